Background: an optimization exercise with open tools, aiming at small area and a short achievable clock period. Do not read the settings as production practice.
Where RTL was checked, it was by simulation tests only, not by an equivalence proof against the original.
The runs stand in the order in which they began. Some may have run side by side, so a run need not build on the results above it, and the first need not be the original design.
The series may have gaps, and a smaller design here may also do less where the tests do not look.
The RTL of runs 3 to 9, 12 to 16, 18, 19, 21, 22 and 24 to 26 was laid out without a check of its function.
Power is estimated from default activity; no workload was simulated.

--- design/flow/config.mk ---
export PLATFORM = sky130hd
export DESIGN_NAME = core_pipeline
export DESIGN_NICKNAME = core_pipeline
export VERILOG_FILES = /design/flow/design.v
export SDC_FILE = /design/flow/constraint.sdc
export NUM_CORES = 4
export LEC_CHECK = 0
export CAP_MARGIN = 20
export CORE_MARGIN = 2
export CORE_UTILIZATION = 40
export SLEW_MARGIN = 20
--- design/flow/constraint.sdc ---
create_clock -name core_clock -period 7.0 [get_ports {i_clk}]
set_input_delay 1.4000 -clock core_clock [delete_from_list [all_inputs] [get_ports {i_clk}]]
set_output_delay 1.4000 -clock core_clock [all_outputs]
set_load 0.01 [all_outputs]
--- design/flow/design.v ---
`timescale 1ns / 1ps
module comb_stage_fetch
    #(
      parameter ADDRESS_SIZE = 10,
      parameter DATA_SIZE = 32 
     )
    (
    input wire i_clk,
    input wire i_rst_n,
    input wire i_sys_halt,
    input wire [15:0] i_instruction,
    input wire i_program_counter_load,
    input wire i_program_counter_stop,
    input wire [ADDRESS_SIZE - 1:0] i_program_counter,
    output wire [ADDRESS_SIZE - 1:0] o_program_counter,
    output wire [15:0] o_instruction
    );
    reg [ADDRESS_SIZE - 1:0] r_program_counter;
    always@(posedge i_clk, negedge i_rst_n)
    begin
        if(~i_rst_n)
            r_program_counter <= 0;
        else if(i_sys_halt)
            r_program_counter <= r_program_counter;
        else case( { i_program_counter_load, i_program_counter_stop} )
                2'b00: r_program_counter <= r_program_counter + 1; 
                2'b01: r_program_counter <= r_program_counter; 
                2'b10: r_program_counter <= i_program_counter; 
                2'b11: r_program_counter <= r_program_counter; 
            endcase
    end
    assign o_program_counter = r_program_counter;
    assign o_instruction = i_instruction;
endmodule
`timescale 1ns / 1ps
module seq_register_fetch
    #(
      parameter ADDRESS_SIZE = 10,
      parameter DATA_SIZE = 32 
     )
    (
    input wire i_clk,
    input wire i_rst_n,
    input wire i_flush,
    input wire i_sys_halt,
    input wire [15:0] i_instruction,
    output reg [15:0] o_instruction
    );
    always@(posedge i_clk, negedge i_rst_n)
    begin   
        if(~i_rst_n)
            o_instruction <= 0;
        else
            if(i_sys_halt)
                o_instruction <= o_instruction;
            else
            begin
                if(i_flush) 
                    o_instruction <= 0;
                else 
                    o_instruction <= i_instruction;
            end            
    end
endmodule
`timescale 1ns / 1ps
module comb_stage_read
    #(
      parameter ADDRESS_SIZE = 10,
      parameter DATA_SIZE = 32  
     )
    (
    input wire [15:0] i_instruction,
    input wire signed [DATA_SIZE - 1:0] i_operand1,
    input wire signed [DATA_SIZE - 1:0] i_operand2,
    output wire [1:0] o_instruction_type,
    output reg [7 - 1:0] o_alu_instruction,
    output reg [7 - 1:0] o_brl_instruction,
    output reg [5 - 1:0] o_mem_instruction,
    output reg [4 - 1:0] o_ctrl_instruction,
    output reg [5:0] o_value,
    output reg [7:0] o_constant,
    output reg signed [5:0] o_offset,
    output reg [2:0] o_cond,
    output reg [2:0] o_source1,
    output reg [2:0] o_source2,
    output reg [2:0] o_destination,
    output wire signed [DATA_SIZE - 1:0] o_operand1,
    output wire signed [DATA_SIZE - 1:0] o_operand2,
    output wire [15:0] o_instruction
    );
    always@(*)  
    begin
       o_alu_instruction = 0;
       o_brl_instruction = 0;
       o_mem_instruction = 0;
       o_ctrl_instruction = 0;
       o_value = 0;
       o_constant = 0;
       o_offset = 0;
       o_cond = 0;
       o_source1 = 0; 
       o_source2 = 0;
       o_destination = 0;
       case(i_instruction[15:14])
        2'b11:
            begin             
                o_alu_instruction = i_instruction[15:9];
                o_destination = i_instruction[8:6]; 
                o_source1 = i_instruction[5:3];
                o_source2 = i_instruction[2:0]; 
            end 
        2'b01:
            begin
                o_brl_instruction = i_instruction[15:9];
                o_destination = i_instruction[8:6]; 
                o_source1 = 0; 
                o_source2 = i_instruction[8:6]; 
                o_value = i_instruction[5:0];              
            end 
        2'b00:
            begin
                o_mem_instruction = i_instruction[15:11];
                o_destination = i_instruction[10:8]; 
                o_source2 = i_instruction[10:8]; 
                o_source1 = i_instruction[2:0];
                o_constant = i_instruction[7:0];              
            end 
        2'b10:
            begin
                o_ctrl_instruction = i_instruction[15:12];
                o_destination = 0;
                o_source2 = i_instruction[8:6]; 
                o_source1 = i_instruction[2:0]; 
                o_offset = i_instruction[5:0];
                o_cond  = i_instruction[11:9];                
            end 
        default: 
            begin
                o_source1 = 0;
                o_source2 = 0;
            end
        endcase 
    end
    assign o_operand1 = i_operand1;
    assign o_operand2 = i_operand2;
    assign o_instruction_type = i_instruction[15:14]; 
    assign o_instruction = i_instruction;
endmodule
`timescale 1ns / 1ps
module seq_register_read
    #(
      parameter ADDRESS_SIZE = 10,
      parameter DATA_SIZE = 32  
     )
    (
    input wire i_clk,
    input wire i_rst_n,
    input wire i_flush,
    input wire i_sys_halt,
    input wire [15:0] i_instruction,
    input wire  [1:0] i_instruction_type,
    input wire  [7 - 1:0] i_alu_instruction,
    input wire  [7 - 1:0] i_brl_instruction,
    input wire  [5 - 1:0] i_mem_instruction,
    input wire  [4 - 1:0] i_ctrl_instruction,
    input wire  [5:0] i_value,
    input wire  [7:0] i_constant,
    input wire signed [5:0] i_offset,
    input wire  [2:0] i_cond,
    input wire  [2:0] i_destination,
    input wire signed [DATA_SIZE - 1:0] i_operand1,
    input wire signed [DATA_SIZE - 1:0] i_operand2,
    input wire i_read_operand1,
    input wire i_read_operand2,
    output reg [1:0] o_instruction_type,
    output reg [7 - 1:0] o_alu_instruction,
    output reg [7 - 1:0] o_brl_instruction,
    output reg [5 - 1:0] o_mem_instruction,
    output reg [4 - 1:0] o_ctrl_instruction,
    output reg [5:0] o_value,
    output reg [7:0] o_constant,
    output reg signed [5:0] o_offset,
    output reg [2:0] o_cond,
    output reg [2:0] o_destination,
    output reg signed [DATA_SIZE - 1:0] o_operand1,
    output reg signed [DATA_SIZE - 1:0] o_operand2,
    output reg [15:0] o_instruction,
    output reg o_read_operand1,
    output reg o_read_operand2
    );
    always@(posedge i_clk, negedge i_rst_n)
    begin
        if(~i_rst_n)
        begin
            o_operand1 <= 0;
            o_operand2 <= 0;
            o_instruction_type <= 0;
            o_alu_instruction <= 0;
            o_brl_instruction <= 0;
            o_mem_instruction <= 0;
            o_ctrl_instruction <= 0;
            o_value <= 0;
            o_constant <= 0;
            o_offset <= 0;
            o_cond <= 0;
            o_destination <= 0;
            o_operand1 <= 0;
            o_operand2 <= 0;
            o_instruction <= 0;
            o_read_operand1 <= 0;
            o_read_operand2 <= 0;
        end
        else if(i_sys_halt)
            begin
                o_operand1 <= o_operand1;
                o_operand2 <= o_operand2;
                o_instruction_type <= o_instruction_type;
                o_alu_instruction <= o_alu_instruction;
                o_brl_instruction <= o_brl_instruction;
                o_mem_instruction <= o_mem_instruction;
                o_ctrl_instruction <= o_ctrl_instruction;
                o_value <= o_value;
                o_constant <= o_constant;
                o_offset <= o_offset;
                o_cond <= o_cond;
                o_destination <= o_destination;
                o_operand1 <= o_operand1;
                o_operand2 <= o_operand2;
                o_instruction <= o_instruction;
                o_read_operand1 <= o_read_operand1;
                o_read_operand2 <= o_read_operand2;
            end
            else
            begin 
                if(i_flush)
                        begin        
                            o_operand1 <= 0;
                            o_operand2 <= 0;
                            o_instruction_type <= 0;
                            o_alu_instruction <= 0;
                            o_brl_instruction <= 0;
                            o_mem_instruction <= 0;
                            o_ctrl_instruction <= 0;
                            o_value <= 0;
                            o_constant <= 0;
                            o_offset <= 0;
                            o_cond <= 0;
                            o_destination <= 0;
                            o_operand1 <= 0;
                            o_operand2 <= 0;
                            o_instruction <= 0;
                            o_read_operand1 <= 0;
                            o_read_operand2 <= 0;
                        end
                    else
                        begin         
                            o_operand1 <= i_operand1;
                            o_operand2 <= i_operand2;
                            o_instruction_type <= i_instruction_type;
                            o_alu_instruction <= i_alu_instruction;
                            o_brl_instruction <= i_brl_instruction;
                            o_mem_instruction <= i_mem_instruction;
                            o_ctrl_instruction <= i_ctrl_instruction;
                            o_value <= i_value;
                            o_constant <= i_constant;
                            o_offset <= i_offset;
                            o_cond <= i_cond;
                            o_destination <= i_destination;
                            o_operand1 <= i_operand1;
                            o_operand2 <= i_operand2;
                            o_instruction <= i_instruction;
                            o_read_operand1 <= i_read_operand1;
                            o_read_operand2 <= i_read_operand2;
                        end           
        end
     end
endmodule
`timescale 1ns / 1ps
module comb_source_extractor(
    input wire [15:0] i_instruction,
    output reg o_source1_flag,
    output reg o_source2_flag,
    output reg [2:0] o_source1,
    output reg [2:0] o_source2
    );
    always@(*)
    begin
    o_source1_flag = 0;
    o_source2_flag = 0;
    o_source1 = 0;
    o_source2 = 0;
        case(i_instruction[15:14])
            2'b11:
            begin
                if(i_instruction[15:9] == 7'b1111_111)
                    begin
                        o_source1_flag = 1'b0;
                        o_source2_flag = 1'b0;
                        o_source1 = 3'd0;
                        o_source2 = 3'd0;
                    end
                else
                    begin
                        o_source1_flag = 1'b1;
                        o_source2_flag = 1'b1;
                        o_source1 = i_instruction[5:3];
                        o_source2 = i_instruction[2:0];
                    end
            end
            2'b01:
            begin
                o_source2_flag = 1'b1;
                o_source1_flag = 1'b0;
                o_source2 = i_instruction[8:6];
                o_source1 = 3'd0;
            end
            2'b00:
            begin
                case(i_instruction[15:11])
                5'b00010:
                     begin
                       o_source1_flag = 1'b0; 
                       o_source2_flag = 1'b1;
                       o_source1 = 3'd0;
                       o_source2 = i_instruction[10:8];
                    end
                5'b00110:
                     begin
                       o_source1_flag = 1'b1; 
                       o_source2_flag = 1'b0;
                       o_source1 = i_instruction[2:0];
                       o_source2 = 3'd0;
                    end
                5'b00100:
                     begin
                       o_source1_flag = 1'b1; 
                       o_source2_flag = 1'b1;
                       o_source1 = i_instruction[2:0];
                       o_source2 = i_instruction[10:8];
                    end
                default:
                    begin
                       o_source1_flag = 1'b0; 
                       o_source2_flag = 1'b0;
                       o_source1 = 3'd0;
                       o_source2 = 3'd0;
                    end
                endcase
            end
            2'b10:
            begin
                case(i_instruction[15:12])
                4'b1010:
                     begin
                       o_source1_flag = 1'b1; 
                       o_source2_flag = 1'b0;
                       o_source1 = i_instruction[2:0];
                       o_source2 = 3'd0;
                    end
                4'b1000:
                     begin
                       o_source1_flag = 1'b0; 
                       o_source2_flag = 1'b0;
                       o_source1 = 3'd0;
                       o_source2 = 3'd0;
                    end
                4'b1011:
                     begin
                       o_source1_flag = 1'b1; 
                       o_source2_flag = 1'b1;
                       o_source1 = i_instruction[2:0];
                       o_source2 = i_instruction[8:6];
                    end
                4'b1001:
                     begin
                       o_source1_flag = 1'b0; 
                       o_source2_flag = 1'b1;
                       o_source1 = 3'd0;
                       o_source2 = i_instruction[8:6];
                    end
                default:
                    begin
                       o_source1_flag = 1'b0; 
                       o_source2_flag = 1'b0;
                       o_source1 = 3'd0;
                       o_source2 = 3'd0;
                    end
                endcase
            end
        endcase
    end
endmodule
`timescale 1ns / 1ps
module comb_destination_extractor(
    input wire [15:0] i_instruction,
    output reg o_destination_flag,
    output reg [2:0] o_destination
    );
    always@(*)
    begin
    o_destination_flag = 1'b0;
    o_destination = 0;
        case(i_instruction[15:14])
            2'b11:
            begin
                if(i_instruction[15:9] == 7'b1111_111)
                    begin
                        o_destination_flag = 1'b0;
                        o_destination = 3'd0;
                    end
                else
                    begin
                        o_destination_flag = 1'b1;
                        o_destination = i_instruction[8:6];
                    end
            end
            2'b01:
            begin
                o_destination_flag = 1'b1;
                o_destination = i_instruction[8:6];
            end
            2'b00:
            begin
                if( (i_instruction[15:11] == 5'b00100) || (i_instruction[15:11] == 5'b00000) )
                    begin
                        o_destination_flag = 1'b0;
                        o_destination = 3'd0;
                    end
                else
                    begin
                        o_destination_flag = 1'b1;
                        o_destination = i_instruction[10:8];
                    end                
            end
            2'b10:
            begin
                o_destination_flag = 1'b0;
                o_destination = 3'd0;
            end
        endcase
    end
endmodule
`timescale 1ns / 1ps
module comb_data_dependency_block_war
    #(
      parameter ADDRESS_SIZE = 10,
      parameter DATA_SIZE = 32  
     )
    (    
    input wire [15:0] i_instruction_read,
    input wire [15:0] i_instruction_execute,
    input wire [15:0] i_instruction_write,
    output reg o_forward_operand1_execute,
    output reg o_forward_operand2_execute,
    output reg o_forward_operand1_write,
    output reg o_forward_operand2_write
    );
    wire w_source1_flag;
    wire w_source2_flag;
    wire w_destination_flag_execute;
    wire w_destination_flag_write;
    wire [2:0] w_source1_read;
    wire [2:0] w_source2_read;
    wire [2:0] w_destination_execute;
    wire [2:0] w_destination_write;
    reg r_mux_operand1_execute;
    reg r_mux_operand2_execute;
    reg r_mux_operand1_write;
    reg r_mux_operand2_write;
    comb_source_extractor SOURCE_EXTRACTOR_READ(
        .i_instruction(i_instruction_read),
        .o_source1_flag(w_source1_flag),
        .o_source2_flag(w_source2_flag),
        .o_source1(w_source1_read),
        .o_source2(w_source2_read)
        );
    comb_destination_extractor DESTINATION_EXTRACTOR_EXECUTE(
        .i_instruction(i_instruction_execute),
        .o_destination_flag(w_destination_flag_execute),
        .o_destination(w_destination_execute)
        );
    comb_destination_extractor DESTINATION_EXTRACTOR_WRITE(
        .i_instruction(i_instruction_write),
        .o_destination_flag(w_destination_flag_write),
        .o_destination(w_destination_write)
        );   
     always@(*)
     begin
     r_mux_operand1_execute = 0;
     if( w_source1_flag  && w_destination_flag_execute )
        begin
            if(w_source1_read == w_destination_execute)
                r_mux_operand1_execute = 1'b1;
            else 
                r_mux_operand1_execute = 0;
        end  
     end
     always@(*)
     begin
     r_mux_operand2_execute = 0;
     if(  w_source2_flag && w_destination_flag_execute )
        begin
            if(w_source2_read == w_destination_execute)
                r_mux_operand2_execute = 1'b1;
            else
                r_mux_operand2_execute = 0;
        end  
     end
     always@(*)
     begin
     r_mux_operand1_write = 0;
     if( w_source1_flag && w_destination_flag_write )
        begin
            if(w_source1_read == w_destination_write)
                r_mux_operand1_write = 1'b1;
            else
                r_mux_operand1_write = 0;
        end  
     end
     always@(*)
     begin
     r_mux_operand2_write = 0;
     if(  w_source2_flag && w_destination_flag_write )
        begin
            if(w_source2_read == w_destination_write)
                r_mux_operand2_write = 1'b1;
            else                
                r_mux_operand2_write = 0;
        end  
     end
     always@(*) 
     begin
     o_forward_operand1_execute = 0;
     o_forward_operand2_execute = 0;
     o_forward_operand1_write = 0;
     o_forward_operand2_write = 0;
     case({r_mux_operand1_execute,r_mux_operand2_execute,r_mux_operand1_write,r_mux_operand2_write})
         4'b1000: 
            begin
                o_forward_operand1_execute = 1;
                o_forward_operand2_execute = 0;
                o_forward_operand1_write = 0;
                o_forward_operand2_write = 0;
            end
         4'b0100: 
            begin
                o_forward_operand1_execute = 0;
                o_forward_operand2_execute = 1;
                o_forward_operand1_write = 0;
                o_forward_operand2_write = 0;
            end
         4'b0010: 
            begin
                o_forward_operand1_execute = 0;
                o_forward_operand2_execute = 0;
                o_forward_operand1_write = 1;
                o_forward_operand2_write = 0;
            end
         4'b0001: 
            begin
                o_forward_operand1_execute = 0;
                o_forward_operand2_execute = 0;
                o_forward_operand1_write = 0;
                o_forward_operand2_write = 1;
            end
        4'b1010: 
            begin
                o_forward_operand1_execute = 1;
                o_forward_operand2_execute = 0;
                o_forward_operand1_write = 0;
                o_forward_operand2_write = 0;
            end
         4'b0101: 
            begin
                o_forward_operand1_execute = 0;
                o_forward_operand2_execute = 1;
                o_forward_operand1_write = 0;
                o_forward_operand2_write = 0;
            end
         4'b1100: 
            begin
                o_forward_operand1_execute = 1;
                o_forward_operand2_execute = 1;
                o_forward_operand1_write = 0;
                o_forward_operand2_write = 0;
            end
         4'b0011: 
            begin
                o_forward_operand1_execute = 0;
                o_forward_operand2_execute = 0;
                o_forward_operand1_write = 1;
                o_forward_operand2_write = 1;
            end
        4'b0000: 
            begin
                o_forward_operand1_execute = 0;
                o_forward_operand2_execute = 0;
                o_forward_operand1_write = 0;
                o_forward_operand2_write = 0;
            end
        4'b0110: 
            begin
                o_forward_operand1_execute = 0;
                o_forward_operand2_execute = 1;
                o_forward_operand1_write = 1;
                o_forward_operand2_write = 0;
            end
        4'b0111: 
            begin
                o_forward_operand1_execute = 0;
                o_forward_operand2_execute = 1;
                o_forward_operand1_write = 1;
                o_forward_operand2_write = 0;
            end
        4'b1001: 
            begin
                o_forward_operand1_execute = 1;
                o_forward_operand2_execute = 0;
                o_forward_operand1_write = 0;
                o_forward_operand2_write = 1;
            end
        4'b1011: 
            begin
                o_forward_operand1_execute = 1;
                o_forward_operand2_execute = 0;
                o_forward_operand1_write = 0;
                o_forward_operand2_write = 1;
            end
        4'b1101: 
            begin
                o_forward_operand1_execute = 1;
                o_forward_operand2_execute = 1;
                o_forward_operand1_write = 0;
                o_forward_operand2_write = 0;
            end
        4'b1110: 
            begin
                o_forward_operand1_execute = 1;
                o_forward_operand2_execute = 1;
                o_forward_operand1_write = 0;
                o_forward_operand2_write = 0;
            end
       4'b1111: 
            begin
                o_forward_operand1_execute = 1;
                o_forward_operand2_execute = 1;
                o_forward_operand1_write = 0;
                o_forward_operand2_write = 0;
            end
     endcase
     end 
endmodule
`timescale 1ns / 1ps
module comb_data_dependency_block_raw
    #(
      parameter ADDRESS_SIZE = 10,
      parameter DATA_SIZE = 32  
     )
    (    
    input wire [15:0] i_instruction_read,
    input wire [15:0] i_instruction_execute,
    input wire [15:0] i_instruction_write,
    output reg o_forward_operand1_execute,
    output reg o_forward_operand2_execute,
    output reg o_forward_operand1_write,
    output reg o_forward_operand2_write
    );
    wire w_source1_flag_read;
    wire w_source2_flag_read;
    wire w_source1_flag_execute;
    wire w_source2_flag_execute;
    wire w_source1_flag_write;
    wire w_source2_flag_write;
    wire [2:0] w_source1_read;
    wire [2:0] w_source2_read;
    wire [2:0] w_source1_execute;
    wire [2:0] w_source2_execute;
    wire [2:0] w_source1_write;
    wire [2:0] w_source2_write;
    reg r_mux_operand1_execute;
    reg r_mux_operand2_execute;
    reg r_mux_operand1_write;
    reg r_mux_operand2_write;
    comb_source_extractor SOURCE_EXTRACTOR_READ(
        .i_instruction(i_instruction_read),
        .o_source1_flag(w_source1_flag_read),
        .o_source2_flag(w_source2_flag_read),
        .o_source1(w_source1_read),
        .o_source2(w_source2_read)
        );
    comb_source_extractor SOURCE_EXTRACTOR_EXECUTE(
        .i_instruction(i_instruction_execute),
        .o_source1_flag(w_source1_flag_execute),
        .o_source2_flag(w_source2_flag_execute),
        .o_source1(w_source1_execute),
        .o_source2(w_source2_execute)
        );
    comb_source_extractor SOURCE_EXTRACTOR_WRITE(
        .i_instruction(i_instruction_write),
        .o_source1_flag(w_source1_flag_write),
        .o_source2_flag(w_source2_flag_write),
        .o_source1(w_source1_write),
        .o_source2(w_source2_write)
        );   
     always@(*)
     begin
     r_mux_operand1_execute = 0;
     r_mux_operand2_execute = 0;
     if( (w_source1_flag_read || w_source2_flag_read) && (w_source1_execute || w_source2_execute) )
        begin
            if(w_source1_read == w_source1_execute)
                r_mux_operand1_execute = 1'b1;
            else 
                r_mux_operand1_execute = 0;
            if(w_source2_read == w_source2_execute)
                r_mux_operand2_execute = 1'b1;
            else
                r_mux_operand2_execute = 0;
            if(w_source1_read == w_source2_execute)
                r_mux_operand1_execute = 1'b1;
            else 
                r_mux_operand1_execute = 0;
            if(w_source2_read == w_source1_execute)
                r_mux_operand2_execute = 1'b1;
            else
                r_mux_operand2_execute = 0;
        end  
     end
     always@(*)
     begin
     r_mux_operand1_write = 0;
     r_mux_operand2_write = 0;
     if( (w_source1_flag_read || w_source2_flag_read) && (w_source1_write || w_source2_write) )
        begin
            if(w_source1_read == w_source1_write)
                r_mux_operand1_write = 1'b1;
            else 
                r_mux_operand1_write = 0;
            if(w_source2_read == w_source2_write)
                r_mux_operand2_write = 1'b1;
            else
                r_mux_operand2_write = 0;
            if(w_source1_read == w_source2_write)
                r_mux_operand1_write = 1'b1;
            else 
                r_mux_operand1_write = 0;
            if(w_source2_read == w_source1_write)
                r_mux_operand2_write = 1'b1;
            else
                r_mux_operand2_write = 0;
        end  
     end
     always@(*) 
     begin
     o_forward_operand1_execute = 0;
     o_forward_operand2_execute = 0;
     o_forward_operand1_write = 0;
     o_forward_operand2_write = 0;
     case({r_mux_operand1_execute,r_mux_operand2_execute,r_mux_operand1_write,r_mux_operand2_write})
         4'b1000: 
            begin
                o_forward_operand1_execute = 1;
                o_forward_operand2_execute = 0;
                o_forward_operand1_write = 0;
                o_forward_operand2_write = 0;
            end
         4'b0100: 
            begin
                o_forward_operand1_execute = 0;
                o_forward_operand2_execute = 1;
                o_forward_operand1_write = 0;
                o_forward_operand2_write = 0;
            end
         4'b0010: 
            begin
                o_forward_operand1_execute = 0;
                o_forward_operand2_execute = 0;
                o_forward_operand1_write = 1;
                o_forward_operand2_write = 0;
            end
         4'b0001: 
            begin
                o_forward_operand1_execute = 0;
                o_forward_operand2_execute = 0;
                o_forward_operand1_write = 0;
                o_forward_operand2_write = 1;
            end
        4'b1010: 
            begin
                o_forward_operand1_execute = 1;
                o_forward_operand2_execute = 0;
                o_forward_operand1_write = 0;
                o_forward_operand2_write = 0;
            end
         4'b0101: 
            begin
                o_forward_operand1_execute = 0;
                o_forward_operand2_execute = 1;
                o_forward_operand1_write = 0;
                o_forward_operand2_write = 0;
            end
         4'b1100: 
            begin
                o_forward_operand1_execute = 1;
                o_forward_operand2_execute = 1;
                o_forward_operand1_write = 0;
                o_forward_operand2_write = 0;
            end
         4'b0011: 
            begin
                o_forward_operand1_execute = 0;
                o_forward_operand2_execute = 0;
                o_forward_operand1_write = 1;
                o_forward_operand2_write = 1;
            end
        4'b0000: 
            begin
                o_forward_operand1_execute = 0;
                o_forward_operand2_execute = 0;
                o_forward_operand1_write = 0;
                o_forward_operand2_write = 0;
            end
        4'b0110: 
            begin
                o_forward_operand1_execute = 0;
                o_forward_operand2_execute = 1;
                o_forward_operand1_write = 1;
                o_forward_operand2_write = 0;
            end
        4'b0111: 
            begin
                o_forward_operand1_execute = 0;
                o_forward_operand2_execute = 1;
                o_forward_operand1_write = 1;
                o_forward_operand2_write = 0;
            end
        4'b1001: 
            begin
                o_forward_operand1_execute = 1;
                o_forward_operand2_execute = 0;
                o_forward_operand1_write = 0;
                o_forward_operand2_write = 1;
            end
        4'b1011: 
            begin
                o_forward_operand1_execute = 1;
                o_forward_operand2_execute = 0;
                o_forward_operand1_write = 0;
                o_forward_operand2_write = 1;
            end
        4'b1101: 
            begin
                o_forward_operand1_execute = 1;
                o_forward_operand2_execute = 1;
                o_forward_operand1_write = 0;
                o_forward_operand2_write = 0;
            end
        4'b1110: 
            begin
                o_forward_operand1_execute = 1;
                o_forward_operand2_execute = 1;
                o_forward_operand1_write = 0;
                o_forward_operand2_write = 0;
            end
       4'b1111: 
            begin
                o_forward_operand1_execute = 1;
                o_forward_operand2_execute = 1;
                o_forward_operand1_write = 0;
                o_forward_operand2_write = 0;
            end
     endcase
     end 
endmodule
`timescale 1ns / 1ps
module comb_data_dependency_block
#(
      parameter ADDRESS_SIZE = 10,
      parameter DATA_SIZE = 32  
     )
    (    
    input wire [15:0] i_instruction_read,
    input wire [15:0] i_instruction_execute,
    input wire [15:0] i_instruction_write,
    input wire [DATA_SIZE-1:0] i_result_execute,
    input wire [DATA_SIZE-1:0] i_result_write,
    input wire [DATA_SIZE-1:0] i_operand1,
    input wire [DATA_SIZE-1:0] i_operand2,
    output wire [DATA_SIZE-1:0] o_operand1,
    output wire [DATA_SIZE-1:0] o_operand2,
    output reg o_read_operand1,
    output reg o_read_operand2
    );
    wire w_forward_operand1_execute_war;
    wire w_forward_operand2_execute_war;
    wire w_forward_operand1_write_war;
    wire w_forward_operand2_write_war;
    wire w_forward_operand1_execute_raw;
    wire w_forward_operand2_execute_raw;
    wire w_forward_operand1_write_raw;
    wire w_forward_operand2_write_raw;
    comb_data_dependency_block_war
    #(
      .ADDRESS_SIZE(ADDRESS_SIZE),
      .DATA_SIZE(DATA_SIZE)  
     )WAR_BLOCK
    (    
        .i_instruction_read(i_instruction_read),
        .i_instruction_execute(i_instruction_execute),
        .i_instruction_write(i_instruction_write),
        .o_forward_operand1_execute(w_forward_operand1_execute_war),
        .o_forward_operand2_execute(w_forward_operand2_execute_war),
        .o_forward_operand1_write(w_forward_operand1_write_war),
        .o_forward_operand2_write(w_forward_operand2_write_war)
    );
        comb_data_dependency_block_raw
    #(
      .ADDRESS_SIZE(ADDRESS_SIZE),
      .DATA_SIZE(DATA_SIZE)  
     )RAW_BLOCK
    (    
        .i_instruction_read(i_instruction_read),
        .i_instruction_execute(i_instruction_execute),
        .i_instruction_write(i_instruction_write),
        .o_forward_operand1_execute(w_forward_operand1_execute_raw),
        .o_forward_operand2_execute(w_forward_operand2_execute_raw),
        .o_forward_operand1_write(w_forward_operand1_write_raw),
        .o_forward_operand2_write(w_forward_operand2_write_raw)
    );
    always@(*)
    begin
    o_read_operand1 = 0;
    if( (i_instruction_execute[15:11] == 5'b00110) && w_forward_operand1_execute_war )
        o_read_operand1 = 1;
    else
        o_read_operand1 = 0;
    end
    always@(*)
    begin
    o_read_operand2 = 0;
    if( (i_instruction_execute[15:11] == 5'b00110) && w_forward_operand2_execute_war )
        o_read_operand2 = 1;
    else
        o_read_operand2 = 0;
    end
    assign o_operand1 = (w_forward_operand1_execute_war) ? i_result_execute :
    (w_forward_operand1_write_war) ? i_result_write : i_operand1;
    assign o_operand2 = (w_forward_operand2_execute_war) ? i_result_execute :
    (w_forward_operand2_write_war) ? i_result_write : i_operand2;
endmodule
`timescale 1ns / 1ps
module comb_stage_execute
    #(
      parameter ADDRESS_SIZE = 10,
      parameter DATA_SIZE = 32  
     )
    (
    input wire [15:0] i_instruction, 
    input wire  [1:0] i_instruction_type,
    input wire  [7 - 1:0] i_alu_instruction,
    input wire  [7 - 1:0] i_brl_instruction,
    input wire  [5 - 1:0] i_mem_instruction,
    input wire  [4 - 1:0] i_ctrl_instruction,
    input wire  [ADDRESS_SIZE - 1:0] i_program_counter,
    input wire  [5:0] i_value,
    input wire  [7:0] i_constant,
    input wire signed [5:0] i_offset,
    input wire  [2:0] i_cond,
    input wire  [2:0] i_destination,
    input wire signed [DATA_SIZE - 1:0] i_operand1,
    input wire signed [DATA_SIZE - 1:0] i_operand2,
    output reg  o_data_source, 
    output reg  [ADDRESS_SIZE - 1:0] o_address,
    output reg  [DATA_SIZE - 1:0] o_data,
    output reg  o_read,
    output reg  o_write,
    output reg  [ADDRESS_SIZE - 1:0] o_program_counter,
    output reg  o_program_counter_load,
    output reg  o_program_counter_stop,
    output wire  [2:0] o_destination,
    output reg signed [DATA_SIZE - 1:0] o_result,
    output reg o_register_file_write,
    output wire [15:0] o_instruction,
    output reg o_flush
    );
    always@(*)  
    begin
       o_flush = 0;
       o_address = 0;
       o_data = 0;
       o_read = 0;
       o_write = 0;
       o_program_counter = 0;
       o_program_counter_load = 0;
       o_program_counter_stop = 0;
       o_result = 0;
       o_data_source = 0;
       o_register_file_write = 0;
       case(i_instruction_type)
        2'b11:
            begin
                case(i_alu_instruction)
                    7'b1100_000:
                        begin
                           o_data_source = 0;
                           o_register_file_write = 1;
                           o_result = i_operand1 + i_operand2;
                        end
                    7'b1100_100:
                        begin
                           o_data_source = 0;
                           o_register_file_write = 1;
                           o_result = i_operand1 + i_operand2;
                        end
                    7'b1101_000:
                        begin
                           o_data_source = 0;
                           o_register_file_write = 1;
                           o_result = i_operand1 - i_operand2;
                        end
                    7'b1101_100:
                        begin
                            o_data_source = 0;
                           o_register_file_write = 1;
                           o_result = i_operand1 - i_operand2;
                        end
                    7'b1110_000:
                        begin
                           o_data_source = 0;
                           o_register_file_write = 1;
                           o_result = i_operand1 & i_operand2;
                        end
                    7'b1110_010:
                        begin
                           o_data_source = 0;
                           o_register_file_write = 1;
                           o_result = i_operand1 | i_operand2;
                        end
                    7'b1110_100:
                        begin
                            o_data_source = 0;
                           o_register_file_write = 1;
                           o_result = i_operand1 ^ i_operand2;
                        end
                    7'b1111_000:
                        begin
                           o_data_source = 0;
                           o_register_file_write = 1;
                           o_result = ~( i_operand1 & i_operand2 );
                        end
                    7'b1111_010:
                        begin
                           o_data_source = 0;
                           o_register_file_write = 1;
                           o_result = ~( i_operand1 | i_operand2 );
                        end
                    7'b1111_100:
                        begin
                           o_data_source = 0;
                           o_register_file_write = 1;
                           o_result = ~( i_operand1 ^ i_operand2 );
                        end
                    7'b1111_111:
                        begin
                            o_program_counter_stop = 1; 
                        end
                    default: o_result = o_result ; 
                endcase 
            end 
        2'b01:
            begin
                case(i_brl_instruction)
                    7'b0100_000:
                        begin
                           o_data_source = 0;
                           o_register_file_write = 1;
                           o_result = i_operand2 >> i_value;
                        end
                    7'b0101_000:
                        begin
                           o_data_source = 0;
                           o_register_file_write = 1;
                           o_result = i_operand2 >>> i_value;
                        end
                    7'b0110_000:
                        begin
                           o_data_source = 0;
                           o_register_file_write = 1;
                           o_result = i_operand2 << i_value;
                        end
                    default: o_result = o_result ; 
                endcase 
            end 
        2'b00:
            begin
                case(i_mem_instruction)
                    5'b00110:
                        begin
                           o_data_source = 1;
                           o_register_file_write = 1;                       
                           o_read = 1'b1; 
                           o_write = 1'b0;
                           o_address = i_operand1[ADDRESS_SIZE - 1:0]; 
                        end
                    5'b00010:
                        begin
                           o_data_source = 0;
                           o_register_file_write = 1;                         
                           o_result = { i_operand2[DATA_SIZE - 1:8], i_constant }; 
                        end
                    5'b00100:
                        begin
                           o_data_source = 0;
                           o_register_file_write = 0;
                           o_read = 1'b0;
                           o_write = 1'b1; 
                           o_address = i_operand2[ADDRESS_SIZE - 1:0]; 
                           o_data = i_operand1;
                        end
                    5'b00000:
                        begin
                            o_data_source = 0;
                            o_register_file_write = 0;
                            o_result = o_result;
                        end
                    default: o_result = o_result;
                endcase 
            end 
        2'b10:
            begin
                case(i_ctrl_instruction)
                    4'b1010:
                        begin
                           o_flush = 1;
                           o_data_source = 0;
                           o_register_file_write = 0;
                           o_program_counter_load = 1;
                           o_program_counter = i_operand1;
                        end
                    4'b1000:
                        begin
                           o_flush = 1;
                           o_data_source = 0;
                           o_register_file_write = 0;
                           o_program_counter_load = 1;
                           o_program_counter = $signed(i_program_counter) + i_offset;
                        end 
                    4'b1011:
                        begin
                           o_data_source = 0;
                           o_register_file_write = 0;
                           case(i_cond)
                              3'b000: if(i_operand2[DATA_SIZE - 1] == 1'b1) 
                                    begin
                                        o_program_counter = i_operand1;
                                        o_program_counter_load = 1;
                                        o_flush = 1;
                                    end
                                  else
                                    o_program_counter = o_program_counter; 
                              3'b001: if(i_operand2[DATA_SIZE - 1] != 1'b1) 
                                     begin
                                        o_program_counter = i_operand1;
                                        o_program_counter_load = 1;
                                        o_flush = 1;
                                     end
                                   else
                                     o_program_counter = o_program_counter; 
                              3'b010: if(i_operand2 == 0) 
                                    begin
                                        o_program_counter = i_operand1;
                                        o_program_counter_load = 1;
                                        o_flush = 1;
                                     end
                                   else
                                     o_program_counter = o_program_counter; 
                              3'b011: if(i_operand2 != 0) 
                                    begin
                                        o_program_counter = i_operand1;
                                        o_program_counter_load = 1;
                                        o_flush = 1;
                                     end
                                   else
                                     o_program_counter = o_program_counter;
                              default: o_result = o_result;
                           endcase
                        end  
                    4'b1001:
                        begin
                           o_data_source = 0;
                           o_register_file_write = 0;
                           case(i_cond)
                              3'b000: if(i_operand2[DATA_SIZE - 1] == 1'b1)
                                    begin
                                        o_program_counter = $signed(i_program_counter) + i_offset;
                                        o_program_counter_load = 1;
                                        o_flush = 1;
                                    end
                                  else
                                    o_program_counter = o_program_counter; 
                              3'b001: if(i_operand2[DATA_SIZE - 1] != 1'b1)
                                    begin
                                        o_program_counter = $signed(i_program_counter) + i_offset;
                                        o_program_counter_load = 1;
                                        o_flush = 1;
                                    end
                                  else
                                    o_program_counter = o_program_counter; 
                              3'b010: if(i_operand2 == 0)
                                    begin
                                        o_program_counter = $signed(i_program_counter) + i_offset;
                                        o_program_counter_load = 1;
                                        o_flush = 1;
                                    end
                                  else
                                    o_program_counter = o_program_counter; 
                             3'b011: if(i_operand2 != 0)
                                    begin
                                        o_program_counter = $signed(i_program_counter) + i_offset;
                                        o_program_counter_load = 1;
                                        o_flush = 1;
                                    end
                                  else
                                    o_program_counter = o_program_counter; 
                              default: o_result = o_result;
                           endcase
                        end
                    default: o_result = o_result;
                endcase 
            end 
        endcase 
    end 
    assign o_destination = i_destination;
    assign o_instruction = i_instruction;
endmodule
`timescale 1ns / 1ps
module seq_register_execute
    #(
      parameter ADDRESS_SIZE = 10,
      parameter DATA_SIZE = 32  
     )
    (
    input wire [15:0] i_instruction,    
    input wire i_clk,
    input wire i_rst_n,
    input wire i_sys_halt,
    input wire i_data_source,
    input wire [2:0] i_destination,
    input wire signed [DATA_SIZE - 1:0] i_result,
    input wire i_register_file_write,
    output reg o_data_source,
    output reg [2:0] o_destination,
    output reg signed [DATA_SIZE - 1:0] o_result,
    output reg o_register_file_write,
    output reg [15:0] o_instruction
    );
    always@(posedge i_clk, negedge i_rst_n)
    begin
        if(~i_rst_n)
            begin
                o_destination <= 0;
                o_result <= 0;
                o_register_file_write <= 0;
                o_data_source <= 0;
                o_instruction <= 0;
            end
        else if(i_sys_halt)
                begin
                    o_destination <= o_destination;
                    o_result <= o_result;
                    o_register_file_write <= o_register_file_write;
                    o_data_source <= o_data_source;
                    o_instruction <= o_instruction;
                end
        else 
            begin
                o_destination <= i_destination;
                o_result <= i_result;
                o_register_file_write <= i_register_file_write;
                o_data_source <= i_data_source;
                o_instruction <= i_instruction;
            end           
    end
endmodule
`timescale 1ns / 1ps
module comb_stage_write
    #(
      parameter ADDRESS_SIZE = 10,
      parameter DATA_SIZE = 32  
     )
    (    
    input wire i_data_source,
    input wire [2:0] i_destination,
    input wire signed [DATA_SIZE - 1:0] i_result,
    input wire i_register_file_write,
    input wire signed [DATA_SIZE - 1:0]i_data,
    output wire  [2:0] o_destination,
    output wire signed [DATA_SIZE - 1:0] o_result,
    output wire o_register_file_write
    );
    assign o_result = ( i_data_source ) ? i_data : i_result;
    assign o_register_file_write = i_register_file_write;
    assign o_destination = i_destination;
endmodule
`timescale 1ns / 1ps
module seq_register_file
    #(
      parameter ADDRESS_SIZE = 10,
      parameter DATA_SIZE = 32  
     )
     (
    input wire i_clk,
    input wire i_rst_n,
    input wire [2:0] i_source1,
    input wire [2:0] i_source2,
    input wire [2:0] i_destination,
    input wire [DATA_SIZE - 1:0] i_result,
    input wire i_register_file_write,
    output wire [DATA_SIZE - 1:0] o_operand1,
    output wire [DATA_SIZE - 1:0] o_operand2
     );
    reg signed [DATA_SIZE - 1 : 0] r_register_file [0:7];
    always@(posedge i_clk, negedge i_rst_n)
    begin
        if(~i_rst_n)
            begin               
                r_register_file[3'b000] <= 0;
                r_register_file[3'b001] <= 0;
                r_register_file[3'b010] <= 0;
                r_register_file[3'b011] <= 0;
                r_register_file[3'b100] <= 0;
                r_register_file[3'b101] <= 0;
                r_register_file[3'b110] <= 0;
                r_register_file[3'b111] <= 0;                          
            end
        else if(i_register_file_write) 
                r_register_file[i_destination] <= i_result;      
   end
   assign o_operand1 = r_register_file[i_source1];
   assign o_operand2 = r_register_file[i_source2];
 endmodule 
`timescale 1ns / 1ps
module core_pipeline
    #(
      parameter ADDRESS_SIZE = 10,
      parameter DATA_SIZE = 32  
     )
    (
    input wire i_clk,
    input wire i_rst_n,
    input wire i_sys_stop,
    input wire i_sys_start,
    input wire signed [DATA_SIZE - 1:0] i_data,
    input wire [15:0] i_instruction,
    output wire o_read,
    output wire o_write,
    output wire [ADDRESS_SIZE - 1:0] o_address,
    output wire signed [DATA_SIZE - 1:0]o_data,
    output wire [ADDRESS_SIZE - 1:0] o_program_counter
    );
    wire [15:0] w_instruction1;
    wire [15:0] w_instruction2;
    wire [15:0] w_instruction3;
    wire [1:0] w_instruction_type1;
    wire [7 - 1:0] w_alu_instruction1;
    wire [7 - 1:0] w_brl_instruction1;
    wire [5 - 1:0] w_mem_instruction1;
    wire [4 - 1:0] w_ctrl_instruction1;
    wire [5:0] w_value1;
    wire [7:0] w_constant1;
    wire signed [5:0] w_offset1;
    wire [2:0] w_cond1;
    wire [2:0] w_source11;
    wire [2:0] w_source21;
    wire [2:0] w_destination1;
    wire signed [DATA_SIZE - 1:0] w_operand11;
    wire signed [DATA_SIZE - 1:0] w_operand21;
    wire [15:0] w_instruction4;
    wire [1:0] w_instruction_type2;
    wire [7 - 1:0] w_alu_instruction2;
    wire [7 - 1:0] w_brl_instruction2;
    wire [5 - 1:0] w_mem_instruction2;
    wire [4 - 1:0] w_ctrl_instruction2;
    wire [5:0] w_value2;
    wire [7:0] w_constant2;
    wire signed [5:0] w_offset2;
    wire [2:0] w_cond2;
    wire [2:0] w_destination2;
    wire signed [DATA_SIZE - 1:0] w_operand12;
    wire signed [DATA_SIZE - 1:0] w_operand22;
    wire w_program_counter_load1;
    wire w_program_counter_stop1;
    wire [ADDRESS_SIZE - 1:0] w_program_counter1; 
    wire [ADDRESS_SIZE - 1:0] w_program_counter2; 
    wire [15:0] w_instruction5;
    wire w_data_source1;
    wire [2:0] w_destination3;
    wire signed [DATA_SIZE - 1:0] w_result1;
    wire w_register_file_write1;
    wire [15:0] w_instruction6;
    wire w_data_source2;
    wire [2:0] w_destination4;
    wire signed [DATA_SIZE - 1:0] w_result2;
    wire w_register_file_write2;
    wire w_flush1;
    wire [2:0] w_destination5;
    wire signed [DATA_SIZE - 1:0] w_result3;
    wire w_register_file_write3;
    wire signed [DATA_SIZE - 1:0] w_operand13;
    wire signed [DATA_SIZE - 1:0] w_operand23;
    wire signed [DATA_SIZE - 1:0] w_operand14;
    wire signed [DATA_SIZE - 1:0] w_operand24;
    wire w_read_operand11;
    wire w_read_operand21;
    wire w_read_operand12;
    wire w_read_operand22;
    wire signed [DATA_SIZE - 1:0] w_read_operand1;
    wire signed [DATA_SIZE - 1:0] w_read_operand2;
    reg r_sys_halt;
    always@(posedge i_clk)
    begin
        if(i_sys_stop)
            r_sys_halt <= 1;
        else if(i_sys_start)
            r_sys_halt <= 0;
    end
    comb_stage_fetch 
    #(
      .ADDRESS_SIZE(ADDRESS_SIZE),
      .DATA_SIZE(DATA_SIZE) 
     )FETCH_COMB
    (
        .i_clk(i_clk),
        .i_rst_n(i_rst_n),
        .i_sys_halt(r_sys_halt),
        .i_instruction(i_instruction),
        .i_program_counter_load(w_program_counter_load1),
        .i_program_counter_stop(w_program_counter_stop1),
        .i_program_counter(w_program_counter2),
        .o_program_counter(w_program_counter1),
        .o_instruction(w_instruction1)
    );
    seq_register_fetch
    #(
      .ADDRESS_SIZE(ADDRESS_SIZE),
      .DATA_SIZE(DATA_SIZE) 
     )FETCH_REG
    (
        .i_clk(i_clk),
        .i_rst_n(i_rst_n),
        .i_flush(w_flush1),
        .i_sys_halt(r_sys_halt),
        .i_instruction(w_instruction1),
        .o_instruction(w_instruction2)
    );
    comb_stage_read
    #(
      .ADDRESS_SIZE(ADDRESS_SIZE),
      .DATA_SIZE(DATA_SIZE) 
     )READ_COMB
    (
        .i_instruction(w_instruction2),
        .i_operand1(w_operand14),
        .i_operand2(w_operand24),
        .o_instruction_type(w_instruction_type1),
        .o_alu_instruction(w_alu_instruction1),
        .o_brl_instruction(w_brl_instruction1),
        .o_mem_instruction(w_mem_instruction1),
        .o_ctrl_instruction(w_ctrl_instruction1),
        .o_value(w_value1),
        .o_constant(w_constant1),
        .o_offset(w_offset1),
        .o_cond(w_cond1),
        .o_source1(w_source11),
        .o_source2(w_source21),
        .o_destination(w_destination1),
        .o_operand1(w_operand11),
        .o_operand2(w_operand21),
        .o_instruction(w_instruction3)
    );
    seq_register_read
    #(
      .ADDRESS_SIZE(ADDRESS_SIZE),
      .DATA_SIZE(DATA_SIZE) 
     )READ_REG
    (
        .i_clk(i_clk),
        .i_rst_n(i_rst_n),
        .i_flush(w_flush1),
        .i_sys_halt(r_sys_halt),
        .i_instruction(w_instruction3),
        .i_instruction_type(w_instruction_type1),
        .i_alu_instruction(w_alu_instruction1),
        .i_brl_instruction(w_brl_instruction1),
        .i_mem_instruction(w_mem_instruction1),
        .i_ctrl_instruction(w_ctrl_instruction1),
        .i_value(w_value1),
        .i_constant(w_constant1),
        .i_offset(w_offset1),
        .i_cond(w_cond1),
        .i_destination(w_destination1),
        .i_operand1(w_operand11),
        .i_operand2(w_operand21),
        .i_read_operand1(w_read_operand11),
        .i_read_operand2(w_read_operand21),
        .o_instruction_type(w_instruction_type2),
        .o_alu_instruction(w_alu_instruction2),
        .o_brl_instruction(w_brl_instruction2),
        .o_mem_instruction(w_mem_instruction2),
        .o_ctrl_instruction(w_ctrl_instruction2),
        .o_value(w_value2),
        .o_constant(w_constant2),
        .o_offset(w_offset2),
        .o_cond(w_cond2),
        .o_destination(w_destination2),
        .o_operand1(w_operand12),
        .o_operand2(w_operand22),
        .o_instruction(w_instruction4),
        .o_read_operand1(w_read_operand12),
        .o_read_operand2(w_read_operand22)
    );
    comb_data_dependency_block 
    #(
      .ADDRESS_SIZE(ADDRESS_SIZE),
      .DATA_SIZE(DATA_SIZE)
      )DATA_CONTROL
       (
        .i_instruction_read(w_instruction2),
        .i_instruction_execute(w_instruction4),
        .i_instruction_write(w_instruction6),
        .i_result_execute(w_result1),
        .i_result_write(w_result3),
        .i_operand1(w_operand13),
        .i_operand2(w_operand23),
        .o_operand1(w_operand14),
        .o_operand2(w_operand24),
        .o_read_operand1(w_read_operand11),
        .o_read_operand2(w_read_operand21)
    );
    assign w_read_operand1 = (w_read_operand12)? i_data : w_operand12;
    assign w_read_operand2 = (w_read_operand22)? i_data : w_operand22;
    comb_stage_execute
    #(
      .ADDRESS_SIZE(ADDRESS_SIZE),
      .DATA_SIZE(DATA_SIZE) 
     )EXECUTE_COMB
    ( 
        .i_instruction(w_instruction4),
        .i_instruction_type(w_instruction_type2),
        .i_alu_instruction(w_alu_instruction2),
        .i_brl_instruction(w_brl_instruction2),
        .i_mem_instruction(w_mem_instruction2),
        .i_ctrl_instruction(w_ctrl_instruction2),
        .i_program_counter(w_program_counter1),
        .i_value(w_value2),
        .i_constant(w_constant2),
        .i_offset(w_offset2),
        .i_cond(w_cond2),
        .i_destination(w_destination2),
        .i_operand1(w_read_operand1),
        .i_operand2(w_read_operand2),
        .o_data_source(w_data_source1), 
        .o_address(o_address),
        .o_data(o_data),
        .o_read(o_read),
        .o_write(o_write),
        .o_program_counter(w_program_counter2),
        .o_program_counter_load(w_program_counter_load1),
        .o_program_counter_stop(w_program_counter_stop1),
        .o_destination(w_destination3),
        .o_result(w_result1),
        .o_register_file_write(w_register_file_write1),
        .o_instruction(w_instruction5),
        .o_flush(w_flush1)
    );
    seq_register_execute
    #(
      .ADDRESS_SIZE(ADDRESS_SIZE),
      .DATA_SIZE(DATA_SIZE) 
     )EXECUTE_REG
    (    
        .i_clk(i_clk),
        .i_rst_n(i_rst_n),
        .i_sys_halt(r_sys_halt),
        .i_instruction(w_instruction5),
        .i_data_source(w_data_source1),
        .i_destination(w_destination3),
        .i_result(w_result1),
        .i_register_file_write(w_register_file_write1),
        .o_data_source(w_data_source2),
        .o_destination(w_destination4),
        .o_result(w_result2),
        .o_register_file_write(w_register_file_write2),
        .o_instruction(w_instruction6)
    );
    comb_stage_write
    #(
      .ADDRESS_SIZE(ADDRESS_SIZE),
      .DATA_SIZE(DATA_SIZE) 
     )WRITE_COMB
    (    
        .i_data_source(w_data_source2),
        .i_destination(w_destination4),
        .i_result(w_result2),
        .i_register_file_write(w_register_file_write2),
        .i_data(i_data),
        .o_destination(w_destination5),
        .o_result(w_result3),
        .o_register_file_write(w_register_file_write3)
    );
    seq_register_file
    #(
      .ADDRESS_SIZE(ADDRESS_SIZE),
      .DATA_SIZE(DATA_SIZE)  
     )REG_FILE
     (
        .i_clk(i_clk),
        .i_rst_n(i_rst_n),
        .i_source1(w_source11),
        .i_source2(w_source21),
        .i_destination(w_destination5),
        .i_result(w_result3),
        .i_register_file_write(w_register_file_write3),
        .o_operand1(w_operand13),
        .o_operand2(w_operand23)
     );
     assign o_program_counter = w_program_counter1; 
endmodule
--- design/flow/run.sh ---
#!/bin/bash
# synth_recipe.tcl (not shown) runs the flow's synth.tcl, then flattens the netlist and writes it again
# the make line also repeats each setting of config.mk as NAME=value (left out here)
make -C /OpenROAD-flow-scripts/flow DESIGN_CONFIG=/design/flow/config.mk WORK_HOME=/design/flow/orfs CLKGATE_MAP_FILE= SYNTH_SCRIPT=/design/flow/synth_recipe.tcl finish
==> results by group, run 1 <==
Outcome
  – Run status: finished clean

Cells and area
  – # nets final: 4407
  – Multi-input gate area: 0.0228 mm2
  – Share of layout cells above drive strength 1: 11.8%
  – Fin util: 44.9%
  – Area growth syn-to-layout: 10.9%
  – Post-route design area: 0.0399 mm2
  – Final Instance Count excl. Fillers: 5446
  – Storage element area: 0.0114 mm2
  – Fill count: 8626

Place
  – Final GP Congestion: 1.12
  – Worst slack, placed: 0.326 ns
  – Post-Place Cell Area: 0.0383 mm2
  – DPL Wire Length: 107000 um
  – Dpl cells: 5351
  – IO buf count: 105

Synth
  – Yosys top cell area share: 31.5%
  – Synth Area per Inst: 8.37 um2
  – Post-synthesis sequential area ratio: 31.6%
  – Net count after synthesis: 4464
  – Post-synth ARST share: 99.8%
  – Synthesized instance count: 4297
  – Most common library cells after synthesis: 665 x nand2_1, 453 x dfrtp_1, 377 x nor2_1
  – Top_reg_cell synth: dfrtp_1
  – Post-synth EDFFs: 0
  – Register bit total from synthesis: 454
  – Top cell type by total area after synthesis: dfrtp_1
  – Top cells by area, synth: dfrtp_1 32%, nand2_1 6.9%, mux2i_1 6.9%
  – Area of the mapped netlist: 0.0360 mm2
  – Top-count cell post-synth: nand2_1
  – Warnings, synthesis: 14
  – Synth cell types: 97

GRT
  – Gr busiest metal: met2
  – Met1 usage: 44.3%
  – Largest net degree at the start of global routing: 178
  – Vias in the first global route: 32683
  – M3 GR Usage: 6.94%
  – Met2 usage in global routing: 48.4%
  – Initial antenna violation count: 4
  – Global route total overflow: 0
  – First-pass GRT wire length: 225000 um
  – Gr usage total: 32.0%

Floorplanning
  – Die Ht: 304 um
  – Rows: 109
  – Die Width: 304 um
  – Starting Density: 40.5%
  – Die Footprint: 0.0923 mm2
  – I/O pin count: 106
  – CORE AREA: 0.0888 mm2

Clocking
  – CTS Hold Buffers Added: 0
  – CTS resizes: 0
  – CTS sink count: 454
  – Root Buffer: clkbuf_16
  – CTS tree: done
  – H-tree depth: 2
  – Setup Buffers After CTS: 0
  – Clock buffer depth: 3
  – CTS Buf Count: 50
  – Worst-path clk slew: 0.06 ns
  – Clk latency of the worst-skew pair: 0.62 ns

Drt
  – Post-Route WL: 152000 um
  – Routed vias: 35179
  – 1st-iter DRT viols: 4433
  – Residual DRC: 0
  – Post-route ant nets: 0
  – DRT Pass-1 Iters: 7
  – Drt via density: 6.46
  – DR WL/cell: 28.0 um

STA
  – Worst setup slack after layout: 0.788 ns
  – Fin. Hold Viols: 0
  – Fin Setup TNS: 0 ns
  – Slew at the pin closest to its max-slew limit: 1.14 ns
  – Period utilization: 88.7%
  – Slew margin rel.: 21.5%
  – Clk_skew: 0.0326 ns
  – Fin Hold WS: 0.490 ns
  – Min cycle time layout: 6.21 ns
  – Fmax: 161 MHz
  – Final setup fails: 0
  – RSZ-0062 raised after global routing: false
  – Slew Viols, Final: 0

Power
  – Sequential share of power: 28.4%
  – Combinational Power Share: 56.7%
  – Switch share: 48.8%
  – Worst IR drop on VDD: 210 uV
  – Lkg Pwr: 16.3 nW
  – P_int: 8.87 mW
  – Clock power share: 15.0%
  – Tot Pwr: 17.3 mW
  – Pwr dens: 435 mW/mm2
  – Net Sw Power: 8.46 mW

Worst setup path
  – CP Cell Sequence: clkdlybuf4s50_1 -> mux2i_1 -> ha_1 -> o221ai_1 -> nand4bb_1 -> or3_1 -> nand2_1 -> xnor2_1 -> ha_1 -> a21oi_1 -> o21ai_0 -> a21o_1 -> a2111oi_0 -> o21ba_2 -> o21ai_0 -> mux2i_1 -> nand2b_1 -> a221o_1
  – Crit Path Class: in2reg
  – Critical path arrival: 6.69 ns
  – Data required, critical path: 7.48 ns
  – Crit-path max cell delay: 0.58 ns
  – Crit path max fanout: 6
  – Crit start category: primary input
  – Slowest stage cell, crit path: clkdlybuf4s50_1
  – Critical path endpoint category: flop

Worst hold path
  – Hold/Removal Path Class: reg2reg

Flow run
  – Max-cap check violation count: 0
-- state kept, by name, summed over array words and instances, names as in the netlist, 3 cells and up --
signal / count
FETCH_COMB.r_program_counter: 10
READ_REG.o_destination: 3
READ_REG.o_cond: 3
READ_REG.o_offset: 6
READ_REG.o_alu_instruction: 6
READ_REG.o_value: 6
READ_REG.o_instruction: 9
READ_REG.o_mem_instruction: 5
EXECUTE_REG.o_destination: 3
READ_REG.o_constant: 8
FETCH_REG.o_instruction: 16
READ_REG.o_operand2: 32
EXECUTE_REG.o_instruction: 10
EXECUTE_REG.o_result: 32
READ_REG.o_brl_instruction: 7
READ_REG.o_ctrl_instruction: 4
READ_REG.o_operand1: 32
REG_FILE.r_register_file: 256
-- kinds of logic (layout without fill, tap and decap cells) --
group	after synthesis	count (layout)	share of synthesized area, %
AO/OA/AOI/OAI	1251	1251	22.4
XOR/XNOR	94	94	2.31
adder cells (fa/ha/maj)	115	115	4.04
buffers and inverters	483	465	5.48
flip-flops	454	454	31.6
multiplexers	448	448	16.5
other	0	2	0
AND/OR/NAND/NOR	1452	1452	17.7
-- layout make-up --
type                    count  area share [%]
well taps                1165            3.65
inverters                 115            1.08
clock inverters            17           0.367
repair buffers            259            5.73
clock buffers              74            3.54
diodes                      2          0.0125
multi-input cells        3360            57.1
flip-flops and latches    454            28.5
-- worst paths after layout --
path / from / end / slack [ns] / cells after the start
worst max-delay path: i_data[0] / READ_REG.o_operand2[29] / 0.79 / 18
max in group asynchronous: i_rst_n / READ_REG.o_operand1[14] / 4.98 / 2
worst max register to register: READ_REG.o_read_operand2 / READ_REG.o_operand2[29] / 1.08 / 17
min in group asynchronous: i_rst_n / REG_FILE.r_register_file[7][28] / 0.66 / 1
worst min register to register: READ_REG.o_destination[0] / READ_REG.o_destination[0] / 0.49 / 2
worst min-delay path: READ_REG.o_destination[0] / READ_REG.o_destination[0] / 0.49 / 2
-- layer usage --
layer	up-vias	share of wire, %
met4	6	4.8
met2	1980	43
met5	-	0.026
met1	17245	42
met3	396	10
li1	15552	-
-- critical path: cells and delay by family --
family | cells | cell delay [ns]
and+or+nand+nor | 4 | 1.24
AOI/OAI and AO/OA | 8 | 2.05
adders and majority gates | 2 | 0.62
muxes | 2 | 0.73
buffers and inverters | 1 | 0.58
xor gates and xnor gates | 1 | 0.08
-- cell usage in the layout, fill, tap and decap left out, types with 107 or more instances in the layout --
cell     synthesis  final
nand2_1        665    665
dfrtp_1        453    445
nor2_1         377    371
o21ai_0        360    360
a21oi_1        308    307
mux2i_1        249    246
buf_4            8    146
nand3_1        129    129
ha_1           113    113
inv_1          107    107
-- power by group through the flow --
stage	registers (mW)	clock network [mW]	logic [mW]
global route	5.05	2.72	10.6
global placement	4.88	0	9.41
finish	4.92	2.59	9.83
floorplan	4.35	0	6.60
CTS	4.87	2.62	9.54
detailed placement	4.90	0	9.50
==> inputs of run 2 (changes only) <==
==> design/flow/design.v (replaced) <==
`timescale 1ns / 1ps
module core_pipeline
    #(
      parameter ADDRESS_SIZE = 10,
      parameter DATA_SIZE = 32
     )
    (
    input wire i_clk,
    input wire i_rst_n,
    input wire i_sys_stop,
    input wire i_sys_start,
    input wire signed [DATA_SIZE - 1:0] i_data,
    input wire [15:0] i_instruction,
    output wire o_read,
    output wire o_write,
    output wire [ADDRESS_SIZE - 1:0] o_address,
    output wire signed [DATA_SIZE - 1:0] o_data,
    output wire [ADDRESS_SIZE - 1:0] o_program_counter
    );
    reg r_sys_halt;
    always @(posedge i_clk)
    begin
        if (i_sys_stop)
            r_sys_halt <= 1'b1;
        else if (i_sys_start)
            r_sys_halt <= 1'b0;
    end
    reg [ADDRESS_SIZE - 1:0] r_pc;      
    reg [15:0] r_ir_read;               
    reg [15:0] r_ir_exec;               
    reg        r_wr_we;                 
    reg        r_wr_load;               
    reg [2:0]  r_wr_dest;               
    reg [DATA_SIZE - 1:0] r_wr_result;  
    reg [DATA_SIZE - 1:0] r_rf [0:7];   
    wire [15:0] ir = r_ir_exec;
    wire g_alu  = ir[15:14] == 2'b11;
    wire g_brl  = ir[15:14] == 2'b01;
    wire g_mem  = ir[15:14] == 2'b00;
    wire g_ctrl = ir[15:14] == 2'b10;
    wire i_arith = g_alu & ~ir[13];
    wire i_logic = g_alu & ir[13] & ~ir[9];
    wire i_halt  = g_alu & ir[9];
    wire i_loadc = g_mem & (ir[13:12] == 2'b01);
    wire i_store = g_mem & (ir[13:12] == 2'b10);
    wire i_load  = g_mem & (ir[13:12] == 2'b11);
    wire i_shl   = g_brl & ir[13];
    wire i_shr   = g_brl & ~ir[13];
    wire [2:0] idx_p = ir[2:0];
    wire [2:0] idx_q = g_alu ? ir[5:3] : g_mem ? ir[10:8] : ir[8:6];
    wire [DATA_SIZE - 1:0] w_wr_value = r_wr_load ? i_data : r_wr_result;
    wire [DATA_SIZE - 1:0] op_p = (r_wr_we && r_wr_dest == idx_p) ? w_wr_value : r_rf[idx_p];
    wire [DATA_SIZE - 1:0] op_q = (r_wr_we && r_wr_dest == idx_q) ? w_wr_value : r_rf[idx_q];
    wire [DATA_SIZE - 1:0] sum = ir[12] ? (op_q - op_p) : (op_q + op_p);
    wire [DATA_SIZE - 1:0] lg0 = ir[11] ? (op_q ^ op_p) : ir[10] ? (op_q | op_p) : (op_q & op_p);
    wire [DATA_SIZE - 1:0] lg = ir[12] ? ~lg0 : lg0;
    function [DATA_SIZE - 1:0] rev;
        input [DATA_SIZE - 1:0] x;
        integer k;
        begin
            for (k = 0; k < DATA_SIZE; k = k + 1)
                rev[k] = x[DATA_SIZE - 1 - k];
        end
    endfunction
    wire [5:0] sh_n = g_brl ? ir[5:0] : 6'd0;
    wire sh_fill = ir[12] & op_q[DATA_SIZE - 1] & g_brl;
    wire [DATA_SIZE - 1:0] sh_in = i_shl ? rev(op_q) : op_q;
    wire signed [DATA_SIZE:0] sh_ext = {sh_fill, sh_in};
    wire signed [DATA_SIZE:0] sh_a = sh_ext >>> sh_n[4:0];
    wire [DATA_SIZE - 1:0] sh_r = sh_n[5] ? {DATA_SIZE{sh_fill}} : sh_a[DATA_SIZE - 1:0];
    wire [DATA_SIZE - 1:0] sh_lc = {sh_r[DATA_SIZE - 1:8], i_loadc ? ir[7:0] : sh_r[7:0]};
    wire [DATA_SIZE - 1:0] result =
        i_arith ? sum :
        i_logic ? lg :
        i_shl   ? rev(sh_r) : sh_lc;
    wire ex_we = (g_alu & ~ir[9]) | g_brl | i_loadc | i_load;
    wire [2:0] ex_dest = g_mem ? ir[10:8] : ir[8:6];
    assign o_read = i_load;
    assign o_write = i_store;
    assign o_address = i_load ? op_p[ADDRESS_SIZE - 1:0] :
                       i_store ? op_q[ADDRESS_SIZE - 1:0] : {ADDRESS_SIZE{1'b0}};
    assign o_data = i_store ? op_p : {DATA_SIZE{1'b0}};
    reg cond;
    always @(*)
    begin
        case (ir[11:9])
            3'd0: cond = op_q[DATA_SIZE - 1];
            3'd1: cond = ~op_q[DATA_SIZE - 1];
            3'd2: cond = op_q == 0;
            3'd3: cond = op_q != 0;
            default: cond = 1'b0;
        endcase
    end
    wire take = g_ctrl & (~ir[12] | cond);
    wire [ADDRESS_SIZE - 1:0] target = ir[13] ? op_p[ADDRESS_SIZE - 1:0] :
        r_pc + {{(ADDRESS_SIZE - 6){ir[5]}}, ir[5:0]};
    always @(posedge i_clk, negedge i_rst_n)
    begin
        if (~i_rst_n)
            r_pc <= 0;
        else if (~r_sys_halt)
        begin
            if (take)
                r_pc <= target;
            else if (~i_halt)
                r_pc <= r_pc + 1'b1;
        end
    end
    assign o_program_counter = r_pc;
    always @(posedge i_clk, negedge i_rst_n)
    begin
        if (~i_rst_n)
        begin
            r_ir_read <= 0;
            r_ir_exec <= 0;
        end
        else if (~r_sys_halt)
        begin
            if (take)
            begin
                r_ir_read <= 0;
                r_ir_exec <= 0;
            end
            else
            begin
                r_ir_read <= i_instruction;
                r_ir_exec <= r_ir_read;
            end
        end
    end
    always @(posedge i_clk, negedge i_rst_n)
    begin
        if (~i_rst_n)
        begin
            r_wr_we <= 1'b0;
            r_wr_load <= 1'b0;
            r_wr_dest <= 3'd0;
            r_wr_result <= 0;
        end
        else if (~r_sys_halt)
        begin
            r_wr_we <= ex_we;
            r_wr_load <= i_load;
            r_wr_dest <= ex_dest;
            r_wr_result <= result;
        end
    end
    integer r;
    always @(posedge i_clk, negedge i_rst_n)
    begin
        if (~i_rst_n)
        begin
            for (r = 0; r < 8; r = r + 1)
                r_rf[r] <= 0;
        end
        else if (r_wr_we)
            r_rf[r_wr_dest] <= w_wr_value;
    end
endmodule
==> results by group, run 2 <==
Drt
  – Met2 wire len: 51300 um
  – Drt via density: 6.44
  – Post-Route WL: 123000 um
  – 1st-iter DRT viols: 3910
  – Routed vias: 28620
  – DRT met1 WL: 50800 um
  – DR WL/cell: 27.6 um
  – Highest metal used: met4
  – Post-route ant nets: 0
  – DRT Pass-1 Iters: 9
  – Residual DRC: 0
  – Metal3 WL: 14200 um

Synth
  – Yosys top cell area share: 30.4%
  – Register bit total from synthesis: 336
  – Post-synth EDFFs: 0
  – Top-count cell post-synth: nand2_1
  – Synthesized instance count: 3456
  – Top_reg_cell synth: dfrtp_1
  – Top cells by area, synth: dfrtp_1 30%, mux2i_1 7.1%, nand2_1 6.0%
  – Post-synthesis sequential area ratio: 30.5%
  – Post-Synth Simple-Gate Area: 17.7%
  – Synth Area per Inst: 7.98 um2
  – Compound-cell area share of the yosys netlist: 26.5%
  – Top cell type by total area after synthesis: dfrtp_1
  – Largest family of logic cells by synthesized area: compound AO/OA/AOI/OAI gates
  – Proportion of synthesized area in mux cells: 10.6%
  – Synth Area in XOR/XNOR: 3.48%
  – Warnings, synthesis: 2
  – Most common library cells after synthesis: 443 x nand2_1, 355 x nor2_1, 335 x dfrtp_1
  – Area share of fa/ha/maj cells after synthesis: 5.05%
  – Area of the mapped netlist: 0.0276 mm2
  – Synth cell types: 107
  – Post-synth ARST share: 99.7%
  – Net count after synthesis: 3618

Floorplanning
  – Die Footprint: 0.0711 mm2
  – Rows: 96
  – Starting Density: 40.3%
  – Die Width: 267 um
  – Die Ht: 267 um
  – I/O pin count: 106
  – CORE AREA: 0.0685 mm2

Cells and area
  – Reg with most FFs: r_rf
  – Commonest non-fill, non-tap cell in the layout: nand2_1
  – Max reg flops: 256
  – Most frequent cells in the layout: 441 x nand2_1, 355 x nor2_1, 327 x dfrtp_1, 321 x o21ai_0, 293 x a21oi_1
  – Ant diodes: 0
  – Top Registers: r_rf x256, r_wr_result x32
  – # nets final: 3697
  – Final Instance Count excl. Fillers: 4446
  – Area growth syn-to-layout: 15.3%
  – Share of layout cells above drive strength 1: 12.1%

Clocking
  – CTS tree: done
  – Clk latency of the worst-skew pair: 0.61 ns
  – Setup Buffers After CTS: 0
  – CTS Buf Count: 41
  – CTS sink count: 336
  – H-tree depth: 2
  – Root Buffer: clkbuf_16
  – Clock buffer depth: 3
  – CTS Hold Buffers Added: 0
  – Worst-path clk slew: 0.07 ns

Place
  – DPL Wire Length: 88400 um
  – Dpl cells: 4374
  – IO buf count: 105
  – Final GP Congestion: 1.01

STA
  – Clk_skew: 0.0354 ns
  – Fin Setup TNS: 0 ns
  – Slew at the pin closest to its max-slew limit: 1.16 ns
  – Min cycle time layout: 6.70 ns
  – Fin. Hold Viols: 0
  – Slew Viols, Final: 0
  – Final setup fails: 0
  – Fin Hold WS: 0.484 ns
  – Fmax: 149 MHz
  – Period utilization: 95.8%
  – Slew margin rel.: 22.9%
  – RSZ-0062 raised after global routing: false

Flow run
  – Max-cap check violation count: 0

Worst setup path
  – Worst Setup EP: r_wr_result[30]
  – Critical path endpoint category: flop
  – RR Startpoint: r_ir_exec[14]
  – Slowest stage cell, crit path: dfrtp_1
  – Data required, critical path: 7.50 ns
  – Crit start category: flop
  – Critical path arrival: 7.20 ns
  – Reg2Reg Depth: 25
  – Crit path max fanout: 18
  – Worst R2R End: r_wr_result[30]
  – Crit Path Class: reg2reg
  – Crit-path max cell delay: 0.68 ns
  – Worst Setup SP: r_ir_exec[14]
  – R2R Setup Slk: 0.30 ns
  – Top cell by count, worst path: buf_4

Worst hold path
  – HP Start: r_ir_read[7]
  – Hold/Removal Path Class: reg2reg

GRT
  – Global route total overflow: 0
  – First-pass GRT wire length: 180000 um
  – Gr usage total: 34.0%
  – Vias in the first global route: 26886
  – Initial antenna violation count: 1
  – Largest net degree at the start of global routing: 127

Outcome
  – Run status: finished clean
-- run 2: cell types whose count changed in the layout (fill, tap and decap cells not counted), moves of 17 or more --
cell,previous run,this run
nand2_1,665,441
dfrtp_1,445,327
mux4_2,106,23
mux2_2,90,26
nand3_1,129,69
buf_4,146,202
mux2i_1,246,193
o21ai_0,360,321
a22o_1,45,13
a211oi_1,29,57
and3_1,35,7
nand2b_1,31,50
xnor2_1,60,78
a221oi_1,39,22
-- run 2: how the worst min path moves through the flow --
stage / slack, ns / depth (start not counted) / to
finish: 0.48 / 2 / r_ir_read[7]
global route: 0.50 / 2 / r_ir_read[8]
CTS: 0.49 / 2 / r_ir_read[7]
detailed placement: 0.47 / 2 / r_ir_read[8]
global placement: 0.47 / 2 / r_ir_read[8]
floorplan: 0.45 / 1 / r_wr_result[24]
-- run 2: critical path, delay by kind of cell (launching register included) --
family          cells  cell delay [ns]
simple gates        4             0.48
flops               1             0.68
buf+inv             3             0.83
mux                 3             0.92
fa+ha+maj           2             0.71
xor+xnor            1             0.19
compound gates     12             2.79
-- run 2: area by class of cell --
class                   instances  area [um2]
fillers                      6828       36700
multi-input cells            2724       17500
flip-flops and latches        336        8420
repair buffers                318        2790
clock buffers                  57        1210
well taps                     882        1100
inverters                     114         430
clock inverters                15         285
-- run 2: routing by layer --
metal	track usage [%]	up-vias
li1	-	12657
met5	0	-
met4	15.9	0
met3	7.95	335
met1	47.3	13768
met2	49.8	1860
-- run 2: logic make-up (layout without fill, tap and decap cells) --
family	Yosys count	after routing
compound gates	1145	1145
flops	336	336
xor+xnor	106	106
simple gates	1109	1109
buf+inv	396	504
mux	254	254
fa+ha+maj	110	110
-- run 2: what timing repair did --
item                                    4_1_cts  5_1_grt
endpoints found under the setup margin        0        2
gates resized for setup                       0        2
endpoints found under the hold margin         0        0
-- run 2: stage by stage --
stage | area [um2] | setup slack, ns | util, %
CTS | 31800 | 0.541 | 46.4
floorplan | 27600 | 0.842 | -
finish | 31800 | 0.297 | 46.4
detailed placement | 30300 | 0.199 | 44.2
global placement | 30300 | 0.285 | 44.2
global route | 31800 | 0.0213 | 46.4
Power of run 2 is left out: the tool's default activity adds up to more than one toggle a clock period on the data nets, which glitch-free logic cannot reach.
==> inputs of run 3 (changes only) <==
--- a/design/flow/design.v
+++ b/design/flow/design.v
@@ -48,12 +48,50 @@
     wire i_shr   = g_brl & ~ir[13];
     wire [2:0] idx_p = ir[2:0];
     wire [2:0] idx_q = g_alu ? ir[5:3] : g_mem ? ir[10:8] : ir[8:6];
+    wire fwd_p = r_wr_we & (r_wr_dest == idx_p);
+    wire fwd_q = r_wr_we & (r_wr_dest == idx_q);
+    reg [DATA_SIZE - 1:0] rf_p, rf_q;
+    integer k;
+    always @(*)
+    begin
+        rf_p = {DATA_SIZE{fwd_p & ~r_wr_load}} & r_wr_result;
+        rf_q = {DATA_SIZE{fwd_q & ~r_wr_load}} & r_wr_result;
+        for (k = 0; k < 8; k = k + 1)
+        begin
+            rf_p = rf_p | ({DATA_SIZE{~fwd_p & (idx_p == k)}} & r_rf[k]);
+            rf_q = rf_q | ({DATA_SIZE{~fwd_q & (idx_q == k)}} & r_rf[k]);
+        end
+    end
+    wire [DATA_SIZE - 1:0] op_p = rf_p | ({DATA_SIZE{fwd_p & r_wr_load}} & i_data);
+    wire [DATA_SIZE - 1:0] op_q = rf_q | ({DATA_SIZE{fwd_q & r_wr_load}} & i_data);
     wire [DATA_SIZE - 1:0] w_wr_value = r_wr_load ? i_data : r_wr_result;
-    wire [DATA_SIZE - 1:0] op_p = (r_wr_we && r_wr_dest == idx_p) ? w_wr_value : r_rf[idx_p];
-    wire [DATA_SIZE - 1:0] op_q = (r_wr_we && r_wr_dest == idx_q) ? w_wr_value : r_rf[idx_q];
-    wire [DATA_SIZE - 1:0] sum = ir[12] ? (op_q - op_p) : (op_q + op_p);
-    wire [DATA_SIZE - 1:0] lg0 = ir[11] ? (op_q ^ op_p) : ir[10] ? (op_q | op_p) : (op_q & op_p);
-    wire [DATA_SIZE - 1:0] lg = ir[12] ? ~lg0 : lg0;
+    wire sub = ~ir[13] & ir[12];
+    wire [DATA_SIZE - 1:0] b = op_p ^ {DATA_SIZE{sub}};
+    wire [DATA_SIZE - 1:0] g0 = op_q & b;
+    wire [DATA_SIZE - 1:0] p0 = op_q ^ b;
+    wire [DATA_SIZE - 1:0] n0 = ~(op_q | b);
+    wire [DATA_SIZE - 1:0] pg [0:5];
+    wire [DATA_SIZE - 1:0] pp [0:5];
+    assign pg[0] = {g0[DATA_SIZE - 2:0], sub};
+    assign pp[0] = {p0[DATA_SIZE - 2:0], 1'b0};
+    genvar l, j;
+    generate
+        for (l = 0; l < 5; l = l + 1) begin : pfx
+            for (j = 0; j < DATA_SIZE; j = j + 1) begin : pos
+                if ((j >> l) & 1) begin : comb
+                    assign pg[l + 1][j] = pg[l][j] | (pp[l][j] & pg[l][((j >> l) << l) - 1]);
+                    assign pp[l + 1][j] = pp[l][j] & pp[l][((j >> l) << l) - 1];
+                end else begin : pass
+                    assign pg[l + 1][j] = pg[l][j];
+                    assign pp[l + 1][j] = pp[l][j];
+                end
+            end
+        end
+    endgenerate
+    wire [DATA_SIZE - 1:0] sum = p0 ^ pg[5];
+    wire lg_a = i_logic & (ir[11] ? ir[12] : ~ir[12]);            
+    wire lg_x = i_logic & (ir[12] ? ~(ir[11] | ir[10]) : (ir[11] | ir[10]));  
+    wire lg_n = i_logic & ir[12];                                  
     function [DATA_SIZE - 1:0] rev;
         input [DATA_SIZE - 1:0] x;
         integer k;
@@ -62,17 +100,23 @@
                 rev[k] = x[DATA_SIZE - 1 - k];
         end
     endfunction
-    wire [5:0] sh_n = g_brl ? ir[5:0] : 6'd0;
-    wire sh_fill = ir[12] & op_q[DATA_SIZE - 1] & g_brl;
+    wire [4:0] sh_n = g_brl ? ir[4:0] : 5'd0;
+    wire sh_big = g_brl & ir[5];
+    wire sh_fill = ir[12] & op_q[DATA_SIZE - 1];
     wire [DATA_SIZE - 1:0] sh_in = i_shl ? rev(op_q) : op_q;
     wire signed [DATA_SIZE:0] sh_ext = {sh_fill, sh_in};
-    wire signed [DATA_SIZE:0] sh_a = sh_ext >>> sh_n[4:0];
-    wire [DATA_SIZE - 1:0] sh_r = sh_n[5] ? {DATA_SIZE{sh_fill}} : sh_a[DATA_SIZE - 1:0];
-    wire [DATA_SIZE - 1:0] sh_lc = {sh_r[DATA_SIZE - 1:8], i_loadc ? ir[7:0] : sh_r[7:0]};
+    wire signed [DATA_SIZE:0] sh_a = sh_ext >>> sh_n;
+    wire [DATA_SIZE - 1:0] sh_r = sh_a[DATA_SIZE - 1:0];
+    wire s_add = i_arith;
+    wire s_shr = (i_shr & ~ir[5]) | g_mem;
+    wire s_shl = i_shl & ~ir[5];
+    wire s_fill = i_shr & ir[5] & sh_fill;
+    wire [DATA_SIZE - 1:0] s_shr_v = {{(DATA_SIZE - 8){s_shr}}, {8{s_shr & ~i_loadc}}};
     wire [DATA_SIZE - 1:0] result =
-        i_arith ? sum :
-        i_logic ? lg :
-        i_shl   ? rev(sh_r) : sh_lc;
+        ({DATA_SIZE{s_add}} & sum) |
+        ({DATA_SIZE{lg_a}} & g0) | ({DATA_SIZE{lg_x}} & p0) | ({DATA_SIZE{lg_n}} & n0) |
+        (s_shr_v & sh_r) | ({DATA_SIZE{s_shl}} & rev(sh_r)) |
+        {{(DATA_SIZE - 8){s_fill}}, {8{s_fill}} | ({8{i_loadc}} & ir[7:0])};
     wire ex_we = (g_alu & ~ir[9]) | g_brl | i_loadc | i_load;
     wire [2:0] ex_dest = g_mem ? ir[10:8] : ir[8:6];
     assign o_read = i_load;
--- a/design/flow/config.mk
+++ b/design/flow/config.mk
@@ -8,4 +8,5 @@
 export CAP_MARGIN = 20
 export CORE_MARGIN = 2
 export CORE_UTILIZATION = 40
+export SETUP_SLACK_MARGIN = 3.0
 export SLEW_MARGIN = 20
==> results by group, run 3 <==
Drt
  – Residual DRC: 0
  – 1st-iter DRT viols: 5465
  – Drt via density: 7.08
  – DR WL/cell: 34.1 um
  – Post-route ant nets: 0
  – Routed vias: 30099
  – Post-Route WL: 145000 um
  – DRT Pass-1 Iters: 17

Cells and area
  – Reg with most FFs: r_rf
  – Area growth syn-to-layout: 49.0%
  – Commonest non-fill, non-tap cell in the layout: nand2_1
  – Share of layout cells above drive strength 1: 34.9%
  – # nets final: 3573
  – Multi-input gate area: 0.0173 mm2
  – Storage element area: 0.00843 mm2
  – Top Registers: r_rf x256, r_wr_result x32
  – Fill count: 4951
  – Most frequent cells in the layout: 444 x nand2_1, 404 x buf_4, 324 x dfrtp_1, 312 x o21ai_0, 144 x buf_6
  – Max reg flops: 256

Worst hold path
  – Hold depth: 1
  – Hold/Removal Path Class: reg2reg

Flow run
  – Max-cap check violation count: 0

Place
  – Final GP Congestion: 1.03
  – IO buf count: 105
  – DPL Wire Length: 89300 um

STA
  – Fmax: 173 MHz
  – Fin. Hold Viols: 0
  – Slew at the pin closest to its max-slew limit: 1.12 ns
  – Final setup fails: 0
  – Slew margin rel.: 25.2%
  – Slew Viols, Final: 0
  – Fin Setup TNS: 0 ns
  – RSZ-0062 raised after global routing: true
  – Clk_skew: 0.0397 ns
  – Min cycle time layout: 5.79 ns
  – Period utilization: 82.8%

GRT
  – First-pass GRT wire length: 196000 um
  – Initial antenna violation count: 4
  – Global route total overflow: 0
  – Largest net degree at the start of global routing: 134
  – Vias in the first global route: 27450
  – Gr usage total: 44.0%

Clocking
  – Clk latency of the worst-skew pair: 0.61 ns
  – CTS tree: done
  – Root Buffer: clkbuf_16
  – CTS Buf Count: 41
  – H-tree depth: 2
  – CTS Hold Buffers Added: 0
  – Clock buffer depth: 3
  – CTS sink count: 336
  – Worst-path clk slew: 0.06 ns

Worst setup path
  – Critical path endpoint category: flop
  – CP delay by family, top: compound AO/OA/AOI/OAI gates
  – Crit Path Class: reg2reg
  – Bufs and invs on worst path: 3
  – Crit-path max cell delay: 0.57 ns
  – CP Cell Sequence: buf_4 -> or4bb_4 -> buf_12 -> nand2_1 -> nor4_2 -> nor4_2 -> nand4_1 -> buf_4 -> ha_4 -> a21o_1 -> a21o_1 -> a21oi_2 -> nor2_2 -> o31a_1 -> a221o_1 -> a211o_1 -> a21o_1 -> a21oi_2 -> or3b_4 -> a21oi_2 -> o32a_1
  – Data required, critical path: 7.46 ns
  – Critical Path Stages: 21
  – Crit path max fanout: 20
  – Reg2Reg Depth: 21
  – Crit start category: flop
  – Slowest stage cell, crit path: or4bb_4
  – Critical path arrival: 6.25 ns
  – R2R Setup Slk: 1.21 ns

Floorplanning
  – Starting Density: 40.4%
  – I/O pin count: 106
  – Die Ht: 248 um
  – Die Footprint: 0.0616 mm2
  – Rows: 89
  – CORE AREA: 0.0590 mm2
  – Die Width: 248 um

Synth
  – Yosys top cell area share: 35.1%
  – Synthesized instance count: 2916
  – Post-synth EDFFs: 0
  – Synth cell types: 97
  – Post-synthesis sequential area ratio: 35.2%
  – Post-synth ARST share: 99.7%
  – Top_reg_cell synth: dfrtp_1
  – Register bit total from synthesis: 336
  – Area of the mapped netlist: 0.0239 mm2
  – Synth Area per Inst: 8.18 um2
  – Warnings, synthesis: 2
  – Top cell type by total area after synthesis: dfrtp_1
  – Net count after synthesis: 3047
  – Top cells by area, synth: dfrtp_1 35%, o21ai_0 7.7%, nand2_1 7.6%
  – Most common library cells after synthesis: 484 x nand2_1, 367 x o21ai_0, 335 x dfrtp_1
  – Top-count cell post-synth: nand2_1

Outcome
  – Run status: finished clean
-- run 3: cell count changes after synthesis, sizes merged, moves of 29 or more --
| cell | delta |
|---|---|
| a31oi | -37 |
| a22oi | +60 |
| buf | -36 |
| nand2b | -32 |
| a211oi | -29 |
| a21oi | -190 |
| ha | -34 |
| a222oi | +58 |
| nand2 | +40 |
| nor2 | -190 |
| o22ai | -33 |
| mux2i | -109 |
| nor4 | +82 |
-- run 3: cell type report --
cell class,count,share of cell area (%)
timing repair buffer,714,19.9
tap,773,2.72
antenna,3,0.0211
inverter,100,1.10
clock buffer,56,3.33
multi-input combinational,2249,48.5
sequential,336,23.7
clock inverter,19,0.693
-- run 3: timing repair --
item | 4_1_cts | 5_1_grt
setup endpoints to repair | 118 | 118
buffers inserted | 286 | 133
gates resized for setup | 657 | 330
pin swaps | 183 | 177
cloned | 22 | 10
-- run 3: path summary, 6_finish.rpt --
path	start	endpoint
max reg2reg	r_wr_dest[2]	r_wr_result[24]
min	r_wr_result[22]	r_wr_result[22]
max	r_wr_dest[2]	r_wr_result[24]
min in group asynchronous	i_rst_n	r_rf[1][24]
min reg2reg	r_wr_result[22]	r_wr_result[22]
max in group asynchronous	i_rst_n	r_wr_load
-- run 3: metal layers --
metal | track usage [%] | share of wire (%) | vias up
met5 | 0 | 0.019 | -
met4 | 29.3 | 9.4 | 4
met3 | 13.7 | 15 | 891
met2 | 61.8 | 39 | 2786
met1 | 57.8 | 36 | 14451
li1 | - | - | 11967
-- run 3: cell families after synthesis --
family	after synthesis	synth area share, %
mux	116	5.34
simple gates	1022	19.9
flops	336	35.2
buf+inv	345	5.96
xor+xnor	60	2.23
fa+ha+maj	79	4.30
compound gates	958	27.0
-- run 3: through the flow --
step	instance area, um2	setup slack, ns	instances	utilization (%)	hold WS [ns]
3_3_place_gp	26700	0.671	3721	45.2	0.464
4_1_cts	33100	1.83	4104	56.0	0.490
2_1_floorplan	24300	1.95	2916	-	0.450
6_report	35500	1.21	4250	60.2	0.486
5_1_grt	35500	1.20	4248	60.2	0.512
3_5_place_dp	26700	0.602	3721	45.2	0.470
Power of run 3 is left out for the same reason.
==> inputs of run 4 (changes only) <==
==> design/flow/design.v (replaced) <==
`timescale 1ns / 1ps
module rf_read_port
    #(parameter DATA_SIZE = 32)
    (
    input wire [8 * DATA_SIZE - 1:0] i_rf,
    input wire [2:0] i_idx,
    input wire i_fwd_res,
    input wire i_fwd_ld,
    input wire [DATA_SIZE - 1:0] i_wr_result,
    output reg [DATA_SIZE - 1:0] o_value
    );
    integer k;
    always @(*)
    begin
        o_value = {DATA_SIZE{i_fwd_res}} & i_wr_result;
        for (k = 0; k < 8; k = k + 1)
            o_value = o_value |
                ({DATA_SIZE{~i_fwd_res & ~i_fwd_ld & (i_idx == k)}} & i_rf[k * DATA_SIZE +: DATA_SIZE]);
    end
endmodule
module late_operand
    #(parameter DATA_SIZE = 32)
    (
    input wire [DATA_SIZE - 1:0] i_value,
    input wire i_ld,
    input wire [DATA_SIZE - 1:0] i_data,
    output wire [DATA_SIZE - 1:0] o_value
    );
    assign o_value = i_value | ({DATA_SIZE{i_ld}} & i_data);
endmodule
module add_unit
    #(parameter DATA_SIZE = 32)
    (
    input wire [DATA_SIZE - 1:0] i_q,
    input wire [DATA_SIZE - 1:0] i_p,
    input wire i_sub,
    output wire [DATA_SIZE - 1:0] o_sum,
    output wire [DATA_SIZE - 1:0] o_and,
    output wire [DATA_SIZE - 1:0] o_xor,
    output wire [DATA_SIZE - 1:0] o_nor
    );
    wire [DATA_SIZE - 1:0] c;
    add_xor #(.DATA_SIZE(DATA_SIZE)) PROP (.i_q(i_q), .i_p(i_p), .i_sub(i_sub), .o_xor(o_xor));
    add_and #(.DATA_SIZE(DATA_SIZE)) GEN (.i_q(i_q), .i_p(i_p), .i_sub(i_sub), .o_and(o_and), .o_nor(o_nor));
    add_prefix #(.DATA_SIZE(DATA_SIZE)) CARRY (.i_g(o_and), .i_p(o_xor), .i_cin(i_sub), .o_c(c));
    add_sum #(.DATA_SIZE(DATA_SIZE)) SUM (.i_p(o_xor), .i_c(c), .o_sum(o_sum));
endmodule
module add_xor
    #(parameter DATA_SIZE = 32)
    (
    input wire [DATA_SIZE - 1:0] i_q,
    input wire [DATA_SIZE - 1:0] i_p,
    input wire i_sub,
    output wire [DATA_SIZE - 1:0] o_xor
    );
    assign o_xor = i_q ^ i_p ^ {DATA_SIZE{i_sub}};
endmodule
module add_and
    #(parameter DATA_SIZE = 32)
    (
    input wire [DATA_SIZE - 1:0] i_q,
    input wire [DATA_SIZE - 1:0] i_p,
    input wire i_sub,
    output wire [DATA_SIZE - 1:0] o_and,
    output wire [DATA_SIZE - 1:0] o_nor
    );
    wire [DATA_SIZE - 1:0] b = i_p ^ {DATA_SIZE{i_sub}};
    assign o_and = i_q & b;
    assign o_nor = ~(i_q | b);
endmodule
module add_prefix
    #(parameter DATA_SIZE = 32)
    (
    input wire [DATA_SIZE - 1:0] i_g,
    input wire [DATA_SIZE - 1:0] i_p,
    input wire i_cin,
    output wire [DATA_SIZE - 1:0] o_c
    );
    wire [DATA_SIZE - 1:0] pg [0:5];
    wire [DATA_SIZE - 1:0] pp [0:5];
    assign pg[0] = {i_g[DATA_SIZE - 2:0], i_cin};
    assign pp[0] = {i_p[DATA_SIZE - 2:0], 1'b0};
    genvar l, j;
    generate
        for (l = 0; l < 5; l = l + 1) begin : pfx
            for (j = 0; j < DATA_SIZE; j = j + 1) begin : pos
                if ((j >> l) & 1) begin : comb
                    assign pg[l + 1][j] = pg[l][j] | (pp[l][j] & pg[l][((j >> l) << l) - 1]);
                    assign pp[l + 1][j] = pp[l][j] & pp[l][((j >> l) << l) - 1];
                end else begin : pass
                    assign pg[l + 1][j] = pg[l][j];
                    assign pp[l + 1][j] = pp[l][j];
                end
            end
        end
    endgenerate
    assign o_c = pg[5];
endmodule
module add_sum
    #(parameter DATA_SIZE = 32)
    (
    input wire [DATA_SIZE - 1:0] i_p,
    input wire [DATA_SIZE - 1:0] i_c,
    output wire [DATA_SIZE - 1:0] o_sum
    );
    assign o_sum = i_p ^ i_c;
endmodule
module shift_unit
    #(parameter DATA_SIZE = 32)
    (
    input wire [DATA_SIZE - 1:0] i_q,
    input wire [4:0] i_n,
    input wire i_left,
    input wire i_arith,
    output wire [DATA_SIZE - 1:0] o_value,
    output wire o_fill
    );
    function [DATA_SIZE - 1:0] rev;
        input [DATA_SIZE - 1:0] x;
        integer k;
        begin
            for (k = 0; k < DATA_SIZE; k = k + 1)
                rev[k] = x[DATA_SIZE - 1 - k];
        end
    endfunction
    assign o_fill = i_arith & i_q[DATA_SIZE - 1];
    wire [DATA_SIZE - 1:0] sh_in = i_left ? rev(i_q) : i_q;
    wire signed [DATA_SIZE:0] sh_ext = {o_fill, sh_in};
    wire signed [DATA_SIZE:0] sh_a = sh_ext >>> i_n;
    assign o_value = sh_a[DATA_SIZE - 1:0];
endmodule
`timescale 1ns / 1ps
module core_pipeline
    #(
      parameter ADDRESS_SIZE = 10,
      parameter DATA_SIZE = 32
     )
    (
    input wire i_clk,
    input wire i_rst_n,
    input wire i_sys_stop,
    input wire i_sys_start,
    input wire signed [DATA_SIZE - 1:0] i_data,
    input wire [15:0] i_instruction,
    output wire o_read,
    output wire o_write,
    output wire [ADDRESS_SIZE - 1:0] o_address,
    output wire signed [DATA_SIZE - 1:0] o_data,
    output wire [ADDRESS_SIZE - 1:0] o_program_counter
    );
    reg r_sys_halt;
    always @(posedge i_clk)
    begin
        if (i_sys_stop)
            r_sys_halt <= 1'b1;
        else if (i_sys_start)
            r_sys_halt <= 1'b0;
    end
    reg [ADDRESS_SIZE - 1:0] r_pc;      
    reg [15:0] r_ir_read;               
    reg [15:0] r_ir_exec;               
    reg        r_wr_we;                 
    reg        r_wr_load;               
    reg [2:0]  r_wr_dest;               
    reg [DATA_SIZE - 1:0] r_wr_result;  
    reg [DATA_SIZE - 1:0] r_rf [0:7];   
    wire [15:0] ir = r_ir_exec;
    wire g_alu  = ir[15:14] == 2'b11;
    wire g_brl  = ir[15:14] == 2'b01;
    wire g_mem  = ir[15:14] == 2'b00;
    wire g_ctrl = ir[15:14] == 2'b10;
    wire i_arith = g_alu & ~ir[13];
    wire i_logic = g_alu & ir[13] & ~ir[9];
    wire i_halt  = g_alu & ir[9];
    wire i_loadc = g_mem & (ir[13:12] == 2'b01);
    wire i_store = g_mem & (ir[13:12] == 2'b10);
    wire i_load  = g_mem & (ir[13:12] == 2'b11);
    wire i_shl   = g_brl & ir[13];
    wire i_shr   = g_brl & ~ir[13];
    wire ex_we = (g_alu & ~ir[9]) | g_brl | i_loadc | i_load;
    wire [2:0] ex_dest = g_mem ? ir[10:8] : ir[8:6];
    wire [15:0] ir_rd = r_ir_read;
    wire [2:0] rd_idx_p = ir_rd[2:0];
    wire [2:0] rd_idx_q = (ir_rd[15:14] == 2'b11) ? ir_rd[5:3] :
                          (ir_rd[15:14] == 2'b00) ? ir_rd[10:8] : ir_rd[8:6];
    wire rd_fwd_p = ex_we & (ex_dest == rd_idx_p);
    wire rd_fwd_q = ex_we & (ex_dest == rd_idx_q);
    reg [2:0] r_idx_q;
    reg r_fwd_p_res, r_fwd_p_ld, r_fwd_q_res, r_fwd_q_ld;
    always @(posedge i_clk)
    begin
        if (~r_sys_halt)
        begin
            r_idx_q <= rd_idx_q;
            r_fwd_p_res <= rd_fwd_p & ~i_load;
            r_fwd_p_ld <= rd_fwd_p & i_load;
            r_fwd_q_res <= rd_fwd_q & ~i_load;
            r_fwd_q_ld <= rd_fwd_q & i_load;
        end
    end
    wire [2:0] idx_p = ir[2:0];
    wire [2:0] idx_q = r_idx_q;
    wire [8 * DATA_SIZE - 1:0] rf_flat = {r_rf[7], r_rf[6], r_rf[5], r_rf[4],
                                          r_rf[3], r_rf[2], r_rf[1], r_rf[0]};
    wire [DATA_SIZE - 1:0] rf_p, rf_q, op_p, op_q;
    rf_read_port #(.DATA_SIZE(DATA_SIZE)) READ_P (
        .i_rf(rf_flat), .i_idx(idx_p), .i_fwd_res(r_fwd_p_res), .i_fwd_ld(r_fwd_p_ld),
        .i_wr_result(r_wr_result), .o_value(rf_p));
    rf_read_port #(.DATA_SIZE(DATA_SIZE)) READ_Q (
        .i_rf(rf_flat), .i_idx(idx_q), .i_fwd_res(r_fwd_q_res), .i_fwd_ld(r_fwd_q_ld),
        .i_wr_result(r_wr_result), .o_value(rf_q));
    late_operand #(.DATA_SIZE(DATA_SIZE)) OP_P (
        .i_value(rf_p), .i_ld(r_fwd_p_ld), .i_data(i_data), .o_value(op_p));
    late_operand #(.DATA_SIZE(DATA_SIZE)) OP_Q (
        .i_value(rf_q), .i_ld(r_fwd_q_ld), .i_data(i_data), .o_value(op_q));
    wire [DATA_SIZE - 1:0] w_wr_value = r_wr_load ? i_data : r_wr_result;
    wire sub = ~ir[13] & ir[12];
    wire [DATA_SIZE - 1:0] sum, g0, p0, n0;
    add_unit #(.DATA_SIZE(DATA_SIZE)) ADDER (
        .i_q(op_q), .i_p(op_p), .i_sub(sub),
        .o_sum(sum), .o_and(g0), .o_xor(p0), .o_nor(n0));
    wire lg_a = i_logic & (ir[11] ? ir[12] : ~ir[12]);                       
    wire lg_x = i_logic & (ir[12] ? ~(ir[11] | ir[10]) : (ir[11] | ir[10]));  
    wire lg_n = i_logic & ir[12];                                             
    function [DATA_SIZE - 1:0] rev;
        input [DATA_SIZE - 1:0] x;
        integer k;
        begin
            for (k = 0; k < DATA_SIZE; k = k + 1)
                rev[k] = x[DATA_SIZE - 1 - k];
        end
    endfunction
    wire [DATA_SIZE - 1:0] sh_r;
    wire sh_fill;
    shift_unit #(.DATA_SIZE(DATA_SIZE)) SHIFTER (
        .i_q(op_q), .i_n(g_brl ? ir[4:0] : 5'd0), .i_left(i_shl), .i_arith(ir[12]),
        .o_value(sh_r), .o_fill(sh_fill));
    wire s_add = i_arith;
    wire s_shr = (i_shr & ~ir[5]) | g_mem;
    wire s_shl = i_shl & ~ir[5];
    wire s_fill = i_shr & ir[5] & sh_fill;
    wire [DATA_SIZE - 1:0] s_shr_v = {{(DATA_SIZE - 8){s_shr}}, {8{s_shr & ~i_loadc}}};
    wire [DATA_SIZE - 1:0] result =
        ({DATA_SIZE{s_add}} & sum) |
        ({DATA_SIZE{lg_a}} & g0) | ({DATA_SIZE{lg_x}} & p0) | ({DATA_SIZE{lg_n}} & n0) |
        (s_shr_v & sh_r) | ({DATA_SIZE{s_shl}} & rev(sh_r)) |
        {{(DATA_SIZE - 8){s_fill}}, {8{s_fill}} | ({8{i_loadc}} & ir[7:0])};
    assign o_read = i_load;
    assign o_write = i_store;
    assign o_address = i_load ? op_p[ADDRESS_SIZE - 1:0] :
                       i_store ? op_q[ADDRESS_SIZE - 1:0] : {ADDRESS_SIZE{1'b0}};
    assign o_data = i_store ? op_p : {DATA_SIZE{1'b0}};
    reg cond;
    always @(*)
    begin
        case (ir[11:9])
            3'd0: cond = op_q[DATA_SIZE - 1];
            3'd1: cond = ~op_q[DATA_SIZE - 1];
            3'd2: cond = op_q == 0;
            3'd3: cond = op_q != 0;
            default: cond = 1'b0;
        endcase
    end
    wire take = g_ctrl & (~ir[12] | cond);
    wire [ADDRESS_SIZE - 1:0] target = ir[13] ? op_p[ADDRESS_SIZE - 1:0] :
        r_pc + {{(ADDRESS_SIZE - 6){ir[5]}}, ir[5:0]};
    always @(posedge i_clk, negedge i_rst_n)
    begin
        if (~i_rst_n)
            r_pc <= 0;
        else if (~r_sys_halt)
        begin
            if (take)
                r_pc <= target;
            else if (~i_halt)
                r_pc <= r_pc + 1'b1;
        end
    end
    assign o_program_counter = r_pc;
    always @(posedge i_clk, negedge i_rst_n)
    begin
        if (~i_rst_n)
        begin
            r_ir_read[15:11] <= 5'd0;
            r_ir_exec[15:11] <= 5'd0;
        end
        else if (~r_sys_halt)
        begin
            if (take)
            begin
                r_ir_read[15:11] <= 5'd0;
                r_ir_exec[15:11] <= 5'd0;
            end
            else
            begin
                r_ir_read[15:11] <= i_instruction[15:11];
                r_ir_exec[15:11] <= r_ir_read[15:11];
            end
        end
    end
    always @(posedge i_clk)
    begin
        if (~r_sys_halt)
        begin
            r_ir_read[10:0] <= i_instruction[10:0];
            r_ir_exec[10:0] <= r_ir_read[10:0];
        end
    end
    always @(posedge i_clk, negedge i_rst_n)
    begin
        if (~i_rst_n)
            r_wr_we <= 1'b0;
        else if (~r_sys_halt)
            r_wr_we <= ex_we;
    end
    always @(posedge i_clk)
    begin
        if (~r_sys_halt)
        begin
            r_wr_load <= i_load;
            r_wr_dest <= ex_dest;
            r_wr_result <= result;
        end
    end
    integer r;
    always @(posedge i_clk, negedge i_rst_n)
    begin
        if (~i_rst_n)
        begin
            for (r = 0; r < 8; r = r + 1)
                r_rf[r] <= 0;
        end
        else if (r_wr_we)
            r_rf[r_wr_dest] <= w_wr_value;
    end
endmodule
--- a/design/flow/config.mk
+++ b/design/flow/config.mk
@@ -8,5 +8,6 @@
 export CAP_MARGIN = 20
 export CORE_MARGIN = 2
 export CORE_UTILIZATION = 40
-export SETUP_SLACK_MARGIN = 3.0
+export PLACE_DENSITY = 0.45
 export SLEW_MARGIN = 20
+export SYNTH_HIERARCHICAL = 1
==> results by group, run 4 <==
Worst setup path
  – Crit start category: flop
  – Data required, critical path: 7.30 ns
  – Reg2Reg Depth: 16
  – CP delay by family, top: compound AO/OA/AOI/OAI gates
  – R2R Setup Slk: 1.14 ns
  – Crit Path Class: reg2reg
  – Critical path arrival: 6.16 ns
  – Critical path endpoint category: flop
  – Crit path max fanout: 21
  – Worst R2R End: r_wr_result[28]
  – Slowest stage cell, crit path: or4b_1
  – CP Cell Sequence: buf_4 -> or4b_1 -> o32ai_1 -> or3_1 -> a21o_1 -> xor3_1 -> nand2_1 -> o21ai_0 -> a221oi_1 -> o31ai_4 -> a31oi_2 -> o21ai_0 -> a21o_1 -> xor2_1 -> a221oi_1 -> nand3_1
  – RR Startpoint: r_fwd_q_res
  – Crit-path max cell delay: 1.02 ns
  – Bufs and invs on worst path: 1

Outcome
  – Run status: finished clean

Worst hold path
  – HP Start: r_ir_read[10]
  – Hold depth: 0
  – Hold/Removal Path Class: reg2reg
  – Hold worst-path end: r_ir_exec[10]

GRT
  – Gr usage total: 31.3%
  – M3 GR Usage: 4.10%
  – Met2 usage in global routing: 49.0%
  – Met1 usage: 44.1%
  – First-pass GRT wire length: 148000 um
  – Largest net degree at the start of global routing: 118
  – Vias in the first global route: 21049
  – Initial antenna violation count: 0
  – Global route total overflow: 0
  – Gr busiest metal: met2

Floorplanning
  – Die Footprint: 0.0644 mm2
  – Starting Density: 40.4%
  – I/O pin count: 106
  – CORE AREA: 0.0617 mm2
  – Die Ht: 254 um
  – Rows: 91
  – Die Width: 254 um

Place
  – DPL Wire Length: 71500 um
  – Final GP Congestion: 0.954
  – IO buf count: 105
  – Dpl cells: 3462

Synth
  – Top cell type by total area after synthesis: dfrtp_1
  – Top cells by area, synth: dfrtp_1 28%, mux2i_1 12%, edfxtp_1 7.8%
  – Net count after synthesis: 2735
  – Register bit total from synthesis: 343
  – Area of the mapped netlist: 0.0249 mm2
  – Synth Area per Inst: 9.34 um2
  – Most common library cells after synthesis: 310 x mux2i_1, 310 x nand2_1, 277 x dfrtp_1
  – Top_reg_cell synth: dfrtp_1
  – Synth cell types: 88
  – Post-synthesis sequential area ratio: 35.7%
  – Warnings, synthesis: 11
  – Post-synth ARST share: 80.8%
  – Synthesized instance count: 2672
  – Yosys top cell area share: 27.8%
  – Post-synth EDFFs: 65

Flow run
  – Max-cap check violation count: 0

Clocking
  – Root Buffer: clkbuf_16
  – Setup Buffers After CTS: 0
  – CTS resizes: 0
  – Clk latency of the worst-skew pair: 0.61 ns
  – CTS Buf Count: 43
  – CTS sink count: 343
  – Worst-path clk slew: 0.06 ns
  – Clock buffer depth: 3
  – H-tree depth: 2
  – CTS Hold Buffers Added: 0
  – CTS tree: done

Power
  – Lkg Pwr: 12.3 nW
  – Switch share: 44.4%
  – Clock power share: 18.5%
  – Tot Pwr: 11.9 mW
  – Worst IR drop on VDD: 177 uV
  – Pwr dens: 426 mW/mm2
  – Combinational Power Share: 49.7%
  – Net Sw Power: 5.27 mW
  – Sequential share of power: 31.8%
  – P_int: 6.61 mW

Drt
  – DR WL/cell: 28.7 um
  – Post-Route WL: 102000 um
  – Post-route ant nets: 0
  – Drt via density: 6.22
  – Residual DRC: 0
  – DRT Pass-1 Iters: 7
  – 1st-iter DRT viols: 2469
  – Routed vias: 22015

STA
  – Fin. Hold Viols: 0
  – Clk_skew: 0.0422 ns
  – Fin Setup TNS: 0 ns
  – Slew at the pin closest to its max-slew limit: 1.12 ns
  – RSZ-0062 raised after global routing: false
  – Min cycle time layout: 5.86 ns
  – Final setup fails: 0
  – Period utilization: 83.7%
  – Fmax: 171 MHz
  – Slew Viols, Final: 0
  – Slew margin rel.: 24.7%

Cells and area
  – Max reg flops: 256
  – Fill count: 6042
  – Share of layout cells above drive strength 1: 8.33%
  – Area growth syn-to-layout: 11.9%
  – Reg with most FFs: r_rf
  – # nets final: 2733
  – Most frequent cells in the layout: 310 x nand2_1, 310 x mux2i_1, 277 x dfrtp_1, 230 x nor2_1, 185 x o21ai_0
  – Top Registers: r_rf x256, r_wr_result x32
  – Final Instance Count excl. Fillers: 3539
[run 4: changes by cell type in the layout (fill, tap and decap cells not counted), sizes merged, moves of 65 or more]
cell    before  now
nor4       100   12
xor2         4   70
nor2       169  235
buf        634   64
o21ai      368  202
edfxtp       0   65
nand2      484  310
a22oi       88    3
a21o        14   90
mux2i       90  310
[run 4: metrics by stage]
stage | worst slack, ns | util, % | hold slack (ns) | instance area, um2
after global placement | 1.31 | 43.0 | 0.434 | 26500
after CTS | 1.21 | 45.2 | 0.456 | 27900
after floorplan | 2.59 | - | 0.418 | 24900
after detailed placement | 1.32 | 43.0 | 0.439 | 26500
after global routing | 0.941 | 45.2 | 0.466 | 27900
final | 1.14 | 45.2 | 0.454 | 27900
[run 4: area by class of cell]
| type | count | area, um2 | share of cell area, % |
|---|---|---|---|
| multi-input cells | 2076 | 14900 | 53.3 |
| flip-flops and latches | 343 | 8900 | 31.9 |
| repair buffers | 168 | 1580 | 5.66 |
| clock buffers | 65 | 1220 | 4.37 |
| well taps | 837 | 1050 | 3.75 |
| clock inverters | 11 | 145 | 0.520 |
| inverters | 38 | 143 | 0.511 |
| diodes | 1 | 2.50 | 0.00897 |
[run 4: power groups by stage]
| stage | sequential [mW] | combinational [mW] | clock (mW) |
|---|---|---|---|
| after floorplan | 3.46 | 4.13 | 0 |
| after global placement | 3.75 | 5.75 | 0 |
| after detailed placement | 3.77 | 5.78 | 0 |
| after CTS | 3.75 | 5.81 | 2.25 |
| after global routing | 3.88 | 6.35 | 2.32 |
| final | 3.78 | 5.90 | 2.20 |
[run 4: kinds of logic (layout without fill, tap and decap cells)]
group	Yosys count	in the layout	share of synthesized area, %
muxes	377	377	17.5
AOI/OAI and AO/OA	757	757	20.2
DFF	343	343	35.7
other	0	1	0
buffers and inverters	253	282	5.05
adders and majority gates	11	11	0.582
and+or+nand+nor	818	818	15.1
xor gates and xnor gates	113	113	5.92
[run 4: metal layers]
metal	share of wire (%)	routed length, um
met5	0	0
met4	4.0	4070
met3	6.4	6530
met2	45	45800
met1	45	45300
[run 4: worst max path at each step]
stage | start | end | slack, ns | cells after the start
after global routing | r_fwd_q_res | r_wr_result[31] | 0.94 | 16
after CTS | r_idx_q[2] | o_address[2] | 1.21 | 6
after floorplan | r_ir_exec[2] | r_wr_result[14] | 2.59 | 17
after global placement | r_fwd_q_res | r_wr_result[28] | 1.31 | 16
final | r_fwd_q_res | r_wr_result[28] | 1.14 | 16
after detailed placement | r_idx_q[2] | r_wr_result[31] | 1.32 | 15
==> inputs of run 5 (changes only) <==
--- a/design/flow/config.mk
+++ b/design/flow/config.mk
@@ -5,9 +5,11 @@
 export SDC_FILE = /design/flow/constraint.sdc
 export NUM_CORES = 4
 export LEC_CHECK = 0
+export ABC_AREA = 1
 export CAP_MARGIN = 20
 export CORE_MARGIN = 2
 export CORE_UTILIZATION = 40
 export PLACE_DENSITY = 0.45
+export SETUP_SLACK_MARGIN = 1.5
 export SLEW_MARGIN = 20
 export SYNTH_HIERARCHICAL = 1
==> results by group, run 5 <==
Clocking
  – CTS Buf Count: 44
  – Worst-path clk slew: 0.06 ns
  – CTS sink count: 343
  – Clock buffer depth: 3
  – Root Buffer: clkbuf_16
  – CTS Hold Buffers Added: 0
  – H-tree depth: 2
  – Clk latency of the worst-skew pair: 0.61 ns
  – CTS tree: done

Cells and area
  – Fin util: 45.2%
  – Share of layout cells above drive strength 1: 13.0%
  – Commonest non-fill, non-tap cell in the layout: nand2_1
  – Reg with most FFs: r_rf
  – Most frequent cells in the layout: 1574 x nand2_1, 530 x nand3_1, 507 x inv_1, 336 x nor2_1
  – Max reg flops: 256
  – Area growth syn-to-layout: 12.4%
  – # nets final: 4405
  – Final Instance Count excl. Fillers: 5326
  – Ant diodes: 0
  – Top Registers: r_rf x256, r_wr_result x32

Synth
  – Top_reg_cell synth: dfrtp_1
  – Register bit total from synthesis: 343
  – Post-Synth Simple-Gate Area: 41.4%
  – Yosys top cell area share: 24.2%
  – Area of the mapped netlist: 0.0287 mm2
  – Post-synthesis sequential area ratio: 31.0%
  – Post-synth ARST share: 80.8%
  – Top cell type by total area after synthesis: dfrtp_1
  – Warnings, synthesis: 11
  – Synth Area per Inst: 6.64 um2
  – Compound-cell area share of the yosys netlist: 3.24%
  – Post-synth EDFFs: 65
  – Proportion of synthesized area in mux cells: 11.3%
  – Synth cell types: 57
  – Synthesized instance count: 4323
  – Net count after synthesis: 4386
  – Top-count cell post-synth: nand2_1
  – Synth Area in XOR/XNOR: 0.550%
  – Largest family of logic cells by synthesized area: simple AND/OR/NAND/NOR gates
  – Most common library cells after synthesis: 1575 x nand2_1, 530 x nand3_1, 508 x inv_1
  – Top cells by area, synth: dfrtp_1 24%, nand2_1 21%, mux2_2 11%
  – Area share of fa/ha/maj cells after synthesis: 0.506%

STA
  – Slew at the pin closest to its max-slew limit: 1.09 ns
  – Slew margin rel.: 27.1%
  – Clk_skew: 0.0405 ns
  – RSZ-0062 raised after global routing: false
  – Worst setup slack after layout: 1.63 ns
  – Fmax: 186 MHz
  – Min cycle time layout: 5.37 ns
  – Final setup fails: 0
  – Period utilization: 76.8%
  – Slew Viols, Final: 0
  – Fin. Hold Viols: 0
  – Fin Setup TNS: 0 ns
  – Fin Hold WS: 0.450 ns

Worst setup path
  – Slowest stage cell, crit path: clkdlybuf4s50_1
  – Critical path endpoint category: output port
  – Bufs and invs on worst path: 4
  – Crit start category: flop
  – Crit-path max cell delay: 0.61 ns
  – Critical path arrival: 3.97 ns
  – Crit path max fanout: 81
  – Crit Path Class: reg2out
  – Data required, critical path: 5.60 ns
  – CP delay by family, top: buffers and inverters
  – CP Cell Sequence: nor2_8 -> buf_8 -> nand4_1 -> nand2_1 -> nor2_1 -> nand3_1 -> inv_1 -> nand2_1 -> inv_1 -> o22ai_1 -> clkdlybuf4s50_1

Power
  – Net Sw Power: 5.54 mW
  – Worst IR drop on VDD: 200 uV
  – Switch share: 46.7%
  – Lkg Pwr: 16.5 nW
  – P_int: 6.33 mW
  – Pwr dens: 368 mW/mm2
  – Clock power share: 20.1%
  – Combinational Power Share: 48.7%
  – Sequential share of power: 31.3%

Drt
  – Routed vias: 29187
  – Post-Route WL: 122000 um
  – Residual DRC: 0
  – Drt via density: 5.48
  – Post-route ant nets: 0
  – DR WL/cell: 22.9 um
  – DRT Pass-1 Iters: 5
  – 1st-iter DRT viols: 2924

Place
  – DPL Wire Length: 79900 um
  – Dpl cells: 5202
  – Final GP Congestion: 0.959
  – IO buf count: 105
  – Worst slack, placed: 1.46 ns

Floorplanning
  – Die Ht: 272 um
  – I/O pin count: 106
  – Rows: 98
  – Starting Density: 40.3%
  – Die Width: 272 um
  – Die Footprint: 0.0739 mm2
  – CORE AREA: 0.0712 mm2

GRT
  – Largest net degree at the start of global routing: 114
  – Vias in the first global route: 27381
  – Gr usage total: 32.4%
  – Global route total overflow: 0
  – Initial antenna violation count: 1
  – First-pass GRT wire length: 181000 um

Flow run
  – Max-cap check violation count: 0

Outcome
  – Run status: finished clean

Worst hold path
  – Hold/Removal Path Class: reg2reg
[run 5: metal layers]
metal  routed length [um]  vias up  track usage [%]
met5                    9        -                0
met4                 4230        2             11.4
met3                 8400      221             4.08
met2                55000     1067             50.8
met1                54400    13924             45.9
li1                     -    13973                -
[run 5: path summary, 6_finish.rpt]
| check | slack, ns | end | from | depth (start not counted) |
|---|---|---|---|---|
| worst min register to register | 0.45 | r_ir_exec[10] | r_ir_read[10] | 0 |
| min in group asynchronous | 0.78 | r_rf[6][0] | i_rst_n | 1 |
| max in group asynchronous | 4.77 | r_pc[7] | i_rst_n | 2 |
| worst min-delay path | 0.45 | r_ir_exec[10] | r_ir_read[10] | 0 |
| worst max register to register | 1.94 | r_wr_result[24] | r_idx_q[2] | 26 |
| worst max-delay path | 1.63 | o_address[2] | r_fwd_q_ld | 11 |
[run 5: final cells by class]
cell class                 count  area, um2
clock inverter                12        199
inverter                     532       2010
tap                          950       1190
sequential                   343       8900
fill                        7503      39000
multi-input combinational   3211      16600
timing repair buffer         210       2090
clock buffer                  68       1270
[run 5: stage by stage]
stage | power [mW] | cell area, um2
5_1_grt | 12.7 | 32200
4_1_cts | 11.8 | 32000
3_3_place_gp | 9.36 | 30200
2_1_floorplan | 7.44 | 28700
6_report | 11.9 | 32200
3_5_place_dp | 9.33 | 30200
[run 5: kinds of logic (layout without fill, tap and decap cells)]
logic type	count (synthesis)	in the layout
compound gates	138	138
xor+xnor	18	18
fa+ha+maj	11	11
buf+inv	772	822
flops	343	343
mux	289	289
simple gates	2752	2755
[run 5: repair_timing]
item                                   CTS  global route
setup endpoints to repair               40            14
pin swaps                                7             4
cloned                                   3             2
setup buffers                           28            11
endpoints found under the hold margin    0             0
resized for setup                        4             6
[run 5: power by group through the flow]
stage	clock network, mW	registers, mW	logic [mW]
floorplan	0	3.44	4.00
global placement	0	3.73	5.62
detailed placement	0	3.70	5.63
CTS	2.43	3.68	5.68
global route	2.51	3.82	6.37
finish	2.38	3.71	5.78
[run 5: worst register-to-register path, stage by stage (launching register included)]
cell and delay [ns]:
edfxtp_1 0.39, buf_4 0.35, nor2_4 0.66, buf_4 0.44
nand3_1 0.13, nand2_1 0.10, nor2_1 0.04, nand3_1 0.07
inv_1 0.04, nand2_1 0.42, inv_1 0.13, nand2_1 0.08
nand3_1 0.08, nand2_1 0.16, nand2_1 0.07, inv_1 0.07
nand2_1 0.05, nand2_1 0.16, nand2_1 0.07, nand2_1 0.29
a21oi_1 0.12, nand2_1 0.11, inv_1 0.04, nand2_1 0.05
nand2_1 0.05, a221oi_1 0.36, nand4_1 0.21
==> inputs of run 6 (changes only) <==
==> design/flow/flow/run.sh (new file) <==
#!/bin/bash
# Layout flow: the standard flow (standard.sh, unchanged synthesis),
# with the port buffers made of buf_4 cells instead of the slow delay-cell
# buffers the resizer otherwise picks (and cannot resize away).
set -euo pipefail
echo 'export BUFFER_PORTS_ARGS = -buffer_cell sky130_fd_sc_hd__buf_4' >> config.mk
bash standard.sh > standard_flow.log 2>&1
==> design/flow/standard.sh (new file) <==
#!/bin/bash
# synth_recipe.tcl (not shown) runs the flow's synth.tcl, then flattens the netlist and writes it again
# the make line also repeats each setting of config.mk as NAME=value (left out here)
make -C /OpenROAD-flow-scripts/flow DESIGN_CONFIG=/design/flow/config.mk WORK_HOME=/design/flow/orfs CLKGATE_MAP_FILE= SYNTH_SCRIPT=/design/flow/synth_recipe.tcl "${@:-finish}"
--- a/design/flow/config.mk
+++ b/design/flow/config.mk
@@ -5,11 +5,11 @@
 export SDC_FILE = /design/flow/constraint.sdc
 export NUM_CORES = 4
 export LEC_CHECK = 0
-export ABC_AREA = 1
 export CAP_MARGIN = 20
 export CORE_MARGIN = 2
 export CORE_UTILIZATION = 40
 export PLACE_DENSITY = 0.45
-export SETUP_SLACK_MARGIN = 1.5
+export SETUP_SLACK_MARGIN = 2.0
 export SLEW_MARGIN = 20
 export SYNTH_HIERARCHICAL = 1
+export BUFFER_PORTS_ARGS = -buffer_cell sky130_fd_sc_hd__buf_4
removed: design/flow/run.sh
==> results by group, run 6 <==
Cells and area
  – Commonest non-fill, non-tap cell in the layout: nand2_1
  – # nets final: 2764
  – Final Instance Count excl. Fillers: 3574
  – Max reg flops: 256
  – Share of layout cells above drive strength 1: 15.8%
  – Reg with most FFs: r_rf
  – Top Registers: r_rf x256, r_wr_result x32
  – Most frequent cells in the layout: 310 x nand2_1, 309 x mux2i_1, 277 x dfrtp_1, 229 x nor2_1, 183 x o21ai_0
  – Area growth syn-to-layout: 13.4%

Flow run
  – Max-cap check violation count: 0

Synth
  – Largest family of logic cells by synthesized area: compound AO/OA/AOI/OAI gates
  – Synth Area in XOR/XNOR: 5.92%
  – Top_reg_cell synth: dfrtp_1
  – Area of the mapped netlist: 0.0249 mm2
  – Net count after synthesis: 2735
  – Synthesized instance count: 2672
  – Synth cell types: 88
  – Synth Area per Inst: 9.34 um2
  – Warnings, synthesis: 11
  – Yosys top cell area share: 27.8%
  – Top cell type by total area after synthesis: dfrtp_1
  – Top cells by area, synth: dfrtp_1 28%, mux2i_1 12%, edfxtp_1 7.8%
  – Post-synthesis sequential area ratio: 35.7%
  – Post-synth EDFFs: 65
  – Area share of fa/ha/maj cells after synthesis: 0.582%
  – Post-Synth Simple-Gate Area: 15.1%
  – Compound-cell area share of the yosys netlist: 20.2%
  – Post-synth ARST share: 80.8%
  – Most common library cells after synthesis: 310 x mux2i_1, 310 x nand2_1, 277 x dfrtp_1
  – Proportion of synthesized area in mux cells: 17.5%
  – Register bit total from synthesis: 343

Floorplanning
  – Die Width: 254 um
  – I/O pin count: 106
  – CORE AREA: 0.0617 mm2
  – Die Footprint: 0.0644 mm2
  – Starting Density: 40.4%
  – Die Ht: 254 um
  – Rows: 91

STA
  – Fmax: 204 MHz
  – Slew Viols, Final: 0
  – Final setup fails: 0
  – Clk_skew: 0.0434 ns
  – Slew at the pin closest to its max-slew limit: 1.08 ns
  – Slew margin rel.: 27.2%
  – Period utilization: 69.9%
  – Fin. Hold Viols: 0
  – Fin Setup TNS: 0 ns
  – Min cycle time layout: 4.89 ns
  – RSZ-0062 raised after global routing: true

Worst setup path
  – Crit Path Class: reg2reg
  – CP Cell Sequence: buf_4 -> or4bb_4 -> o22ai_1 -> or3_1 -> a21o_2 -> xor3_4 -> a21o_4 -> a31o_4 -> a31oi_4 -> o21bai_1 -> a21o_1 -> a21o_1 -> a21o_1 -> xor2_1 -> a221oi_2 -> nand3_1
  – Slowest stage cell, crit path: or4bb_4
  – Critical path endpoint category: flop
  – Bufs and invs on worst path: 1
  – Worst Setup SP: r_idx_q[1]
  – R2R Setup Slk: 2.11 ns
  – Reg2Reg Depth: 16
  – Crit start category: flop
  – Worst R2R End: r_wr_result[14]
  – RR Startpoint: r_idx_q[1]
  – Top cell by count, worst path: a21o_1
  – Crit-path max cell delay: 0.68 ns
  – Critical Path Stages: 16
  – Critical path arrival: 5.19 ns
  – Worst Setup EP: r_wr_result[14]
  – CP delay by family, top: compound AO/OA/AOI/OAI gates
  – Crit path max fanout: 12
  – Data required, critical path: 7.30 ns

Power
  – Worst IR drop on VDD: 189 uV
  – Pwr dens: 428 mW/mm2
  – Lkg Pwr: 12.7 nW

Drt
  – 1st-iter DRT viols: 2383
  – Residual DRC: 0
  – DRT Pass-1 Iters: 8
  – Routed vias: 22231
  – DR WL/cell: 29.4 um
  – Post-Route WL: 105000 um
  – Post-route ant nets: 0
  – Drt via density: 6.22

GRT
  – Largest net degree at the start of global routing: 108
  – Gr usage total: 32.2%
  – Initial antenna violation count: 2
  – Global route total overflow: 0
  – Vias in the first global route: 21389
  – First-pass GRT wire length: 151000 um

Clocking
  – Worst-path clk slew: 0.06 ns
  – Clk latency of the worst-skew pair: 0.61 ns
  – Clock buffer depth: 3
  – CTS sink count: 343
  – CTS Buf Count: 43
  – Root Buffer: clkbuf_16
  – CTS tree: done
  – H-tree depth: 2

Worst hold path
  – Hold/Removal Path Class: reg2reg

Outcome
  – Run status: finished clean

Place
  – DPL Wire Length: 72700 um
  – Final GP Congestion: 0.963
  – IO buf count: 105
  – Dpl cells: 3457
run 6: changes by cell type after synthesis, moves of 80 or more:
cell,delta
a21oi_1,+109
inv_1,-474
buf_2,-88
mux2_2,-252
nor2_1,-123
nand2_1,-1265
nand4_1,-204
o21ai_0,+170
nand3_1,-484
mux2i_1,+309
clkbuf_1,+80
o22ai_1,+80
run 6: stage by stage:
stage                     power [mW]  instance area [um2]  utilization (%)  hold WS (ns)  setup slack, ns
after floorplan                 7.59                24900                -         0.418             2.59
after global placement          9.54                26200             42.5         0.435             1.11
after detailed placement        9.56                26200             42.5         0.439             1.11
after CTS                       11.9                27900             45.3         0.455             2.00
after global routing            12.8                28300             45.8         0.470             1.98
final                           12.1                28300             45.8         0.456             2.11
run 6: area by class of cell:
cell class	instances	area [um2]
clock inverters	14	140
well taps	837	1050
repair buffers	197	1660
flip-flops and latches	343	8900
multi-input cells	2078	15100
diodes	1	2.50
fillers	6003	33400
clock buffers	66	1280
inverters	38	143
run 6: report_power, final:
group	leakage [nW]	internal, mW	switching, mW
registers	3.79	2.93	0.860
clock network	0.697	1.31	0.952
logic	8.17	2.47	3.59
run 6: layer usage:
layer / part of all wire [%] / routed length [um] / vias to the layer above / global-route usage, %
met2: 45 / 47100 / 934 / 49.9
li1: - / - / 9952 / -
met1: 44 / 45800 / 11150 / 45.0
met4: 4.1 / 4280 / 0 / 12.3
met5: 0 / 0 / - / 0
met3: 7.5 / 7830 / 195 / 5.24
run 6: what timing repair did:
| item | in CTS | in global routing |
|---|---|---|
| setup buffers | 14 | 19 |
| resized for setup | 46 | 51 |
| hold buffers | 0 | 0 |
| pin swaps | 5 | 13 |
| gates cloned | 1 | 2 |
| endpoints found under the setup margin | 67 | 23 |
run 6: worst min-delay path by stage:
stage	start	end	cells after the start
6_report	r_ir_read[10]	r_ir_exec[10]	0
5_1_grt	r_ir_read[5]	r_ir_exec[5]	0
4_1_cts	r_ir_read[10]	r_ir_exec[10]	0
3_5_place_dp	r_ir_read[10]	r_ir_exec[10]	0
3_3_place_gp	r_ir_read[10]	r_ir_exec[10]	0
2_1_floorplan	r_ir_read[10]	r_ir_exec[10]	0
run 6: logic make-up after synthesis:
family | Yosys count
simple gates | 818
mux | 377
buf+inv | 253
xor+xnor | 113
flops | 343
fa+ha+maj | 11
compound gates | 757
==> inputs of run 7 (changes only) <==
--- a/design/flow/config.mk
+++ b/design/flow/config.mk
@@ -9,7 +9,7 @@
 export CORE_MARGIN = 2
 export CORE_UTILIZATION = 40
 export PLACE_DENSITY = 0.45
-export SETUP_SLACK_MARGIN = 2.0
+export SETUP_SLACK_MARGIN = 3.0
 export SLEW_MARGIN = 20
 export SYNTH_HIERARCHICAL = 1
 export BUFFER_PORTS_ARGS = -buffer_cell sky130_fd_sc_hd__buf_4
==> results by group, run 7 <==
Worst setup path
  – Crit path max fanout: 8
  – Crit start category: flop
  – CP delay by family, top: compound AO/OA/AOI/OAI gates
  – Data required, critical path: 7.45 ns
  – Critical path endpoint category: flop
  – Bufs and invs on worst path: 4
  – Critical path arrival: 5.05 ns
  – Crit Path Class: reg2reg
  – Top cell by count, worst path: buf_12
  – CP Cell Sequence: buf_12 -> or4b_4 -> buf_12 -> buf_12 -> o22ai_1 -> a211o_1 -> a21o_2 -> mux4_2 -> buf_4 -> mux2i_4 -> mux4_2 -> o21ai_0 -> a222oi_1 -> nand3_1
  – Crit-path max cell delay: 0.73 ns
  – Slowest stage cell, crit path: o21ai_0

Cells and area
  – Commonest non-fill, non-tap cell in the layout: nand2_1
  – Area growth syn-to-layout: 33.4%
  – Share of layout cells above drive strength 1: 31.8%
  – Storage element area: 0.00890 mm2
  – Final Instance Count excl. Fillers: 3817
  – Most frequent cells in the layout: 300 x nand2_1, 279 x buf_4, 276 x dfrtp_1, 275 x mux2i_1, 217 x nor2_1
  – Post-route design area: 0.0333 mm2
  – # nets final: 3008
  – Fin util: 53.9%
  – Max reg flops: 256
  – Top Registers: r_rf x256, r_wr_result x32
  – Fill count: 5610
  – Reg with most FFs: r_rf
  – Multi-input gate area: 0.0171 mm2

Power
  – Worst IR drop on VDD: 187 uV
  – Lkg Pwr: 14.6 nW
  – Tot Pwr: 13.9 mW
  – Pwr dens: 419 mW/mm2

Clocking
  – CTS sink count: 343
  – CTS Buf Count: 43
  – Worst-path clk slew: 0.06 ns
  – Clk latency of the worst-skew pair: 0.60 ns
  – CTS tree: done
  – H-tree depth: 2
  – Clock buffer depth: 3
  – CTS Hold Buffers Added: 0
  – Root Buffer: clkbuf_16

STA
  – Fmax: 218 MHz
  – Fin Hold WS: 0.458 ns
  – RSZ-0062 raised after global routing: true
  – Clk_skew: 0.0427 ns
  – Slew at the pin closest to its max-slew limit: 1.24 ns
  – Min cycle time layout: 4.60 ns
  – Slew margin rel.: 16.4%
  – Fin Setup TNS: 0 ns
  – Period utilization: 65.7%
  – Worst setup slack after layout: 2.40 ns
  – Slew Viols, Final: 0
  – Fin. Hold Viols: 0
  – Final setup fails: 0

Floorplanning
  – Die Ht: 254 um
  – Die Footprint: 0.0644 mm2
  – Die Width: 254 um
  – Rows: 91
  – Starting Density: 40.4%
  – CORE AREA: 0.0617 mm2
  – I/O pin count: 106

Synth
  – Top_reg_cell synth: dfrtp_1
  – Top cell type by total area after synthesis: dfrtp_1
  – Most common library cells after synthesis: 310 x mux2i_1, 310 x nand2_1, 277 x dfrtp_1
  – Post-synth EDFFs: 65
  – Post-synth ARST share: 80.8%
  – Net count after synthesis: 2735
  – Synthesized instance count: 2672
  – Area of the mapped netlist: 0.0249 mm2
  – Post-synthesis sequential area ratio: 35.7%
  – Synth Area per Inst: 9.34 um2
  – Top cells by area, synth: dfrtp_1 28%, mux2i_1 12%, edfxtp_1 7.8%
  – Warnings, synthesis: 11
  – Yosys top cell area share: 27.8%
  – Synth cell types: 88
  – Register bit total from synthesis: 343

Drt
  – Post-route ant nets: 0
  – Routed vias: 23770
  – Post-Route WL: 113000 um
  – DRT Pass-1 Iters: 9
  – 1st-iter DRT viols: 2372
  – Drt via density: 6.23
  – DR WL/cell: 29.5 um
  – Residual DRC: 0

Place
  – Final GP Congestion: 0.925
  – IO buf count: 105
  – Dpl cells: 3451
  – DPL Wire Length: 70500 um
  – Worst slack, placed: 1.36 ns
  – Post-Place Cell Area: 0.0262 mm2

GRT
  – Largest net degree at the start of global routing: 121
  – Global route total overflow: 0
  – Initial antenna violation count: 3
  – Gr usage total: 34.2%
  – First-pass GRT wire length: 161000 um
  – Vias in the first global route: 22766

Outcome
  – Run status: finished clean

Worst hold path
  – Hold/Removal Path Class: reg2reg

Flow run
  – Max-cap check violation count: 0
-- run 7: cell counts after synthesis --
Identical to the previous run, type by type.
-- run 7: final cells by class --
cell class / count / share of cell area, %
antenna: 1 / 0.00752
clock buffer: 68 / 3.85
clock inverter: 11 / 0.365
inverter: 38 / 0.436
multi-input combinational: 2082 / 51.3
sequential: 343 / 26.8
tap: 837 / 3.15
timing repair buffer: 437 / 14.1
-- run 7: where the power goes --
group,internal (mW),switching (mW)
logic,3.61,4.27
registers,2.93,0.858
clock network,1.30,0.955
total,7.85,6.08
-- run 7: cell families after synthesis --
kind of cell	after synthesis	synth area share [%]
and+or+nand+nor	818	15.1
AOI/OAI and AO/OA	757	20.2
muxes	377	17.5
DFF	343	35.7
buffers and inverters	253	5.05
xor gates and xnor gates	113	5.92
adders and majority gates	11	0.582
-- run 7: worst register-to-register path: stages (launching register included) --
cell and delay [ns]:
edfxtp_1 0.46, buf_12 0.18, or4b_4 0.58, buf_12 0.18
buf_12 0.15, o22ai_1 0.19, a211o_1 0.13, a21o_2 0.33
mux4_2 0.38, buf_4 0.13, mux2i_4 0.08, mux4_2 0.51
o21ai_0 0.73, a222oi_1 0.26, nand3_1 0.18
-- run 7: path summary, 6_finish.rpt --
path                              endpoint     startpoint  slack, ns  depth (start not counted)
setup / recovery           r_wr_result[13]    r_fwd_q_res       2.40                         14
max in group asynchronous      r_rf[6][18]        i_rst_n       4.74                          2
setup reg to reg           r_wr_result[13]    r_fwd_q_res       2.40                         14
hold / removal               r_ir_exec[10]  r_ir_read[10]       0.46                          0
min in group asynchronous       r_rf[1][6]        i_rst_n       0.88                          1
hold reg to reg              r_ir_exec[10]  r_ir_read[10]       0.46                          0
-- run 7: metal layers --
| layer | global-route usage [%] | vias up | part of all wire (%) |
|---|---|---|---|
| li1 | - | 10456 | - |
| met1 | 45.7 | 12006 | 41 |
| met2 | 54.9 | 1058 | 46 |
| met3 | 5.29 | 250 | 7.3 |
| met4 | 15.2 | 0 | 4.8 |
| met5 | 0 | - | 0 |
-- run 7: timing repair --
item	in CTS	in global routing
cloned	25	5
endpoints found under the setup margin	95	95
gates resized for setup	400	231
pin swaps	122	116
hold endpoints to repair	0	0
buffers inserted	176	80
==> inputs of run 8 (changes only) <==
--- a/design/flow/design.v
+++ b/design/flow/design.v
@@ -3,9 +3,8 @@
     #(parameter DATA_SIZE = 32)
     (
     input wire [8 * DATA_SIZE - 1:0] i_rf,
-    input wire [2:0] i_idx,
+    input wire [7:0] i_sel,
     input wire i_fwd_res,
-    input wire i_fwd_ld,
     input wire [DATA_SIZE - 1:0] i_wr_result,
     output reg [DATA_SIZE - 1:0] o_value
     );
@@ -14,8 +13,7 @@
     begin
         o_value = {DATA_SIZE{i_fwd_res}} & i_wr_result;
         for (k = 0; k < 8; k = k + 1)
-            o_value = o_value |
-                ({DATA_SIZE{~i_fwd_res & ~i_fwd_ld & (i_idx == k)}} & i_rf[k * DATA_SIZE +: DATA_SIZE]);
+            o_value = o_value | ({DATA_SIZE{i_sel[k]}} & i_rf[k * DATA_SIZE +: DATA_SIZE]);
     end
 endmodule
 module late_operand
@@ -185,29 +183,32 @@
                           (ir_rd[15:14] == 2'b00) ? ir_rd[10:8] : ir_rd[8:6];
     wire rd_fwd_p = ex_we & (ex_dest == rd_idx_p);
     wire rd_fwd_q = ex_we & (ex_dest == rd_idx_q);
-    reg [2:0] r_idx_q;
+    reg [7:0] r_sel_p, r_sel_q;
     reg r_fwd_p_res, r_fwd_p_ld, r_fwd_q_res, r_fwd_q_ld;
+    integer s;
     always @(posedge i_clk)
     begin
         if (~r_sys_halt)
         begin
-            r_idx_q <= rd_idx_q;
+            for (s = 0; s < 8; s = s + 1)
+            begin
+                r_sel_p[s] <= ~rd_fwd_p & (rd_idx_p == s);
+                r_sel_q[s] <= ~rd_fwd_q & (rd_idx_q == s);
+            end
             r_fwd_p_res <= rd_fwd_p & ~i_load;
             r_fwd_p_ld <= rd_fwd_p & i_load;
             r_fwd_q_res <= rd_fwd_q & ~i_load;
             r_fwd_q_ld <= rd_fwd_q & i_load;
         end
     end
-    wire [2:0] idx_p = ir[2:0];
-    wire [2:0] idx_q = r_idx_q;
     wire [8 * DATA_SIZE - 1:0] rf_flat = {r_rf[7], r_rf[6], r_rf[5], r_rf[4],
                                           r_rf[3], r_rf[2], r_rf[1], r_rf[0]};
     wire [DATA_SIZE - 1:0] rf_p, rf_q, op_p, op_q;
     rf_read_port #(.DATA_SIZE(DATA_SIZE)) READ_P (
-        .i_rf(rf_flat), .i_idx(idx_p), .i_fwd_res(r_fwd_p_res), .i_fwd_ld(r_fwd_p_ld),
+        .i_rf(rf_flat), .i_sel(r_sel_p), .i_fwd_res(r_fwd_p_res),
         .i_wr_result(r_wr_result), .o_value(rf_p));
     rf_read_port #(.DATA_SIZE(DATA_SIZE)) READ_Q (
-        .i_rf(rf_flat), .i_idx(idx_q), .i_fwd_res(r_fwd_q_res), .i_fwd_ld(r_fwd_q_ld),
+        .i_rf(rf_flat), .i_sel(r_sel_q), .i_fwd_res(r_fwd_q_res),
         .i_wr_result(r_wr_result), .o_value(rf_q));
     late_operand #(.DATA_SIZE(DATA_SIZE)) OP_P (
         .i_value(rf_p), .i_ld(r_fwd_p_ld), .i_data(i_data), .o_value(op_p));
--- a/design/flow/config.mk
+++ b/design/flow/config.mk
@@ -9,7 +9,7 @@
 export CORE_MARGIN = 2
 export CORE_UTILIZATION = 40
 export PLACE_DENSITY = 0.45
-export SETUP_SLACK_MARGIN = 3.0
+export SETUP_SLACK_MARGIN = 2.0
 export SLEW_MARGIN = 20
 export SYNTH_HIERARCHICAL = 1
 export BUFFER_PORTS_ARGS = -buffer_cell sky130_fd_sc_hd__buf_4
==> results by group, run 8 <==
GRT
  – First-pass GRT wire length: 144000 um
  – Gr usage total: 32.0%
  – Global route total overflow: 0
  – Vias in the first global route: 20366
  – Largest net degree at the start of global routing: 153
  – Initial antenna violation count: 0

Clocking
  – Root Buffer: clkbuf_16
  – Clock buffer depth: 3
  – H-tree depth: 2
  – Worst-path clk slew: 0.06 ns
  – CTS Buf Count: 44
  – CTS sink count: 356
  – CTS tree: done
  – CTS Hold Buffers Added: 0
  – Clk latency of the worst-skew pair: 0.61 ns

STA
  – RSZ-0062 raised after global routing: true
  – Period utilization: 68.4%
  – Final setup fails: 0
  – Slew at the pin closest to its max-slew limit: 1.18 ns
  – Fmax: 209 MHz
  – Slew Viols, Final: 0
  – Clk_skew: 0.0329 ns
  – Fin. Hold Viols: 0
  – Fin Setup TNS: 0 ns
  – Fin Hold WS: 0.448 ns
  – Slew margin rel.: 20.4%
  – Min cycle time layout: 4.79 ns
  – Worst setup slack after layout: 2.21 ns

Worst hold path
  – HP Start: r_ir_read[10]
  – Hold/Removal Path Class: reg2reg
  – Hold depth: 0
  – Hold worst-path end: r_ir_exec[10]

Place
  – Final GP Congestion: 0.912
  – DPL Wire Length: 66500 um
  – Worst slack, placed: 1.90 ns
  – IO buf count: 105

Worst setup path
  – CP Cell Sequence: buf_4 -> a222oi_1 -> nand3_1 -> a21o_1 -> xor3_1 -> nand2_1 -> o21ai_0 -> a221oi_1 -> o31ai_4 -> a31oi_2 -> inv_1 -> nand2_1 -> a21boi_0 -> xor2_1 -> a221oi_1 -> nand3_1
  – Critical path endpoint category: flop
  – Slowest stage cell, crit path: edfxtp_1
  – Bufs and invs on worst path: 2
  – Data required, critical path: 7.32 ns
  – R2R Setup Slk: 2.21 ns
  – Crit path max fanout: 27
  – Worst R2R End: r_wr_result[25]
  – Reg2Reg Depth: 16
  – Crit Path Class: reg2reg
  – Crit-path max cell delay: 0.54 ns
  – CP delay by family, top: compound AO/OA/AOI/OAI gates
  – Critical path arrival: 5.10 ns
  – Crit start category: flop
  – RR Startpoint: r_sel_p[0]

Synth
  – Top_reg_cell synth: dfrtp_1
  – Top cell type by total area after synthesis: dfrtp_1
  – Synth Area in XOR/XNOR: 6.28%
  – Compound-cell area share of the yosys netlist: 27.3%
  – Warnings, synthesis: 11
  – Top-count cell post-synth: dfrtp_1
  – Yosys top cell area share: 29.1%
  – Post-synth ARST share: 77.8%
  – Register bit total from synthesis: 356
  – Post-synthesis sequential area ratio: 39.0%
  – Proportion of synthesized area in mux cells: 8.54%
  – Top cells by area, synth: dfrtp_1 29%, edfxtp_1 9.8%, a222oi_1 4.0%
  – Net count after synthesis: 2497
  – Post-Synth Simple-Gate Area: 13.8%
  – Largest family of logic cells by synthesized area: compound AO/OA/AOI/OAI gates
  – Synthesized instance count: 2434
  – Area of the mapped netlist: 0.0238 mm2
  – Synth Area per Inst: 9.79 um2
  – Most common library cells after synthesis: 277 x dfrtp_1, 245 x nand2_1, 230 x nor2_1
  – Post-synth EDFFs: 78
  – Synth cell types: 85
  – Area share of fa/ha/maj cells after synthesis: 0.609%

Floorplanning
  – Rows: 89
  – Die Ht: 248 um
  – Starting Density: 40.4%
  – I/O pin count: 106
  – Die Footprint: 0.0615 mm2
  – Die Width: 248 um
  – CORE AREA: 0.0589 mm2

Cells and area
  – # nets final: 2540
  – Fill count: 5650
  – Share of layout cells above drive strength 1: 17.0%
  – Most frequent cells in the layout: 276 x dfrtp_1, 245 x nand2_1, 223 x nor2_1, 182 x buf_4, 166 x a21oi_1
  – Reg with most FFs: r_rf
  – Max reg flops: 256
  – Area growth syn-to-layout: 13.4%
  – Commonest non-fill, non-tap cell in the layout: dfrtp_1
  – Top Registers: r_rf x256, r_wr_result x32

Power
  – Lkg Pwr: 11.0 nW
  – Switch share: 41.9%
  – P_int: 6.56 mW
  – Sequential share of power: 34.6%
  – Clock power share: 21.9%
  – Pwr dens: 418 mW/mm2
  – Net Sw Power: 4.72 mW
  – Worst IR drop on VDD: 242 uV
  – Combinational Power Share: 43.4%

Drt
  – Post-Route WL: 99400 um
  – DRT Pass-1 Iters: 9
  – DR WL/cell: 30.2 um
  – Drt via density: 6.47
  – 1st-iter DRT viols: 2969
  – Routed vias: 21273
  – Residual DRC: 0
  – Post-route ant nets: 0

Outcome
  – Run status: finished clean

Flow run
  – Max-cap check violation count: 0
==> run 8: kinds of logic after synthesis <==
logic type                 Yosys count
AOI/OAI and AO/OA                  849
xor gates and xnor gates           115
adders and majority gates           11
buffers and inverters              221
DFF                                356
muxes                              147
and+or+nand+nor                    735
==> run 8: layout make-up <==
| cell class | instances | area [um2] | area share, % |
|---|---|---|---|
| multi-input cells | 1858 | 13500 | 50.1 |
| flip-flops and latches | 356 | 9300 | 34.4 |
| repair buffers | 192 | 1530 | 5.65 |
| clock buffers | 66 | 1340 | 4.95 |
| well taps | 773 | 967 | 3.58 |
| clock inverters | 16 | 236 | 0.876 |
| inverters | 25 | 95.1 | 0.352 |
| diodes | 1 | 2.50 | 0.00927 |
==> run 8: how the worst max path moves through the flow <==
stage	from	to	slack, ns	cells past startpoint
5_1_grt	r_ir_exec[14]	r_wr_result[4]	2.00	8
4_1_cts	r_sel_p[3]	r_wr_result[28]	2.01	15
3_3_place_gp	r_ir_exec[12]	r_wr_result[28]	1.86	14
6_report	r_sel_p[0]	r_wr_result[25]	2.21	16
2_1_floorplan	i_data[0]	r_wr_result[14]	2.77	12
3_5_place_dp	r_ir_exec[12]	r_wr_result[28]	1.90	14
==> run 8: power groups by stage <==
stage / clock, mW / combinational (mW) / sequential, mW
after floorplan: 0 / 3.45 / 3.64
after global placement: 0 / 4.72 / 3.89
after detailed placement: 0 / 4.76 / 3.91
after CTS: 2.52 / 4.77 / 3.89
after global routing: 2.60 / 5.31 / 4.02
final: 2.48 / 4.90 / 3.90
==> run 8: stage by stage <==
stage	area, um2	power [mW]	std cells	util [%]
global placement	25100	8.61	3168	42.6
floorplan	23800	7.08	2434	-
global route	27000	11.9	3286	45.8
detailed placement	25100	8.67	3168	42.6
finish	27000	11.3	3287	45.8
CTS	26700	11.2	3251	45.3
==> run 8: timing repair <==
| action | 4_1_cts | 5_1_grt |
|---|---|---|
| resized for setup | 0 | 5 |
| endpoints found under the hold margin | 0 | 0 |
| pin swaps | 1 | 1 |
| gates cloned | 1 | 0 |
| endpoints found under the setup margin | 7 | 25 |
| buffers inserted | 0 | 35 |
==> run 8: per-layer routing <==
layer / vias up / global-route usage (%) / routed length [um]
li1: 9425 / - / -
met1: 10701 / 43.1 / 42300
met2: 955 / 51.0 / 45600
met3: 192 / 5.10 / 7380
met4: 0 / 13.9 / 4180
met5: - / 0 / 0
==> run 8: worst reg2reg max path, stage by stage (launching register included) <==
cell      delay [ns]
edfxtp_1        0.54
buf_4           0.36
a222oi_1        0.30
nand3_1         0.28
a21o_1          0.39
xor3_1          0.51
nand2_1         0.10
o21ai_0         0.12
a221oi_1        0.46
o31ai_4         0.21
a31oi_2         0.28
inv_1           0.13
nand2_1         0.12
a21boi_0        0.11
xor2_1          0.17
a221oi_1        0.31
nand3_1         0.13
==> inputs of run 9 (changes only) <==
--- a/design/flow/config.mk
+++ b/design/flow/config.mk
@@ -9,7 +9,7 @@
 export CORE_MARGIN = 2
 export CORE_UTILIZATION = 40
 export PLACE_DENSITY = 0.45
-export SETUP_SLACK_MARGIN = 2.0
+export SETUP_SLACK_MARGIN = 2.5
 export SLEW_MARGIN = 20
 export SYNTH_HIERARCHICAL = 1
 export BUFFER_PORTS_ARGS = -buffer_cell sky130_fd_sc_hd__buf_4
==> results by group, run 9 <==
Drt
  – DRT Pass-1 Iters: 9
  – Drt via density: 6.49
  – Routed vias: 21442
  – Post-route ant nets: 0
  – 1st-iter DRT viols: 2870
  – DR WL/cell: 30.4 um
  – Residual DRC: 0
  – Post-Route WL: 100000 um

Worst setup path
  – Reg2Reg Depth: 14
  – R2R Setup Slk: 2.57 ns
  – Data required, critical path: 7.33 ns
  – Crit start category: flop
  – Critical path endpoint category: flop
  – Crit path max fanout: 32
  – RR Startpoint: r_sel_q[4]
  – Crit Path Class: reg2reg
  – Worst R2R End: r_wr_result[31]
  – Critical path arrival: 4.76 ns

Synth
  – Compound-cell area share of the yosys netlist: 27.3%
  – Top_reg_cell synth: dfrtp_1
  – Synth cell types: 85
  – Warnings, synthesis: 11
  – Post-synth ARST share: 77.8%
  – Area of the mapped netlist: 0.0238 mm2
  – Synthesized instance count: 2434
  – Top-count cell post-synth: dfrtp_1
  – Post-synth EDFFs: 78
  – Post-synthesis sequential area ratio: 39.0%
  – Post-Synth Simple-Gate Area: 13.8%
  – Synth Area in XOR/XNOR: 6.28%
  – Top cells by area, synth: dfrtp_1 29%, edfxtp_1 9.8%, a222oi_1 4.0%
  – Top cell type by total area after synthesis: dfrtp_1
  – Net count after synthesis: 2497
  – Synth Area per Inst: 9.79 um2
  – Proportion of synthesized area in mux cells: 8.54%
  – Register bit total from synthesis: 356
  – Most common library cells after synthesis: 277 x dfrtp_1, 245 x nand2_1, 230 x nor2_1
  – Area share of fa/ha/maj cells after synthesis: 0.609%
  – Yosys top cell area share: 29.1%
  – Largest family of logic cells by synthesized area: compound AO/OA/AOI/OAI gates

STA
  – Fin. Hold Viols: 0
  – Min cycle time layout: 4.43 ns
  – Fin Setup TNS: 0 ns
  – Slew Viols, Final: 0
  – Slew margin rel.: 25.5%
  – RSZ-0062 raised after global routing: true
  – Clk_skew: 0.0301 ns
  – Period utilization: 63.4%
  – Slew at the pin closest to its max-slew limit: 1.10 ns
  – Final setup fails: 0
  – Worst setup slack after layout: 2.57 ns
  – Fmax: 225 MHz

Cells and area
  – Area growth syn-to-layout: 15.0%
  – Most frequent cells in the layout: 276 x dfrtp_1, 245 x nand2_1, 223 x nor2_1, 193 x buf_4, 164 x a21oi_1
  – Max reg flops: 256
  – Top Registers: r_rf x256, r_wr_result x32
  – Commonest non-fill, non-tap cell in the layout: dfrtp_1
  – Reg with most FFs: r_rf
  – # nets final: 2559
  – Final Instance Count excl. Fillers: 3306
  – Share of layout cells above drive strength 1: 19.6%
  – Fill count: 5623
  – Fin util: 46.5%

Worst hold path
  – Hold worst-path end: r_ir_exec[10]
  – Hold/Removal Path Class: reg2reg
  – Hold depth: 0
  – HP Start: r_ir_read[10]

Floorplanning
  – Starting Density: 40.4%
  – Die Footprint: 0.0615 mm2
  – CORE AREA: 0.0589 mm2
  – Rows: 89
  – Die Width: 248 um
  – I/O pin count: 106
  – Die Ht: 248 um

Flow run
  – Max-cap check violation count: 0

Clocking
  – Clk latency of the worst-skew pair: 0.61 ns
  – Clock buffer depth: 3
  – Worst-path clk slew: 0.06 ns
  – CTS Buf Count: 44
  – Root Buffer: clkbuf_16
  – CTS tree: done
  – CTS sink count: 356
  – H-tree depth: 2

Place
  – Worst slack, placed: 1.90 ns
  – Dpl cells: 3168
  – Final GP Congestion: 0.912
  – IO buf count: 105
  – DPL Wire Length: 66500 um

Outcome
  – Run status: finished clean

Power
  – Pwr dens: 417 mW/mm2
  – Lkg Pwr: 11.1 nW
  – Worst IR drop on VDD: 240 uV

GRT
  – Global route total overflow: 0
  – Vias in the first global route: 20621
  – Gr usage total: 32.3%
  – First-pass GRT wire length: 145000 um
  – Initial antenna violation count: 0
  – Largest net degree at the start of global routing: 153
## run 9: cell types whose count changed in the layout (fill, tap and decap cells not counted), sizes merged
| cell | previous run | this run |
|---|---|---|
| and2 | 71 | 72 |
| buf | 192 | 210 |
## run 9: worst max-delay path by stage
stage	from	end	slack, ns
global placement	r_ir_exec[12]	r_wr_result[28]	1.86
CTS	r_fwd_p_res	r_wr_result[28]	2.53
floorplan	i_data[0]	r_wr_result[14]	2.77
global route	r_fwd_p_res	r_wr_result[31]	2.45
detailed placement	r_ir_exec[12]	r_wr_result[28]	1.90
finish	r_sel_q[4]	r_wr_result[31]	2.57
## run 9: worst max-delay path: stages (launching register included)
cell and delay (ns):
edfxtp_1 0.35, buf_4 0.32, a222oi_1 0.40, nand3_1 0.30, a21o_2 0.39, xor3_1 0.36, a31o_4 0.22, a31oi_4 0.12
o31ai_4 0.43, a31oi_4 0.16, o211a_1 0.27, o31ai_1 0.32, xor2_1 0.11, a221oi_1 0.27, nand3_1 0.10
## run 9: metrics by stage
step	area (um2)	power (mW)	hold WS (ns)
final	27400	11.4	0.450
after detailed placement	25100	8.67	0.437
after global placement	25100	8.61	0.432
after CTS	27000	11.2	0.452
after global routing	27400	12.1	0.468
after floorplan	23800	7.08	0.418
## run 9: final cells by class
class | instances | area, um2 | area share (%)
multi-input cells | 1859 | 13800 | 50.3
flip-flops and latches | 356 | 9300 | 33.9
repair buffers | 210 | 1680 | 6.13
clock buffers | 66 | 1340 | 4.88
well taps | 773 | 967 | 3.53
clock inverters | 16 | 236 | 0.863
inverters | 25 | 95.1 | 0.347
diodes | 1 | 2.50 | 0.00913
## run 9: power breakdown
part | switching, mW | internal, mW | total, mW
sequential | 0.885 | 3.02 | 3.91
clock | 0.996 | 1.48 | 2.48
combinational | 2.91 | 2.13 | 5.04
total | 4.79 | 6.63 | 11.4
## run 9: metal layers
layer / track usage, % / wire length, um / vias up
met5: 0 / 0 / -
met4: 14.6 / 4700 / 0
met3: 5.19 / 7510 / 204
met2: 51.4 / 46000 / 994
met1: 43.4 / 42200 / 10793
li1: - / - / 9451
## run 9: kinds of logic after synthesis
kind of cell,count (synthesis)
AOI/OAI and AO/OA,849
and+or+nand+nor,735
DFF,356
buffers and inverters,221
muxes,147
xor gates and xnor gates,115
adders and majority gates,11
## run 9: repair_timing
| action | CTS | global route |
|---|---|---|
| hold buffers | 0 | 0 |
| pin swaps | 2 | 21 |
| setup buffers | 35 | 18 |
| gates cloned | 2 | 0 |
| hold endpoints to repair | 0 | 0 |
| resized for setup | 16 | 71 |
| setup endpoints to repair | 38 | 27 |
==> inputs of run 10 (changes only) <==
--- a/design/flow/design.v
+++ b/design/flow/design.v
@@ -74,6 +74,7 @@
     input wire i_cin,
     output wire [DATA_SIZE - 1:0] o_c
     );
+    localparam H = DATA_SIZE / 2;
     wire [DATA_SIZE - 1:0] pg [0:5];
     wire [DATA_SIZE - 1:0] pp [0:5];
     assign pg[0] = {i_g[DATA_SIZE - 2:0], i_cin};
@@ -81,19 +82,41 @@
     genvar l, j;
     generate
         for (l = 0; l < 5; l = l + 1) begin : pfx
+            wire [H - 1:0] g_hi, p_hi, g_lo, p_lo, g_out, p_out;
             for (j = 0; j < DATA_SIZE; j = j + 1) begin : pos
                 if ((j >> l) & 1) begin : comb
-                    assign pg[l + 1][j] = pg[l][j] | (pp[l][j] & pg[l][((j >> l) << l) - 1]);
-                    assign pp[l + 1][j] = pp[l][j] & pp[l][((j >> l) << l) - 1];
+                    localparam integer K = ((j >> (l + 1)) << l) + (j & ((1 << l) - 1));
+                    assign g_hi[K] = pg[l][j];
+                    assign p_hi[K] = pp[l][j];
+                    assign g_lo[K] = pg[l][((j >> l) << l) - 1];
+                    assign p_lo[K] = pp[l][((j >> l) << l) - 1];
+                    assign pg[l + 1][j] = g_out[K];
+                    assign pp[l + 1][j] = p_out[K];
                 end else begin : pass
                     assign pg[l + 1][j] = pg[l][j];
                     assign pp[l + 1][j] = pp[l][j];
                 end
             end
+            add_prefix_level #(.H(H), .WITH_P(l < 4)) LVL (
+                .i_g_hi(g_hi), .i_p_hi(p_hi), .i_g_lo(g_lo), .i_p_lo(p_lo),
+                .o_g(g_out), .o_p(p_out));
         end
     endgenerate
     assign o_c = pg[5];
 endmodule
+module add_prefix_level
+    #(parameter H = 16, parameter WITH_P = 1)
+    (
+    input wire [H - 1:0] i_g_hi,
+    input wire [H - 1:0] i_p_hi,
+    input wire [H - 1:0] i_g_lo,
+    input wire [H - 1:0] i_p_lo,
+    output wire [H - 1:0] o_g,
+    output wire [H - 1:0] o_p
+    );
+    assign o_g = i_g_hi | (i_p_hi & i_g_lo);
+    assign o_p = WITH_P ? (i_p_hi & i_p_lo) : {H{1'b0}};
+endmodule
 module add_sum
     #(parameter DATA_SIZE = 32)
     (
@@ -171,8 +194,9 @@
     wire i_logic = g_alu & ir[13] & ~ir[9];
     wire i_halt  = g_alu & ir[9];
     wire i_loadc = g_mem & (ir[13:12] == 2'b01);
-    wire i_store = g_mem & (ir[13:12] == 2'b10);
-    wire i_load  = g_mem & (ir[13:12] == 2'b11);
+    reg r_ex_store, r_ex_load;           
+    wire i_store = r_ex_store;
+    wire i_load  = r_ex_load;
     wire i_shl   = g_brl & ir[13];
     wire i_shr   = g_brl & ~ir[13];
     wire ex_we = (g_alu & ~ir[9]) | g_brl | i_loadc | i_load;
@@ -284,6 +308,8 @@
         begin
             r_ir_read[15:11] <= 5'd0;
             r_ir_exec[15:11] <= 5'd0;
+            r_ex_store <= 1'b0;
+            r_ex_load <= 1'b0;
         end
         else if (~r_sys_halt)
         begin
@@ -291,11 +317,15 @@
             begin
                 r_ir_read[15:11] <= 5'd0;
                 r_ir_exec[15:11] <= 5'd0;
+                r_ex_store <= 1'b0;
+                r_ex_load <= 1'b0;
             end
             else
             begin
                 r_ir_read[15:11] <= i_instruction[15:11];
                 r_ir_exec[15:11] <= r_ir_read[15:11];
+                r_ex_store <= (r_ir_read[15:12] == 4'b0010);
+                r_ex_load <= (r_ir_read[15:12] == 4'b0011);
             end
         end
     end
--- a/design/flow/config.mk
+++ b/design/flow/config.mk
@@ -9,7 +9,7 @@
 export CORE_MARGIN = 2
 export CORE_UTILIZATION = 40
 export PLACE_DENSITY = 0.45
-export SETUP_SLACK_MARGIN = 2.5
+export SETUP_SLACK_MARGIN = 3.5
 export SLEW_MARGIN = 20
 export SYNTH_HIERARCHICAL = 1
 export BUFFER_PORTS_ARGS = -buffer_cell sky130_fd_sc_hd__buf_4
==> results by group, run 10 <==
Power
  – Lkg Pwr: 12.5 nW
  – Sequential share of power: 32.1%
  – Tot Pwr: 12.2 mW
  – Switch share: 41.9%
  – Worst IR drop on VDD: 220 uV
  – Net Sw Power: 5.11 mW
  – Combinational Power Share: 47.9%
  – P_int: 7.09 mW
  – Clock power share: 20.0%
  – Pwr dens: 398 mW/mm2

Cells and area
  – Post-route design area: 0.0306 mm2
  – Fin util: 50.8%
  – Most frequent cells in the layout: 279 x dfrtp_1, 236 x nand2_1, 203 x nor2_1, 195 x buf_4
  – Reg with most FFs: r_rf
  – Commonest non-fill, non-tap cell in the layout: dfrtp_1
  – # nets final: 2722
  – Share of layout cells above drive strength 1: 28.7%
  – Fill count: 5601
  – Max reg flops: 256
  – Area growth syn-to-layout: 25.6%
  – Top Registers: r_rf x256, r_wr_result x32

Drt
  – DRT Pass-1 Iters: 11
  – DR WL/cell: 30.6 um
  – 1st-iter DRT viols: 2839
  – Routed vias: 22559
  – Drt via density: 6.48
  – Post-route ant nets: 0
  – Post-Route WL: 106000 um
  – Residual DRC: 0

Floorplanning
  – Die Width: 251 um
  – Die Footprint: 0.0630 mm2
  – I/O pin count: 106
  – Starting Density: 40.4%
  – Rows: 90
  – Die Ht: 251 um
  – CORE AREA: 0.0604 mm2

Place
  – Post-Place Cell Area: 0.0257 mm2
  – DPL Wire Length: 66500 um
  – Final GP Congestion: 0.917
  – IO buf count: 105

Clocking
  – H-tree depth: 2
  – Clk latency of the worst-skew pair: 0.63 ns
  – CTS tree: done
  – Worst-path clk slew: 0.06 ns
  – Root Buffer: clkbuf_16
  – CTS Hold Buffers Added: 0
  – Clock buffer depth: 3
  – CTS sink count: 358
  – CTS Buf Count: 46

Synth
  – Synth Area per Inst: 9.74 um2
  – Warnings, synthesis: 11
  – Synthesized instance count: 2505
  – Area of the mapped netlist: 0.0244 mm2
  – Net count after synthesis: 2568

STA
  – Fmax: 242 MHz
  – Fin. Hold Viols: 0
  – Slew margin rel.: 21.3%
  – RSZ-0062 raised after global routing: true
  – Period utilization: 59.1%
  – Final setup fails: 0
  – Slew Viols, Final: 0
  – Slew at the pin closest to its max-slew limit: 1.17 ns
  – Fin Setup TNS: 0 ns
  – Clk_skew: 0.0661 ns
  – Min cycle time layout: 4.14 ns

Worst setup path
  – Bufs and invs on worst path: 5
  – Crit-path max cell delay: 0.50 ns
  – Crit start category: flop
  – CP delay by family, top: multiplexers
  – Slowest stage cell, crit path: mux4_2
  – Critical path endpoint category: flop
  – Crit path max fanout: 7
  – Data required, critical path: 7.29 ns
  – Crit Path Class: reg2reg
  – CP Cell Sequence: buf_6 -> buf_8 -> buf_8 -> a222oi_1 -> nand3_1 -> a21o_4 -> buf_12 -> mux4_2 -> mux2_4 -> mux4_2 -> a211o_4 -> buf_4 -> nand2_2 -> nand4_1
  – Critical path arrival: 4.43 ns

Flow run
  – Max-cap check violation count: 0

GRT
  – Initial antenna violation count: 0
  – Global route total overflow: 0
  – Vias in the first global route: 21347
  – First-pass GRT wire length: 151000 um
  – Largest net degree at the start of global routing: 157
  – Gr usage total: 32.5%

Worst hold path
  – Hold/Removal Path Class: reg2reg

Outcome
  – Run status: finished clean
-- run 10: timing repair --
item                       4_1_cts  5_1_grt
setup endpoints to repair       96       96
cloned                          10       10
resized for setup              290      162
buffers inserted                77       54
pin swaps                       78      119
-- run 10: power groups by stage --
stage | combinational (mW) | clock [mW] | sequential (mW)
after global placement | 4.78 | 0 | 3.90
after global routing | 6.28 | 2.55 | 4.02
final | 5.84 | 2.44 | 3.91
after detailed placement | 4.83 | 0 | 3.91
after floorplan | 3.59 | 0 | 3.62
after CTS | 5.37 | 2.47 | 3.87
-- run 10: layout make-up --
| class | instances | area [um2] | share of cell area, % |
|---|---|---|---|
| multi-input cells | 1937 | 15600 | 50.8 |
| flip-flops and latches | 358 | 9340 | 30.5 |
| repair buffers | 297 | 3150 | 10.3 |
| clock buffers | 72 | 1370 | 4.47 |
| well taps | 782 | 978 | 3.19 |
| clock inverters | 13 | 168 | 0.547 |
| inverters | 19 | 80.1 | 0.261 |
| diodes | 1 | 2.50 | 0.00817 |
-- run 10: per-layer routing --
layer,wire [um],vias to the layer above,part of all wire (%),track usage (%)
met2,49000,1038,46,52.1
met3,7380,223,6.9,4.96
met1,46100,11419,43,45.1
met5,0,-,0,0
li1,-,9879,-,-
met4,3880,0,3.6,10.5
-- run 10: per-stage QoR --
stage	hold slack (ns)	worst slack (ns)	instances
2_1_floorplan	0.418	3.09	2505
3_3_place_gp	0.450	2.35	3242
3_5_place_dp	0.445	2.37	3242
4_1_cts	0.451	2.98	3414
5_1_grt	0.463	2.83	3478
6_report	0.452	2.86	3479
-- run 10: final timing paths --
kind | endpoint | slack (ns) | start | cells past startpoint
max in group asynchronous | r_rf[6][28] | 4.90 | i_rst_n | 2
max | r_wr_result[1] | 2.86 | r_sel_q[4] | 14
max reg2reg | r_wr_result[1] | 2.86 | r_sel_q[4] | 14
min | r_ir_exec[10] | 0.45 | r_ir_read[10] | 0
min reg2reg | r_ir_exec[10] | 0.45 | r_ir_read[10] | 0
min in group asynchronous | r_rf[0][3] | 0.71 | i_rst_n | 1
-- run 10: worst reg2reg max path, cell delays in order, from the launching register on --
cell	delay, ns
edfxtp_1	0.38
buf_6	0.16
buf_8	0.14
buf_8	0.14
a222oi_1	0.28
nand3_1	0.25
a21o_4	0.29
buf_12	0.15
mux4_2	0.50
mux2_4	0.29
mux4_2	0.50
a211o_4	0.37
buf_4	0.15
nand2_2	0.04
nand4_1	0.20
==> inputs of run 11 (changes only) <==
--- a/design/flow/config.mk
+++ b/design/flow/config.mk
@@ -9,7 +9,7 @@
 export CORE_MARGIN = 2
 export CORE_UTILIZATION = 40
 export PLACE_DENSITY = 0.45
-export SETUP_SLACK_MARGIN = 3.5
+export SETUP_SLACK_MARGIN = 3.0
 export SLEW_MARGIN = 20
 export SYNTH_HIERARCHICAL = 1
 export BUFFER_PORTS_ARGS = -buffer_cell sky130_fd_sc_hd__buf_4
==> results by group, run 11 <==
Outcome
  – Run status: finished clean

Worst setup path
  – Critical path arrival: 4.36 ns
  – Slowest stage cell, crit path: mux4_2
  – RR Startpoint: r_sel_q[4]
  – Crit-path max cell delay: 0.51 ns
  – Reg2Reg Depth: 11
  – CP delay by family, top: compound AO/OA/AOI/OAI gates
  – Critical path endpoint category: flop
  – Crit Path Class: reg2reg
  – Crit start category: flop
  – Data required, critical path: 7.31 ns
  – Critical Path Stages: 11
  – CP Cell Sequence: buf_12 -> buf_6 -> a222oi_1 -> nand3_1 -> a21o_4 -> mux4_2 -> mux2_4 -> mux4_2 -> a211o_1 -> a222oi_1 -> nand3_1
  – Crit path max fanout: 10
  – Worst Setup EP: r_wr_result[30]
  – Worst R2R End: r_wr_result[30]
  – R2R Setup Slk: 2.95 ns
  – Worst Setup SP: r_sel_q[4]
  – Bufs and invs on worst path: 2

GRT
  – Gr usage total: 32.2%
  – Largest net degree at the start of global routing: 179
  – First-pass GRT wire length: 150000 um
  – Vias in the first global route: 21162
  – Global route total overflow: 0
  – Initial antenna violation count: 2

Floorplanning
  – Rows: 90
  – Die Footprint: 0.0630 mm2
  – Die Width: 251 um
  – CORE AREA: 0.0604 mm2
  – Die Ht: 251 um
  – I/O pin count: 106
  – Starting Density: 40.4%

Cells and area
  – Most frequent cells in the layout: 276 x dfrtp_1, 259 x nand2_1, 211 x buf_4, 206 x nor2_1, 152 x o21ai_0
  – # nets final: 2695
  – Max reg flops: 256
  – Ant diodes: 0
  – Share of layout cells above drive strength 1: 24.0%
  – Final Instance Count excl. Fillers: 3450
  – Area growth syn-to-layout: 19.7%
  – Top Registers: r_rf x256, r_wr_result x32
  – Commonest non-fill, non-tap cell in the layout: dfrtp_1
  – Fill count: 5695
  – Reg with most FFs: r_rf

Clocking
  – Worst-path clk slew: 0.06 ns
  – CTS tree: done
  – CTS sink count: 358
  – H-tree depth: 2
  – Clock buffer depth: 3
  – Root Buffer: clkbuf_16
  – CTS Hold Buffers Added: 0
  – CTS Buf Count: 45
  – Clk latency of the worst-skew pair: 0.61 ns

STA
  – Fmax: 247 MHz
  – Slew at the pin closest to its max-slew limit: 1.13 ns
  – RSZ-0062 raised after global routing: true
  – Clk_skew: 0.0362 ns
  – Period utilization: 57.9%
  – Min cycle time layout: 4.05 ns
  – Fin Hold WS: 0.465 ns
  – Slew Viols, Final: 0
  – Final setup fails: 0
  – Slew margin rel.: 24.8%
  – Fin Setup TNS: 0 ns
  – Fin. Hold Viols: 0

Drt
  – Post-route ant nets: 0
  – DRT Pass-1 Iters: 10
  – Post-Route WL: 106000 um
  – 1st-iter DRT viols: 2833
  – DR WL/cell: 30.7 um
  – Drt via density: 6.51
  – Residual DRC: 0
  – Routed vias: 22471

Place
  – IO buf count: 105
  – Final GP Congestion: 0.916
  – DPL Wire Length: 66300 um
  – Dpl cells: 3244

Power
  – Sequential share of power: 33.2%
  – P_int: 6.81 mW
  – Switch share: 42.1%
  – Worst IR drop on VDD: 186 uV
  – Pwr dens: 403 mW/mm2
  – Net Sw Power: 4.95 mW
  – Combinational Power Share: 46.8%
  – Clock power share: 20.0%
  – Tot Pwr: 11.8 mW
  – Lkg Pwr: 12.0 nW

Flow run
  – Max-cap check violation count: 0

Synth
  – Area of the mapped netlist: 0.0244 mm2
  – Warnings, synthesis: 11
  – Synthesized instance count: 2505
  – Net count after synthesis: 2568
  – Synth Area per Inst: 9.74 um2

Worst hold path
  – Hold/Removal Path Class: reg2reg
run 11: worst min-delay path by stage:
stage                              from            end  cells past startpoint
after global placement     r_ir_read[9]   r_ir_exec[9]                      0
after floorplan           r_ir_read[10]  r_ir_exec[10]                      0
after CTS                  r_ir_read[9]   r_ir_exec[9]                      0
after global routing      r_ir_read[10]  r_ir_exec[10]                      0
final                      r_ir_read[9]   r_ir_exec[9]                      0
after detailed placement  r_ir_read[10]  r_ir_exec[10]                      0
run 11: layer usage:
metal	wire length [um]	vias up	track usage [%]
met5	11	-	0
met4	3340	2	11.2
met3	7760	196	4.70
met2	49500	1113	51.6
met1	45400	11328	44.6
li1	-	9832	-
run 11: stage by stage:
step                cell area (um2)  util [%]  setup WS (ns)
CTS                           28100      46.5           2.96
global placement              25600      42.4           2.30
floorplan                     24400         -           3.01
finish                        29200      48.4           2.95
global route                  29200      48.4           2.91
detailed placement            25600      42.4           2.24
run 11: area by class of cell:
class                   instances  area (um2)  area share [%]
multi-input cells            1940       14800            50.8
clock buffers                  67        1350            4.62
inverters                      19        76.3           0.261
repair buffers                268        2480            8.49
clock inverters                16         131           0.450
flip-flops and latches        358        9350            32.0
well taps                     782         978            3.35
run 11: repair_timing:
item | CTS | global route
setup endpoints to repair | 96 | 66
pin swaps | 32 | 70
endpoints found under the hold margin | 0 | 0
gates resized for setup | 118 | 152
cloned | 5 | 8
buffers inserted | 54 | 55
run 11: power by group through the flow:
stage               Sequential [mW]  Combinational, mW  Clock (mW)
floorplan                      3.62               3.55           0
global placement               3.90               4.74           0
detailed placement             3.91               4.79           0
CTS                            3.86               5.06        2.40
global route                   4.01               5.90        2.48
finish                         3.90               5.50        2.35
==> inputs of run 12 (changes only) <==
--- a/design/flow/design.v
+++ b/design/flow/design.v
@@ -6,26 +6,18 @@
     input wire [7:0] i_sel,
     input wire i_fwd_res,
     input wire [DATA_SIZE - 1:0] i_wr_result,
+    input wire i_fwd_ld,
+    input wire [DATA_SIZE - 1:0] i_data,
     output reg [DATA_SIZE - 1:0] o_value
     );
     integer k;
     always @(*)
     begin
-        o_value = {DATA_SIZE{i_fwd_res}} & i_wr_result;
+        o_value = ({DATA_SIZE{i_fwd_res}} & i_wr_result) | ({DATA_SIZE{i_fwd_ld}} & i_data);
         for (k = 0; k < 8; k = k + 1)
             o_value = o_value | ({DATA_SIZE{i_sel[k]}} & i_rf[k * DATA_SIZE +: DATA_SIZE]);
     end
 endmodule
-module late_operand
-    #(parameter DATA_SIZE = 32)
-    (
-    input wire [DATA_SIZE - 1:0] i_value,
-    input wire i_ld,
-    input wire [DATA_SIZE - 1:0] i_data,
-    output wire [DATA_SIZE - 1:0] o_value
-    );
-    assign o_value = i_value | ({DATA_SIZE{i_ld}} & i_data);
-endmodule
 module add_unit
     #(parameter DATA_SIZE = 32)
     (
@@ -227,17 +219,13 @@
     end
     wire [8 * DATA_SIZE - 1:0] rf_flat = {r_rf[7], r_rf[6], r_rf[5], r_rf[4],
                                           r_rf[3], r_rf[2], r_rf[1], r_rf[0]};
-    wire [DATA_SIZE - 1:0] rf_p, rf_q, op_p, op_q;
+    wire [DATA_SIZE - 1:0] op_p, op_q;
     rf_read_port #(.DATA_SIZE(DATA_SIZE)) READ_P (
-        .i_rf(rf_flat), .i_sel(r_sel_p), .i_fwd_res(r_fwd_p_res),
-        .i_wr_result(r_wr_result), .o_value(rf_p));
+        .i_rf(rf_flat), .i_sel(r_sel_p), .i_fwd_res(r_fwd_p_res), .i_wr_result(r_wr_result),
+        .i_fwd_ld(r_fwd_p_ld), .i_data(i_data), .o_value(op_p));
     rf_read_port #(.DATA_SIZE(DATA_SIZE)) READ_Q (
-        .i_rf(rf_flat), .i_sel(r_sel_q), .i_fwd_res(r_fwd_q_res),
-        .i_wr_result(r_wr_result), .o_value(rf_q));
-    late_operand #(.DATA_SIZE(DATA_SIZE)) OP_P (
-        .i_value(rf_p), .i_ld(r_fwd_p_ld), .i_data(i_data), .o_value(op_p));
-    late_operand #(.DATA_SIZE(DATA_SIZE)) OP_Q (
-        .i_value(rf_q), .i_ld(r_fwd_q_ld), .i_data(i_data), .o_value(op_q));
+        .i_rf(rf_flat), .i_sel(r_sel_q), .i_fwd_res(r_fwd_q_res), .i_wr_result(r_wr_result),
+        .i_fwd_ld(r_fwd_q_ld), .i_data(i_data), .o_value(op_q));
     wire [DATA_SIZE - 1:0] w_wr_value = r_wr_load ? i_data : r_wr_result;
     wire sub = ~ir[13] & ir[12];
     wire [DATA_SIZE - 1:0] sum, g0, p0, n0;
==> results by group, run 12 <==
Outcome
  – Run status: finished clean

STA
  – Fin Hold WS: 0.483 ns
  – Period utilization: 57.6%
  – Clk_skew: 0.0301 ns
  – Worst setup slack after layout: 2.97 ns
  – Final setup fails: 0
  – Fmax: 248 MHz
  – Slew at the pin closest to its max-slew limit: 1.22 ns
  – Slew margin rel.: 18.4%
  – RSZ-0062 raised after global routing: true
  – Fin Setup TNS: 0 ns
  – Slew Viols, Final: 0
  – Min cycle time layout: 4.03 ns
  – Fin. Hold Viols: 0

Worst setup path
  – Bufs and invs on worst path: 2
  – Critical path endpoint category: flop
  – CP delay by family, top: compound AO/OA/AOI/OAI gates
  – Reg2Reg Depth: 14
  – Critical path arrival: 4.34 ns
  – Crit-path max cell delay: 0.46 ns
  – CP Cell Sequence: buf_4 -> a22oi_2 -> nand4_1 -> buf_6 -> xor3_4 -> a21o_1 -> a21o_1 -> a21o_4 -> a21o_4 -> a21o_1 -> xor2_1 -> a221oi_2 -> nand3_1
  – Crit Path Class: in2reg
  – Crit start category: primary input
  – Data required, critical path: 7.31 ns
  – Crit path max fanout: 8
  – RR Startpoint: r_sel_q[6]
  – Worst Setup SP: i_data[0]
  – R2R Setup Slk: 2.98 ns
  – Critical Path Stages: 13
  – Slowest stage cell, crit path: xor3_4
  – Top cell by count, worst path: a21o_1
  – Worst Setup EP: r_wr_result[28]
  – Worst R2R End: r_wr_result[28]

Clocking
  – CTS tree: done
  – Clk latency of the worst-skew pair: 0.60 ns
  – Worst-path clk slew: 0.06 ns
  – Clock buffer depth: 3
  – H-tree depth: 2
  – CTS Buf Count: 45
  – Root Buffer: clkbuf_16
  – CTS sink count: 358

Power
  – P_int: 6.87 mW
  – Sequential share of power: 32.8%
  – Clock power share: 20.1%
  – Switch share: 41.7%
  – Lkg Pwr: 12.0 nW
  – Pwr dens: 405 mW/mm2
  – Net Sw Power: 4.91 mW
  – Combinational Power Share: 47.2%
  – Worst IR drop on VDD: 217 uV

Cells and area
  – Post-route design area: 0.0291 mm2
  – Multi-input gate area: 0.0143 mm2
  – # nets final: 2744
  – Final Instance Count excl. Fillers: 3498
  – Max reg flops: 256
  – Top Registers: r_rf x256, r_wr_result x32
  – Storage element area: 0.00935 mm2
  – Commonest non-fill, non-tap cell in the layout: dfrtp_1
  – Most frequent cells in the layout: 277 x dfrtp_1, 263 x buf_4, 261 x nand2_1, 205 x nor2_1, 193 x a22oi_1
  – Reg with most FFs: r_rf
  – Area growth syn-to-layout: 19.6%
  – Fill count: 5676
  – Share of layout cells above drive strength 1: 21.8%

Drt
  – Routed vias: 22738
  – DR WL/cell: 31.1 um
  – Post-Route WL: 109000 um
  – DRT Pass-1 Iters: 7
  – Drt via density: 6.50
  – Residual DRC: 0
  – 1st-iter DRT viols: 2518
  – Post-route ant nets: 0

GRT
  – Gr usage total: 33.7%
  – Largest net degree at the start of global routing: 122
  – Initial antenna violation count: 4
  – Vias in the first global route: 22076
  – First-pass GRT wire length: 155000 um
  – Global route total overflow: 0

Floorplanning
  – Rows: 90
  – Die Ht: 251 um
  – Die Footprint: 0.0628 mm2
  – I/O pin count: 106
  – Starting Density: 40.4%
  – CORE AREA: 0.0602 mm2
  – Die Width: 251 um

Synth
  – Area of the mapped netlist: 0.0243 mm2
  – Synth Area per Inst: 9.71 um2
  – Synthesized instance count: 2505
  – Warnings, synthesis: 11
  – Net count after synthesis: 2568

Flow run
  – Max-cap check violation count: 0

Worst hold path
  – Hold/Removal Path Class: reg2reg
  – HP Start: r_ir_read[10]

Place
  – Worst slack, placed: 1.53 ns
  – Post-Place Cell Area: 0.0256 mm2
  – Final GP Congestion: 0.950
  – IO buf count: 105
  – DPL Wire Length: 65000 um
  – Dpl cells: 3251
[run 12: cell types whose count changed in the layout (fill, tap and decap cells not counted), moves of 48 or more]
cell / delta
a22oi_1: +125
a21o_4: -48
nand3_1: -54
nand4_1: +64
a222oi_1: -64
buf_4: +52
[run 12: worst reg2reg max path: cells and delay by family (launching register included)]
family	cells	cell delay, ns
DFF	1	0.41
xor gates and xnor gates	2	0.66
buffers and inverters	2	0.39
AOI/OAI and AO/OA	8	1.95
and+or+nand+nor	2	0.34
[run 12: power groups by stage]
| stage | logic [mW] | clock network (mW) | registers (mW) |
|---|---|---|---|
| 5_1_grt | 6.00 | 2.50 | 3.96 |
| 2_1_floorplan | 3.59 | 0 | 3.61 |
| 6_report | 5.56 | 2.37 | 3.86 |
| 3_3_place_gp | 4.89 | 0 | 3.83 |
| 3_5_place_dp | 4.92 | 0 | 3.85 |
| 4_1_cts | 5.31 | 2.42 | 3.82 |
[run 12: how the worst min path moves through the flow]
stage	to	slack (ns)	cells after the start
after floorplan	r_ir_exec[10]	0.42	0
after global placement	r_ir_exec[10]	0.44	0
after detailed placement	r_ir_exec[10]	0.47	0
after CTS	r_ir_exec[10]	0.49	0
after global routing	r_ir_exec[10]	0.50	0
final	r_ir_exec[10]	0.48	0
[run 12: metrics by stage]
stage | power (mW) | utilization, %
6_report | 11.8 | 48.3
5_1_grt | 12.5 | 48.3
4_1_cts | 11.5 | 47.2
3_5_place_dp | 8.77 | 42.6
3_3_place_gp | 8.72 | 42.5
2_1_floorplan | 7.20 | -
[run 12: routing by layer]
metal	wire length [um]	track usage, %	vias up
li1	-	-	9921
met1	44700	44.7	11377
met2	50600	54.2	1181
met3	8600	5.84	257
met4	5020	15.1	2
met5	8	0	-
[run 12: final cells by class]
cell class	count	share of cell area, %
Antenna cell	2	0.0172
Clock buffer	62	4.34
Clock inverter	18	0.740
Inverter	19	0.267
Multi-Input combinational cell	1935	49.0
Sequential cell	358	32.1
Tap cell	782	3.36
Timing Repair Buffer	322	10.1
[run 12: what timing repair did]
action / CTS / global route
pin swaps: 64 / 32
endpoints found under the setup margin: 95 / 38
hold buffers: 0 / 0
cloned: 4 / 4
gates resized for setup: 49 / 74
setup buffers: 132 / 24
==> inputs of run 13 (changes only) <==
--- a/design/flow/design.v
+++ b/design/flow/design.v
@@ -4,16 +4,14 @@
     (
     input wire [8 * DATA_SIZE - 1:0] i_rf,
     input wire [7:0] i_sel,
-    input wire i_fwd_res,
-    input wire [DATA_SIZE - 1:0] i_wr_result,
-    input wire i_fwd_ld,
-    input wire [DATA_SIZE - 1:0] i_data,
+    input wire i_fwd,
+    input wire [DATA_SIZE - 1:0] i_wr_value,
     output reg [DATA_SIZE - 1:0] o_value
     );
     integer k;
     always @(*)
     begin
-        o_value = ({DATA_SIZE{i_fwd_res}} & i_wr_result) | ({DATA_SIZE{i_fwd_ld}} & i_data);
+        o_value = {DATA_SIZE{i_fwd}} & i_wr_value;
         for (k = 0; k < 8; k = k + 1)
             o_value = o_value | ({DATA_SIZE{i_sel[k]}} & i_rf[k * DATA_SIZE +: DATA_SIZE]);
     end
@@ -30,8 +28,10 @@
     output wire [DATA_SIZE - 1:0] o_nor
     );
     wire [DATA_SIZE - 1:0] c;
-    add_xor #(.DATA_SIZE(DATA_SIZE)) PROP (.i_q(i_q), .i_p(i_p), .i_sub(i_sub), .o_xor(o_xor));
-    add_and #(.DATA_SIZE(DATA_SIZE)) GEN (.i_q(i_q), .i_p(i_p), .i_sub(i_sub), .o_and(o_and), .o_nor(o_nor));
+    wire [DATA_SIZE - 1:0] b;
+    add_xor #(.DATA_SIZE(DATA_SIZE)) INV (.i_q(i_p), .i_p({DATA_SIZE{i_sub}}), .o_xor(b));
+    add_xor #(.DATA_SIZE(DATA_SIZE)) PROP (.i_q(i_q), .i_p(b), .o_xor(o_xor));
+    add_and #(.DATA_SIZE(DATA_SIZE)) GEN (.i_q(i_q), .i_b(b), .o_and(o_and), .o_nor(o_nor));
     add_prefix #(.DATA_SIZE(DATA_SIZE)) CARRY (.i_g(o_and), .i_p(o_xor), .i_cin(i_sub), .o_c(c));
     add_sum #(.DATA_SIZE(DATA_SIZE)) SUM (.i_p(o_xor), .i_c(c), .o_sum(o_sum));
 endmodule
@@ -40,23 +40,20 @@
     (
     input wire [DATA_SIZE - 1:0] i_q,
     input wire [DATA_SIZE - 1:0] i_p,
-    input wire i_sub,
     output wire [DATA_SIZE - 1:0] o_xor
     );
-    assign o_xor = i_q ^ i_p ^ {DATA_SIZE{i_sub}};
+    assign o_xor = i_q ^ i_p;
 endmodule
 module add_and
     #(parameter DATA_SIZE = 32)
     (
     input wire [DATA_SIZE - 1:0] i_q,
-    input wire [DATA_SIZE - 1:0] i_p,
-    input wire i_sub,
+    input wire [DATA_SIZE - 1:0] i_b,
     output wire [DATA_SIZE - 1:0] o_and,
     output wire [DATA_SIZE - 1:0] o_nor
     );
-    wire [DATA_SIZE - 1:0] b = i_p ^ {DATA_SIZE{i_sub}};
-    assign o_and = i_q & b;
-    assign o_nor = ~(i_q | b);
+    assign o_and = i_q & i_b;
+    assign o_nor = ~(i_q | i_b);
 endmodule
 module add_prefix
     #(parameter DATA_SIZE = 32)
@@ -200,7 +197,7 @@
     wire rd_fwd_p = ex_we & (ex_dest == rd_idx_p);
     wire rd_fwd_q = ex_we & (ex_dest == rd_idx_q);
     reg [7:0] r_sel_p, r_sel_q;
-    reg r_fwd_p_res, r_fwd_p_ld, r_fwd_q_res, r_fwd_q_ld;
+    reg r_fwd_p, r_fwd_q;
     integer s;
     always @(posedge i_clk)
     begin
@@ -211,22 +208,18 @@
                 r_sel_p[s] <= ~rd_fwd_p & (rd_idx_p == s);
                 r_sel_q[s] <= ~rd_fwd_q & (rd_idx_q == s);
             end
-            r_fwd_p_res <= rd_fwd_p & ~i_load;
-            r_fwd_p_ld <= rd_fwd_p & i_load;
-            r_fwd_q_res <= rd_fwd_q & ~i_load;
-            r_fwd_q_ld <= rd_fwd_q & i_load;
+            r_fwd_p <= rd_fwd_p;
+            r_fwd_q <= rd_fwd_q;
         end
     end
     wire [8 * DATA_SIZE - 1:0] rf_flat = {r_rf[7], r_rf[6], r_rf[5], r_rf[4],
                                           r_rf[3], r_rf[2], r_rf[1], r_rf[0]};
     wire [DATA_SIZE - 1:0] op_p, op_q;
+    wire [DATA_SIZE - 1:0] w_wr_value = r_wr_load ? i_data : r_wr_result;
     rf_read_port #(.DATA_SIZE(DATA_SIZE)) READ_P (
-        .i_rf(rf_flat), .i_sel(r_sel_p), .i_fwd_res(r_fwd_p_res), .i_wr_result(r_wr_result),
-        .i_fwd_ld(r_fwd_p_ld), .i_data(i_data), .o_value(op_p));
+        .i_rf(rf_flat), .i_sel(r_sel_p), .i_fwd(r_fwd_p), .i_wr_value(w_wr_value), .o_value(op_p));
     rf_read_port #(.DATA_SIZE(DATA_SIZE)) READ_Q (
-        .i_rf(rf_flat), .i_sel(r_sel_q), .i_fwd_res(r_fwd_q_res), .i_wr_result(r_wr_result),
-        .i_fwd_ld(r_fwd_q_ld), .i_data(i_data), .o_value(op_q));
-    wire [DATA_SIZE - 1:0] w_wr_value = r_wr_load ? i_data : r_wr_result;
+        .i_rf(rf_flat), .i_sel(r_sel_q), .i_fwd(r_fwd_q), .i_wr_value(w_wr_value), .o_value(op_q));
     wire sub = ~ir[13] & ir[12];
     wire [DATA_SIZE - 1:0] sum, g0, p0, n0;
     add_unit #(.DATA_SIZE(DATA_SIZE)) ADDER (
==> results by group, run 13 <==
Floorplanning
  – Die Ht: 245 um
  – CORE AREA: 0.0577 mm2
  – Die Footprint: 0.0603 mm2
  – Starting Density: 40.4%
  – Die Width: 245 um
  – I/O pin count: 106
  – Rows: 88

Cells and area
  – Share of layout cells above drive strength 1: 33.3%
  – Most frequent cells in the layout: 279 x dfrtp_1, 237 x nand2_1, 223 x buf_4, 207 x nor2_1, 152 x o21ai_0
  – Area growth syn-to-layout: 32.4%
  – Commonest non-fill, non-tap cell in the layout: dfrtp_1
  – # nets final: 2739
  – Reg with most FFs: r_rf
  – Ant diodes: 0
  – Top Registers: r_rf x256, r_wr_result x32
  – Max reg flops: 256

Worst setup path
  – Critical path arrival: 2.92 ns
  – R2R Setup Slk: 2.76 ns
  – Worst R2R End: r_wr_result[30]
  – Reg2Reg Depth: 13
  – RR Startpoint: r_wr_load
  – Data required, critical path: 5.60 ns
  – Slowest stage cell, crit path: a221oi_2
  – CP Cell Sequence: buf_6 -> mux2i_4 -> inv_2 -> a22o_1 -> a221oi_2 -> nand3_4 -> buf_6 -> buf_6 -> nand2_4 -> o21ai_2 -> buf_4
  – Crit start category: primary input
  – Top cell by count, worst path: buf_6
  – Critical path endpoint category: output port
  – Crit Path Class: in2out
  – Crit-path max cell delay: 0.25 ns
  – Crit path max fanout: 3

Synth
  – Area of the mapped netlist: 0.0233 mm2
  – Warnings, synthesis: 11
  – Net count after synthesis: 2526
  – Synth Area per Inst: 9.47 um2
  – Synthesized instance count: 2463

Power
  – Tot Pwr: 13.2 mW
  – Worst IR drop on VDD: 254 uV
  – Switch share: 43.7%
  – Clock power share: 17.4%
  – Sequential share of power: 29.5%
  – Combinational Power Share: 53.2%
  – Net Sw Power: 5.77 mW
  – Lkg Pwr: 12.0 nW
  – P_int: 7.43 mW
  – Pwr dens: 428 mW/mm2

STA
  – Worst setup slack after layout: 2.68 ns
  – Period utilization: 61.7%
  – RSZ-0062 raised after global routing: true
  – Min cycle time layout: 4.32 ns
  – Slew at the pin closest to its max-slew limit: 1.29 ns
  – Fin. Hold Viols: 0
  – Final setup fails: 0
  – Slew margin rel.: 14.2%
  – Fin Setup TNS: 0 ns
  – Slew Viols, Final: 0
  – Clk_skew: 0.0254 ns
  – Fmax: 232 MHz

Drt
  – DRT Pass-1 Iters: 6
  – Post-Route WL: 107000 um
  – DR WL/cell: 30.9 um
  – Drt via density: 6.50
  – Routed vias: 22578
  – Residual DRC: 0
  – 1st-iter DRT viols: 3033
  – Post-route ant nets: 0

Clocking
  – Worst-path clk slew: 0.06 ns
  – CTS tree: done
  – CTS Buf Count: 44
  – CTS sink count: 356
  – H-tree depth: 2
  – Clk latency of the worst-skew pair: 0.59 ns
  – Root Buffer: clkbuf_16
  – Clock buffer depth: 3

Place
  – DPL Wire Length: 64300 um
  – Worst slack, placed: 1.55 ns
  – Final GP Congestion: 0.920
  – IO buf count: 105

GRT
  – Vias in the first global route: 21644
  – Gr usage total: 35.3%
  – Largest net degree at the start of global routing: 140
  – Initial antenna violation count: 7
  – First-pass GRT wire length: 155000 um
  – M3 GR Usage: 6.47%
  – Global route total overflow: 0
  – Met2 usage in global routing: 53.6%
  – Met1 usage: 48.7%
  – Gr busiest metal: met2

Worst hold path
  – Hold worst-path end: r_ir_exec[4]
  – HP Start: r_ir_read[4]
  – Hold/Removal Path Class: reg2reg
  – Hold depth: 0

Flow run
  – Max-cap check violation count: 0

Outcome
  – Run status: finished clean
run 13: worst max path at each step:
stage	start	cells after the start	end	slack, ns
3_3_place_gp	i_data[6]	16	r_wr_result[29]	1.53
5_1_grt	i_data[1]	11	o_address[1]	2.61
2_1_floorplan	i_data[0]	15	r_wr_result[30]	2.49
6_report	i_data[1]	11	o_address[1]	2.68
4_1_cts	i_data[10]	9	o_data[10]	2.71
3_5_place_dp	i_data[5]	16	r_wr_result[20]	1.55
run 13: what timing repair did:
item,in CTS,in global routing
endpoints found under the setup margin,96,96
cloned,7,1
hold buffers,0,0
pin swaps,142,93
buffers inserted,143,46
gates resized for setup,370,134
endpoints found under the hold margin,0,0
run 13: power groups by stage:
| stage | logic, mW | clock network (mW) | registers, mW |
|---|---|---|---|
| finish | 7.02 | 2.29 | 3.89 |
| global route | 7.49 | 2.42 | 3.99 |
| CTS | 6.47 | 2.33 | 3.85 |
| detailed placement | 5.30 | 0 | 3.89 |
| global placement | 5.25 | 0 | 3.86 |
| floorplan | 3.81 | 0 | 3.64 |
run 13: area by class of cell:
cell class | count | area [um2]
sequential | 356 | 9280
fill | 5278 | 26800
clock inverter | 10 | 93.8
inverter | 51 | 196
tap | 765 | 957
clock buffer | 70 | 1330
multi-input combinational | 1871 | 15600
timing repair buffer | 352 | 3410
run 13: metal layers:
metal  part of all wire [%]  vias to the layer above
met5                  0.023                        -
met4                    5.5                        4
met3                    8.6                      299
met2                     44                     1211
met1                     42                    11317
li1                       -                     9747
run 13: worst max-delay path: cells and delay by family:
kind / cells / cell delay (ns)
buf+inv: 5 / 0.60
compound gates: 3 / 0.52
simple gates: 2 / 0.23
mux: 1 / 0.16
run 13: metrics by stage:
stage / hold WS (ns) / cells / cell area [um2] / utilization (%)
floorplan: 0.418 / 2463 / 23900 / -
global placement: 0.435 / 3198 / 25300 / 43.9
detailed placement: 0.439 / 3198 / 25300 / 43.9
CTS: 0.453 / 3428 / 29800 / 51.7
global route: 0.479 / 3475 / 30900 / 53.5
finish: 0.453 / 3475 / 30900 / 53.5
==> inputs of run 14 (changes only) <==
--- a/design/flow/config.mk
+++ b/design/flow/config.mk
@@ -7,8 +7,8 @@
 export LEC_CHECK = 0
 export CAP_MARGIN = 20
 export CORE_MARGIN = 2
-export CORE_UTILIZATION = 40
-export PLACE_DENSITY = 0.45
+export CORE_UTILIZATION = 55
+export PLACE_DENSITY = 0.65
 export SETUP_SLACK_MARGIN = 3.0
 export SLEW_MARGIN = 20
 export SYNTH_HIERARCHICAL = 1
==> results by group, run 14 <==
Outcome
  – Run status: finished clean

Place
  – Final GP Congestion: 1.01
  – IO buf count: 105
  – Dpl cells: 2966
  – DPL Wire Length: 54300 um

STA
  – Fmax: 229 MHz
  – Slew margin rel.: 18.7%
  – RSZ-0062 raised after global routing: true
  – Slew Viols, Final: 0
  – Fin. Hold Viols: 0
  – Slew at the pin closest to its max-slew limit: 1.21 ns
  – Min cycle time layout: 4.37 ns
  – Period utilization: 62.4%
  – Clk_skew: 0.0303 ns
  – Final setup fails: 0
  – Fin Setup TNS: 0 ns

Floorplanning
  – Die Ht: 210 um
  – Die Width: 210 um
  – Rows: 75
  – Die Footprint: 0.0441 mm2
  – CORE AREA: 0.0419 mm2
  – I/O pin count: 106
  – Starting Density: 55.7%

Drt
  – DRT Pass-1 Iters: 10
  – Residual DRC: 0
  – 1st-iter DRT viols: 3775
  – Post-route ant nets: 0
  – Drt via density: 7.14
  – Post-Route WL: 94000 um
  – Routed vias: 23020
  – DR WL/cell: 29.1 um

Synth
  – Net count after synthesis: 2526
  – Synthesized instance count: 2463
  – Synth Area per Inst: 9.47 um2
  – Area of the mapped netlist: 0.0233 mm2
  – Warnings, synthesis: 11

Clocking
  – Worst-path clk slew: 0.06 ns
  – CTS Buf Count: 41
  – Clk latency of the worst-skew pair: 0.59 ns
  – CTS sink count: 356
  – Clock buffer depth: 3
  – CTS Hold Buffers Added: 0
  – Root Buffer: clkbuf_16
  – H-tree depth: 2
  – CTS tree: done

GRT
  – Gr usage total: 41.9%
  – First-pass GRT wire length: 139000 um
  – Global route total overflow: 0
  – Largest net degree at the start of global routing: 133
  – Initial antenna violation count: 1
  – Vias in the first global route: 22138

Cells and area
  – # nets final: 2721
  – Ant diodes: 0
  – Top Registers: r_rf x256, r_wr_result x32
  – Fill count: 3109
  – Most frequent cells in the layout: 279 x dfrtp_1, 236 x buf_4, 230 x nand2_1, 211 x nor2_1, 145 x o21ai_0
  – Reg with most FFs: r_rf
  – Area growth syn-to-layout: 28.0%
  – Share of layout cells above drive strength 1: 32.0%
  – Final Instance Count excl. Fillers: 3226
  – Max reg flops: 256
  – Commonest non-fill, non-tap cell in the layout: dfrtp_1

Flow run
  – Max-cap check violation count: 0

Worst hold path
  – Hold/Removal Path Class: reg2reg

Worst setup path
  – Crit start category: primary input
  – Crit path max fanout: 3
  – Data required, critical path: 5.60 ns
  – Critical path endpoint category: output port
  – Critical path arrival: 2.97 ns
  – Crit Path Class: in2out

Power
  – Worst IR drop on VDD: 259 uV
  – Pwr dens: 425 mW/mm2
  – Tot Pwr: 12.7 mW
  – Lkg Pwr: 11.8 nW
run 14: layer usage:
layer,routed length (um),vias up,global-route usage [%]
met5,13,-,0
met4,6450,2,24.4
met2,42000,1675,65.3
li1,-,9709,-
met3,11000,434,11.3
met1,34600,11200,52.8
run 14: worst paths after layout:
path,from,endpoint,slack (ns),cells after the start
min,r_ir_read[9],r_ir_exec[9],0.45,0
min reg2reg,r_ir_read[9],r_ir_exec[9],0.45,0
max in group asynchronous,i_rst_n,r_rf[0][26],4.82,2
min in group asynchronous,i_rst_n,r_rf[0][16],0.79,1
max reg2reg,r_wr_load,r_wr_result[30],2.70,14
max,i_data[2],o_address[2],2.63,10
run 14: what timing repair did:
action / CTS / global route
resized for setup: 283 / 158
pin swaps: 118 / 72
cloned: 9 / 3
setup buffers: 131 / 45
endpoints found under the setup margin: 96 / 96
endpoints found under the hold margin: 0 / 0
run 14: layout make-up:
| type | instances | area (um2) | area share (%) |
|---|---|---|---|
| Tap cell | 539 | 674 | 2.26 |
| Timing Repair Buffer | 335 | 3090 | 10.3 |
| Inverter | 51 | 193 | 0.645 |
| Sequential cell | 356 | 9280 | 31.1 |
| Multi-Input combinational cell | 1873 | 15300 | 51.4 |
| Clock buffer | 62 | 1220 | 4.08 |
| Clock inverter | 10 | 61.3 | 0.205 |
run 14: power breakdown:
group | internal [mW] | total (mW) | switching, mW
Sequential | 3.02 | 3.89 | 0.862
Clock | 1.20 | 2.10 | 0.904
Combinational | 2.90 | 6.69 | 3.79
Total | 7.12 | 12.7 | 5.56
run 14: metrics by stage:
stage	setup slack [ns]	utilization, %	instance area (um2)	hold slack, ns
5_1_grt	2.58	71.3	29900	0.472
6_report	2.63	71.3	29900	0.450
4_1_cts	2.73	68.7	28800	0.452
3_5_place_dp	1.65	59.8	25000	0.438
3_3_place_gp	1.72	59.8	25000	0.440
2_1_floorplan	2.49	-	23900	0.418
run 14: worst max-delay path, cell delays in order:
cell and delay [ns]:
buf_6 0.09, mux2i_4 0.16, inv_2 0.06, a22o_1 0.23
a221oi_2 0.22, nand3_2 0.23, buf_6 0.20, nand2_1 0.05
o21ai_1 0.11, buf_4 0.21
==> inputs of run 15 (changes only) <==
--- a/design/flow/design.v
+++ b/design/flow/design.v
@@ -4,14 +4,16 @@
     (
     input wire [8 * DATA_SIZE - 1:0] i_rf,
     input wire [7:0] i_sel,
-    input wire i_fwd,
-    input wire [DATA_SIZE - 1:0] i_wr_value,
+    input wire i_fwd_res,
+    input wire [DATA_SIZE - 1:0] i_wr_result,
+    input wire i_fwd_ld,
+    input wire [DATA_SIZE - 1:0] i_data,
     output reg [DATA_SIZE - 1:0] o_value
     );
     integer k;
     always @(*)
     begin
-        o_value = {DATA_SIZE{i_fwd}} & i_wr_value;
+        o_value = ({DATA_SIZE{i_fwd_res}} & i_wr_result) | ({DATA_SIZE{i_fwd_ld}} & i_data);
         for (k = 0; k < 8; k = k + 1)
             o_value = o_value | ({DATA_SIZE{i_sel[k]}} & i_rf[k * DATA_SIZE +: DATA_SIZE]);
     end
@@ -135,9 +137,19 @@
     endfunction
     assign o_fill = i_arith & i_q[DATA_SIZE - 1];
     wire [DATA_SIZE - 1:0] sh_in = i_left ? rev(i_q) : i_q;
-    wire signed [DATA_SIZE:0] sh_ext = {o_fill, sh_in};
-    wire signed [DATA_SIZE:0] sh_a = sh_ext >>> i_n;
-    assign o_value = sh_a[DATA_SIZE - 1:0];
+    wire [3:0] a = 4'b0001 << i_n[1:0];
+    wire [3:0] b = 4'b0001 << i_n[3:2];
+    wire [DATA_SIZE + 2:0] x0 = {{3{o_fill}}, sh_in};
+    wire [DATA_SIZE - 1:0] x1, x2;
+    wire [DATA_SIZE + 11:0] x1e = {{12{o_fill}}, x1};
+    genvar i;
+    generate
+        for (i = 0; i < DATA_SIZE; i = i + 1) begin : bitx
+            assign x1[i] = (a[0] & x0[i]) | (a[1] & x0[i + 1]) | (a[2] & x0[i + 2]) | (a[3] & x0[i + 3]);
+            assign x2[i] = (b[0] & x1e[i]) | (b[1] & x1e[i + 4]) | (b[2] & x1e[i + 8]) | (b[3] & x1e[i + 12]);
+        end
+    endgenerate
+    assign o_value = i_n[4] ? {{16{o_fill}}, x2[DATA_SIZE - 1:16]} : x2;
 endmodule
 `timescale 1ns / 1ps
 module core_pipeline
@@ -197,7 +209,7 @@
     wire rd_fwd_p = ex_we & (ex_dest == rd_idx_p);
     wire rd_fwd_q = ex_we & (ex_dest == rd_idx_q);
     reg [7:0] r_sel_p, r_sel_q;
-    reg r_fwd_p, r_fwd_q;
+    reg r_fwd_p_res, r_fwd_p_ld, r_fwd_q_res, r_fwd_q_ld;
     integer s;
     always @(posedge i_clk)
     begin
@@ -208,18 +220,22 @@
                 r_sel_p[s] <= ~rd_fwd_p & (rd_idx_p == s);
                 r_sel_q[s] <= ~rd_fwd_q & (rd_idx_q == s);
             end
-            r_fwd_p <= rd_fwd_p;
-            r_fwd_q <= rd_fwd_q;
+            r_fwd_p_res <= rd_fwd_p & ~i_load;
+            r_fwd_p_ld <= rd_fwd_p & i_load;
+            r_fwd_q_res <= rd_fwd_q & ~i_load;
+            r_fwd_q_ld <= rd_fwd_q & i_load;
         end
     end
     wire [8 * DATA_SIZE - 1:0] rf_flat = {r_rf[7], r_rf[6], r_rf[5], r_rf[4],
                                           r_rf[3], r_rf[2], r_rf[1], r_rf[0]};
     wire [DATA_SIZE - 1:0] op_p, op_q;
-    wire [DATA_SIZE - 1:0] w_wr_value = r_wr_load ? i_data : r_wr_result;
     rf_read_port #(.DATA_SIZE(DATA_SIZE)) READ_P (
-        .i_rf(rf_flat), .i_sel(r_sel_p), .i_fwd(r_fwd_p), .i_wr_value(w_wr_value), .o_value(op_p));
+        .i_rf(rf_flat), .i_sel(r_sel_p), .i_fwd_res(r_fwd_p_res), .i_wr_result(r_wr_result),
+        .i_fwd_ld(r_fwd_p_ld), .i_data(i_data), .o_value(op_p));
     rf_read_port #(.DATA_SIZE(DATA_SIZE)) READ_Q (
-        .i_rf(rf_flat), .i_sel(r_sel_q), .i_fwd(r_fwd_q), .i_wr_value(w_wr_value), .o_value(op_q));
+        .i_rf(rf_flat), .i_sel(r_sel_q), .i_fwd_res(r_fwd_q_res), .i_wr_result(r_wr_result),
+        .i_fwd_ld(r_fwd_q_ld), .i_data(i_data), .o_value(op_q));
+    wire [DATA_SIZE - 1:0] w_wr_value = r_wr_load ? i_data : r_wr_result;
     wire sub = ~ir[13] & ir[12];
     wire [DATA_SIZE - 1:0] sum, g0, p0, n0;
     add_unit #(.DATA_SIZE(DATA_SIZE)) ADDER (
--- a/design/flow/config.mk
+++ b/design/flow/config.mk
@@ -7,8 +7,8 @@
 export LEC_CHECK = 0
 export CAP_MARGIN = 20
 export CORE_MARGIN = 2
-export CORE_UTILIZATION = 55
-export PLACE_DENSITY = 0.65
+export CORE_UTILIZATION = 40
+export PLACE_DENSITY = 0.45
 export SETUP_SLACK_MARGIN = 3.0
 export SLEW_MARGIN = 20
 export SYNTH_HIERARCHICAL = 1
==> results by group, run 15 <==
Clocking
  – H-tree depth: 2
  – Clock buffer depth: 3
  – CTS sink count: 358
  – Worst-path clk slew: 0.06 ns
  – CTS Hold Buffers Added: 0
  – Root Buffer: clkbuf_16
  – CTS tree: done
  – CTS Buf Count: 45
  – Clk latency of the worst-skew pair: 0.60 ns

Cells and area
  – Reg with most FFs: r_rf
  – Most frequent cells in the layout: 275 x dfrtp_1, 265 x nand2_1, 257 x buf_4, 209 x nor2_1, 202 x a22oi_1
  – Fin util: 48.6%
  – # nets final: 2700
  – Area growth syn-to-layout: 20.1%
  – Share of layout cells above drive strength 1: 21.7%
  – Commonest non-fill, non-tap cell in the layout: dfrtp_1
  – Max reg flops: 256
  – Top Registers: r_rf x256, r_wr_result x32

GRT
  – Largest net degree at the start of global routing: 152
  – Gr usage total: 34.0%
  – Global route total overflow: 0
  – Initial antenna violation count: 4
  – Vias in the first global route: 21588
  – First-pass GRT wire length: 150000 um

Drt
  – DRT Pass-1 Iters: 10
  – Post-Route WL: 105000 um
  – Drt via density: 6.47
  – 1st-iter DRT viols: 2308
  – Residual DRC: 0
  – DR WL/cell: 30.6 um
  – Post-route ant nets: 0
  – Routed vias: 22271

Place
  – IO buf count: 105
  – DPL Wire Length: 63600 um
  – Final GP Congestion: 0.988

Synth
  – Net count after synthesis: 2533
  – Synth Area per Inst: 9.48 um2
  – Synthesized instance count: 2470
  – Area of the mapped netlist: 0.0234 mm2
  – Warnings, synthesis: 11

STA
  – Min cycle time layout: 4.04 ns
  – RSZ-0062 raised after global routing: true
  – Slew Viols, Final: 0
  – Final setup fails: 0
  – Clk_skew: 0.0249 ns
  – Slew margin rel.: 27.3%
  – Period utilization: 57.7%
  – Fin. Hold Viols: 0
  – Fin Setup TNS: 0 ns
  – Fmax: 247 MHz
  – Slew at the pin closest to its max-slew limit: 1.08 ns

Power
  – Lkg Pwr: 11.2 nW
  – Pwr dens: 409 mW/mm2
  – Clock power share: 20.3%
  – Sequential share of power: 33.5%
  – Switch share: 42.5%
  – Worst IR drop on VDD: 224 uV
  – P_int: 6.60 mW
  – Tot Pwr: 11.5 mW
  – Net Sw Power: 4.88 mW
  – Combinational Power Share: 46.2%

Floorplanning
  – Die Width: 246 um
  – Die Ht: 246 um
  – Rows: 88
  – I/O pin count: 106
  – CORE AREA: 0.0578 mm2
  – Starting Density: 40.5%
  – Die Footprint: 0.0605 mm2

Flow run
  – Max-cap check violation count: 0

Worst setup path
  – Critical path arrival: 2.64 ns
  – Data required, critical path: 5.60 ns
  – Critical path endpoint category: output port
  – Crit start category: flop
  – Crit Path Class: reg2out
  – Crit path max fanout: 32

Worst hold path
  – Hold/Removal Path Class: reg2reg

Outcome
  – Run status: finished clean
==> run 15: worst max-delay path, cell delays in order, from the launching register on <==
cell,delay (ns)
edfxtp_1,0.34
buf_6,0.49
a221oi_2,0.15
nand4_1,0.14
buf_4,0.22
nand2_1,0.07
o21ai_0,0.37
buf_4,0.21
==> run 15: path summary, 6_finish.rpt <==
path / to / slack, ns / startpoint / cells past startpoint
worst max-delay path: o_address[9] / 2.96 / r_fwd_q_res / 7
worst min-delay path: r_ir_exec[9] / 0.45 / r_ir_read[9] / 0
worst max register to register: r_wr_result[17] / 3.01 / r_sel_p[2] / 16
worst min register to register: r_ir_exec[9] / 0.45 / r_ir_read[9] / 0
max in group asynchronous: r_pc[9] / 4.87 / i_rst_n / 2
min in group asynchronous: r_rf[1][20] / 0.74 / i_rst_n / 1
==> run 15: through the flow <==
| stage | instances | area (um2) | hold slack, ns | setup slack [ns] |
|---|---|---|---|---|
| 6_report | 3441 | 28100 | 0.451 | 2.96 |
| 5_1_grt | 3441 | 28100 | 0.466 | 2.90 |
| 4_1_cts | 3382 | 27200 | 0.453 | 2.99 |
| 3_5_place_dp | 3210 | 24800 | 0.439 | 1.83 |
| 3_3_place_gp | 3210 | 24800 | 0.440 | 1.83 |
| 2_1_floorplan | 2470 | 23400 | 0.418 | 2.98 |
==> run 15: layout make-up <==
class,instances,area [um2]
fill,5533,29700
clock buffer,70,1360
sequential,358,9350
clock inverter,14,110
multi-input combinational,1918,13700
inverter,16,66.3
timing repair buffer,298,2600
antenna,2,5.00
tap,765,957
==> run 15: repair_timing <==
item                                   CTS  global route
buffers inserted                        85            51
setup endpoints to repair               96            56
pin swaps                               43            39
endpoints found under the hold margin    0             0
gates resized for setup                 45            75
gates cloned                             3             6
==> run 15: power groups by stage <==
| stage | clock [mW] | sequential, mW | combinational (mW) |
|---|---|---|---|
| final | 2.33 | 3.85 | 5.31 |
| after global routing | 2.46 | 3.95 | 5.74 |
| after CTS | 2.37 | 3.82 | 4.93 |
| after detailed placement | 0 | 3.85 | 4.67 |
| after global placement | 0 | 3.82 | 4.63 |
| after floorplan | 0 | 3.60 | 3.37 |
==> run 15: layer usage <==
layer / GRT usage [%] / share of wire, %
met1: 46.2 / 42
met2: 52.8 / 45
met3: 5.76 / 8.1
met4: 15.7 / 4.8
met5: 0 / 0.021
==> inputs of run 16 (changes only) <==
--- a/design/flow/config.mk
+++ b/design/flow/config.mk
@@ -7,8 +7,8 @@
 export LEC_CHECK = 0
 export CAP_MARGIN = 20
 export CORE_MARGIN = 2
-export CORE_UTILIZATION = 40
-export PLACE_DENSITY = 0.45
+export CORE_UTILIZATION = 55
+export PLACE_DENSITY = 0.65
 export SETUP_SLACK_MARGIN = 3.0
 export SLEW_MARGIN = 20
 export SYNTH_HIERARCHICAL = 1
==> results by group, run 16 <==
Outcome
  – Run status: finished clean

Cells and area
  – Fill count: 3472
  – # nets final: 2656
  – Top Registers: r_rf x256, r_wr_result x32
  – Share of layout cells above drive strength 1: 20.1%
  – Most frequent cells in the layout: 279 x dfrtp_1, 265 x nand2_1, 229 x buf_4, 209 x nor2_1, 204 x a22oi_1
  – Reg with most FFs: r_rf
  – Area growth syn-to-layout: 16.6%
  – Fin util: 65.1%
  – Commonest non-fill, non-tap cell in the layout: dfrtp_1
  – Max reg flops: 256

Worst hold path
  – Hold/Removal Path Class: reg2reg
  – Hold depth: 0

STA
  – Fmax: 244 MHz
  – Slew at the pin closest to its max-slew limit: 1.23 ns
  – Fin Setup TNS: 0 ns
  – Slew margin rel.: 17.6%
  – RSZ-0062 raised after global routing: true
  – Clk_skew: 0.0185 ns
  – Period utilization: 58.7%
  – Final setup fails: 0
  – Fin. Hold Viols: 0
  – Slew Viols, Final: 0
  – Min cycle time layout: 4.11 ns

Clocking
  – H-tree depth: 2
  – Clk latency of the worst-skew pair: 0.59 ns
  – CTS Hold Buffers Added: 0
  – Root Buffer: clkbuf_16
  – CTS Buf Count: 41
  – CTS tree: done
  – Clock buffer depth: 3
  – CTS sink count: 358
  – Worst-path clk slew: 0.06 ns

Drt
  – Met2 wire len: 41800 um
  – Routed vias: 22612
  – Metal3 WL: 11300 um
  – Post-route ant nets: 0
  – 1st-iter DRT viols: 3214
  – Highest metal used: met4
  – Drt via density: 7.14
  – Residual DRC: 0
  – DRT met1 WL: 36200 um
  – DR WL/cell: 30.5 um
  – DRT Pass-1 Iters: 7
  – Post-Route WL: 96400 um

GRT
  – Global route total overflow: 0
  – Largest net degree at the start of global routing: 147
  – Vias in the first global route: 21501
  – First-pass GRT wire length: 139000 um
  – Gr usage total: 42.5%
  – Initial antenna violation count: 3

Floorplanning
  – Die Ht: 210 um
  – Die Width: 210 um
  – Starting Density: 55.8%
  – CORE AREA: 0.0419 mm2
  – Rows: 75
  – I/O pin count: 106
  – Die Footprint: 0.0442 mm2

Synth
  – Synthesized instance count: 2470
  – Net count after synthesis: 2533
  – Warnings, synthesis: 11
  – Area of the mapped netlist: 0.0234 mm2
  – Synth Area per Inst: 9.48 um2

Worst setup path
  – Data required, critical path: 7.32 ns
  – Crit path max fanout: 8
  – Critical path arrival: 4.42 ns
  – Reg2Reg Depth: 16
  – Crit Path Class: in2reg
  – Crit start category: primary input
  – Critical path endpoint category: flop

Power
  – Pwr dens: 418 mW/mm2
  – Worst IR drop on VDD: 278 uV
  – Tot Pwr: 11.4 mW
  – Lkg Pwr: 11.0 nW

Flow run
  – Max-cap check violation count: 0

Place
  – IO buf count: 105
  – Final GP Congestion: 1.08
  – DPL Wire Length: 57000 um
[run 16: worst paths after layout]
| check | end | slack [ns] | from |
|---|---|---|---|
| worst min register to register | r_ir_exec[9] | 0.47 | r_ir_read[9] |
| max in group asynchronous | r_pc[4] | 4.88 | i_rst_n |
| worst min-delay path | r_ir_exec[9] | 0.47 | r_ir_read[9] |
| min in group asynchronous | r_rf[5][21] | 0.78 | i_rst_n |
| worst max-delay path | r_wr_result[23] | 2.89 | i_data[5] |
| worst max register to register | r_wr_result[23] | 2.95 | r_sel_p[2] |
[run 16: per-stage QoR]
step,cells,setup WS (ns),instance area (um2),hold slack (ns)
detailed placement,2971,1.99,24400,0.454
CTS,3125,2.95,26600,0.468
floorplan,2470,2.98,23400,0.418
finish,3166,2.89,27300,0.470
global placement,2971,1.92,24400,0.460
global route,3166,2.91,27300,0.471
[run 16: repair_timing]
item | in CTS | in global routing
setup endpoints to repair | 95 | 74
buffers inserted | 77 | 34
resized for setup | 11 | 83
pin swaps | 42 | 37
cloned | 3 | 4
[run 16: layout make-up]
cell class              instances  area [um2]  share of cell area, %
repair buffers                259        2180                   8.00
inverters                      16        61.3                  0.225
clock buffers                  57        1240                   4.54
flip-flops and latches        358        9340                   34.2
clock inverters                17         215                  0.789
diodes                          3        7.51                 0.0275
well taps                     539         674                   2.47
multi-input cells            1917       13600                   49.7
[run 16: power by group]
group          internal [mW]  total (mW)  switching [mW]
registers               3.02        3.85           0.831
logic                   2.18        5.21            3.04
clock network           1.39        2.34           0.946
[run 16: critical path, stage by stage]
cell	delay, ns
buf_4	0.13
a221oi_2	0.26
nand4_1	0.19
buf_4	0.21
xor2_2	0.17
xor2_2	0.24
and2_1	0.17
and2_2	0.23
a21o_4	0.27
a21o_4	0.28
a21o_1	0.18
xor2_1	0.18
a221oi_1	0.34
nand3_1	0.14
[run 16: per-layer routing]
metal,GRT usage [%],vias to the layer above
li1,-,9620
met1,55.3,10888
met2,63.3,1677
met3,10.6,427
met4,27.8,0
met5,0,-
==> inputs of run 17 (changes only) <==
--- a/design/flow/design.v
+++ b/design/flow/design.v
@@ -65,48 +65,102 @@
     input wire i_cin,
     output wire [DATA_SIZE - 1:0] o_c
     );
-    localparam H = DATA_SIZE / 2;
-    wire [DATA_SIZE - 1:0] pg [0:5];
-    wire [DATA_SIZE - 1:0] pp [0:5];
-    assign pg[0] = {i_g[DATA_SIZE - 2:0], i_cin};
-    assign pp[0] = {i_p[DATA_SIZE - 2:0], 1'b0};
-    genvar l, j;
-    generate
-        for (l = 0; l < 5; l = l + 1) begin : pfx
-            wire [H - 1:0] g_hi, p_hi, g_lo, p_lo, g_out, p_out;
-            for (j = 0; j < DATA_SIZE; j = j + 1) begin : pos
-                if ((j >> l) & 1) begin : comb
-                    localparam integer K = ((j >> (l + 1)) << l) + (j & ((1 << l) - 1));
-                    assign g_hi[K] = pg[l][j];
-                    assign p_hi[K] = pp[l][j];
-                    assign g_lo[K] = pg[l][((j >> l) << l) - 1];
-                    assign p_lo[K] = pp[l][((j >> l) << l) - 1];
-                    assign pg[l + 1][j] = g_out[K];
-                    assign pp[l + 1][j] = p_out[K];
-                end else begin : pass
-                    assign pg[l + 1][j] = pg[l][j];
-                    assign pp[l + 1][j] = pp[l][j];
-                end
-            end
-            add_prefix_level #(.H(H), .WITH_P(l < 4)) LVL (
-                .i_g_hi(g_hi), .i_p_hi(p_hi), .i_g_lo(g_lo), .i_p_lo(p_lo),
-                .o_g(g_out), .o_p(p_out));
-        end
-    endgenerate
-    assign o_c = pg[5];
-endmodule
-module add_prefix_level
-    #(parameter H = 16, parameter WITH_P = 1)
-    (
-    input wire [H - 1:0] i_g_hi,
-    input wire [H - 1:0] i_p_hi,
-    input wire [H - 1:0] i_g_lo,
-    input wire [H - 1:0] i_p_lo,
-    output wire [H - 1:0] o_g,
-    output wire [H - 1:0] o_p
-    );
-    assign o_g = i_g_hi | (i_p_hi & i_g_lo);
-    assign o_p = WITH_P ? (i_p_hi & i_p_lo) : {H{1'b0}};
+    wire [DATA_SIZE - 1:0] g0 = {i_g[DATA_SIZE - 2:0], i_cin};
+    wire [DATA_SIZE - 1:0] p0 = {i_p[DATA_SIZE - 2:0], 1'b0};
+    wire [15:0] L0_T_g, L0_T_p;
+    add_prefix_aoi #(.K(16), .WITH_P(1)) L0_T (
+        .i_g_hi({g0[31], g0[29], g0[27], g0[25], g0[23], g0[21], g0[19], g0[17], g0[15], g0[13], g0[11], g0[9], g0[7], g0[5], g0[3], g0[1]}),
+        .i_p_hi({p0[31], p0[29], p0[27], p0[25], p0[23], p0[21], p0[19], p0[17], p0[15], p0[13], p0[11], p0[9], p0[7], p0[5], p0[3], p0[1]}),
+        .i_g_lo({g0[30], g0[28], g0[26], g0[24], g0[22], g0[20], g0[18], g0[16], g0[14], g0[12], g0[10], g0[8], g0[6], g0[4], g0[2], g0[0]}),
+        .i_p_lo({p0[30], p0[28], p0[26], p0[24], p0[22], p0[20], p0[18], p0[16], p0[14], p0[12], p0[10], p0[8], p0[6], p0[4], p0[2], 1'b0}),
+        .o_g(L0_T_g), .o_p(L0_T_p));
+    wire gi_0 = ~L0_T_g[0];
+    wire gi_1 = ~L0_T_g[2];
+    wire gi_2 = ~L0_T_g[4];
+    wire gi_3 = ~L0_T_g[6];
+    wire gi_4 = ~L0_T_g[8];
+    wire gi_5 = ~L0_T_g[10];
+    wire gi_6 = ~L0_T_g[12];
+    wire gi_7 = ~L0_T_g[14];
+    wire pi_8 = ~L0_T_p[0];
+    wire pi_9 = ~L0_T_p[2];
+    wire pi_10 = ~L0_T_p[4];
+    wire pi_11 = ~L0_T_p[6];
+    wire pi_12 = ~L0_T_p[8];
+    wire pi_13 = ~L0_T_p[10];
+    wire pi_14 = ~L0_T_p[12];
+    wire pi_15 = ~L0_T_p[14];
+    wire [7:0] L1_T_g, L1_T_p;
+    add_prefix_aoi #(.K(8), .WITH_P(1)) L1_T (
+        .i_g_hi({g0[30], g0[26], g0[22], g0[18], g0[14], g0[10], g0[6], g0[2]}),
+        .i_p_hi({p0[30], p0[26], p0[22], p0[18], p0[14], p0[10], p0[6], p0[2]}),
+        .i_g_lo({gi_7, gi_6, gi_5, gi_4, gi_3, gi_2, gi_1, gi_0}),
+        .i_p_lo({pi_15, pi_14, pi_13, pi_12, pi_11, pi_10, pi_9, pi_8}),
+        .o_g(L1_T_g), .o_p(L1_T_p));
+    wire [7:0] L1_N_g, L1_N_p;
+    add_prefix_oai #(.K(8), .WITH_P(1)) L1_N (
+        .i_g_hi({L0_T_g[15], L0_T_g[13], L0_T_g[11], L0_T_g[9], L0_T_g[7], L0_T_g[5], L0_T_g[3], L0_T_g[1]}),
+        .i_p_hi({L0_T_p[15], L0_T_p[13], L0_T_p[11], L0_T_p[9], L0_T_p[7], L0_T_p[5], L0_T_p[3], L0_T_p[1]}),
+        .i_g_lo({L0_T_g[14], L0_T_g[12], L0_T_g[10], L0_T_g[8], L0_T_g[6], L0_T_g[4], L0_T_g[2], L0_T_g[0]}),
+        .i_p_lo({L0_T_p[14], L0_T_p[12], L0_T_p[10], L0_T_p[8], L0_T_p[6], L0_T_p[4], L0_T_p[2], L0_T_p[0]}),
+        .o_g(L1_N_g), .o_p(L1_N_p));
+    wire [7:0] L2_T_g, L2_T_p;
+    add_prefix_aoi #(.K(8), .WITH_P(1)) L2_T (
+        .i_g_hi({L1_N_g[7], g0[28], L1_N_g[5], g0[20], L1_N_g[3], g0[12], L1_N_g[1], g0[4]}),
+        .i_p_hi({L1_N_p[7], p0[28], L1_N_p[5], p0[20], L1_N_p[3], p0[12], L1_N_p[1], p0[4]}),
+        .i_g_lo({L1_N_g[6], L1_N_g[6], L1_N_g[4], L1_N_g[4], L1_N_g[2], L1_N_g[2], L1_N_g[0], L1_N_g[0]}),
+        .i_p_lo({L1_N_p[6], L1_N_p[6], L1_N_p[4], L1_N_p[4], L1_N_p[2], L1_N_p[2], L1_N_p[0], L1_N_p[0]}),
+        .o_g(L2_T_g), .o_p(L2_T_p));
+    wire gi_16 = ~L1_N_g[0];
+    wire gi_17 = ~L1_N_g[2];
+    wire gi_18 = ~L1_N_g[4];
+    wire gi_19 = ~L1_N_g[6];
+    wire pi_20 = ~L1_N_p[0];
+    wire pi_21 = ~L1_N_p[2];
+    wire pi_22 = ~L1_N_p[4];
+    wire pi_23 = ~L1_N_p[6];
+    wire [7:0] L2_N_g, L2_N_p;
+    add_prefix_oai #(.K(8), .WITH_P(1)) L2_N (
+        .i_g_hi({L1_T_g[7], L0_T_g[14], L1_T_g[5], L0_T_g[10], L1_T_g[3], L0_T_g[6], L1_T_g[1], L0_T_g[2]}),
+        .i_p_hi({L1_T_p[7], L0_T_p[14], L1_T_p[5], L0_T_p[10], L1_T_p[3], L0_T_p[6], L1_T_p[1], L0_T_p[2]}),
+        .i_g_lo({gi_19, gi_19, gi_18, gi_18, gi_17, gi_17, gi_16, gi_16}),
+        .i_p_lo({pi_23, pi_23, pi_22, pi_22, pi_21, pi_21, pi_20, pi_20}),
+        .o_g(L2_N_g), .o_p(L2_N_p));
+    wire gi_24 = ~L2_T_g[1];
+    wire gi_25 = ~L2_T_g[5];
+    wire pi_26 = ~L2_T_p[1];
+    wire pi_27 = ~L2_T_p[5];
+    wire [7:0] L3_T_g, L3_T_p;
+    add_prefix_aoi #(.K(8), .WITH_P(1)) L3_T (
+        .i_g_hi({L2_N_g[7], L2_N_g[6], L1_N_g[6], g0[24], L2_N_g[3], L2_N_g[2], L1_N_g[2], g0[8]}),
+        .i_p_hi({L2_N_p[7], L2_N_p[6], L1_N_p[6], p0[24], L2_N_p[3], L2_N_p[2], L1_N_p[2], p0[8]}),
+        .i_g_lo({gi_25, gi_25, gi_25, gi_25, gi_24, gi_24, gi_24, gi_24}),
+        .i_p_lo({pi_27, pi_27, pi_27, pi_27, pi_26, pi_26, pi_26, pi_26}),
+        .o_g(L3_T_g), .o_p(L3_T_p));
+    wire [7:0] L3_N_g, L3_N_p;
+    add_prefix_oai #(.K(8), .WITH_P(1)) L3_N (
+        .i_g_hi({L2_T_g[7], L2_T_g[6], L1_T_g[6], L0_T_g[12], L2_T_g[3], L2_T_g[2], L1_T_g[2], L0_T_g[4]}),
+        .i_p_hi({L2_T_p[7], L2_T_p[6], L1_T_p[6], L0_T_p[12], L2_T_p[3], L2_T_p[2], L1_T_p[2], L0_T_p[4]}),
+        .i_g_lo({L2_T_g[5], L2_T_g[5], L2_T_g[5], L2_T_g[5], L2_T_g[1], L2_T_g[1], L2_T_g[1], L2_T_g[1]}),
+        .i_p_lo({L2_T_p[5], L2_T_p[5], L2_T_p[5], L2_T_p[5], L2_T_p[1], L2_T_p[1], L2_T_p[1], L2_T_p[1]}),
+        .o_g(L3_N_g), .o_p(L3_N_p));
+    wire [7:0] L4_T_g, L4_T_p;
+    add_prefix_aoi #(.K(8), .WITH_P(0)) L4_T (
+        .i_g_hi({L3_N_g[7], L3_N_g[6], L3_N_g[5], L3_N_g[4], L2_N_g[5], L2_N_g[4], L1_N_g[4], g0[16]}),
+        .i_p_hi({L3_N_p[7], L3_N_p[6], L3_N_p[5], L3_N_p[4], L2_N_p[5], L2_N_p[4], L1_N_p[4], p0[16]}),
+        .i_g_lo({L3_N_g[3], L3_N_g[3], L3_N_g[3], L3_N_g[3], L3_N_g[3], L3_N_g[3], L3_N_g[3], L3_N_g[3]}),
+        .i_p_lo({L3_N_p[3], L3_N_p[3], L3_N_p[3], L3_N_p[3], L3_N_p[3], L3_N_p[3], L3_N_p[3], L3_N_p[3]}),
+        .o_g(L4_T_g), .o_p(L4_T_p));
+    wire gi_28 = ~L3_N_g[3];
+    wire pi_29 = ~L3_N_p[3];
+    wire [7:0] L4_N_g, L4_N_p;
+    add_prefix_oai #(.K(8), .WITH_P(0)) L4_N (
+        .i_g_hi({L3_T_g[7], L3_T_g[6], L3_T_g[5], L3_T_g[4], L2_T_g[5], L2_T_g[4], L1_T_g[4], L0_T_g[8]}),
+        .i_p_hi({L3_T_p[7], L3_T_p[6], L3_T_p[5], L3_T_p[4], L2_T_p[5], L2_T_p[4], L1_T_p[4], L0_T_p[8]}),
+        .i_g_lo({gi_28, gi_28, gi_28, gi_28, gi_28, gi_28, gi_28, gi_28}),
+        .i_p_lo({pi_29, pi_29, pi_29, pi_29, pi_29, pi_29, pi_29, pi_29}),
+        .o_g(L4_N_g), .o_p(L4_N_p));
+    assign o_c = {L4_T_g[7], L4_N_g[7], L4_N_g[6], L4_T_g[6], L4_N_g[5], L4_T_g[5], L4_T_g[4], L4_N_g[4], L4_N_g[3], L4_T_g[3], L4_T_g[2], L4_N_g[2], L4_T_g[1], L4_N_g[1], L4_N_g[0], L4_T_g[0], L3_N_g[3], L3_T_g[3], L3_T_g[2], L3_N_g[2], L3_T_g[1], L3_N_g[1], L3_N_g[0], L3_T_g[0], L2_T_g[1], L2_N_g[1], L2_N_g[0], L2_T_g[0], L1_N_g[0], L1_T_g[0], L0_T_g[0], g0[0]};
 endmodule
 module add_sum
     #(parameter DATA_SIZE = 32)
@@ -115,7 +169,33 @@
     input wire [DATA_SIZE - 1:0] i_c,
     output wire [DATA_SIZE - 1:0] o_sum
     );
-    assign o_sum = i_p ^ i_c;
+    assign o_sum = i_p ^ i_c ^ 32'h96696996;
+endmodule
+module add_prefix_aoi
+    #(parameter K = 16, parameter WITH_P = 1)
+    (
+    input wire [K - 1:0] i_g_hi,
+    input wire [K - 1:0] i_p_hi,
+    input wire [K - 1:0] i_g_lo,
+    input wire [K - 1:0] i_p_lo,
+    output wire [K - 1:0] o_g,
+    output wire [K - 1:0] o_p
+    );
+    assign o_g = ~(i_g_hi | (i_p_hi & i_g_lo));
+    assign o_p = WITH_P ? ~(i_p_hi & i_p_lo) : {K{1'b0}};
+endmodule
+module add_prefix_oai
+    #(parameter K = 16, parameter WITH_P = 1)
+    (
+    input wire [K - 1:0] i_g_hi,
+    input wire [K - 1:0] i_p_hi,
+    input wire [K - 1:0] i_g_lo,
+    input wire [K - 1:0] i_p_lo,
+    output wire [K - 1:0] o_g,
+    output wire [K - 1:0] o_p
+    );
+    assign o_g = ~(i_g_hi & (i_p_hi | i_g_lo));
+    assign o_p = WITH_P ? ~(i_p_hi | i_p_lo) : {K{1'b0}};
 endmodule
 module shift_unit
     #(parameter DATA_SIZE = 32)
--- a/design/flow/config.mk
+++ b/design/flow/config.mk
@@ -7,8 +7,8 @@
 export LEC_CHECK = 0
 export CAP_MARGIN = 20
 export CORE_MARGIN = 2
-export CORE_UTILIZATION = 55
-export PLACE_DENSITY = 0.65
+export CORE_UTILIZATION = 40
+export PLACE_DENSITY = 0.45
 export SETUP_SLACK_MARGIN = 3.0
 export SLEW_MARGIN = 20
 export SYNTH_HIERARCHICAL = 1
==> results by group, run 17 <==
STA
  – Fmax: 247 MHz
  – Period utilization: 57.7%
  – Clk_skew: 0.0178 ns
  – Final setup fails: 0
  – Slew margin rel.: 21.0%
  – Slew at the pin closest to its max-slew limit: 1.18 ns
  – Fin. Hold Viols: 0
  – Fin Setup TNS: 0 ns
  – Min cycle time layout: 4.04 ns
  – RSZ-0062 raised after global routing: true
  – Slew Viols, Final: 0

Clocking
  – Clock buffer depth: 3
  – CTS sink count: 358
  – CTS Buf Count: 44
  – Clk latency of the worst-skew pair: 0.59 ns
  – CTS tree: done
  – Root Buffer: clkbuf_16
  – H-tree depth: 2
  – Worst-path clk slew: 0.05 ns

Floorplanning
  – Die Ht: 245 um
  – CORE AREA: 0.0575 mm2
  – Die Footprint: 0.0598 mm2
  – Starting Density: 40.3%
  – Rows: 88
  – Die Width: 245 um
  – I/O pin count: 106

Flow run
  – Max-cap check violation count: 0

GRT
  – Vias in the first global route: 21777
  – First-pass GRT wire length: 152000 um
  – Largest net degree at the start of global routing: 112
  – Gr usage total: 34.8%
  – Initial antenna violation count: 4
  – Global route total overflow: 0

Drt
  – Routed vias: 22743
  – Post-Route WL: 108000 um
  – Residual DRC: 0
  – DRT Pass-1 Iters: 7
  – Post-route ant nets: 0
  – 1st-iter DRT viols: 2895
  – DR WL/cell: 30.8 um
  – Drt via density: 6.52

Worst hold path
  – Hold/Removal Path Class: reg2reg

Place
  – IO buf count: 105
  – DPL Wire Length: 67300 um
  – Final GP Congestion: 0.973

Cells and area
  – # nets final: 2751
  – Area growth syn-to-layout: 22.9%
  – Most frequent cells in the layout: 299 x buf_4, 297 x nand2_1, 279 x dfrtp_1, 214 x nor2_1, 197 x a22oi_1
  – Ant diodes: 0
  – Fill count: 5490
  – Top Registers: r_rf x256, r_wr_result x32
  – Reg with most FFs: r_rf
  – Max reg flops: 256
  – Commonest non-fill, non-tap cell in the layout: buf_4
  – Share of layout cells above drive strength 1: 24.9%

Synth
  – Warnings, synthesis: 10
  – Synthesized instance count: 2479
  – Synth Area per Inst: 9.34 um2
  – Area of the mapped netlist: 0.0231 mm2
  – Net count after synthesis: 2542

Power
  – Lkg Pwr: 11.2 nW
  – Pwr dens: 414 mW/mm2
  – Worst IR drop on VDD: 245 uV
  – Tot Pwr: 11.8 mW

Worst setup path
  – CP Cell Sequence: buf_4 -> a22oi_1 -> nand4_1 -> buf_4 -> nand2_1 -> o21ai_0 -> buf_4
  – Crit start category: primary input
  – Critical path arrival: 2.64 ns
  – Crit path max fanout: 3
  – Crit Path Class: in2out
  – Data required, critical path: 5.60 ns
  – Crit-path max cell delay: 0.24 ns
  – Top cell by count, worst path: buf_4
  – Critical path endpoint category: output port
  – Slowest stage cell, crit path: buf_4
  – CP delay by family, top: buffers and inverters
  – Bufs and invs on worst path: 3

Outcome
  – Run status: finished clean
run 17: per-stage QoR:
stage / util, % / hold slack, ns / cells / cell area, um2 / setup WS (ns)
finish: 49.5 / 0.454 / 3489 / 28400 / 2.96
global placement: 43.0 / 0.445 / 3229 / 24700 / 1.66
floorplan: - / 0.418 / 2479 / 23200 / 2.93
detailed placement: 43.0 / 0.444 / 3229 / 24700 / 1.58
global route: 49.5 / 0.483 / 3489 / 28400 / 2.89
CTS: 47.7 / 0.457 / 3432 / 27400 / 2.96
run 17: cell type report:
cell class	count	area [um2]	area share [%]
clock buffer	59	1270	4.47
clock inverter	23	203	0.713
inverter	44	170	0.598
multi-input combinational	1898	13500	47.5
sequential	358	9340	32.9
tap	765	957	3.37
timing repair buffer	342	2990	10.5
run 17: timing repair:
item / 4_1_cts / 5_1_grt
endpoints found under the setup margin: 96 / 63
resized for setup: 52 / 89
hold buffers: 0 / 0
gates cloned: 3 / 3
setup buffers: 118 / 54
pin swaps: 50 / 46
run 17: path summary, 6_finish.rpt:
check,from,endpoint,slack (ns),cells after the start
max,i_data[1],o_address[1],2.96,7
min,r_ir_read[9],r_ir_exec[9],0.45,0
max reg2reg,r_sel_q[3],r_wr_result[3],3.02,14
min reg2reg,r_ir_read[9],r_ir_exec[9],0.45,0
max in group asynchronous,i_rst_n,r_wr_we,4.55,2
min in group asynchronous,i_rst_n,r_rf[5][20],0.84,1
run 17: power breakdown:
| part | internal, mW | switching [mW] | total [mW] |
|---|---|---|---|
| logic | 2.29 | 3.25 | 5.55 |
| registers | 3.02 | 0.834 | 3.85 |
| clock network | 1.39 | 0.984 | 2.37 |
| total | 6.70 | 5.07 | 11.8 |
run 17: metal layers:
layer | GRT usage, % | part of all wire [%]
met2 | 54.7 | 45
met5 | 0 | 0
met4 | 18.0 | 6.0
met1 | 46.5 | 41
met3 | 5.33 | 8.1
==> inputs of run 18 (changes only) <==
--- a/design/flow/design.v
+++ b/design/flow/design.v
@@ -285,6 +285,7 @@
     wire [15:0] ir_rd = r_ir_read;
     wire [2:0] rd_idx_p = ir_rd[2:0];
     wire [2:0] rd_idx_q = (ir_rd[15:14] == 2'b11) ? ir_rd[5:3] :
+                          (ir_rd[15:12] == 4'b0011) ? ir_rd[2:0] :
                           (ir_rd[15:14] == 2'b00) ? ir_rd[10:8] : ir_rd[8:6];
     wire rd_fwd_p = ex_we & (ex_dest == rd_idx_p);
     wire rd_fwd_q = ex_we & (ex_dest == rd_idx_q);
@@ -349,8 +350,7 @@
         {{(DATA_SIZE - 8){s_fill}}, {8{s_fill}} | ({8{i_loadc}} & ir[7:0])};
     assign o_read = i_load;
     assign o_write = i_store;
-    assign o_address = i_load ? op_p[ADDRESS_SIZE - 1:0] :
-                       i_store ? op_q[ADDRESS_SIZE - 1:0] : {ADDRESS_SIZE{1'b0}};
+    assign o_address = (i_load | i_store) ? op_q[ADDRESS_SIZE - 1:0] : {ADDRESS_SIZE{1'b0}};
     assign o_data = i_store ? op_p : {DATA_SIZE{1'b0}};
     reg cond;
     always @(*)
--- a/design/flow/config.mk
+++ b/design/flow/config.mk
@@ -9,7 +9,7 @@
 export CORE_MARGIN = 2
 export CORE_UTILIZATION = 40
 export PLACE_DENSITY = 0.45
-export SETUP_SLACK_MARGIN = 3.0
+export SETUP_SLACK_MARGIN = 3.3
 export SLEW_MARGIN = 20
 export SYNTH_HIERARCHICAL = 1
 export BUFFER_PORTS_ARGS = -buffer_cell sky130_fd_sc_hd__buf_4
==> results by group, run 18 <==
Floorplanning
  – Starting Density: 40.6%
  – Die Width: 244 um
  – I/O pin count: 106
  – Rows: 87
  – Die Footprint: 0.0595 mm2
  – Die Ht: 244 um
  – CORE AREA: 0.0567 mm2

Cells and area
  – # nets final: 2810
  – Share of layout cells above drive strength 1: 31.9%
  – Fill count: 5167
  – Commonest non-fill, non-tap cell in the layout: dfrtp_1
  – Reg with most FFs: r_rf
  – Multi-input gate area: 0.0145 mm2
  – Max reg flops: 256
  – Most frequent cells in the layout: 278 x dfrtp_1, 259 x nand2_1, 242 x buf_4, 217 x nor2_1
  – Storage element area: 0.00935 mm2
  – Top Registers: r_rf x256, r_wr_result x32
  – Area growth syn-to-layout: 33.1%

STA
  – Min cycle time layout: 3.99 ns
  – Worst setup slack after layout: 3.01 ns
  – Slew margin rel.: 19.9%
  – Clk_skew: 0.0169 ns
  – Slew at the pin closest to its max-slew limit: 1.20 ns
  – Final setup fails: 0
  – Fin Setup TNS: 0 ns
  – Slew Viols, Final: 0
  – RSZ-0062 raised after global routing: true
  – Period utilization: 57.0%
  – Fin. Hold Viols: 0
  – Fmax: 250 MHz

Drt
  – Routed vias: 23363
  – Post-route ant nets: 0
  – DR WL/cell: 31.8 um
  – Drt via density: 6.60
  – Residual DRC: 0
  – DRT Pass-1 Iters: 8
  – 1st-iter DRT viols: 2937
  – Post-Route WL: 113000 um

Worst hold path
  – HP Start: r_ir_read[9]
  – Hold/Removal Path Class: reg2reg

GRT
  – Gr usage total: 36.6%
  – Vias in the first global route: 22552
  – First-pass GRT wire length: 159000 um
  – Initial antenna violation count: 5
  – Largest net degree at the start of global routing: 146
  – Global route total overflow: 0

Place
  – Final GP Congestion: 0.971
  – Worst slack, placed: 1.53 ns
  – IO buf count: 105
  – DPL Wire Length: 63000 um

Clocking
  – CTS sink count: 358
  – CTS Hold Buffers Added: 0
  – Worst-path clk slew: 0.06 ns
  – CTS tree: done
  – Clk latency of the worst-skew pair: 0.59 ns
  – H-tree depth: 2
  – CTS Buf Count: 45
  – Clock buffer depth: 3
  – Root Buffer: clkbuf_16

Power
  – Worst IR drop on VDD: 248 uV
  – Tot Pwr: 13.0 mW
  – Pwr dens: 424 mW/mm2
  – Lkg Pwr: 12.1 nW

Worst setup path
  – RR Startpoint: r_sel_p[3]
  – Data required, critical path: 5.60 ns
  – Crit path max fanout: 8
  – Worst Setup SP: r_sel_p[6]
  – Critical path arrival: 2.59 ns
  – Crit Path Class: reg2out
  – Crit start category: flop
  – Critical path endpoint category: output port

Synth
  – Warnings, synthesis: 10
  – Synthesized instance count: 2470
  – Synth Area per Inst: 9.33 um2
  – Area of the mapped netlist: 0.0230 mm2
  – Net count after synthesis: 2533

Outcome
  – Run status: finished clean

Flow run
  – Max-cap check violation count: 0
## run 18: cell type report
| class | count | area share [%] |
|---|---|---|
| clock buffers | 69 | 4.23 |
| diodes | 3 | 0.0245 |
| repair buffers | 408 | 13.9 |
| inverters | 44 | 0.645 |
| multi-input cells | 1890 | 47.2 |
| clock inverters | 14 | 0.518 |
| flip-flops and latches | 358 | 30.5 |
| well taps | 756 | 3.08 |
## run 18: final timing paths
path                                   end  slack, ns  depth (start not counted)
max                              o_data[8]       3.01                          9
max reg2reg                r_wr_result[17]       3.01                         18
min reg2reg                   r_ir_exec[9]       0.49                          0
min                           r_ir_exec[9]       0.49                          0
max in group asynchronous    r_ir_exec[13]       4.78                          2
min in group asynchronous      r_rf[1][18]       0.80                          1
## run 18: power by group
group	switching, mW	internal [mW]
clock	0.984	1.39
sequential	0.871	3.03
combinational	3.79	2.92
total	5.65	7.34
## run 18: worst max-delay path, stage by stage (launching register included)
cell and delay (ns):
edfxtp_1 0.40, buf_6 0.16, buf_12 0.16, a22o_1 0.24, a221oi_4 0.29, nand4_1 0.13
buf_4 0.19, buf_4 0.14, and2_1 0.13, buf_4 0.14
## run 18: routing by layer
| layer | GRT usage (%) | wire (um) | vias up |
|---|---|---|---|
| met5 | 0 | 10 | - |
| li1 | - | - | 9887 |
| met4 | 22.1 | 7700 | 2 |
| met3 | 6.75 | 9380 | 396 |
| met1 | 47.2 | 44600 | 11748 |
| met2 | 57.1 | 50900 | 1330 |
## run 18: what timing repair did
action	in CTS	in global routing
setup endpoints to repair	96	96
gates cloned	11	8
pin swaps	131	139
resized for setup	334	175
buffers inserted	190	46
endpoints found under the hold margin	0	0
## run 18: metrics by stage
step	std cells	hold slack, ns	area (um2)	util [%]
final	3542	0.491	30700	54.1
after global routing	3541	0.512	30700	54.1
after global placement	3199	0.473	24400	43.1
after CTS	3483	0.492	29300	51.7
after floorplan	2470	0.426	23100	-
after detailed placement	3199	0.480	24400	43.1
==> inputs of run 19 (changes only) <==
--- a/design/flow/config.mk
+++ b/design/flow/config.mk
@@ -9,7 +9,8 @@
 export CORE_MARGIN = 2
 export CORE_UTILIZATION = 40
 export PLACE_DENSITY = 0.45
-export SETUP_SLACK_MARGIN = 3.3
+export SETUP_SLACK_MARGIN = 3.6
 export SLEW_MARGIN = 20
 export SYNTH_HIERARCHICAL = 1
+export TNS_END_PERCENT = 0
 export BUFFER_PORTS_ARGS = -buffer_cell sky130_fd_sc_hd__buf_4
==> results by group, run 19 <==
STA
  – Final setup fails: 0
  – Fin Setup TNS: 0 ns
  – Period utilization: 56.9%
  – Slew Viols, Final: 0
  – RSZ-0062 raised after global routing: true
  – Fin. Hold Viols: 0
  – Fin Hold WS: 0.468 ns
  – Fmax: 251 MHz
  – Min cycle time layout: 3.98 ns
  – Clk_skew: 0.0296 ns
  – Slew margin rel.: 21.8%
  – Slew at the pin closest to its max-slew limit: 1.17 ns

GRT
  – Initial antenna violation count: 2
  – Global route total overflow: 0
  – Largest net degree at the start of global routing: 136
  – First-pass GRT wire length: 151000 um
  – Gr usage total: 34.6%
  – Vias in the first global route: 21818

Synth
  – Synth Area per Inst: 9.33 um2
  – Net count after synthesis: 2533
  – Synthesized instance count: 2470
  – Warnings, synthesis: 10
  – Area of the mapped netlist: 0.0230 mm2

Place
  – Final GP Congestion: 1.00
  – IO buf count: 105
  – DPL Wire Length: 64200 um
  – Post-Place Cell Area: 0.0245 mm2

Drt
  – Post-Route WL: 106000 um
  – 1st-iter DRT viols: 2580
  – Routed vias: 22379
  – Drt via density: 6.49
  – Post-route ant nets: 0
  – DRT Pass-1 Iters: 9
  – Residual DRC: 0
  – DR WL/cell: 30.7 um

Clocking
  – CTS Buf Count: 45
  – Worst-path clk slew: 0.06 ns
  – H-tree depth: 2
  – CTS Hold Buffers Added: 0
  – Clock buffer depth: 3
  – CTS tree: done
  – Clk latency of the worst-skew pair: 0.61 ns
  – CTS sink count: 358
  – Root Buffer: clkbuf_16

Worst setup path
  – Data required, critical path: 5.60 ns
  – Critical path arrival: 2.58 ns
  – Worst Setup EP: o_address[0]
  – Crit start category: flop
  – Worst R2R End: r_wr_result[15]
  – Crit path max fanout: 8
  – Reg2Reg Depth: 14
  – R2R Setup Slk: 3.02 ns
  – Worst Setup SP: r_sel_q[2]
  – Critical path endpoint category: output port
  – Crit Path Class: reg2out
  – RR Startpoint: r_sel_q[2]

Floorplanning
  – Starting Density: 40.6%
  – CORE AREA: 0.0567 mm2
  – Die Footprint: 0.0595 mm2
  – Die Width: 244 um
  – Rows: 87
  – I/O pin count: 106
  – Die Ht: 244 um

Power
  – Pwr dens: 427 mW/mm2
  – Lkg Pwr: 11.1 nW
  – Worst IR drop on VDD: 220 uV

Cells and area
  – Most frequent cells in the layout: 278 x nand2_1, 276 x dfrtp_1, 265 x buf_4, 218 x nor2_1, 193 x a22oi_1
  – Area growth syn-to-layout: 23.2%
  – # nets final: 2717
  – Commonest non-fill, non-tap cell in the layout: nand2_1
  – Reg with most FFs: r_rf
  – Share of layout cells above drive strength 1: 24.9%
  – Post-route design area: 0.0284 mm2
  – Max reg flops: 256
  – Top Registers: r_rf x256, r_wr_result x32

Outcome
  – Run status: finished clean

Worst hold path
  – Hold/Removal Path Class: reg2reg

Flow run
  – Max-cap check violation count: 0
==> run 19: worst min-delay path by stage <==
stage / end / slack, ns / from / cells after the start
finish: r_ir_exec[10] / 0.47 / r_ir_read[10] / 0
CTS: r_ir_exec[10] / 0.46 / r_ir_read[10] / 0
floorplan: r_ir_exec[10] / 0.43 / r_ir_read[10] / 0
global placement: r_ir_exec[5] / 0.46 / r_ir_read[5] / 0
detailed placement: r_ir_exec[10] / 0.45 / r_ir_read[10] / 0
global route: r_ir_exec[10] / 0.47 / r_ir_read[10] / 0
==> run 19: final cells by class <==
cell class,count,area [um2]
Tap cell,756,946
Timing Repair inverter,1,8.76
Antenna cell,2,5.00
Multi-Input combinational cell,1889,13600
Clock inverter,15,166
Inverter,44,199
Fill cell,5358,28300
Clock buffer,69,1310
Sequential cell,358,9350
Timing Repair Buffer,315,2840
==> run 19: stage by stage <==
stage | util, % | total power [mW] | setup WS, ns | std cells
after CTS | 48.8 | 11.7 | 3.13 | 3427
after global placement | 43.2 | 8.73 | 1.95 | 3207
after detailed placement | 43.2 | 8.80 | 1.92 | 3207
final | 50.1 | 12.1 | 3.02 | 3449
after floorplan | - | 7.19 | 2.94 | 2470
after global routing | 50.0 | 12.8 | 2.98 | 3447
==> run 19: what timing repair did <==
| item | in CTS | in global routing |
|---|---|---|
| gates cloned | 5 | 3 |
| pin swaps | 68 | 39 |
| setup buffers | 131 | 17 |
| endpoints found under the setup margin | 96 | 96 |
| resized for setup | 115 | 83 |
==> run 19: critical path: stages (launching register included) <==
cell and delay [ns]:
edfxtp_1 0.41, buf_6 0.17, buf_12 0.17, a22o_1 0.23, a221oi_2 0.20, nand4_1 0.20, buf_12 0.20, nor2b_1 0.17
buf_4 0.21
==> run 19: layer usage <==
metal,routed length [um],global-route usage [%],vias to the layer above
met5,0,0,-
met4,6180,17.8,0
met3,8960,6.53,289
met2,48400,54.9,1151
met1,42500,45.1,11218
li1,-,-,9721
==> run 19: power by group <==
part / switching, mW / internal (mW)
Sequential: 0.856 / 3.03
Combinational: 3.42 / 2.44
Clock: 0.996 / 1.37
Total: 5.27 / 6.84
==> inputs of run 20 (changes only) <==
--- a/design/flow/design.v
+++ b/design/flow/design.v
@@ -285,7 +285,6 @@
     wire [15:0] ir_rd = r_ir_read;
     wire [2:0] rd_idx_p = ir_rd[2:0];
     wire [2:0] rd_idx_q = (ir_rd[15:14] == 2'b11) ? ir_rd[5:3] :
-                          (ir_rd[15:12] == 4'b0011) ? ir_rd[2:0] :
                           (ir_rd[15:14] == 2'b00) ? ir_rd[10:8] : ir_rd[8:6];
     wire rd_fwd_p = ex_we & (ex_dest == rd_idx_p);
     wire rd_fwd_q = ex_we & (ex_dest == rd_idx_q);
@@ -350,7 +349,8 @@
         {{(DATA_SIZE - 8){s_fill}}, {8{s_fill}} | ({8{i_loadc}} & ir[7:0])};
     assign o_read = i_load;
     assign o_write = i_store;
-    assign o_address = (i_load | i_store) ? op_q[ADDRESS_SIZE - 1:0] : {ADDRESS_SIZE{1'b0}};
+    assign o_address = i_load ? op_p[ADDRESS_SIZE - 1:0] :
+                       i_store ? op_q[ADDRESS_SIZE - 1:0] : {ADDRESS_SIZE{1'b0}};
     assign o_data = i_store ? op_p : {DATA_SIZE{1'b0}};
     reg cond;
     always @(*)
--- a/design/flow/config.mk
+++ b/design/flow/config.mk
@@ -7,10 +7,9 @@
 export LEC_CHECK = 0
 export CAP_MARGIN = 20
 export CORE_MARGIN = 2
-export CORE_UTILIZATION = 40
-export PLACE_DENSITY = 0.45
-export SETUP_SLACK_MARGIN = 3.6
+export CORE_UTILIZATION = 55
+export PLACE_DENSITY = 0.65
+export SETUP_SLACK_MARGIN = 3.0
 export SLEW_MARGIN = 20
 export SYNTH_HIERARCHICAL = 1
-export TNS_END_PERCENT = 0
 export BUFFER_PORTS_ARGS = -buffer_cell sky130_fd_sc_hd__buf_4
==> results by group, run 20 <==
Outcome
  – Run status: finished clean

Flow run
  – Max-cap check violation count: 0

Clocking
  – Root Buffer: clkbuf_16
  – CTS Hold Buffers Added: 0
  – CTS Buf Count: 42
  – Worst-path clk slew: 0.06 ns
  – Clk latency of the worst-skew pair: 0.59 ns
  – Clock buffer depth: 3
  – CTS tree: done
  – H-tree depth: 2
  – CTS sink count: 358

Drt
  – Highest metal used: met5
  – Residual DRC: 0
  – Met2 wire len: 41900 um
  – Routed vias: 22791
  – Drt via density: 7.16
  – Metal3 WL: 10900 um
  – Post-route ant nets: 0
  – DRT met1 WL: 34500 um
  – DRT Pass-1 Iters: 10
  – DR WL/cell: 29.6 um
  – Post-Route WL: 94100 um
  – 1st-iter DRT viols: 3125

STA
  – Slew margin rel.: 19.9%
  – Final setup fails: 0
  – Min cycle time layout: 4.04 ns
  – Worst setup slack after layout: 2.96 ns
  – Period utilization: 57.7%
  – Fmax: 248 MHz
  – Fin. Hold Viols: 0
  – Fin Hold WS: 0.461 ns
  – Clk_skew: 0.0235 ns
  – Fin Setup TNS: 0 ns
  – Slew at the pin closest to its max-slew limit: 1.19 ns
  – Slew Viols, Final: 0
  – RSZ-0062 raised after global routing: true

Cells and area
  – # nets final: 2673
  – Share of layout cells above drive strength 1: 21.9%
  – Multi-input gate area: 0.0133 mm2
  – Area growth syn-to-layout: 17.6%
  – Top Registers: r_rf x256, r_wr_result x32
  – Fin util: 65.1%
  – Reg with most FFs: r_rf
  – Most frequent cells in the layout: 298 x nand2_1, 278 x dfrtp_1, 239 x buf_4, 215 x nor2_1, 196 x a22oi_1
  – Max reg flops: 256
  – Fill count: 3446
  – Commonest non-fill, non-tap cell in the layout: nand2_1
  – Storage element area: 0.00935 mm2

Worst setup path
  – Crit path max fanout: 31
  – Crit Path Class: in2reg
  – Critical path arrival: 4.55 ns
  – R2R Setup Slk: 3.02 ns
  – Bufs and invs on worst path: 3
  – CP delay by family, top: simple AND/OR/NAND/NOR gates
  – CP Cell Sequence: buf_4 -> a22oi_1 -> nand4_1 -> buf_4 -> nor4_1 -> and4_1 -> and3_1 -> o311ai_4 -> buf_4 -> or4_1 -> nand3_1
  – Data required, critical path: 7.52 ns
  – Reg2Reg Depth: 13
  – Crit-path max cell delay: 0.65 ns
  – Crit start category: primary input
  – Critical path endpoint category: flop
  – Slowest stage cell, crit path: nor4_1
  – Top cell by count, worst path: buf_4
  – RR Startpoint: r_sel_q[6]
  – Worst R2R End: r_wr_result[9]

GRT
  – First-pass GRT wire length: 140000 um
  – Vias in the first global route: 22158
  – Gr usage total: 42.9%
  – Global route total overflow: 0
  – Initial antenna violation count: 2
  – Largest net degree at the start of global routing: 145

Floorplanning
  – Rows: 75
  – Die Footprint: 0.0437 mm2
  – CORE AREA: 0.0418 mm2
  – Die Width: 209 um
  – Starting Density: 55.4%
  – I/O pin count: 106
  – Die Ht: 209 um

Worst hold path
  – HP Start: r_ir_read[10]
  – Hold/Removal Path Class: reg2reg
  – Hold depth: 0
  – Hold worst-path end: r_ir_exec[10]

Power
  – Tot Pwr: 11.4 mW
  – Lkg Pwr: 10.7 nW
  – Pwr dens: 419 mW/mm2
  – Worst IR drop on VDD: 272 uV

Place
  – IO buf count: 105
  – Final GP Congestion: 1.04
  – DPL Wire Length: 57300 um
  – Worst slack, placed: 1.84 ns

Synth
  – Synth Area per Inst: 9.34 um2
  – Area of the mapped netlist: 0.0231 mm2
  – Warnings, synthesis: 10
  – Net count after synthesis: 2542
  – Synthesized instance count: 2479
## run 20: final cells by class
type	instances	share of cell area [%]
clock buffers	63	4.60
multi-input cells	1898	49.0
inverters	44	0.648
well taps	539	2.48
repair buffers	266	8.11
flip-flops and latches	358	34.4
diodes	1	0.00920
clock inverters	15	0.754
## run 20: power by group
group	internal [mW]	total, mW	switching [mW]
sequential	3.02	3.86	0.841
combinational	2.12	5.20	3.09
clock	1.40	2.33	0.938
total	6.53	11.4	4.87
## run 20: per-stage QoR
step | instance area, um2 | instances
2_1_floorplan | 23200 | 2479
3_3_place_gp | 24200 | 2986
3_5_place_dp | 24200 | 2986
4_1_cts | 26600 | 3157
5_1_grt | 27200 | 3183
6_report | 27200 | 3184
## run 20: timing repair
| item | in CTS | in global routing |
|---|---|---|
| endpoints found under the setup margin | 74 | 43 |
| cloned | 4 | 0 |
| setup buffers | 89 | 24 |
| resized for setup | 31 | 81 |
| pin swaps | 44 | 25 |
## run 20: worst max-delay path by stage
stage	startpoint	to	cells past startpoint
after floorplan	i_data[5]	r_wr_result[29]	13
after global placement	i_data[7]	r_wr_result[27]	14
after detailed placement	i_data[7]	r_wr_result[30]	14
after CTS	r_sel_q[1]	o_address[9]	7
after global routing	i_data[23]	r_wr_result[30]	14
final	i_data[16]	r_pc[9]	11
## run 20: worst register-to-register path, cell delays in order, from the launching register on
cell and delay, ns:
edfxtp_1 0.40, buf_6 0.17, bufbuf_16 0.31, a22o_1 0.21
a221oi_2 0.17, nand4_1 0.11, buf_4 0.20, buf_4 0.17
mux4_2 0.53, mux4_2 0.54, o22ai_1 0.18, a31oi_1 0.15
a221oi_1 0.34, nand3_1 0.20
## run 20: layer usage
layer / global-route usage (%) / vias to the layer above
li1: - / 9616
met1: 54.6 / 11002
met2: 65.8 / 1719
met3: 10.6 / 452
met4: 27.2 / 2
met5: 0 / -
==> inputs of run 21 (changes only) <==
--- a/design/flow/design.v
+++ b/design/flow/design.v
@@ -285,6 +285,7 @@
     wire [15:0] ir_rd = r_ir_read;
     wire [2:0] rd_idx_p = ir_rd[2:0];
     wire [2:0] rd_idx_q = (ir_rd[15:14] == 2'b11) ? ir_rd[5:3] :
+                          (ir_rd[15:12] == 4'b0011) ? ir_rd[2:0] :
                           (ir_rd[15:14] == 2'b00) ? ir_rd[10:8] : ir_rd[8:6];
     wire rd_fwd_p = ex_we & (ex_dest == rd_idx_p);
     wire rd_fwd_q = ex_we & (ex_dest == rd_idx_q);
@@ -349,8 +350,7 @@
         {{(DATA_SIZE - 8){s_fill}}, {8{s_fill}} | ({8{i_loadc}} & ir[7:0])};
     assign o_read = i_load;
     assign o_write = i_store;
-    assign o_address = i_load ? op_p[ADDRESS_SIZE - 1:0] :
-                       i_store ? op_q[ADDRESS_SIZE - 1:0] : {ADDRESS_SIZE{1'b0}};
+    assign o_address = (i_load | i_store) ? op_q[ADDRESS_SIZE - 1:0] : {ADDRESS_SIZE{1'b0}};
     assign o_data = i_store ? op_p : {DATA_SIZE{1'b0}};
     reg cond;
     always @(*)
--- a/design/flow/config.mk
+++ b/design/flow/config.mk
@@ -9,7 +9,8 @@
 export CORE_MARGIN = 2
 export CORE_UTILIZATION = 55
 export PLACE_DENSITY = 0.65
-export SETUP_SLACK_MARGIN = 3.0
+export SETUP_SLACK_MARGIN = 3.6
 export SLEW_MARGIN = 20
 export SYNTH_HIERARCHICAL = 1
+export TNS_END_PERCENT = 0
 export BUFFER_PORTS_ARGS = -buffer_cell sky130_fd_sc_hd__buf_4
==> results by group, run 21 <==
Cells and area
  – Reg with most FFs: r_rf
  – Share of layout cells above drive strength 1: 22.0%
  – Fin util: 65.8%
  – Area growth syn-to-layout: 17.4%
  – Top Registers: r_rf x256, r_wr_result x32
  – # nets final: 2662
  – Fill count: 3387
  – Ant diodes: 0
  – Commonest non-fill, non-tap cell in the layout: dfrtp_1
  – Max reg flops: 256
  – Most frequent cells in the layout: 279 x dfrtp_1, 277 x nand2_1, 237 x buf_4, 219 x nor2_1, 193 x a22oi_1

Drt
  – Post-route ant nets: 0
  – DRT Pass-1 Iters: 10
  – Drt via density: 7.22
  – Residual DRC: 0
  – Post-Route WL: 95300 um
  – DR WL/cell: 30.2 um
  – 1st-iter DRT viols: 3577
  – Routed vias: 22818

Clocking
  – Clk latency of the worst-skew pair: 0.59 ns
  – CTS Buf Count: 42
  – CTS tree: done
  – Root Buffer: clkbuf_16
  – CTS sink count: 358
  – Clock buffer depth: 3
  – H-tree depth: 2
  – Worst-path clk slew: 0.06 ns

Floorplanning
  – I/O pin count: 106
  – Starting Density: 56.0%
  – CORE AREA: 0.0411 mm2
  – Die Footprint: 0.0435 mm2
  – Die Width: 209 um
  – Die Ht: 209 um
  – Rows: 74

GRT
  – Initial antenna violation count: 2
  – First-pass GRT wire length: 140000 um
  – Vias in the first global route: 21745
  – Largest net degree at the start of global routing: 119
  – Gr usage total: 42.9%
  – Global route total overflow: 0

Place
  – DPL Wire Length: 56700 um
  – Final GP Congestion: 0.993
  – IO buf count: 105
  – Worst slack, placed: 1.94 ns

STA
  – RSZ-0062 raised after global routing: true
  – Period utilization: 57.6%
  – Worst setup slack after layout: 2.97 ns
  – Fin Hold WS: 0.457 ns
  – Fmax: 248 MHz
  – Slew at the pin closest to its max-slew limit: 1.09 ns
  – Fin Setup TNS: 0 ns
  – Slew margin rel.: 27.6%
  – Fin. Hold Viols: 0
  – Min cycle time layout: 4.03 ns
  – Final setup fails: 0
  – Clk_skew: 0.0295 ns
  – Slew Viols, Final: 0

Synth
  – Area of the mapped netlist: 0.0230 mm2
  – Warnings, synthesis: 10
  – Synthesized instance count: 2470
  – Net count after synthesis: 2533
  – Synth Area per Inst: 9.33 um2

Worst setup path
  – Crit Path Class: in2reg
  – Worst R2R End: r_wr_result[13]
  – Critical path endpoint category: flop
  – Crit path max fanout: 5
  – Reg2Reg Depth: 10
  – Crit start category: primary input
  – RR Startpoint: r_sel_q[3]
  – R2R Setup Slk: 2.97 ns
  – Critical path arrival: 4.33 ns
  – Data required, critical path: 7.30 ns

Power
  – Worst IR drop on VDD: 333 uV
  – Lkg Pwr: 10.7 nW
  – Pwr dens: 435 mW/mm2
  – Tot Pwr: 11.7 mW

Worst hold path
  – Hold depth: 0
  – HP Start: r_ir_read[10]
  – Hold/Removal Path Class: reg2reg
  – Hold worst-path end: r_ir_exec[10]

Outcome
  – Run status: finished clean

Flow run
  – Max-cap check violation count: 0
-- run 21: timing repair --
item                                   4_1_cts  5_1_grt
hold buffers                                 0        0
gates resized for setup                     59       41
setup endpoints to repair                   96       96
pin swaps                                   65       19
buffers inserted                            96       11
cloned                                       4        1
endpoints found under the hold margin        0        0
-- run 21: how the worst max path moves through the flow --
stage,to,cells after the start,startpoint
CTS,o_data[5],6,i_data[5]
global placement,r_wr_result[17],14,i_data[7]
global route,r_wr_result[28],15,i_data[2]
floorplan,r_wr_result[29],13,i_data[5]
finish,r_wr_result[13],9,i_data[11]
detailed placement,r_wr_result[17],14,i_data[1]
-- run 21: per-layer routing --
layer	track usage, %	wire (um)
met5	0	10
met4	28.5	7510
met3	11.3	12000
met2	64.6	41300
met1	54.8	34500
-- run 21: power by group --
group          total [mW]  internal [mW]  switching, mW
clock                2.26           1.33          0.936
sequential           3.86           3.03          0.832
combinational        5.62           2.30           3.33
total                11.7           6.65           5.09
-- run 21: final cells by class --
class / instances / area (um2) / area share [%]
Clock buffer: 54 / 1170 / 4.32
Multi-Input combinational cell: 1891 / 13300 / 49.1
Inverter: 44 / 199 / 0.736
Sequential cell: 358 / 9340 / 34.6
Timing Repair Buffer: 261 / 2170 / 8.02
Clock inverter: 20 / 213 / 0.787
Tap cell: 532 / 666 / 2.46
Timing Repair inverter: 1 / 8.76 / 0.0324
-- run 21: critical path: stages --
cell and delay [ns]:
buf_4 0.13, a22oi_1 0.18, nand4_1 0.35, mux4_2 0.64
mux2_2 0.32, mux2i_1 0.39, o21ai_0 0.41, a222oi_1 0.39
nand3_1 0.12
-- run 21: per-stage QoR --
step | cell area, um2 | std cells
floorplan | 23100 | 2470
global placement | 24100 | 2975
detailed placement | 24100 | 2975
CTS | 26700 | 3149
global route | 27000 | 3161
finish | 27000 | 3161
==> inputs of run 22 (changes only) <==
--- a/design/flow/config.mk
+++ b/design/flow/config.mk
@@ -9,7 +9,7 @@
 export CORE_MARGIN = 2
 export CORE_UTILIZATION = 55
 export PLACE_DENSITY = 0.65
-export SETUP_SLACK_MARGIN = 3.6
+export SETUP_SLACK_MARGIN = 4.0
 export SLEW_MARGIN = 20
 export SYNTH_HIERARCHICAL = 1
 export TNS_END_PERCENT = 0
==> results by group, run 22 <==
Power
  – Clock power share: 19.3%
  – Switch share: 43.4%
  – P_int: 6.65 mW
  – Pwr dens: 435 mW/mm2
  – Sequential share of power: 32.9%
  – Worst IR drop on VDD: 333 uV
  – Net Sw Power: 5.09 mW
  – Lkg Pwr: 10.7 nW
  – Combinational Power Share: 47.8%

Clocking
  – Clk latency of the worst-skew pair: 0.59 ns
  – H-tree depth: 2
  – CTS tree: done
  – CTS sink count: 358
  – Worst-path clk slew: 0.06 ns
  – Root Buffer: clkbuf_16
  – Clock buffer depth: 3
  – CTS Buf Count: 42
  – CTS Hold Buffers Added: 0

Worst setup path
  – Slowest stage cell, crit path: mux4_2
  – Crit path max fanout: 5
  – Crit Path Class: in2reg
  – Crit start category: primary input
  – CP Cell Sequence: buf_4 -> a22oi_1 -> nand4_1 -> mux4_2 -> mux2_2 -> mux2i_1 -> o21ai_0 -> a222oi_1 -> nand3_1
  – Bufs and invs on worst path: 1
  – Data required, critical path: 7.30 ns
  – Critical path endpoint category: flop
  – Critical path arrival: 4.33 ns
  – Crit-path max cell delay: 0.64 ns
  – CP delay by family, top: multiplexers

STA
  – Period utilization: 57.6%
  – Fmax: 248 MHz
  – Fin Setup TNS: 0 ns
  – Clk_skew: 0.0295 ns
  – Fin Hold WS: 0.457 ns
  – Slew Viols, Final: 0
  – RSZ-0062 raised after global routing: true
  – Min cycle time layout: 4.03 ns
  – Slew margin rel.: 27.6%
  – Fin. Hold Viols: 0
  – Slew at the pin closest to its max-slew limit: 1.09 ns
  – Final setup fails: 0

Place
  – IO buf count: 105
  – Post-Place Cell Area: 0.0241 mm2
  – Dpl cells: 2975
  – Final GP Congestion: 0.993
  – DPL Wire Length: 56700 um

Cells and area
  – Top Registers: r_rf x256, r_wr_result x32
  – # nets final: 2662
  – Commonest non-fill, non-tap cell in the layout: dfrtp_1
  – Area growth syn-to-layout: 17.4%
  – Max reg flops: 256
  – Post-route design area: 0.0270 mm2
  – Fill count: 3387
  – Most frequent cells in the layout: 279 x dfrtp_1, 277 x nand2_1, 237 x buf_4, 219 x nor2_1, 193 x a22oi_1
  – Reg with most FFs: r_rf
  – Ant diodes: 0
  – Final Instance Count excl. Fillers: 3161
  – Share of layout cells above drive strength 1: 22.0%

GRT
  – Gr usage total: 42.9%
  – Initial antenna violation count: 2
  – Global route total overflow: 0
  – First-pass GRT wire length: 140000 um
  – Largest net degree at the start of global routing: 119
  – Vias in the first global route: 21745

Drt
  – Post-route ant nets: 0
  – DRT Pass-1 Iters: 10
  – DR WL/cell: 30.2 um
  – Post-Route WL: 95300 um
  – Routed vias: 22818
  – Drt via density: 7.22
  – Residual DRC: 0
  – 1st-iter DRT viols: 3577

Synth
  – Area of the mapped netlist: 0.0230 mm2
  – Synth Area per Inst: 9.33 um2
  – Warnings, synthesis: 10
  – Net count after synthesis: 2533
  – Synthesized instance count: 2470

Floorplanning
  – Rows: 74
  – Die Footprint: 0.0435 mm2
  – Die Ht: 209 um
  – Die Width: 209 um
  – I/O pin count: 106
  – Starting Density: 56.0%
  – CORE AREA: 0.0411 mm2

Flow run
  – Max-cap check violation count: 0

Outcome
  – Run status: finished clean

Worst hold path
  – Hold/Removal Path Class: reg2reg
-- run 22: final cells by class --
cell class,instances,area (um2),area share [%]
multi-input combinational,1891,13300,49.1
inverter,44,199,0.736
sequential,358,9340,34.6
timing repair inverter,1,8.76,0.0324
tap,532,666,2.46
timing repair buffer,261,2170,8.02
clock inverter,20,213,0.787
clock buffer,54,1170,4.32
-- run 22: power groups by stage --
| stage | Combinational, mW | Clock [mW] | Sequential (mW) |
|---|---|---|---|
| floorplan | 3.55 | 0 | 3.63 |
| global placement | 4.75 | 0 | 3.82 |
| detailed placement | 4.82 | 0 | 3.86 |
| CTS | 5.26 | 2.27 | 3.82 |
| global route | 6.00 | 2.35 | 3.96 |
| finish | 5.62 | 2.26 | 3.86 |
-- run 22: metal layers --
metal  GRT usage, %  part of all wire [%]  routed length, um  vias to the layer above
met5              0                 0.010                 10                        -
met4           28.5                   7.9               7510                        2
met3           11.3                    13              12000                      465
met2           64.6                    43              41300                     1793
met1           54.8                    36              34500                    10988
li1               -                     -                  -                     9570
-- run 22: worst paths after layout --
check	from	slack, ns	to	cells past startpoint
worst max-delay path	i_data[11]	2.97	r_wr_result[13]	9
min in group asynchronous	i_rst_n	0.85	r_rf[1][17]	1
worst min register to register	r_ir_read[10]	0.46	r_ir_exec[10]	0
max in group asynchronous	i_rst_n	4.55	r_ir_read[15]	2
worst min-delay path	r_ir_read[10]	0.46	r_ir_exec[10]	0
worst max register to register	r_sel_q[3]	2.97	r_wr_result[13]	10
-- run 22: per-stage QoR --
step	utilization, %	power, mW	setup WS [ns]
6_report	65.8	11.7	2.97
5_1_grt	65.8	12.3	2.95
4_1_cts	65.0	11.3	3.15
3_5_place_dp	58.7	8.68	1.94
3_3_place_gp	58.7	8.56	1.95
2_1_floorplan	-	7.19	2.94
-- run 22: what timing repair did --
action / CTS / global route
setup buffers: 96 / 11
setup endpoints to repair: 96 / 97
cloned: 4 / 1
gates resized for setup: 59 / 41
pin swaps: 65 / 19
==> inputs of run 23 (changes only) <==
--- a/design/flow/design.v
+++ b/design/flow/design.v
@@ -207,29 +207,68 @@
     output wire [DATA_SIZE - 1:0] o_value,
     output wire o_fill
     );
-    function [DATA_SIZE - 1:0] rev;
-        input [DATA_SIZE - 1:0] x;
-        integer k;
-        begin
-            for (k = 0; k < DATA_SIZE; k = k + 1)
-                rev[k] = x[DATA_SIZE - 1 - k];
-        end
-    endfunction
     assign o_fill = i_arith & i_q[DATA_SIZE - 1];
-    wire [DATA_SIZE - 1:0] sh_in = i_left ? rev(i_q) : i_q;
     wire [3:0] a = 4'b0001 << i_n[1:0];
     wire [3:0] b = 4'b0001 << i_n[3:2];
-    wire [DATA_SIZE + 2:0] x0 = {{3{o_fill}}, sh_in};
     wire [DATA_SIZE - 1:0] x1, x2;
-    wire [DATA_SIZE + 11:0] x1e = {{12{o_fill}}, x1};
-    genvar i;
-    generate
-        for (i = 0; i < DATA_SIZE; i = i + 1) begin : bitx
-            assign x1[i] = (a[0] & x0[i]) | (a[1] & x0[i + 1]) | (a[2] & x0[i + 2]) | (a[3] & x0[i + 3]);
-            assign x2[i] = (b[0] & x1e[i]) | (b[1] & x1e[i + 4]) | (b[2] & x1e[i + 8]) | (b[3] & x1e[i + 12]);
+    shift_step_a #(.DATA_SIZE(DATA_SIZE)) STEP_A (
+        .i_x(i_q), .i_fill(o_fill), .i_sel_r(a & {4{~i_left}}), .i_sel_l(a & {4{i_left}}), .o_y(x1));
+    shift_step_b #(.DATA_SIZE(DATA_SIZE)) STEP_B (
+        .i_x(x1), .i_fill(o_fill), .i_sel(b), .o_y(x2));
+    shift_step_c #(.DATA_SIZE(DATA_SIZE)) STEP_C (
+        .i_x(x2), .i_fill(o_fill), .i_n4(i_n[4]), .o_y(o_value));
+endmodule
+module shift_step_a
+    #(parameter DATA_SIZE = 32)
+    (
+    input wire [DATA_SIZE - 1:0] i_x,
+    input wire i_fill,
+    input wire [3:0] i_sel_r,
+    input wire [3:0] i_sel_l,
+    output reg [DATA_SIZE - 1:0] o_y
+    );
+    integer i, k;
+    always @(*)
+    begin
+        for (i = 0; i < DATA_SIZE; i = i + 1)
+        begin
+            o_y[i] = 1'b0;
+            for (k = 0; k < 4; k = k + 1)
+                if (i + k < DATA_SIZE)
+                    o_y[i] = o_y[i] | (i_sel_r[k] & i_x[i + k]) | (i_sel_l[k] & i_x[DATA_SIZE - 1 - i - k]);
+                else
+                    o_y[i] = o_y[i] | (i_sel_r[k] & i_fill);
         end
-    endgenerate
-    assign o_value = i_n[4] ? {{16{o_fill}}, x2[DATA_SIZE - 1:16]} : x2;
+    end
+endmodule
+module shift_step_b
+    #(parameter DATA_SIZE = 32)
+    (
+    input wire [DATA_SIZE - 1:0] i_x,
+    input wire i_fill,
+    input wire [3:0] i_sel,
+    output reg [DATA_SIZE - 1:0] o_y
+    );
+    integer i, k;
+    always @(*)
+    begin
+        for (i = 0; i < DATA_SIZE; i = i + 1)
+        begin
+            o_y[i] = 1'b0;
+            for (k = 0; k < 4; k = k + 1)
+                o_y[i] = o_y[i] | (i_sel[k] & ((i + 4 * k < DATA_SIZE) ? i_x[i + 4 * k] : i_fill));
+        end
+    end
+endmodule
+module shift_step_c
+    #(parameter DATA_SIZE = 32)
+    (
+    input wire [DATA_SIZE - 1:0] i_x,
+    input wire i_fill,
+    input wire i_n4,
+    output wire [DATA_SIZE - 1:0] o_y
+    );
+    assign o_y = i_n4 ? {{(DATA_SIZE / 2){i_fill}}, i_x[DATA_SIZE - 1:DATA_SIZE / 2]} : i_x;
 endmodule
 `timescale 1ns / 1ps
 module core_pipeline
--- a/design/flow/config.mk
+++ b/design/flow/config.mk
@@ -9,7 +9,7 @@
 export CORE_MARGIN = 2
 export CORE_UTILIZATION = 55
 export PLACE_DENSITY = 0.65
-export SETUP_SLACK_MARGIN = 4.0
+export SETUP_SLACK_MARGIN = 3.6
 export SLEW_MARGIN = 20
 export SYNTH_HIERARCHICAL = 1
 export TNS_END_PERCENT = 0
==> results by group, run 23 <==
Synth
  – Warnings, synthesis: 11
  – Synthesized instance count: 2569
  – Net count after synthesis: 2632
  – Area of the mapped netlist: 0.0234 mm2
  – Synth Area per Inst: 9.12 um2

Power
  – Tot Pwr: 12.5 mW
  – Net Sw Power: 5.52 mW
  – Pwr dens: 448 mW/mm2
  – Lkg Pwr: 11.0 nW
  – Worst IR drop on VDD: 264 uV
  – Switch share: 44.0%
  – Clock power share: 17.6%
  – P_int: 7.01 mW
  – Combinational Power Share: 51.5%
  – Sequential share of power: 30.9%

Clocking
  – H-tree depth: 2
  – Clock buffer depth: 3
  – Worst-path clk slew: 0.06 ns
  – CTS sink count: 358
  – CTS Hold Buffers Added: 0
  – CTS Buf Count: 42
  – Clk latency of the worst-skew pair: 0.59 ns
  – CTS tree: done
  – Root Buffer: clkbuf_16

Cells and area
  – Multi-input gate area: 0.0138 mm2
  – Commonest non-fill, non-tap cell in the layout: a22oi_1
  – Post-route design area: 0.0280 mm2
  – # nets final: 2777
  – Most frequent cells in the layout: 342 x a22oi_1, 285 x buf_4, 277 x nand2_1, 277 x dfrtp_1, 187 x nor2_1
  – Storage element area: 0.00935 mm2
  – Ant diodes: 0
  – Top Registers: r_rf x256, r_wr_result x32
  – Fill count: 3441
  – Share of layout cells above drive strength 1: 23.9%
  – Max reg flops: 256
  – Reg with most FFs: r_rf
  – Area growth syn-to-layout: 19.4%

STA
  – Period utilization: 55.6%
  – Min cycle time layout: 3.89 ns
  – Slew margin rel.: 28.6%
  – Slew Viols, Final: 0
  – Fin Setup TNS: 0 ns
  – Clk_skew: 0.0377 ns
  – Fmax: 257 MHz
  – RSZ-0062 raised after global routing: true
  – Slew at the pin closest to its max-slew limit: 1.07 ns
  – Fin. Hold Viols: 0
  – Final setup fails: 0

Worst setup path
  – Reg2Reg Depth: 10
  – Data required, critical path: 5.60 ns
  – RR Startpoint: r_fwd_q_res
  – Worst Setup EP: o_address[0]
  – R2R Setup Slk: 3.17 ns
  – Critical path endpoint category: output port
  – Critical path arrival: 2.49 ns
  – Crit path max fanout: 32
  – Crit Path Class: reg2out
  – Worst R2R End: r_pc[7]
  – Worst Setup SP: r_sel_q[0]
  – Crit start category: flop

Worst hold path
  – Hold depth: 0
  – Hold/Removal Path Class: reg2reg

Drt
  – DRT met1 WL: 35300 um
  – Post-Route WL: 96900 um
  – DR WL/cell: 29.5 um
  – Metal3 WL: 10600 um
  – Highest metal used: met4
  – Met2 wire len: 42700 um
  – 1st-iter DRT viols: 3897
  – Post-route ant nets: 0
  – Residual DRC: 0
  – Drt via density: 7.26
  – DRT Pass-1 Iters: 8
  – Routed vias: 23860

Floorplanning
  – Die Ht: 210 um
  – Starting Density: 55.8%
  – Die Width: 210 um
  – I/O pin count: 106
  – CORE AREA: 0.0420 mm2
  – Rows: 75
  – Die Footprint: 0.0443 mm2

GRT
  – Largest net degree at the start of global routing: 141
  – Initial antenna violation count: 0
  – First-pass GRT wire length: 142000 um
  – Global route total overflow: 0
  – Gr usage total: 42.8%
  – Vias in the first global route: 22500

Place
  – Final GP Congestion: 1.02
  – DPL Wire Length: 57800 um
  – Post-Place Cell Area: 0.0244 mm2
  – IO buf count: 105

Outcome
  – Run status: finished clean

Flow run
  – Max-cap check violation count: 0
run 23: power by group through the flow:
| stage | combinational (mW) | sequential, mW | clock [mW] |
|---|---|---|---|
| global route | 6.90 | 3.96 | 2.29 |
| CTS | 5.75 | 3.82 | 2.22 |
| floorplan | 3.92 | 3.62 | 0 |
| global placement | 5.23 | 3.80 | 0 |
| finish | 6.45 | 3.87 | 2.21 |
| detailed placement | 5.32 | 3.84 | 0 |
run 23: critical path: stages (launching register included):
cell	delay [ns]
edfxtp_1	0.32
buf_4	0.55
a22oi_1	0.15
nand4_1	0.15
buf_4	0.20
nor2b_1	0.32
buf_4	0.19
run 23: what timing repair did:
action                                  4_1_cts  5_1_grt
pin swaps                                    58       65
endpoints found under the setup margin       96       96
resized for setup                            58      116
gates cloned                                  0        1
buffers inserted                            117       47
run 23: per-layer routing:
| metal | vias to the layer above | global-route usage, % |
|---|---|---|
| met5 | - | 0 |
| met4 | 0 | 31.0 |
| met3 | 519 | 8.60 |
| met2 | 1826 | 65.2 |
| met1 | 11493 | 54.7 |
| li1 | 10022 | - |
run 23: cell type report:
type                            instances  share of cell area (%)
Inverter                               38                   0.617
Multi-Input combinational cell       1954                    49.2
Clock buffer                           64                    4.38
Clock inverter                         14                   0.510
Timing Repair inverter                  1                  0.0313
Timing Repair Buffer                  319                    9.46
Tap cell                              539                    2.41
Sequential cell                       358                    33.4
run 23: worst min-delay path by stage:
| stage | slack [ns] | start | endpoint |
|---|---|---|---|
| final | 0.44 | r_ir_read[5] | r_ir_exec[5] |
| after global routing | 0.45 | r_ir_read[7] | r_ir_exec[7] |
| after CTS | 0.44 | r_ir_read[5] | r_ir_exec[5] |
| after detailed placement | 0.43 | r_ir_read[7] | r_ir_exec[7] |
| after global placement | 0.43 | r_ir_read[5] | r_ir_exec[5] |
| after floorplan | 0.42 | r_ir_read[7] | r_ir_exec[7] |
run 23: per-stage QoR:
step | setup slack (ns) | util [%] | hold WS (ns) | instances
floorplan | 2.94 | - | 0.420 | 2569
global placement | 2.05 | 58.0 | 0.431 | 3044
detailed placement | 1.95 | 58.0 | 0.430 | 3044
CTS | 3.17 | 64.2 | 0.441 | 3239
global route | 3.07 | 66.6 | 0.447 | 3287
finish | 3.11 | 66.6 | 0.440 | 3287
==> inputs of run 24 (changes only) <==
--- a/design/flow/design.v
+++ b/design/flow/design.v
@@ -1,6 +1,6 @@
 `timescale 1ns / 1ps
 module rf_read_port
-    #(parameter DATA_SIZE = 32)
+    #(parameter DATA_SIZE = 32, parameter GATED = 32)
     (
     input wire [8 * DATA_SIZE - 1:0] i_rf,
     input wire [7:0] i_sel,
@@ -8,7 +8,9 @@
     input wire [DATA_SIZE - 1:0] i_wr_result,
     input wire i_fwd_ld,
     input wire [DATA_SIZE - 1:0] i_data,
-    output reg [DATA_SIZE - 1:0] o_value
+    input wire i_en,
+    output reg [DATA_SIZE - 1:0] o_value,
+    output wire [GATED - 1:0] o_gated
     );
     integer k;
     always @(*)
@@ -17,6 +19,15 @@
         for (k = 0; k < 8; k = k + 1)
             o_value = o_value | ({DATA_SIZE{i_sel[k]}} & i_rf[k * DATA_SIZE +: DATA_SIZE]);
     end
+    assign o_gated = {GATED{i_en}} & o_value[GATED - 1:0];
+endmodule
+module zero_detect
+    #(parameter DATA_SIZE = 32)
+    (
+    input wire [DATA_SIZE - 1:0] i_x,
+    output wire o_zero
+    );
+    assign o_zero = ~|i_x;
 endmodule
 module add_unit
     #(parameter DATA_SIZE = 32)
@@ -349,12 +360,14 @@
     wire [8 * DATA_SIZE - 1:0] rf_flat = {r_rf[7], r_rf[6], r_rf[5], r_rf[4],
                                           r_rf[3], r_rf[2], r_rf[1], r_rf[0]};
     wire [DATA_SIZE - 1:0] op_p, op_q;
-    rf_read_port #(.DATA_SIZE(DATA_SIZE)) READ_P (
+    wire [DATA_SIZE - 1:0] w_data_out;
+    wire [ADDRESS_SIZE - 1:0] w_address_out;
+    rf_read_port #(.DATA_SIZE(DATA_SIZE), .GATED(DATA_SIZE)) READ_P (
         .i_rf(rf_flat), .i_sel(r_sel_p), .i_fwd_res(r_fwd_p_res), .i_wr_result(r_wr_result),
-        .i_fwd_ld(r_fwd_p_ld), .i_data(i_data), .o_value(op_p));
-    rf_read_port #(.DATA_SIZE(DATA_SIZE)) READ_Q (
+        .i_fwd_ld(r_fwd_p_ld), .i_data(i_data), .i_en(i_store), .o_value(op_p), .o_gated(w_data_out));
+    rf_read_port #(.DATA_SIZE(DATA_SIZE), .GATED(ADDRESS_SIZE)) READ_Q (
         .i_rf(rf_flat), .i_sel(r_sel_q), .i_fwd_res(r_fwd_q_res), .i_wr_result(r_wr_result),
-        .i_fwd_ld(r_fwd_q_ld), .i_data(i_data), .o_value(op_q));
+        .i_fwd_ld(r_fwd_q_ld), .i_data(i_data), .i_en(i_load | i_store), .o_value(op_q), .o_gated(w_address_out));
     wire [DATA_SIZE - 1:0] w_wr_value = r_wr_load ? i_data : r_wr_result;
     wire sub = ~ir[13] & ir[12];
     wire [DATA_SIZE - 1:0] sum, g0, p0, n0;
@@ -389,16 +402,18 @@
         {{(DATA_SIZE - 8){s_fill}}, {8{s_fill}} | ({8{i_loadc}} & ir[7:0])};
     assign o_read = i_load;
     assign o_write = i_store;
-    assign o_address = (i_load | i_store) ? op_q[ADDRESS_SIZE - 1:0] : {ADDRESS_SIZE{1'b0}};
-    assign o_data = i_store ? op_p : {DATA_SIZE{1'b0}};
+    assign o_address = w_address_out;   
+    assign o_data = w_data_out;         
+    wire q_zero;
+    zero_detect #(.DATA_SIZE(DATA_SIZE)) Q_ZERO (.i_x(op_q), .o_zero(q_zero));
     reg cond;
     always @(*)
     begin
         case (ir[11:9])
             3'd0: cond = op_q[DATA_SIZE - 1];
             3'd1: cond = ~op_q[DATA_SIZE - 1];
-            3'd2: cond = op_q == 0;
-            3'd3: cond = op_q != 0;
+            3'd2: cond = q_zero;
+            3'd3: cond = ~q_zero;
             default: cond = 1'b0;
         endcase
     end
==> results by group, run 24 <==
Worst setup path
  – Slowest stage cell, crit path: xor2_1
  – Critical Path Stages: 18
  – CP delay by family, top: compound AO/OA/AOI/OAI gates
  – Reg2Reg Depth: 18
  – CP Cell Sequence: buf_6 -> a22o_1 -> a221oi_2 -> nand4_1 -> xor2_1 -> xor2_1 -> nand2_1 -> o21ai_4 -> a21oi_4 -> buf_12 -> o21ai_4 -> buf_12 -> a21oi_4 -> xnor2_2 -> nand2_1 -> a21oi_2 -> a221oi_2 -> nand2_1
  – Top cell by count, worst path: nand2_1
  – Crit start category: primary input
  – Data required, critical path: 7.32 ns
  – Critical path arrival: 4.44 ns
  – Critical path endpoint category: flop
  – Crit path max fanout: 6
  – Crit-path max cell delay: 0.30 ns
  – Bufs and invs on worst path: 3
  – Crit Path Class: in2reg

Cells and area
  – Multi-input gate area: 0.0139 mm2
  – Storage element area: 0.00934 mm2
  – Top Registers: r_rf x256, r_wr_result x32
  – Share of layout cells above drive strength 1: 21.9%
  – Max reg flops: 256
  – # nets final: 2786
  – Fill count: 3545
  – Area growth syn-to-layout: 16.4%
  – Most frequent cells in the layout: 354 x a22oi_1, 288 x nand2_1, 279 x dfrtp_1, 268 x buf_4, 213 x nor2_1
  – Reg with most FFs: r_rf
  – Ant diodes: 0
  – Fin util: 64.5%
  – Commonest non-fill, non-tap cell in the layout: a22oi_1

Power
  – P_int: 7.24 mW
  – Switch share: 46.4%
  – Worst IR drop on VDD: 385 uV
  – Sequential share of power: 29.8%
  – Clock power share: 15.6%
  – Pwr dens: 488 mW/mm2
  – Lkg Pwr: 10.8 nW
  – Net Sw Power: 6.27 mW
  – Combinational Power Share: 54.7%

Drt
  – Post-Route WL: 97400 um
  – Post-route ant nets: 0
  – DRT Pass-1 Iters: 6
  – 1st-iter DRT viols: 3580
  – Drt via density: 7.19
  – Routed vias: 23989
  – Residual DRC: 0
  – DR WL/cell: 29.2 um

Floorplanning
  – Starting Density: 55.5%
  – Die Width: 212 um
  – I/O pin count: 106
  – CORE AREA: 0.0429 mm2
  – Die Ht: 212 um
  – Rows: 76
  – Die Footprint: 0.0449 mm2

Place
  – DPL Wire Length: 60600 um
  – Worst slack, placed: 1.61 ns
  – IO buf count: 105
  – Final GP Congestion: 0.985

Clocking
  – Root Buffer: clkbuf_16
  – H-tree depth: 2
  – CTS tree: done
  – Clock buffer depth: 3
  – CTS sink count: 358
  – CTS Buf Count: 41
  – Clk latency of the worst-skew pair: 0.59 ns
  – CTS Hold Buffers Added: 0
  – Worst-path clk slew: 0.06 ns

STA
  – Min cycle time layout: 4.12 ns
  – Slew Viols, Final: 0
  – Worst setup slack after layout: 2.88 ns
  – RSZ-0062 raised after global routing: true
  – Slew margin rel.: 20.0%
  – Fin Hold WS: 0.489 ns
  – Fmax: 243 MHz
  – Clk_skew: 0.0300 ns
  – Period utilization: 58.9%
  – Slew at the pin closest to its max-slew limit: 1.20 ns
  – Fin Setup TNS: 0 ns
  – Fin. Hold Viols: 0
  – Final setup fails: 0

Synth
  – Area of the mapped netlist: 0.0238 mm2
  – Net count after synthesis: 2682
  – Warnings, synthesis: 12
  – Synthesized instance count: 2619
  – Synth Area per Inst: 9.08 um2

GRT
  – First-pass GRT wire length: 145000 um
  – Vias in the first global route: 22804
  – Gr usage total: 43.0%
  – Largest net degree at the start of global routing: 138
  – Initial antenna violation count: 3
  – Global route total overflow: 0

Worst hold path
  – Hold depth: 2
  – Hold/Removal Path Class: reg2reg

Outcome
  – Run status: finished clean

Flow run
  – Max-cap check violation count: 0
run 24: routing by layer:
layer  global-route usage, %  vias to the layer above  routed length [um]
li1                        -                    10210                   -
met1                    58.1                    11584               37900
met2                    62.3                     1794               41300
met3                    12.1                      397               12300
met4                    23.6                        4                5890
met5                       0                        -                  23
run 24: worst paths after layout:
check                         startpoint              end  slack [ns]
min in group asynchronous        i_rst_n      r_rf[4][29]        0.78
max in group asynchronous        i_rst_n      r_rf[7][16]        4.82
hold / removal             r_ir_read[11]    r_ir_read[11]        0.49
setup / recovery               i_data[1]  r_wr_result[26]        2.88
setup reg to reg              r_sel_p[5]  r_wr_result[26]        2.95
hold reg to reg            r_ir_read[11]    r_ir_read[11]        0.49
run 24: per-stage QoR:
stage                     cells  cell area [um2]  total power [mW]
final                      3337            27700              13.5
after detailed placement   3159            24900              10.4
after floorplan            2619            23900              8.44
after global placement     3157            24900              10.3
after CTS                  3326            27400              13.1
after global routing       3337            27700              14.2
run 24: power groups by stage:
stage | logic, mW | clock network, mW | registers, mW
after global placement | 6.30 | 0 | 3.98
final | 7.39 | 2.10 | 4.02
after detailed placement | 6.40 | 0 | 4.01
after CTS | 7.00 | 2.11 | 3.97
after floorplan | 4.71 | 0 | 3.73
after global routing | 7.91 | 2.20 | 4.11
run 24: area by class of cell:
cell class                      count  area share, %
Tap cell                          585           2.64
Timing Repair Buffer              283           8.08
Inverter                           41          0.570
Clock buffer                       60           4.26
Clock inverter                     12          0.353
Sequential cell                   358           33.8
Multi-Input combinational cell   1998           50.3
run 24: what timing repair did:
action | in CTS | in global routing
pin swaps | 65 | 22
buffers inserted | 95 | 11
cloned | 0 | 0
setup endpoints to repair | 96 | 96
gates resized for setup | 77 | 31
run 24: worst min-delay path, cell delays in order (launching register included):
cell and delay [ns]:
dfrtp_1 0.34, nand2_1 0.05, o21ai_0 0.06
==> inputs of run 25 (changes only) <==
==> design/flow/flow/run.sh (replaced) <==
#!/bin/bash
# Layout flow: the standard flow (standard.sh, unchanged synthesis),
# with the port buffers made of buf_2 cells instead of the slow delay-cell
# buffers the resizer otherwise picks (and cannot resize away).
set -euo pipefail
echo 'export BUFFER_PORTS_ARGS = -buffer_cell sky130_fd_sc_hd__buf_2' >> config.mk
bash standard.sh > standard_flow.log 2>&1
--- a/design/flow/config.mk
+++ b/design/flow/config.mk
@@ -13,4 +13,4 @@
 export SLEW_MARGIN = 20
 export SYNTH_HIERARCHICAL = 1
 export TNS_END_PERCENT = 0
-export BUFFER_PORTS_ARGS = -buffer_cell sky130_fd_sc_hd__buf_4
+export BUFFER_PORTS_ARGS = -buffer_cell sky130_fd_sc_hd__buf_2
==> results by group, run 25 <==
Outcome
  – Run status: finished clean

STA
  – Fin Setup TNS: 0 ns
  – Worst setup slack after layout: 2.86 ns
  – Slew at the pin closest to its max-slew limit: 1.08 ns
  – Fmax: 242 MHz
  – Clk_skew: 0.0260 ns
  – Period utilization: 59.1%
  – Slew margin rel.: 27.7%
  – Fin. Hold Viols: 0
  – Min cycle time layout: 4.14 ns
  – RSZ-0062 raised after global routing: true
  – Final setup fails: 0
  – Slew Viols, Final: 0

Power
  – Lkg Pwr: 10.8 nW
  – Worst IR drop on VDD: 296 uV
  – Pwr dens: 490 mW/mm2
  – Tot Pwr: 13.4 mW

Place
  – Final GP Congestion: 1.01
  – IO buf count: 105
  – DPL Wire Length: 59800 um
  – Post-Place Cell Area: 0.0246 mm2
  – Worst slack, placed: 1.58 ns

GRT
  – Vias in the first global route: 22612
  – First-pass GRT wire length: 143000 um
  – Initial antenna violation count: 3
  – Largest net degree at the start of global routing: 125
  – Global route total overflow: 0
  – Gr usage total: 42.5%

Clocking
  – CTS tree: done
  – CTS Buf Count: 41
  – Clk latency of the worst-skew pair: 0.59 ns
  – Worst-path clk slew: 0.06 ns
  – H-tree depth: 2
  – Root Buffer: clkbuf_16
  – Clock buffer depth: 3
  – CTS sink count: 358

Drt
  – Post-route ant nets: 0
  – Post-Route WL: 96700 um
  – Residual DRC: 0
  – DRT Pass-1 Iters: 7
  – Drt via density: 7.17
  – Routed vias: 23978
  – DR WL/cell: 28.9 um
  – 1st-iter DRT viols: 3673

Cells and area
  – Post-route design area: 0.0274 mm2
  – Area growth syn-to-layout: 15.1%
  – # nets final: 2789
  – Most frequent cells in the layout: 354 x a22oi_1, 289 x nand2_1, 279 x dfrtp_1, 213 x nor2_1, 201 x a21oi_1
  – Top Registers: r_rf x256, r_wr_result x32
  – Reg with most FFs: r_rf
  – Commonest non-fill, non-tap cell in the layout: a22oi_1
  – Share of layout cells above drive strength 1: 21.1%
  – Max reg flops: 256
  – Fin util: 63.8%
  – Fill count: 3639

Floorplanning
  – Rows: 76
  – Die Width: 212 um
  – Die Ht: 212 um
  – Starting Density: 55.5%
  – CORE AREA: 0.0429 mm2
  – Die Footprint: 0.0449 mm2
  – I/O pin count: 106

Worst setup path
  – CP Cell Sequence: buf_2 -> a22oi_1 -> nand4_1 -> buf_4 -> and2_1 -> buf_4 -> a222oi_1 -> nand3_1 -> a221o_1 -> mux2_4 -> a221oi_1 -> nand2_1
  – Crit-path max cell delay: 0.41 ns
  – Crit path max fanout: 24
  – CP delay by family, top: compound AO/OA/AOI/OAI gates
  – Slowest stage cell, crit path: a221o_1
  – Bufs and invs on worst path: 3
  – Top cell by count, worst path: buf_4
  – Critical path endpoint category: flop
  – Critical path arrival: 4.41 ns
  – Crit start category: primary input
  – Data required, critical path: 7.27 ns
  – Crit Path Class: in2reg

Worst hold path
  – Hold/Removal Path Class: reg2reg

Synth
  – Synthesized instance count: 2619
  – Area of the mapped netlist: 0.0238 mm2
  – Warnings, synthesis: 12
  – Net count after synthesis: 2682
  – Synth Area per Inst: 9.08 um2

Flow run
  – Max-cap check violation count: 0
[run 25: final cells by class]
cell class / instances / area [um2] / area share, %
multi-input combinational: 1998 / 13800 / 50.2
clock inverter: 12 / 156 / 0.571
tap: 585 / 732 / 2.67
timing repair buffer: 286 / 2010 / 7.33
antenna: 1 / 2.50 / 0.00914
sequential: 358 / 9340 / 34.1
clock buffer: 63 / 1220 / 4.46
inverter: 41 / 158 / 0.576
[run 25: path summary, 6_finish.rpt]
check	startpoint	endpoint	slack [ns]	cells past startpoint
hold reg to reg	r_ir_read[7]	r_ir_exec[7]	0.47	0
hold / removal	r_ir_read[7]	r_ir_exec[7]	0.47	0
max in group asynchronous	i_rst_n	r_rf[1][16]	4.73	2
setup / recovery	i_data[31]	r_wr_result[9]	2.86	12
setup reg to reg	r_sel_q[4]	r_wr_result[9]	2.87	13
min in group asynchronous	i_rst_n	r_rf[6][29]	0.80	1
[run 25: routing by layer]
metal  wire [um]  GRT usage (%)  share of wire, %  vias up
li1            -              -                 -    10214
met1       38000           57.2                39    11637
met2       41300           61.8                43     1733
met3       11500           11.5                12      388
met4        5820           24.1               6.0        6
met5          37              0             0.038        -
[run 25: power breakdown]
part | switching [mW] | leakage [nW] | internal (mW)
registers | 0.900 | 3.97 | 3.10
clock network | 0.916 | 0.664 | 1.31
logic | 4.37 | 6.14 | 2.81
total | 6.19 | 10.8 | 7.22
[run 25: timing repair]
action                                  CTS  global route
resized for setup                        52            26
endpoints found under the setup margin   96            96
pin swaps                                49            24
hold buffers                              0             0
setup buffers                            98            12
[run 25: metrics by stage]
step / std cells / hold WS (ns)
after floorplan: 2619 / 0.420
after global placement: 3158 / 0.456
after detailed placement: 3158 / 0.455
after CTS: 3331 / 0.468
after global routing: 3343 / 0.486
final: 3344 / 0.470
==> inputs of run 26 (changes only) <==
--- a/design/flow/design.v
+++ b/design/flow/design.v
@@ -9,16 +9,54 @@
     input wire i_fwd_ld,
     input wire [DATA_SIZE - 1:0] i_data,
     input wire i_en,
-    output reg [DATA_SIZE - 1:0] o_value,
+    output wire [DATA_SIZE - 1:0] o_value,
     output wire [GATED - 1:0] o_gated
     );
-    integer k;
-    always @(*)
-    begin
-        o_value = ({DATA_SIZE{i_fwd_res}} & i_wr_result) | ({DATA_SIZE{i_fwd_ld}} & i_data);
-        for (k = 0; k < 8; k = k + 1)
-            o_value = o_value | ({DATA_SIZE{i_sel[k]}} & i_rf[k * DATA_SIZE +: DATA_SIZE]);
-    end
+    wire [3 * DATA_SIZE - 1:0] t;
+    rf_read_terms #(.DATA_SIZE(DATA_SIZE)) TERMS (
+        .i_rf(i_rf), .i_sel(i_sel), .i_fwd_res(i_fwd_res), .i_wr_result(i_wr_result), .o_t(t));
+    rf_read_final #(.DATA_SIZE(DATA_SIZE), .GATED(GATED)) FINAL (
+        .i_t(t), .i_fwd_ld(i_fwd_ld), .i_data(i_data), .i_en(i_en),
+        .o_value(o_value), .o_gated(o_gated));
+endmodule
+module rf_read_terms
+    #(parameter DATA_SIZE = 32)
+    (
+    input wire [8 * DATA_SIZE - 1:0] i_rf,
+    input wire [7:0] i_sel,
+    input wire i_fwd_res,
+    input wire [DATA_SIZE - 1:0] i_wr_result,
+    output wire [3 * DATA_SIZE - 1:0] o_t
+    );
+    wire [DATA_SIZE - 1:0] r0 = i_rf[0 * DATA_SIZE +: DATA_SIZE];
+    wire [DATA_SIZE - 1:0] r1 = i_rf[1 * DATA_SIZE +: DATA_SIZE];
+    wire [DATA_SIZE - 1:0] r2 = i_rf[2 * DATA_SIZE +: DATA_SIZE];
+    wire [DATA_SIZE - 1:0] r3 = i_rf[3 * DATA_SIZE +: DATA_SIZE];
+    wire [DATA_SIZE - 1:0] r4 = i_rf[4 * DATA_SIZE +: DATA_SIZE];
+    wire [DATA_SIZE - 1:0] r5 = i_rf[5 * DATA_SIZE +: DATA_SIZE];
+    wire [DATA_SIZE - 1:0] r6 = i_rf[6 * DATA_SIZE +: DATA_SIZE];
+    wire [DATA_SIZE - 1:0] r7 = i_rf[7 * DATA_SIZE +: DATA_SIZE];
+    assign o_t[0 * DATA_SIZE +: DATA_SIZE] = ~(({DATA_SIZE{i_sel[0]}} & r0) | ({DATA_SIZE{i_sel[1]}} & r1) |
+                                               ({DATA_SIZE{i_sel[2]}} & r2));
+    assign o_t[1 * DATA_SIZE +: DATA_SIZE] = ~(({DATA_SIZE{i_sel[3]}} & r3) | ({DATA_SIZE{i_sel[4]}} & r4) |
+                                               ({DATA_SIZE{i_sel[5]}} & r5));
+    assign o_t[2 * DATA_SIZE +: DATA_SIZE] = ~(({DATA_SIZE{i_sel[6]}} & r6) | ({DATA_SIZE{i_sel[7]}} & r7) |
+                                               ({DATA_SIZE{i_fwd_res}} & i_wr_result));
+endmodule
+module rf_read_final
+    #(parameter DATA_SIZE = 32, parameter GATED = 32)
+    (
+    input wire [3 * DATA_SIZE - 1:0] i_t,
+    input wire i_fwd_ld,
+    input wire [DATA_SIZE - 1:0] i_data,
+    input wire i_en,
+    output wire [DATA_SIZE - 1:0] o_value,
+    output wire [GATED - 1:0] o_gated
+    );
+    wire [DATA_SIZE - 1:0] d_n = ~({DATA_SIZE{i_fwd_ld}} & i_data);
+    wire [DATA_SIZE - 1:0] all_n = i_t[0 * DATA_SIZE +: DATA_SIZE] & i_t[1 * DATA_SIZE +: DATA_SIZE] &
+                                   i_t[2 * DATA_SIZE +: DATA_SIZE];
+    assign o_value = ~(all_n & d_n);
     assign o_gated = {GATED{i_en}} & o_value[GATED - 1:0];
 endmodule
 module zero_detect
==> design/flow/flow/run.sh (replaced) <==
#!/bin/bash
# Layout flow: the standard flow (standard.sh, unchanged synthesis),
# with the port buffers made of buf_4 cells instead of the slow delay-cell
# buffers the resizer otherwise picks (and cannot resize away).
set -euo pipefail
echo 'export BUFFER_PORTS_ARGS = -buffer_cell sky130_fd_sc_hd__buf_4' >> config.mk
bash standard.sh > standard_flow.log 2>&1
--- a/design/flow/config.mk
+++ b/design/flow/config.mk
@@ -13,4 +13,4 @@
 export SLEW_MARGIN = 20
 export SYNTH_HIERARCHICAL = 1
 export TNS_END_PERCENT = 0
-export BUFFER_PORTS_ARGS = -buffer_cell sky130_fd_sc_hd__buf_2
+export BUFFER_PORTS_ARGS = -buffer_cell sky130_fd_sc_hd__buf_4
==> results by group, run 26 <==
Place
  – DPL Wire Length: 59700 um
  – Worst slack, placed: 2.02 ns
  – Dpl cells: 3031
  – IO buf count: 105
  – Final GP Congestion: 1.04

STA
  – Fin Hold WS: 0.458 ns
  – Period utilization: 57.0%
  – Min cycle time layout: 3.99 ns
  – Fin Setup TNS: 0 ns
  – Final setup fails: 0
  – Worst setup slack after layout: 3.01 ns
  – Slew margin rel.: 23.2%
  – Slew Viols, Final: 0
  – Clk_skew: 0.0333 ns
  – Slew at the pin closest to its max-slew limit: 1.15 ns
  – Fmax: 251 MHz
  – Fin. Hold Viols: 0
  – RSZ-0062 raised after global routing: true

Worst setup path
  – R2R Setup Slk: 3.01 ns
  – Data required, critical path: 7.28 ns
  – RR Startpoint: r_sel_q[1]
  – Crit path max fanout: 8
  – Crit Path Class: reg2reg
  – Crit start category: flop
  – Reg2Reg Depth: 15
  – Worst R2R End: r_wr_result[0]
  – Critical path endpoint category: flop
  – Critical path arrival: 4.27 ns

Synth
  – Synthesized instance count: 2552
  – Warnings, synthesis: 10
  – Synth Area per Inst: 9.11 um2
  – Net count after synthesis: 2615
  – Area of the mapped netlist: 0.0233 mm2

GRT
  – Vias in the first global route: 22939
  – Gr usage total: 43.3%
  – First-pass GRT wire length: 143000 um
  – Global route total overflow: 0
  – Largest net degree at the start of global routing: 156
  – Initial antenna violation count: 1

Power
  – Lkg Pwr: 11.1 nW
  – Worst IR drop on VDD: 287 uV
  – Tot Pwr: 14.0 mW
  – Pwr dens: 500 mW/mm2

Clocking
  – Clock buffer depth: 3
  – CTS sink count: 358
  – Worst-path clk slew: 0.06 ns
  – Clk latency of the worst-skew pair: 0.59 ns
  – H-tree depth: 2
  – CTS tree: done
  – Root Buffer: clkbuf_16
  – CTS Hold Buffers Added: 0
  – CTS Buf Count: 40

Cells and area
  – Max reg flops: 256
  – Final Instance Count excl. Fillers: 3319
  – Top Registers: r_rf x256, r_wr_result x32
  – # nets final: 2810
  – Reg with most FFs: r_rf
  – Share of layout cells above drive strength 1: 23.9%
  – Most frequent cells in the layout: 350 x nand2_1, 339 x buf_4, 279 x dfrtp_1, 217 x a222oi_1, 208 x nor2_1
  – Commonest non-fill, non-tap cell in the layout: nand2_1
  – Area growth syn-to-layout: 20.8%

Drt
  – Routed vias: 24429
  – Post-Route WL: 98500 um
  – Residual DRC: 0
  – Drt via density: 7.36
  – Metal3 WL: 13800 um
  – 1st-iter DRT viols: 5071
  – DR WL/cell: 29.7 um
  – Highest metal used: met4
  – DRT met1 WL: 37100 um
  – DRT Pass-1 Iters: 14
  – Post-route ant nets: 0
  – Met2 wire len: 41400 um

Floorplanning
  – Die Ht: 210 um
  – Rows: 75
  – I/O pin count: 106
  – Die Width: 210 um
  – CORE AREA: 0.0419 mm2
  – Starting Density: 55.6%
  – Die Footprint: 0.0440 mm2

Worst hold path
  – Hold/Removal Path Class: reg2reg
  – Hold worst-path end: r_ir_exec[7]
  – Hold depth: 0
  – HP Start: r_ir_read[7]

Outcome
  – Run status: finished clean

Flow run
  – Max-cap check violation count: 0
==> run 26: cell count changes in the layout (fill, tap and decap cells not counted), sizes merged, moves of 61 or more <==
cell	previous run	this run
a222oi	25	217
a22o	64	0
buf	286	370
a22oi	361	166
nand2	293	357
a221oi	93	32
==> run 26: report_power, final <==
group	switching (mW)	internal [mW]	total (mW)
Combinational	4.61	3.22	7.82
Sequential	0.878	3.10	3.98
Clock	0.921	1.32	2.24
==> run 26: final cells by class <==
class	instances	area, um2
Antenna cell	1	2.50
Clock buffer	62	1260
Clock inverter	12	131
Fill cell	3394	13800
Inverter	41	159
Multi-Input combinational cell	1931	13300
Sequential cell	358	9340
Tap cell	539	674
Timing Repair Buffer	375	3190
==> run 26: worst max-delay path by stage <==
stage                                  to  slack, ns       start  cells past startpoint
final                      r_wr_result[0]       3.01  r_sel_q[1]                     15
after global routing      r_wr_result[16]       2.97  r_sel_p[3]                     18
after CTS                      o_data[20]       3.26  r_sel_p[0]                      6
after detailed placement          r_pc[9]       2.02   i_data[5]                     13
after global placement            r_pc[9]       2.02   i_data[5]                     13
after floorplan           r_wr_result[29]       3.04   i_data[0]                     15
==> run 26: layer usage <==
metal  GRT usage (%)  vias to the layer above
met5               0                        -
met4            25.3                        0
met3            13.8                      430
met2            62.3                     2049
met1            57.5                    11705
li1                -                    10245
==> run 26: repair_timing <==
| action | in CTS | in global routing |
|---|---|---|
| gates resized for setup | 114 | 55 |
| buffers inserted | 173 | 34 |
| cloned | 4 | 1 |
| pin swaps | 135 | 83 |
| endpoints found under the setup margin | 96 | 96 |
==> run 26: per-stage QoR <==
stage          cell area [um2]  util, %
6_report                 28100     67.1
2_1_floorplan            23300        -
5_1_grt                  28100     67.1
4_1_cts                  27500     65.8
3_3_place_gp             24000     57.4
3_5_place_dp             24000     57.4
==> run 26: critical path, cell delays in order, from the launching register on <==
cell	delay, ns
edfxtp_1	0.38
buf_6	0.17
bufbuf_16	0.30
a222oi_1	0.50
nand4_1	0.18
buf_4	0.21
buf_4	0.16
buf_4	0.16
a22oi_1	0.16
nand4_1	0.22
buf_4	0.21
a22oi_1	0.13
nand2_1	0.12
mux2_4	0.33
a221oi_1	0.32
nand4_1	0.14
==> inputs of run 27 (changes only) <==
==> design/flow/design.v: back to that of run 23 <==
==> design/flow/flow/run.sh (replaced) <==
#!/bin/bash
# Layout flow: the standard flow (standard.sh, unchanged synthesis),
# with the port buffers made of buf_2 cells instead of the slow delay-cell
# buffers the resizer otherwise picks (and cannot resize away).
set -euo pipefail
echo 'export BUFFER_PORTS_ARGS = -buffer_cell sky130_fd_sc_hd__buf_2' >> config.mk
bash standard.sh > standard_flow.log 2>&1
--- a/design/flow/config.mk
+++ b/design/flow/config.mk
@@ -13,4 +13,4 @@
 export SLEW_MARGIN = 20
 export SYNTH_HIERARCHICAL = 1
 export TNS_END_PERCENT = 0
-export BUFFER_PORTS_ARGS = -buffer_cell sky130_fd_sc_hd__buf_4
+export BUFFER_PORTS_ARGS = -buffer_cell sky130_fd_sc_hd__buf_2
==> results by group, run 27 <==
Outcome
  – Run status: finished clean

GRT
  – Vias in the first global route: 22575
  – First-pass GRT wire length: 142000 um
  – Global route total overflow: 0
  – Largest net degree at the start of global routing: 117
  – Gr usage total: 42.5%
  – Initial antenna violation count: 5

Power
  – Net Sw Power: 5.42 mW
  – Switch share: 44.1%
  – Lkg Pwr: 11.0 nW
  – Combinational Power Share: 50.8%
  – Worst IR drop on VDD: 229 uV
  – P_int: 6.86 mW
  – Clock power share: 17.7%
  – Sequential share of power: 31.5%
  – Pwr dens: 443 mW/mm2

STA
  – Period utilization: 56.0%
  – Final setup fails: 0
  – Worst setup slack after layout: 3.08 ns
  – Min cycle time layout: 3.92 ns
  – Slew Viols, Final: 0
  – Fin Setup TNS: 0 ns
  – Clk_skew: 0.0192 ns
  – Slew at the pin closest to its max-slew limit: 1.00 ns
  – Fmax: 255 MHz
  – RSZ-0062 raised after global routing: true
  – Fin. Hold Viols: 0
  – Slew margin rel.: 33.1%

Floorplanning
  – Die Ht: 210 um
  – Die Footprint: 0.0443 mm2
  – Starting Density: 55.8%
  – I/O pin count: 106
  – CORE AREA: 0.0420 mm2
  – Die Width: 210 um
  – Rows: 75

Cells and area
  – Reg with most FFs: r_rf
  – # nets final: 2776
  – Share of layout cells above drive strength 1: 23.2%
  – Most frequent cells in the layout: 337 x a22oi_1, 279 x nand2_1, 278 x dfrtp_1, 188 x nor2_1, 170 x buf_4
  – Area growth syn-to-layout: 18.2%
  – Top Registers: r_rf x256, r_wr_result x32
  – Commonest non-fill, non-tap cell in the layout: a22oi_1
  – Max reg flops: 256

Worst setup path
  – Crit-path max cell delay: 0.54 ns
  – Top cell by count, worst path: buf_12
  – Crit path max fanout: 5
  – R2R Setup Slk: 3.09 ns
  – Bufs and invs on worst path: 4
  – CP delay by family, top: buffers and inverters
  – Crit start category: flop
  – CP Cell Sequence: buf_12 -> buf_16 -> a22o_1 -> a221oi_2 -> nand4_1 -> buf_12 -> nor2b_4 -> buf_6
  – Crit Path Class: reg2out
  – Critical path endpoint category: output port
  – Data required, critical path: 5.60 ns
  – Slowest stage cell, crit path: edfxtp_1
  – Critical path arrival: 2.52 ns

Clocking
  – H-tree depth: 2
  – CTS Buf Count: 42
  – Clock buffer depth: 3
  – Worst-path clk slew: 0.06 ns
  – Clk latency of the worst-skew pair: 0.59 ns
  – CTS sink count: 358
  – Root Buffer: clkbuf_16
  – CTS Hold Buffers Added: 0
  – CTS tree: done

Drt
  – Residual DRC: 0
  – Highest metal used: met5
  – Post-route ant nets: 0
  – Routed vias: 23670
  – Met2 wire len: 41700 um
  – DRT Pass-1 Iters: 9
  – Post-Route WL: 95300 um
  – DRT met1 WL: 35200 um
  – DR WL/cell: 29.0 um
  – 1st-iter DRT viols: 3800
  – Drt via density: 7.20
  – Metal3 WL: 10700 um

Worst hold path
  – Hold/Removal Path Class: reg2reg

Place
  – DPL Wire Length: 57700 um
  – Final GP Congestion: 0.996
  – Worst slack, placed: 1.83 ns
  – IO buf count: 105

Synth
  – Synth Area per Inst: 9.12 um2
  – Area of the mapped netlist: 0.0234 mm2
  – Synthesized instance count: 2569
  – Net count after synthesis: 2632
  – Warnings, synthesis: 11

Flow run
  – Max-cap check violation count: 0
## run 27: path summary, 6_finish.rpt
check                           cells past startpoint              to          from
max in group asynchronous                           2   r_ir_exec[12]       i_rst_n
worst max-delay path                                8    o_address[2]    r_sel_q[6]
worst max register to register                     14  r_wr_result[4]    r_sel_q[6]
worst min-delay path                                0    r_ir_exec[5]  r_ir_read[5]
min in group asynchronous                           1     r_rf[6][21]       i_rst_n
worst min register to register                      0    r_ir_exec[5]  r_ir_read[5]
## run 27: worst reg2reg max path: stages, from the launching register on
cell and delay (ns):
edfxtp_1 0.54, buf_12 0.21, buf_16 0.14, a22o_1 0.20, a221oi_2 0.17, nand4_1 0.20, buf_12 0.19, buf_12 0.13
buf_4 0.16, a22oi_1 0.16, nand4_1 0.18, a221o_1 0.44, mux2_4 0.33, a222oi_1 0.34, nand4_1 0.23
## run 27: power groups by stage
stage / registers, mW / logic (mW) / clock network (mW)
final: 3.87 / 6.23 / 2.18
after global routing: 3.96 / 6.68 / 2.27
after detailed placement: 3.86 / 5.21 / 0
after global placement: 3.82 / 5.13 / 0
after floorplan: 3.62 / 3.92 / 0
after CTS: 3.82 / 5.77 / 2.18
## run 27: cell type report
class                      instances  area [um2]
tap                              539         674
antenna                            3        7.51
clock inverter                    17         138
fill                            3444       14300
inverter                          38         159
sequential                       358        9350
clock buffer                      58        1190
timing repair buffer             319        2570
multi-input combinational       1954       13600
## run 27: repair_timing
item | CTS | global route
gates cloned | 3 | 0
gates resized for setup | 78 | 68
pin swaps | 68 | 59
setup buffers | 135 | 26
endpoints found under the setup margin | 96 | 96
## run 27: stage by stage
stage	utilization [%]	power (mW)	hold slack (ns)	instance area, um2	cells
finish	65.9	12.3	0.448	27700	3286
detailed placement	57.4	9.08	0.432	24100	3044
CTS	64.5	11.8	0.446	27100	3257
global placement	57.4	8.95	0.435	24100	3044
floorplan	-	7.53	0.420	23500	2569
global route	65.9	12.9	0.459	27700	3286
## run 27: per-layer routing
layer  GRT usage [%]  vias up
met4            29.7        4
met3            10.1      453
met5               0        -
met2            63.9     1727
li1                -    10048
met1            54.2    11438
==> inputs of run 28 (changes only) <==
--- a/design/flow/design.v
+++ b/design/flow/design.v
@@ -1,22 +1,71 @@
 `timescale 1ns / 1ps
 module rf_read_port
+    #(parameter DATA_SIZE = 32, parameter GATED = 32)
+    (
+    input wire [8 * DATA_SIZE - 1:0] i_rf,
+    input wire [7:0] i_sel,
+    input wire i_fwd_res,
+    input wire [DATA_SIZE - 1:0] i_wr_result,
+    input wire i_fwd_ld,
+    input wire [DATA_SIZE - 1:0] i_data,
+    input wire i_en,
+    output wire [DATA_SIZE - 1:0] o_value,
+    output wire [GATED - 1:0] o_gated
+    );
+    wire [3 * DATA_SIZE - 1:0] t;
+    rf_read_terms #(.DATA_SIZE(DATA_SIZE)) TERMS (
+        .i_rf(i_rf), .i_sel(i_sel), .i_fwd_res(i_fwd_res), .i_wr_result(i_wr_result), .o_t(t));
+    rf_read_final #(.DATA_SIZE(DATA_SIZE), .GATED(GATED)) FINAL (
+        .i_t(t), .i_fwd_ld(i_fwd_ld), .i_data(i_data), .i_en(i_en),
+        .o_value(o_value), .o_gated(o_gated));
+endmodule
+module rf_read_terms
     #(parameter DATA_SIZE = 32)
     (
     input wire [8 * DATA_SIZE - 1:0] i_rf,
     input wire [7:0] i_sel,
     input wire i_fwd_res,
     input wire [DATA_SIZE - 1:0] i_wr_result,
+    output wire [3 * DATA_SIZE - 1:0] o_t
+    );
+    wire [DATA_SIZE - 1:0] r0 = i_rf[0 * DATA_SIZE +: DATA_SIZE];
+    wire [DATA_SIZE - 1:0] r1 = i_rf[1 * DATA_SIZE +: DATA_SIZE];
+    wire [DATA_SIZE - 1:0] r2 = i_rf[2 * DATA_SIZE +: DATA_SIZE];
+    wire [DATA_SIZE - 1:0] r3 = i_rf[3 * DATA_SIZE +: DATA_SIZE];
+    wire [DATA_SIZE - 1:0] r4 = i_rf[4 * DATA_SIZE +: DATA_SIZE];
+    wire [DATA_SIZE - 1:0] r5 = i_rf[5 * DATA_SIZE +: DATA_SIZE];
+    wire [DATA_SIZE - 1:0] r6 = i_rf[6 * DATA_SIZE +: DATA_SIZE];
+    wire [DATA_SIZE - 1:0] r7 = i_rf[7 * DATA_SIZE +: DATA_SIZE];
+    assign o_t[0 * DATA_SIZE +: DATA_SIZE] = ~(({DATA_SIZE{i_sel[0]}} & r0) | ({DATA_SIZE{i_sel[1]}} & r1) |
+                                               ({DATA_SIZE{i_sel[2]}} & r2));
+    assign o_t[1 * DATA_SIZE +: DATA_SIZE] = ~(({DATA_SIZE{i_sel[3]}} & r3) | ({DATA_SIZE{i_sel[4]}} & r4) |
+                                               ({DATA_SIZE{i_sel[5]}} & r5));
+    assign o_t[2 * DATA_SIZE +: DATA_SIZE] = ~(({DATA_SIZE{i_sel[6]}} & r6) | ({DATA_SIZE{i_sel[7]}} & r7) |
+                                               ({DATA_SIZE{i_fwd_res}} & i_wr_result));
+endmodule
+module rf_read_final
+    #(parameter DATA_SIZE = 32, parameter GATED = 32)
+    (
+    input wire [3 * DATA_SIZE - 1:0] i_t,
     input wire i_fwd_ld,
     input wire [DATA_SIZE - 1:0] i_data,
-    output reg [DATA_SIZE - 1:0] o_value
+    input wire i_en,
+    output wire [DATA_SIZE - 1:0] o_value,
+    output wire [GATED - 1:0] o_gated
     );
-    integer k;
-    always @(*)
-    begin
-        o_value = ({DATA_SIZE{i_fwd_res}} & i_wr_result) | ({DATA_SIZE{i_fwd_ld}} & i_data);
-        for (k = 0; k < 8; k = k + 1)
-            o_value = o_value | ({DATA_SIZE{i_sel[k]}} & i_rf[k * DATA_SIZE +: DATA_SIZE]);
-    end
+    wire [DATA_SIZE - 1:0] d_n = ~({DATA_SIZE{i_fwd_ld}} & i_data);
+    wire [DATA_SIZE - 1:0] all_n = i_t[0 * DATA_SIZE +: DATA_SIZE] & i_t[1 * DATA_SIZE +: DATA_SIZE] &
+                                   i_t[2 * DATA_SIZE +: DATA_SIZE];
+    assign o_value = ~(all_n & d_n);
+    assign o_gated = {GATED{i_en}} & o_value[GATED - 1:0];
+endmodule
+module zero_detect
+    #(parameter DATA_SIZE = 32)
+    (
+    input wire [DATA_SIZE - 1:0] i_x,
+    output wire o_zero
+    );
+    assign o_zero = ~|i_x;
 endmodule
 module add_unit
     #(parameter DATA_SIZE = 32)
@@ -270,6 +319,37 @@
     );
     assign o_y = i_n4 ? {{(DATA_SIZE / 2){i_fill}}, i_x[DATA_SIZE - 1:DATA_SIZE / 2]} : i_x;
 endmodule
+module result_rest
+    #(parameter DATA_SIZE = 32)
+    (
+    input wire [DATA_SIZE - 1:0] i_and,
+    input wire [DATA_SIZE - 1:0] i_xor,
+    input wire [DATA_SIZE - 1:0] i_nor,
+    input wire i_sel_and,
+    input wire i_sel_xor,
+    input wire i_sel_nor,
+    input wire [DATA_SIZE - 1:0] i_const,
+    output wire [DATA_SIZE - 1:0] o_rest_n
+    );
+    assign o_rest_n = ~(({DATA_SIZE{i_sel_and}} & i_and) | ({DATA_SIZE{i_sel_xor}} & i_xor) |
+                        ({DATA_SIZE{i_sel_nor}} & i_nor) | i_const);
+endmodule
+module result_final
+    #(parameter DATA_SIZE = 32)
+    (
+    input wire [DATA_SIZE - 1:0] i_rest_n,
+    input wire [DATA_SIZE - 1:0] i_sum,
+    input wire i_sel_sum,
+    input wire [DATA_SIZE - 1:0] i_shr,
+    input wire [DATA_SIZE - 1:0] i_sel_shr,
+    input wire [DATA_SIZE - 1:0] i_shl,
+    input wire i_sel_shl,
+    output wire [DATA_SIZE - 1:0] o_result
+    );
+    wire [DATA_SIZE - 1:0] sum_n = ~({DATA_SIZE{i_sel_sum}} & i_sum);
+    wire [DATA_SIZE - 1:0] sh_n = ~((i_sel_shr & i_shr) | ({DATA_SIZE{i_sel_shl}} & i_shl));
+    assign o_result = ~(i_rest_n & sum_n & sh_n);
+endmodule
 `timescale 1ns / 1ps
 module core_pipeline
     #(
@@ -349,12 +429,14 @@
     wire [8 * DATA_SIZE - 1:0] rf_flat = {r_rf[7], r_rf[6], r_rf[5], r_rf[4],
                                           r_rf[3], r_rf[2], r_rf[1], r_rf[0]};
     wire [DATA_SIZE - 1:0] op_p, op_q;
-    rf_read_port #(.DATA_SIZE(DATA_SIZE)) READ_P (
+    wire [DATA_SIZE - 1:0] w_data_out;
+    wire [ADDRESS_SIZE - 1:0] w_address_out;
+    rf_read_port #(.DATA_SIZE(DATA_SIZE), .GATED(DATA_SIZE)) READ_P (
         .i_rf(rf_flat), .i_sel(r_sel_p), .i_fwd_res(r_fwd_p_res), .i_wr_result(r_wr_result),
-        .i_fwd_ld(r_fwd_p_ld), .i_data(i_data), .o_value(op_p));
-    rf_read_port #(.DATA_SIZE(DATA_SIZE)) READ_Q (
+        .i_fwd_ld(r_fwd_p_ld), .i_data(i_data), .i_en(i_store), .o_value(op_p), .o_gated(w_data_out));
+    rf_read_port #(.DATA_SIZE(DATA_SIZE), .GATED(ADDRESS_SIZE)) READ_Q (
         .i_rf(rf_flat), .i_sel(r_sel_q), .i_fwd_res(r_fwd_q_res), .i_wr_result(r_wr_result),
-        .i_fwd_ld(r_fwd_q_ld), .i_data(i_data), .o_value(op_q));
+        .i_fwd_ld(r_fwd_q_ld), .i_data(i_data), .i_en(i_load | i_store), .o_value(op_q), .o_gated(w_address_out));
     wire [DATA_SIZE - 1:0] w_wr_value = r_wr_load ? i_data : r_wr_result;
     wire sub = ~ir[13] & ir[12];
     wire [DATA_SIZE - 1:0] sum, g0, p0, n0;
@@ -382,23 +464,29 @@
     wire s_shl = i_shl & ~ir[5];
     wire s_fill = i_shr & ir[5] & sh_fill;
     wire [DATA_SIZE - 1:0] s_shr_v = {{(DATA_SIZE - 8){s_shr}}, {8{s_shr & ~i_loadc}}};
-    wire [DATA_SIZE - 1:0] result =
-        ({DATA_SIZE{s_add}} & sum) |
-        ({DATA_SIZE{lg_a}} & g0) | ({DATA_SIZE{lg_x}} & p0) | ({DATA_SIZE{lg_n}} & n0) |
-        (s_shr_v & sh_r) | ({DATA_SIZE{s_shl}} & rev(sh_r)) |
-        {{(DATA_SIZE - 8){s_fill}}, {8{s_fill}} | ({8{i_loadc}} & ir[7:0])};
+    wire [DATA_SIZE - 1:0] rest_n, result;
+    result_rest #(.DATA_SIZE(DATA_SIZE)) RESULT_REST (
+        .i_and(g0), .i_xor(p0), .i_nor(n0), .i_sel_and(lg_a), .i_sel_xor(lg_x), .i_sel_nor(lg_n),
+        .i_const({{(DATA_SIZE - 8){s_fill}}, {8{s_fill}} | ({8{i_loadc}} & ir[7:0])}),
+        .o_rest_n(rest_n));
+    result_final #(.DATA_SIZE(DATA_SIZE)) RESULT (
+        .i_rest_n(rest_n), .i_sum(sum), .i_sel_sum(s_add),
+        .i_shr(sh_r), .i_sel_shr(s_shr_v), .i_shl(rev(sh_r)), .i_sel_shl(s_shl),
+        .o_result(result));
     assign o_read = i_load;
     assign o_write = i_store;
-    assign o_address = (i_load | i_store) ? op_q[ADDRESS_SIZE - 1:0] : {ADDRESS_SIZE{1'b0}};
-    assign o_data = i_store ? op_p : {DATA_SIZE{1'b0}};
+    assign o_address = w_address_out;   
+    assign o_data = w_data_out;         
+    wire q_zero;
+    zero_detect #(.DATA_SIZE(DATA_SIZE)) Q_ZERO (.i_x(op_q), .o_zero(q_zero));
     reg cond;
     always @(*)
     begin
         case (ir[11:9])
             3'd0: cond = op_q[DATA_SIZE - 1];
             3'd1: cond = ~op_q[DATA_SIZE - 1];
-            3'd2: cond = op_q == 0;
-            3'd3: cond = op_q != 0;
+            3'd2: cond = q_zero;
+            3'd3: cond = ~q_zero;
             default: cond = 1'b0;
         endcase
     end
==> results by group, run 28 <==
Worst hold path
  – Hold/Removal Path Class: reg2reg

Worst setup path
  – Crit-path max cell delay: 0.69 ns
  – Data required, critical path: 7.31 ns
  – Crit path max fanout: 32
  – Slowest stage cell, crit path: a222oi_1
  – CP delay by family, top: compound AO/OA/AOI/OAI gates
  – R2R Setup Slk: 3.17 ns
  – Crit start category: flop
  – CP Cell Sequence: buf_6 -> a222oi_1 -> nand4_1 -> buf_4 -> buf_4 -> xor2_4 -> a21oi_2 -> o21ai_4 -> a21oi_2 -> inv_1 -> a21oi_1 -> o21ai_2 -> xor2_1 -> a22oi_1 -> nand3_1
  – Crit Path Class: reg2reg
  – Bufs and invs on worst path: 4
  – Critical path arrival: 4.14 ns
  – Critical path endpoint category: flop

STA
  – Fin Setup TNS: 0 ns
  – Slew margin rel.: 29.5%
  – Final setup fails: 0
  – RSZ-0062 raised after global routing: true
  – Slew Viols, Final: 0
  – Fin. Hold Viols: 0
  – Slew at the pin closest to its max-slew limit: 1.06 ns
  – Clk_skew: 0.0247 ns
  – Min cycle time layout: 3.83 ns
  – Fmax: 261 MHz
  – Period utilization: 54.8%

Place
  – Final GP Congestion: 1.01
  – DPL Wire Length: 56000 um
  – IO buf count: 105

GRT
  – Global route total overflow: 0
  – First-pass GRT wire length: 139000 um
  – Largest net degree at the start of global routing: 133
  – Initial antenna violation count: 3
  – Gr usage total: 41.3%
  – Vias in the first global route: 22726

Clocking
  – CTS Buf Count: 42
  – Worst-path clk slew: 0.06 ns
  – CTS sink count: 358
  – CTS tree: done
  – H-tree depth: 2
  – CTS Hold Buffers Added: 0
  – Root Buffer: clkbuf_16
  – Clock buffer depth: 3
  – Clk latency of the worst-skew pair: 0.59 ns

Floorplanning
  – Die Ht: 211 um
  – Starting Density: 56.0%
  – Rows: 75
  – Die Footprint: 0.0446 mm2
  – Die Width: 211 um
  – CORE AREA: 0.0421 mm2
  – I/O pin count: 106

Drt
  – Metal3 WL: 11500 um
  – Met2 wire len: 41300 um
  – DRT Pass-1 Iters: 11
  – Routed vias: 23795
  – Post-route ant nets: 0
  – DRT met1 WL: 34200 um
  – DR WL/cell: 28.6 um
  – Highest metal used: met5
  – 1st-iter DRT viols: 4450
  – Post-Route WL: 92800 um
  – Residual DRC: 0
  – Drt via density: 7.34

Power
  – Switch share: 45.5%
  – Worst IR drop on VDD: 289 uV
  – Lkg Pwr: 10.6 nW
  – Clock power share: 16.8%
  – Pwr dens: 474 mW/mm2
  – Net Sw Power: 5.83 mW
  – Combinational Power Share: 52.5%
  – P_int: 6.98 mW
  – Sequential share of power: 30.6%

Synth
  – Synth Area per Inst: 9.24 um2
  – Area of the mapped netlist: 0.0236 mm2
  – Warnings, synthesis: 10
  – Net count after synthesis: 2618
  – Synthesized instance count: 2555

Cells and area
  – Storage element area: 0.00935 mm2
  – Multi-input gate area: 0.0134 mm2
  – Area growth syn-to-layout: 14.4%
  – Share of layout cells above drive strength 1: 20.9%
  – Fin util: 64.1%
  – Commonest non-fill, non-tap cell in the layout: nand2_1
  – # nets final: 2735
  – Max reg flops: 256
  – Fill count: 3575
  – Reg with most FFs: r_rf
  – Most frequent cells in the layout: 339 x nand2_1, 276 x dfrtp_1, 197 x nor2_1, 193 x a222oi_1, 183 x a22oi_1
  – Top Registers: r_rf x256, r_wr_result x32

Flow run
  – Max-cap check violation count: 0

Outcome
  – Run status: finished clean
## run 28: cell type report
cell class | count | share of cell area, %
inverters | 42 | 0.602
diodes | 1 | 0.00926
flip-flops and latches | 358 | 34.6
clock buffers | 61 | 4.38
repair buffers | 289 | 7.65
clock inverters | 15 | 0.551
multi-input cells | 1939 | 49.7
well taps | 539 | 2.50
## run 28: worst reg2reg max path, delay by kind of cell (launching register included)
family | cells | cell delay [ns]
XOR/XNOR | 2 | 0.38
flip-flops | 1 | 0.41
AO/OA/AOI/OAI | 7 | 1.71
buffers and inverters | 4 | 0.80
AND/OR/NAND/NOR | 2 | 0.25
## run 28: metal layers
layer	vias up	GRT usage, %
met5	-	0.667
met4	4	22.6
met3	428	11.6
met2	1803	63.7
met1	11422	52.7
li1	10138	-
## run 28: stage by stage
step	total power, mW	instance area, um2	worst slack (ns)	std cells	hold slack (ns)
2_1_floorplan	7.99	23700	3.20	2555	0.419
3_3_place_gp	9.55	24000	1.99	3031	0.435
3_5_place_dp	9.70	24000	1.96	3031	0.437
4_1_cts	12.4	26700	3.36	3227	0.452
5_1_grt	13.5	27000	3.00	3244	0.461
6_report	12.8	27000	3.17	3244	0.454
## run 28: final timing paths
path	start	end	cells after the start
hold / removal	r_ir_read[3]	r_ir_exec[3]	0
setup / recovery	r_sel_q[1]	r_wr_result[24]	15
hold reg to reg	r_ir_read[3]	r_ir_exec[3]	0
min in group asynchronous	i_rst_n	r_rf[4][27]	1
setup reg to reg	r_sel_q[1]	r_wr_result[24]	15
max in group asynchronous	i_rst_n	r_rf[2][15]	2
## run 28: timing repair
item / 4_1_cts / 5_1_grt
pin swaps: 100 / 36
setup endpoints to repair: 96 / 96
resized for setup: 79 / 34
endpoints found under the hold margin: 0 / 0
setup buffers: 120 / 16
## run 28: power by group through the flow
stage	logic, mW	registers (mW)	clock network (mW)
6_report	6.73	3.92	2.16
4_1_cts	6.32	3.87	2.17
3_3_place_gp	5.70	3.85	0
2_1_floorplan	4.33	3.66	0
3_5_place_dp	5.80	3.90	0
5_1_grt	7.22	4.01	2.26
==> inputs of run 29 (changes only) <==
==> design/flow/design.v: back to that of run 23 <==
==> design/flow/flow/run.sh (replaced) <==
#!/bin/bash
# Layout flow: the standard flow (standard.sh, unchanged synthesis),
# with the port buffers made of buf_4 cells instead of the slow delay-cell
# buffers (clkdlybuf4s50) the flow otherwise picks.
set -euo pipefail
echo 'export BUFFER_PORTS_ARGS = -buffer_cell sky130_fd_sc_hd__buf_4' >> config.mk
bash standard.sh > standard_flow.log 2>&1
--- a/design/flow/config.mk
+++ b/design/flow/config.mk
@@ -13,4 +13,4 @@
 export SLEW_MARGIN = 20
 export SYNTH_HIERARCHICAL = 1
 export TNS_END_PERCENT = 0
-export BUFFER_PORTS_ARGS = -buffer_cell sky130_fd_sc_hd__buf_2
+export BUFFER_PORTS_ARGS = -buffer_cell sky130_fd_sc_hd__buf_4
==> results by group, run 29 <==
Clocking
  – CTS Buf Count: 42
  – H-tree depth: 2
  – Root Buffer: clkbuf_16
  – CTS Hold Buffers Added: 0
  – CTS tree: done
  – Clk latency of the worst-skew pair: 0.59 ns
  – CTS sink count: 358
  – Worst-path clk slew: 0.06 ns
  – Clock buffer depth: 3

Synth
  – Synth Area per Inst: 9.12 um2
  – Net count after synthesis: 2632
  – Warnings, synthesis: 11
  – Area of the mapped netlist: 0.0234 mm2
  – Synthesized instance count: 2569

Place
  – DPL Wire Length: 57800 um
  – Final GP Congestion: 1.02
  – IO buf count: 105

Worst setup path
  – RR Startpoint: r_fwd_q_res
  – Crit-path max cell delay: 0.55 ns
  – Crit Path Class: reg2out
  – Top cell by count, worst path: buf_4
  – CP Cell Sequence: buf_4 -> a22oi_1 -> nand4_1 -> buf_4 -> nor2b_1 -> buf_4
  – Reg2Reg Depth: 10
  – CP delay by family, top: buffers and inverters
  – Bufs and invs on worst path: 3
  – Critical path endpoint category: output port
  – Critical Path Stages: 6
  – Data required, critical path: 5.60 ns
  – Critical path arrival: 2.49 ns
  – Crit start category: flop
  – R2R Setup Slk: 3.17 ns
  – Crit path max fanout: 32
  – Slowest stage cell, crit path: buf_4
  – Worst R2R End: r_pc[7]

STA
  – Slew at the pin closest to its max-slew limit: 1.07 ns
  – Slew Viols, Final: 0
  – Fmax: 257 MHz
  – Period utilization: 55.6%
  – Clk_skew: 0.0377 ns
  – Fin Setup TNS: 0 ns
  – Fin Hold WS: 0.440 ns
  – Fin. Hold Viols: 0
  – Min cycle time layout: 3.89 ns
  – Final setup fails: 0
  – Slew margin rel.: 28.6%
  – RSZ-0062 raised after global routing: true

Cells and area
  – Most frequent cells in the layout: 342 x a22oi_1, 285 x buf_4, 277 x nand2_1, 277 x dfrtp_1, 187 x nor2_1
  – Top Registers: r_rf x256, r_wr_result x32
  – Commonest non-fill, non-tap cell in the layout: a22oi_1
  – Max reg flops: 256
  – # nets final: 2777
  – Ant diodes: 0
  – Area growth syn-to-layout: 19.4%
  – Reg with most FFs: r_rf
  – Share of layout cells above drive strength 1: 23.9%

Drt
  – Drt via density: 7.26
  – DR WL/cell: 29.5 um
  – Post-Route WL: 96900 um
  – DRT Pass-1 Iters: 8
  – Residual DRC: 0
  – Post-route ant nets: 0
  – 1st-iter DRT viols: 3897
  – Routed vias: 23860

Flow run
  – Max-cap check violation count: 0

Floorplanning
  – Die Width: 210 um
  – I/O pin count: 106
  – Rows: 75
  – CORE AREA: 0.0420 mm2
  – Die Footprint: 0.0443 mm2
  – Die Ht: 210 um
  – Starting Density: 55.8%

Worst hold path
  – HP Start: r_ir_read[5]
  – Hold depth: 0
  – Hold worst-path end: r_ir_exec[5]
  – Hold/Removal Path Class: reg2reg

Power
  – Pwr dens: 448 mW/mm2
  – Worst IR drop on VDD: 264 uV
  – Lkg Pwr: 11.0 nW

GRT
  – First-pass GRT wire length: 142000 um
  – Largest net degree at the start of global routing: 141
  – Initial antenna violation count: 0
  – Gr usage total: 42.8%
  – Vias in the first global route: 22500
  – Global route total overflow: 0

Outcome
  – Run status: finished clean
## run 29: worst max path at each step
stage / startpoint / endpoint / slack (ns)
floorplan: i_data[5] / r_wr_result[29] / 2.94
global placement: i_data[5] / r_wr_result[24] / 2.05
detailed placement: i_data[5] / r_wr_result[27] / 1.95
CTS: r_sel_p[2] / o_data[0] / 3.17
global route: i_data[13] / r_wr_result[28] / 3.07
finish: r_sel_q[0] / o_address[0] / 3.11
## run 29: what timing repair did
action	CTS	global route
pin swaps	58	65
gates cloned	0	1
buffers inserted	117	47
resized for setup	58	116
endpoints found under the setup margin	96	96
## run 29: per-stage QoR
stage / power (mW) / setup WS [ns] / instance area [um2] / util (%) / cells
after detailed placement: 9.16 / 1.95 / 24400 / 58.0 / 3044
final: 12.5 / 3.11 / 28000 / 66.6 / 3287
after global routing: 13.1 / 3.07 / 28000 / 66.6 / 3287
after global placement: 9.03 / 2.05 / 24400 / 58.0 / 3044
after floorplan: 7.53 / 2.94 / 23500 / - / 2569
after CTS: 11.8 / 3.17 / 27000 / 64.2 / 3239
## run 29: area by class of cell
| type | count | area [um2] |
|---|---|---|
| multi-input combinational | 1954 | 13800 |
| timing repair inverter | 1 | 8.76 |
| clock buffer | 64 | 1220 |
| tap | 539 | 674 |
| timing repair buffer | 319 | 2650 |
| sequential | 358 | 9350 |
| clock inverter | 14 | 143 |
| inverter | 38 | 173 |
| fill | 3441 | 14100 |
## run 29: routing by layer
layer / share of wire [%] / global-route usage, % / up-vias
met3: 11 / 8.60 / 519
met5: 0 / 0 / -
met1: 36 / 54.7 / 11493
li1: - / - / 10022
met2: 44 / 65.2 / 1826
met4: 8.6 / 31.0 / 0
## run 29: where the power goes
part	switching (mW)	total (mW)	internal, mW
Clock	0.920	2.21	1.29
Combinational	3.76	6.45	2.69
Sequential	0.839	3.87	3.03
Total	5.52	12.5	7.01
==> inputs of run 30 (changes only) <==
==> design/flow/design.v: back to that of run 28 <==
==> design/flow/flow/run.sh (replaced) <==
#!/bin/bash
# Layout flow: the standard flow (standard.sh, unchanged synthesis),
# with the port buffers made of buf_2 cells instead of the slow delay-cell
# buffers (clkdlybuf4s50) the flow otherwise picks.
set -euo pipefail
echo 'export BUFFER_PORTS_ARGS = -buffer_cell sky130_fd_sc_hd__buf_2' >> config.mk
bash standard.sh > standard_flow.log 2>&1
--- a/design/flow/config.mk
+++ b/design/flow/config.mk
@@ -13,4 +13,4 @@
 export SLEW_MARGIN = 20
 export SYNTH_HIERARCHICAL = 1
 export TNS_END_PERCENT = 0
-export BUFFER_PORTS_ARGS = -buffer_cell sky130_fd_sc_hd__buf_4
+export BUFFER_PORTS_ARGS = -buffer_cell sky130_fd_sc_hd__buf_2
==> results by group, run 30 <==
Cells and area
  – Fin util: 64.1%
  – Area growth syn-to-layout: 14.4%
  – Reg with most FFs: r_rf
  – Post-route design area: 0.0270 mm2
  – Commonest non-fill, non-tap cell in the layout: nand2_1
  – Most frequent cells in the layout: 339 x nand2_1, 276 x dfrtp_1, 197 x nor2_1, 193 x a222oi_1, 183 x a22oi_1
  – Top Registers: r_rf x256, r_wr_result x32
  – Share of layout cells above drive strength 1: 20.9%
  – # nets final: 2735
  – Max reg flops: 256
  – Final Instance Count excl. Fillers: 3244
  – Fill count: 3575

STA
  – RSZ-0062 raised after global routing: true
  – Min cycle time layout: 3.83 ns
  – Period utilization: 54.8%
  – Fmax: 261 MHz
  – Slew Viols, Final: 0
  – Fin. Hold Viols: 0
  – Fin Setup TNS: 0 ns
  – Clk_skew: 0.0247 ns
  – Final setup fails: 0
  – Slew at the pin closest to its max-slew limit: 1.06 ns
  – Slew margin rel.: 29.5%

Drt
  – 1st-iter DRT viols: 4450
  – Post-route ant nets: 0
  – DRT Pass-1 Iters: 11
  – Residual DRC: 0
  – DR WL/cell: 28.6 um
  – Drt via density: 7.34
  – Routed vias: 23795
  – Post-Route WL: 92800 um

Worst setup path
  – Worst R2R End: r_wr_result[24]
  – Crit start category: flop
  – Slowest stage cell, crit path: a222oi_1
  – Crit Path Class: reg2reg
  – Critical Path Stages: 15
  – R2R Setup Slk: 3.17 ns
  – CP Cell Sequence: buf_6 -> a222oi_1 -> nand4_1 -> buf_4 -> buf_4 -> xor2_4 -> a21oi_2 -> o21ai_4 -> a21oi_2 -> inv_1 -> a21oi_1 -> o21ai_2 -> xor2_1 -> a22oi_1 -> nand3_1
  – RR Startpoint: r_sel_q[1]
  – Bufs and invs on worst path: 4
  – Crit path max fanout: 32
  – Worst Setup SP: r_sel_q[1]
  – Reg2Reg Depth: 15
  – Worst Setup EP: r_wr_result[24]
  – Data required, critical path: 7.31 ns
  – Critical path arrival: 4.14 ns
  – Critical path endpoint category: flop
  – CP delay by family, top: compound AO/OA/AOI/OAI gates
  – Crit-path max cell delay: 0.69 ns

Outcome
  – Run status: finished clean

Synth
  – Synthesized instance count: 2555
  – Warnings, synthesis: 10
  – Net count after synthesis: 2618
  – Area of the mapped netlist: 0.0236 mm2
  – Synth Area per Inst: 9.24 um2

Clocking
  – CTS Buf Count: 42
  – CTS sink count: 358
  – Root Buffer: clkbuf_16
  – CTS tree: done
  – Clk latency of the worst-skew pair: 0.59 ns
  – Worst-path clk slew: 0.06 ns
  – Clock buffer depth: 3
  – H-tree depth: 2

GRT
  – Largest net degree at the start of global routing: 133
  – Global route total overflow: 0
  – Gr usage total: 41.3%
  – Vias in the first global route: 22726
  – Initial antenna violation count: 3
  – First-pass GRT wire length: 139000 um

Worst hold path
  – Hold depth: 0
  – HP Start: r_ir_read[3]
  – Hold/Removal Path Class: reg2reg

Floorplanning
  – Starting Density: 56.0%
  – CORE AREA: 0.0421 mm2
  – Rows: 75
  – Die Ht: 211 um
  – Die Footprint: 0.0446 mm2
  – Die Width: 211 um
  – I/O pin count: 106

Place
  – Final GP Congestion: 1.01
  – Dpl cells: 3031
  – IO buf count: 105
  – Post-Place Cell Area: 0.0240 mm2
  – DPL Wire Length: 56000 um

Power
  – Tot Pwr: 12.8 mW
  – Lkg Pwr: 10.6 nW
  – Worst IR drop on VDD: 289 uV
  – Pwr dens: 474 mW/mm2

Flow run
  – Max-cap check violation count: 0
## run 30: changes by cell type in the layout (fill, tap and decap cells not counted), sizes merged, moves of 30 or more
cell and change:
a22o -32, a22oi -165, a41oi +44, nand2 +60, a221oi -97, buf -30
a222oi +160
## run 30: final cells by class
class / count / area [um2] / area share, %
Antenna cell: 1 / 2.50 / 0.00926
Multi-Input combinational cell: 1939 / 13400 / 49.7
Timing Repair Buffer: 289 / 2070 / 7.65
Inverter: 42 / 163 / 0.602
Clock inverter: 15 / 149 / 0.551
Tap cell: 539 / 674 / 2.50
Sequential cell: 358 / 9350 / 34.6
Clock buffer: 61 / 1180 / 4.38
## run 30: worst register-to-register path: stages, from the launching register on
cell	delay, ns
edfxtp_1	0.41
buf_6	0.27
a222oi_1	0.71
nand4_1	0.16
buf_4	0.20
buf_4	0.19
xor2_4	0.21
a21oi_2	0.20
o21ai_4	0.10
a21oi_2	0.21
inv_1	0.14
a21oi_1	0.21
o21ai_2	0.09
xor2_1	0.17
a22oi_1	0.19
nand3_1	0.09
## run 30: how the worst min path moves through the flow
stage / endpoint / slack (ns)
after floorplan: r_ir_exec[9] / 0.42
after global placement: r_ir_exec[3] / 0.44
after detailed placement: r_ir_exec[3] / 0.44
after CTS: r_ir_exec[3] / 0.45
after global routing: r_ir_exec[3] / 0.46
final: r_ir_exec[3] / 0.45
## run 30: report_power, final
group          internal [mW]  total, mW  switching [mW]
Sequential              3.10       3.92           0.825
Combinational           2.63       6.73            4.10
Clock                   1.25       2.16           0.908
Total                   6.98       12.8            5.83
## run 30: per-layer routing
| metal | GRT usage, % | share of wire [%] |
|---|---|---|
| met1 | 52.7 | 37 |
| met2 | 63.7 | 44 |
| met3 | 11.6 | 12 |
| met4 | 22.6 | 6.2 |
| met5 | 0.667 | 0.054 |
## run 30: timing repair
item / in CTS / in global routing
setup endpoints to repair: 96 / 96
hold endpoints to repair: 0 / 0
hold buffers: 0 / 0
pin swaps: 100 / 36
buffers inserted: 120 / 16
gates resized for setup: 79 / 34
## run 30: metrics by stage
stage / setup slack [ns] / hold WS, ns
finish: 3.17 / 0.454
global route: 3.00 / 0.461
floorplan: 3.20 / 0.419
CTS: 3.36 / 0.452
global placement: 1.99 / 0.435
detailed placement: 1.96 / 0.437
==> inputs of run 31 (changes only) <==
--- a/design/flow/config.mk
+++ b/design/flow/config.mk
@@ -7,8 +7,8 @@
 export LEC_CHECK = 0
 export CAP_MARGIN = 20
 export CORE_MARGIN = 2
-export CORE_UTILIZATION = 55
-export PLACE_DENSITY = 0.65
+export CORE_UTILIZATION = 50
+export PLACE_DENSITY = 0.6
 export SETUP_SLACK_MARGIN = 3.6
 export SLEW_MARGIN = 20
 export SYNTH_HIERARCHICAL = 1
==> results by group, run 31 <==
STA
  – Fmax: 266 MHz
  – Clk_skew: 0.0317 ns
  – Slew Viols, Final: 0
  – Final setup fails: 0
  – Slew at the pin closest to its max-slew limit: 1.08 ns
  – Slew margin rel.: 27.9%
  – Fin. Hold Viols: 0
  – RSZ-0062 raised after global routing: true
  – Period utilization: 53.7%
  – Min cycle time layout: 3.76 ns
  – Fin Setup TNS: 0 ns

Worst setup path
  – Worst Setup EP: r_wr_result[31]
  – R2R Setup Slk: 3.24 ns
  – Critical path endpoint category: flop
  – Critical path arrival: 4.09 ns
  – Crit start category: flop
  – RR Startpoint: r_sel_p[2]
  – Worst R2R End: r_wr_result[31]
  – Data required, critical path: 7.33 ns
  – Worst Setup SP: r_sel_p[2]
  – Reg2Reg Depth: 15
  – Crit path max fanout: 32
  – Crit Path Class: reg2reg

Clocking
  – Clk latency of the worst-skew pair: 0.60 ns
  – H-tree depth: 2
  – Clock buffer depth: 3
  – CTS Hold Buffers Added: 0
  – Root Buffer: clkbuf_16
  – Worst-path clk slew: 0.06 ns
  – CTS sink count: 358
  – CTS tree: done
  – CTS Buf Count: 42

Cells and area
  – Top Registers: r_rf x256, r_wr_result x32
  – # nets final: 2727
  – Fill count: 4092
  – Share of layout cells above drive strength 1: 20.4%
  – Area growth syn-to-layout: 14.1%
  – Commonest non-fill, non-tap cell in the layout: nand2_1
  – Most frequent cells in the layout: 341 x nand2_1, 277 x dfrtp_1, 196 x nor2_1, 193 x a222oi_1, 183 x a22oi_1
  – Reg with most FFs: r_rf
  – Max reg flops: 256

Drt
  – Drt via density: 7.08
  – Post-Route WL: 92600 um
  – Post-route ant nets: 0
  – Residual DRC: 0
  – Routed vias: 23404
  – DRT Pass-1 Iters: 9
  – 1st-iter DRT viols: 4231
  – DR WL/cell: 28.0 um

GRT
  – Gr usage total: 36.5%
  – Global route total overflow: 0
  – Initial antenna violation count: 3
  – Largest net degree at the start of global routing: 149
  – Vias in the first global route: 21993
  – First-pass GRT wire length: 138000 um

Floorplanning
  – I/O pin count: 106
  – Starting Density: 50.7%
  – CORE AREA: 0.0466 mm2
  – Rows: 79
  – Die Ht: 221 um
  – Die Width: 221 um
  – Die Footprint: 0.0490 mm2

Synth
  – Warnings, synthesis: 10
  – Synthesized instance count: 2555
  – Net count after synthesis: 2618
  – Synth Area per Inst: 9.24 um2
  – Area of the mapped netlist: 0.0236 mm2

Flow run
  – Max-cap check violation count: 0

Power
  – Pwr dens: 471 mW/mm2
  – Tot Pwr: 12.7 mW
  – Worst IR drop on VDD: 289 uV
  – Lkg Pwr: 10.6 nW

Place
  – IO buf count: 105
  – DPL Wire Length: 55700 um
  – Final GP Congestion: 0.991

Worst hold path
  – Hold/Removal Path Class: reg2reg

Outcome
  – Run status: finished clean
==> run 31: cell count changes in the layout (fill, tap and decap cells not counted), sizes merged <==
| cell | change |
|---|---|
| clkinv | +2 |
| diode | +1 |
| clkinvlp | +1 |
| clkbuf | -5 |
| buf | -8 |
| bufinv | +2 |
==> run 31: through the flow <==
stage | setup WS (ns) | instances | hold slack [ns] | utilization [%] | area (um2)
floorplan | 3.20 | 2555 | 0.419 | - | 23700
global placement | 2.13 | 3098 | 0.436 | 51.7 | 24100
detailed placement | 2.07 | 3098 | 0.439 | 51.7 | 24100
CTS | 3.33 | 3276 | 0.452 | 57.1 | 26600
global route | 3.01 | 3304 | 0.466 | 57.9 | 26900
finish | 3.24 | 3305 | 0.454 | 57.9 | 26900
==> run 31: final cells by class <==
type                            instances  area (um2)  area share [%]
Clock inverter                         20         225           0.836
Tap cell                              607         759            2.82
Antenna cell                            2        5.00          0.0186
Multi-Input combinational cell       1939       13300            49.3
Sequential cell                       358        9350            34.7
Timing Repair Buffer                  281        2010            7.44
Inverter                               42         165           0.613
Clock buffer                           56        1150            4.29
==> run 31: repair_timing <==
item / CTS / global route
pin swaps: 75 / 43
resized for setup: 63 / 26
buffers inserted: 102 / 27
hold endpoints to repair: 0 / 0
setup endpoints to repair: 96 / 96
==> run 31: worst max-delay path, stage by stage, from the launching register on <==
cell and delay [ns]:
edfxtp_1 0.37, buf_4 0.32, a222oi_1 0.42, nand4_1 0.15
buf_4 0.19, xor2_2 0.23, xor2_2 0.27, nand2_1 0.14
o21ai_4 0.25, a21oi_4 0.14, o21ai_4 0.30, buf_12 0.18
a21oi_2 0.07, xnor2_1 0.12, a22oi_1 0.19, nand3_1 0.11
==> run 31: worst min-delay path by stage <==
stage	endpoint	from	slack [ns]	cells after the start
finish	r_ir_exec[3]	r_ir_read[3]	0.45	0
global route	r_ir_exec[3]	r_ir_read[3]	0.47	0
CTS	r_ir_exec[3]	r_ir_read[3]	0.45	0
detailed placement	r_ir_exec[3]	r_ir_read[3]	0.44	0
global placement	r_ir_exec[3]	r_ir_read[3]	0.44	0
floorplan	r_ir_exec[9]	r_ir_read[9]	0.42	0
==> run 31: metal layers <==
layer	vias up	wire length, um	part of all wire [%]	GRT usage (%)
met3	301	10400	11	9.02
li1	10113	-	-	-
met1	11360	36000	39	48.2
met2	1626	41800	45	56.0
met4	4	4330	4.7	18.1
met5	-	22	0.024	0
==> run 31: power by group <==
part / leakage [nW] / internal, mW / switching (mW)
clock network: 0.678 / 1.31 / 0.943
logic: 5.98 / 2.56 / 3.95
registers: 3.94 / 3.10 / 0.834
total: 10.6 / 6.97 / 5.73
==> inputs of run 32 (changes only) <==
--- a/design/flow/config.mk
+++ b/design/flow/config.mk
@@ -7,8 +7,8 @@
 export LEC_CHECK = 0
 export CAP_MARGIN = 20
 export CORE_MARGIN = 2
-export CORE_UTILIZATION = 50
-export PLACE_DENSITY = 0.6
+export CORE_UTILIZATION = 60
+export PLACE_DENSITY = 0.7
 export SETUP_SLACK_MARGIN = 3.6
 export SLEW_MARGIN = 20
 export SYNTH_HIERARCHICAL = 1
==> results by group, run 32 <==
Outcome
  – Run status: finished clean

Worst setup path
  – Data required, critical path: 7.25 ns
  – Crit start category: flop
  – Crit-path max cell delay: 0.41 ns
  – Crit path max fanout: 32
  – Critical path endpoint category: flop
  – CP delay by family, top: compound AO/OA/AOI/OAI gates
  – Top cell by count, worst path: buf_4
  – Critical path arrival: 4.05 ns
  – Bufs and invs on worst path: 4
  – CP Cell Sequence: buf_8 -> a222oi_1 -> nand4_1 -> buf_4 -> xor2_2 -> xor2_2 -> buf_4 -> a21oi_2 -> o21ai_4 -> a21oi_4 -> o21ai_4 -> buf_4 -> xor2_1 -> a22oi_1 -> nand3_1
  – Crit Path Class: reg2reg
  – Slowest stage cell, crit path: edfxtp_1

Power
  – Lkg Pwr: 10.7 nW
  – Tot Pwr: 12.9 mW
  – Worst IR drop on VDD: 280 uV
  – Pwr dens: 477 mW/mm2

STA
  – Fin Setup TNS: 0 ns
  – Final setup fails: 0
  – Fmax: 264 MHz
  – RSZ-0062 raised after global routing: true
  – Slew margin rel.: 20.3%
  – Period utilization: 54.2%
  – Min cycle time layout: 3.79 ns
  – Slew Viols, Final: 0
  – Slew at the pin closest to its max-slew limit: 1.19 ns
  – Fin. Hold Viols: 0
  – Clk_skew: 0.0214 ns

Drt
  – 1st-iter DRT viols: 4836
  – Post-route ant nets: 0
  – Post-Route WL: 93200 um
  – DR WL/cell: 28.8 um
  – Residual DRC: 0
  – Routed vias: 24188
  – DRT Pass-1 Iters: 14
  – Drt via density: 7.48

Synth
  – Net count after synthesis: 2618
  – Synthesized instance count: 2555
  – Synth Area per Inst: 9.24 um2
  – Warnings, synthesis: 10
  – Area of the mapped netlist: 0.0236 mm2

Cells and area
  – Max reg flops: 256
  – Most frequent cells in the layout: 340 x nand2_1, 278 x dfrtp_1, 195 x nor2_1, 193 x a222oi_1, 184 x buf_4
  – Area growth syn-to-layout: 14.4%
  – Top Registers: r_rf x256, r_wr_result x32
  – Reg with most FFs: r_rf
  – Commonest non-fill, non-tap cell in the layout: nand2_1
  – Share of layout cells above drive strength 1: 21.3%
  – # nets final: 2751
  – Ant diodes: 0

Floorplanning
  – Die Ht: 202 um
  – I/O pin count: 106
  – CORE AREA: 0.0387 mm2
  – Starting Density: 61.0%
  – Rows: 72
  – Die Footprint: 0.0410 mm2
  – Die Width: 202 um

GRT
  – Gr usage total: 44.1%
  – Largest net degree at the start of global routing: 155
  – Initial antenna violation count: 2
  – Global route total overflow: 0
  – Vias in the first global route: 22789
  – First-pass GRT wire length: 138000 um

Clocking
  – Root Buffer: clkbuf_16
  – Clock buffer depth: 3
  – CTS Hold Buffers Added: 0
  – CTS tree: done
  – H-tree depth: 2
  – Clk latency of the worst-skew pair: 0.58 ns
  – CTS sink count: 358
  – Worst-path clk slew: 0.06 ns
  – CTS Buf Count: 39

Flow run
  – Max-cap check violation count: 0

Place
  – DPL Wire Length: 54900 um
  – IO buf count: 105
  – Final GP Congestion: 1.01

Worst hold path
  – Hold/Removal Path Class: reg2reg
## run 32: power by group
part           switching, mW  total (mW)  internal [mW]  leakage, nW
combinational           4.15        6.83           2.68         6.11
sequential             0.828        3.92           3.10         3.94
clock                  0.876        2.12           1.24        0.630
## run 32: per-stage QoR
step	area, um2	hold slack, ns	setup slack [ns]	util [%]	cells
global placement	24000	0.451	2.30	61.9	3009
floorplan	23700	0.419	3.20	-	2555
detailed placement	24000	0.449	2.22	61.9	3010
CTS	26400	0.463	3.35	68.2	3189
finish	27000	0.463	3.21	69.7	3235
global route	27000	0.477	3.02	69.7	3235
## run 32: layer usage
metal | up-vias | part of all wire, % | track usage [%]
met5 | - | 0.014 | 0.357
met4 | 2 | 6.2 | 25.0
met3 | 448 | 14 | 11.6
met2 | 1967 | 44 | 66.5
met1 | 11608 | 36 | 57.7
li1 | 10163 | - | -
## run 32: path summary, 6_finish.rpt
kind                         startpoint  cells past startpoint               to  slack, ns
max                          r_sel_p[1]                     15  r_wr_result[15]       3.21
min                        r_ir_read[3]                      0     r_ir_exec[3]       0.46
max reg2reg                  r_sel_p[1]                     15  r_wr_result[15]       3.21
min reg2reg                r_ir_read[3]                      0     r_ir_exec[3]       0.46
max in group asynchronous       i_rst_n                      2      r_rf[4][15]       4.71
min in group asynchronous       i_rst_n                      1      r_rf[0][27]       0.85
## run 32: cell type report
cell class                      count  area [um2]
Tap cell                          518         648
Clock buffer                       61        1150
Sequential cell                   358        9350
Inverter                           42         163
Multi-Input combinational cell   1939       13400
Fill cell                        3001       11700
Timing Repair Buffer              308        2180
Clock inverter                      9         136
## run 32: repair_timing
item / CTS / global route
pin swaps: 81 / 73
gates resized for setup: 59 / 45
endpoints found under the setup margin: 96 / 96
setup buffers: 109 / 46
==> inputs of run 33 (changes only) <==
--- a/design/flow/config.mk
+++ b/design/flow/config.mk
@@ -7,8 +7,8 @@
 export LEC_CHECK = 0
 export CAP_MARGIN = 20
 export CORE_MARGIN = 2
-export CORE_UTILIZATION = 60
-export PLACE_DENSITY = 0.7
+export CORE_UTILIZATION = 45
+export PLACE_DENSITY = 0.55
 export SETUP_SLACK_MARGIN = 3.6
 export SLEW_MARGIN = 20
 export SYNTH_HIERARCHICAL = 1
==> results by group, run 33 <==
STA
  – Slew Viols, Final: 0
  – Final setup fails: 0
  – Fin Setup TNS: 0 ns
  – RSZ-0062 raised after global routing: true
  – Period utilization: 55.6%
  – Slew at the pin closest to its max-slew limit: 1.07 ns
  – Fmax: 257 MHz
  – Min cycle time layout: 3.89 ns
  – Fin. Hold Viols: 0
  – Slew margin rel.: 28.3%
  – Clk_skew: 0.0263 ns

Power
  – Pwr dens: 469 mW/mm2
  – Worst IR drop on VDD: 197 uV
  – Lkg Pwr: 10.7 nW
  – Tot Pwr: 12.7 mW

Clocking
  – Worst-path clk slew: 0.06 ns
  – CTS Hold Buffers Added: 0
  – Clock buffer depth: 3
  – CTS tree: done
  – Root Buffer: clkbuf_16
  – CTS sink count: 358
  – H-tree depth: 2
  – CTS Buf Count: 42
  – Clk latency of the worst-skew pair: 0.60 ns

Cells and area
  – Area growth syn-to-layout: 15.1%
  – # nets final: 2746
  – Share of layout cells above drive strength 1: 21.0%
  – Most frequent cells in the layout: 340 x nand2_1, 278 x dfrtp_1, 195 x nor2_1, 193 x a222oi_1, 183 x a22oi_1
  – Top Registers: r_rf x256, r_wr_result x32
  – Post-route design area: 0.0272 mm2
  – Fill count: 4779
  – Ant diodes: 0
  – Fin util: 52.6%
  – Final Instance Count excl. Fillers: 3396
  – Reg with most FFs: r_rf
  – Max reg flops: 256
  – Commonest non-fill, non-tap cell in the layout: nand2_1

Floorplanning
  – Starting Density: 45.7%
  – Die Width: 233 um
  – Rows: 83
  – CORE AREA: 0.0516 mm2
  – Die Footprint: 0.0543 mm2
  – I/O pin count: 106
  – Die Ht: 233 um

Synth
  – Warnings, synthesis: 10
  – Area of the mapped netlist: 0.0236 mm2
  – Synth Area per Inst: 9.24 um2
  – Synthesized instance count: 2555
  – Net count after synthesis: 2618

Drt
  – Residual DRC: 0
  – Post-route ant nets: 0
  – DRT Pass-1 Iters: 11
  – DR WL/cell: 28.2 um
  – Drt via density: 6.87
  – Routed vias: 23341
  – 1st-iter DRT viols: 3954
  – Post-Route WL: 95700 um

Place
  – DPL Wire Length: 58100 um
  – IO buf count: 105
  – Post-Place Cell Area: 0.0242 mm2
  – Dpl cells: 3177
  – Final GP Congestion: 0.982

Worst setup path
  – Worst R2R End: r_wr_result[11]
  – Crit Path Class: reg2reg
  – RR Startpoint: r_sel_q[0]
  – R2R Setup Slk: 3.11 ns
  – Crit-path max cell delay: 0.43 ns
  – Reg2Reg Depth: 15
  – Slowest stage cell, crit path: a222oi_1
  – Critical path endpoint category: flop
  – Data required, critical path: 7.31 ns
  – Top cell by count, worst path: buf_4
  – Crit path max fanout: 18
  – Crit start category: flop
  – CP Cell Sequence: buf_4 -> buf_4 -> a222oi_1 -> nand4_1 -> buf_4 -> buf_4 -> and2_1 -> a21oi_2 -> o21ai_2 -> a21oi_4 -> inv_1 -> a21oi_1 -> xnor2_1 -> a22oi_1 -> nand3_1
  – Critical path arrival: 4.20 ns

Outcome
  – Run status: finished clean

GRT
  – Global route total overflow: 0
  – Largest net degree at the start of global routing: 123
  – Initial antenna violation count: 0
  – Gr usage total: 34.7%
  – Vias in the first global route: 22327
  – First-pass GRT wire length: 142000 um

Worst hold path
  – HP Start: r_ir_read[3]
  – Hold worst-path end: r_ir_exec[3]
  – Hold depth: 0
  – Hold/Removal Path Class: reg2reg

Flow run
  – Max-cap check violation count: 0
==> run 33: cell types whose count changed in the layout (fill, tap and decap cells not counted), moves of 7 or more <==
cell / change
clkinv_1: +9
buf_4: -9
clkbuf_1: -8
clkinv_2: +7
==> run 33: cell type report <==
| type | count | area [um2] | share of cell area (%) |
|---|---|---|---|
| Multi-Input combinational cell | 1939 | 13300 | 49.1 |
| Sequential cell | 358 | 9350 | 34.4 |
| Timing Repair Buffer | 300 | 2150 | 7.91 |
| Clock buffer | 53 | 1150 | 4.25 |
| Tap cell | 680 | 851 | 3.13 |
| Inverter | 42 | 169 | 0.622 |
| Clock inverter | 24 | 164 | 0.603 |
==> run 33: metal layers <==
metal  part of all wire, %  global-route usage [%]
met4                   5.2                    18.4
met5                     0                       0
met3                    11                    8.11
met1                    39                    45.8
met2                    44                    52.9
==> run 33: where the power goes <==
part	leakage, nW	switching, mW	internal [mW]
clock	0.655	0.942	1.21
combinational	6.09	4.05	2.62
sequential	3.94	0.819	3.10
total	10.7	5.81	6.92
==> run 33: worst max path at each step <==
stage                             start              end  slack [ns]  cells after the start
after floorplan           r_ir_exec[13]  r_wr_result[29]        3.20                     14
after global placement       i_data[20]          r_pc[5]        2.02                     11
after detailed placement     r_sel_q[0]          r_pc[5]        1.91                     11
after CTS                    r_sel_p[3]  r_wr_result[22]        3.26                     16
after global routing         r_sel_p[1]  r_wr_result[22]        3.04                     15
final                        r_sel_q[0]  r_wr_result[11]        3.11                     15
==> run 33: per-stage QoR <==
stage	hold WS [ns]	setup WS [ns]
floorplan	0.419	3.20
global placement	0.434	2.02
detailed placement	0.441	1.91
CTS	0.455	3.26
global route	0.458	3.04
finish	0.449	3.11
==> run 33: worst max-delay path: cells and delay by family (launching register included) <==
family | cells | cell delay [ns]
simple gates | 3 | 0.49
xor+xnor | 1 | 0.11
buf+inv | 5 | 0.91
compound gates | 6 | 1.71
flops | 1 | 0.38
==> run 33: repair_timing <==
| item | 4_1_cts | 5_1_grt |
|---|---|---|
| hold endpoints to repair | 0 | 0 |
| pin swaps | 80 | 31 |
| setup endpoints to repair | 96 | 96 |
| cloned | 0 | 0 |
| buffers inserted | 122 | 20 |
| gates resized for setup | 52 | 44 |
==> inputs of run 34 (changes only) <==
--- a/design/flow/config.mk
+++ b/design/flow/config.mk
@@ -7,8 +7,8 @@
 export LEC_CHECK = 0
 export CAP_MARGIN = 20
 export CORE_MARGIN = 2
-export CORE_UTILIZATION = 45
-export PLACE_DENSITY = 0.55
+export CORE_UTILIZATION = 50
+export PLACE_DENSITY = 0.5
 export SETUP_SLACK_MARGIN = 3.6
 export SLEW_MARGIN = 20
 export SYNTH_HIERARCHICAL = 1
==> results by group, run 34 <==
Cells and area
  – Reg with most FFs: r_rf
  – Most frequent cells in the layout: 340 x nand2_1, 277 x dfrtp_1, 196 x nor2_1, 193 x a222oi_1, 190 x buf_4
  – Post-route design area: 0.0274 mm2
  – # nets final: 2766
  – Commonest non-fill, non-tap cell in the layout: nand2_1
  – Fin util: 58.8%
  – Area growth syn-to-layout: 16.0%
  – Max reg flops: 256
  – Top Registers: r_rf x256, r_wr_result x32
  – Share of layout cells above drive strength 1: 22.0%
  – Final Instance Count excl. Fillers: 3344

Flow run
  – Max-cap check violation count: 0

Worst setup path
  – RR Startpoint: r_sel_q[6]
  – Crit path max fanout: 17
  – Critical path endpoint category: flop
  – Crit start category: flop
  – Critical path arrival: 4.07 ns
  – Reg2Reg Depth: 14
  – Crit Path Class: reg2reg
  – Data required, critical path: 7.31 ns
  – Worst R2R End: r_wr_result[6]
  – R2R Setup Slk: 3.24 ns

Drt
  – Routed vias: 23808
  – DR WL/cell: 29.0 um
  – Post-Route WL: 97000 um
  – Post-route ant nets: 0
  – DRT Pass-1 Iters: 11
  – Residual DRC: 0
  – 1st-iter DRT viols: 4343
  – Drt via density: 7.12

Power
  – Lkg Pwr: 10.8 nW
  – Net Sw Power: 5.85 mW
  – Combinational Power Share: 52.6%
  – Pwr dens: 468 mW/mm2
  – Sequential share of power: 30.9%
  – P_int: 6.96 mW
  – Switch share: 45.7%
  – Tot Pwr: 12.8 mW
  – Clock power share: 16.5%
  – Worst IR drop on VDD: 318 uV

Clocking
  – H-tree depth: 2
  – CTS tree: done
  – CTS sink count: 358
  – Clk latency of the worst-skew pair: 0.57 ns
  – Root Buffer: clkbuf_16
  – CTS Buf Count: 41
  – Worst-path clk slew: 0.06 ns
  – Clock buffer depth: 3

STA
  – Period utilization: 53.7%
  – RSZ-0062 raised after global routing: true
  – Slew at the pin closest to its max-slew limit: 1.08 ns
  – Min cycle time layout: 3.76 ns
  – Clk_skew: 0.0280 ns
  – Final setup fails: 0
  – Slew margin rel.: 28.1%
  – Fin Hold WS: 0.452 ns
  – Fmax: 266 MHz
  – Slew Viols, Final: 0
  – Fin. Hold Viols: 0
  – Fin Setup TNS: 0 ns
  – Worst setup slack after layout: 3.24 ns

GRT
  – Largest net degree at the start of global routing: 151
  – First-pass GRT wire length: 142000 um
  – Gr usage total: 38.0%
  – Initial antenna violation count: 4
  – Global route total overflow: 0
  – Vias in the first global route: 22239

Synth
  – Area of the mapped netlist: 0.0236 mm2
  – Warnings, synthesis: 10
  – Synthesized instance count: 2555
  – Synth Area per Inst: 9.24 um2
  – Net count after synthesis: 2618

Worst hold path
  – HP Start: r_ir_read[5]
  – Hold/Removal Path Class: reg2reg
  – Hold depth: 0
  – Hold worst-path end: r_ir_exec[5]

Place
  – Dpl cells: 3102
  – DPL Wire Length: 59700 um
  – Post-Place Cell Area: 0.0241 mm2
  – IO buf count: 105
  – Final GP Congestion: 1.03
  – Worst slack, placed: 1.92 ns

Floorplanning
  – Die Width: 221 um
  – Starting Density: 50.7%
  – Rows: 79
  – I/O pin count: 106
  – CORE AREA: 0.0466 mm2
  – Die Ht: 221 um
  – Die Footprint: 0.0490 mm2

Outcome
  – Run status: finished clean
==> run 34: power by group through the flow <==
stage,registers (mW),logic (mW),clock network [mW]
floorplan,3.66,4.33,0
global placement,3.96,5.71,0
detailed placement,3.97,5.81,0
CTS,3.91,6.35,2.13
global route,4.05,7.21,2.22
finish,3.96,6.74,2.11
==> run 34: critical path: stages, from the launching register on <==
cell	delay, ns
edfxtp_1	0.38
buf_6	0.19
buf_8	0.19
a222oi_1	0.38
nand4_1	0.16
buf_4	0.19
buf_4	0.14
buf_4	0.14
and2_2	0.22
a222oi_1	0.31
nand3_1	0.23
a221o_1	0.36
mux2_4	0.32
a22oi_1	0.16
nand3_1	0.11
==> run 34: how the worst max path moves through the flow <==
stage | start | cells past startpoint | to | slack (ns)
3_3_place_gp | r_sel_q[4] | 11 | r_pc[5] | 1.98
3_5_place_dp | r_sel_q[1] | 11 | r_pc[5] | 1.92
2_1_floorplan | r_ir_exec[13] | 14 | r_wr_result[29] | 3.20
4_1_cts | r_sel_p[3] | 15 | r_wr_result[21] | 3.36
5_1_grt | r_sel_q[5] | 15 | r_wr_result[14] | 3.16
6_report | r_sel_q[6] | 14 | r_wr_result[6] | 3.24
==> run 34: timing repair <==
item / in CTS / in global routing
pin swaps: 96 / 62
setup buffers: 138 / 26
gates resized for setup: 93 / 34
hold buffers: 0 / 0
cloned: 1 / 0
endpoints found under the setup margin: 96 / 96
==> run 34: layout make-up <==
class | count | area [um2]
clock inverters | 10 | 61.3
diodes | 2 | 5.00
multi-input cells | 1939 | 13400
flip-flops and latches | 358 | 9350
clock buffers | 65 | 1240
repair buffers | 321 | 2380
well taps | 607 | 759
fillers | 4092 | 19200
inverters | 42 | 166
==> run 34: routing by layer <==
metal | vias up | GRT usage [%] | part of all wire (%)
li1 | 10182 | - | -
met1 | 11610 | 50.8 | 39
met2 | 1700 | 57.9 | 44
met3 | 314 | 9.20 | 12
met4 | 2 | 18.5 | 5.3
met5 | - | 0 | 0.0082

==> separate check: timing with driven ports <==
The flow's constraints put no driver on any port. The routed layouts listed below were extracted and timed again, unchanged, in two steps. Step 1 assumes that a clkbuf_16 drives the clock port and a buf_2 every other input. Step 2 times the ports against the registers' clock, not the clock port: input delays grow and output delays shrink by t, the midpoint of the rising clock arrivals with the driver on. Three values: ideal ports, drivers, drivers and shift; two values: the first two.
run	shift t [ns]	setup slack, ns	worst hold slack (ns)	clock arrival spread, ns	worst data-port slew with drivers (ns)
run 1	0.675	0.788 / 0.834 / 0.158	0.490 / 0.490 / 0.490	0.033 / 0.033	0.11
run 2	0.653	0.297 / 0.297 / 0.059	0.484 / 0.484 / 0.484	0.038 / 0.038	0.05
run 3	0.659	1.206 / 1.206 / 0.962	0.486 / 0.486 / 0.486	0.040 / 0.040	0.06
run 4	0.648	1.141 / 1.098 / 1.141	0.454 / 0.454 / 0.454	0.042 / 0.042	0.06
run 5	0.668	1.627 / 1.553 / 1.935	0.450 / 0.450 / 0.450	0.040 / 0.040	0.07
run 6	0.651	2.108 / 2.108 / 2.108	0.456 / 0.456 / 0.456	0.044 / 0.043	0.06
run 7	0.646	2.403 / 2.353 / 2.395	0.458 / 0.458 / 0.458	0.043 / 0.042	0.07
run 8	0.659	2.214 / 2.214 / 2.080	0.448 / 0.448 / 0.448	0.033 / 0.033	0.10
run 9	0.662	2.565 / 2.565 / 2.320	0.450 / 0.450 / 0.450	0.030 / 0.030	0.10
run 10	0.651	2.865 / 2.844 / 2.660	0.452 / 0.452 / 0.452	0.066 / 0.066	0.11
run 11	0.655	2.949 / 2.926 / 2.657	0.465 / 0.465 / 0.465	0.036 / 0.036	0.10
run 12	0.651	2.966 / 2.969 / 2.333	0.483 / 0.483 / 0.483	0.030 / 0.030	0.13
run 13	0.647	2.680 / 2.637 / 2.056	0.453 / 0.453 / 0.453	0.026 / 0.025	0.12
run 14	0.636	2.631 / 2.587 / 2.079	0.450 / 0.450 / 0.450	0.031 / 0.030	0.06
run 15	0.654	2.959 / 2.893 / 2.323	0.451 / 0.451 / 0.451	0.025 / 0.026	0.17
run 16	0.647	2.894 / 2.926 / 2.289	0.470 / 0.470 / 0.470	0.019 / 0.019	0.18
run 17	0.644	2.959 / 2.920 / 2.361	0.454 / 0.454 / 0.454	0.020 / 0.020	0.09
run 18	0.643	3.007 / 2.944 / 2.439	0.491 / 0.491 / 0.491	0.017 / 0.017	0.10
run 19	0.657	3.020 / 2.960 / 2.455	0.468 / 0.468 / 0.468	0.030 / 0.029	0.15
run 20	0.635	2.964 / 2.931 / 2.325	0.461 / 0.461 / 0.461	0.024 / 0.023	0.13
run 21	0.645	2.969 / 2.971 / 2.329	0.457 / 0.457 / 0.457	0.029 / 0.030	0.09
run 22	0.645	2.969 / 2.971 / 2.329	0.457 / 0.457 / 0.457	0.029 / 0.030	0.09
run 23	0.634	3.106 / 3.023 / 2.561	0.440 / 0.440 / 0.440	0.038 / 0.038	0.15
run 24	0.634	2.877 / 2.890 / 2.256	0.489 / 0.489 / 0.489	0.030 / 0.030	0.15
run 25	0.638	2.863 / 2.869 / 2.265	0.470 / 0.470 / 0.470	0.026 / 0.026	0.14
run 26	0.639	3.010 / 3.010 / 2.672	0.458 / 0.458 / 0.458	0.034 / 0.033	0.09
run 27	0.637	3.081 / 3.021 / 2.475	0.448 / 0.448 / 0.448	0.019 / 0.019	0.12
run 28	0.639	3.165 / 3.143 / 2.721	0.454 / 0.454 / 0.454	0.025 / 0.025	0.11
run 29	0.634	3.106 / 3.023 / 2.561	0.440 / 0.440 / 0.440	0.038 / 0.038	0.15
run 30	0.639	3.165 / 3.143 / 2.721	0.454 / 0.454 / 0.454	0.025 / 0.025	0.11
run 31	0.653	3.238 / 3.181 / 2.790	0.454 / 0.454 / 0.454	0.032 / 0.031	0.13
run 32	0.623	3.208 / 3.154 / 2.734	0.463 / 0.463 / 0.463	0.022 / 0.021	0.11
run 33	0.645	3.110 / 3.110 / 2.703	0.449 / 0.449 / 0.449	0.027 / 0.027	0.10
run 34	0.624	3.244 / 3.220 / 2.847	0.452 / 0.452 / 0.452	0.028 / 0.028	0.13
After both steps every run listed still meets setup and hold.
